This is an optimization exercise on Yosys and OpenROAD, whose aim is small area, a short achievable clock period and few clock cycles per item, not a production implementation. RTL that was checked went through simulation tests only; none was proved equivalent to the original. Runs are listed by start time; runs that overlapped did not see each other's results, and the first one shown may already differ from the original design. Some runs may be left out. An edit can pass the tests and still lose a function that they never use. Only the layout flow was run in runs 3 to 6, 18 and 19; the RTL was not checked for function there. The clock port is modelled as an ideal driver, which makes a skipped or thinned clock tree look cheaper than it is; a real chip needs a root buffer or a tree. No activity file was given, so power comes from the tool's default toggle rates.

==> flow/design.v <==
`timescale 1ns / 1ns
module ram_dual_port
(
	clk,
	reset,
	clken,
	address_a,
	write_en_a,
	write_data_a,
	byte_en_a,
	read_data_a,
	address_b,
	write_en_b,
	write_data_b,
	byte_en_b,
	read_data_b
);
parameter  width_a = 1'd1;
parameter  widthad_a = 1'd1;
parameter  numwords_a = 1'd1;
parameter  width_be_a = 1'd1;
parameter  width_b = 1'd1;
parameter  widthad_b = 1'd1;
parameter  numwords_b = 1'd1;
parameter  width_be_b = 1'd1;
parameter  init_file = "";
parameter  latency = 1;
input  clk;
input  reset;
input  clken;
input [(widthad_a-1):0] address_a;
input  write_en_a;
input [(width_a-1):0] write_data_a;
input [width_be_a-1:0] byte_en_a;
output reg [(width_a-1):0] read_data_a;
input [(widthad_b-1):0] address_b;
input  write_en_b;
input [(width_b-1):0] write_data_b;
input [width_be_b-1:0] byte_en_b;
output reg [(width_b-1):0] read_data_b;
reg [width_a-1:0] ram [numwords_a-1:0];
always @(posedge clk) begin
	if (clken) begin
		if (write_en_a) ram[address_a] <= write_data_a;
		else read_data_a <= ram[address_a];
		if (write_en_b) ram[address_b] <= write_data_b;
		else read_data_b <= ram[address_b];
	end
end
endmodule
`timescale 1 ns / 1 ns
module gaussian_filter_pipelined_top
(
	clk,
	reset,
	start,
	ready,
	finish,
	on_switch,
	input_fifo,
	input_fifo_ready,
	input_fifo_valid,
	output_fifo,
	output_fifo_ready,
	output_fifo_valid
);
input  clk;
input  reset;
input  start;
output reg  ready;
output reg  finish;
input  on_switch;
input [7:0] input_fifo;
output reg  input_fifo_ready;
input  input_fifo_valid;
output reg [7:0] output_fifo;
input  output_fifo_ready;
output reg  output_fifo_valid;
reg  gaussian_filter_pipelined_inst_clk;
reg  gaussian_filter_pipelined_inst_reset;
reg  gaussian_filter_pipelined_inst_start;
wire  gaussian_filter_pipelined_inst_ready;
wire  gaussian_filter_pipelined_inst_finish;
reg  gaussian_filter_pipelined_inst_on_switch;
reg [7:0] gaussian_filter_pipelined_inst_input_fifo;
wire  gaussian_filter_pipelined_inst_input_fifo_ready;
reg  gaussian_filter_pipelined_inst_input_fifo_valid;
wire [7:0] gaussian_filter_pipelined_inst_output_fifo;
reg  gaussian_filter_pipelined_inst_output_fifo_ready;
wire  gaussian_filter_pipelined_inst_output_fifo_valid;
reg  gaussian_filter_pipelined_inst_finish_reg;
gaussian_filter_pipelined gaussian_filter_pipelined_inst (
	.clk (gaussian_filter_pipelined_inst_clk),
	.reset (gaussian_filter_pipelined_inst_reset),
	.start (gaussian_filter_pipelined_inst_start),
	.ready (gaussian_filter_pipelined_inst_ready),
	.finish (gaussian_filter_pipelined_inst_finish),
	.on_switch (gaussian_filter_pipelined_inst_on_switch),
	.input_fifo (gaussian_filter_pipelined_inst_input_fifo),
	.input_fifo_ready (gaussian_filter_pipelined_inst_input_fifo_ready),
	.input_fifo_valid (gaussian_filter_pipelined_inst_input_fifo_valid),
	.output_fifo (gaussian_filter_pipelined_inst_output_fifo),
	.output_fifo_ready (gaussian_filter_pipelined_inst_output_fifo_ready),
	.output_fifo_valid (gaussian_filter_pipelined_inst_output_fifo_valid)
);
always @(*) begin
	gaussian_filter_pipelined_inst_clk = clk;
end
always @(*) begin
	gaussian_filter_pipelined_inst_reset = reset;
end
always @(*) begin
	gaussian_filter_pipelined_inst_start = start;
end
always @(*) begin
	gaussian_filter_pipelined_inst_on_switch = on_switch;
end
always @(*) begin
	gaussian_filter_pipelined_inst_input_fifo = input_fifo;
end
always @(*) begin
	gaussian_filter_pipelined_inst_input_fifo_valid = input_fifo_valid;
end
always @(*) begin
	gaussian_filter_pipelined_inst_output_fifo_ready = output_fifo_ready;
end
always @(posedge clk) begin
	if ((reset | gaussian_filter_pipelined_inst_start)) begin
		gaussian_filter_pipelined_inst_finish_reg <= 1'd0;
	end
	if (gaussian_filter_pipelined_inst_finish) begin
		gaussian_filter_pipelined_inst_finish_reg <= 1'd1;
	end
end
always @(*) begin
	ready = gaussian_filter_pipelined_inst_ready;
end
always @(*) begin
	finish = gaussian_filter_pipelined_inst_finish;
end
always @(*) begin
	input_fifo_ready = gaussian_filter_pipelined_inst_input_fifo_ready;
end
always @(*) begin
	output_fifo = gaussian_filter_pipelined_inst_output_fifo;
end
always @(*) begin
	output_fifo_valid = gaussian_filter_pipelined_inst_output_fifo_valid;
end
endmodule
`timescale 1 ns / 1 ns
module gaussian_filter_pipelined
(
	clk,
	reset,
	start,
	ready,
	finish,
	on_switch,
	input_fifo,
	input_fifo_ready,
	input_fifo_valid,
	output_fifo,
	output_fifo_ready,
	output_fifo_valid
);
input  clk;
input  reset;
input  start;
output reg  ready;
output reg  finish;
input  on_switch;
input [7:0] input_fifo;
output reg  input_fifo_ready;
input  input_fifo_valid;
output reg [7:0] output_fifo;
input  output_fifo_ready;
output reg  output_fifo_valid;
reg  on_switch_reg;
reg [7:0] gaussian_filter_pipelined_entry_1;
reg [7:0] gaussian_filter_pipelined_entry_3;
reg [7:0] gaussian_filter_pipelined_entry_4;
reg [7:0] gaussian_filter_pipelined_entry_5;
reg [7:0] gaussian_filter_pipelined_entry_6;
reg [7:0] gaussian_filter_pipelined_entry_8;
reg [7:0] gaussian_filter_pipelined_entry_9;
reg [7:0] gaussian_filter_pipelined_entry_10;
reg [7:0] gaussian_filter_pipelined_entry_11;
reg [7:0] gaussian_filter_pipelined_entry_13;
reg [7:0] gaussian_filter_pipelined_entry_14;
reg [7:0] gaussian_filter_pipelined_entry_15;
reg [7:0] gaussian_filter_pipelined_entry_16;
reg [7:0] gaussian_filter_pipelined_entry_18;
reg [7:0] gaussian_filter_pipelined_entry_19;
reg [7:0] gaussian_filter_pipelined_entry_20;
reg [7:0] gaussian_filter_pipelined_entry_21;
reg [7:0] gaussian_filter_pipelined_entry_23;
reg [7:0] gaussian_filter_pipelined_entry_24;
reg [7:0] gaussian_filter_pipelined_entry_25;
reg [31:0] gaussian_filter_pipelined_entry_26;
reg [31:0] gaussian_filter_pipelined_entry_27;
reg [31:0] gaussian_filter_pipelined_entry_28;
reg [31:0] gaussian_filter_pipelined_entry_29;
wire  gaussian_filter_pipelined_entry_30;
reg  gaussian_filter_pipelined_entry_NotCondition;
reg [7:0] gaussian_filter_pipelined_entry_31;
reg [32-1:0] gaussian_filter_pipelined_entry_32;
reg [7:0] gaussian_filter_pipelined_entry_33;
reg [32-1:0] gaussian_filter_pipelined_entry_34;
reg [7:0] gaussian_filter_pipelined_entry_35;
reg [32-1:0] gaussian_filter_pipelined_entry_36;
reg [7:0] gaussian_filter_pipelined_entry_37;
reg [32-1:0] gaussian_filter_pipelined_entry_38;
reg [7:0] gaussian_filter_pipelined_entry_39;
reg  gaussian_filter_pipelined_entry_cmp46_i;
reg [31:0] gaussian_filter_pipelined_entry_add50_i;
reg [31:0] gaussian_filter_pipelined_entry_add50_i_var0;
reg  gaussian_filter_pipelined_entry_cmp_i;
reg  gaussian_filter_pipelined_entry_exitMask_T1;
reg [31:0] gaussian_filter_pipelined_entry_off;
reg  gaussian_filter_pipelined_entry_40;
reg [31:0] gaussian_filter_pipelined_entry_bit_concat43;
reg  gaussian_filter_pipelined_entry_cmp4_i;
reg [31:0] gaussian_filter_pipelined_entry_bit_concat42;
reg [31:0] gaussian_filter_pipelined_entry_or6_i;
reg  gaussian_filter_pipelined_entry_cmp9_i;
reg [31:0] gaussian_filter_pipelined_entry_bit_concat41;
reg [31:0] gaussian_filter_pipelined_entry_or11_i;
reg  gaussian_filter_pipelined_entry_tobool_i;
reg  gaussian_filter_pipelined_entry_cmp_i2;
reg  gaussian_filter_pipelined_entry_exitMask_T4;
reg [31:0] gaussian_filter_pipelined_entry_inc_i;
reg  gaussian_filter_pipelined_entry_cmp1_i;
reg  gaussian_filter_pipelined_entry_cmp2_i3;
reg  gaussian_filter_pipelined_entry_or_cond_i;
reg [31:0] gaussian_filter_pipelined_entry_inc5_i;
reg [31:0] gaussian_filter_pipelined_entry_inc5_i_var1;
reg [31:0] gaussian_filter_pipelined_entry_select11;
reg [31:0] gaussian_filter_pipelined_entry_select;
reg  gaussian_filter_pipelined_entry_41;
reg  gaussian_filter_pipelined_entry_brmerge;
reg  gaussian_filter_pipelined_entry_exitMask_T7;
reg  gaussian_filter_pipelined_entry_tobool_i_not;
reg  gaussian_filter_pipelined_entry_NotCondition8;
reg  gaussian_filter_pipelined_entry_exitMask_F9;
reg [31:0] gaussian_filter_pipelined_entry_bit_concat40;
reg [31:0] gaussian_filter_pipelined_entry_bit_concat39;
reg [31:0] gaussian_filter_pipelined_entry_bit_concat38;
reg [31:0] gaussian_filter_pipelined_entry_sr_add3;
reg [31:0] gaussian_filter_pipelined_entry_bit_concat37;
reg [31:0] gaussian_filter_pipelined_entry_newEarly_add_2;
reg [31:0] gaussian_filter_pipelined_entry_newCurOp_add_2;
reg [31:0] gaussian_filter_pipelined_entry_bit_concat36;
reg [31:0] gaussian_filter_pipelined_entry_bit_concat35;
reg [31:0] gaussian_filter_pipelined_entry_sr_add5;
reg [31:0] gaussian_filter_pipelined_entry_bit_concat34;
reg [31:0] gaussian_filter_pipelined_entry_bit_concat33;
reg [31:0] gaussian_filter_pipelined_entry_bit_concat32;
reg [31:0] gaussian_filter_pipelined_entry_sr_add8;
reg [31:0] gaussian_filter_pipelined_entry_bit_concat31;
reg [31:0] gaussian_filter_pipelined_entry_newEarly_newEarly_;
reg [31:0] gaussian_filter_pipelined_entry_bit_concat30;
reg [31:0] gaussian_filter_pipelined_entry_bit_concat29;
reg [31:0] gaussian_filter_pipelined_entry_sr_add11;
reg [31:0] gaussian_filter_pipelined_entry_newEarly_newEarly__var2;
reg [31:0] gaussian_filter_pipelined_entry_bit_concat28;
reg [31:0] gaussian_filter_pipelined_entry_bit_concat27;
reg [31:0] gaussian_filter_pipelined_entry_bit_concat26;
reg [31:0] gaussian_filter_pipelined_entry_sr_add13;
reg [31:0] gaussian_filter_pipelined_entry_bit_concat25;
reg [31:0] gaussian_filter_pipelined_entry_bit_concat24;
reg [31:0] gaussian_filter_pipelined_entry_bit_concat23;
reg [31:0] gaussian_filter_pipelined_entry_sr_add16;
reg [31:0] gaussian_filter_pipelined_entry_bit_concat22;
reg [31:0] gaussian_filter_pipelined_entry_bit_concat21;
reg [31:0] gaussian_filter_pipelined_entry_sr_add19;
reg [31:0] gaussian_filter_pipelined_entry_bit_concat20;
reg [31:0] gaussian_filter_pipelined_entry_bit_concat19;
reg [31:0] gaussian_filter_pipelined_entry_sr_add22;
reg [31:0] gaussian_filter_pipelined_entry_newEarly_add_1_1;
reg [31:0] gaussian_filter_pipelined_entry_bit_concat18;
reg [31:0] gaussian_filter_pipelined_entry_mul_291;
reg [31:0] gaussian_filter_pipelined_entry_bit_concat17;
reg [31:0] gaussian_filter_pipelined_entry_bit_concat16;
reg [31:0] gaussian_filter_pipelined_entry_sr_add24;
reg [31:0] gaussian_filter_pipelined_entry_newEarly_newEarly__var3;
reg [31:0] gaussian_filter_pipelined_entry_bit_concat15;
reg [31:0] gaussian_filter_pipelined_entry_bit_concat14;
reg [31:0] gaussian_filter_pipelined_entry_bit_concat13;
reg [31:0] gaussian_filter_pipelined_entry_sr_add28;
reg [31:0] gaussian_filter_pipelined_entry_newEarly_newEarly__var4;
reg [31:0] gaussian_filter_pipelined_entry_bit_concat12;
reg [31:0] gaussian_filter_pipelined_entry_newEarly_newEarly__var5;
reg [31:0] gaussian_filter_pipelined_entry_bit_concat11;
reg [31:0] gaussian_filter_pipelined_entry_bit_concat10;
reg [31:0] gaussian_filter_pipelined_entry_sr_add30;
reg [31:0] gaussian_filter_pipelined_entry_newEarly_newEarly__var6;
reg [31:0] gaussian_filter_pipelined_entry_bit_concat9;
reg [31:0] gaussian_filter_pipelined_entry_newEarly_newEarly__var7;
reg [31:0] gaussian_filter_pipelined_entry_newCurOp_newEarly_;
reg [31:0] gaussian_filter_pipelined_entry_bit_concat8;
reg [31:0] gaussian_filter_pipelined_entry_bit_concat7;
reg [31:0] gaussian_filter_pipelined_entry_sr_add32;
reg [31:0] gaussian_filter_pipelined_entry_newEarly_newEarly__var8;
reg [31:0] gaussian_filter_pipelined_entry_newCurOp_newEarly__var9;
reg [31:0] gaussian_filter_pipelined_entry_bit_concat6;
reg [31:0] gaussian_filter_pipelined_entry_newEarly_add_2302;
reg [29:0] gaussian_filter_pipelined_entry_bit_select4;
reg [31:0] gaussian_filter_pipelined_entry_bit_concat5;
reg [31:0] gaussian_filter_pipelined_entry_newCurOp_newEarly__var10;
reg [31:0] gaussian_filter_pipelined_entry_bit_concat3;
reg [31:0] gaussian_filter_pipelined_entry_bit_concat2;
reg [31:0] gaussian_filter_pipelined_entry_sr_add34;
reg [31:0] gaussian_filter_pipelined_entry_newEarly_newEarly__var11;
reg [31:0] gaussian_filter_pipelined_entry_newCurOp_newEarly__var12;
reg [31:0] gaussian_filter_pipelined_entry_newCurOp_newEarly__var13;
reg [31:0] gaussian_filter_pipelined_entry_bit_concat1;
reg [31:0] gaussian_filter_pipelined_entry_newEarly_newEarly__var14;
reg [31:0] gaussian_filter_pipelined_entry_newCurOp_newEarly__var15;
reg [31:0] gaussian_filter_pipelined_entry_newCurOp_newEarly__var16;
reg [31:0] gaussian_filter_pipelined_entry_newCurOp_newEarly__var17;
reg [31:0] gaussian_filter_pipelined_entry_newCurOp_add_4_4;
reg [7:0] gaussian_filter_pipelined_entry_bit_select;
reg  gaussian_filter_pipelined_entry_ORexitM180;
reg [7:0] gaussian_filter_pipelined_entry_select181;
reg [7:0] gaussian_filter_pipelined_entry_select185;
reg [7:0] gaussian_filter_pipelined_entry_select169;
reg [7:0] gaussian_filter_pipelined_entry_select173;
reg [7:0] gaussian_filter_pipelined_entry_select163;
reg [7:0] gaussian_filter_pipelined_entry_select167;
reg [7:0] gaussian_filter_pipelined_entry_select157;
reg [7:0] gaussian_filter_pipelined_entry_select161;
reg [7:0] gaussian_filter_pipelined_entry_select151;
reg [7:0] gaussian_filter_pipelined_entry_select155;
reg [7:0] gaussian_filter_pipelined_entry_select139;
reg [7:0] gaussian_filter_pipelined_entry_select143;
reg [7:0] gaussian_filter_pipelined_entry_select133;
reg [7:0] gaussian_filter_pipelined_entry_select137;
reg [7:0] gaussian_filter_pipelined_entry_select127;
reg [7:0] gaussian_filter_pipelined_entry_select131;
reg [7:0] gaussian_filter_pipelined_entry_select121;
reg [7:0] gaussian_filter_pipelined_entry_select125;
reg [7:0] gaussian_filter_pipelined_entry_select109;
reg [7:0] gaussian_filter_pipelined_entry_select113;
reg [7:0] gaussian_filter_pipelined_entry_select103;
reg [7:0] gaussian_filter_pipelined_entry_select107;
reg [7:0] gaussian_filter_pipelined_entry_select97;
reg [7:0] gaussian_filter_pipelined_entry_select101;
reg [7:0] gaussian_filter_pipelined_entry_select91;
reg [7:0] gaussian_filter_pipelined_entry_select95;
reg [7:0] gaussian_filter_pipelined_entry_select79;
reg [7:0] gaussian_filter_pipelined_entry_select83;
reg [7:0] gaussian_filter_pipelined_entry_select73;
reg [7:0] gaussian_filter_pipelined_entry_select77;
reg [7:0] gaussian_filter_pipelined_entry_select67;
reg [7:0] gaussian_filter_pipelined_entry_select71;
reg [7:0] gaussian_filter_pipelined_entry_select61;
reg [7:0] gaussian_filter_pipelined_entry_select65;
reg [7:0] gaussian_filter_pipelined_entry_select49;
reg [7:0] gaussian_filter_pipelined_entry_select53;
reg [7:0] gaussian_filter_pipelined_entry_select43;
reg [7:0] gaussian_filter_pipelined_entry_select47;
reg [7:0] gaussian_filter_pipelined_entry_select37;
reg [7:0] gaussian_filter_pipelined_entry_select41;
reg [31:0] gaussian_filter_pipelined_entry_select31;
reg [31:0] gaussian_filter_pipelined_entry_select35;
reg [31:0] gaussian_filter_pipelined_entry_bit_concat;
reg [31:0] gaussian_filter_pipelined_entry_inc;
reg [31:0] gaussian_filter_pipelined_entry_select27;
reg [31:0] gaussian_filter_pipelined_entry_select29;
reg [31:0] gaussian_filter_pipelined_entry_select19;
reg [31:0] gaussian_filter_pipelined_entry_select21;
reg [31:0] gaussian_filter_pipelined_entry_select23;
reg [31:0] gaussian_filter_pipelined_entry_select13;
reg [31:0] gaussian_filter_pipelined_entry_select15;
reg [31:0] gaussian_filter_pipelined_entry_select17;
reg [7:0] gaussian_filter_pipelined_line_buffer_window_a0_a1_inferred_reg;
reg [7:0] gaussian_filter_pipelined_line_buffer_window_a0_a2_inferred_reg;
reg [7:0] gaussian_filter_pipelined_line_buffer_window_a0_a3_inferred_reg;
reg [7:0] gaussian_filter_pipelined_line_buffer_window_a0_a4_inferred_reg;
reg [7:0] gaussian_filter_pipelined_line_buffer_window_a1_a1_inferred_reg;
reg [7:0] gaussian_filter_pipelined_line_buffer_window_a1_a2_inferred_reg;
reg [7:0] gaussian_filter_pipelined_line_buffer_window_a1_a3_inferred_reg;
reg [7:0] gaussian_filter_pipelined_line_buffer_window_a1_a4_inferred_reg;
reg [7:0] gaussian_filter_pipelined_line_buffer_window_a2_a1_inferred_reg;
reg [7:0] gaussian_filter_pipelined_line_buffer_window_a2_a2_inferred_reg;
reg [7:0] gaussian_filter_pipelined_line_buffer_window_a2_a3_inferred_reg;
reg [7:0] gaussian_filter_pipelined_line_buffer_window_a2_a4_inferred_reg;
reg [7:0] gaussian_filter_pipelined_line_buffer_window_a3_a1_inferred_reg;
reg [7:0] gaussian_filter_pipelined_line_buffer_window_a3_a2_inferred_reg;
reg [7:0] gaussian_filter_pipelined_line_buffer_window_a3_a3_inferred_reg;
reg [7:0] gaussian_filter_pipelined_line_buffer_window_a3_a4_inferred_reg;
reg [7:0] gaussian_filter_pipelined_line_buffer_window_a4_a1_inferred_reg;
reg [7:0] gaussian_filter_pipelined_line_buffer_window_a4_a2_inferred_reg;
reg [7:0] gaussian_filter_pipelined_line_buffer_window_a4_a3_inferred_reg;
reg [7:0] gaussian_filter_pipelined_line_buffer_window_a4_a4_inferred_reg;
reg [31:0] gaussian_filter_pipelined_line_buffer_prev_row_ind_inferred_reg;
reg  gaussian_filter_pipelined_line_buffer_prev_row_a0__clken;
reg [10:0] gaussian_filter_pipelined_line_buffer_prev_row_a0__address_a;
wire  gaussian_filter_pipelined_line_buffer_prev_row_a0__write_en_a;
wire [7:0] gaussian_filter_pipelined_line_buffer_prev_row_a0__write_data_a;
wire [7:0] gaussian_filter_pipelined_line_buffer_prev_row_a0__read_data_a;
reg  gaussian_filter_pipelined_line_buffer_prev_row_a0__read_en_a;
reg [10:0] gaussian_filter_pipelined_line_buffer_prev_row_a0__address_b;
reg  gaussian_filter_pipelined_line_buffer_prev_row_a0__write_en_b;
reg [7:0] gaussian_filter_pipelined_line_buffer_prev_row_a0__write_data_b;
wire [7:0] gaussian_filter_pipelined_line_buffer_prev_row_a0__read_data_b;
wire  gaussian_filter_pipelined_line_buffer_prev_row_a0__read_en_b;
reg  gaussian_filter_pipelined_line_buffer_prev_row_a1__clken;
reg [10:0] gaussian_filter_pipelined_line_buffer_prev_row_a1__address_a;
wire  gaussian_filter_pipelined_line_buffer_prev_row_a1__write_en_a;
wire [7:0] gaussian_filter_pipelined_line_buffer_prev_row_a1__write_data_a;
wire [7:0] gaussian_filter_pipelined_line_buffer_prev_row_a1__read_data_a;
reg  gaussian_filter_pipelined_line_buffer_prev_row_a1__read_en_a;
reg [10:0] gaussian_filter_pipelined_line_buffer_prev_row_a1__address_b;
reg  gaussian_filter_pipelined_line_buffer_prev_row_a1__write_en_b;
reg [7:0] gaussian_filter_pipelined_line_buffer_prev_row_a1__write_data_b;
wire [7:0] gaussian_filter_pipelined_line_buffer_prev_row_a1__read_data_b;
wire  gaussian_filter_pipelined_line_buffer_prev_row_a1__read_en_b;
reg  gaussian_filter_pipelined_line_buffer_prev_row_a2__clken;
reg [10:0] gaussian_filter_pipelined_line_buffer_prev_row_a2__address_a;
wire  gaussian_filter_pipelined_line_buffer_prev_row_a2__write_en_a;
wire [7:0] gaussian_filter_pipelined_line_buffer_prev_row_a2__write_data_a;
wire [7:0] gaussian_filter_pipelined_line_buffer_prev_row_a2__read_data_a;
reg  gaussian_filter_pipelined_line_buffer_prev_row_a2__read_en_a;
reg [10:0] gaussian_filter_pipelined_line_buffer_prev_row_a2__address_b;
reg  gaussian_filter_pipelined_line_buffer_prev_row_a2__write_en_b;
reg [7:0] gaussian_filter_pipelined_line_buffer_prev_row_a2__write_data_b;
wire [7:0] gaussian_filter_pipelined_line_buffer_prev_row_a2__read_data_b;
wire  gaussian_filter_pipelined_line_buffer_prev_row_a2__read_en_b;
reg  gaussian_filter_pipelined_line_buffer_prev_row_a3__clken;
reg [10:0] gaussian_filter_pipelined_line_buffer_prev_row_a3__address_a;
wire  gaussian_filter_pipelined_line_buffer_prev_row_a3__write_en_a;
wire [7:0] gaussian_filter_pipelined_line_buffer_prev_row_a3__write_data_a;
wire [7:0] gaussian_filter_pipelined_line_buffer_prev_row_a3__read_data_a;
reg  gaussian_filter_pipelined_line_buffer_prev_row_a3__read_en_a;
reg [10:0] gaussian_filter_pipelined_line_buffer_prev_row_a3__address_b;
reg  gaussian_filter_pipelined_line_buffer_prev_row_a3__write_en_b;
reg [7:0] gaussian_filter_pipelined_line_buffer_prev_row_a3__write_data_b;
wire [7:0] gaussian_filter_pipelined_line_buffer_prev_row_a3__read_data_b;
wire  gaussian_filter_pipelined_line_buffer_prev_row_a3__read_en_b;
reg [31:0] gaussian_filter_pipelined_count_inferred_reg;
reg [31:0] gaussian_filter_pipelined_i_inferred_reg;
reg [31:0] gaussian_filter_pipelined_j_inferred_reg;
reg  gaussian_filter_pipelined_valid_bit_0;
reg  gaussian_filter_pipelined_state_stall_0;
reg  gaussian_filter_pipelined_state_enable_0;
reg  gaussian_filter_pipelined_valid_bit_1;
reg  gaussian_filter_pipelined_state_stall_1;
reg  gaussian_filter_pipelined_state_enable_1;
reg  gaussian_filter_pipelined_valid_bit_2;
reg  gaussian_filter_pipelined_state_stall_2;
reg  gaussian_filter_pipelined_state_enable_2;
reg  gaussian_filter_pipelined_valid_bit_3;
reg  gaussian_filter_pipelined_state_stall_3;
reg  gaussian_filter_pipelined_state_enable_3;
reg  gaussian_filter_pipelined_valid_bit_4;
reg  gaussian_filter_pipelined_state_stall_4;
reg  gaussian_filter_pipelined_state_enable_4;
reg  gaussian_filter_pipelined_valid_bit_5;
wire  gaussian_filter_pipelined_state_stall_5;
reg  gaussian_filter_pipelined_state_enable_5;
reg  gaussian_filter_pipelined_II_counter;
reg [7:0] gaussian_filter_pipelined_entry_14_reg_stage3;
reg [7:0] gaussian_filter_pipelined_entry_14_reg_stage4;
reg  gaussian_filter_pipelined_entry_30_reg_stage1;
reg  gaussian_filter_pipelined_entry_30_reg_stage2;
reg  gaussian_filter_pipelined_entry_30_reg_stage3;
reg  gaussian_filter_pipelined_entry_30_reg_stage4;
reg  gaussian_filter_pipelined_entry_NotCondition_reg_stage1;
reg  gaussian_filter_pipelined_entry_NotCondition_reg_stage2;
reg  gaussian_filter_pipelined_entry_NotCondition_reg_stage3;
reg [32-1:0] gaussian_filter_pipelined_entry_32_reg_stage1;
reg [32-1:0] gaussian_filter_pipelined_entry_32_reg_stage2;
reg [32-1:0] gaussian_filter_pipelined_entry_32_reg_stage3;
reg [32-1:0] gaussian_filter_pipelined_entry_34_reg_stage1;
reg [32-1:0] gaussian_filter_pipelined_entry_34_reg_stage2;
reg [32-1:0] gaussian_filter_pipelined_entry_36_reg_stage1;
reg  gaussian_filter_pipelined_entry_exitMask_T7_reg_stage1;
reg  gaussian_filter_pipelined_entry_exitMask_T7_reg_stage2;
reg  gaussian_filter_pipelined_entry_exitMask_T7_reg_stage3;
reg  gaussian_filter_pipelined_entry_exitMask_T7_reg_stage4;
reg  gaussian_filter_pipelined_entry_exitMask_F9_reg_stage1;
reg  gaussian_filter_pipelined_entry_exitMask_F9_reg_stage2;
reg  gaussian_filter_pipelined_entry_exitMask_F9_reg_stage3;
reg  gaussian_filter_pipelined_entry_exitMask_F9_reg_stage4;
reg [31:0] gaussian_filter_pipelined_entry_bit_concat31_reg_stage4;
reg [31:0] gaussian_filter_pipelined_entry_sr_add22_reg_stage3;
reg [31:0] gaussian_filter_pipelined_entry_sr_add24_reg_stage2;
reg [31:0] gaussian_filter_pipelined_entry_sr_add28_reg_stage2;
reg [31:0] gaussian_filter_pipelined_entry_sr_add28_reg_stage3;
reg [31:0] gaussian_filter_pipelined_entry_sr_add28_reg_stage4;
reg [31:0] gaussian_filter_pipelined_entry_bit_concat12_reg_stage2;
reg [31:0] gaussian_filter_pipelined_entry_bit_concat12_reg_stage3;
reg [31:0] gaussian_filter_pipelined_entry_bit_concat12_reg_stage4;
reg [31:0] gaussian_filter_pipelined_entry_sr_add30_reg_stage2;
reg [31:0] gaussian_filter_pipelined_entry_sr_add30_reg_stage3;
reg [31:0] gaussian_filter_pipelined_entry_bit_concat9_reg_stage1;
reg [31:0] gaussian_filter_pipelined_entry_bit_concat9_reg_stage2;
reg [31:0] gaussian_filter_pipelined_entry_bit_concat9_reg_stage3;
reg [31:0] gaussian_filter_pipelined_entry_newEarly_newEarly__var7_reg_stage4;
reg [31:0] gaussian_filter_pipelined_entry_sr_add32_reg_stage1;
reg [31:0] gaussian_filter_pipelined_entry_sr_add32_reg_stage2;
reg [31:0] gaussian_filter_pipelined_entry_sr_add32_reg_stage3;
reg [31:0] gaussian_filter_pipelined_entry_newEarly_newEarly__var8_reg_stage4;
reg [31:0] gaussian_filter_pipelined_entry_bit_concat6_reg_stage1;
reg [31:0] gaussian_filter_pipelined_entry_bit_concat6_reg_stage2;
reg [31:0] gaussian_filter_pipelined_entry_bit_concat5_reg_stage3;
reg [31:0] gaussian_filter_pipelined_entry_bit_concat5_reg_stage4;
reg [31:0] gaussian_filter_pipelined_entry_sr_add34_reg_stage1;
reg [31:0] gaussian_filter_pipelined_entry_sr_add34_reg_stage2;
reg [31:0] gaussian_filter_pipelined_entry_newEarly_newEarly__var11_reg_stage3;
reg [31:0] gaussian_filter_pipelined_entry_newCurOp_newEarly__var12_reg_stage4;
reg [31:0] gaussian_filter_pipelined_entry_bit_concat1_reg_stage1;
reg [31:0] gaussian_filter_pipelined_entry_newEarly_newEarly__var14_reg_stage2;
reg [31:0] gaussian_filter_pipelined_entry_newCurOp_newEarly__var15_reg_stage3;
reg [31:0] gaussian_filter_pipelined_entry_newCurOp_newEarly__var15_reg_stage4;
reg  gaussian_filter_pipelined_entry_ORexitM180_reg_stage1;
reg  gaussian_filter_pipelined_entry_ORexitM180_reg_stage2;
reg  gaussian_filter_pipelined_entry_ORexitM180_reg_stage3;
reg  gaussian_filter_pipelined_entry_ORexitM180_reg_stage4;
reg  input_fifo_consumed_valid;
reg [7:0] input_fifo_consumed_data;
reg  input_fifo_consumed_taken;
reg [7:0] gaussian_filter_pipelined_line_buffer_prev_row_a3__read_data_wire_a;
reg  gaussian_filter_pipelined_line_buffer_prev_row_a3__clken_pipeline_cond;
reg [7:0] gaussian_filter_pipelined_line_buffer_prev_row_a2__read_data_wire_a;
reg  gaussian_filter_pipelined_line_buffer_prev_row_a2__clken_pipeline_cond;
reg [7:0] gaussian_filter_pipelined_line_buffer_prev_row_a1__read_data_wire_a;
reg  gaussian_filter_pipelined_line_buffer_prev_row_a1__clken_pipeline_cond;
reg [7:0] gaussian_filter_pipelined_line_buffer_prev_row_a0__read_data_wire_a;
reg  gaussian_filter_pipelined_line_buffer_prev_row_a0__clken_pipeline_cond;
wire [30:0] gaussian_filter_pipelined_entry_bit_concat43_bit_select_operand_0;
wire [30:0] gaussian_filter_pipelined_entry_bit_concat42_bit_select_operand_0;
wire [30:0] gaussian_filter_pipelined_entry_bit_concat41_bit_select_operand_0;
wire [12:0] gaussian_filter_pipelined_entry_cmp_i2_op1_temp;
reg  output_fifo_gaussian_filter_pipelined_state_4_not_accessed_due_to_stall_a;
reg  output_fifo_gaussian_filter_pipelined_state_4_stalln_reg;
reg  output_fifo_gaussian_filter_pipelined_state_4_enable_cond_a;
wire [23:0] gaussian_filter_pipelined_entry_bit_concat40_bit_select_operand_0;
wire [23:0] gaussian_filter_pipelined_entry_bit_concat39_bit_select_operand_0;
wire [22:0] gaussian_filter_pipelined_entry_bit_concat38_bit_select_operand_0;
wire  gaussian_filter_pipelined_entry_bit_concat38_bit_select_operand_4;
wire [21:0] gaussian_filter_pipelined_entry_bit_concat37_bit_select_operand_0;
wire [1:0] gaussian_filter_pipelined_entry_bit_concat37_bit_select_operand_4;
wire [23:0] gaussian_filter_pipelined_entry_bit_concat36_bit_select_operand_0;
wire [22:0] gaussian_filter_pipelined_entry_bit_concat35_bit_select_operand_0;
wire  gaussian_filter_pipelined_entry_bit_concat35_bit_select_operand_4;
wire [23:0] gaussian_filter_pipelined_entry_bit_concat34_bit_select_operand_0;
wire [23:0] gaussian_filter_pipelined_entry_bit_concat33_bit_select_operand_0;
wire [22:0] gaussian_filter_pipelined_entry_bit_concat32_bit_select_operand_0;
wire  gaussian_filter_pipelined_entry_bit_concat32_bit_select_operand_4;
wire [20:0] gaussian_filter_pipelined_entry_bit_concat31_bit_select_operand_0;
wire [2:0] gaussian_filter_pipelined_entry_bit_concat31_bit_select_operand_4;
wire [22:0] gaussian_filter_pipelined_entry_bit_concat30_bit_select_operand_0;
wire  gaussian_filter_pipelined_entry_bit_concat30_bit_select_operand_4;
wire [20:0] gaussian_filter_pipelined_entry_bit_concat29_bit_select_operand_0;
wire [2:0] gaussian_filter_pipelined_entry_bit_concat29_bit_select_operand_4;
wire [20:0] gaussian_filter_pipelined_entry_bit_concat28_bit_select_operand_0;
wire [2:0] gaussian_filter_pipelined_entry_bit_concat28_bit_select_operand_4;
wire [23:0] gaussian_filter_pipelined_entry_bit_concat27_bit_select_operand_0;
wire [22:0] gaussian_filter_pipelined_entry_bit_concat26_bit_select_operand_0;
wire  gaussian_filter_pipelined_entry_bit_concat26_bit_select_operand_4;
wire [23:0] gaussian_filter_pipelined_entry_bit_concat25_bit_select_operand_0;
wire [22:0] gaussian_filter_pipelined_entry_bit_concat24_bit_select_operand_0;
wire  gaussian_filter_pipelined_entry_bit_concat24_bit_select_operand_4;
wire [20:0] gaussian_filter_pipelined_entry_bit_concat23_bit_select_operand_0;
wire [2:0] gaussian_filter_pipelined_entry_bit_concat23_bit_select_operand_4;
wire [21:0] gaussian_filter_pipelined_entry_bit_concat22_bit_select_operand_0;
wire [1:0] gaussian_filter_pipelined_entry_bit_concat22_bit_select_operand_4;
wire [20:0] gaussian_filter_pipelined_entry_bit_concat21_bit_select_operand_0;
wire [2:0] gaussian_filter_pipelined_entry_bit_concat21_bit_select_operand_4;
wire [22:0] gaussian_filter_pipelined_entry_bit_concat20_bit_select_operand_0;
wire  gaussian_filter_pipelined_entry_bit_concat20_bit_select_operand_4;
wire [20:0] gaussian_filter_pipelined_entry_bit_concat19_bit_select_operand_0;
wire [2:0] gaussian_filter_pipelined_entry_bit_concat19_bit_select_operand_4;
wire [23:0] gaussian_filter_pipelined_entry_bit_concat18_bit_select_operand_0;
wire [23:0] gaussian_filter_pipelined_entry_bit_concat17_bit_select_operand_0;
wire [22:0] gaussian_filter_pipelined_entry_bit_concat16_bit_select_operand_0;
wire  gaussian_filter_pipelined_entry_bit_concat16_bit_select_operand_4;
wire [20:0] gaussian_filter_pipelined_entry_bit_concat15_bit_select_operand_0;
wire [2:0] gaussian_filter_pipelined_entry_bit_concat15_bit_select_operand_4;
wire [22:0] gaussian_filter_pipelined_entry_bit_concat14_bit_select_operand_0;
wire  gaussian_filter_pipelined_entry_bit_concat14_bit_select_operand_4;
wire [20:0] gaussian_filter_pipelined_entry_bit_concat13_bit_select_operand_0;
wire [2:0] gaussian_filter_pipelined_entry_bit_concat13_bit_select_operand_4;
wire [20:0] gaussian_filter_pipelined_entry_bit_concat12_bit_select_operand_0;
wire [2:0] gaussian_filter_pipelined_entry_bit_concat12_bit_select_operand_4;
wire [23:0] gaussian_filter_pipelined_entry_bit_concat11_bit_select_operand_0;
wire [22:0] gaussian_filter_pipelined_entry_bit_concat10_bit_select_operand_0;
wire  gaussian_filter_pipelined_entry_bit_concat10_bit_select_operand_4;
wire [23:0] gaussian_filter_pipelined_entry_bit_concat9_bit_select_operand_0;
wire [23:0] gaussian_filter_pipelined_entry_bit_concat8_bit_select_operand_0;
wire [22:0] gaussian_filter_pipelined_entry_bit_concat7_bit_select_operand_0;
wire  gaussian_filter_pipelined_entry_bit_concat7_bit_select_operand_4;
wire [23:0] gaussian_filter_pipelined_entry_bit_concat6_bit_select_operand_0;
wire [1:0] gaussian_filter_pipelined_entry_bit_concat5_bit_select_operand_2;
wire [23:0] gaussian_filter_pipelined_entry_bit_concat3_bit_select_operand_0;
wire [22:0] gaussian_filter_pipelined_entry_bit_concat2_bit_select_operand_0;
wire  gaussian_filter_pipelined_entry_bit_concat2_bit_select_operand_4;
wire [23:0] gaussian_filter_pipelined_entry_bit_concat1_bit_select_operand_0;
wire [30:0] gaussian_filter_pipelined_entry_bit_concat_bit_select_operand_0;
ram_dual_port gaussian_filter_pipelined_line_buffer_prev_row_a0_ (
	.clk( clk ),
	.reset( reset ),
	.clken( gaussian_filter_pipelined_line_buffer_prev_row_a0__clken ),
	.address_a( gaussian_filter_pipelined_line_buffer_prev_row_a0__address_a ),
	.write_en_a( gaussian_filter_pipelined_line_buffer_prev_row_a0__write_en_a ),
	.write_data_a( gaussian_filter_pipelined_line_buffer_prev_row_a0__write_data_a ),
	.byte_en_a( {1{1'b1}} ),
	.read_data_a( gaussian_filter_pipelined_line_buffer_prev_row_a0__read_data_a ),
	.address_b( gaussian_filter_pipelined_line_buffer_prev_row_a0__address_b ),
	.write_en_b( gaussian_filter_pipelined_line_buffer_prev_row_a0__write_en_b ),
	.write_data_b( gaussian_filter_pipelined_line_buffer_prev_row_a0__write_data_b ),
	.byte_en_b( {1{1'b1}} ),
	.read_data_b( gaussian_filter_pipelined_line_buffer_prev_row_a0__read_data_b )
);
defparam gaussian_filter_pipelined_line_buffer_prev_row_a0_.width_a = 8;
defparam gaussian_filter_pipelined_line_buffer_prev_row_a0_.widthad_a = 11;
defparam gaussian_filter_pipelined_line_buffer_prev_row_a0_.width_be_a = 1;
defparam gaussian_filter_pipelined_line_buffer_prev_row_a0_.numwords_a = 64;
defparam gaussian_filter_pipelined_line_buffer_prev_row_a0_.width_b = 8;
defparam gaussian_filter_pipelined_line_buffer_prev_row_a0_.widthad_b = 11;
defparam gaussian_filter_pipelined_line_buffer_prev_row_a0_.width_be_b = 1;
defparam gaussian_filter_pipelined_line_buffer_prev_row_a0_.numwords_b = 64;
defparam gaussian_filter_pipelined_line_buffer_prev_row_a0_.latency = 1;
defparam gaussian_filter_pipelined_line_buffer_prev_row_a0_.init_file = {"../mem_init/", "gaussian_filter_pipelined_line_buffer_prev_row_a0_.mem"};
ram_dual_port gaussian_filter_pipelined_line_buffer_prev_row_a1_ (
	.clk( clk ),
	.reset( reset ),
	.clken( gaussian_filter_pipelined_line_buffer_prev_row_a1__clken ),
	.address_a( gaussian_filter_pipelined_line_buffer_prev_row_a1__address_a ),
	.write_en_a( gaussian_filter_pipelined_line_buffer_prev_row_a1__write_en_a ),
	.write_data_a( gaussian_filter_pipelined_line_buffer_prev_row_a1__write_data_a ),
	.byte_en_a( {1{1'b1}} ),
	.read_data_a( gaussian_filter_pipelined_line_buffer_prev_row_a1__read_data_a ),
	.address_b( gaussian_filter_pipelined_line_buffer_prev_row_a1__address_b ),
	.write_en_b( gaussian_filter_pipelined_line_buffer_prev_row_a1__write_en_b ),
	.write_data_b( gaussian_filter_pipelined_line_buffer_prev_row_a1__write_data_b ),
	.byte_en_b( {1{1'b1}} ),
	.read_data_b( gaussian_filter_pipelined_line_buffer_prev_row_a1__read_data_b )
);
defparam gaussian_filter_pipelined_line_buffer_prev_row_a1_.width_a = 8;
defparam gaussian_filter_pipelined_line_buffer_prev_row_a1_.widthad_a = 11;
defparam gaussian_filter_pipelined_line_buffer_prev_row_a1_.width_be_a = 1;
defparam gaussian_filter_pipelined_line_buffer_prev_row_a1_.numwords_a = 64;
defparam gaussian_filter_pipelined_line_buffer_prev_row_a1_.width_b = 8;
defparam gaussian_filter_pipelined_line_buffer_prev_row_a1_.widthad_b = 11;
defparam gaussian_filter_pipelined_line_buffer_prev_row_a1_.width_be_b = 1;
defparam gaussian_filter_pipelined_line_buffer_prev_row_a1_.numwords_b = 64;
defparam gaussian_filter_pipelined_line_buffer_prev_row_a1_.latency = 1;
defparam gaussian_filter_pipelined_line_buffer_prev_row_a1_.init_file = {"../mem_init/", "gaussian_filter_pipelined_line_buffer_prev_row_a1_.mem"};
ram_dual_port gaussian_filter_pipelined_line_buffer_prev_row_a2_ (
	.clk( clk ),
	.reset( reset ),
	.clken( gaussian_filter_pipelined_line_buffer_prev_row_a2__clken ),
	.address_a( gaussian_filter_pipelined_line_buffer_prev_row_a2__address_a ),
	.write_en_a( gaussian_filter_pipelined_line_buffer_prev_row_a2__write_en_a ),
	.write_data_a( gaussian_filter_pipelined_line_buffer_prev_row_a2__write_data_a ),
	.byte_en_a( {1{1'b1}} ),
	.read_data_a( gaussian_filter_pipelined_line_buffer_prev_row_a2__read_data_a ),
	.address_b( gaussian_filter_pipelined_line_buffer_prev_row_a2__address_b ),
	.write_en_b( gaussian_filter_pipelined_line_buffer_prev_row_a2__write_en_b ),
	.write_data_b( gaussian_filter_pipelined_line_buffer_prev_row_a2__write_data_b ),
	.byte_en_b( {1{1'b1}} ),
	.read_data_b( gaussian_filter_pipelined_line_buffer_prev_row_a2__read_data_b )
);
defparam gaussian_filter_pipelined_line_buffer_prev_row_a2_.width_a = 8;
defparam gaussian_filter_pipelined_line_buffer_prev_row_a2_.widthad_a = 11;
defparam gaussian_filter_pipelined_line_buffer_prev_row_a2_.width_be_a = 1;
defparam gaussian_filter_pipelined_line_buffer_prev_row_a2_.numwords_a = 64;
defparam gaussian_filter_pipelined_line_buffer_prev_row_a2_.width_b = 8;
defparam gaussian_filter_pipelined_line_buffer_prev_row_a2_.widthad_b = 11;
defparam gaussian_filter_pipelined_line_buffer_prev_row_a2_.width_be_b = 1;
defparam gaussian_filter_pipelined_line_buffer_prev_row_a2_.numwords_b = 64;
defparam gaussian_filter_pipelined_line_buffer_prev_row_a2_.latency = 1;
defparam gaussian_filter_pipelined_line_buffer_prev_row_a2_.init_file = {"../mem_init/", "gaussian_filter_pipelined_line_buffer_prev_row_a2_.mem"};
ram_dual_port gaussian_filter_pipelined_line_buffer_prev_row_a3_ (
	.clk( clk ),
	.reset( reset ),
	.clken( gaussian_filter_pipelined_line_buffer_prev_row_a3__clken ),
	.address_a( gaussian_filter_pipelined_line_buffer_prev_row_a3__address_a ),
	.write_en_a( gaussian_filter_pipelined_line_buffer_prev_row_a3__write_en_a ),
	.write_data_a( gaussian_filter_pipelined_line_buffer_prev_row_a3__write_data_a ),
	.byte_en_a( {1{1'b1}} ),
	.read_data_a( gaussian_filter_pipelined_line_buffer_prev_row_a3__read_data_a ),
	.address_b( gaussian_filter_pipelined_line_buffer_prev_row_a3__address_b ),
	.write_en_b( gaussian_filter_pipelined_line_buffer_prev_row_a3__write_en_b ),
	.write_data_b( gaussian_filter_pipelined_line_buffer_prev_row_a3__write_data_b ),
	.byte_en_b( {1{1'b1}} ),
	.read_data_b( gaussian_filter_pipelined_line_buffer_prev_row_a3__read_data_b )
);
defparam gaussian_filter_pipelined_line_buffer_prev_row_a3_.width_a = 8;
defparam gaussian_filter_pipelined_line_buffer_prev_row_a3_.widthad_a = 11;
defparam gaussian_filter_pipelined_line_buffer_prev_row_a3_.width_be_a = 1;
defparam gaussian_filter_pipelined_line_buffer_prev_row_a3_.numwords_a = 64;
defparam gaussian_filter_pipelined_line_buffer_prev_row_a3_.width_b = 8;
defparam gaussian_filter_pipelined_line_buffer_prev_row_a3_.widthad_b = 11;
defparam gaussian_filter_pipelined_line_buffer_prev_row_a3_.width_be_b = 1;
defparam gaussian_filter_pipelined_line_buffer_prev_row_a3_.numwords_b = 64;
defparam gaussian_filter_pipelined_line_buffer_prev_row_a3_.latency = 1;
defparam gaussian_filter_pipelined_line_buffer_prev_row_a3_.init_file = {"../mem_init/", "gaussian_filter_pipelined_line_buffer_prev_row_a3_.mem"};
always @(posedge clk) begin
	if ((start & ready)) begin
		on_switch_reg <= on_switch;
	end
end
always @(*) begin
		gaussian_filter_pipelined_entry_1 = gaussian_filter_pipelined_line_buffer_window_a0_a1_inferred_reg;
end
always @(*) begin
		gaussian_filter_pipelined_entry_3 = gaussian_filter_pipelined_line_buffer_window_a0_a2_inferred_reg;
end
always @(*) begin
		gaussian_filter_pipelined_entry_4 = gaussian_filter_pipelined_line_buffer_window_a0_a3_inferred_reg;
end
always @(*) begin
		gaussian_filter_pipelined_entry_5 = gaussian_filter_pipelined_line_buffer_window_a0_a4_inferred_reg;
end
always @(*) begin
		gaussian_filter_pipelined_entry_6 = gaussian_filter_pipelined_line_buffer_window_a1_a1_inferred_reg;
end
always @(*) begin
		gaussian_filter_pipelined_entry_8 = gaussian_filter_pipelined_line_buffer_window_a1_a2_inferred_reg;
end
always @(*) begin
		gaussian_filter_pipelined_entry_9 = gaussian_filter_pipelined_line_buffer_window_a1_a3_inferred_reg;
end
always @(*) begin
		gaussian_filter_pipelined_entry_10 = gaussian_filter_pipelined_line_buffer_window_a1_a4_inferred_reg;
end
always @(*) begin
		gaussian_filter_pipelined_entry_11 = gaussian_filter_pipelined_line_buffer_window_a2_a1_inferred_reg;
end
always @(*) begin
		gaussian_filter_pipelined_entry_13 = gaussian_filter_pipelined_line_buffer_window_a2_a2_inferred_reg;
end
always @(*) begin
		gaussian_filter_pipelined_entry_14 = gaussian_filter_pipelined_line_buffer_window_a2_a3_inferred_reg;
end
always @(*) begin
		gaussian_filter_pipelined_entry_15 = gaussian_filter_pipelined_line_buffer_window_a2_a4_inferred_reg;
end
always @(*) begin
		gaussian_filter_pipelined_entry_16 = gaussian_filter_pipelined_line_buffer_window_a3_a1_inferred_reg;
end
always @(*) begin
		gaussian_filter_pipelined_entry_18 = gaussian_filter_pipelined_line_buffer_window_a3_a2_inferred_reg;
end
always @(*) begin
		gaussian_filter_pipelined_entry_19 = gaussian_filter_pipelined_line_buffer_window_a3_a3_inferred_reg;
end
always @(*) begin
		gaussian_filter_pipelined_entry_20 = gaussian_filter_pipelined_line_buffer_window_a3_a4_inferred_reg;
end
always @(*) begin
		gaussian_filter_pipelined_entry_21 = gaussian_filter_pipelined_line_buffer_window_a4_a1_inferred_reg;
end
always @(*) begin
		gaussian_filter_pipelined_entry_23 = gaussian_filter_pipelined_line_buffer_window_a4_a2_inferred_reg;
end
always @(*) begin
		gaussian_filter_pipelined_entry_24 = gaussian_filter_pipelined_line_buffer_window_a4_a3_inferred_reg;
end
always @(*) begin
		gaussian_filter_pipelined_entry_25 = gaussian_filter_pipelined_line_buffer_window_a4_a4_inferred_reg;
end
always @(*) begin
		gaussian_filter_pipelined_entry_26 = gaussian_filter_pipelined_line_buffer_prev_row_ind_inferred_reg;
end
always @(*) begin
		gaussian_filter_pipelined_entry_27 = gaussian_filter_pipelined_count_inferred_reg;
end
always @(*) begin
		gaussian_filter_pipelined_entry_28 = gaussian_filter_pipelined_i_inferred_reg;
end
always @(*) begin
		gaussian_filter_pipelined_entry_29 = gaussian_filter_pipelined_j_inferred_reg;
end
assign gaussian_filter_pipelined_entry_30 = ~(input_fifo_consumed_valid);
always @(*) begin
		gaussian_filter_pipelined_entry_NotCondition = (gaussian_filter_pipelined_entry_30 ^ 1'd1);
end
always @(*) begin
	gaussian_filter_pipelined_entry_31 = input_fifo_consumed_data;
end
always @(*) begin
		gaussian_filter_pipelined_entry_32 = (1'd0 + (1 * gaussian_filter_pipelined_entry_26));
end
always @(*) begin
		gaussian_filter_pipelined_entry_33 = gaussian_filter_pipelined_line_buffer_prev_row_a3__read_data_wire_a;
end
always @(*) begin
		gaussian_filter_pipelined_entry_34 = (1'd0 + (1 * gaussian_filter_pipelined_entry_26));
end
always @(*) begin
		gaussian_filter_pipelined_entry_35 = gaussian_filter_pipelined_line_buffer_prev_row_a2__read_data_wire_a;
end
always @(*) begin
		gaussian_filter_pipelined_entry_36 = (1'd0 + (1 * gaussian_filter_pipelined_entry_26));
end
always @(*) begin
		gaussian_filter_pipelined_entry_37 = gaussian_filter_pipelined_line_buffer_prev_row_a1__read_data_wire_a;
end
always @(*) begin
		gaussian_filter_pipelined_entry_38 = (1'd0 + (1 * gaussian_filter_pipelined_entry_26));
end
always @(*) begin
		gaussian_filter_pipelined_entry_39 = gaussian_filter_pipelined_line_buffer_prev_row_a0__read_data_wire_a;
end
always @(*) begin
		gaussian_filter_pipelined_entry_cmp46_i = (gaussian_filter_pipelined_entry_26 == 32'd63);
end
always @(*) begin
		gaussian_filter_pipelined_entry_add50_i = (gaussian_filter_pipelined_entry_26 + 32'd1);
end
always @(*) begin
		gaussian_filter_pipelined_entry_add50_i_var0 = (gaussian_filter_pipelined_entry_cmp46_i ? 32'd0 : gaussian_filter_pipelined_entry_add50_i);
end
always @(*) begin
		gaussian_filter_pipelined_entry_cmp_i = (gaussian_filter_pipelined_entry_27 > 32'd129);
end
always @(*) begin
		gaussian_filter_pipelined_entry_exitMask_T1 = (gaussian_filter_pipelined_entry_cmp_i & gaussian_filter_pipelined_entry_NotCondition);
end
always @(*) begin
		gaussian_filter_pipelined_entry_off = (gaussian_filter_pipelined_entry_28 + $signed(-32'd2));
end
always @(*) begin
		gaussian_filter_pipelined_entry_40 = (gaussian_filter_pipelined_entry_off > 32'd27);
end
always @(*) begin
		gaussian_filter_pipelined_entry_bit_concat43 = {gaussian_filter_pipelined_entry_bit_concat43_bit_select_operand_0[30:0], gaussian_filter_pipelined_entry_40};
end
always @(*) begin
		gaussian_filter_pipelined_entry_cmp4_i = (gaussian_filter_pipelined_entry_29 < 32'd2);
end
always @(*) begin
		gaussian_filter_pipelined_entry_bit_concat42 = {gaussian_filter_pipelined_entry_bit_concat42_bit_select_operand_0[30:0], gaussian_filter_pipelined_entry_cmp4_i};
end
always @(*) begin
		gaussian_filter_pipelined_entry_or6_i = (gaussian_filter_pipelined_entry_bit_concat43 | gaussian_filter_pipelined_entry_bit_concat42);
end
always @(*) begin
		gaussian_filter_pipelined_entry_cmp9_i = (gaussian_filter_pipelined_entry_29 > 32'd61);
end
always @(*) begin
		gaussian_filter_pipelined_entry_bit_concat41 = {gaussian_filter_pipelined_entry_bit_concat41_bit_select_operand_0[30:0], gaussian_filter_pipelined_entry_cmp9_i};
end
always @(*) begin
		gaussian_filter_pipelined_entry_or11_i = (gaussian_filter_pipelined_entry_or6_i | gaussian_filter_pipelined_entry_bit_concat41);
end
always @(*) begin
		gaussian_filter_pipelined_entry_tobool_i = (gaussian_filter_pipelined_entry_or11_i != 32'd0);
end
always @(*) begin
		gaussian_filter_pipelined_entry_cmp_i2 = ($signed(gaussian_filter_pipelined_entry_29) < $signed({19'd0,gaussian_filter_pipelined_entry_cmp_i2_op1_temp}));
end
always @(*) begin
		gaussian_filter_pipelined_entry_exitMask_T4 = (gaussian_filter_pipelined_entry_exitMask_T1 & gaussian_filter_pipelined_entry_cmp_i2);
end
always @(*) begin
		gaussian_filter_pipelined_entry_inc_i = (gaussian_filter_pipelined_entry_29 + 32'd1);
end
always @(*) begin
		gaussian_filter_pipelined_entry_cmp1_i = (gaussian_filter_pipelined_entry_28 == 32'd31);
end
always @(*) begin
		gaussian_filter_pipelined_entry_cmp2_i3 = (gaussian_filter_pipelined_entry_29 == 32'd63);
end
always @(*) begin
		gaussian_filter_pipelined_entry_or_cond_i = (gaussian_filter_pipelined_entry_cmp1_i & gaussian_filter_pipelined_entry_cmp2_i3);
end
always @(*) begin
		gaussian_filter_pipelined_entry_inc5_i = (gaussian_filter_pipelined_entry_28 + 32'd1);
end
always @(*) begin
		gaussian_filter_pipelined_entry_inc5_i_var1 = (gaussian_filter_pipelined_entry_or_cond_i ? 32'd0 : gaussian_filter_pipelined_entry_inc5_i);
end
always @(*) begin
		gaussian_filter_pipelined_entry_select11 = (gaussian_filter_pipelined_entry_exitMask_T4 ? gaussian_filter_pipelined_entry_28 : gaussian_filter_pipelined_entry_inc5_i_var1);
end
always @(*) begin
		gaussian_filter_pipelined_entry_select = (gaussian_filter_pipelined_entry_exitMask_T4 ? gaussian_filter_pipelined_entry_inc_i : 32'd0);
end
always @(*) begin
		gaussian_filter_pipelined_entry_41 = (on_switch_reg ^ 1'd1);
end
always @(*) begin
		gaussian_filter_pipelined_entry_brmerge = (gaussian_filter_pipelined_entry_tobool_i | gaussian_filter_pipelined_entry_41);
end
always @(*) begin
		gaussian_filter_pipelined_entry_exitMask_T7 = (gaussian_filter_pipelined_entry_exitMask_T1 & gaussian_filter_pipelined_entry_brmerge);
end
always @(*) begin
		gaussian_filter_pipelined_entry_tobool_i_not = (gaussian_filter_pipelined_entry_tobool_i ^ 1'd1);
end
always @(*) begin
		gaussian_filter_pipelined_entry_NotCondition8 = (on_switch_reg & gaussian_filter_pipelined_entry_tobool_i_not);
end
always @(*) begin
		gaussian_filter_pipelined_entry_exitMask_F9 = (gaussian_filter_pipelined_entry_exitMask_T1 & gaussian_filter_pipelined_entry_NotCondition8);
end
always @(*) begin
		gaussian_filter_pipelined_entry_bit_concat40 = {gaussian_filter_pipelined_entry_bit_concat40_bit_select_operand_0[23:0], gaussian_filter_pipelined_entry_1[7:0]};
end
always @(*) begin
		gaussian_filter_pipelined_entry_bit_concat39 = {gaussian_filter_pipelined_entry_bit_concat39_bit_select_operand_0[23:0], gaussian_filter_pipelined_entry_3[7:0]};
end
always @(*) begin
		gaussian_filter_pipelined_entry_bit_concat38 = {{gaussian_filter_pipelined_entry_bit_concat38_bit_select_operand_0[22:0], gaussian_filter_pipelined_entry_3[7:0]}, gaussian_filter_pipelined_entry_bit_concat38_bit_select_operand_4};
end
always @(*) begin
		gaussian_filter_pipelined_entry_sr_add3 = (gaussian_filter_pipelined_entry_bit_concat39 + gaussian_filter_pipelined_entry_bit_concat38);
end
always @(*) begin
		gaussian_filter_pipelined_entry_bit_concat37 = {{gaussian_filter_pipelined_entry_bit_concat37_bit_select_operand_0[21:0], gaussian_filter_pipelined_entry_4[7:0]}, gaussian_filter_pipelined_entry_bit_concat37_bit_select_operand_4[1:0]};
end
always @(*) begin
		gaussian_filter_pipelined_entry_newEarly_add_2 = (gaussian_filter_pipelined_entry_bit_concat40 + gaussian_filter_pipelined_entry_bit_concat37);
end
always @(*) begin
		gaussian_filter_pipelined_entry_newCurOp_add_2 = (gaussian_filter_pipelined_entry_newEarly_add_2 + gaussian_filter_pipelined_entry_sr_add3);
end
always @(*) begin
		gaussian_filter_pipelined_entry_bit_concat36 = {gaussian_filter_pipelined_entry_bit_concat36_bit_select_operand_0[23:0], gaussian_filter_pipelined_entry_5[7:0]};
end
always @(*) begin
		gaussian_filter_pipelined_entry_bit_concat35 = {{gaussian_filter_pipelined_entry_bit_concat35_bit_select_operand_0[22:0], gaussian_filter_pipelined_entry_5[7:0]}, gaussian_filter_pipelined_entry_bit_concat35_bit_select_operand_4};
end
always @(*) begin
		gaussian_filter_pipelined_entry_sr_add5 = (gaussian_filter_pipelined_entry_bit_concat36 + gaussian_filter_pipelined_entry_bit_concat35);
end
always @(*) begin
		gaussian_filter_pipelined_entry_bit_concat34 = {gaussian_filter_pipelined_entry_bit_concat34_bit_select_operand_0[23:0], gaussian_filter_pipelined_entry_33[7:0]};
end
always @(*) begin
		gaussian_filter_pipelined_entry_bit_concat33 = {gaussian_filter_pipelined_entry_bit_concat33_bit_select_operand_0[23:0], gaussian_filter_pipelined_entry_6[7:0]};
end
always @(*) begin
		gaussian_filter_pipelined_entry_bit_concat32 = {{gaussian_filter_pipelined_entry_bit_concat32_bit_select_operand_0[22:0], gaussian_filter_pipelined_entry_6[7:0]}, gaussian_filter_pipelined_entry_bit_concat32_bit_select_operand_4};
end
always @(*) begin
		gaussian_filter_pipelined_entry_sr_add8 = (gaussian_filter_pipelined_entry_bit_concat33 + gaussian_filter_pipelined_entry_bit_concat32);
end
always @(*) begin
		gaussian_filter_pipelined_entry_bit_concat31 = {{gaussian_filter_pipelined_entry_bit_concat31_bit_select_operand_0[20:0], gaussian_filter_pipelined_entry_8[7:0]}, gaussian_filter_pipelined_entry_bit_concat31_bit_select_operand_4[2:0]};
end
always @(*) begin
		gaussian_filter_pipelined_entry_newEarly_newEarly_ = (gaussian_filter_pipelined_entry_bit_concat34 + gaussian_filter_pipelined_entry_bit_concat31_reg_stage4);
end
always @(*) begin
		gaussian_filter_pipelined_entry_bit_concat30 = {{gaussian_filter_pipelined_entry_bit_concat30_bit_select_operand_0[22:0], gaussian_filter_pipelined_entry_9[7:0]}, gaussian_filter_pipelined_entry_bit_concat30_bit_select_operand_4};
end
always @(*) begin
		gaussian_filter_pipelined_entry_bit_concat29 = {{gaussian_filter_pipelined_entry_bit_concat29_bit_select_operand_0[20:0], gaussian_filter_pipelined_entry_9[7:0]}, gaussian_filter_pipelined_entry_bit_concat29_bit_select_operand_4[2:0]};
end
always @(*) begin
		gaussian_filter_pipelined_entry_sr_add11 = (gaussian_filter_pipelined_entry_bit_concat30 + gaussian_filter_pipelined_entry_bit_concat29);
end
always @(*) begin
		gaussian_filter_pipelined_entry_newEarly_newEarly__var2 = (gaussian_filter_pipelined_entry_sr_add8 + gaussian_filter_pipelined_entry_sr_add11);
end
always @(*) begin
		gaussian_filter_pipelined_entry_bit_concat28 = {{gaussian_filter_pipelined_entry_bit_concat28_bit_select_operand_0[20:0], gaussian_filter_pipelined_entry_10[7:0]}, gaussian_filter_pipelined_entry_bit_concat28_bit_select_operand_4[2:0]};
end
always @(*) begin
		gaussian_filter_pipelined_entry_bit_concat27 = {gaussian_filter_pipelined_entry_bit_concat27_bit_select_operand_0[23:0], gaussian_filter_pipelined_entry_35[7:0]};
end
always @(*) begin
		gaussian_filter_pipelined_entry_bit_concat26 = {{gaussian_filter_pipelined_entry_bit_concat26_bit_select_operand_0[22:0], gaussian_filter_pipelined_entry_35[7:0]}, gaussian_filter_pipelined_entry_bit_concat26_bit_select_operand_4};
end
always @(*) begin
		gaussian_filter_pipelined_entry_sr_add13 = (gaussian_filter_pipelined_entry_bit_concat27 + gaussian_filter_pipelined_entry_bit_concat26);
end
always @(*) begin
		gaussian_filter_pipelined_entry_bit_concat25 = {gaussian_filter_pipelined_entry_bit_concat25_bit_select_operand_0[23:0], gaussian_filter_pipelined_entry_11[7:0]};
end
always @(*) begin
		gaussian_filter_pipelined_entry_bit_concat24 = {{gaussian_filter_pipelined_entry_bit_concat24_bit_select_operand_0[22:0], gaussian_filter_pipelined_entry_13[7:0]}, gaussian_filter_pipelined_entry_bit_concat24_bit_select_operand_4};
end
always @(*) begin
		gaussian_filter_pipelined_entry_bit_concat23 = {{gaussian_filter_pipelined_entry_bit_concat23_bit_select_operand_0[20:0], gaussian_filter_pipelined_entry_13[7:0]}, gaussian_filter_pipelined_entry_bit_concat23_bit_select_operand_4[2:0]};
end
always @(*) begin
		gaussian_filter_pipelined_entry_sr_add16 = (gaussian_filter_pipelined_entry_bit_concat24 + gaussian_filter_pipelined_entry_bit_concat23);
end
always @(*) begin
		gaussian_filter_pipelined_entry_bit_concat22 = {{gaussian_filter_pipelined_entry_bit_concat22_bit_select_operand_0[21:0], gaussian_filter_pipelined_entry_14[7:0]}, gaussian_filter_pipelined_entry_bit_concat22_bit_select_operand_4[1:0]};
end
always @(*) begin
		gaussian_filter_pipelined_entry_bit_concat21 = {{gaussian_filter_pipelined_entry_bit_concat21_bit_select_operand_0[20:0], gaussian_filter_pipelined_entry_14[7:0]}, gaussian_filter_pipelined_entry_bit_concat21_bit_select_operand_4[2:0]};
end
always @(*) begin
		gaussian_filter_pipelined_entry_sr_add19 = (gaussian_filter_pipelined_entry_bit_concat22 + gaussian_filter_pipelined_entry_bit_concat21);
end
always @(*) begin
		gaussian_filter_pipelined_entry_bit_concat20 = {{gaussian_filter_pipelined_entry_bit_concat20_bit_select_operand_0[22:0], gaussian_filter_pipelined_entry_15[7:0]}, gaussian_filter_pipelined_entry_bit_concat20_bit_select_operand_4};
end
always @(*) begin
		gaussian_filter_pipelined_entry_bit_concat19 = {{gaussian_filter_pipelined_entry_bit_concat19_bit_select_operand_0[20:0], gaussian_filter_pipelined_entry_15[7:0]}, gaussian_filter_pipelined_entry_bit_concat19_bit_select_operand_4[2:0]};
end
always @(*) begin
		gaussian_filter_pipelined_entry_sr_add22 = (gaussian_filter_pipelined_entry_bit_concat20 + gaussian_filter_pipelined_entry_bit_concat19);
end
always @(*) begin
		gaussian_filter_pipelined_entry_newEarly_add_1_1 = (gaussian_filter_pipelined_entry_sr_add13 + gaussian_filter_pipelined_entry_sr_add22_reg_stage3);
end
always @(*) begin
		gaussian_filter_pipelined_entry_bit_concat18 = {gaussian_filter_pipelined_entry_bit_concat18_bit_select_operand_0[23:0], gaussian_filter_pipelined_entry_37[7:0]};
end
always @(*) begin
		gaussian_filter_pipelined_entry_mul_291 = (gaussian_filter_pipelined_entry_bit_concat25 + gaussian_filter_pipelined_entry_bit_concat18);
end
always @(*) begin
		gaussian_filter_pipelined_entry_bit_concat17 = {gaussian_filter_pipelined_entry_bit_concat17_bit_select_operand_0[23:0], gaussian_filter_pipelined_entry_16[7:0]};
end
always @(*) begin
		gaussian_filter_pipelined_entry_bit_concat16 = {{gaussian_filter_pipelined_entry_bit_concat16_bit_select_operand_0[22:0], gaussian_filter_pipelined_entry_16[7:0]}, gaussian_filter_pipelined_entry_bit_concat16_bit_select_operand_4};
end
always @(*) begin
		gaussian_filter_pipelined_entry_sr_add24 = (gaussian_filter_pipelined_entry_bit_concat17 + gaussian_filter_pipelined_entry_bit_concat16);
end
always @(*) begin
		gaussian_filter_pipelined_entry_newEarly_newEarly__var3 = (gaussian_filter_pipelined_entry_sr_add16 + gaussian_filter_pipelined_entry_sr_add24_reg_stage2);
end
always @(*) begin
		gaussian_filter_pipelined_entry_bit_concat15 = {{gaussian_filter_pipelined_entry_bit_concat15_bit_select_operand_0[20:0], gaussian_filter_pipelined_entry_18[7:0]}, gaussian_filter_pipelined_entry_bit_concat15_bit_select_operand_4[2:0]};
end
always @(*) begin
		gaussian_filter_pipelined_entry_bit_concat14 = {{gaussian_filter_pipelined_entry_bit_concat14_bit_select_operand_0[22:0], gaussian_filter_pipelined_entry_19[7:0]}, gaussian_filter_pipelined_entry_bit_concat14_bit_select_operand_4};
end
always @(*) begin
		gaussian_filter_pipelined_entry_bit_concat13 = {{gaussian_filter_pipelined_entry_bit_concat13_bit_select_operand_0[20:0], gaussian_filter_pipelined_entry_19[7:0]}, gaussian_filter_pipelined_entry_bit_concat13_bit_select_operand_4[2:0]};
end
always @(*) begin
		gaussian_filter_pipelined_entry_sr_add28 = (gaussian_filter_pipelined_entry_bit_concat14 + gaussian_filter_pipelined_entry_bit_concat13);
end
always @(*) begin
		gaussian_filter_pipelined_entry_newEarly_newEarly__var4 = (gaussian_filter_pipelined_entry_newCurOp_add_2 + gaussian_filter_pipelined_entry_sr_add28_reg_stage4);
end
always @(*) begin
		gaussian_filter_pipelined_entry_bit_concat12 = {{gaussian_filter_pipelined_entry_bit_concat12_bit_select_operand_0[20:0], gaussian_filter_pipelined_entry_20[7:0]}, gaussian_filter_pipelined_entry_bit_concat12_bit_select_operand_4[2:0]};
end
always @(*) begin
		gaussian_filter_pipelined_entry_newEarly_newEarly__var5 = (gaussian_filter_pipelined_entry_newEarly_newEarly_ + gaussian_filter_pipelined_entry_bit_concat12_reg_stage4);
end
always @(*) begin
		gaussian_filter_pipelined_entry_bit_concat11 = {gaussian_filter_pipelined_entry_bit_concat11_bit_select_operand_0[23:0], gaussian_filter_pipelined_entry_39[7:0]};
end
always @(*) begin
		gaussian_filter_pipelined_entry_bit_concat10 = {{gaussian_filter_pipelined_entry_bit_concat10_bit_select_operand_0[22:0], gaussian_filter_pipelined_entry_39[7:0]}, gaussian_filter_pipelined_entry_bit_concat10_bit_select_operand_4};
end
always @(*) begin
		gaussian_filter_pipelined_entry_sr_add30 = (gaussian_filter_pipelined_entry_bit_concat11 + gaussian_filter_pipelined_entry_bit_concat10);
end
always @(*) begin
		gaussian_filter_pipelined_entry_newEarly_newEarly__var6 = (gaussian_filter_pipelined_entry_newEarly_newEarly__var2 + gaussian_filter_pipelined_entry_sr_add30_reg_stage3);
end
always @(*) begin
		gaussian_filter_pipelined_entry_bit_concat9 = {gaussian_filter_pipelined_entry_bit_concat9_bit_select_operand_0[23:0], gaussian_filter_pipelined_entry_21[7:0]};
end
always @(*) begin
		gaussian_filter_pipelined_entry_newEarly_newEarly__var7 = (gaussian_filter_pipelined_entry_bit_concat28 + gaussian_filter_pipelined_entry_bit_concat9_reg_stage3);
end
always @(*) begin
		gaussian_filter_pipelined_entry_newCurOp_newEarly_ = (gaussian_filter_pipelined_entry_sr_add5 + gaussian_filter_pipelined_entry_newEarly_newEarly__var7_reg_stage4);
end
always @(*) begin
		gaussian_filter_pipelined_entry_bit_concat8 = {gaussian_filter_pipelined_entry_bit_concat8_bit_select_operand_0[23:0], gaussian_filter_pipelined_entry_23[7:0]};
end
always @(*) begin
		gaussian_filter_pipelined_entry_bit_concat7 = {{gaussian_filter_pipelined_entry_bit_concat7_bit_select_operand_0[22:0], gaussian_filter_pipelined_entry_23[7:0]}, gaussian_filter_pipelined_entry_bit_concat7_bit_select_operand_4};
end
always @(*) begin
		gaussian_filter_pipelined_entry_sr_add32 = (gaussian_filter_pipelined_entry_bit_concat8 + gaussian_filter_pipelined_entry_bit_concat7);
end
always @(*) begin
		gaussian_filter_pipelined_entry_newEarly_newEarly__var8 = (gaussian_filter_pipelined_entry_newEarly_add_1_1 + gaussian_filter_pipelined_entry_sr_add32_reg_stage3);
end
always @(*) begin
		gaussian_filter_pipelined_entry_newCurOp_newEarly__var9 = (gaussian_filter_pipelined_entry_newEarly_newEarly__var4 + gaussian_filter_pipelined_entry_newEarly_newEarly__var8_reg_stage4);
end
always @(*) begin
		gaussian_filter_pipelined_entry_bit_concat6 = {gaussian_filter_pipelined_entry_bit_concat6_bit_select_operand_0[23:0], gaussian_filter_pipelined_entry_24[7:0]};
end
always @(*) begin
		gaussian_filter_pipelined_entry_newEarly_add_2302 = (gaussian_filter_pipelined_entry_mul_291 + gaussian_filter_pipelined_entry_bit_concat6_reg_stage2);
end
always @(*) begin
		gaussian_filter_pipelined_entry_bit_select4 = gaussian_filter_pipelined_entry_newEarly_add_2302[29:0];
end
always @(*) begin
		gaussian_filter_pipelined_entry_bit_concat5 = {gaussian_filter_pipelined_entry_bit_select4[29:0], gaussian_filter_pipelined_entry_bit_concat5_bit_select_operand_2[1:0]};
end
always @(*) begin
		gaussian_filter_pipelined_entry_newCurOp_newEarly__var10 = (gaussian_filter_pipelined_entry_newEarly_newEarly__var5 + gaussian_filter_pipelined_entry_bit_concat5_reg_stage4);
end
always @(*) begin
		gaussian_filter_pipelined_entry_bit_concat3 = {gaussian_filter_pipelined_entry_bit_concat3_bit_select_operand_0[23:0], gaussian_filter_pipelined_entry_25[7:0]};
end
always @(*) begin
		gaussian_filter_pipelined_entry_bit_concat2 = {{gaussian_filter_pipelined_entry_bit_concat2_bit_select_operand_0[22:0], gaussian_filter_pipelined_entry_25[7:0]}, gaussian_filter_pipelined_entry_bit_concat2_bit_select_operand_4};
end
always @(*) begin
		gaussian_filter_pipelined_entry_sr_add34 = (gaussian_filter_pipelined_entry_bit_concat3 + gaussian_filter_pipelined_entry_bit_concat2);
end
always @(*) begin
		gaussian_filter_pipelined_entry_newEarly_newEarly__var11 = (gaussian_filter_pipelined_entry_newEarly_newEarly__var3 + gaussian_filter_pipelined_entry_sr_add34_reg_stage2);
end
always @(*) begin
		gaussian_filter_pipelined_entry_newCurOp_newEarly__var12 = (gaussian_filter_pipelined_entry_newEarly_newEarly__var6 + gaussian_filter_pipelined_entry_newEarly_newEarly__var11_reg_stage3);
end
always @(*) begin
		gaussian_filter_pipelined_entry_newCurOp_newEarly__var13 = (gaussian_filter_pipelined_entry_newCurOp_newEarly__var9 + gaussian_filter_pipelined_entry_newCurOp_newEarly__var12_reg_stage4);
end
always @(*) begin
		gaussian_filter_pipelined_entry_bit_concat1 = {gaussian_filter_pipelined_entry_bit_concat1_bit_select_operand_0[23:0], gaussian_filter_pipelined_entry_31[7:0]};
end
always @(*) begin
		gaussian_filter_pipelined_entry_newEarly_newEarly__var14 = (gaussian_filter_pipelined_entry_bit_concat15 + gaussian_filter_pipelined_entry_bit_concat1_reg_stage1);
end
always @(*) begin
		gaussian_filter_pipelined_entry_newCurOp_newEarly__var15 = (gaussian_filter_pipelined_entry_sr_add19 + gaussian_filter_pipelined_entry_newEarly_newEarly__var14_reg_stage2);
end
always @(*) begin
		gaussian_filter_pipelined_entry_newCurOp_newEarly__var16 = (gaussian_filter_pipelined_entry_newCurOp_newEarly_ + gaussian_filter_pipelined_entry_newCurOp_newEarly__var15_reg_stage4);
end
always @(*) begin
		gaussian_filter_pipelined_entry_newCurOp_newEarly__var17 = (gaussian_filter_pipelined_entry_newCurOp_newEarly__var16 + gaussian_filter_pipelined_entry_newCurOp_newEarly__var10);
end
always @(*) begin
		gaussian_filter_pipelined_entry_newCurOp_add_4_4 = (gaussian_filter_pipelined_entry_newCurOp_newEarly__var13 + gaussian_filter_pipelined_entry_newCurOp_newEarly__var17);
end
always @(*) begin
		gaussian_filter_pipelined_entry_bit_select = gaussian_filter_pipelined_entry_newCurOp_add_4_4[14:7];
end
always @(*) begin
		gaussian_filter_pipelined_entry_ORexitM180 = (gaussian_filter_pipelined_entry_30 | gaussian_filter_pipelined_entry_exitMask_T7);
end
always @(*) begin
		gaussian_filter_pipelined_entry_select181 = (gaussian_filter_pipelined_entry_30_reg_stage4 ? gaussian_filter_pipelined_entry_1 : gaussian_filter_pipelined_entry_3);
end
always @(*) begin
		gaussian_filter_pipelined_entry_select185 = (gaussian_filter_pipelined_entry_ORexitM180_reg_stage4 ? gaussian_filter_pipelined_entry_select181 : gaussian_filter_pipelined_entry_3);
end
always @(*) begin
		gaussian_filter_pipelined_entry_select169 = (gaussian_filter_pipelined_entry_30_reg_stage4 ? gaussian_filter_pipelined_entry_3 : gaussian_filter_pipelined_entry_4);
end
always @(*) begin
		gaussian_filter_pipelined_entry_select173 = (gaussian_filter_pipelined_entry_ORexitM180_reg_stage4 ? gaussian_filter_pipelined_entry_select169 : gaussian_filter_pipelined_entry_4);
end
always @(*) begin
		gaussian_filter_pipelined_entry_select163 = (gaussian_filter_pipelined_entry_30_reg_stage4 ? gaussian_filter_pipelined_entry_4 : gaussian_filter_pipelined_entry_5);
end
always @(*) begin
		gaussian_filter_pipelined_entry_select167 = (gaussian_filter_pipelined_entry_ORexitM180_reg_stage4 ? gaussian_filter_pipelined_entry_select163 : gaussian_filter_pipelined_entry_5);
end
always @(*) begin
		gaussian_filter_pipelined_entry_select157 = (gaussian_filter_pipelined_entry_30_reg_stage4 ? gaussian_filter_pipelined_entry_5 : gaussian_filter_pipelined_entry_33);
end
always @(*) begin
		gaussian_filter_pipelined_entry_select161 = (gaussian_filter_pipelined_entry_ORexitM180_reg_stage4 ? gaussian_filter_pipelined_entry_select157 : gaussian_filter_pipelined_entry_33);
end
always @(*) begin
		gaussian_filter_pipelined_entry_select151 = (gaussian_filter_pipelined_entry_30_reg_stage3 ? gaussian_filter_pipelined_entry_6 : gaussian_filter_pipelined_entry_8);
end
always @(*) begin
		gaussian_filter_pipelined_entry_select155 = (gaussian_filter_pipelined_entry_ORexitM180_reg_stage3 ? gaussian_filter_pipelined_entry_select151 : gaussian_filter_pipelined_entry_8);
end
always @(*) begin
		gaussian_filter_pipelined_entry_select139 = (gaussian_filter_pipelined_entry_30_reg_stage3 ? gaussian_filter_pipelined_entry_8 : gaussian_filter_pipelined_entry_9);
end
always @(*) begin
		gaussian_filter_pipelined_entry_select143 = (gaussian_filter_pipelined_entry_ORexitM180_reg_stage3 ? gaussian_filter_pipelined_entry_select139 : gaussian_filter_pipelined_entry_9);
end
always @(*) begin
		gaussian_filter_pipelined_entry_select133 = (gaussian_filter_pipelined_entry_30_reg_stage3 ? gaussian_filter_pipelined_entry_9 : gaussian_filter_pipelined_entry_10);
end
always @(*) begin
		gaussian_filter_pipelined_entry_select137 = (gaussian_filter_pipelined_entry_ORexitM180_reg_stage3 ? gaussian_filter_pipelined_entry_select133 : gaussian_filter_pipelined_entry_10);
end
always @(*) begin
		gaussian_filter_pipelined_entry_select127 = (gaussian_filter_pipelined_entry_30_reg_stage3 ? gaussian_filter_pipelined_entry_10 : gaussian_filter_pipelined_entry_35);
end
always @(*) begin
		gaussian_filter_pipelined_entry_select131 = (gaussian_filter_pipelined_entry_ORexitM180_reg_stage3 ? gaussian_filter_pipelined_entry_select127 : gaussian_filter_pipelined_entry_35);
end
always @(*) begin
		gaussian_filter_pipelined_entry_select121 = (gaussian_filter_pipelined_entry_30_reg_stage2 ? gaussian_filter_pipelined_entry_11 : gaussian_filter_pipelined_entry_13);
end
always @(*) begin
		gaussian_filter_pipelined_entry_select125 = (gaussian_filter_pipelined_entry_ORexitM180_reg_stage2 ? gaussian_filter_pipelined_entry_select121 : gaussian_filter_pipelined_entry_13);
end
always @(*) begin
		gaussian_filter_pipelined_entry_select109 = (gaussian_filter_pipelined_entry_30_reg_stage2 ? gaussian_filter_pipelined_entry_13 : gaussian_filter_pipelined_entry_14);
end
always @(*) begin
		gaussian_filter_pipelined_entry_select113 = (gaussian_filter_pipelined_entry_ORexitM180_reg_stage2 ? gaussian_filter_pipelined_entry_select109 : gaussian_filter_pipelined_entry_14);
end
always @(*) begin
		gaussian_filter_pipelined_entry_select103 = (gaussian_filter_pipelined_entry_30_reg_stage2 ? gaussian_filter_pipelined_entry_14 : gaussian_filter_pipelined_entry_15);
end
always @(*) begin
		gaussian_filter_pipelined_entry_select107 = (gaussian_filter_pipelined_entry_ORexitM180_reg_stage2 ? gaussian_filter_pipelined_entry_select103 : gaussian_filter_pipelined_entry_15);
end
always @(*) begin
		gaussian_filter_pipelined_entry_select97 = (gaussian_filter_pipelined_entry_30_reg_stage2 ? gaussian_filter_pipelined_entry_15 : gaussian_filter_pipelined_entry_37);
end
always @(*) begin
		gaussian_filter_pipelined_entry_select101 = (gaussian_filter_pipelined_entry_ORexitM180_reg_stage2 ? gaussian_filter_pipelined_entry_select97 : gaussian_filter_pipelined_entry_37);
end
always @(*) begin
		gaussian_filter_pipelined_entry_select91 = (gaussian_filter_pipelined_entry_30_reg_stage1 ? gaussian_filter_pipelined_entry_16 : gaussian_filter_pipelined_entry_18);
end
always @(*) begin
		gaussian_filter_pipelined_entry_select95 = (gaussian_filter_pipelined_entry_ORexitM180_reg_stage1 ? gaussian_filter_pipelined_entry_select91 : gaussian_filter_pipelined_entry_18);
end
always @(*) begin
		gaussian_filter_pipelined_entry_select79 = (gaussian_filter_pipelined_entry_30_reg_stage1 ? gaussian_filter_pipelined_entry_18 : gaussian_filter_pipelined_entry_19);
end
always @(*) begin
		gaussian_filter_pipelined_entry_select83 = (gaussian_filter_pipelined_entry_ORexitM180_reg_stage1 ? gaussian_filter_pipelined_entry_select79 : gaussian_filter_pipelined_entry_19);
end
always @(*) begin
		gaussian_filter_pipelined_entry_select73 = (gaussian_filter_pipelined_entry_30_reg_stage1 ? gaussian_filter_pipelined_entry_19 : gaussian_filter_pipelined_entry_20);
end
always @(*) begin
		gaussian_filter_pipelined_entry_select77 = (gaussian_filter_pipelined_entry_ORexitM180_reg_stage1 ? gaussian_filter_pipelined_entry_select73 : gaussian_filter_pipelined_entry_20);
end
always @(*) begin
		gaussian_filter_pipelined_entry_select67 = (gaussian_filter_pipelined_entry_30_reg_stage1 ? gaussian_filter_pipelined_entry_20 : gaussian_filter_pipelined_entry_39);
end
always @(*) begin
		gaussian_filter_pipelined_entry_select71 = (gaussian_filter_pipelined_entry_ORexitM180_reg_stage1 ? gaussian_filter_pipelined_entry_select67 : gaussian_filter_pipelined_entry_39);
end
always @(*) begin
		gaussian_filter_pipelined_entry_select61 = (gaussian_filter_pipelined_entry_30 ? gaussian_filter_pipelined_entry_21 : gaussian_filter_pipelined_entry_23);
end
always @(*) begin
		gaussian_filter_pipelined_entry_select65 = (gaussian_filter_pipelined_entry_ORexitM180 ? gaussian_filter_pipelined_entry_select61 : gaussian_filter_pipelined_entry_23);
end
always @(*) begin
		gaussian_filter_pipelined_entry_select49 = (gaussian_filter_pipelined_entry_30 ? gaussian_filter_pipelined_entry_23 : gaussian_filter_pipelined_entry_24);
end
always @(*) begin
		gaussian_filter_pipelined_entry_select53 = (gaussian_filter_pipelined_entry_ORexitM180 ? gaussian_filter_pipelined_entry_select49 : gaussian_filter_pipelined_entry_24);
end
always @(*) begin
		gaussian_filter_pipelined_entry_select43 = (gaussian_filter_pipelined_entry_30 ? gaussian_filter_pipelined_entry_24 : gaussian_filter_pipelined_entry_25);
end
always @(*) begin
		gaussian_filter_pipelined_entry_select47 = (gaussian_filter_pipelined_entry_ORexitM180 ? gaussian_filter_pipelined_entry_select43 : gaussian_filter_pipelined_entry_25);
end
always @(*) begin
		gaussian_filter_pipelined_entry_select37 = (gaussian_filter_pipelined_entry_30 ? gaussian_filter_pipelined_entry_25 : gaussian_filter_pipelined_entry_31);
end
always @(*) begin
		gaussian_filter_pipelined_entry_select41 = (gaussian_filter_pipelined_entry_ORexitM180 ? gaussian_filter_pipelined_entry_select37 : gaussian_filter_pipelined_entry_31);
end
always @(*) begin
		gaussian_filter_pipelined_entry_select31 = (gaussian_filter_pipelined_entry_30 ? gaussian_filter_pipelined_entry_26 : gaussian_filter_pipelined_entry_add50_i_var0);
end
always @(*) begin
		gaussian_filter_pipelined_entry_select35 = (gaussian_filter_pipelined_entry_ORexitM180 ? gaussian_filter_pipelined_entry_select31 : gaussian_filter_pipelined_entry_add50_i_var0);
end
always @(*) begin
		gaussian_filter_pipelined_entry_bit_concat = {gaussian_filter_pipelined_entry_bit_concat_bit_select_operand_0[30:0], gaussian_filter_pipelined_entry_exitMask_F9};
end
always @(*) begin
		gaussian_filter_pipelined_entry_inc = (gaussian_filter_pipelined_entry_bit_concat ^ 32'd1);
end
always @(*) begin
		gaussian_filter_pipelined_entry_select27 = (gaussian_filter_pipelined_entry_ORexitM180 ? 32'd0 : gaussian_filter_pipelined_entry_inc);
end
always @(*) begin
		gaussian_filter_pipelined_entry_select29 = (gaussian_filter_pipelined_entry_27 + gaussian_filter_pipelined_entry_select27);
end
always @(*) begin
		gaussian_filter_pipelined_entry_select19 = (gaussian_filter_pipelined_entry_30 ? gaussian_filter_pipelined_entry_28 : gaussian_filter_pipelined_entry_select11);
end
always @(*) begin
		gaussian_filter_pipelined_entry_select21 = (gaussian_filter_pipelined_entry_exitMask_F9 ? gaussian_filter_pipelined_entry_select11 : gaussian_filter_pipelined_entry_28);
end
always @(*) begin
		gaussian_filter_pipelined_entry_select23 = (gaussian_filter_pipelined_entry_ORexitM180 ? gaussian_filter_pipelined_entry_select19 : gaussian_filter_pipelined_entry_select21);
end
always @(*) begin
		gaussian_filter_pipelined_entry_select13 = (gaussian_filter_pipelined_entry_30 ? gaussian_filter_pipelined_entry_29 : gaussian_filter_pipelined_entry_select);
end
always @(*) begin
		gaussian_filter_pipelined_entry_select15 = (gaussian_filter_pipelined_entry_exitMask_F9 ? gaussian_filter_pipelined_entry_select : gaussian_filter_pipelined_entry_29);
end
always @(*) begin
		gaussian_filter_pipelined_entry_select17 = (gaussian_filter_pipelined_entry_ORexitM180 ? gaussian_filter_pipelined_entry_select13 : gaussian_filter_pipelined_entry_select15);
end
always @(posedge clk) begin
	if (reset) begin
		gaussian_filter_pipelined_line_buffer_window_a0_a1_inferred_reg <= 8'd0;
	end
	if ((gaussian_filter_pipelined_state_enable_4 & 1'd1)) begin
		gaussian_filter_pipelined_line_buffer_window_a0_a1_inferred_reg <= gaussian_filter_pipelined_entry_select185;
	end
end
always @(posedge clk) begin
	if (reset) begin
		gaussian_filter_pipelined_line_buffer_window_a0_a2_inferred_reg <= 8'd0;
	end
	if ((gaussian_filter_pipelined_state_enable_4 & 1'd1)) begin
		gaussian_filter_pipelined_line_buffer_window_a0_a2_inferred_reg <= gaussian_filter_pipelined_entry_select173;
	end
end
always @(posedge clk) begin
	if (reset) begin
		gaussian_filter_pipelined_line_buffer_window_a0_a3_inferred_reg <= 8'd0;
	end
	if ((gaussian_filter_pipelined_state_enable_4 & 1'd1)) begin
		gaussian_filter_pipelined_line_buffer_window_a0_a3_inferred_reg <= gaussian_filter_pipelined_entry_select167;
	end
end
always @(posedge clk) begin
	if (reset) begin
		gaussian_filter_pipelined_line_buffer_window_a0_a4_inferred_reg <= 8'd0;
	end
	if ((gaussian_filter_pipelined_state_enable_4 & 1'd1)) begin
		gaussian_filter_pipelined_line_buffer_window_a0_a4_inferred_reg <= gaussian_filter_pipelined_entry_select161;
	end
end
always @(posedge clk) begin
	if (reset) begin
		gaussian_filter_pipelined_line_buffer_window_a1_a1_inferred_reg <= 8'd0;
	end
	if ((gaussian_filter_pipelined_state_enable_3 & 1'd1)) begin
		gaussian_filter_pipelined_line_buffer_window_a1_a1_inferred_reg <= gaussian_filter_pipelined_entry_select155;
	end
end
always @(posedge clk) begin
	if (reset) begin
		gaussian_filter_pipelined_line_buffer_window_a1_a2_inferred_reg <= 8'd0;
	end
	if ((gaussian_filter_pipelined_state_enable_3 & 1'd1)) begin
		gaussian_filter_pipelined_line_buffer_window_a1_a2_inferred_reg <= gaussian_filter_pipelined_entry_select143;
	end
end
always @(posedge clk) begin
	if (reset) begin
		gaussian_filter_pipelined_line_buffer_window_a1_a3_inferred_reg <= 8'd0;
	end
	if ((gaussian_filter_pipelined_state_enable_3 & 1'd1)) begin
		gaussian_filter_pipelined_line_buffer_window_a1_a3_inferred_reg <= gaussian_filter_pipelined_entry_select137;
	end
end
always @(posedge clk) begin
	if (reset) begin
		gaussian_filter_pipelined_line_buffer_window_a1_a4_inferred_reg <= 8'd0;
	end
	if ((gaussian_filter_pipelined_state_enable_3 & 1'd1)) begin
		gaussian_filter_pipelined_line_buffer_window_a1_a4_inferred_reg <= gaussian_filter_pipelined_entry_select131;
	end
end
always @(posedge clk) begin
	if (reset) begin
		gaussian_filter_pipelined_line_buffer_window_a2_a1_inferred_reg <= 8'd0;
	end
	if ((gaussian_filter_pipelined_state_enable_2 & 1'd1)) begin
		gaussian_filter_pipelined_line_buffer_window_a2_a1_inferred_reg <= gaussian_filter_pipelined_entry_select125;
	end
end
always @(posedge clk) begin
	if (reset) begin
		gaussian_filter_pipelined_line_buffer_window_a2_a2_inferred_reg <= 8'd0;
	end
	if ((gaussian_filter_pipelined_state_enable_2 & 1'd1)) begin
		gaussian_filter_pipelined_line_buffer_window_a2_a2_inferred_reg <= gaussian_filter_pipelined_entry_select113;
	end
end
always @(posedge clk) begin
	if (reset) begin
		gaussian_filter_pipelined_line_buffer_window_a2_a3_inferred_reg <= 8'd0;
	end
	if ((gaussian_filter_pipelined_state_enable_2 & 1'd1)) begin
		gaussian_filter_pipelined_line_buffer_window_a2_a3_inferred_reg <= gaussian_filter_pipelined_entry_select107;
	end
end
always @(posedge clk) begin
	if (reset) begin
		gaussian_filter_pipelined_line_buffer_window_a2_a4_inferred_reg <= 8'd0;
	end
	if ((gaussian_filter_pipelined_state_enable_2 & 1'd1)) begin
		gaussian_filter_pipelined_line_buffer_window_a2_a4_inferred_reg <= gaussian_filter_pipelined_entry_select101;
	end
end
always @(posedge clk) begin
	if (reset) begin
		gaussian_filter_pipelined_line_buffer_window_a3_a1_inferred_reg <= 8'd0;
	end
	if ((gaussian_filter_pipelined_state_enable_1 & 1'd1)) begin
		gaussian_filter_pipelined_line_buffer_window_a3_a1_inferred_reg <= gaussian_filter_pipelined_entry_select95;
	end
end
always @(posedge clk) begin
	if (reset) begin
		gaussian_filter_pipelined_line_buffer_window_a3_a2_inferred_reg <= 8'd0;
	end
	if ((gaussian_filter_pipelined_state_enable_1 & 1'd1)) begin
		gaussian_filter_pipelined_line_buffer_window_a3_a2_inferred_reg <= gaussian_filter_pipelined_entry_select83;
	end
end
always @(posedge clk) begin
	if (reset) begin
		gaussian_filter_pipelined_line_buffer_window_a3_a3_inferred_reg <= 8'd0;
	end
	if ((gaussian_filter_pipelined_state_enable_1 & 1'd1)) begin
		gaussian_filter_pipelined_line_buffer_window_a3_a3_inferred_reg <= gaussian_filter_pipelined_entry_select77;
	end
end
always @(posedge clk) begin
	if (reset) begin
		gaussian_filter_pipelined_line_buffer_window_a3_a4_inferred_reg <= 8'd0;
	end
	if ((gaussian_filter_pipelined_state_enable_1 & 1'd1)) begin
		gaussian_filter_pipelined_line_buffer_window_a3_a4_inferred_reg <= gaussian_filter_pipelined_entry_select71;
	end
end
always @(posedge clk) begin
	if (reset) begin
		gaussian_filter_pipelined_line_buffer_window_a4_a1_inferred_reg <= 8'd0;
	end
	if ((gaussian_filter_pipelined_state_enable_0 & 1'd1)) begin
		gaussian_filter_pipelined_line_buffer_window_a4_a1_inferred_reg <= gaussian_filter_pipelined_entry_select65;
	end
end
always @(posedge clk) begin
	if (reset) begin
		gaussian_filter_pipelined_line_buffer_window_a4_a2_inferred_reg <= 8'd0;
	end
	if ((gaussian_filter_pipelined_state_enable_0 & 1'd1)) begin
		gaussian_filter_pipelined_line_buffer_window_a4_a2_inferred_reg <= gaussian_filter_pipelined_entry_select53;
	end
end
always @(posedge clk) begin
	if (reset) begin
		gaussian_filter_pipelined_line_buffer_window_a4_a3_inferred_reg <= 8'd0;
	end
	if ((gaussian_filter_pipelined_state_enable_0 & 1'd1)) begin
		gaussian_filter_pipelined_line_buffer_window_a4_a3_inferred_reg <= gaussian_filter_pipelined_entry_select47;
	end
end
always @(posedge clk) begin
	if (reset) begin
		gaussian_filter_pipelined_line_buffer_window_a4_a4_inferred_reg <= 8'd0;
	end
	if ((gaussian_filter_pipelined_state_enable_0 & 1'd1)) begin
		gaussian_filter_pipelined_line_buffer_window_a4_a4_inferred_reg <= gaussian_filter_pipelined_entry_select41;
	end
end
always @(posedge clk) begin
	if (reset) begin
		gaussian_filter_pipelined_line_buffer_prev_row_ind_inferred_reg <= 32'd0;
	end
	if ((gaussian_filter_pipelined_state_enable_0 & 1'd1)) begin
		gaussian_filter_pipelined_line_buffer_prev_row_ind_inferred_reg <= gaussian_filter_pipelined_entry_select35;
	end
end
always @(*) begin
	gaussian_filter_pipelined_line_buffer_prev_row_a0__clken = gaussian_filter_pipelined_line_buffer_prev_row_a0__clken_pipeline_cond;
end
always @(*) begin
	gaussian_filter_pipelined_line_buffer_prev_row_a0__address_a = 'dx;
	if ((gaussian_filter_pipelined_state_enable_0 & gaussian_filter_pipelined_entry_NotCondition)) begin
		gaussian_filter_pipelined_line_buffer_prev_row_a0__address_a = (gaussian_filter_pipelined_entry_38 >>> 1'd0);
	end
end
assign gaussian_filter_pipelined_line_buffer_prev_row_a0__write_en_a = 'd0;
assign gaussian_filter_pipelined_line_buffer_prev_row_a0__write_data_a = 'dx;
always @(*) begin
	gaussian_filter_pipelined_line_buffer_prev_row_a0__read_en_a = 'd0;
	if (gaussian_filter_pipelined_state_enable_0) begin
		gaussian_filter_pipelined_line_buffer_prev_row_a0__read_en_a = 1'd1;
	end
end
always @(*) begin
	gaussian_filter_pipelined_line_buffer_prev_row_a0__address_b = 'dx;
	if ((gaussian_filter_pipelined_valid_bit_0 & gaussian_filter_pipelined_entry_NotCondition)) begin
		gaussian_filter_pipelined_line_buffer_prev_row_a0__address_b = (gaussian_filter_pipelined_entry_38 >>> 1'd0);
	end
end
always @(*) begin
	gaussian_filter_pipelined_line_buffer_prev_row_a0__write_en_b = 'd0;
	if ((gaussian_filter_pipelined_state_enable_0 & gaussian_filter_pipelined_entry_NotCondition)) begin
		gaussian_filter_pipelined_line_buffer_prev_row_a0__write_en_b = 1'd1;
	end
end
always @(*) begin
	gaussian_filter_pipelined_line_buffer_prev_row_a0__write_data_b = 'dx;
	if ((gaussian_filter_pipelined_valid_bit_0 & gaussian_filter_pipelined_entry_NotCondition)) begin
		gaussian_filter_pipelined_line_buffer_prev_row_a0__write_data_b = gaussian_filter_pipelined_entry_31;
	end
end
assign gaussian_filter_pipelined_line_buffer_prev_row_a0__read_en_b = 'd0;
always @(*) begin
	gaussian_filter_pipelined_line_buffer_prev_row_a1__clken = gaussian_filter_pipelined_line_buffer_prev_row_a1__clken_pipeline_cond;
end
always @(*) begin
	gaussian_filter_pipelined_line_buffer_prev_row_a1__address_a = 'dx;
	if ((gaussian_filter_pipelined_state_enable_1 & gaussian_filter_pipelined_entry_NotCondition_reg_stage1)) begin
		gaussian_filter_pipelined_line_buffer_prev_row_a1__address_a = (gaussian_filter_pipelined_entry_36_reg_stage1 >>> 1'd0);
	end
end
assign gaussian_filter_pipelined_line_buffer_prev_row_a1__write_en_a = 'd0;
assign gaussian_filter_pipelined_line_buffer_prev_row_a1__write_data_a = 'dx;
always @(*) begin
	gaussian_filter_pipelined_line_buffer_prev_row_a1__read_en_a = 'd0;
	if (gaussian_filter_pipelined_state_enable_1) begin
		gaussian_filter_pipelined_line_buffer_prev_row_a1__read_en_a = 1'd1;
	end
end
always @(*) begin
	gaussian_filter_pipelined_line_buffer_prev_row_a1__address_b = 'dx;
	if ((gaussian_filter_pipelined_valid_bit_1 & gaussian_filter_pipelined_entry_NotCondition_reg_stage1)) begin
		gaussian_filter_pipelined_line_buffer_prev_row_a1__address_b = (gaussian_filter_pipelined_entry_36_reg_stage1 >>> 1'd0);
	end
end
always @(*) begin
	gaussian_filter_pipelined_line_buffer_prev_row_a1__write_en_b = 'd0;
	if ((gaussian_filter_pipelined_state_enable_1 & gaussian_filter_pipelined_entry_NotCondition_reg_stage1)) begin
		gaussian_filter_pipelined_line_buffer_prev_row_a1__write_en_b = 1'd1;
	end
end
always @(*) begin
	gaussian_filter_pipelined_line_buffer_prev_row_a1__write_data_b = 'dx;
	if ((gaussian_filter_pipelined_valid_bit_1 & gaussian_filter_pipelined_entry_NotCondition_reg_stage1)) begin
		gaussian_filter_pipelined_line_buffer_prev_row_a1__write_data_b = gaussian_filter_pipelined_entry_39;
	end
end
assign gaussian_filter_pipelined_line_buffer_prev_row_a1__read_en_b = 'd0;
always @(*) begin
	gaussian_filter_pipelined_line_buffer_prev_row_a2__clken = gaussian_filter_pipelined_line_buffer_prev_row_a2__clken_pipeline_cond;
end
always @(*) begin
	gaussian_filter_pipelined_line_buffer_prev_row_a2__address_a = 'dx;
	if ((gaussian_filter_pipelined_state_enable_2 & gaussian_filter_pipelined_entry_NotCondition_reg_stage2)) begin
		gaussian_filter_pipelined_line_buffer_prev_row_a2__address_a = (gaussian_filter_pipelined_entry_34_reg_stage2 >>> 1'd0);
	end
end
assign gaussian_filter_pipelined_line_buffer_prev_row_a2__write_en_a = 'd0;
assign gaussian_filter_pipelined_line_buffer_prev_row_a2__write_data_a = 'dx;
always @(*) begin
	gaussian_filter_pipelined_line_buffer_prev_row_a2__read_en_a = 'd0;
	if (gaussian_filter_pipelined_state_enable_2) begin
		gaussian_filter_pipelined_line_buffer_prev_row_a2__read_en_a = 1'd1;
	end
end
always @(*) begin
	gaussian_filter_pipelined_line_buffer_prev_row_a2__address_b = 'dx;
	if ((gaussian_filter_pipelined_valid_bit_2 & gaussian_filter_pipelined_entry_NotCondition_reg_stage2)) begin
		gaussian_filter_pipelined_line_buffer_prev_row_a2__address_b = (gaussian_filter_pipelined_entry_34_reg_stage2 >>> 1'd0);
	end
end
always @(*) begin
	gaussian_filter_pipelined_line_buffer_prev_row_a2__write_en_b = 'd0;
	if ((gaussian_filter_pipelined_state_enable_2 & gaussian_filter_pipelined_entry_NotCondition_reg_stage2)) begin
		gaussian_filter_pipelined_line_buffer_prev_row_a2__write_en_b = 1'd1;
	end
end
always @(*) begin
	gaussian_filter_pipelined_line_buffer_prev_row_a2__write_data_b = 'dx;
	if ((gaussian_filter_pipelined_valid_bit_2 & gaussian_filter_pipelined_entry_NotCondition_reg_stage2)) begin
		gaussian_filter_pipelined_line_buffer_prev_row_a2__write_data_b = gaussian_filter_pipelined_entry_37;
	end
end
assign gaussian_filter_pipelined_line_buffer_prev_row_a2__read_en_b = 'd0;
always @(*) begin
	gaussian_filter_pipelined_line_buffer_prev_row_a3__clken = gaussian_filter_pipelined_line_buffer_prev_row_a3__clken_pipeline_cond;
end
always @(*) begin
	gaussian_filter_pipelined_line_buffer_prev_row_a3__address_a = 'dx;
	if ((gaussian_filter_pipelined_state_enable_3 & gaussian_filter_pipelined_entry_NotCondition_reg_stage3)) begin
		gaussian_filter_pipelined_line_buffer_prev_row_a3__address_a = (gaussian_filter_pipelined_entry_32_reg_stage3 >>> 1'd0);
	end
end
assign gaussian_filter_pipelined_line_buffer_prev_row_a3__write_en_a = 'd0;
assign gaussian_filter_pipelined_line_buffer_prev_row_a3__write_data_a = 'dx;
always @(*) begin
	gaussian_filter_pipelined_line_buffer_prev_row_a3__read_en_a = 'd0;
	if (gaussian_filter_pipelined_state_enable_3) begin
		gaussian_filter_pipelined_line_buffer_prev_row_a3__read_en_a = 1'd1;
	end
end
always @(*) begin
	gaussian_filter_pipelined_line_buffer_prev_row_a3__address_b = 'dx;
	if ((gaussian_filter_pipelined_valid_bit_3 & gaussian_filter_pipelined_entry_NotCondition_reg_stage3)) begin
		gaussian_filter_pipelined_line_buffer_prev_row_a3__address_b = (gaussian_filter_pipelined_entry_32_reg_stage3 >>> 1'd0);
	end
end
always @(*) begin
	gaussian_filter_pipelined_line_buffer_prev_row_a3__write_en_b = 'd0;
	if ((gaussian_filter_pipelined_state_enable_3 & gaussian_filter_pipelined_entry_NotCondition_reg_stage3)) begin
		gaussian_filter_pipelined_line_buffer_prev_row_a3__write_en_b = 1'd1;
	end
end
always @(*) begin
	gaussian_filter_pipelined_line_buffer_prev_row_a3__write_data_b = 'dx;
	if ((gaussian_filter_pipelined_valid_bit_3 & gaussian_filter_pipelined_entry_NotCondition_reg_stage3)) begin
		gaussian_filter_pipelined_line_buffer_prev_row_a3__write_data_b = gaussian_filter_pipelined_entry_35;
	end
end
assign gaussian_filter_pipelined_line_buffer_prev_row_a3__read_en_b = 'd0;
always @(posedge clk) begin
	if (reset) begin
		gaussian_filter_pipelined_count_inferred_reg <= 32'd0;
	end
	if ((gaussian_filter_pipelined_state_enable_0 & 1'd1)) begin
		gaussian_filter_pipelined_count_inferred_reg <= gaussian_filter_pipelined_entry_select29;
	end
end
always @(posedge clk) begin
	if (reset) begin
		gaussian_filter_pipelined_i_inferred_reg <= 32'd0;
	end
	if ((gaussian_filter_pipelined_state_enable_0 & 1'd1)) begin
		gaussian_filter_pipelined_i_inferred_reg <= gaussian_filter_pipelined_entry_select23;
	end
end
always @(posedge clk) begin
	if (reset) begin
		gaussian_filter_pipelined_j_inferred_reg <= 32'd0;
	end
	if ((gaussian_filter_pipelined_state_enable_0 & 1'd1)) begin
		gaussian_filter_pipelined_j_inferred_reg <= gaussian_filter_pipelined_entry_select17;
	end
end
always @(posedge clk) begin
	if (~(gaussian_filter_pipelined_state_stall_0)) begin
		gaussian_filter_pipelined_valid_bit_0 <= (gaussian_filter_pipelined_II_counter & start);
	end
	if (reset) begin
		gaussian_filter_pipelined_valid_bit_0 <= 1'd0;
	end
end
always @(*) begin
	gaussian_filter_pipelined_state_stall_0 = 1'd0;
	if (gaussian_filter_pipelined_state_stall_1) begin
		gaussian_filter_pipelined_state_stall_0 = 1'd1;
	end
	if (((gaussian_filter_pipelined_valid_bit_0 & gaussian_filter_pipelined_entry_NotCondition) & ~(input_fifo_consumed_valid))) begin
		gaussian_filter_pipelined_state_stall_0 = 1'd1;
	end
end
always @(*) begin
	gaussian_filter_pipelined_state_enable_0 = (gaussian_filter_pipelined_valid_bit_0 & ~(gaussian_filter_pipelined_state_stall_0));
end
always @(posedge clk) begin
	if (~(gaussian_filter_pipelined_state_stall_1)) begin
		gaussian_filter_pipelined_valid_bit_1 <= gaussian_filter_pipelined_state_enable_0;
	end
	if (reset) begin
		gaussian_filter_pipelined_valid_bit_1 <= 1'd0;
	end
end
always @(*) begin
	gaussian_filter_pipelined_state_stall_1 = 1'd0;
	if (gaussian_filter_pipelined_state_stall_2) begin
		gaussian_filter_pipelined_state_stall_1 = 1'd1;
	end
end
always @(*) begin
	gaussian_filter_pipelined_state_enable_1 = (gaussian_filter_pipelined_valid_bit_1 & ~(gaussian_filter_pipelined_state_stall_1));
end
always @(posedge clk) begin
	if (~(gaussian_filter_pipelined_state_stall_2)) begin
		gaussian_filter_pipelined_valid_bit_2 <= gaussian_filter_pipelined_state_enable_1;
	end
	if (reset) begin
		gaussian_filter_pipelined_valid_bit_2 <= 1'd0;
	end
end
always @(*) begin
	gaussian_filter_pipelined_state_stall_2 = 1'd0;
	if (gaussian_filter_pipelined_state_stall_3) begin
		gaussian_filter_pipelined_state_stall_2 = 1'd1;
	end
end
always @(*) begin
	gaussian_filter_pipelined_state_enable_2 = (gaussian_filter_pipelined_valid_bit_2 & ~(gaussian_filter_pipelined_state_stall_2));
end
always @(posedge clk) begin
	if (~(gaussian_filter_pipelined_state_stall_3)) begin
		gaussian_filter_pipelined_valid_bit_3 <= gaussian_filter_pipelined_state_enable_2;
	end
	if (reset) begin
		gaussian_filter_pipelined_valid_bit_3 <= 1'd0;
	end
end
always @(*) begin
	gaussian_filter_pipelined_state_stall_3 = 1'd0;
	if (gaussian_filter_pipelined_state_stall_4) begin
		gaussian_filter_pipelined_state_stall_3 = 1'd1;
	end
end
always @(*) begin
	gaussian_filter_pipelined_state_enable_3 = (gaussian_filter_pipelined_valid_bit_3 & ~(gaussian_filter_pipelined_state_stall_3));
end
always @(posedge clk) begin
	if (~(gaussian_filter_pipelined_state_stall_4)) begin
		gaussian_filter_pipelined_valid_bit_4 <= gaussian_filter_pipelined_state_enable_3;
	end
	if (reset) begin
		gaussian_filter_pipelined_valid_bit_4 <= 1'd0;
	end
end
always @(*) begin
	gaussian_filter_pipelined_state_stall_4 = 1'd0;
	if (gaussian_filter_pipelined_state_stall_5) begin
		gaussian_filter_pipelined_state_stall_4 = 1'd1;
	end
	if ((((gaussian_filter_pipelined_valid_bit_4 & output_fifo_valid) & ~(output_fifo_ready)) & (output_fifo_gaussian_filter_pipelined_state_4_not_accessed_due_to_stall_a | output_fifo_gaussian_filter_pipelined_state_4_stalln_reg))) begin
		gaussian_filter_pipelined_state_stall_4 = 1'd1;
	end
	if ((((gaussian_filter_pipelined_valid_bit_4 & output_fifo_valid) & ~(output_fifo_ready)) & (output_fifo_gaussian_filter_pipelined_state_4_not_accessed_due_to_stall_a | output_fifo_gaussian_filter_pipelined_state_4_stalln_reg))) begin
		gaussian_filter_pipelined_state_stall_4 = 1'd1;
	end
end
always @(*) begin
	gaussian_filter_pipelined_state_enable_4 = (gaussian_filter_pipelined_valid_bit_4 & ~(gaussian_filter_pipelined_state_stall_4));
end
always @(posedge clk) begin
	if (~(gaussian_filter_pipelined_state_stall_5)) begin
		gaussian_filter_pipelined_valid_bit_5 <= gaussian_filter_pipelined_state_enable_4;
	end
	if (reset) begin
		gaussian_filter_pipelined_valid_bit_5 <= 1'd0;
	end
end
assign gaussian_filter_pipelined_state_stall_5 = 1'd0;
always @(*) begin
	gaussian_filter_pipelined_state_enable_5 = (gaussian_filter_pipelined_valid_bit_5 & ~(gaussian_filter_pipelined_state_stall_5));
end
always @(posedge clk) begin
	gaussian_filter_pipelined_II_counter <= 1'd1;
end
always @(posedge clk) begin
	if (gaussian_filter_pipelined_state_enable_2) begin
		gaussian_filter_pipelined_entry_14_reg_stage3 <= gaussian_filter_pipelined_entry_14;
	end
end
always @(posedge clk) begin
	if (gaussian_filter_pipelined_state_enable_3) begin
		gaussian_filter_pipelined_entry_14_reg_stage4 <= gaussian_filter_pipelined_entry_14_reg_stage3;
	end
end
always @(posedge clk) begin
	if (gaussian_filter_pipelined_state_enable_0) begin
		gaussian_filter_pipelined_entry_30_reg_stage1 <= gaussian_filter_pipelined_entry_30;
	end
end
always @(posedge clk) begin
	if (gaussian_filter_pipelined_state_enable_1) begin
		gaussian_filter_pipelined_entry_30_reg_stage2 <= gaussian_filter_pipelined_entry_30_reg_stage1;
	end
end
always @(posedge clk) begin
	if (gaussian_filter_pipelined_state_enable_2) begin
		gaussian_filter_pipelined_entry_30_reg_stage3 <= gaussian_filter_pipelined_entry_30_reg_stage2;
	end
end
always @(posedge clk) begin
	if (gaussian_filter_pipelined_state_enable_3) begin
		gaussian_filter_pipelined_entry_30_reg_stage4 <= gaussian_filter_pipelined_entry_30_reg_stage3;
	end
end
always @(posedge clk) begin
	if (gaussian_filter_pipelined_state_enable_0) begin
		gaussian_filter_pipelined_entry_NotCondition_reg_stage1 <= gaussian_filter_pipelined_entry_NotCondition;
	end
end
always @(posedge clk) begin
	if (gaussian_filter_pipelined_state_enable_1) begin
		gaussian_filter_pipelined_entry_NotCondition_reg_stage2 <= gaussian_filter_pipelined_entry_NotCondition_reg_stage1;
	end
end
always @(posedge clk) begin
	if (gaussian_filter_pipelined_state_enable_2) begin
		gaussian_filter_pipelined_entry_NotCondition_reg_stage3 <= gaussian_filter_pipelined_entry_NotCondition_reg_stage2;
	end
end
always @(posedge clk) begin
	if (gaussian_filter_pipelined_state_enable_0) begin
		gaussian_filter_pipelined_entry_32_reg_stage1 <= gaussian_filter_pipelined_entry_32;
	end
end
always @(posedge clk) begin
	if (gaussian_filter_pipelined_state_enable_1) begin
		gaussian_filter_pipelined_entry_32_reg_stage2 <= gaussian_filter_pipelined_entry_32_reg_stage1;
	end
end
always @(posedge clk) begin
	if (gaussian_filter_pipelined_state_enable_2) begin
		gaussian_filter_pipelined_entry_32_reg_stage3 <= gaussian_filter_pipelined_entry_32_reg_stage2;
	end
end
always @(posedge clk) begin
	if (gaussian_filter_pipelined_state_enable_0) begin
		gaussian_filter_pipelined_entry_34_reg_stage1 <= gaussian_filter_pipelined_entry_34;
	end
end
always @(posedge clk) begin
	if (gaussian_filter_pipelined_state_enable_1) begin
		gaussian_filter_pipelined_entry_34_reg_stage2 <= gaussian_filter_pipelined_entry_34_reg_stage1;
	end
end
always @(posedge clk) begin
	if (gaussian_filter_pipelined_state_enable_0) begin
		gaussian_filter_pipelined_entry_36_reg_stage1 <= gaussian_filter_pipelined_entry_36;
	end
end
always @(posedge clk) begin
	if (gaussian_filter_pipelined_state_enable_0) begin
		gaussian_filter_pipelined_entry_exitMask_T7_reg_stage1 <= gaussian_filter_pipelined_entry_exitMask_T7;
	end
end
always @(posedge clk) begin
	if (gaussian_filter_pipelined_state_enable_1) begin
		gaussian_filter_pipelined_entry_exitMask_T7_reg_stage2 <= gaussian_filter_pipelined_entry_exitMask_T7_reg_stage1;
	end
end
always @(posedge clk) begin
	if (gaussian_filter_pipelined_state_enable_2) begin
		gaussian_filter_pipelined_entry_exitMask_T7_reg_stage3 <= gaussian_filter_pipelined_entry_exitMask_T7_reg_stage2;
	end
end
always @(posedge clk) begin
	if (gaussian_filter_pipelined_state_enable_3) begin
		gaussian_filter_pipelined_entry_exitMask_T7_reg_stage4 <= gaussian_filter_pipelined_entry_exitMask_T7_reg_stage3;
	end
end
always @(posedge clk) begin
	if (gaussian_filter_pipelined_state_enable_0) begin
		gaussian_filter_pipelined_entry_exitMask_F9_reg_stage1 <= gaussian_filter_pipelined_entry_exitMask_F9;
	end
end
always @(posedge clk) begin
	if (gaussian_filter_pipelined_state_enable_1) begin
		gaussian_filter_pipelined_entry_exitMask_F9_reg_stage2 <= gaussian_filter_pipelined_entry_exitMask_F9_reg_stage1;
	end
end
always @(posedge clk) begin
	if (gaussian_filter_pipelined_state_enable_2) begin
		gaussian_filter_pipelined_entry_exitMask_F9_reg_stage3 <= gaussian_filter_pipelined_entry_exitMask_F9_reg_stage2;
	end
end
always @(posedge clk) begin
	if (gaussian_filter_pipelined_state_enable_3) begin
		gaussian_filter_pipelined_entry_exitMask_F9_reg_stage4 <= gaussian_filter_pipelined_entry_exitMask_F9_reg_stage3;
	end
end
always @(posedge clk) begin
	if (gaussian_filter_pipelined_state_enable_3) begin
		gaussian_filter_pipelined_entry_bit_concat31_reg_stage4 <= gaussian_filter_pipelined_entry_bit_concat31;
	end
end
always @(posedge clk) begin
	if (gaussian_filter_pipelined_state_enable_2) begin
		gaussian_filter_pipelined_entry_sr_add22_reg_stage3 <= gaussian_filter_pipelined_entry_sr_add22;
	end
end
always @(posedge clk) begin
	if (gaussian_filter_pipelined_state_enable_1) begin
		gaussian_filter_pipelined_entry_sr_add24_reg_stage2 <= gaussian_filter_pipelined_entry_sr_add24;
	end
end
always @(posedge clk) begin
	if (gaussian_filter_pipelined_state_enable_1) begin
		gaussian_filter_pipelined_entry_sr_add28_reg_stage2 <= gaussian_filter_pipelined_entry_sr_add28;
	end
end
always @(posedge clk) begin
	if (gaussian_filter_pipelined_state_enable_2) begin
		gaussian_filter_pipelined_entry_sr_add28_reg_stage3 <= gaussian_filter_pipelined_entry_sr_add28_reg_stage2;
	end
end
always @(posedge clk) begin
	if (gaussian_filter_pipelined_state_enable_3) begin
		gaussian_filter_pipelined_entry_sr_add28_reg_stage4 <= gaussian_filter_pipelined_entry_sr_add28_reg_stage3;
	end
end
always @(posedge clk) begin
	if (gaussian_filter_pipelined_state_enable_1) begin
		gaussian_filter_pipelined_entry_bit_concat12_reg_stage2 <= gaussian_filter_pipelined_entry_bit_concat12;
	end
end
always @(posedge clk) begin
	if (gaussian_filter_pipelined_state_enable_2) begin
		gaussian_filter_pipelined_entry_bit_concat12_reg_stage3 <= gaussian_filter_pipelined_entry_bit_concat12_reg_stage2;
	end
end
always @(posedge clk) begin
	if (gaussian_filter_pipelined_state_enable_3) begin
		gaussian_filter_pipelined_entry_bit_concat12_reg_stage4 <= gaussian_filter_pipelined_entry_bit_concat12_reg_stage3;
	end
end
always @(posedge clk) begin
	if (gaussian_filter_pipelined_state_enable_1) begin
		gaussian_filter_pipelined_entry_sr_add30_reg_stage2 <= gaussian_filter_pipelined_entry_sr_add30;
	end
end
always @(posedge clk) begin
	if (gaussian_filter_pipelined_state_enable_2) begin
		gaussian_filter_pipelined_entry_sr_add30_reg_stage3 <= gaussian_filter_pipelined_entry_sr_add30_reg_stage2;
	end
end
always @(posedge clk) begin
	if (gaussian_filter_pipelined_state_enable_0) begin
		gaussian_filter_pipelined_entry_bit_concat9_reg_stage1 <= gaussian_filter_pipelined_entry_bit_concat9;
	end
end
always @(posedge clk) begin
	if (gaussian_filter_pipelined_state_enable_1) begin
		gaussian_filter_pipelined_entry_bit_concat9_reg_stage2 <= gaussian_filter_pipelined_entry_bit_concat9_reg_stage1;
	end
end
always @(posedge clk) begin
	if (gaussian_filter_pipelined_state_enable_2) begin
		gaussian_filter_pipelined_entry_bit_concat9_reg_stage3 <= gaussian_filter_pipelined_entry_bit_concat9_reg_stage2;
	end
end
always @(posedge clk) begin
	if (gaussian_filter_pipelined_state_enable_3) begin
		gaussian_filter_pipelined_entry_newEarly_newEarly__var7_reg_stage4 <= gaussian_filter_pipelined_entry_newEarly_newEarly__var7;
	end
end
always @(posedge clk) begin
	if (gaussian_filter_pipelined_state_enable_0) begin
		gaussian_filter_pipelined_entry_sr_add32_reg_stage1 <= gaussian_filter_pipelined_entry_sr_add32;
	end
end
always @(posedge clk) begin
	if (gaussian_filter_pipelined_state_enable_1) begin
		gaussian_filter_pipelined_entry_sr_add32_reg_stage2 <= gaussian_filter_pipelined_entry_sr_add32_reg_stage1;
	end
end
always @(posedge clk) begin
	if (gaussian_filter_pipelined_state_enable_2) begin
		gaussian_filter_pipelined_entry_sr_add32_reg_stage3 <= gaussian_filter_pipelined_entry_sr_add32_reg_stage2;
	end
end
always @(posedge clk) begin
	if (gaussian_filter_pipelined_state_enable_3) begin
		gaussian_filter_pipelined_entry_newEarly_newEarly__var8_reg_stage4 <= gaussian_filter_pipelined_entry_newEarly_newEarly__var8;
	end
end
always @(posedge clk) begin
	if (gaussian_filter_pipelined_state_enable_0) begin
		gaussian_filter_pipelined_entry_bit_concat6_reg_stage1 <= gaussian_filter_pipelined_entry_bit_concat6;
	end
end
always @(posedge clk) begin
	if (gaussian_filter_pipelined_state_enable_1) begin
		gaussian_filter_pipelined_entry_bit_concat6_reg_stage2 <= gaussian_filter_pipelined_entry_bit_concat6_reg_stage1;
	end
end
always @(posedge clk) begin
	if (gaussian_filter_pipelined_state_enable_2) begin
		gaussian_filter_pipelined_entry_bit_concat5_reg_stage3 <= gaussian_filter_pipelined_entry_bit_concat5;
	end
end
always @(posedge clk) begin
	if (gaussian_filter_pipelined_state_enable_3) begin
		gaussian_filter_pipelined_entry_bit_concat5_reg_stage4 <= gaussian_filter_pipelined_entry_bit_concat5_reg_stage3;
	end
end
always @(posedge clk) begin
	if (gaussian_filter_pipelined_state_enable_0) begin
		gaussian_filter_pipelined_entry_sr_add34_reg_stage1 <= gaussian_filter_pipelined_entry_sr_add34;
	end
end
always @(posedge clk) begin
	if (gaussian_filter_pipelined_state_enable_1) begin
		gaussian_filter_pipelined_entry_sr_add34_reg_stage2 <= gaussian_filter_pipelined_entry_sr_add34_reg_stage1;
	end
end
always @(posedge clk) begin
	if (gaussian_filter_pipelined_state_enable_2) begin
		gaussian_filter_pipelined_entry_newEarly_newEarly__var11_reg_stage3 <= gaussian_filter_pipelined_entry_newEarly_newEarly__var11;
	end
end
always @(posedge clk) begin
	if (gaussian_filter_pipelined_state_enable_3) begin
		gaussian_filter_pipelined_entry_newCurOp_newEarly__var12_reg_stage4 <= gaussian_filter_pipelined_entry_newCurOp_newEarly__var12;
	end
end
always @(posedge clk) begin
	if (gaussian_filter_pipelined_state_enable_0) begin
		gaussian_filter_pipelined_entry_bit_concat1_reg_stage1 <= gaussian_filter_pipelined_entry_bit_concat1;
	end
end
always @(posedge clk) begin
	if (gaussian_filter_pipelined_state_enable_1) begin
		gaussian_filter_pipelined_entry_newEarly_newEarly__var14_reg_stage2 <= gaussian_filter_pipelined_entry_newEarly_newEarly__var14;
	end
end
always @(posedge clk) begin
	if (gaussian_filter_pipelined_state_enable_2) begin
		gaussian_filter_pipelined_entry_newCurOp_newEarly__var15_reg_stage3 <= gaussian_filter_pipelined_entry_newCurOp_newEarly__var15;
	end
end
always @(posedge clk) begin
	if (gaussian_filter_pipelined_state_enable_3) begin
		gaussian_filter_pipelined_entry_newCurOp_newEarly__var15_reg_stage4 <= gaussian_filter_pipelined_entry_newCurOp_newEarly__var15_reg_stage3;
	end
end
always @(posedge clk) begin
	if (gaussian_filter_pipelined_state_enable_0) begin
		gaussian_filter_pipelined_entry_ORexitM180_reg_stage1 <= gaussian_filter_pipelined_entry_ORexitM180;
	end
end
always @(posedge clk) begin
	if (gaussian_filter_pipelined_state_enable_1) begin
		gaussian_filter_pipelined_entry_ORexitM180_reg_stage2 <= gaussian_filter_pipelined_entry_ORexitM180_reg_stage1;
	end
end
always @(posedge clk) begin
	if (gaussian_filter_pipelined_state_enable_2) begin
		gaussian_filter_pipelined_entry_ORexitM180_reg_stage3 <= gaussian_filter_pipelined_entry_ORexitM180_reg_stage2;
	end
end
always @(posedge clk) begin
	if (gaussian_filter_pipelined_state_enable_3) begin
		gaussian_filter_pipelined_entry_ORexitM180_reg_stage4 <= gaussian_filter_pipelined_entry_ORexitM180_reg_stage3;
	end
end
always @(posedge clk) begin
	if (input_fifo_consumed_taken) begin
		input_fifo_consumed_valid <= 1'd0;
	end
	if ((input_fifo_ready & input_fifo_valid)) begin
		input_fifo_consumed_valid <= 1'd1;
	end
	if (reset) begin
		input_fifo_consumed_valid <= 1'd0;
	end
end
always @(posedge clk) begin
	if ((input_fifo_ready & input_fifo_valid)) begin
		input_fifo_consumed_data <= input_fifo;
	end
	if (reset) begin
		input_fifo_consumed_data <= 1'd0;
	end
end
always @(*) begin
	input_fifo_consumed_taken = 1'd0;
	if ((gaussian_filter_pipelined_valid_bit_0 & gaussian_filter_pipelined_entry_NotCondition)) begin
		input_fifo_consumed_taken = ~(gaussian_filter_pipelined_state_stall_0);
	end
end
always @(*) begin
	gaussian_filter_pipelined_line_buffer_prev_row_a3__read_data_wire_a = gaussian_filter_pipelined_line_buffer_prev_row_a3__read_data_a;
end
always @(*) begin
	gaussian_filter_pipelined_line_buffer_prev_row_a3__clken_pipeline_cond = ~(gaussian_filter_pipelined_state_stall_4);
end
always @(*) begin
	gaussian_filter_pipelined_line_buffer_prev_row_a2__read_data_wire_a = gaussian_filter_pipelined_line_buffer_prev_row_a2__read_data_a;
end
always @(*) begin
	gaussian_filter_pipelined_line_buffer_prev_row_a2__clken_pipeline_cond = ~(gaussian_filter_pipelined_state_stall_3);
end
always @(*) begin
	gaussian_filter_pipelined_line_buffer_prev_row_a1__read_data_wire_a = gaussian_filter_pipelined_line_buffer_prev_row_a1__read_data_a;
end
always @(*) begin
	gaussian_filter_pipelined_line_buffer_prev_row_a1__clken_pipeline_cond = ~(gaussian_filter_pipelined_state_stall_2);
end
always @(*) begin
	gaussian_filter_pipelined_line_buffer_prev_row_a0__read_data_wire_a = gaussian_filter_pipelined_line_buffer_prev_row_a0__read_data_a;
end
always @(*) begin
	gaussian_filter_pipelined_line_buffer_prev_row_a0__clken_pipeline_cond = ~(gaussian_filter_pipelined_state_stall_1);
end
assign gaussian_filter_pipelined_entry_bit_concat43_bit_select_operand_0 = 31'd0;
assign gaussian_filter_pipelined_entry_bit_concat42_bit_select_operand_0 = 31'd0;
assign gaussian_filter_pipelined_entry_bit_concat41_bit_select_operand_0 = 31'd0;
assign gaussian_filter_pipelined_entry_cmp_i2_op1_temp = 32'd63;
always @(posedge clk) begin
	output_fifo_gaussian_filter_pipelined_state_4_not_accessed_due_to_stall_a <= ((gaussian_filter_pipelined_state_stall_4 & output_fifo_valid) & ~(output_fifo_ready));
end
always @(posedge clk) begin
	output_fifo_gaussian_filter_pipelined_state_4_stalln_reg <= ~(gaussian_filter_pipelined_state_stall_4);
end
always @(*) begin
	output_fifo_gaussian_filter_pipelined_state_4_enable_cond_a = (gaussian_filter_pipelined_valid_bit_4 & (output_fifo_gaussian_filter_pipelined_state_4_not_accessed_due_to_stall_a | output_fifo_gaussian_filter_pipelined_state_4_stalln_reg));
end
assign gaussian_filter_pipelined_entry_bit_concat40_bit_select_operand_0 = 24'd0;
assign gaussian_filter_pipelined_entry_bit_concat39_bit_select_operand_0 = 24'd0;
assign gaussian_filter_pipelined_entry_bit_concat38_bit_select_operand_0 = 23'd0;
assign gaussian_filter_pipelined_entry_bit_concat38_bit_select_operand_4 = 1'd0;
assign gaussian_filter_pipelined_entry_bit_concat37_bit_select_operand_0 = 22'd0;
assign gaussian_filter_pipelined_entry_bit_concat37_bit_select_operand_4 = 2'd0;
assign gaussian_filter_pipelined_entry_bit_concat36_bit_select_operand_0 = 24'd0;
assign gaussian_filter_pipelined_entry_bit_concat35_bit_select_operand_0 = 23'd0;
assign gaussian_filter_pipelined_entry_bit_concat35_bit_select_operand_4 = 1'd0;
assign gaussian_filter_pipelined_entry_bit_concat34_bit_select_operand_0 = 24'd0;
assign gaussian_filter_pipelined_entry_bit_concat33_bit_select_operand_0 = 24'd0;
assign gaussian_filter_pipelined_entry_bit_concat32_bit_select_operand_0 = 23'd0;
assign gaussian_filter_pipelined_entry_bit_concat32_bit_select_operand_4 = 1'd0;
assign gaussian_filter_pipelined_entry_bit_concat31_bit_select_operand_0 = 21'd0;
assign gaussian_filter_pipelined_entry_bit_concat31_bit_select_operand_4 = 3'd0;
assign gaussian_filter_pipelined_entry_bit_concat30_bit_select_operand_0 = 23'd0;
assign gaussian_filter_pipelined_entry_bit_concat30_bit_select_operand_4 = 1'd0;
assign gaussian_filter_pipelined_entry_bit_concat29_bit_select_operand_0 = 21'd0;
assign gaussian_filter_pipelined_entry_bit_concat29_bit_select_operand_4 = 3'd0;
assign gaussian_filter_pipelined_entry_bit_concat28_bit_select_operand_0 = 21'd0;
assign gaussian_filter_pipelined_entry_bit_concat28_bit_select_operand_4 = 3'd0;
assign gaussian_filter_pipelined_entry_bit_concat27_bit_select_operand_0 = 24'd0;
assign gaussian_filter_pipelined_entry_bit_concat26_bit_select_operand_0 = 23'd0;
assign gaussian_filter_pipelined_entry_bit_concat26_bit_select_operand_4 = 1'd0;
assign gaussian_filter_pipelined_entry_bit_concat25_bit_select_operand_0 = 24'd0;
assign gaussian_filter_pipelined_entry_bit_concat24_bit_select_operand_0 = 23'd0;
assign gaussian_filter_pipelined_entry_bit_concat24_bit_select_operand_4 = 1'd0;
assign gaussian_filter_pipelined_entry_bit_concat23_bit_select_operand_0 = 21'd0;
assign gaussian_filter_pipelined_entry_bit_concat23_bit_select_operand_4 = 3'd0;
assign gaussian_filter_pipelined_entry_bit_concat22_bit_select_operand_0 = 22'd0;
assign gaussian_filter_pipelined_entry_bit_concat22_bit_select_operand_4 = 2'd0;
assign gaussian_filter_pipelined_entry_bit_concat21_bit_select_operand_0 = 21'd0;
assign gaussian_filter_pipelined_entry_bit_concat21_bit_select_operand_4 = 3'd0;
assign gaussian_filter_pipelined_entry_bit_concat20_bit_select_operand_0 = 23'd0;
assign gaussian_filter_pipelined_entry_bit_concat20_bit_select_operand_4 = 1'd0;
assign gaussian_filter_pipelined_entry_bit_concat19_bit_select_operand_0 = 21'd0;
assign gaussian_filter_pipelined_entry_bit_concat19_bit_select_operand_4 = 3'd0;
assign gaussian_filter_pipelined_entry_bit_concat18_bit_select_operand_0 = 24'd0;
assign gaussian_filter_pipelined_entry_bit_concat17_bit_select_operand_0 = 24'd0;
assign gaussian_filter_pipelined_entry_bit_concat16_bit_select_operand_0 = 23'd0;
assign gaussian_filter_pipelined_entry_bit_concat16_bit_select_operand_4 = 1'd0;
assign gaussian_filter_pipelined_entry_bit_concat15_bit_select_operand_0 = 21'd0;
assign gaussian_filter_pipelined_entry_bit_concat15_bit_select_operand_4 = 3'd0;
assign gaussian_filter_pipelined_entry_bit_concat14_bit_select_operand_0 = 23'd0;
assign gaussian_filter_pipelined_entry_bit_concat14_bit_select_operand_4 = 1'd0;
assign gaussian_filter_pipelined_entry_bit_concat13_bit_select_operand_0 = 21'd0;
assign gaussian_filter_pipelined_entry_bit_concat13_bit_select_operand_4 = 3'd0;
assign gaussian_filter_pipelined_entry_bit_concat12_bit_select_operand_0 = 21'd0;
assign gaussian_filter_pipelined_entry_bit_concat12_bit_select_operand_4 = 3'd0;
assign gaussian_filter_pipelined_entry_bit_concat11_bit_select_operand_0 = 24'd0;
assign gaussian_filter_pipelined_entry_bit_concat10_bit_select_operand_0 = 23'd0;
assign gaussian_filter_pipelined_entry_bit_concat10_bit_select_operand_4 = 1'd0;
assign gaussian_filter_pipelined_entry_bit_concat9_bit_select_operand_0 = 24'd0;
assign gaussian_filter_pipelined_entry_bit_concat8_bit_select_operand_0 = 24'd0;
assign gaussian_filter_pipelined_entry_bit_concat7_bit_select_operand_0 = 23'd0;
assign gaussian_filter_pipelined_entry_bit_concat7_bit_select_operand_4 = 1'd0;
assign gaussian_filter_pipelined_entry_bit_concat6_bit_select_operand_0 = 24'd0;
assign gaussian_filter_pipelined_entry_bit_concat5_bit_select_operand_2 = 2'd0;
assign gaussian_filter_pipelined_entry_bit_concat3_bit_select_operand_0 = 24'd0;
assign gaussian_filter_pipelined_entry_bit_concat2_bit_select_operand_0 = 23'd0;
assign gaussian_filter_pipelined_entry_bit_concat2_bit_select_operand_4 = 1'd0;
assign gaussian_filter_pipelined_entry_bit_concat1_bit_select_operand_0 = 24'd0;
assign gaussian_filter_pipelined_entry_bit_concat_bit_select_operand_0 = 31'd0;
always @(*) begin
	ready = ~(gaussian_filter_pipelined_state_stall_0);
end
always @(posedge clk) begin
	finish <= gaussian_filter_pipelined_state_enable_5;
end
always @(*) begin
	input_fifo_ready = (~(input_fifo_consumed_valid) | input_fifo_consumed_taken);
	if (reset) begin
		input_fifo_ready = 1'd0;
	end
end
always @(*) begin
	if ((gaussian_filter_pipelined_valid_bit_4 & gaussian_filter_pipelined_entry_exitMask_T7_reg_stage4)) begin
		output_fifo = gaussian_filter_pipelined_entry_14_reg_stage4;
	end
	else   begin
		output_fifo = gaussian_filter_pipelined_entry_bit_select;
	end
end
always @(*) begin
	output_fifo_valid = 1'd0;
	if ((output_fifo_gaussian_filter_pipelined_state_4_enable_cond_a & gaussian_filter_pipelined_entry_exitMask_T7_reg_stage4)) begin
		output_fifo_valid = 1'd1;
	end
	if ((output_fifo_gaussian_filter_pipelined_state_4_enable_cond_a & gaussian_filter_pipelined_entry_exitMask_F9_reg_stage4)) begin
		output_fifo_valid = 1'd1;
	end
end
endmodule
`timescale 1 ns / 1 ns
module gaussian_stream
(
	input        clk,
	input        reset,
	input        on_switch,
	input  [7:0] input_fifo,
	input        input_fifo_valid,
	output       input_fifo_ready,
	output [7:0] output_fifo,
	output       output_fifo_valid,
	input        output_fifo_ready
);
wire unused_ready;
wire unused_finish;
gaussian_filter_pipelined_top core (
	.clk (clk),
	.reset (reset),
	.start (1'b1),
	.ready (unused_ready),
	.finish (unused_finish),
	.on_switch (on_switch),
	.input_fifo (input_fifo),
	.input_fifo_ready (input_fifo_ready),
	.input_fifo_valid (input_fifo_valid),
	.output_fifo (output_fifo),
	.output_fifo_ready (output_fifo_ready),
	.output_fifo_valid (output_fifo_valid)
);
endmodule
==> flow/run.sh <==
#!/bin/bash
# synth_recipe.tcl (not shown) runs the flow's synth.tcl, then flattens the netlist and writes it again
# the make line also repeats each setting of config.mk as NAME=value (left out here)
make -C /OpenROAD-flow-scripts/flow DESIGN_CONFIG=/design/flow/config.mk WORK_HOME=/design/flow/orfs CLKGATE_MAP_FILE= SYNTH_SCRIPT=/design/flow/synth_recipe.tcl finish
==> flow/config.mk <==
export PLATFORM = sky130hd
export DESIGN_NAME = gaussian_stream
export DESIGN_NICKNAME = gaussian_stream
export VERILOG_FILES = /design/flow/design.v
export SDC_FILE = /design/flow/constraint.sdc
export NUM_CORES = 4
export LEC_CHECK = 0
export CAP_MARGIN = 20
export CORE_MARGIN = 2
export CORE_UTILIZATION = 40
export PLACE_DENSITY = 0.6
export SLEW_MARGIN = 20
==> flow/constraint.sdc <==
create_clock -name core_clock -period 10.0 [get_ports {clk}]
set_input_delay 2.0000 -clock core_clock [delete_from_list [all_inputs] [get_ports {clk}]]
set_output_delay 2.0000 -clock core_clock [all_outputs]
set_load 0.01 [all_outputs]
==> results.py, run 1 <==
metrics = {
    "cells_and_area": {
        "area_growth_syn_to_layout_pct": 13.2,
        "utilization_pct": 45.6,
        "final_nets": 7227,
        "instances_no_fill": 10700,
        "multi_input_comb_area_sq_um": 26200,
        "drive_above_1_share_pct": 9.14,
        "seqCellArea_sq_um": 82500,
        "fillers": 23400,
    },
    "hold_path": {
        "min_path_type": "register to register",
    },
    "timing": {
        "hold_viol": 0,
        "fin_hold_ws_ns": 0.397,
        "rsz0062_at_grt": "true",
        "max_freq_mhz": 103,
        "setup_slack_ns": 0.307,
        "fin_crit_sh_pct": 96.9,
        "slew-limit-headroom_pct": 27.0,
        "finalClockSkew_ns": 0.0514,
        "layout_min_cycle_time_ns": 9.69,
        "final-max-slew-violation-count": 0,
        "setup_viol": 0,
        "worstMarginPinSlew_ns": 1.09,
    },
    "synthesis": {
        "ys_seq_area_share_pct": 74.6,
        "synth_top_area_cell": "edfxtp_1",
        "syn-num-nets": 7119,
        "ys_seq_elements": 2752,
        "netlist_instances": 6731,
        "synth_area_per_cell_sq_um": 16.4,
        "synth_edf_count": 2736,
        "async_flop_share_pct": 0,
        "ys_types": 73,
        "synthFlopType": "edfxtp_1",
        "synth.top_cell.area_share_pct": 74.4,
        "syn_area_sq_um": 110000,
        "ys_warn_count": 6,
        "synthTopCellsByArea": "edfxtp_1, a22oi_1, fa_1",
    },
    "cts": {
        "clk_path_buf_depth": 4,
        "clkSlewWorstSetupHoldPaths_ns": 0.06,
        "clock_latency_ns": 0.93,
        "cts_root_buf": "clkbuf_16",
        "clock-sinks": 2752,
        "cts_max_level": 5,
        "cts_hold_buf": 0,
        "cts_tree": "done",
        "numCtsBuffers": 305,
    },
    "drt": {
        "wl_per_cell_um": 25.6,
        "wirelength_mm": 275,
        "first_pass_iters": 6,
        "drt_iter0_markers": 6917,
        "drc": 0,
        "vias_per_cell": 5.72,
        "vias": 61400,
        "ant_nets": 0,
    },
    "floorplan": {
        "start_util_pct": 40.3,
        "coreArea_sq_um": 274000,
        "ios": 23,
        "fp-row-count": 192,
        "fp.dieH_um": 530,
        "die_area_sq_um": 280000,
        "die_w_um": 530,
    },
    "global_routing": {
        "first_global_vias": 60600,
        "grt_max_degree": 89,
        "antenna_found_initial": 6,
        "grt_pass1_wl_mm": 409,
        "grt-ovfl-total": 0,
        "grt_use_total_pct": 19.4,
    },
    "critical_path": {
        "setup.worst_path.class": "register to output port",
        "critPathArrivalTime_ns": 7.69,
        "cp_common_cell": "fa_1",
        "crit_required_ns": 8.00,
        "path_max_fanout": 4,
        "slowest_delay_ns": 0.54,
        "critPathCaptureType": "output port",
        "setup.worst_path.start_class": "register",
        "crit_slowest_cell": "fa_1",
    },
    "placed_design": {
        "gp_congestion": 0.817,
        "pre_cts_ws_ns": 0.0453,
        "place_inst": 10200,
        "portBuffers": 22,
        "dp_hpwl_mm": 163,
    },
    "outcome": {
        "status": "complete, no violations",
    },
    "job": {
        "maxCapViolations": 0,
    },
    "power": {
        "vdd_drop_max_v": 0.000375,
        "power_per_cell_area_nw_per_um2": 240,
        "power.leakage_uw": 0.0411,
        "p_total_uw": 30000,
    },
}
-- where the power goes --
part           internal [uW]  leakage, uW  total, uW  switching (uW)
Clock                   6570      0.00470      11000            4410
Sequential             13300       0.0254      13500             200
Combinational           2240       0.0110       5480            3240
Total                  22100       0.0411      30000            7850
-- path summary, 6_finish.rpt --
| check | from | end | slack, ns | cells after the start |
|---|---|---|---|---|
| worst max-delay path | register | output_fifo[7] | 0.31 | 28 |
| worst min-delay path | register | register | 0.40 | 0 |
| worst max register to register | register | register | 5.12 | 16 |
| worst min register to register | register | register | 0.40 | 0 |
-- kinds of logic after synthesis --
kind of cell	share of synthesized area [%]
adder cells (fa/ha/maj)	5.44
AO/OA/AOI/OAI	10.4
flip-flops	74.6
multiplexers	0.132
buffers and inverters	2.03
AND/OR/NAND/NOR	5.58
XOR/XNOR	1.79
-- critical path, delay by kind of cell (launching register included) --
family / cells / cell delay [ns]
compound gates: 7 / 1.40
fa+ha+maj: 8 / 3.56
buf+inv: 8 / 0.71
flops: 1 / 0.34
simple gates: 5 / 0.74
-- Yosys cell counts, types with 25 or more instances --
library cell and instances:
a21oi_1 151, fa_1 176, a22oi_1 650, a21o_1 45, inv_1 246, nor2_1 475
nand3_1 100, a221oi_1 189, buf_1 43, xor2_1 97, a22o_1 191, a31oi_1 179
nand2_1 117, xnor2_1 129, o21ai_0 55, edfxtp_1 2736, ha_1 199, nand4_1 113
or3_1 25, nor3_1 29, and3_1 185, o21bai_1 34, clkbuf_1 292, nor4_1 67
-- what timing repair did --
| action | CTS | global route |
|---|---|---|
| resized for setup | 26 | 28 |
| pin swaps | 12 | 33 |
| setup buffers | 3 | 3 |
| endpoints found under the setup margin | 6 | 7 |
-- cell type report --
type / count / area share (%)
flip-flops and latches: 2752 / 66.0
clock inverters: 155 / 1.32
inverters: 247 / 0.746
repair buffers: 146 / 0.964
multi-input cells: 3387 / 20.9
clock buffers: 370 / 6.39
diodes: 2 / 0.00400
well taps: 3686 / 3.69
-- through the flow --
step                      instance area (sq um)  setup TNS [ns]
after floorplan                          110000               0
after global placement                   115000         -0.0171
after detailed placement                 115000               0
after CTS                                125000         -0.0516
after global routing                     125000         -0.0750
final                                    125000               0
-- layer usage --
metal / GRT usage (%) / share of wire, % / vias up
met5: 0 / 0.0047 / -
li1: - / - / 27000
met2: 31.0 / 47 / 2318
met1: 27.6 / 43 / 31600
met3: 2.72 / 6.6 / 471
met4: 5.69 / 2.7 / 2
-- cell usage in the layout (no fill, tap or decap), types with 10 or more instances in the layout --
master and instances:
clkbuf_16 309, and3_1 181, nand2_1 114, clkinv_2 37, o21ai_0 50, xor2_1 95
clkbuf_1 58, a31oi_1 175, a22oi_1 650, a21oi_1 147, edfxtp_1 2736, nor3b_2 13
nor4_1 67, nor2b_1 13, ha_1 195, nand4_1 113, bufinv_16 35, buf_4 122
a221oi_1 189, and2_1 14, nor2_1 469, a21o_1 45, nor3_1 24, clkinv_1 64
nand2b_1 13, or3_1 24, xnor2_1 129, inv_1 238, o211ai_1 10, o21bai_1 34
fa_1 175, a22o_1 191, nand3b_1 11, inv_6 10, nand3_1 100, clkdlybuf4s50_1 16
Testbench counts, summed over its fixed seeds: cycles 49,192, items 49,152.
==> run 2, diff against run 1 <==
==> flow/design.v (replaced) <==
`timescale 1 ns / 1 ns
module gaussian_stream
(
	input        clk,
	input        reset,
	input        on_switch,
	input  [7:0] input_fifo,
	input        input_fifo_valid,
	output       input_fifo_ready,
	output [7:0] output_fifo,
	output       output_fifo_valid,
	input        output_fifo_ready
);
localparam integer DEPTH = 260;    
localparam integer SLOTS = 5;      
reg        rdy;
reg  [7:0] in_reg;
reg        sh;
wire       take = input_fifo_valid & rdy & ~reset;
always @(posedge clk) begin
	if (take) in_reg <= input_fifo;
	sh <= take;
end
reg [8*DEPTH-1:0] chain;
always @(posedge clk)
	if (sh) chain <= {chain[8*DEPTH-9:0], in_reg};
function [7:0] tap;
	input integer d;
	begin
		if (d == 0) tap = in_reg;
		else tap = chain[8*(d-1) +: 8];
	end
endfunction
reg [10:0] pos;
reg        primed;
wire [5:0] px = pos[5:0];
wire [4:0] py = pos[10:6];
wire border = ~on_switch | (px < 6'd2) | (px > 6'd61) | (py < 5'd2) | (py > 5'd29);
always @(posedge clk) begin
	if (reset) begin
		pos <= 11'd1918;       
		primed <= 1'b0;
	end else if (sh) begin
		pos <= pos + 11'd1;
		if (pos == 11'd2047) primed <= 1'b1;
	end
end
reg        v1, b1;
reg  [7:0] ctr1;
reg  [9:0] c1, c3a, c3b, c4, c8, c10;
always @(posedge clk) begin
	v1 <= ~reset & sh & primed;
	b1 <= border;
	ctr1 <= tap(260 - 64*(2) - (2));
	c1  <= tap(260 - 64*(0) - (0)) + tap(260 - 64*(0) - (4)) + tap(260 - 64*(4) - (0)) + tap(260 - 64*(4) - (4));
	c3a <= tap(260 - 64*(0) - (1)) + tap(260 - 64*(0) - (3)) + tap(260 - 64*(1) - (0)) + tap(260 - 64*(3) - (0));
	c3b <= tap(260 - 64*(4) - (1)) + tap(260 - 64*(4) - (3)) + tap(260 - 64*(1) - (4)) + tap(260 - 64*(3) - (4));
	c4  <= tap(260 - 64*(0) - (2)) + tap(260 - 64*(2) - (0)) + tap(260 - 64*(4) - (2)) + tap(260 - 64*(2) - (4));
	c8  <= tap(260 - 64*(1) - (1)) + tap(260 - 64*(1) - (3)) + tap(260 - 64*(3) - (1)) + tap(260 - 64*(3) - (3));
	c10 <= tap(260 - 64*(1) - (2)) + tap(260 - 64*(2) - (1)) + tap(260 - 64*(3) - (2)) + tap(260 - 64*(2) - (3));
end
reg        v2, b2;
reg  [7:0] ctr2;
reg [13:0] sx, sy;      
always @(posedge clk) begin
	v2 <= ~reset & v1;
	b2 <= b1;
	ctr2 <= ctr1;
	sx <= c1 + c3a + c3b + {c3a, 1'b0} + {c3b, 1'b0} + {c4, 2'b00};
	sy <= {c8, 2'b00} + c10 + {c10, 2'b00} + {ctr1, 1'b0} + {ctr1, 2'b00};
end
wire [14:0] s = sx + {sy, 1'b0};
wire  [7:0] res = b2 ? ctr2 : s[14:7];
reg        ovalid;
reg  [7:0] odata;
reg  [7:0] mem [0:SLOTS-2];
reg  [1:0] wp, rp;
reg  [2:0] fcnt;
reg  [2:0] occ;
wire head_free = ~ovalid | output_fifo_ready;
wire otake = ovalid & output_fifo_ready;
wire pop = head_free & (fcnt != 3'd0);
wire push = v2 & ~(head_free & (fcnt == 3'd0));
wire drop = sh & ~primed;
wire [2:0] occ_n = occ + {2'b00, take} - {2'b00, drop} - {2'b00, otake};
always @(posedge clk) begin
	if (push) mem[wp] <= res;
	if (reset) begin
		ovalid <= 1'b0;
		wp <= 2'd0;
		rp <= 2'd0;
		fcnt <= 3'd0;
		occ <= 3'd0;
		rdy <= 1'b1;
	end else begin
		if (head_free) begin
			if (pop) begin
				odata <= mem[rp];
				ovalid <= 1'b1;
			end else if (v2) begin
				odata <= res;
				ovalid <= 1'b1;
			end else begin
				ovalid <= 1'b0;
			end
		end
		if (push) wp <= wp + 2'd1;
		if (pop) rp <= rp + 2'd1;
		fcnt <= fcnt + {2'b00, push} - {2'b00, pop};
		occ <= occ_n;
		rdy <= occ_n < SLOTS;
	end
end
assign input_fifo_ready = rdy;
assign output_fifo = odata;
assign output_fifo_valid = ovalid;
endmodule
==> run 2 against run 1 <==
Against the previous run: power decreased by 29%; register-to-register slack gained 0.65 ns; wire length decreased by 64%; clock power fell by 31%; still clean; synthesized cell count down 53%; non-clock buffer count shrank 106; highest routed layer is now met4.
==> results.py, run 2 <==
metrics = {
    "outcome": {
        "status": "complete, no violations",
    },
    "hold_path": {
        "min_path_type": "register to register",
    },
    "timing": {
        "layout_min_cycle_time_ns": 4.67,
        "fin_hold_ws_ns": 0.336,
        "max_freq_mhz": 214,
        "fin_crit_sh_pct": 46.7,
        "finalClockSkew_ns": 0.0284,
        "worstMarginPinSlew_ns": 1.16,
        "setup_tns_ns": 0,
        "setup_viol": 0,
        "hold_viol": 0,
        "final-max-slew-violation-count": 0,
        "slew-limit-headroom_pct": 22.4,
        "rsz0062_at_grt": "false",
        "setup_slack_ns": 5.33,
    },
    "placed_design": {
        "dp_hpwl_mm": 52.9,
        "pre_cts_ws_ns": 4.45,
        "gp_congestion": 0.759,
        "portBuffers": 22,
    },
    "synthesis": {
        "ys_types": 48,
        "ys_seq_area_share_pct": 89.3,
        "synthTopCellsByCount": "edfxtp_1, inv_1, fa_1",
        "synthTopCellsByArea": "edfxtp_1, fa_1, dfxtp_1",
        "synthFlopType": "edfxtp_1",
        "synth_edf_count": 2128,
        "yosysMostFrequentCell": "edfxtp_1",
        "synth.top_cell.area_share_pct": 85.7,
        "ys_seq_elements": 2262,
        "netlist_instances": 3145,
        "syn_area_sq_um": 74500,
        "ys_warn_count": 1,
        "async_flop_share_pct": 0,
        "synth_area_per_cell_sq_um": 23.7,
        "synth_top_area_cell": "edfxtp_1",
        "syn-num-nets": 3431,
    },
    "drt": {
        "vias_per_cell": 4.43,
        "drc": 0,
        "first_pass_iters": 5,
        "wl_per_cell_um": 16.3,
        "drt_iter0_markers": 2385,
        "drt-met1-wl_mm": 51.1,
        "ant_nets": 0,
        "wirelength_mm": 98.3,
        "wl_met3_mm": 3.79,
        "top_layer_used": "met4",
        "vias": 26800,
        "wl_met2_mm": 41.0,
    },
    "critical_path": {
        "crit_family": "buffers and inverters",
        "slowest_delay_ns": 0.91,
        "crit_slowest_cell": "and3_1",
        "path_buf_inv": 2,
        "critPathArrivalTime_ns": 5.34,
        "path_cells": "clkdlybuf4s50_1 -> inv_1 -> and3_1 -> fa_1 -> ha_2 -> ha_4 -> xnor2_1 -> nor2_1 -> o21ai_1",
        "setup.worst_path.class": "primary input to register",
        "path_max_fanout": 18,
        "setup.worst_path.start_class": "primary input",
        "critPathCaptureType": "register",
        "crit_required_ns": 10.67,
    },
    "cts": {
        "numCtsBuffers": 207,
        "clk_path_buf_depth": 3,
        "clock_latency_ns": 0.80,
        "cts_hold_buf": 0,
        "clkSlewWorstSetupHoldPaths_ns": 0.06,
        "cts_max_level": 4,
        "cts_tree": "done",
        "clock-sinks": 2262,
        "post_cts_resized": 0,
        "cts_root_buf": "clkbuf_16",
        "postCtsSetupRepairBufs": 0,
    },
    "floorplan": {
        "fp-row-count": 158,
        "die_w_um": 436,
        "die_area_sq_um": 190000,
        "fp.dieH_um": 436,
        "start_util_pct": 40.2,
        "coreArea_sq_um": 185000,
        "ios": 23,
    },
    "global_routing": {
        "grt_pass1_wl_mm": 154,
        "grt-ovfl-total": 0,
        "first_global_vias": 26500,
        "antenna_found_initial": 5,
        "grt_max_degree": 220,
        "grt_use_total_pct": 10.3,
    },
    "cells_and_area": {
        "top_regs": "chain: 2080 flops, mem: 32 flops, sy: 14 flops",
        "largest_register_ffs": 2080,
        "final_nets": 3670,
        "largest_register": "chain",
        "drive_above_1_share_pct": 9.17,
        "final_common_cell": "edfxtp_1",
        "layout_common_cells": "edfxtp_1, clkbuf_16, inv_1",
        "area_growth_syn_to_layout_pct": 13.7,
        "fillers": 15200,
        "utilization_pct": 45.7,
    },
    "power": {
        "power_frac_comb_pct": 11.6,
        "switching_share_pct": 23.8,
        "power_per_cell_area_nw_per_um2": 251,
        "p_int_uw": 16200,
        "p_switching_uw": 5050,
        "power.share.sequential_pct": 52.4,
        "clockPowerShare_pct": 36.0,
        "power.leakage_uw": 0.0225,
        "vdd_drop_max_v": 0.000232,
        "p_total_uw": 21200,
    },
    "job": {
        "maxCapViolations": 0,
    },
}
run 2: layout make-up:
class	count	area [sq um]	share of cell area [%]
antenna	1	2.50	0.00295
clock buffer	262	5470	6.45
clock inverter	119	1120	1.32
inverter	198	743	0.877
multi-input combinational	675	7200	8.49
sequential	2262	66600	78.6
tap	2480	3100	3.66
timing repair buffer	40	519	0.613
run 2: cell families after synthesis:
kind of cell,after synthesis,share of synthesized area [%]
flops,2262,89.3
fa+ha+maj,273,6.19
buf+inv,208,1.05
simple gates,191,1.20
compound gates,128,1.10
xor+xnor,68,0.799
mux,15,0.347
run 2: metrics by stage:
| stage | instance area [sq um] | cells |
|---|---|---|
| final | 84700 | 6037 |
| after global routing | 84700 | 6037 |
| after CTS | 84600 | 6033 |
| after detailed placement | 78100 | 5652 |
| after global placement | 78100 | 5652 |
| after floorplan | 74600 | 3145 |
run 2: layer usage:
layer	track usage, %	up-vias
met2	13.6	384
li1	-	12500
met4	3.54	0
met3	2.44	194
met1	16.5	13700
met5	0	-
run 2: worst paths after layout:
path / cells past startpoint / startpoint / slack (ns) / to
worst max-delay path: 9 / reset / 5.33 / rdy$_SDFF_PP1_
worst min-delay path: 0 / b1$_DFF_P_ / 0.34 / b2$_DFF_P_
worst max register to register: 15 / ctr1[1]$_DFF_P_ / 5.77 / sy[13]$_DFF_P_
worst min register to register: 0 / b1$_DFF_P_ / 0.34 / b2$_DFF_P_
run 2: power groups by stage:
stage	combinational, uW	clock, uW	sequential, uW
final	2470	7640	11100
after global routing	2800	8270	11200
after CTS	2490	7900	11100
after detailed placement	2480	0	11300
after global placement	2430	0	11300
after floorplan	1440	0	12400
Testbench counts for the RTL of run 2, summed over its fixed seeds: cycles 49,184, items 49,152.
==> run 3, diff against run 2 <==
--- a/flow/design.v
+++ b/flow/design.v
@@ -18,7 +18,7 @@
 reg        sh;
 wire       take = input_fifo_valid & rdy & ~reset;
 always @(posedge clk) begin
-	if (take) in_reg <= input_fifo;
+	in_reg <= input_fifo;
 	sh <= take;
 end
 reg [8*DEPTH-1:0] chain;
--- a/flow/config.mk
+++ b/flow/config.mk
@@ -7,6 +7,9 @@
 export LEC_CHECK = 0
 export CAP_MARGIN = 20
 export CORE_MARGIN = 2
-export CORE_UTILIZATION = 40
-export PLACE_DENSITY = 0.6
+export CORE_UTILIZATION = 60
+export CTS_CLUSTER_DIAMETER = 80
+export CTS_CLUSTER_SIZE = 30
+export PLACE_DENSITY = 0.7
+export SETUP_SLACK_MARGIN = 5
 export SLEW_MARGIN = 20
==> run 3 against run 2 <==
Against the previous run: area after synthesis decreased by 0.11%; synthesized cell count is the same; highest routed layer unchanged; sequential share of layout area rose by 4.9 points; wire length fell by 5.1%; non-clock buffer count up 3; first-iteration DRC count rose by 9.4%; still clean; utilization rose by 19 points; critical path depth is 6 higher; critical path type is now register to register; power fell by 16%.
==> results.py, run 3 <==
metrics = {
    "outcome": {
        "status": "complete, no violations",
    },
    "critical_path": {
        "critPathArrivalTime_ns": 4.90,
        "setup.worst_path.class": "register to register",
        "crit_slowest_cell": "fa_1",
        "rrSetupSlack_ns": 5.69,
        "setup.worst_path.start_class": "register",
        "crit_required_ns": 10.59,
        "path_cells": "inv_1 -> fa_1 -> inv_1 -> fa_1 -> inv_1 -> fa_1 -> inv_1 -> ha_1 -> fa_1 -> a21oi_1 -> nor2b_1 -> o31a_1 -> or4_1 -> a2111o_1 -> o311ai_1",
        "timing.rr.start": "ctr1[1]$_DFF_P_",
        "reg2reg_depth": 15,
        "slowest_delay_ns": 0.53,
        "path_max_fanout": 3,
        "r2r-end": "sy[13]$_DFF_P_",
        "critPathCaptureType": "register",
    },
    "power": {
        "power.leakage_uw": 0.0206,
        "p_total_uw": 17800,
        "power_per_cell_area_nw_per_um2": 223,
        "vdd_drop_max_v": 0.000241,
    },
    "floorplan": {
        "fp-row-count": 129,
        "fp.dieH_um": 356,
        "coreArea_sq_um": 123000,
        "start_util_pct": 60.3,
        "ios": 23,
        "die_w_um": 356,
        "die_area_sq_um": 127000,
    },
    "placed_design": {
        "dp_hpwl_mm": 52.7,
        "gp_congestion": 0.842,
        "pre_cts_ws_ns": 5.05,
        "portBuffers": 22,
    },
    "drt": {
        "drt_iter0_markers": 2609,
        "vias": 26100,
        "wirelength_mm": 93.2,
        "vias_per_cell": 5.26,
        "first_pass_iters": 5,
        "ant_nets": 0,
        "wl_per_cell_um": 18.8,
        "drc": 0,
    },
    "timing": {
        "setup_viol": 0,
        "fin_crit_sh_pct": 43.1,
        "layout_min_cycle_time_ns": 4.31,
        "hold_viol": 0,
        "setup_tns_ns": 0,
        "final-max-slew-violation-count": 0,
        "fin_hold_ws_ns": 0.342,
        "slew-limit-headroom_pct": 25.1,
        "finalClockSkew_ns": 0.0344,
        "max_freq_mhz": 232,
        "worstMarginPinSlew_ns": 1.12,
        "rsz0062_at_grt": "false",
        "setup_slack_ns": 5.69,
    },
    "synthesis": {
        "synthTopCellsByArea": "edfxtp_1, fa_1, dfxtp_1",
        "synth.top_cell.area_share_pct": 85.5,
        "syn_area_sq_um": 74500,
        "yosysMostFrequentCell": "edfxtp_1",
        "ys_warn_count": 1,
        "syn-num-nets": 3431,
        "synthFlopType": "edfxtp_1",
        "synth_area_per_cell_sq_um": 23.7,
        "ys_seq_area_share_pct": 89.3,
        "ys_seq_elements": 2262,
        "netlist_instances": 3145,
        "synth_top_area_cell": "edfxtp_1",
        "ys_types": 48,
        "synth_edf_count": 2120,
        "synthTopCellsByCount": "edfxtp_1, inv_1, fa_1",
        "async_flop_share_pct": 0,
    },
    "cts": {
        "cts_max_level": 3,
        "clock-sinks": 2262,
        "post_cts_resized": 0,
        "clkSlewWorstSetupHoldPaths_ns": 0.11,
        "postCtsSetupRepairBufs": 0,
        "cts_root_buf": "clkbuf_16",
        "cts_hold_buf": 0,
        "clock_latency_ns": 0.70,
        "cts_tree": "done",
        "numCtsBuffers": 90,
        "clk_path_buf_depth": 3,
    },
    "hold_path": {
        "hp-start": "b1$_DFF_P_",
        "min_path_type": "register to register",
        "min_to": "b2$_DFF_P_",
        "hold_path_depth": 0,
    },
    "cells_and_area": {
        "final_common_cell": "edfxtp_1",
        "layout_common_cells": "edfxtp_1, inv_1, fa_1",
        "final_nets": 3556,
        "area_growth_syn_to_layout_pct": 7.00,
        "drive_above_1_share_pct": 4.73,
        "utilization_pct": 64.5,
        "top_regs": "chain: 2080 flops, mem: 32 flops, sy: 14 flops",
        "largest_register_ffs": 2080,
        "largest_register": "chain",
        "fillers": 7901,
    },
    "global_routing": {
        "first_global_vias": 26100,
        "antenna_found_initial": 3,
        "grt-ovfl-total": 0,
        "grt_max_degree": 231,
        "grt_pass1_wl_mm": 148,
        "grt_use_total_pct": 14.9,
    },
    "job": {
        "maxCapViolations": 0,
    },
}
-- run 3: cell count changes after synthesis, sizes merged --
| cell | previous run | this run |
|---|---|---|
| edfxtp | 2128 | 2120 |
| dfxtp | 134 | 142 |
-- run 3: routing by layer --
metal | share of wire, % | track usage (%) | vias to the layer above
met4 | 2.4 | 4.36 | 0
met3 | 3.2 | 2.08 | 145
met1 | 50 | 24.0 | 13500
li1 | - | - | 12100
met2 | 45 | 21.6 | 334
met5 | 0 | 0 | -
-- run 3: worst max-delay path by stage --
stage,startpoint,endpoint,cells after the start
finish,ctr1[1]$_DFF_P_,sy[13]$_DFF_P_,15
global route,ctr1[1]$_DFF_P_,sy[13]$_DFF_P_,15
CTS,ctr1[1]$_DFF_P_,sy[13]$_DFF_P_,15
detailed placement,reset,rdy$_SDFF_PP1_,11
global placement,reset,rdy$_SDFF_PP1_,11
floorplan,sh$_DFF_P_,rdy$_SDFF_PP1_,8
-- run 3: power breakdown --
part	total (uW)	internal, uW	switching, uW
Sequential	11100	10900	155
Clock	4380	1780	2600
Combinational	2310	827	1480
Total	17800	13500	4240
-- run 3: critical path, delay by kind of cell, from the launching register on --
kind                       cells  cell delay [ns]
AOI/OAI and AO/OA              4             0.89
and+or+nand+nor                2             0.53
adders and majority gates      5             2.16
buffers and inverters          4             0.24
DFF                            1             0.39
-- run 3: through the flow --
step	area [sq um]	instances
3_5_place_dp	76900	4813
4_1_cts	79600	4957
5_1_grt	79700	4959
6_report	79700	4960
2_1_floorplan	74500	3145
3_3_place_gp	76900	4813
-- run 3: area by class of cell --
| class | instances | area, sq um | share of cell area [%] |
|---|---|---|---|
| antenna | 1 | 2.50 | 0.00314 |
| timing repair buffer | 43 | 500 | 0.628 |
| tap | 1637 | 2050 | 2.57 |
| sequential | 2262 | 66500 | 83.5 |
| multi-input combinational | 675 | 7200 | 9.04 |
| clock buffer | 124 | 2450 | 3.08 |
| clock inverter | 20 | 219 | 0.275 |
| inverter | 198 | 743 | 0.933 |
-- run 3: cell families after synthesis --
kind of cell | share of synthesized area [%]
flops | 89.3
fa+ha+maj | 6.20
buf+inv | 1.05
simple gates | 1.20
compound gates | 1.10
xor+xnor | 0.800
mux | 0.348
==> run 4, diff against run 3 <==
==> flow/flow/run.sh (new file) <==
#!/bin/bash
set -euo pipefail
bash standard.sh SETUP_SLACK_MARGIN=7 finish > standard_flow.log 2>&1
==> flow/standard.sh (new file) <==
#!/bin/bash
# synth_recipe.tcl (not shown) runs the flow's synth.tcl, then flattens the netlist and writes it again
# the make line also repeats each setting of config.mk as NAME=value (left out here)
make -C /OpenROAD-flow-scripts/flow DESIGN_CONFIG=/design/flow/config.mk WORK_HOME=/design/flow/orfs CLKGATE_MAP_FILE= SYNTH_SCRIPT=/design/flow/synth_recipe.tcl "${@:-finish}"
--- a/flow/config.mk
+++ b/flow/config.mk
@@ -11,5 +11,4 @@
 export CTS_CLUSTER_DIAMETER = 80
 export CTS_CLUSTER_SIZE = 30
 export PLACE_DENSITY = 0.7
-export SETUP_SLACK_MARGIN = 5
 export SLEW_MARGIN = 20
removed: flow/run.sh
==> run 4 against run 3 <==
Against the previous run: synthesized cell count unchanged; clock skew up 0.00089 ns; die area unchanged; hold slack better by 0.0019 ns; still clean on timing, DRC and antenna; sequential share of layout area down 1.0 points; power up 4.3%; highest routed layer unchanged; cell area up 1.2%.
==> results.py, run 4 <==
metrics = {
    "critical_path": {
        "setup.worst_path.class": "register to register",
        "crit_slowest_cell": "fa_1",
        "critPathArrivalTime_ns": 4.73,
        "path_max_fanout": 2,
        "crit_required_ns": 10.60,
        "slowest_delay_ns": 0.54,
        "setup.worst_path.start_class": "register",
        "path_cells": "inv_2 -> fa_1 -> inv_2 -> fa_1 -> inv_2 -> fa_1 -> inv_1 -> ha_2 -> fa_2 -> a21oi_2 -> nor2b_1 -> o31a_1 -> or4_4 -> a2111o_1 -> o311ai_1",
        "reg2reg_depth": 15,
        "critPathCaptureType": "register",
    },
    "synthesis": {
        "synth.top_cell.area_share_pct": 85.5,
        "ys_types": 48,
        "synth_area_per_cell_sq_um": 23.7,
        "netlist_instances": 3145,
        "synthMuxAreaShare_pct": 0.348,
        "synth_top_area_cell": "edfxtp_1",
        "yosys.area_share.xor_xnor_pct": 0.800,
        "syn_area_sq_um": 74500,
        "async_flop_share_pct": 0,
        "ys_warn_count": 1,
        "synth-simple-area-share_pct": 1.20,
        "synthTopCellsByCount": "edfxtp_1, inv_1, fa_1",
        "yosysMostFrequentCell": "edfxtp_1",
        "synthFlopType": "edfxtp_1",
        "synth_compound_area_share_pct": 1.10,
        "synthTopCellsByArea": "edfxtp_1, fa_1, dfxtp_1",
        "ys_seq_area_share_pct": 89.3,
        "synthAdderAreaFrac_pct": 6.20,
        "syn-num-nets": 3431,
        "synth_top_family_by_area": "adder cells",
        "ys_seq_elements": 2262,
        "synth_edf_count": 2120,
    },
    "timing": {
        "layout_min_cycle_time_ns": 4.13,
        "worstMarginPinSlew_ns": 1.09,
        "rsz0062_at_grt": "true",
        "fin_crit_sh_pct": 41.3,
        "setup_tns_ns": 0,
        "slew-limit-headroom_pct": 27.3,
        "hold_viol": 0,
        "max_freq_mhz": 242,
        "final-max-slew-violation-count": 0,
        "finalClockSkew_ns": 0.0353,
        "setup_viol": 0,
    },
    "floorplan": {
        "ios": 23,
        "die_area_sq_um": 127000,
        "coreArea_sq_um": 123000,
        "fp.dieH_um": 356,
        "fp-row-count": 129,
        "start_util_pct": 60.3,
        "die_w_um": 356,
    },
    "cells_and_area": {
        "drive_above_1_share_pct": 10.2,
        "final_common_cell": "edfxtp_1",
        "layout_common_cells": "edfxtp_1, inv_1, fa_1",
        "largest_register": "chain",
        "fillers": 7801,
        "num_antenna_cells": 0,
        "largest_register_ffs": 2080,
        "final_nets": 3610,
        "top_regs": "chain: 2080 flops, mem: 32 flops, sy: 14 flops",
        "final_cell_area_sq_um": 80700,
        "area_growth_syn_to_layout_pct": 8.32,
    },
    "drt": {
        "wl_per_cell_um": 19.0,
        "ant_nets": 0,
        "wirelength_mm": 95.2,
        "vias_per_cell": 5.27,
        "first_pass_iters": 5,
        "drt_iter0_markers": 2454,
        "drc": 0,
        "vias": 26400,
    },
    "global_routing": {
        "grt-ovfl-total": 0,
        "grt_use_total_pct": 15.1,
        "grt_max_degree": 231,
        "grt_pass1_wl_mm": 150,
        "first_global_vias": 26500,
        "antenna_found_initial": 3,
    },
    "cts": {
        "cts_tree": "done",
        "cts_root_buf": "clkbuf_16",
        "cts_hold_buf": 0,
        "cts_max_level": 3,
        "clock-sinks": 2262,
        "clk_path_buf_depth": 3,
        "numCtsBuffers": 90,
        "clkSlewWorstSetupHoldPaths_ns": 0.11,
        "clock_latency_ns": 0.70,
    },
    "placed_design": {
        "dpl_cell_area_sq_um": 76900,
        "gp_congestion": 0.842,
        "portBuffers": 22,
        "dp_hpwl_mm": 52.7,
    },
    "outcome": {
        "status": "complete, no violations",
    },
    "job": {
        "maxCapViolations": 0,
    },
    "hold_path": {
        "min_path_type": "register to register",
        "hold_path_depth": 0,
    },
    "power": {
        "power_per_cell_area_nw_per_um2": 230,
        "power.leakage_uw": 0.0210,
        "vdd_drop_max_v": 0.000343,
    },
}
run 4: cell counts after synthesis:
No cell type changed its count.
run 4: kinds of logic after synthesis:
group	count (synthesis)
xor+xnor	68
buf+inv	208
compound gates	128
mux	15
flops	2262
fa+ha+maj	273
simple gates	191
run 4: final timing paths:
path	startpoint	endpoint	slack, ns
min	b1$_DFF_P_	b2$_DFF_P_	0.34
min reg2reg	b1$_DFF_P_	b2$_DFF_P_	0.34
max reg2reg	ctr1[1]$_DFF_P_	sy[13]$_DFF_P_	5.87
max	ctr1[1]$_DFF_P_	sy[13]$_DFF_P_	5.87
run 4: stage by stage:
step                worst slack [ns]  power (uW)  hold WS [ns]  instances  util, %
floorplan                      -5.86       13800         0.310       3145        -
finish                          5.87       18600         0.344       5013     65.3
CTS                             5.87       18400         0.340       4987     65.0
detailed placement              5.05       13700         0.315       4813     62.3
global placement                5.13       13600         0.325       4813     62.3
global route                    5.71       19400         0.348       5013     65.3
run 4: routing by layer:
| layer | global-route usage (%) | vias up | part of all wire (%) |
|---|---|---|---|
| met5 | 0 | - | 0 |
| met4 | 4.34 | 0 | 2.4 |
| met3 | 2.10 | 155 | 3.2 |
| met2 | 22.2 | 350 | 45 |
| met1 | 24.3 | 13700 | 49 |
| li1 | - | 12200 | - |
run 4: cell type report:
| class | count | area [sq um] | share of cell area, % |
|---|---|---|---|
| multi-input cells | 675 | 7630 | 9.46 |
| clock inverters | 20 | 219 | 0.271 |
| well taps | 1637 | 2050 | 2.54 |
| repair buffers | 97 | 1040 | 1.29 |
| flip-flops and latches | 2262 | 66500 | 82.5 |
| inverters | 198 | 747 | 0.926 |
| clock buffers | 124 | 2450 | 3.04 |
run 4: critical path: cells and delay by family, from the launching register on:
kind                       cells  cell delay (ns)
adders and majority gates      5             2.12
and+or+nand+nor                2             0.51
buffers and inverters          4             0.16
DFF                            1             0.35
AOI/OAI and AO/OA              4             0.87
run 4: timing repair:
item / in CTS / in global routing
pin swaps: 40 / 55
setup endpoints to repair: 842 / 983
buffers inserted: 28 / 25
resized for setup: 162 / 78
cloned: 2 / 0
run 4: report_power, final:
| part | switching, uW | total (uW) | internal (uW) |
|---|---|---|---|
| clock network | 2610 | 4390 | 1780 |
| registers | 150 | 11100 | 10900 |
| logic | 1780 | 3080 | 1310 |
| total | 4540 | 18600 | 14000 |
==> run 5, diff against run 4 <==
==> flow/design.v (replaced) <==
`timescale 1 ns / 1 ns
module gaussian_stream
(
	input        clk,
	input        reset,
	input        on_switch,
	input  [7:0] input_fifo,
	input        input_fifo_valid,
	output       input_fifo_ready,
	output [7:0] output_fifo,
	output       output_fifo_valid,
	input        output_fifo_ready
);
localparam integer SLOTS = 6;      
reg        rdy;
reg  [7:0] in_reg;
reg        sh;            
wire       take = input_fifo_valid & rdy & ~reset;
always @(posedge clk) begin
	in_reg <= input_fifo;
	sh <= take;
end
reg [511:0] ring0, ring1, ring2, ring3;
reg  [31:0] ev;           
wire [7:0] out0 = ring0[511:504];
wire [7:0] out1 = ring1[511:504];
wire [7:0] out2 = ring2[511:504];
wire [7:0] out3 = ring3[511:504];
always @(posedge clk) begin
	ring0 <= {ring0[503:0], sh ? in_reg : out0};
	ring1 <= {ring1[503:0], sh ? out0 : out1};
	ring2 <= {ring2[503:0], sh ? out1 : out2};
	ring3 <= {ring3[503:0], sh ? out2 : out3};
	if (sh) ev <= {ev[23:0], out3};
end
function [7:0] win;
	input integer m, n;
	reg [511:0] r;
	begin
		if (n == 4) begin
			case (m)
			4: win = in_reg;
			3: win = out0;
			2: win = out1;
			1: win = out2;
			default: win = out3;
			endcase
		end else begin
			case (m)
			4: r = ring0;
			3: r = ring1;
			2: r = ring2;
			default: r = ring3;
			endcase
			if (m == 0) win = ev[8*(3-n) +: 8];
			else win = r[8*(3-n) +: 8];
		end
	end
endfunction
reg  [5:0] ph, nx;
reg [10:0] pos;
reg        primed;
wire [5:0] px = pos[5:0];
wire [4:0] py = pos[10:6];
wire border = ~on_switch | (px < 6'd2) | (px > 6'd61) | (py < 5'd2) | (py > 5'd29);
always @(posedge clk) begin
	if (reset) begin
		ph <= 6'd63;
		nx <= 6'd0;
		pos <= 11'd1918;       
		primed <= 1'b0;
	end else begin
		ph <= ph + 6'd1;
		if (take) nx <= nx + 6'd1;
		if (sh) begin
			pos <= pos + 11'd1;
			if (pos == 11'd2047) primed <= 1'b1;
		end
	end
end
reg        v1, b1;
reg  [7:0] ctr1;
reg  [9:0] c1, c3a, c3b, c4, c8, c10;
always @(posedge clk) begin
	v1 <= ~reset & sh & primed;
	b1 <= border;
	ctr1 <= win(2, 2);
	c1  <= win(0, 0) + win(0, 4) + win(4, 0) + win(4, 4);
	c3a <= win(0, 1) + win(0, 3) + win(1, 0) + win(3, 0);
	c3b <= win(4, 1) + win(4, 3) + win(1, 4) + win(3, 4);
	c4  <= win(0, 2) + win(2, 0) + win(4, 2) + win(2, 4);
	c8  <= win(1, 1) + win(1, 3) + win(3, 1) + win(3, 3);
	c10 <= win(1, 2) + win(2, 1) + win(3, 2) + win(2, 3);
end
reg        v2, b2;
reg  [7:0] ctr2;
reg [11:0] sa;            
reg [11:0] sb, sd;        
reg [10:0] se;            
wire [11:0] a_sum = c1 + c3a + c3b;
always @(posedge clk) begin
	v2 <= ~reset & v1;
	b2 <= b1;
	ctr2 <= ctr1;
	sa <= a_sum;
	sb <= c3a + c3b + {c4, 1'b0};
	sd <= c8 + c10 + ctr1;
	se <= c10 + {ctr1, 1'b0};
end
reg        v3, b3;
reg  [7:0] ctr3;
reg [10:0] sf;            
reg [11:0] sd3;
wire [12:0] f_sum = sa[11:1] + sb + se;
always @(posedge clk) begin
	v3 <= ~reset & v2;
	b3 <= b2;
	ctr3 <= ctr2;
	sf <= f_sum[12:2];
	sd3 <= sd;
end
wire [11:0] t = sf + sd3;     
wire  [7:0] res = b3 ? ctr3 : t[11:4];
reg        ovalid;
reg  [7:0] odata;
reg  [7:0] mem [0:SLOTS-2];
reg  [2:0] wp, rp;
reg  [2:0] fcnt;
reg  [2:0] occ;
wire head_free = ~ovalid | output_fifo_ready;
wire otake = ovalid & output_fifo_ready;
wire pop = head_free & (fcnt != 3'd0);
wire push = v3 & ~(head_free & (fcnt == 3'd0));
wire drop = sh & ~primed;
wire [2:0] occ_n = occ + {2'b00, take} - {2'b00, drop} - {2'b00, otake};
wire [5:0] nx_n = nx + {5'd0, take};
always @(posedge clk) begin
	if (push) mem[wp] <= res;
	if (reset) begin
		ovalid <= 1'b0;
		wp <= 3'd0;
		rp <= 3'd0;
		fcnt <= 3'd0;
		occ <= 3'd0;
		rdy <= 1'b1;
	end else begin
		if (head_free) begin
			if (pop) begin
				odata <= mem[rp];
				ovalid <= 1'b1;
			end else if (v3) begin
				odata <= res;
				ovalid <= 1'b1;
			end else begin
				ovalid <= 1'b0;
			end
		end
		if (push) wp <= (wp == SLOTS - 2) ? 3'd0 : wp + 3'd1;
		if (pop) rp <= (rp == SLOTS - 2) ? 3'd0 : rp + 3'd1;
		fcnt <= fcnt + {2'b00, push} - {2'b00, pop};
		occ <= occ_n;
		rdy <= (occ_n < SLOTS) & (ph + 6'd2 == nx_n);
	end
end
assign input_fifo_ready = rdy;
assign output_fifo = odata;
assign output_fifo_valid = ovalid;
endmodule
==> flow/run.sh (new file) <==
#!/bin/bash
# synth_recipe.tcl (not shown) runs the flow's synth.tcl, then flattens the netlist and writes it again
# the make line also repeats each setting of config.mk as NAME=value (left out here)
make -C /OpenROAD-flow-scripts/flow DESIGN_CONFIG=/design/flow/config.mk WORK_HOME=/design/flow/orfs CLKGATE_MAP_FILE= SYNTH_SCRIPT=/design/flow/synth_recipe.tcl finish
--- a/flow/config.mk
+++ b/flow/config.mk
@@ -11,4 +11,5 @@
 export CTS_CLUSTER_DIAMETER = 80
 export CTS_CLUSTER_SIZE = 30
 export PLACE_DENSITY = 0.7
+export SETUP_SLACK_MARGIN = 5
 export SLEW_MARGIN = 20
removed: flow/flow/run.sh
removed: flow/standard.sh
==> run 5 against run 4 <==
Against the previous run: still clean; wire length fell by 29%; power fell by 10%; clock skew fell by 0.0058 ns; clock-buffer cell count fell by 17; combinational power fell by about 20%; maximum frequency fell by 6.2%; first-iteration DRC count fell by 55%; register-to-register slack improved by 0.87 ns; sequential cell count rose by 51; utilization fell by 0.22 points; hold slack got worse by 0.045 ns; critical path type is now primary input to register; critical endpoint is now rdy$_SDFF_PP1_.
==> results.py, run 5 <==
metrics = {
    "drt": {
        "vias_per_cell": 4.41,
        "ant_nets": 0,
        "vias": 21400,
        "first_pass_iters": 5,
        "wl_per_cell_um": 13.9,
        "wirelength_mm": 67.6,
        "drt_iter0_markers": 1116,
        "drc": 0,
    },
    "timing": {
        "hold_viol": 0,
        "setup_slack_ns": 5.59,
        "setup_tns_ns": 0,
        "layout_min_cycle_time_ns": 4.41,
        "final-max-slew-violation-count": 0,
        "slew-limit-headroom_pct": 44.2,
        "setup_viol": 0,
        "rsz0062_at_grt": "false",
        "max_freq_mhz": 227,
        "fin_crit_sh_pct": 44.1,
        "worstMarginPinSlew_ns": 0.837,
        "fin_hold_ws_ns": 0.299,
        "finalClockSkew_ns": 0.0295,
    },
    "critical_path": {
        "critPathCaptureType": "register",
        "rrSetupSlack_ns": 6.74,
        "critPathArrivalTime_ns": 5.04,
        "reg2reg_depth": 10,
        "setup.worst_path.class": "primary input to register",
        "timing.rr.start": "ring2[18]$_DFF_P_",
        "path_max_fanout": 28,
        "r2r-end": "c10[8]$_DFF_P_",
        "setup.worst_path.start_class": "primary input",
        "crit_required_ns": 10.64,
    },
    "cts": {
        "cts_tree": "done",
        "cts_root_buf": "clkbuf_16",
        "numCtsBuffers": 89,
        "clkSlewWorstSetupHoldPaths_ns": 0.11,
        "cts_hold_buf": 0,
        "cts_max_level": 3,
        "postCtsSetupRepairBufs": 0,
        "clock_latency_ns": 0.68,
        "post_cts_resized": 0,
        "clock-sinks": 2313,
        "clk_path_buf_depth": 3,
    },
    "outcome": {
        "status": "complete, no violations",
    },
    "floorplan": {
        "die_w_um": 311,
        "coreArea_sq_um": 93300,
        "fp-row-count": 112,
        "ios": 23,
        "start_util_pct": 60.5,
        "fp.dieH_um": 311,
        "die_area_sq_um": 96700,
    },
    "synthesis": {
        "synth.top_cell.area_share_pct": 79.1,
        "ys_seq_elements": 2313,
        "syn_area_sq_um": 56500,
        "async_flop_share_pct": 0,
        "ys_warn_count": 1,
        "yosysMostFrequentCell": "dfxtp_1",
        "netlist_instances": 3473,
        "synth_area_per_cell_sq_um": 16.3,
        "synthFlopType": "dfxtp_1",
        "synth_edf_count": 80,
        "synthTopCellsByArea": "dfxtp_1, fa_1, edfxtp_1",
        "ys_seq_area_share_pct": 83.4,
        "synthTopCellsByCount": "dfxtp_1, inv_1, fa_1",
        "syn-num-nets": 3757,
        "ys_types": 62,
        "synth_top_area_cell": "dfxtp_1",
    },
    "power": {
        "power_frac_comb_pct": 14.7,
        "p_int_uw": 12600,
        "power.share.sequential_pct": 59.9,
        "power_per_cell_area_nw_per_um2": 275,
        "switching_share_pct": 24.3,
        "p_switching_uw": 4050,
        "power.leakage_uw": 0.0252,
        "vdd_drop_max_v": 0.000218,
        "clockPowerShare_pct": 25.4,
    },
    "cells_and_area": {
        "layout_common_cells": "dfxtp_1, inv_1, fa_1",
        "final_common_cell": "dfxtp_1",
        "final_nets": 3856,
        "final_cell_area_sq_um": 60800,
        "num_antenna_cells": 0,
        "area_growth_syn_to_layout_pct": 7.54,
        "drive_above_1_share_pct": 4.14,
    },
    "global_routing": {
        "antenna_found_initial": 3,
        "use_met1_pct": 21.9,
        "busiest_layer": "met1",
        "grt_use_total_pct": 14.4,
        "grt_max_degree": 53,
        "grt_pass1_wl_mm": 112,
        "first_global_vias": 21600,
        "grt_use_met2_pct": 21.2,
        "grt.met3_usage_pct": 2.89,
        "grt-ovfl-total": 0,
    },
    "job": {
        "maxCapViolations": 0,
    },
    "placed_design": {
        "dpl_cell_area_sq_um": 58300,
        "pre_cts_ws_ns": 4.89,
        "gp_congestion": 0.792,
        "portBuffers": 22,
        "dp_hpwl_mm": 42.3,
    },
    "hold_path": {
        "min_path_type": "register to register",
        "hold_path_depth": 0,
        "hp-start": "ring0[265]$_DFF_P_",
        "min_to": "ring0[273]$_DFF_P_",
    },
}
-- run 5: per-stage QoR --
stage / util (%) / total power, uW / instances
floorplan: - / 12100 / 3473
global placement: 62.4 / 12600 / 4735
detailed placement: 62.4 / 12700 / 4735
CTS: 65.1 / 16900 / 4854
global route: 65.1 / 17600 / 4854
finish: 65.1 / 16700 / 4854
-- run 5: how the worst max path moves through the flow --
stage | start | end | cells after the start | slack (ns)
finish | reset | rdy$_SDFF_PP1_ | 12 | 5.59
global route | reset | rdy$_SDFF_PP1_ | 12 | 5.46
CTS | reset | rdy$_SDFF_PP1_ | 12 | 5.64
detailed placement | reset | rdy$_SDFF_PP1_ | 12 | 4.89
global placement | reset | rdy$_SDFF_PP1_ | 12 | 4.93
floorplan | reset | rdy$_SDFF_PP1_ | 11 | 5.62
-- run 5: cell type report --
| cell class | count | area (sq um) |
|---|---|---|
| sequential | 2313 | 47100 |
| fill | 6557 | 32600 |
| multi-input combinational | 874 | 8320 |
| clock buffer | 107 | 2330 |
| tap | 1254 | 1570 |
| inverter | 264 | 991 |
| timing repair buffer | 30 | 280 |
| clock inverter | 12 | 171 |
-- run 5: cells by family after synthesis --
group | after synthesis | share of synthesized area, %
multiplexers | 32 | 0.775
buffers and inverters | 286 | 1.91
AND/OR/NAND/NOR | 239 | 1.97
AO/OA/AOI/OAI | 221 | 2.42
XOR/XNOR | 111 | 1.72
adder cells (fa/ha/maj) | 271 | 7.85
flip-flops | 2313 | 83.4
-- run 5: power by group through the flow --
stage          sequential (uW)  combinational [uW]  clock (uW)
5_1_grt                  10000                2800        4700
3_3_place_gp             10200                2440           0
2_1_floorplan            10100                1980           0
3_5_place_dp             10200                2470           0
4_1_cts                  10000                2490        4390
6_report                  9990                2460        4240
-- run 5: worst max-delay path, cell delays in order --
cell and delay (ns):
clkdlybuf4s50_1 0.39, buf_4 0.22, nor2_1 0.41, inv_1 0.13, fa_1 0.45, ha_1 0.28
inv_1 0.04, ha_1 0.20, xnor2_1 0.13, xnor2_1 0.14, a2111oi_0 0.42, a31o_2 0.21
-- run 5: metal layers --
| layer | wire length [um] | part of all wire (%) |
|---|---|---|
| met5 | 37 | 0.055 |
| met4 | 1640 | 2.4 |
| met3 | 2070 | 3.1 |
| met2 | 28000 | 41 |
| met1 | 35900 | 53 |
==> run 6, diff against run 5 <==
==> flow/flow/run.sh (new file) <==
#!/bin/bash
set -euo pipefail
bash standard.sh SETUP_SLACK_MARGIN=7 finish > standard_flow.log 2>&1
==> flow/standard.sh (new file) <==
#!/bin/bash
# synth_recipe.tcl (not shown) runs the flow's synth.tcl, then flattens the netlist and writes it again
# the make line also repeats each setting of config.mk as NAME=value (left out here)
make -C /OpenROAD-flow-scripts/flow DESIGN_CONFIG=/design/flow/config.mk WORK_HOME=/design/flow/orfs CLKGATE_MAP_FILE= SYNTH_SCRIPT=/design/flow/synth_recipe.tcl "${@:-finish}"
--- a/flow/config.mk
+++ b/flow/config.mk
@@ -11,5 +11,4 @@
 export CTS_CLUSTER_DIAMETER = 80
 export CTS_CLUSTER_SIZE = 30
 export PLACE_DENSITY = 0.7
-export SETUP_SLACK_MARGIN = 5
 export SLEW_MARGIN = 20
removed: flow/run.sh
==> run 6 against run 5 <==
Against the previous run: still clean on timing, DRC and antenna; sequential power is essentially flat; power grew 1.3%; cell area grew 1.0%; non-clock buffer count grew 8; sequential share of layout area shrank 0.73 points; via count grew 1.9%; maximum frequency grew 28%; synthesized cell count is the same; utilization grew 0.65 points; critical path type unchanged; largest cell class unchanged; highest routed layer is now met4.
==> results.py, run 6 <==
metrics = {
    "timing": {
        "setup_viol": 0,
        "slew-limit-headroom_pct": 28.3,
        "worstMarginPinSlew_ns": 1.08,
        "max_freq_mhz": 290,
        "final-max-slew-violation-count": 0,
        "layout_min_cycle_time_ns": 3.44,
        "fin_crit_sh_pct": 34.4,
        "hold_viol": 0,
        "rsz0062_at_grt": "true",
        "setup_tns_ns": 0,
        "finalClockSkew_ns": 0.0284,
    },
    "cts": {
        "cts_tree": "done",
        "cts_max_level": 3,
        "numCtsBuffers": 89,
        "clock-sinks": 2313,
        "cts_root_buf": "clkbuf_16",
        "clkSlewWorstSetupHoldPaths_ns": 0.11,
        "clock_latency_ns": 0.69,
        "clk_path_buf_depth": 3,
    },
    "global_routing": {
        "antenna_found_initial": 2,
        "grt_use_total_pct": 15.1,
        "first_global_vias": 22900,
        "grt_pass1_wl_mm": 119,
        "grt-ovfl-total": 0,
        "grt_max_degree": 85,
    },
    "cells_and_area": {
        "fillers": 6460,
        "final_cell_area_sq_um": 61400,
        "final_nets": 3865,
        "seqCellArea_sq_um": 47100,
        "multi_input_comb_area_sq_um": 8790,
        "utilization_pct": 65.8,
        "drive_above_1_share_pct": 7.15,
        "instances_no_fill": 4864,
        "layout_common_cells": "dfxtp_1, inv_1, fa_1",
        "final_common_cell": "dfxtp_1",
        "area_growth_syn_to_layout_pct": 8.62,
    },
    "power": {
        "power.share.sequential_pct": 59.2,
        "switching_share_pct": 24.7,
        "power_frac_comb_pct": 15.4,
        "p_int_uw": 12700,
        "vdd_drop_max_v": 0.000196,
        "power.leakage_uw": 0.0253,
        "p_switching_uw": 4170,
        "power_per_cell_area_nw_per_um2": 275,
        "clockPowerShare_pct": 25.4,
    },
    "floorplan": {
        "fp.dieH_um": 311,
        "start_util_pct": 60.5,
        "die_w_um": 311,
        "fp-row-count": 112,
        "ios": 23,
        "coreArea_sq_um": 93300,
        "die_area_sq_um": 96700,
    },
    "drt": {
        "wirelength_mm": 71.6,
        "drc": 0,
        "vias_per_cell": 4.48,
        "vias": 21800,
        "drt_iter0_markers": 960,
        "ant_nets": 0,
        "first_pass_iters": 5,
        "wl_per_cell_um": 14.7,
    },
    "critical_path": {
        "path_max_fanout": 2,
        "critPathArrivalTime_ns": 4.05,
        "crit_required_ns": 10.61,
        "setup.worst_path.start_class": "primary input",
        "timing.rr.start": "ring1[1]$_DFF_P_",
        "setup.worst_path.class": "primary input to register",
        "cp-startpoint": "reset",
        "critPathCaptureType": "register",
    },
    "synthesis": {
        "syn_area_sq_um": 56500,
        "synth_top_family_by_area": "adder cells",
        "ys_types": 62,
        "synthTopCellsByArea": "dfxtp_1, fa_1, edfxtp_1",
        "synth_edf_count": 80,
        "synthFlopType": "dfxtp_1",
        "synthMuxAreaShare_pct": 0.775,
        "ys_seq_area_share_pct": 83.4,
        "synth_area_per_cell_sq_um": 16.3,
        "netlist_instances": 3473,
        "yosys.area_share.xor_xnor_pct": 1.72,
        "ys_warn_count": 1,
        "synth_compound_area_share_pct": 2.42,
        "yosysMostFrequentCell": "dfxtp_1",
        "ys_seq_elements": 2313,
        "syn-num-nets": 3757,
        "synth.top_cell.area_share_pct": 79.1,
        "synthAdderAreaFrac_pct": 7.85,
        "synth_top_area_cell": "dfxtp_1",
        "async_flop_share_pct": 0,
        "synthTopCellsByCount": "dfxtp_1, inv_1, fa_1",
        "synth-simple-area-share_pct": 1.97,
    },
    "placed_design": {
        "portBuffers": 22,
        "place_inst": 4729,
        "dpl_cell_area_sq_um": 58400,
        "dp_hpwl_mm": 44.8,
        "gp_congestion": 0.826,
    },
    "outcome": {
        "status": "complete, no violations",
    },
    "hold_path": {
        "min_path_type": "register to register",
        "hp-start": "ring2[132]$_DFF_P_",
    },
    "job": {
        "maxCapViolations": 0,
    },
}
==> run 6: changes by cell type in the layout (fill, tap and decap cells not counted), moves of 8 or more <==
cell             previous run  this run
dfxtp_1                  2232      2219
clkdlybuf4s50_1            22         9
a21oi_1                    68        50
ha_1                      132       122
fa_2                        0         8
fa_1                      139       131
a21oi_2                     2        16
o21ai_0                    62        53
buf_2                       0        10
dfxtp_2                     0        10
==> run 6: path summary, 6_finish.rpt <==
kind                         to  slack, ns  depth (start not counted)
min          ring2[140]$_DFF_P_       0.31                          0
max reg2reg       c8[7]$_DFF_P_       7.04                         11
min reg2reg  ring2[140]$_DFF_P_       0.31                          0
max              rdy$_SDFF_PP1_       6.56                         12
==> run 6: worst max-delay path, stage by stage <==
cell       delay [ns]
buf_8            0.10
buf_12           0.11
nor2_4           0.09
inv_2            0.04
fa_2             0.52
inv_2            0.05
ha_4             0.15
ha_4             0.17
xnor2_4          0.13
xnor2_2          0.17
a2111oi_4        0.31
a31o_2           0.20
==> run 6: cell families after synthesis <==
kind of cell,count (synthesis)
buffers and inverters,286
AO/OA/AOI/OAI,221
AND/OR/NAND/NOR,239
flip-flops,2313
XOR/XNOR,111
multiplexers,32
adder cells (fa/ha/maj),271
==> run 6: cell type report <==
type                            count  share of cell area [%]
Tap cell                         1254                    2.56
Antenna cell                        1                 0.00408
Multi-Input combinational cell    875                    14.3
Timing Repair Buffer               38                   0.546
Sequential cell                  2313                    76.8
Inverter                          264                    1.61
Clock inverter                     13                   0.338
Clock buffer                      106                    3.84
==> run 6: power groups by stage <==
stage / sequential (uW) / clock (uW) / combinational (uW)
2_1_floorplan: 10100 / 0 / 2010
3_3_place_gp: 10200 / 0 / 2480
3_5_place_dp: 10200 / 0 / 2530
4_1_cts: 10000 / 4430 / 2580
5_1_grt: 10100 / 4740 / 2930
6_report: 10000 / 4290 / 2610
==> run 6: layer usage <==
layer	track usage, %	part of all wire (%)	wire (um)	up-vias
li1	-	-	-	11100
met1	22.5	52	36900	10400
met2	22.8	43	30700	219
met3	2.47	3.3	2330	110
met4	4.95	2.4	1720	0
met5	0	0	0	-
==> run 6: repair_timing <==
item / CTS / global route
buffers inserted: 5 / 8
gates cloned: 1 / 1
hold buffers: 0 / 0
pin swaps: 14 / 37
resized for setup: 105 / 43
setup endpoints to repair: 93 / 36
==> run 6: metrics by stage <==
stage / total power (uW) / hold WS [ns] / worst slack [ns]
6_report: 16900 / 0.315 / 6.56
5_1_grt: 17700 / 0.321 / 6.51
4_1_cts: 17000 / 0.313 / 6.50
3_5_place_dp: 12700 / 0.312 / 5.12
3_3_place_gp: 12700 / 0.310 / 5.18
2_1_floorplan: 12100 / 0.310 / 6.01
==> run 7, diff against run 6 <==
--- a/flow/design.v
+++ b/flow/design.v
@@ -66,12 +66,10 @@
 always @(posedge clk) begin
 	if (reset) begin
 		ph <= 6'd63;
-		nx <= 6'd0;
 		pos <= 11'd1918;       
 		primed <= 1'b0;
 	end else begin
 		ph <= ph + 6'd1;
-		if (take) nx <= nx + 6'd1;
 		if (sh) begin
 			pos <= pos + 11'd1;
 			if (pos == 11'd2047) primed <= 1'b1;
@@ -123,43 +121,44 @@
 wire  [7:0] res = b3 ? ctr3 : t[11:4];
 reg        ovalid;
 reg  [7:0] odata;
-reg  [7:0] mem [0:SLOTS-2];
+reg  [7:0] mem [0:SLOTS-1];
 reg  [2:0] wp, rp;
-reg  [2:0] fcnt;
+reg  [2:0] cnt;
 reg  [2:0] occ;
-wire head_free = ~ovalid | output_fifo_ready;
-wire otake = ovalid & output_fifo_ready;
-wire pop = head_free & (fcnt != 3'd0);
-wire push = v3 & ~(head_free & (fcnt == 3'd0));
-wire drop = sh & ~primed;
-wire [2:0] occ_n = occ + {2'b00, take} - {2'b00, drop} - {2'b00, otake};
-wire [5:0] nx_n = nx + {5'd0, take};
+wire       push = v3;
+wire       pop = ovalid & output_fifo_ready;
+wire [2:0] wp1 = (wp == SLOTS - 1) ? 3'd0 : wp + 3'd1;
+wire [2:0] rp1 = (rp == SLOTS - 1) ? 3'd0 : rp + 3'd1;
+wire [7:0] head0 = mem[rp];
+wire [7:0] head1 = mem[rp1];
+wire       empty0 = cnt == 3'd0;
+wire       empty1 = cnt == 3'd1;
+wire       left_empty = empty0 | (empty1 & pop);    
+wire       drop = sh & ~primed;                     
+wire [2:0] occ_b = occ - {2'b00, drop};
+wire       room_p = occ_b < SLOTS - 1;
+wire       room_0 = occ_b < SLOTS;
+wire       eq0 = (ph + 6'd2) == nx;
+wire       eq1 = (ph + 6'd1) == nx;
 always @(posedge clk) begin
 	if (push) mem[wp] <= res;
+	odata <= left_empty ? res : pop ? head1 : head0;
 	if (reset) begin
 		ovalid <= 1'b0;
 		wp <= 3'd0;
 		rp <= 3'd0;
-		fcnt <= 3'd0;
+		cnt <= 3'd0;
 		occ <= 3'd0;
+		nx <= 6'd0;
 		rdy <= 1'b1;
 	end else begin
-		if (head_free) begin
-			if (pop) begin
-				odata <= mem[rp];
-				ovalid <= 1'b1;
-			end else if (v3) begin
-				odata <= res;
-				ovalid <= 1'b1;
-			end else begin
-				ovalid <= 1'b0;
-			end
-		end
-		if (push) wp <= (wp == SLOTS - 2) ? 3'd0 : wp + 3'd1;
-		if (pop) rp <= (rp == SLOTS - 2) ? 3'd0 : rp + 3'd1;
-		fcnt <= fcnt + {2'b00, push} - {2'b00, pop};
-		occ <= occ_n;
-		rdy <= (occ_n < SLOTS) & (ph + 6'd2 == nx_n);
+		ovalid <= push | ~left_empty;
+		if (push) wp <= wp1;
+		if (pop) rp <= rp1;
+		cnt <= pop ? (push ? cnt : cnt - 3'd1) : (push ? cnt + 3'd1 : cnt);
+		occ <= take ? (pop ? occ_b : occ_b + 3'd1) : (pop ? occ_b - 3'd1 : occ_b);
+		if (take) nx <= nx + 6'd1;
+		rdy <= take ? (eq1 & (pop ? room_0 : room_p)) : (eq0 & (pop | room_0));
 	end
 end
 assign input_fifo_ready = rdy;
==> flow/run.sh (new file) <==
#!/bin/bash
# synth_recipe.tcl (not shown) runs the flow's synth.tcl, then flattens the netlist and writes it again
# the make line also repeats each setting of config.mk as NAME=value (left out here)
make -C /OpenROAD-flow-scripts/flow DESIGN_CONFIG=/design/flow/config.mk WORK_HOME=/design/flow/orfs CLKGATE_MAP_FILE= SYNTH_SCRIPT=/design/flow/synth_recipe.tcl finish
--- a/flow/config.mk
+++ b/flow/config.mk
@@ -11,4 +11,5 @@
 export CTS_CLUSTER_DIAMETER = 80
 export CTS_CLUSTER_SIZE = 30
 export PLACE_DENSITY = 0.7
+export SETUP_SLACK_MARGIN = 5
 export SLEW_MARGIN = 20
removed: flow/flow/run.sh
removed: flow/standard.sh
==> run 7 against run 6 <==
Against the previous run: maximum frequency fell by 7.5%; still clean; via count rose by 2.7%; sequential share of layout area barely moved; critical path type is now register to output port; clock skew fell by 0.0082 ns; clock-buffer cell count fell by 2.
==> results.py, run 7 <==
metrics = {
    "outcome": {
        "status": "complete, no violations",
    },
    "critical_path": {
        "timing.rr.start": "ring2[17]$_DFF_P_",
        "r2r-end": "c10[9]$_DFF_P_",
        "crit_family": "buffers and inverters",
        "critPathArrivalTime_ns": 1.72,
        "slowest_delay_ns": 0.59,
        "path_cells": "clkdlybuf4s50_1",
        "crit_required_ns": 8.00,
        "critPathCaptureType": "output port",
        "crit_slowest_cell": "clkdlybuf4s50_1",
        "path_buf_inv": 1,
        "setup.worst_path.start_class": "register",
        "path_max_fanout": 1,
        "reg2reg_depth": 11,
        "setup.worst_path.class": "register to output port",
        "rrSetupSlack_ns": 6.81,
    },
    "cts": {
        "cts_root_buf": "clkbuf_16",
        "cts_hold_buf": 0,
        "numCtsBuffers": 90,
        "clock_latency_ns": 0.70,
        "clkSlewWorstSetupHoldPaths_ns": 0.11,
        "clock-sinks": 2321,
        "cts_tree": "done",
        "postCtsSetupRepairBufs": 0,
        "cts_max_level": 3,
        "clk_path_buf_depth": 3,
        "post_cts_resized": 0,
    },
    "floorplan": {
        "die_w_um": 313,
        "ios": 23,
        "fp-row-count": 113,
        "die_area_sq_um": 97900,
        "coreArea_sq_um": 94700,
        "start_util_pct": 60.5,
        "fp.dieH_um": 313,
    },
    "timing": {
        "worstMarginPinSlew_ns": 1.09,
        "setup_tns_ns": 0,
        "fin_crit_sh_pct": 37.2,
        "max_freq_mhz": 269,
        "hold_viol": 0,
        "setup_viol": 0,
        "layout_min_cycle_time_ns": 3.72,
        "slew-limit-headroom_pct": 27.4,
        "fin_hold_ws_ns": 0.318,
        "final-max-slew-violation-count": 0,
        "rsz0062_at_grt": "false",
        "finalClockSkew_ns": 0.0202,
        "setup_slack_ns": 6.28,
    },
    "placed_design": {
        "gp_congestion": 0.795,
        "portBuffers": 22,
        "place_inst": 4830,
        "pre_cts_ws_ns": 5.64,
        "dp_hpwl_mm": 44.9,
    },
    "cells_and_area": {
        "num_antenna_cells": 0,
        "layout_common_cells": "dfxtp_1, inv_1, fa_1",
        "instances_no_fill": 4951,
        "utilization_pct": 65.0,
        "final_common_cell": "dfxtp_1",
        "area_growth_syn_to_layout_pct": 7.49,
        "final_nets": 3936,
        "drive_above_1_share_pct": 4.34,
    },
    "power": {
        "power_per_cell_area_nw_per_um2": 272,
        "vdd_drop_max_v": 0.000184,
        "power.leakage_uw": 0.0253,
    },
    "synthesis": {
        "netlist_instances": 3570,
        "yosysMostFrequentCell": "dfxtp_1",
        "synthTopCellsByArea": "dfxtp_1, fa_1, edfxtp_1",
        "ys_seq_area_share_pct": 82.5,
        "synthAdderAreaFrac_pct": 7.61,
        "yosys.area_share.xor_xnor_pct": 1.71,
        "synth_area_per_cell_sq_um": 16.0,
        "ys_warn_count": 1,
        "ys_types": 63,
        "synth.top_cell.area_share_pct": 78.3,
        "async_flop_share_pct": 0,
        "synth_edf_count": 80,
        "syn_area_sq_um": 57300,
        "synth_compound_area_share_pct": 2.63,
        "synth_top_family_by_area": "adder cells",
        "ys_seq_elements": 2321,
        "synth-simple-area-share_pct": 2.50,
        "synthTopCellsByCount": "dfxtp_1, inv_1, fa_1",
        "syn-num-nets": 3849,
        "synthMuxAreaShare_pct": 1.12,
        "synth_top_area_cell": "dfxtp_1",
        "synthFlopType": "dfxtp_1",
    },
    "job": {
        "maxCapViolations": 0,
    },
    "hold_path": {
        "hp-start": "ring0[63]$_DFF_P_",
        "min_to": "ring0[71]$_DFF_P_",
        "hold_path_depth": 0,
        "min_path_type": "register to register",
    },
    "drt": {
        "vias": 22400,
        "first_pass_iters": 5,
        "drc": 0,
        "wirelength_mm": 72.0,
        "ant_nets": 0,
        "vias_per_cell": 4.52,
        "wl_per_cell_um": 14.6,
        "drt_iter0_markers": 1311,
    },
    "global_routing": {
        "antenna_found_initial": 0,
        "grt_max_degree": 87,
        "first_global_vias": 22500,
        "grt_use_total_pct": 15.1,
        "grt-ovfl-total": 0,
        "grt_pass1_wl_mm": 118,
    },
}
==> run 7: cell types whose count changed in the layout (fill, tap and decap cells not counted), sizes merged, moves of 12 or more <==
| cell | previous run | this run |
|---|---|---|
| buf | 28 | 7 |
| nor3 | 11 | 29 |
| nor2 | 64 | 80 |
| nand2 | 89 | 104 |
| clkdlybuf4s50 | 9 | 22 |
| nand3 | 11 | 23 |
==> run 7: per-layer routing <==
| metal | routed length, um | global-route usage, % |
|---|---|---|
| met1 | 37500 | 22.5 |
| met2 | 30600 | 22.9 |
| met3 | 2170 | 2.64 |
| met4 | 1820 | 4.50 |
| met5 | 0 | 0 |
==> run 7: power by group <==
| group | switching, uW | leakage, uW | internal (uW) |
|---|---|---|---|
| combinational | 1290 | 0.00500 | 1130 |
| clock | 2590 | 0.00126 | 1740 |
| sequential | 209 | 0.0190 | 9790 |
==> run 7: cell type report <==
cell class	instances	area, sq um
sequential	2321	47300
multi-input combinational	965	8930
clock inverter	17	188
clock buffer	104	2380
tap	1265	1580
fill	6702	33200
timing repair buffer	29	273
inverter	250	941
==> run 7: cell families (layout without fill, tap and decap cells) <==
family          after synthesis  in the layout
xor+xnor                    112            112
compound gates              240            240
mux                          42             42
fa+ha+maj                   266            266
simple gates                305            305
flops                      2321           2321
buf+inv                     284            400
==> run 7: worst max-delay path by stage <==
stage / from / endpoint / slack (ns) / cells after the start
global route: odata[4]$_DFF_P_ / output_fifo[4] / 6.22 / 1
global placement: reset / rdy$_SDFF_PP1_ / 5.67 / 8
CTS: odata[4]$_DFF_P_ / output_fifo[4] / 6.22 / 1
floorplan: reset / rdy$_SDFF_PP1_ / 6.48 / 8
finish: odata[4]$_DFF_P_ / output_fifo[4] / 6.28 / 1
detailed placement: output_fifo_ready / rdy$_SDFF_PP1_ / 5.64 / 7
==> run 7: stage by stage <==
step | power, uW | cell area, sq um
after floorplan | 12100 | 57300
after global placement | 12600 | 59000
after detailed placement | 12600 | 59000
after CTS | 16900 | 61600
after global routing | 17600 | 61600
final | 16800 | 61600
Testbench counts for the RTL of run 7, summed over its fixed seeds: cycles 49,192, items 49,152.
==> run 8, diff against run 7 <==
==> flow/flow/run.sh (new file) <==
#!/bin/bash
set -euo pipefail
bash standard.sh SETUP_SLACK_MARGIN=7 finish > standard_flow.log 2>&1
==> flow/standard.sh (new file) <==
#!/bin/bash
# synth_recipe.tcl (not shown) runs the flow's synth.tcl, then flattens the netlist and writes it again
# the make line also repeats each setting of config.mk as NAME=value (left out here)
make -C /OpenROAD-flow-scripts/flow DESIGN_CONFIG=/design/flow/config.mk WORK_HOME=/design/flow/orfs CLKGATE_MAP_FILE= SYNTH_SCRIPT=/design/flow/synth_recipe.tcl "${@:-finish}"
--- a/flow/config.mk
+++ b/flow/config.mk
@@ -7,9 +7,8 @@
 export LEC_CHECK = 0
 export CAP_MARGIN = 20
 export CORE_MARGIN = 2
-export CORE_UTILIZATION = 60
+export CORE_UTILIZATION = 70
 export CTS_CLUSTER_DIAMETER = 80
 export CTS_CLUSTER_SIZE = 30
-export PLACE_DENSITY = 0.7
-export SETUP_SLACK_MARGIN = 5
+export PLACE_DENSITY = 0.8
 export SLEW_MARGIN = 20
removed: flow/run.sh
==> run 8 against run 7 <==
Against the previous run: critical endpoint unchanged; cell area grew 0.48%; register-to-register slack improved by 0.08 ns; highest routed layer unchanged; setup slack better by 0.57 ns; power increased by 1.5%; utilization is 12 points higher; wire length up 27%; still clean; largest cell class unchanged; critical path depth did not move; largest power group unchanged; final cell count down 3.7%; sequential share of layout area shrank 0.31 points; critical path type unchanged.
==> results.py, run 8 <==
metrics = {
    "outcome": {
        "status": "complete, no violations",
    },
    "timing": {
        "fin_crit_sh_pct": 31.5,
        "hold_viol": 0,
        "layout_min_cycle_time_ns": 3.15,
        "slew-limit-headroom_pct": 26.6,
        "max_freq_mhz": 317,
        "finalClockSkew_ns": 0.0389,
        "setup_tns_ns": 0,
        "final-max-slew-violation-count": 0,
        "worstMarginPinSlew_ns": 1.09,
        "setup_viol": 0,
        "rsz0062_at_grt": "true",
    },
    "synthesis": {
        "ys_types": 63,
        "netlist_instances": 3570,
        "yosysMostFrequentCell": "dfxtp_1",
        "async_flop_share_pct": 0,
        "synth_top_area_cell": "dfxtp_1",
        "ys_warn_count": 1,
        "synthTopCellsByCount": "dfxtp_1, inv_1, fa_1",
        "synthTopCellsByArea": "dfxtp_1, fa_1, edfxtp_1",
        "ys_seq_area_share_pct": 82.5,
        "synth_edf_count": 80,
        "syn-num-nets": 3849,
        "synth_area_per_cell_sq_um": 16.0,
        "ys_seq_elements": 2321,
        "syn_area_sq_um": 57300,
        "synth.top_cell.area_share_pct": 78.3,
        "synthFlopType": "dfxtp_1",
    },
    "global_routing": {
        "grt_pass1_wl_mm": 145,
        "grt_use_total_pct": 22.1,
        "grt-ovfl-total": 0,
        "grt_max_degree": 91,
        "antenna_found_initial": 1,
        "first_global_vias": 25900,
    },
    "floorplan": {
        "coreArea_sq_um": 80800,
        "fp.dieH_um": 290,
        "die_w_um": 290,
        "start_util_pct": 70.9,
        "die_area_sq_um": 84100,
        "ios": 23,
        "fp-row-count": 104,
    },
    "cells_and_area": {
        "final_nets": 3961,
        "layout_common_cells": "dfxtp_1, inv_1, fa_1",
        "instances_no_fill": 4767,
        "drive_above_1_share_pct": 7.53,
        "utilization_pct": 76.5,
        "area_growth_syn_to_layout_pct": 8.01,
        "final_common_cell": "dfxtp_1",
        "num_antenna_cells": 0,
    },
    "critical_path": {
        "path_max_fanout": 1,
        "slowest_delay_ns": 0.38,
        "crit_slowest_cell": "dfxtp_4",
        "setup.worst_path.class": "register to output port",
        "r2r-end": "c3a[8]$_DFF_P_",
        "crit_required_ns": 8.00,
        "path_cells": "buf_6",
        "cp-startpoint": "odata[4]$_DFF_P_",
        "path_depth": 1,
        "critPathArrivalTime_ns": 1.15,
        "crit_family": "flip-flops",
        "critPathCaptureType": "output port",
        "rrSetupSlack_ns": 6.89,
        "crit_end": "output_fifo[4]",
        "setup.worst_path.start_class": "register",
        "reg2reg_depth": 10,
        "path_buf_inv": 1,
        "timing.rr.start": "ev[2]$_DFFE_PP_",
    },
    "hold_path": {
        "min_path_type": "register to register",
    },
    "power": {
        "power.leakage_uw": 0.0255,
        "power_per_cell_area_nw_per_um2": 275,
        "vdd_drop_max_v": 0.000199,
    },
    "drt": {
        "drt_iter0_markers": 1255,
        "vias": 23500,
        "first_pass_iters": 5,
        "drc": 0,
        "wirelength_mm": 91.2,
        "ant_nets": 0,
        "wl_per_cell_um": 19.1,
        "vias_per_cell": 4.93,
    },
    "placed_design": {
        "dp_hpwl_mm": 51.6,
        "gp_congestion": 0.850,
        "portBuffers": 22,
        "place_inst": 4624,
    },
    "cts": {
        "clk_path_buf_depth": 3,
        "clock_latency_ns": 0.69,
        "numCtsBuffers": 89,
        "clkSlewWorstSetupHoldPaths_ns": 0.11,
        "cts_root_buf": "clkbuf_16",
        "cts_max_level": 3,
        "clock-sinks": 2321,
        "cts_tree": "done",
    },
    "job": {
        "maxCapViolations": 0,
    },
}
## run 8: cell types whose count changed in the layout (fill, tap and decap cells not counted), moves of 10 or more
cell             delta
dfxtp_1            -26
dfxtp_2            +25
buf_4              +23
a21oi_1            -18
a21oi_2            +16
clkdlybuf4s50_1    -12
fa_1               -10
fa_2               +10
o21ai_0            -10
## run 8: metal layers
metal,track usage [%],wire length [um],vias to the layer above
met5,0,0,-
met4,6.08,2040,0
met3,2.77,2770,133
met2,39.0,46500,352
met1,29.1,39900,11500
li1,-,-,11500
## run 8: logic make-up (layout without fill, tap and decap cells)
group	Yosys count	count (layout)	share of synthesized area (%)
buffers and inverters	284	421	1.90
multiplexers	42	42	1.12
flip-flops	2321	2321	82.5
AND/OR/NAND/NOR	305	305	2.50
adder cells (fa/ha/maj)	266	266	7.61
XOR/XNOR	112	112	1.71
AO/OA/AOI/OAI	240	240	2.63
## run 8: worst min-delay path by stage
stage	startpoint	endpoint	slack (ns)	depth (start not counted)
after floorplan	b1$_DFF_P_	b2$_DFF_P_	0.31	0
after global placement	ring2[204]$_DFF_P_	ring2[212]$_DFF_P_	0.31	0
after detailed placement	ring0[286]$_DFF_P_	ring0[294]$_DFF_P_	0.31	0
after CTS	ring2[126]$_DFF_P_	ring2[134]$_DFF_P_	0.31	0
after global routing	ring2[45]$_DFF_P_	ring2[53]$_DFF_P_	0.31	0
final	ring2[45]$_DFF_P_	ring2[53]$_DFF_P_	0.30	0
## run 8: cell type report
class / instances / area (sq um)
Sequential cell: 2321 / 47300
Fill cell: 4296 / 19000
Multi-Input combinational cell: 965 / 9200
Clock buffer: 105 / 2350
Tap cell: 1060 / 1330
Inverter: 250 / 946
Timing Repair Buffer: 55 / 519
Clock inverter: 11 / 201
## run 8: what timing repair did
item / 4_1_cts / 5_1_grt
setup endpoints to repair: 44 / 34
setup buffers: 10 / 15
resized for setup: 104 / 50
gates cloned: 1 / 0
pin swaps: 15 / 45
hold buffers: 0 / 0
## run 8: per-stage QoR
step                      hold slack [ns]  setup slack [ns]  total power, uW  area, sq um
after floorplan                     0.310              6.60            12100        57400
after global placement              0.310              5.77            12600        58800
after detailed placement            0.312              5.77            12700        58800
after CTS                           0.306              6.81            17000        61600
after global routing                0.313              6.81            17700        61900
final                               0.304              6.85            17000        61900
## run 8: report_power, final
part | internal [uW] | total, uW | switching, uW
Sequential | 9800 | 10000 | 229
Clock | 1720 | 4390 | 2660
Combinational | 1180 | 2590 | 1410
==> run 9, diff against run 8 <==
--- a/flow/config.mk
+++ b/flow/config.mk
@@ -7,8 +7,8 @@
 export LEC_CHECK = 0
 export CAP_MARGIN = 20
 export CORE_MARGIN = 2
-export CORE_UTILIZATION = 70
+export CORE_UTILIZATION = 60
 export CTS_CLUSTER_DIAMETER = 80
 export CTS_CLUSTER_SIZE = 30
-export PLACE_DENSITY = 0.8
+export PLACE_DENSITY = 0.7
 export SLEW_MARGIN = 20
==> run 9 against run 8 <==
Against the previous run: still clean; final cell count is 4.0% higher; first-iteration DRC count is 2.5% higher; synthesized cell count stayed put; die area is 16% higher; critical path depth stayed put; utilization is 11 points lower; largest cell class unchanged.
==> results.py, run 9 <==
metrics = {
    "job": {
        "maxCapViolations": 0,
    },
    "cells_and_area": {
        "final_nets": 3945,
        "layout_common_cells": "dfxtp_1, inv_1, fa_1",
        "final_cell_area_sq_um": 61900,
        "multi_input_comb_area_sq_um": 9180,
        "final_common_cell": "dfxtp_1",
        "num_antenna_cells": 0,
        "fillers": 6642,
        "seqCellArea_sq_um": 47300,
        "area_growth_syn_to_layout_pct": 8.06,
        "drive_above_1_share_pct": 6.56,
    },
    "cts": {
        "clock_latency_ns": 0.70,
        "cts_hold_buf": 0,
        "cts_max_level": 3,
        "numCtsBuffers": 89,
        "clkSlewWorstSetupHoldPaths_ns": 0.11,
        "clk_path_buf_depth": 3,
        "cts_tree": "done",
        "clock-sinks": 2321,
        "cts_root_buf": "clkbuf_16",
    },
    "hold_path": {
        "min_path_type": "register to register",
        "hold_path_depth": 0,
    },
    "global_routing": {
        "grt_pass1_wl_mm": 119,
        "first_global_vias": 22800,
        "grt_max_degree": 50,
        "grt-ovfl-total": 0,
        "antenna_found_initial": 0,
        "grt_use_total_pct": 15.3,
    },
    "critical_path": {
        "path_cells": "buf_6",
        "critPathArrivalTime_ns": 1.19,
        "rrSetupSlack_ns": 7.11,
        "slowest_delay_ns": 0.38,
        "crit_family": "flip-flops",
        "path_depth": 1,
        "setup.worst_path.class": "register to output port",
        "crit_required_ns": 8.00,
        "critPathCaptureType": "output port",
        "setup.worst_path.start_class": "register",
        "crit_slowest_cell": "dfxtp_4",
        "path_buf_inv": 1,
        "reg2reg_depth": 11,
        "path_max_fanout": 1,
    },
    "drt": {
        "drc": 0,
        "ant_nets": 0,
        "wirelength_mm": 72.5,
        "vias_per_cell": 4.53,
        "vias": 22500,
        "wl_per_cell_um": 14.6,
        "first_pass_iters": 5,
        "drt_iter0_markers": 1286,
    },
    "timing": {
        "hold_viol": 0,
        "max_freq_mhz": 314,
        "worstMarginPinSlew_ns": 0.971,
        "fin_crit_sh_pct": 31.9,
        "layout_min_cycle_time_ns": 3.19,
        "slew-limit-headroom_pct": 34.6,
        "setup_tns_ns": 0,
        "setup_slack_ns": 6.81,
        "final-max-slew-violation-count": 0,
        "rsz0062_at_grt": "true",
        "setup_viol": 0,
        "finalClockSkew_ns": 0.0210,
    },
    "power": {
        "power_per_cell_area_nw_per_um2": 271,
        "power.leakage_uw": 0.0254,
        "p_total_uw": 16700,
        "vdd_drop_max_v": 0.000176,
    },
    "synthesis": {
        "synth_edf_count": 80,
        "ys_seq_area_share_pct": 82.5,
        "synthTopCellsByArea": "dfxtp_1, fa_1, edfxtp_1",
        "ys_seq_elements": 2321,
        "netlist_instances": 3570,
        "syn-num-nets": 3849,
        "synth_area_per_cell_sq_um": 16.0,
        "synthFlopType": "dfxtp_1",
        "synth_top_area_cell": "dfxtp_1",
        "synthTopCellsByCount": "dfxtp_1, inv_1, fa_1",
        "syn_area_sq_um": 57300,
        "synth.top_cell.area_share_pct": 78.3,
        "ys_warn_count": 1,
        "ys_types": 63,
        "async_flop_share_pct": 0,
        "yosysMostFrequentCell": "dfxtp_1",
    },
    "placed_design": {
        "gp_congestion": 0.796,
        "portBuffers": 22,
        "pre_cts_ws_ns": 5.79,
        "dpl_cell_area_sq_um": 59000,
        "dp_hpwl_mm": 45.2,
    },
    "floorplan": {
        "coreArea_sq_um": 94700,
        "fp.dieH_um": 313,
        "ios": 23,
        "die_area_sq_um": 97900,
        "die_w_um": 313,
        "fp-row-count": 113,
        "start_util_pct": 60.5,
    },
    "outcome": {
        "status": "complete, no violations",
    },
}
[run 9: cell counts after synthesis]
Identical to the previous run, type by type.
[run 9: path summary, 6_finish.rpt]
kind                                           end                from
worst max register to register       c1[9]$_DFF_P_   in_reg[1]$_DFF_P_
worst min register to register  ring0[282]$_DFF_P_  ring0[274]$_DFF_P_
worst max-delay path                output_fifo[6]    odata[6]$_DFF_P_
worst min-delay path            ring0[282]$_DFF_P_  ring0[274]$_DFF_P_
[run 9: power by group]
group	internal [uW]	leakage (uW)	switching [uW]	total, uW
clock network	1690	0.00121	2570	4260
logic	1160	0.00514	1320	2480
registers	9800	0.0190	207	10000
total	12600	0.0254	4090	16700
[run 9: logic make-up after synthesis]
group	count (synthesis)	share of synthesized area, %
AO/OA/AOI/OAI	240	2.63
XOR/XNOR	112	1.71
adder cells (fa/ha/maj)	266	7.61
buffers and inverters	284	1.90
flip-flops	2321	82.5
multiplexers	42	1.12
AND/OR/NAND/NOR	305	2.50
[run 9: layout make-up]
| class | count | area share [%] |
|---|---|---|
| well taps | 1265 | 2.56 |
| clock inverters | 15 | 0.340 |
| flip-flops and latches | 2321 | 76.4 |
| clock buffers | 101 | 3.67 |
| repair buffers | 39 | 0.633 |
| multi-input cells | 965 | 14.8 |
| inverters | 250 | 1.53 |
[run 9: timing repair]
item | in CTS | in global routing
gates resized for setup | 94 | 38
setup buffers | 6 | 4
gates cloned | 1 | 0
endpoints found under the setup margin | 37 | 32
pin swaps | 14 | 26
[run 9: metal layers]
metal  global-route usage (%)  up-vias  wire length, um
met3                     2.79      126             2180
met4                     4.99        0             2110
li1                         -    11500                -
met5                        0        -                0
met2                     23.0      226            30700
met1                     22.5    10700            37500
[run 9: per-stage QoR]
| step | cells | hold WS [ns] | utilization (%) |
|---|---|---|---|
| final | 4956 | 0.319 | 65.3 |
| after detailed placement | 4829 | 0.312 | 62.3 |
| after global routing | 4956 | 0.327 | 65.3 |
| after CTS | 4952 | 0.324 | 65.1 |
| after global placement | 4829 | 0.310 | 62.3 |
| after floorplan | 3570 | 0.310 | - |
==> run 10, diff against run 9 <==
--- a/flow/design.v
+++ b/flow/design.v
@@ -57,19 +57,21 @@
 		end
 	end
 endfunction
-reg  [5:0] ph, nx;
+wire [7:0] ctr_1 = ring2[8*2 +: 8];
+wire [7:0] ctr_2 = ring2[8*3 +: 8];
 reg [10:0] pos;
 reg        primed;
+reg  [5:0] lead;
 wire [5:0] px = pos[5:0];
 wire [4:0] py = pos[10:6];
 wire border = ~on_switch | (px < 6'd2) | (px > 6'd61) | (py < 5'd2) | (py > 5'd29);
 always @(posedge clk) begin
 	if (reset) begin
-		ph <= 6'd63;
 		pos <= 11'd1918;       
 		primed <= 1'b0;
+		lead <= 6'd1;
 	end else begin
-		ph <= ph + 6'd1;
+		lead <= sh ? lead : lead + 6'd1;
 		if (sh) begin
 			pos <= pos + 11'd1;
 			if (pos == 11'd2047) primed <= 1'b1;
@@ -77,12 +79,10 @@
 	end
 end
 reg        v1, b1;
-reg  [7:0] ctr1;
 reg  [9:0] c1, c3a, c3b, c4, c8, c10;
 always @(posedge clk) begin
 	v1 <= ~reset & sh & primed;
 	b1 <= border;
-	ctr1 <= win(2, 2);
 	c1  <= win(0, 0) + win(0, 4) + win(4, 0) + win(4, 4);
 	c3a <= win(0, 1) + win(0, 3) + win(1, 0) + win(3, 0);
 	c3b <= win(4, 1) + win(4, 3) + win(1, 4) + win(3, 4);
@@ -91,34 +91,25 @@
 	c10 <= win(1, 2) + win(2, 1) + win(3, 2) + win(2, 3);
 end
 reg        v2, b2;
-reg  [7:0] ctr2;
-reg [11:0] sa;            
+reg [10:0] sa;            
 reg [11:0] sb, sd;        
 reg [10:0] se;            
 wire [11:0] a_sum = c1 + c3a + c3b;
 always @(posedge clk) begin
 	v2 <= ~reset & v1;
 	b2 <= b1;
-	ctr2 <= ctr1;
-	sa <= a_sum;
+	sa <= a_sum[11:1];
 	sb <= c3a + c3b + {c4, 1'b0};
-	sd <= c8 + c10 + ctr1;
-	se <= c10 + {ctr1, 1'b0};
+	sd <= c8 + c10 + ctr_1;
+	se <= c10 + {ctr_1, 1'b0};
 end
-reg        v3, b3;
-reg  [7:0] ctr3;
-reg [10:0] sf;            
-reg [11:0] sd3;
-wire [12:0] f_sum = sa[11:1] + sb + se;
+reg        v3;
+reg  [7:0] res;
+wire [13:0] h = sa + sb + se + {sd, 2'b00};     
 always @(posedge clk) begin
 	v3 <= ~reset & v2;
-	b3 <= b2;
-	ctr3 <= ctr2;
-	sf <= f_sum[12:2];
-	sd3 <= sd;
+	res <= b2 ? ctr_2 : h[13:6];
 end
-wire [11:0] t = sf + sd3;     
-wire  [7:0] res = b3 ? ctr3 : t[11:4];
 reg        ovalid;
 reg  [7:0] odata;
 reg  [7:0] mem [0:SLOTS-1];
@@ -138,8 +129,8 @@
 wire [2:0] occ_b = occ - {2'b00, drop};
 wire       room_p = occ_b < SLOTS - 1;
 wire       room_0 = occ_b < SLOTS;
-wire       eq0 = (ph + 6'd2) == nx;
-wire       eq1 = (ph + 6'd1) == nx;
+wire       eq0 = lead == {5'd0, sh};
+wire       eq1 = lead == {5'd0, sh} + 6'd1;
 always @(posedge clk) begin
 	if (push) mem[wp] <= res;
 	odata <= left_empty ? res : pop ? head1 : head0;
@@ -149,7 +140,6 @@
 		rp <= 3'd0;
 		cnt <= 3'd0;
 		occ <= 3'd0;
-		nx <= 6'd0;
 		rdy <= 1'b1;
 	end else begin
 		ovalid <= push | ~left_empty;
@@ -157,7 +147,6 @@
 		if (pop) rp <= rp1;
 		cnt <= pop ? (push ? cnt : cnt - 3'd1) : (push ? cnt + 3'd1 : cnt);
 		occ <= take ? (pop ? occ_b : occ_b + 3'd1) : (pop ? occ_b - 3'd1 : occ_b);
-		if (take) nx <= nx + 6'd1;
 		rdy <= take ? (eq1 & (pop ? room_0 : room_p)) : (eq0 & (pop | room_0));
 	end
 end
==> run 10 against run 9 <==
Against the previous run: wire length down 3.7%; sequential cell count fell by 22; via count down 3.3%; die area decreased by 1.5%; sequential power hardly changed; final cell count decreased by 1.3%; critical endpoint is now input_fifo_ready; non-clock buffer count up 10; area after synthesis down 1.5%; cell area fell by 1.2%; critical path depth unchanged; synthesized cell count fell by 1.8%; register-to-register slack lost 0.22 ns.
==> results.py, run 10 <==
metrics = {
    "outcome": {
        "status": "complete, no violations",
    },
    "critical_path": {
        "crit_required_ns": 8.00,
        "crit_family": "flip-flops",
        "path_max_fanout": 2,
        "path_buf_inv": 1,
        "slowest_delay_ns": 0.34,
        "path_cells": "buf_6",
        "crit_slowest_cell": "dfxtp_2",
        "critPathArrivalTime_ns": 1.15,
        "setup.worst_path.class": "register to output port",
        "critPathCaptureType": "output port",
        "setup.worst_path.start_class": "register",
        "rrSetupSlack_ns": 6.89,
    },
    "placed_design": {
        "gp_congestion": 0.793,
        "pre_cts_ws_ns": 5.89,
        "portBuffers": 22,
        "dp_hpwl_mm": 43.7,
    },
    "cts": {
        "cts_tree": "done",
        "cts_hold_buf": 0,
        "numCtsBuffers": 88,
        "cts_root_buf": "clkbuf_16",
        "clock-sinks": 2299,
        "clk_path_buf_depth": 3,
        "clock_latency_ns": 0.70,
        "cts_max_level": 3,
        "clkSlewWorstSetupHoldPaths_ns": 0.11,
    },
    "timing": {
        "rsz0062_at_grt": "true",
        "fin_crit_sh_pct": 31.5,
        "slew-limit-headroom_pct": 28.4,
        "final-max-slew-violation-count": 0,
        "max_freq_mhz": 318,
        "layout_min_cycle_time_ns": 3.15,
        "setup_slack_ns": 6.85,
        "setup_viol": 0,
        "finalClockSkew_ns": 0.0165,
        "fin_hold_ws_ns": 0.321,
        "hold_viol": 0,
        "setup_tns_ns": 0,
        "worstMarginPinSlew_ns": 1.06,
    },
    "power": {
        "power.leakage_uw": 0.0253,
        "power_per_cell_area_nw_per_um2": 283,
        "vdd_drop_max_v": 0.000287,
    },
    "cells_and_area": {
        "area_growth_syn_to_layout_pct": 8.37,
        "drive_above_1_share_pct": 7.58,
        "final_nets": 3891,
        "final_common_cell": "dfxtp_1",
        "num_antenna_cells": 0,
        "layout_common_cells": "dfxtp_1, inv_1, fa_1",
    },
    "hold_path": {
        "min_path_type": "register to register",
    },
    "synthesis": {
        "ys_warn_count": 1,
        "ys_seq_area_share_pct": 83.0,
        "synthMuxAreaShare_pct": 1.02,
        "yosysMostFrequentCell": "dfxtp_1",
        "syn-num-nets": 3783,
        "synthAdderAreaFrac_pct": 7.81,
        "syn_area_sq_um": 56400,
        "synth_compound_area_share_pct": 2.42,
        "synth_edf_count": 80,
        "synthTopCellsByArea": "dfxtp_1, fa_1, edfxtp_1",
        "ys_types": 58,
        "synth-simple-area-share_pct": 2.46,
        "synth_area_per_cell_sq_um": 16.1,
        "synth.top_cell.area_share_pct": 78.8,
        "synthTopCellsByCount": "dfxtp_1, inv_1, fa_1",
        "synthFlopType": "dfxtp_1",
        "ys_seq_elements": 2299,
        "synth_top_family_by_area": "adder cells",
        "synth_top_area_cell": "dfxtp_1",
        "yosys.area_share.xor_xnor_pct": 1.32,
        "async_flop_share_pct": 0,
        "netlist_instances": 3505,
    },
    "floorplan": {
        "fp.dieH_um": 311,
        "start_util_pct": 60.5,
        "die_w_um": 311,
        "coreArea_sq_um": 93200,
        "ios": 23,
        "fp-row-count": 112,
        "die_area_sq_um": 96500,
    },
    "job": {
        "maxCapViolations": 0,
    },
    "drt": {
        "vias_per_cell": 4.44,
        "first_pass_iters": 5,
        "drt-met1-wl_mm": 36.7,
        "drc": 0,
        "top_layer_used": "met4",
        "ant_nets": 0,
        "wl_met3_mm": 1.88,
        "wl_per_cell_um": 14.3,
        "wirelength_mm": 69.8,
        "vias": 21700,
        "drt_iter0_markers": 1177,
        "wl_met2_mm": 29.5,
    },
    "global_routing": {
        "grt_use_total_pct": 14.7,
        "grt-ovfl-total": 0,
        "first_global_vias": 21700,
        "grt_max_degree": 58,
        "grt_pass1_wl_mm": 114,
        "antenna_found_initial": 2,
    },
}
-- run 10: changes by cell type after synthesis, sizes merged, moves of 12 or more --
cell,change
mux2,+14
xnor2,-13
nand2b,+13
o21ai,+19
a21oi,-19
nand2,-13
nor2,+12
xor2,-14
dfxtp,-22
-- run 10: report_power, final --
part | total [uW] | internal [uW] | switching [uW]
clock | 4270 | 1710 | 2560
sequential | 9920 | 9710 | 203
combinational | 3090 | 1400 | 1690
total | 17300 | 12800 | 4450
-- run 10: worst paths after layout --
path                            cells past startpoint               start                 end
worst min-delay path                                0  ring1[418]$_DFF_P_  ring1[426]$_DFF_P_
worst max-delay path                                1      rdy$_SDFF_PP1_    input_fifo_ready
worst min register to register                      0  ring1[418]$_DFF_P_  ring1[426]$_DFF_P_
worst max register to register                     11       sa[4]$_DFF_P_      res[6]$_DFF_P_
-- run 10: timing repair --
item	in CTS	in global routing
endpoints found under the setup margin	49	53
pin swaps	11	47
gates resized for setup	88	85
gates cloned	0	0
buffers inserted	6	14
endpoints found under the hold margin	0	0
-- run 10: layer usage --
metal | vias to the layer above | track usage, %
li1 | 11200 | -
met1 | 10200 | 22.4
met2 | 195 | 21.8
met3 | 107 | 2.57
met4 | 0 | 4.31
met5 | - | 0
-- run 10: kinds of logic after synthesis --
group,count (synthesis)
flops,2299
simple gates,301
buf+inv,292
fa+ha+maj,265
compound gates,219
xor+xnor,85
mux,44
-- run 10: stage by stage --
step	cell area [sq um]	instances	total power, uW	util [%]
2_1_floorplan	56400	3505	12000	-
3_3_place_gp	58100	4757	12700	62.4
3_5_place_dp	58200	4757	12800	62.4
4_1_cts	60800	4879	17200	65.3
5_1_grt	61100	4893	18200	65.6
6_report	61100	4893	17300	65.6
-- run 10: area by class of cell --
type	count	area (sq um)
sequential	2299	46900
tap	1254	1570
fill	6459	32100
timing repair buffer	49	430
clock buffer	101	2250
clock inverter	15	269
inverter	261	980
multi-input combinational	914	8750
Testbench counts for the RTL of run 10, summed over its fixed seeds: cycles 49,192, items 49,152.
==> run 11, diff against run 10 <==
==> flow/flow/run.sh (replaced) <==
#!/bin/bash
set -euo pipefail
bash standard.sh SETUP_SLACK_MARGIN=7 "CTS_ARGS=-sink_clustering_enable -repair_clock_nets -sink_clustering_size 30 -sink_clustering_max_diameter 80 -apply_ndr full -dont_use_dummy_load" finish > standard_flow.log 2>&1
==> run 11 against run 10 <==
Against the previous run: die area unchanged; sequential power about the same; maximum frequency increased by 0.42%; combinational power increased by 2%; critical path depth increased by 10; area after synthesis unchanged; clock power decreased by 5.6%; first-iteration DRC count decreased by 2.5%; hold slack got worse by 0.030 ns; setup slack improved by 0.013 ns; largest cell class unchanged.
==> results.py, run 11 <==
metrics = {
    "timing": {
        "rsz0062_at_grt": "true",
        "fin_crit_sh_pct": 31.3,
        "layout_min_cycle_time_ns": 3.13,
        "hold_viol": 0,
        "setup_viol": 0,
        "final-max-slew-violation-count": 0,
        "setup_tns_ns": 0,
        "worstMarginPinSlew_ns": 1.06,
        "slew-limit-headroom_pct": 28.9,
        "finalClockSkew_ns": 0.0549,
        "max_freq_mhz": 319,
    },
    "hold_path": {
        "hp-start": "ring3[461]$_DFF_P_",
        "hold_path_depth": 0,
        "min_to": "ring3[469]$_DFF_P_",
        "min_path_type": "register to register",
    },
    "floorplan": {
        "start_util_pct": 60.5,
        "fp-row-count": 112,
        "ios": 23,
        "coreArea_sq_um": 93200,
        "die_w_um": 311,
        "die_area_sq_um": 96500,
        "fp.dieH_um": 311,
    },
    "critical_path": {
        "critPathArrivalTime_ns": 3.70,
        "setup.worst_path.class": "register to register",
        "crit_required_ns": 10.57,
        "timing.rr.start": "sa[4]$_DFF_P_",
        "path_max_fanout": 3,
        "critPathCaptureType": "register",
        "setup.worst_path.start_class": "register",
        "reg2reg_depth": 11,
        "rrSetupSlack_ns": 6.87,
        "r2r-end": "res[6]$_DFF_P_",
    },
    "cells_and_area": {
        "layout_common_cells": "dfxtp_1, inv_1, fa_1",
        "final_common_cell": "dfxtp_1",
        "num_antenna_cells": 0,
        "area_growth_syn_to_layout_pct": 7.88,
        "final_nets": 3895,
        "drive_above_1_share_pct": 7.33,
    },
    "synthesis": {
        "async_flop_share_pct": 0,
        "synthTopCellsByCount": "dfxtp_1, inv_1, fa_1",
        "ys_seq_area_share_pct": 83.0,
        "ys_warn_count": 1,
        "syn-num-nets": 3783,
        "synthFlopType": "dfxtp_1",
        "ys_seq_elements": 2299,
        "synth_edf_count": 80,
        "synth.top_cell.area_share_pct": 78.8,
        "yosysMostFrequentCell": "dfxtp_1",
        "ys_types": 58,
        "syn_area_sq_um": 56400,
        "synthTopCellsByArea": "dfxtp_1, fa_1, edfxtp_1",
        "netlist_instances": 3505,
        "synth_top_area_cell": "dfxtp_1",
        "synth_area_per_cell_sq_um": 16.1,
    },
    "power": {
        "power.leakage_uw": 0.0251,
        "power_per_cell_area_nw_per_um2": 281,
        "p_total_uw": 17100,
        "vdd_drop_max_v": 0.000264,
    },
    "job": {
        "maxCapViolations": 0,
    },
    "cts": {
        "clock-sinks": 2299,
        "cts_hold_buf": 0,
        "clock_latency_ns": 0.70,
        "cts_max_level": 3,
        "clkSlewWorstSetupHoldPaths_ns": 0.10,
        "clk_path_buf_depth": 3,
        "cts_tree": "done",
        "numCtsBuffers": 88,
        "cts_root_buf": "clkbuf_16",
    },
    "global_routing": {
        "grt_pass1_wl_mm": 114,
        "grt_use_total_pct": 14.7,
        "grt_max_degree": 58,
        "first_global_vias": 21600,
        "antenna_found_initial": 2,
        "grt-ovfl-total": 0,
    },
    "drt": {
        "ant_nets": 0,
        "drc": 0,
        "drt_iter0_markers": 1147,
        "wl_per_cell_um": 14.3,
        "vias": 21700,
        "vias_per_cell": 4.45,
        "wirelength_mm": 69.7,
        "first_pass_iters": 5,
    },
    "placed_design": {
        "gp_congestion": 0.793,
        "dp_hpwl_mm": 43.7,
        "portBuffers": 22,
    },
    "outcome": {
        "status": "complete, no violations",
    },
}
[run 11: cell counts after synthesis]
No cell type changed its count.
[run 11: cell type report]
| type | instances | area [sq um] |
|---|---|---|
| Clock buffer | 88 | 2200 |
| Fill cell | 6502 | 32300 |
| Tap cell | 1254 | 1570 |
| Inverter | 261 | 980 |
| Timing Repair Buffer | 53 | 460 |
| Multi-Input combinational cell | 914 | 8770 |
| Sequential cell | 2299 | 46900 |
[run 11: where the power goes]
group	total (uW)	switching (uW)	internal [uW]
clock network	4030	2440	1590
logic	3150	1710	1440
registers	9920	203	9710
[run 11: worst max path at each step]
| stage | start | endpoint | cells past startpoint |
|---|---|---|---|
| 3_3_place_gp | output_fifo_ready | odata[5]$_DFF_P_ | 5 |
| 5_1_grt | sa[4]$_DFF_P_ | res[6]$_DFF_P_ | 11 |
| 3_5_place_dp | output_fifo_ready | odata[6]$_DFF_P_ | 5 |
| 6_report | sa[4]$_DFF_P_ | res[6]$_DFF_P_ | 11 |
| 4_1_cts | rdy$_SDFF_PP1_ | input_fifo_ready | 1 |
| 2_1_floorplan | sa[9]$_DFF_P_ | res[6]$_DFF_P_ | 10 |
[run 11: what timing repair did]
item,4_1_cts,5_1_grt
endpoints found under the setup margin,47,58
gates resized for setup,85,90
pin swaps,11,52
gates cloned,0,0
buffers inserted,5,19
hold endpoints to repair,0,0
[run 11: kinds of logic (layout without fill, tap and decap cells)]
logic type	count (synthesis)	count (layout)	synth area share, %
muxes	44	44	1.02
adders and majority gates	265	265	7.81
and+or+nand+nor	301	301	2.46
buffers and inverters	292	402	1.96
DFF	2299	2299	83.0
xor gates and xnor gates	85	85	1.32
AOI/OAI and AO/OA	219	219	2.42
[run 11: per-layer routing]
metal	share of wire [%]	wire length, um	vias up	track usage, %
met2	42	29400	187	21.7
met1	53	36700	10200	22.4
met3	2.6	1830	112	2.51
met5	0	0	-	0
met4	2.6	1790	0	4.21
li1	-	-	11200	-
[run 11: critical path: stages (launching register included)]
cell and delay (ns):
dfxtp_2 0.33, inv_2 0.03, fa_1 0.54, inv_2 0.04
fa_1 0.56, ha_4 0.22, a21oi_2 0.14, o21ai_2 0.09
a41o_2 0.27, o311a_1 0.31, or3_1 0.31, a31o_1 0.19
[run 11: per-stage QoR]
stage	util (%)	setup WS [ns]	cells	area, sq um	hold slack [ns]
floorplan	-	7.00	3505	56400	0.310
global placement	62.4	5.94	4757	58100	0.310
detailed placement	62.4	5.89	4757	58200	0.312
CTS	64.9	6.83	4850	60500	0.302
global route	65.3	6.77	4869	60800	0.295
finish	65.3	6.87	4869	60800	0.290
==> run 12, diff against run 11 <==
==> flow/flow/run.sh (replaced) <==
#!/bin/bash
set -euo pipefail
bash standard.sh SETUP_SLACK_MARGIN=7 "CTS_ARGS=-sink_clustering_enable -repair_clock_nets -sink_clustering_size 20 -sink_clustering_max_diameter 60 -sink_clustering_buffer sky130_fd_sc_hd__clkbuf_8 -dont_use_dummy_load" finish > standard_flow.log 2>&1
==> run 12 against run 11 <==
Against the previous run: utilization fell by 0.13 points; clock power fell by 4%; still clean on timing, DRC and antenna; power fell by 1.3%; register-to-register slack improved by 0.03 ns; largest power group unchanged; setup slack got worse by 0.016 ns; die area did not move.
==> results.py, run 12 <==
metrics = {
    "critical_path": {
        "crit_family": "flip-flops",
        "rrSetupSlack_ns": 6.90,
        "crit_slowest_cell": "dfxtp_2",
        "path_max_fanout": 1,
        "setup.worst_path.start_class": "register",
        "setup.worst_path.class": "register to output port",
        "path_cells": "buf_6",
        "crit_required_ns": 8.00,
        "critPathArrivalTime_ns": 1.15,
        "slowest_delay_ns": 0.34,
        "path_buf_inv": 1,
        "critPathCaptureType": "output port",
    },
    "placed_design": {
        "portBuffers": 22,
        "gp_congestion": 0.793,
        "dp_hpwl_mm": 43.7,
    },
    "cts": {
        "clkSlewWorstSetupHoldPaths_ns": 0.11,
        "clock_latency_ns": 0.71,
        "cts_root_buf": "clkbuf_16",
        "clk_path_buf_depth": 3,
        "cts_max_level": 4,
        "numCtsBuffers": 140,
        "cts_hold_buf": 0,
        "clock-sinks": 2299,
        "cts_tree": "done",
    },
    "global_routing": {
        "antenna_found_initial": 2,
        "first_global_vias": 22200,
        "grt_pass1_wl_mm": 115,
        "grt-ovfl-total": 0,
        "grt_max_degree": 58,
        "grt_use_total_pct": 15.0,
    },
    "timing": {
        "slew-limit-headroom_pct": 29.5,
        "hold_viol": 0,
        "setup_tns_ns": 0,
        "layout_min_cycle_time_ns": 3.15,
        "final-max-slew-violation-count": 0,
        "rsz0062_at_grt": "true",
        "finalClockSkew_ns": 0.0630,
        "fin_hold_ws_ns": 0.250,
        "worstMarginPinSlew_ns": 1.05,
        "fin_crit_sh_pct": 31.5,
        "setup_viol": 0,
        "max_freq_mhz": 318,
    },
    "power": {
        "power.leakage_uw": 0.0251,
        "p_int_uw": 12500,
        "power_per_cell_area_nw_per_um2": 278,
        "vdd_drop_max_v": 0.000259,
        "power.share.sequential_pct": 58.8,
        "switching_share_pct": 25.8,
        "clockPowerShare_pct": 23.0,
        "power_frac_comb_pct": 18.2,
        "p_switching_uw": 4350,
    },
    "drt": {
        "vias_per_cell": 4.47,
        "wirelength_mm": 70.0,
        "first_pass_iters": 6,
        "drt_iter0_markers": 1050,
        "wl_per_cell_um": 14.2,
        "vias": 22000,
        "drc": 0,
        "ant_nets": 0,
    },
    "synthesis": {
        "synth_edf_count": 80,
        "synthTopCellsByArea": "dfxtp_1, fa_1, edfxtp_1",
        "ys_seq_elements": 2299,
        "synth_area_per_cell_sq_um": 16.1,
        "ys_types": 58,
        "ys_warn_count": 1,
        "yosysMostFrequentCell": "dfxtp_1",
        "synthFlopType": "dfxtp_1",
        "synth_top_area_cell": "dfxtp_1",
        "ys_seq_area_share_pct": 83.0,
        "synth.top_cell.area_share_pct": 78.8,
        "netlist_instances": 3505,
        "syn-num-nets": 3783,
        "synthTopCellsByCount": "dfxtp_1, inv_1, fa_1",
        "syn_area_sq_um": 56400,
        "async_flop_share_pct": 0,
    },
    "floorplan": {
        "coreArea_sq_um": 93200,
        "fp.dieH_um": 311,
        "ios": 23,
        "start_util_pct": 60.5,
        "die_w_um": 311,
        "die_area_sq_um": 96500,
        "fp-row-count": 112,
    },
    "cells_and_area": {
        "area_growth_syn_to_layout_pct": 7.68,
        "final_common_cell": "dfxtp_1",
        "layout_common_cells": "dfxtp_1, inv_1, fa_1",
        "num_antenna_cells": 0,
        "final_nets": 3945,
        "drive_above_1_share_pct": 8.57,
    },
    "job": {
        "maxCapViolations": 0,
    },
    "outcome": {
        "status": "complete, no violations",
    },
    "hold_path": {
        "min_path_type": "register to register",
    },
}
[run 12: cell counts after synthesis]
No cell type changed its count.
[run 12: cell type report]
class / count / area [sq um]
Fill cell: 6485 / 32500
Timing Repair Buffer: 51 / 445
Inverter: 261 / 982
Multi-Input combinational cell: 914 / 8750
Sequential cell: 2299 / 46900
Tap cell: 1254 / 1570
Clock buffer: 140 / 2120
[run 12: through the flow]
stage | power (uW) | utilization (%) | area (sq um) | setup WS (ns) | cells
after global routing | 17800 | 65.2 | 60700 | 6.78 | 4919
after global placement | 12700 | 62.4 | 58100 | 5.94 | 4757
after detailed placement | 12800 | 62.4 | 58200 | 5.89 | 4757
after floorplan | 12000 | - | 56400 | 7.00 | 3505
final | 16900 | 65.2 | 60700 | 6.85 | 4919
after CTS | 16900 | 64.8 | 60400 | 6.79 | 4903
[run 12: repair_timing]
action / CTS / global route
hold endpoints to repair: 0 / 0
pin swaps: 12 / 54
setup endpoints to repair: 48 / 54
setup buffers: 6 / 16
gates resized for setup: 88 / 86
[run 12: cell families after synthesis]
| logic type | count (synthesis) | share of synthesized area [%] |
|---|---|---|
| simple gates | 301 | 2.46 |
| compound gates | 219 | 2.42 |
| flops | 2299 | 83.0 |
| fa+ha+maj | 265 | 7.81 |
| xor+xnor | 85 | 1.32 |
| buf+inv | 292 | 1.96 |
| mux | 44 | 1.02 |
[run 12: final timing paths]
kind | depth (start not counted) | to | from
max reg2reg | 11 | res[6]$_DFF_P_ | sa[4]$_DFF_P_
max | 1 | output_fifo[4] | odata[4]$_DFF_P_
min | 0 | ring1[252]$_DFF_P_ | ring1[244]$_DFF_P_
min reg2reg | 0 | ring1[252]$_DFF_P_ | ring1[244]$_DFF_P_
[run 12: power by group through the flow]
stage	Sequential [uW]	Clock [uW]	Combinational (uW)
2_1_floorplan	10100	0	1960
5_1_grt	9980	4380	3450
3_5_place_dp	10100	0	2660
3_3_place_gp	10100	0	2610
6_report	9920	3880	3070
4_1_cts	9920	4060	2870
[run 12: layer usage]
metal  routed length [um]  track usage, %
met1                35900            22.1
met2                29400            21.8
met3                 2520            2.97
met4                 2190            6.41
met5                    0               0
==> run 13, diff against run 12 <==
==> flow/design.v (replaced) <==
`timescale 1 ns / 1 ns
module gaussian_stream
(
	input        clk,
	input        reset,
	input        on_switch,
	input  [7:0] input_fifo,
	input        input_fifo_valid,
	output       input_fifo_ready,
	output [7:0] output_fifo,
	output       output_fifo_valid,
	input        output_fifo_ready
);
localparam integer SLOTS = 6;      
reg        rdy;
reg  [7:0] in_reg;
reg        sh;            
wire       take = input_fifo_valid & rdy & ~reset;
always @(posedge clk) begin
	in_reg <= input_fifo;
	sh <= take;
end
localparam integer DEPTH = 260;    
reg [8*DEPTH-1:0] chain;
always @(posedge clk)
	if (sh) chain <= {chain[8*DEPTH-9:0], in_reg};
function [7:0] tap;
	input integer d;
	begin
		if (d == 0) tap = in_reg;
		else tap = chain[8*(d-1) +: 8];
	end
endfunction
reg [10:0] pos;
reg        primed;
wire [5:0] px = pos[5:0];
wire [4:0] py = pos[10:6];
wire border = ~on_switch | (px < 6'd2) | (px > 6'd61) | (py < 5'd2) | (py > 5'd29);
always @(posedge clk) begin
	if (reset) begin
		pos <= 11'd1918;       
		primed <= 1'b0;
	end else begin
		if (sh) begin
			pos <= pos + 11'd1;
			if (pos == 11'd2047) primed <= 1'b1;
		end
	end
end
reg        v1, b1;
reg  [7:0] ctr_1, ctr_2;
reg  [9:0] c1, c3a, c3b, c4, c8, c10;
always @(posedge clk) begin
	v1 <= ~reset & sh & primed;
	b1 <= border;
	ctr_1 <= tap(260 - 64*(2) - (2));
	c1  <= tap(260 - 64*(0) - (0)) + tap(260 - 64*(0) - (4)) + tap(260 - 64*(4) - (0)) + tap(260 - 64*(4) - (4));
	c3a <= tap(260 - 64*(0) - (1)) + tap(260 - 64*(0) - (3)) + tap(260 - 64*(1) - (0)) + tap(260 - 64*(3) - (0));
	c3b <= tap(260 - 64*(4) - (1)) + tap(260 - 64*(4) - (3)) + tap(260 - 64*(1) - (4)) + tap(260 - 64*(3) - (4));
	c4  <= tap(260 - 64*(0) - (2)) + tap(260 - 64*(2) - (0)) + tap(260 - 64*(4) - (2)) + tap(260 - 64*(2) - (4));
	c8  <= tap(260 - 64*(1) - (1)) + tap(260 - 64*(1) - (3)) + tap(260 - 64*(3) - (1)) + tap(260 - 64*(3) - (3));
	c10 <= tap(260 - 64*(1) - (2)) + tap(260 - 64*(2) - (1)) + tap(260 - 64*(3) - (2)) + tap(260 - 64*(2) - (3));
end
reg        v2, b2;
reg [10:0] sa;            
reg [11:0] sb, sd;        
reg [10:0] se;            
wire [11:0] a_sum = c1 + c3a + c3b;
always @(posedge clk) begin
	v2 <= ~reset & v1;
	b2 <= b1;
	ctr_2 <= ctr_1;
	sa <= a_sum[11:1];
	sb <= c3a + c3b + {c4, 1'b0};
	sd <= c8 + c10 + ctr_1;
	se <= c10 + {ctr_1, 1'b0};
end
reg        v3;
reg  [7:0] res;
wire [13:0] h = sa + sb + se + {sd, 2'b00};     
always @(posedge clk) begin
	v3 <= ~reset & v2;
	res <= b2 ? ctr_2 : h[13:6];
end
reg        ovalid;
reg  [7:0] odata;
reg  [7:0] mem [0:SLOTS-1];
reg  [2:0] wp, rp;
reg  [2:0] cnt;
reg  [2:0] occ;
wire       push = v3;
wire       pop = ovalid & output_fifo_ready;
wire [2:0] wp1 = (wp == SLOTS - 1) ? 3'd0 : wp + 3'd1;
wire [2:0] rp1 = (rp == SLOTS - 1) ? 3'd0 : rp + 3'd1;
wire [7:0] head0 = mem[rp];
wire [7:0] head1 = mem[rp1];
wire       empty0 = cnt == 3'd0;
wire       empty1 = cnt == 3'd1;
wire       left_empty = empty0 | (empty1 & pop);    
wire       drop = sh & ~primed;                     
wire [2:0] occ_b = occ - {2'b00, drop};
wire       room_p = occ_b < SLOTS - 1;
wire       room_0 = occ_b < SLOTS;
always @(posedge clk) begin
	if (push) mem[wp] <= res;
	odata <= left_empty ? res : pop ? head1 : head0;
	if (reset) begin
		ovalid <= 1'b0;
		wp <= 3'd0;
		rp <= 3'd0;
		cnt <= 3'd0;
		occ <= 3'd0;
		rdy <= 1'b1;
	end else begin
		ovalid <= push | ~left_empty;
		if (push) wp <= wp1;
		if (pop) rp <= rp1;
		cnt <= pop ? (push ? cnt : cnt - 3'd1) : (push ? cnt + 3'd1 : cnt);
		occ <= take ? (pop ? occ_b : occ_b + 3'd1) : (pop ? occ_b - 3'd1 : occ_b);
		rdy <= take ? (pop ? room_0 : room_p) : (pop | room_0);
	end
end
assign input_fifo_ready = rdy;
assign output_fifo = odata;
assign output_fifo_valid = ovalid;
endmodule
==> flow/flow/run.sh (replaced) <==
#!/bin/bash
set -euo pipefail
bash standard.sh SETUP_SLACK_MARGIN=7 finish > standard_flow.log 2>&1
==> run 13 against run 12 <==
Against the previous run: still clean; sequential power is 11% higher; clock power rose by 19%; setup slack got worse by 0.057 ns; sequential share of layout area rose by 4.3 points; cell area rose by 36%; critical endpoint is now output_fifo[6]; highest routed layer unchanged.
==> results.py, run 13 <==
metrics = {
    "synthesis": {
        "synth_area_per_cell_sq_um": 22.7,
        "ys_seq_area_share_pct": 88.2,
        "synth_top_area_cell": "edfxtp_1",
        "synth_edf_count": 2128,
        "synth.top_cell.area_share_pct": 83.5,
        "ys_types": 57,
        "ys_warn_count": 1,
        "yosysMostFrequentCell": "edfxtp_1",
        "synthTopCellsByCount": "edfxtp_1, inv_1, dfxtp_1",
        "netlist_instances": 3369,
        "async_flop_share_pct": 0,
        "synthFlopType": "edfxtp_1",
        "syn-num-nets": 3646,
        "synthTopCellsByArea": "edfxtp_1, dfxtp_1, fa_1",
        "ys_seq_elements": 2309,
        "syn_area_sq_um": 76500,
    },
    "cts": {
        "cts_hold_buf": 0,
        "cts_tree": "done",
        "clk_path_buf_depth": 3,
        "clock-sinks": 2309,
        "clock_latency_ns": 0.74,
        "clkSlewWorstSetupHoldPaths_ns": 0.11,
        "cts_max_level": 3,
        "cts_root_buf": "clkbuf_16",
        "numCtsBuffers": 92,
    },
    "critical_path": {
        "crit_required_ns": 8.00,
        "cp-startpoint": "odata[6]$_DFF_P_",
        "timing.rr.start": "chain[1537]$_DFFE_PP_",
        "rrSetupSlack_ns": 7.07,
        "path_max_fanout": 1,
        "path_buf_inv": 1,
        "r2r-end": "c8[7]$_DFF_P_",
        "setup.worst_path.start_class": "register",
        "setup.worst_path.class": "register to output port",
        "crit_slowest_cell": "dfxtp_4",
        "crit_family": "flip-flops",
        "critPathArrivalTime_ns": 1.20,
        "slowest_delay_ns": 0.37,
        "reg2reg_depth": 13,
        "path_cells": "buf_6",
        "critPathCaptureType": "output port",
    },
    "hold_path": {
        "hold_path_depth": 0,
        "min_path_type": "register to register",
        "min_to": "b2$_DFF_P_",
        "hp-start": "b1$_DFF_P_",
    },
    "timing": {
        "layout_min_cycle_time_ns": 3.20,
        "worstMarginPinSlew_ns": 1.10,
        "hold_viol": 0,
        "fin_hold_ws_ns": 0.366,
        "setup_viol": 0,
        "rsz0062_at_grt": "true",
        "fin_crit_sh_pct": 32.0,
        "setup_slack_ns": 6.80,
        "slew-limit-headroom_pct": 26.4,
        "final-max-slew-violation-count": 0,
        "max_freq_mhz": 312,
        "setup_tns_ns": 0,
        "finalClockSkew_ns": 0.0373,
    },
    "floorplan": {
        "fp-row-count": 131,
        "die_area_sq_um": 130000,
        "fp.dieH_um": 361,
        "die_w_um": 361,
        "coreArea_sq_um": 127000,
        "start_util_pct": 60.3,
        "ios": 23,
    },
    "global_routing": {
        "grt_use_total_pct": 15.4,
        "grt_max_degree": 213,
        "grt_pass1_wl_mm": 157,
        "grt-ovfl-total": 0,
        "first_global_vias": 27700,
        "antenna_found_initial": 2,
    },
    "cells_and_area": {
        "top_regs": "chain: 2080 flops, mem: 48 flops",
        "fillers": 8043,
        "drive_above_1_share_pct": 9.71,
        "final_cell_area_sq_um": 82900,
        "layout_common_cells": "edfxtp_1, inv_1, dfxtp_1",
        "area_growth_syn_to_layout_pct": 8.27,
        "largest_register": "chain",
        "largest_register_ffs": 2080,
        "final_common_cell": "edfxtp_1",
        "num_antenna_cells": 0,
        "final_nets": 3807,
    },
    "power": {
        "power_per_cell_area_nw_per_um2": 214,
        "vdd_drop_max_v": 0.000184,
        "power.leakage_uw": 0.0225,
        "p_total_uw": 17800,
    },
    "drt": {
        "vias": 27700,
        "drc": 0,
        "wl_per_cell_um": 19.0,
        "first_pass_iters": 5,
        "wirelength_mm": 99.9,
        "vias_per_cell": 5.27,
        "ant_nets": 0,
        "drt_iter0_markers": 2350,
    },
    "placed_design": {
        "gp_congestion": 0.823,
        "dp_hpwl_mm": 55.1,
        "dpl_cell_area_sq_um": 79000,
        "pre_cts_ws_ns": 5.34,
        "portBuffers": 22,
    },
    "outcome": {
        "status": "complete, no violations",
    },
    "job": {
        "maxCapViolations": 0,
    },
}
## run 13: cell types whose count changed in the layout (fill, tap and decap cells not counted), sizes merged, moves of 25 or more
cell    previous run  this run
inv              261       286
o21ai             87        42
dfxtp           2219       181
buf               39        73
edfxtp            80      2128
nor2              92        66
nand2             91        57
## run 13: worst max path at each step
stage	endpoint	slack, ns	cells after the start
2_1_floorplan	occ[2]$_SDFF_PP0_	-5.79	8
3_3_place_gp	odata[4]$_DFF_P_	5.41	6
3_5_place_dp	odata[4]$_DFF_P_	5.34	6
4_1_cts	output_fifo[6]	6.73	1
5_1_grt	output_fifo[6]	6.73	1
6_report	output_fifo[6]	6.80	1
## run 13: layer usage
layer | global-route usage, % | wire [um] | vias up
li1 | - | - | 12900
met5 | 0 | 0 | -
met4 | 4.26 | 2490 | 0
met2 | 23.2 | 46400 | 329
met3 | 2.44 | 2840 | 165
met1 | 23.9 | 48100 | 14300
## run 13: through the flow
step / util (%) / cells
6_report: 65.2 / 5265
3_5_place_dp: 62.2 / 5055
2_1_floorplan: - / 3369
3_3_place_gp: 62.2 / 5053
4_1_cts: 64.8 / 5235
5_1_grt: 65.2 / 5265
## run 13: area by class of cell
cell class	instances	area, sq um	share of cell area, %
Clock inverter	28	330	0.399
Sequential cell	2309	67500	81.5
Inverter	277	1040	1.25
Multi-Input combinational cell	763	8390	10.1
Timing Repair Buffer	87	925	1.12
Clock buffer	139	2550	3.08
Tap cell	1662	2080	2.51
## run 13: timing repair
action / 4_1_cts / 5_1_grt
endpoints found under the hold margin: 0 / 0
cloned: 0 / 2
endpoints found under the setup margin: 949 / 1208
gates resized for setup: 127 / 82
pin swaps: 21 / 81
buffers inserted: 13 / 28
## run 13: kinds of logic after synthesis
| kind of cell | count (synthesis) | synth area share (%) |
|---|---|---|
| multiplexers | 41 | 0.860 |
| XOR/XNOR | 89 | 1.02 |
| AND/OR/NAND/NOR | 187 | 1.11 |
| adder cells (fa/ha/maj) | 264 | 5.74 |
| AO/OA/AOI/OAI | 182 | 1.54 |
| flip-flops | 2309 | 88.2 |
| buffers and inverters | 297 | 1.51 |
## run 13: power breakdown
group          internal, uW  switching [uW]
Clock                  1890            2700
Combinational           945            1240
Sequential            10800             121
Testbench counts for the RTL of run 13, summed over its fixed seeds: cycles 49,192, items 49,152.
==> run 14, diff against run 13 <==
==> flow/design.v (replaced) <==
`timescale 1 ns / 1 ns
module gaussian_stream
(
	input        clk,
	input        reset,
	input        on_switch,
	input  [7:0] input_fifo,
	input        input_fifo_valid,
	output       input_fifo_ready,
	output [7:0] output_fifo,
	output       output_fifo_valid,
	input        output_fifo_ready
);
localparam integer SLOTS = 7;      
reg        rdy;
reg  [7:0] in_reg;
reg        sh;            
wire       take = input_fifo_valid & rdy & ~reset;
always @(posedge clk) begin
	in_reg <= input_fifo;
	sh <= take;
end
reg [511:0] ring0, ring1, ring2, ring3;
reg  [31:0] ev;           
wire [7:0] out0 = ring0[511:504];
wire [7:0] out1 = ring1[511:504];
wire [7:0] out2 = ring2[511:504];
wire [7:0] out3 = ring3[511:504];
always @(posedge clk) begin
	ring0 <= {ring0[503:0], sh ? in_reg : out0};
	ring1 <= {ring1[503:0], sh ? out0 : out1};
	ring2 <= {ring2[503:0], sh ? out1 : out2};
	ring3 <= {ring3[503:0], sh ? out2 : out3};
	if (sh) ev <= {ev[23:0], out3};
end
function [7:0] win;
	input integer m, n;
	reg [511:0] r;
	begin
		if (n == 4) begin
			case (m)
			4: win = in_reg;
			3: win = out0;
			2: win = out1;
			1: win = out2;
			default: win = out3;
			endcase
		end else begin
			case (m)
			4: r = ring0;
			3: r = ring1;
			2: r = ring2;
			default: r = ring3;
			endcase
			if (m == 0) win = ev[8*(3-n) +: 8];
			else win = r[8*(3-n) +: 8];
		end
	end
endfunction
wire [7:0] ctr_1 = ring2[8*2 +: 8];
wire [7:0] ctr_3 = ring2[8*4 +: 8];
reg [10:0] pos;
reg        primed;
reg  [5:0] lead;
wire [5:0] px = pos[5:0];
wire [4:0] py = pos[10:6];
wire border = ~on_switch | (px < 6'd2) | (px > 6'd61) | (py < 5'd2) | (py > 5'd29);
always @(posedge clk) begin
	if (reset) begin
		pos <= 11'd1918;       
		primed <= 1'b0;
		lead <= 6'd1;
	end else begin
		lead <= sh ? lead : lead + 6'd1;
		if (sh) begin
			pos <= pos + 11'd1;
			if (pos == 11'd2047) primed <= 1'b1;
		end
	end
end
reg        v1, b1;
reg  [9:0] c1, c3a, c3b, c4, c8, c10;
always @(posedge clk) begin
	v1 <= ~reset & sh & primed;
	b1 <= border;
	c1  <= win(0, 0) + win(0, 4) + win(4, 0) + win(4, 4);
	c3a <= win(0, 1) + win(0, 3) + win(1, 0) + win(3, 0);
	c3b <= win(4, 1) + win(4, 3) + win(1, 4) + win(3, 4);
	c4  <= win(0, 2) + win(2, 0) + win(4, 2) + win(2, 4);
	c8  <= win(1, 1) + win(1, 3) + win(3, 1) + win(3, 3);
	c10 <= win(1, 2) + win(2, 1) + win(3, 2) + win(2, 3);
end
reg        v2, b2;
reg [10:0] sa;            
reg [11:0] sb, sd;        
reg [10:0] se;            
wire [11:0] a_sum = c1 + c3a + c3b;
always @(posedge clk) begin
	v2 <= ~reset & v1;
	b2 <= b1;
	sa <= a_sum[11:1];
	sb <= c3a + c3b + {c4, 1'b0};
	sd <= c8 + c10 + ctr_1;
	se <= c10 + {ctr_1, 1'b0};
end
wire [13:0] ta = {3'b000, sa};
wire [13:0] tb = {2'b00, sb};
wire [13:0] tc = {3'b000, se};
wire [13:0] td = {sd, 2'b00};
wire [13:0] x1 = ta ^ tb ^ tc;
wire [13:0] y1 = {(ta[12:0] & tb[12:0]) | (ta[12:0] & tc[12:0]) | (tb[12:0] & tc[12:0]), 1'b0};
wire [13:0] x2 = x1 ^ y1 ^ td;
wire [13:0] y2 = {(x1[12:0] & y1[12:0]) | (x1[12:0] & td[12:0]) | (y1[12:0] & td[12:0]), 1'b0};
wire  [6:0] low = x2[5:0] + y2[5:0];
reg        v3, b3;
reg  [7:0] hx, hy;
reg        hc;
always @(posedge clk) begin
	v3 <= ~reset & v2;
	b3 <= b2;
	hx <= x2[13:6];
	hy <= y2[13:6];
	hc <= low[6];
end
reg        v4;
reg  [7:0] res;
wire [7:0] h = hx + hy + {7'd0, hc};
always @(posedge clk) begin
	v4 <= ~reset & v3;
	res <= b3 ? ctr_3 : h;
end
reg        ovalid;
reg  [7:0] odata;
reg  [7:0] mem [0:SLOTS-1];
reg  [2:0] wp, rp;
reg  [2:0] cnt;
reg  [2:0] occ;
wire       push = v4;
wire       pop = ovalid & output_fifo_ready;
wire [2:0] wp1 = (wp == SLOTS - 1) ? 3'd0 : wp + 3'd1;
wire [2:0] rp1 = (rp == SLOTS - 1) ? 3'd0 : rp + 3'd1;
wire [7:0] head0 = mem[rp];
wire [7:0] head1 = mem[rp1];
wire       empty0 = cnt == 3'd0;
wire       empty1 = cnt == 3'd1;
wire       left_empty = empty0 | (empty1 & pop);    
wire       drop = sh & ~primed;                     
wire [2:0] occ_b = occ - {2'b00, drop};
wire       room_p = occ_b < SLOTS - 1;
wire       room_0 = occ_b < SLOTS;
wire       eq0 = lead == {5'd0, sh};
wire       eq1 = lead == {5'd0, sh} + 6'd1;
always @(posedge clk) begin
	if (push) mem[wp] <= res;
	odata <= left_empty ? res : pop ? head1 : head0;
	if (reset) begin
		ovalid <= 1'b0;
		wp <= 3'd0;
		rp <= 3'd0;
		cnt <= 3'd0;
		occ <= 3'd0;
		rdy <= 1'b1;
	end else begin
		ovalid <= push | ~left_empty;
		if (push) wp <= wp1;
		if (pop) rp <= rp1;
		cnt <= pop ? (push ? cnt : cnt - 3'd1) : (push ? cnt + 3'd1 : cnt);
		occ <= take ? (pop ? occ_b : occ_b + 3'd1) : (pop ? occ_b - 3'd1 : occ_b);
		rdy <= take ? (eq1 & (pop ? room_0 : room_p)) : (eq0 & (pop | room_0));
	end
end
assign input_fifo_ready = rdy;
assign output_fifo = odata;
assign output_fifo_valid = ovalid;
endmodule
==> flow/flow/run.sh (replaced) <==
#!/bin/bash
set -euo pipefail
here=$(pwd)
bash standard.sh SETUP_SLACK_MARGIN=7 \
  "CTS_ARGS=-sink_clustering_enable -repair_clock_nets -sink_clustering_size 30 -sink_clustering_max_diameter 80 -dont_use_dummy_load" \
  POST_CTS_TCL="$here/flow/clktop.tcl" finish > standard_flow.log 2>&1
==> flow/flow/clktop.tcl (new file) <==
# POST_CTS hook: rebuild the top of the clock tree as two buffer levels.
# The clock port drives 4 new root buffers (clkbuf_16), one per quadrant of
# the leaf buffers, and each root drives the leaf buffers of its quadrant;
# the leaf level that CTS built is kept. Every register still gets its clock
# through two buffers, so the tree stays balanced, with a shorter insertion
# delay than the three-level tree.
set nroot [expr {[info exists ::env(NROOT)] ? $::env(NROOT) : 4}]
set block [ord::get_db_block]
set db [ord::get_db]
set master [$db findMaster sky130_fd_sc_hd__clkbuf_16]
set clkport [$block findBTerm clk]
set clknet [$clkport getNet]
# the old upper tree: every buffer between the port and the leaf buffers
# (CTS names the leaf buffers clkbuf_leaf_*)
proc upstream {inst} {
  foreach it [$inst getITerms] { if {[$it isInputSignal]} { return [$it getNet] } }
  return NULL
}
set leaves {}
set oldinsts {}
set oldnets {}
set todo [list $clknet]
while {[llength $todo]} {
  set net [lindex $todo 0]
  set todo [lrange $todo 1 end]
  foreach it [$net getITerms] {
    if {![$it isInputSignal]} continue
    set inst [$it getInst]
    set n [$inst getName]
    if {[string match "clkbuf_leaf_*" $n]} { lappend leaves $inst; continue }
    if {[string match "clkload*" $n]} { lappend oldinsts $n; continue }
    if {![string match "*clkbuf*" [[$inst getMaster] getName]]} {
      error "clktop: $n, a [[$inst getMaster] getName], sits above the leaf buffers"
    }
    lappend oldinsts $n
    foreach ot [$inst getITerms] {
      if {[$ot isOutputSignal] && [$ot getNet] ne "NULL"} {
        lappend oldnets [[$ot getNet] getName]
        lappend todo [$ot getNet]
      }
    }
  }
}
puts "clktop: [llength $leaves] leaf buffers; old upper tree: $oldinsts"
# leaf locations, k-means into nroot groups
set pts {}
foreach l $leaves { set loc [$l getLocation]; lappend pts [list [lindex $loc 0] [lindex $loc 1]] }
set xs [lmap p $pts {lindex $p 0}]; set ys [lmap p $pts {lindex $p 1}]
set xmin [tcl::mathfunc::min {*}$xs]; set xmax [tcl::mathfunc::max {*}$xs]
set ymin [tcl::mathfunc::min {*}$ys]; set ymax [tcl::mathfunc::max {*}$ys]
set cents {}
if {$nroot == 4} {
  foreach fx {0.25 0.75} { foreach fy {0.25 0.75} { lappend cents [list [expr {$xmin + $fx*($xmax-$xmin)}] [expr {$ymin + $fy*($ymax-$ymin)}]] } }
} else {
  foreach fx {0.5} { foreach fy {0.25 0.75} { lappend cents [list [expr {$xmin + $fx*($xmax-$xmin)}] [expr {$ymin + $fy*($ymax-$ymin)}]] } }
}
for {set it 0} {$it < 20} {incr it} {
  set asg {}
  foreach p $pts {
    set best 0; set bd 1e18; set k 0
    foreach c $cents { set d [expr {abs([lindex $p 0]-[lindex $c 0]) + abs([lindex $p 1]-[lindex $c 1])}]; if {$d < $bd} {set bd $d; set best $k}; incr k }
    lappend asg $best
  }
  set nc {}
  for {set k 0} {$k < [llength $cents]} {incr k} {
    set sx 0; set sy 0; set cnt 0
    foreach p $pts a $asg { if {$a == $k} { set sx [expr {$sx+[lindex $p 0]}]; set sy [expr {$sy+[lindex $p 1]}]; incr cnt } }
    if {$cnt > 0} { lappend nc [list [expr {$sx/$cnt}] [expr {$sy/$cnt}]] } else { lappend nc [lindex $cents $k] }
  }
  set cents $nc
}
# disconnect port net from the old root, delete old tree
foreach nn $oldinsts { odb::dbInst_destroy [$block findInst $nn] }
foreach nn $oldnets { set net [$block findNet $nn]; if {$net ne "NULL"} { odb::dbNet_destroy $net } }
# also dummy loads left without a net are harmless; remove instances whose input is unconnected
foreach inst [$block getInsts] {
  if {[string match "clkload*" [$inst getName]] && [upstream $inst] eq "NULL"} {
    odb::dbInst_destroy $inst
  }
}
# new roots
set k 0
foreach c $cents {
  set inst [odb::dbInst_create $block $master "clkroot_$k"]
  set net [odb::dbNet_create $block "clkroot_net_$k"]
  $net setSigType CLOCK
  [$inst findITerm A] connect $clknet
  [$inst findITerm X] connect $net
  $inst setLocation [expr {int([lindex $c 0])}] [expr {int([lindex $c 1])}]
  $inst setPlacementStatus PLACED
  incr k
}
foreach l $leaves a $asg {
  set it [$l findITerm A]
  $it disconnect
  $it connect [$block findNet "clkroot_net_$a"]
}
set cnts {}
for {set k 0} {$k < [llength $cents]} {incr k} { lappend cnts [llength [lsearch -all $asg $k]] }
puts "clktop: roots at $cents with leaves $cnts"
detailed_placement
check_placement -verbose
estimate_parasitics -placement
report_clock_latency
repair_timing_helper
detailed_placement
check_placement -verbose
estimate_parasitics -placement
report_clock_latency
report_worst_slack -max
report_worst_slack -min
==> run 14 against run 13 <==
Against the previous run: critical path depth stayed put; hold slack worse by 0.088 ns; via count is 20% lower; largest power group unchanged.
==> results.py, run 14 <==
metrics = {
    "cells_and_area": {
        "layout_common_cells": "dfxtp_1, inv_1, fa_1",
        "area_growth_syn_to_layout_pct": 7.12,
        "instances_no_fill": 4905,
        "num_antenna_cells": 0,
        "drive_above_1_share_pct": 5.91,
        "final_nets": 3918,
        "final_common_cell": "dfxtp_1",
    },
    "critical_path": {
        "path_max_fanout": 2,
        "critPathCaptureType": "output port",
        "path_cells": "buf_6",
        "path_buf_inv": 1,
        "critPathArrivalTime_ns": 1.00,
        "setup.worst_path.class": "register to output port",
        "crit_family": "flip-flops",
        "crit_slowest_cell": "dfxtp_2",
        "setup.worst_path.start_class": "register",
        "slowest_delay_ns": 0.34,
        "crit_required_ns": 8.00,
    },
    "global_routing": {
        "grt_pass1_wl_mm": 116,
        "grt_use_total_pct": 14.7,
        "grt-ovfl-total": 0,
        "grt_max_degree": 87,
        "antenna_found_initial": 0,
        "first_global_vias": 22300,
    },
    "cts": {
        "clock_latency_ns": 0.55,
        "clkSlewWorstSetupHoldPaths_ns": 0.11,
        "clock-sinks": 2325,
    },
    "timing": {
        "slew-limit-headroom_pct": 33.0,
        "worstMarginPinSlew_ns": 1.00,
        "layout_min_cycle_time_ns": 3.00,
        "setup_tns_ns": 0,
        "fin_crit_sh_pct": 30.0,
        "setup_slack_ns": 7.00,
        "max_freq_mhz": 333,
        "finalClockSkew_ns": 0.0684,
        "hold_viol": 0,
        "rsz0062_at_grt": "true",
        "setup_viol": 0,
        "final-max-slew-violation-count": 0,
    },
    "synthesis": {
        "synthFlopType": "dfxtp_1",
        "async_flop_share_pct": 0,
        "ys_seq_elements": 2325,
        "ys_warn_count": 1,
        "syn_area_sq_um": 57200,
        "yosysMostFrequentCell": "dfxtp_1",
        "synth_area_per_cell_sq_um": 16.1,
        "ys_types": 63,
        "synth_edf_count": 88,
        "synth.top_cell.area_share_pct": 78.2,
        "ys_seq_area_share_pct": 82.8,
        "synth_top_area_cell": "dfxtp_1",
        "netlist_instances": 3548,
        "synthTopCellsByCount": "dfxtp_1, inv_1, fa_1",
        "synthTopCellsByArea": "dfxtp_1, fa_1, edfxtp_1",
        "syn-num-nets": 3824,
    },
    "placed_design": {
        "pre_cts_ws_ns": 6.11,
        "gp_congestion": 0.794,
        "place_inst": 4808,
        "portBuffers": 22,
        "dp_hpwl_mm": 44.6,
    },
    "floorplan": {
        "ios": 23,
        "fp.dieH_um": 313,
        "die_area_sq_um": 97900,
        "fp-row-count": 113,
        "coreArea_sq_um": 94700,
        "die_w_um": 313,
        "start_util_pct": 60.4,
    },
    "drt": {
        "ant_nets": 0,
        "drc": 0,
        "drt_iter0_markers": 1181,
        "wl_per_cell_um": 14.4,
        "vias": 22100,
        "first_pass_iters": 4,
        "vias_per_cell": 4.51,
        "wirelength_mm": 70.8,
    },
    "power": {
        "power.leakage_uw": 0.0252,
        "power_per_cell_area_nw_per_um2": 277,
        "vdd_drop_max_v": 0.000219,
    },
    "job": {
        "maxCapViolations": 0,
    },
    "hold_path": {
        "min_path_type": "register to register",
    },
    "outcome": {
        "status": "complete, no violations",
    },
}
-- run 14: path summary, 6_finish.rpt --
check                                        start                  to  slack [ns]  cells after the start
worst max register to register     ev[1]$_DFFE_PP_      c3a[9]$_DFF_P_        7.01                      9
worst min register to register  ring2[289]$_DFF_P_  ring2[297]$_DFF_P_        0.28                      0
worst max-delay path                rdy$_SDFF_PP1_    input_fifo_ready        7.00                      1
worst min-delay path            ring2[289]$_DFF_P_  ring2[297]$_DFF_P_        0.28                      0
-- run 14: per-stage QoR --
stage	hold WS [ns]	utilization (%)	instance area, sq um	total power, uW
after global placement	0.310	62.2	58900	13200
final	0.278	64.7	61300	17000
after floorplan	0.310	-	57200	12500
after detailed placement	0.312	62.2	58900	13300
after global routing	0.290	64.7	61300	17900
-- run 14: final cells by class, clock buffers not listed --
type / instances / area (sq um)
Fill cell: 6704 / 33400
Inverter: 283 / 1060
Buffer: 4 / 100
Timing Repair Buffer: 38 / 334
Tap cell: 1265 / 1580
Multi-Input combinational cell: 911 / 8810
Sequential cell: 2325 / 47500
-- run 14: logic make-up (layout without fill, tap and decap cells) --
kind of cell	Yosys count	after routing	synth area share (%)
AOI/OAI and AO/OA	251	251	2.90
xor gates and xnor gates	85	85	1.30
adders and majority gates	264	264	7.71
buffers and inverters	314	404	2.12
DFF	2325	2325	82.8
muxes	46	46	1.02
and+or+nand+nor	263	265	2.11
-- run 14: metal layers --
layer	wire length [um]	global-route usage (%)
met1	37700	22.7
met2	29700	22.1
met3	1800	2.09
met5	0	0
met4	1720	3.74
-- run 14: power breakdown --
group          internal [uW]  switching [uW]
Sequential             10000             286
Clock                   1480            2400
Combinational           1270            1510
Total                  12800            4200
Testbench counts for the RTL of run 14, summed over its fixed seeds: cycles 49,200, items 49,152.
==> run 15, diff against run 14 <==
==> flow/flow/run.sh (replaced) <==
#!/bin/bash
set -euo pipefail
here=$(pwd)
bash standard.sh SETUP_SLACK_MARGIN=7 \
  "CTS_ARGS=-sink_clustering_enable -repair_clock_nets -sink_clustering_size 20 -sink_clustering_max_diameter 60 -sink_clustering_buffer sky130_fd_sc_hd__clkbuf_8 -dont_use_dummy_load" \
  POST_CTS_TCL="$here/flow/clktop.tcl" finish > standard_flow.log 2>&1
==> run 15 against run 14 <==
Against the previous run: still clean on timing, DRC and antenna; sequential cell count did not move; utilization fell by 0.28 points; cell area decreased by 0.43%; via count rose by 1.4%; highest routed layer unchanged; final cell count is 0.94% higher; clock power fell by 8.0%; critical endpoint is now odata[0]$_DFF_P_; first-iteration DRC count shrank 8.6%; setup slack got worse by 0.0079 ns; register-to-register slack better by 0.02 ns; combinational power about the same.
==> results.py, run 15 <==
metrics = {
    "power": {
        "vdd_drop_max_v": 0.000181,
        "power.leakage_uw": 0.0251,
        "p_total_uw": 16700,
        "power_per_cell_area_nw_per_um2": 273,
    },
    "timing": {
        "final-max-slew-violation-count": 0,
        "max_freq_mhz": 332,
        "worstMarginPinSlew_ns": 1.00,
        "layout_min_cycle_time_ns": 3.01,
        "finalClockSkew_ns": 0.0884,
        "slew-limit-headroom_pct": 33.3,
        "rsz0062_at_grt": "true",
        "setup_tns_ns": 0,
        "fin_hold_ws_ns": 0.272,
        "setup_viol": 0,
        "fin_crit_sh_pct": 30.1,
        "setup_slack_ns": 6.99,
        "hold_viol": 0,
    },
    "floorplan": {
        "fp.dieH_um": 313,
        "coreArea_sq_um": 94700,
        "ios": 23,
        "start_util_pct": 60.4,
        "die_w_um": 313,
        "fp-row-count": 113,
        "die_area_sq_um": 97900,
    },
    "placed_design": {
        "portBuffers": 22,
        "pre_cts_ws_ns": 6.11,
        "gp_congestion": 0.794,
        "dp_hpwl_mm": 44.6,
        "place_inst": 4808,
    },
    "cts": {
        "clock-sinks": 2325,
        "clkSlewWorstSetupHoldPaths_ns": 0.11,
        "clock_latency_ns": 0.55,
    },
    "synthesis": {
        "synth_edf_count": 88,
        "synthTopCellsByCount": "dfxtp_1, inv_1, fa_1",
        "synth_top_family_by_area": "adder cells",
        "synthAdderAreaFrac_pct": 7.71,
        "synthMuxAreaShare_pct": 1.02,
        "syn_area_sq_um": 57200,
        "synth-simple-area-share_pct": 2.11,
        "synth_top_area_cell": "dfxtp_1",
        "netlist_instances": 3548,
        "synthTopCellsByArea": "dfxtp_1, fa_1, edfxtp_1",
        "synth_area_per_cell_sq_um": 16.1,
        "yosys.area_share.xor_xnor_pct": 1.30,
        "syn-num-nets": 3824,
        "ys_warn_count": 1,
        "ys_types": 63,
        "ys_seq_elements": 2325,
        "async_flop_share_pct": 0,
        "synth.top_cell.area_share_pct": 78.2,
        "yosysMostFrequentCell": "dfxtp_1",
        "ys_seq_area_share_pct": 82.8,
        "synthFlopType": "dfxtp_1",
        "synth_compound_area_share_pct": 2.90,
    },
    "critical_path": {
        "path_cells": "clkdlybuf4s50_1 -> a31oi_4 -> or2_4 -> o211ai_1 -> o22ai_1 -> a21oi_1",
        "slowest_delay_ns": 0.62,
        "setup.worst_path.start_class": "primary input",
        "setup.worst_path.class": "primary input to register",
        "path_buf_inv": 1,
        "critPathCaptureType": "register",
        "crit_slowest_cell": "clkdlybuf4s50_1",
        "crit_required_ns": 10.40,
        "path_max_fanout": 8,
        "crit_family": "buffers and inverters",
        "critPathArrivalTime_ns": 3.42,
    },
    "cells_and_area": {
        "layout_common_cells": "dfxtp_1, inv_1, fa_1",
        "fillers": 6752,
        "final_common_cell": "dfxtp_1",
        "instances_no_fill": 4951,
        "drive_above_1_share_pct": 6.98,
        "final_nets": 3962,
        "area_growth_syn_to_layout_pct": 6.66,
    },
    "global_routing": {
        "antenna_found_initial": 0,
        "first_global_vias": 22600,
        "grt_pass1_wl_mm": 117,
        "grt_use_total_pct": 14.8,
        "grt_max_degree": 87,
        "grt-ovfl-total": 0,
    },
    "drt": {
        "vias_per_cell": 4.53,
        "drt_iter0_markers": 1079,
        "drc": 0,
        "wirelength_mm": 71.2,
        "ant_nets": 0,
        "first_pass_iters": 5,
        "wl_per_cell_um": 14.4,
        "vias": 22400,
    },
    "outcome": {
        "status": "complete, no violations",
    },
    "hold_path": {
        "min_path_type": "register to register",
    },
    "job": {
        "maxCapViolations": 0,
    },
}
## run 15: kinds of logic (layout without fill, tap and decap cells)
family	after synthesis	in the layout
compound gates	251	251
xor+xnor	85	85
fa+ha+maj	264	264
buf+inv	314	447
flops	2325	2325
mux	46	46
other cells	0	2
simple gates	263	266
## run 15: path summary, 6_finish.rpt
| check | startpoint | end | slack, ns | depth (start not counted) |
|---|---|---|---|---|
| worst max-delay path | output_fifo_ready | odata[0]$_DFF_P_ | 6.99 | 6 |
| worst min-delay path | ring0[117]$_DFF_P_ | ring0[125]$_DFF_P_ | 0.27 | 0 |
| worst max register to register | ring0[9]$_DFF_P_ | c4[9]$_DFF_P_ | 7.03 | 11 |
| worst min register to register | ring0[117]$_DFF_P_ | ring0[125]$_DFF_P_ | 0.27 | 0 |
## run 15: worst reg2reg max path: stages, from the launching register on
cell and delay (ns):
dfxtp_2 0.35, inv_1 0.05, fa_1 0.53, inv_1 0.05, fa_1 0.48, ha_4 0.19, fa_2 0.35, a21o_1 0.20
a21oi_4 0.19, o211ai_1 0.15, a21o_1 0.19, a21o_1 0.16
## run 15: final cells by class, clock buffers not listed
type / instances / area [sq um] / area share (%)
inverters: 283 / 1060 / 1.74
well taps: 1265 / 1580 / 2.59
plain buffers: 4 / 100 / 0.164
repair buffers: 37 / 327 / 0.535
multi-input cells: 912 / 8840 / 14.5
flip-flops and latches: 2325 / 47500 / 77.7
diodes: 2 / 5.00 / 0.00820
## run 15: stage by stage
stage	util (%)	instance area (sq um)
5_1_grt	64.4	61100
3_5_place_dp	62.2	58900
3_3_place_gp	62.2	58900
6_report	64.5	61100
2_1_floorplan	-	57200
## run 15: per-layer routing
layer  track usage [%]  wire [um]  vias to the layer above
met3              2.53       2280                      137
li1                  -          -                    11400
met4              4.40       1900                        0
met5                 0          0                        -
met2              21.9      29600                      282
met1              22.5      37400                    10600
## run 15: power by group
group	leakage [uW]	total, uW	internal (uW)	switching, uW
registers	0.0191	10300	10000	286
clock network	0.000934	3570	1170	2400
logic	0.00501	2790	1270	1520
==> run 16, diff against run 15 <==
==> flow/flow/run.sh (replaced) <==
#!/bin/bash
set -euo pipefail
here=$(pwd)
bash standard.sh SETUP_SLACK_MARGIN=7.2 \
  "CTS_ARGS=-sink_clustering_enable -repair_clock_nets -sink_clustering_size 30 -sink_clustering_max_diameter 80 -dont_use_dummy_load" \
  POST_CTS_TCL="$here/flow/clktop.tcl" finish > standard_flow.log 2>&1
==> run 16 against run 15 <==
Against the previous run: combinational power increased by 3%; critical endpoint is now output_fifo[7]; via count decreased by 0.82%; register-to-register slack improved by 0.09 ns; largest cell class unchanged; sequential cell count unchanged; utilization increased by 0.70 points; first-iteration DRC count increased by 20%; critical path type is now register to output port; hold slack got worse by 0.017 ns; global-route usage increased by 0.20 points; area after synthesis unchanged; synthesized cell count unchanged.
==> results.py, run 16 <==
metrics = {
    "outcome": {
        "status": "complete, no violations",
    },
    "timing": {
        "layout_min_cycle_time_ns": 2.98,
        "rsz0062_at_grt": "true",
        "setup_tns_ns": 0,
        "setup_viol": 0,
        "slew-limit-headroom_pct": 36.3,
        "fin_hold_ws_ns": 0.256,
        "hold_viol": 0,
        "finalClockSkew_ns": 0.0729,
        "final-max-slew-violation-count": 0,
        "fin_crit_sh_pct": 29.8,
        "worstMarginPinSlew_ns": 0.954,
        "max_freq_mhz": 336,
    },
    "power": {
        "vdd_drop_max_v": 0.000230,
        "p_total_uw": 17100,
        "power_per_cell_area_nw_per_um2": 277,
        "power.leakage_uw": 0.0253,
    },
    "synthesis": {
        "syn-num-nets": 3824,
        "yosysMostFrequentCell": "dfxtp_1",
        "ys_seq_elements": 2325,
        "synthTopCellsByCount": "dfxtp_1, inv_1, fa_1",
        "synthTopCellsByArea": "dfxtp_1, fa_1, edfxtp_1",
        "synth_top_area_cell": "dfxtp_1",
        "ys_seq_area_share_pct": 82.8,
        "syn_area_sq_um": 57200,
        "synthFlopType": "dfxtp_1",
        "synth_edf_count": 88,
        "synth_area_per_cell_sq_um": 16.1,
        "async_flop_share_pct": 0,
        "netlist_instances": 3548,
        "synth.top_cell.area_share_pct": 78.2,
        "ys_warn_count": 1,
        "ys_types": 63,
    },
    "hold_path": {
        "hp-start": "ring0[142]$_DFF_P_",
        "min_to": "ring0[150]$_DFF_P_",
        "hold_path_depth": 0,
        "min_path_type": "register to register",
    },
    "critical_path": {
        "path_max_fanout": 1,
        "critPathArrivalTime_ns": 0.98,
        "setup.worst_path.class": "register to output port",
        "crit_required_ns": 8.00,
        "r2r-end": "c3b[9]$_DFF_P_",
        "setup.worst_path.start_class": "register",
        "path_buf_inv": 1,
        "rrSetupSlack_ns": 7.12,
        "crit_family": "flip-flops",
        "reg2reg_depth": 11,
        "critPathCaptureType": "output port",
        "timing.rr.start": "ring0[1]$_DFF_P_",
        "slowest_delay_ns": 0.37,
        "path_cells": "buf_6",
        "crit_slowest_cell": "dfxtp_2",
    },
    "global_routing": {
        "first_global_vias": 22200,
        "antenna_found_initial": 3,
        "grt_pass1_wl_mm": 118,
        "grt-ovfl-total": 0,
        "grt_use_total_pct": 15.0,
        "grt_max_degree": 82,
    },
    "drt": {
        "wl_per_cell_um": 14.7,
        "first_pass_iters": 5,
        "wirelength_mm": 72.5,
        "drt_iter0_markers": 1299,
        "vias": 22300,
        "vias_per_cell": 4.52,
        "ant_nets": 0,
        "drc": 0,
    },
    "floorplan": {
        "fp-row-count": 113,
        "die_w_um": 313,
        "fp.dieH_um": 313,
        "ios": 23,
        "start_util_pct": 60.4,
        "die_area_sq_um": 97900,
        "coreArea_sq_um": 94700,
    },
    "cells_and_area": {
        "instances_no_fill": 4922,
        "seqCellArea_sq_um": 47500,
        "final_nets": 3933,
        "area_growth_syn_to_layout_pct": 7.82,
        "fillers": 6696,
        "drive_above_1_share_pct": 8.04,
        "multi_input_comb_area_sq_um": 9000,
        "final_common_cell": "dfxtp_1",
        "layout_common_cells": "dfxtp_1, inv_1, fa_1",
    },
    "cts": {
        "clock_latency_ns": 0.55,
        "clock-sinks": 2325,
        "clkSlewWorstSetupHoldPaths_ns": 0.11,
    },
    "placed_design": {
        "gp_congestion": 0.804,
        "dp_hpwl_mm": 45.2,
        "portBuffers": 22,
        "place_inst": 4807,
    },
    "job": {
        "maxCapViolations": 0,
    },
}
-- run 16: cell counts after synthesis --
No cell type changed its count.
-- run 16: report_power, final --
part / switching (uW) / internal (uW) / total [uW]
sequential: 300 / 10000 / 10300
combinational: 1540 / 1320 / 2860
clock: 2440 / 1500 / 3930
-- run 16: cells by family after synthesis --
family | count (synthesis) | share of synthesized area, %
adders and majority gates | 264 | 7.71
DFF | 2325 | 82.8
buffers and inverters | 314 | 2.12
and+or+nand+nor | 263 | 2.11
AOI/OAI and AO/OA | 251 | 2.90
xor gates and xnor gates | 85 | 1.30
muxes | 46 | 1.02
-- run 16: per-stage QoR --
stage | setup slack [ns] | util [%] | instance area, sq um
global placement | 5.98 | 62.3 | 59000
floorplan | 7.13 | - | 57300
detailed placement | 5.97 | 62.3 | 59000
finish | 7.02 | 65.2 | 61700
global route | 6.97 | 65.2 | 61700
-- run 16: metal layers --
layer / wire length (um) / global-route usage (%) / share of wire, % / up-vias
li1: - / - / - / 11400
met2: 31200 / 23.2 / 43 / 234
met5: 10 / 0 / 0.014 / -
met3: 2210 / 1.97 / 3.0 / 124
met4: 1740 / 4.23 / 2.4 / 2
met1: 37300 / 22.4 / 51 / 10500
-- run 16: worst max path at each step --
stage	slack, ns	endpoint	cells after the start	from
final	7.02	output_fifo[7]	1	odata[7]$_DFF_P_
after detailed placement	5.97	rdy$_SDFF_PP1_	6	output_fifo_ready
after global routing	6.97	output_fifo_valid	1	ovalid$_SDFF_PP0_
after global placement	5.98	rdy$_SDFF_PP1_	6	output_fifo_ready
after floorplan	7.13	odata[6]$_DFF_P_	6	output_fifo_ready
-- run 16: area by class of cell, clock buffers not listed --
| class | count | share of cell area, % |
|---|---|---|
| flip-flops and latches | 2325 | 77.0 |
| diodes | 2 | 0.00811 |
| plain buffers | 4 | 0.162 |
| inverters | 283 | 1.73 |
| multi-input cells | 910 | 14.6 |
| well taps | 1265 | 2.56 |
| repair buffers | 53 | 0.756 |
==> run 17, diff against run 16 <==
==> flow/flow/run.sh (replaced) <==
#!/bin/bash
set -euo pipefail
here=$(pwd)
bash standard.sh SETUP_SLACK_MARGIN=7 \
  "CTS_ARGS=-sink_clustering_enable -repair_clock_nets -sink_clustering_size 30 -sink_clustering_max_diameter 80 -dont_use_dummy_load" \
  POST_CTS_TCL="$here/flow/clktop.tcl" finish > standard_flow.log 2>&1
--- a/flow/config.mk
+++ b/flow/config.mk
@@ -7,8 +7,8 @@
 export LEC_CHECK = 0
 export CAP_MARGIN = 20
 export CORE_MARGIN = 2
-export CORE_UTILIZATION = 60
+export CORE_UTILIZATION = 70
 export CTS_CLUSTER_DIAMETER = 80
 export CTS_CLUSTER_SIZE = 30
-export PLACE_DENSITY = 0.7
+export PLACE_DENSITY = 0.8
 export SLEW_MARGIN = 20
==> run 17 against run 16 <==
Against the previous run: setup slack got worse by 0.056 ns; utilization up 10 points; wire length grew 18%; largest cell class unchanged; register-to-register slack got worse by 0.15 ns; largest power group unchanged; critical endpoint is now c1[9]$_DFF_P_; maximum frequency is 1.8% lower; final cell count decreased by 4.4%; cell area down 1.1%; sequential share of layout area is 0.76 points higher; synthesized cell count is the same; area after synthesis unchanged; critical path type is now register to register; sequential cell count is the same.
==> results.py, run 17 <==
metrics = {
    "floorplan": {
        "fp.dieH_um": 290,
        "ios": 23,
        "fp-row-count": 104,
        "coreArea_sq_um": 80800,
        "die_area_sq_um": 84100,
        "start_util_pct": 70.8,
        "die_w_um": 290,
    },
    "critical_path": {
        "setup.worst_path.start_class": "register",
        "crit_required_ns": 10.42,
        "critPathArrivalTime_ns": 3.46,
        "setup.worst_path.class": "register to register",
        "rrSetupSlack_ns": 6.97,
        "reg2reg_depth": 11,
        "critPathCaptureType": "register",
        "path_max_fanout": 2,
    },
    "outcome": {
        "status": "complete, no violations",
    },
    "synthesis": {
        "netlist_instances": 3548,
        "synth_edf_count": 88,
        "synth_area_per_cell_sq_um": 16.1,
        "ys_seq_area_share_pct": 82.8,
        "synth.top_cell.area_share_pct": 78.2,
        "ys_types": 63,
        "synth_top_area_cell": "dfxtp_1",
        "synthTopCellsByArea": "dfxtp_1, fa_1, edfxtp_1",
        "syn-num-nets": 3824,
        "async_flop_share_pct": 0,
        "syn_area_sq_um": 57200,
        "ys_warn_count": 1,
        "yosysMostFrequentCell": "dfxtp_1",
        "ys_seq_elements": 2325,
        "synthFlopType": "dfxtp_1",
        "synthTopCellsByCount": "dfxtp_1, inv_1, fa_1",
    },
    "timing": {
        "worstMarginPinSlew_ns": 1.10,
        "slew-limit-headroom_pct": 26.7,
        "rsz0062_at_grt": "true",
        "hold_viol": 0,
        "layout_min_cycle_time_ns": 3.03,
        "setup_tns_ns": 0,
        "final-max-slew-violation-count": 0,
        "finalClockSkew_ns": 0.0531,
        "setup_viol": 0,
        "fin_crit_sh_pct": 30.3,
        "max_freq_mhz": 330,
        "fin_hold_ws_ns": 0.297,
    },
    "global_routing": {
        "grt_use_total_pct": 20.7,
        "antenna_found_initial": 1,
        "grt_max_degree": 90,
        "first_global_vias": 24700,
        "grt_pass1_wl_mm": 137,
        "grt-ovfl-total": 0,
    },
    "drt": {
        "wirelength_mm": 85.7,
        "first_pass_iters": 5,
        "wl_per_cell_um": 18.2,
        "ant_nets": 0,
        "drt_iter0_markers": 1365,
        "vias_per_cell": 4.92,
        "drc": 0,
        "vias": 23100,
    },
    "power": {
        "p_int_uw": 12800,
        "power_frac_comb_pct": 16.8,
        "power.leakage_uw": 0.0252,
        "clockPowerShare_pct": 23.0,
        "switching_share_pct": 25.4,
        "vdd_drop_max_v": 0.000246,
        "p_switching_uw": 4370,
        "power.share.sequential_pct": 60.2,
        "p_total_uw": 17200,
        "power_per_cell_area_nw_per_um2": 281,
    },
    "cells_and_area": {
        "final_common_cell": "dfxtp_1",
        "drive_above_1_share_pct": 6.01,
        "layout_common_cells": "dfxtp_1, inv_1, fa_1",
        "final_nets": 3923,
        "fillers": 4520,
        "area_growth_syn_to_layout_pct": 6.67,
    },
    "hold_path": {
        "min_path_type": "register to register",
        "hold_path_depth": 0,
    },
    "placed_design": {
        "dp_hpwl_mm": 51.2,
        "portBuffers": 22,
        "gp_congestion": 0.857,
    },
    "cts": {
        "clkSlewWorstSetupHoldPaths_ns": 0.11,
        "clock-sinks": 2325,
        "clock_latency_ns": 0.53,
    },
    "job": {
        "maxCapViolations": 0,
    },
}
run 17: cell count changes in the layout (fill, tap and decap cells not counted), sizes merged:
| cell | change |
|---|---|
| diode | -1 |
| dlygate4sd2 | -1 |
| clkinvlp | -1 |
| buf | -9 |
| inv | +1 |
run 17: kinds of logic after synthesis:
logic type                 Yosys count  share of synthesized area, %
and+or+nand+nor                    263                          2.11
muxes                               46                          1.02
xor gates and xnor gates            85                          1.30
buffers and inverters              314                          2.12
adders and majority gates          264                          7.71
AOI/OAI and AO/OA                  251                          2.90
DFF                               2325                          82.8
run 17: layout make-up, clock buffers not listed:
class / instances / area [sq um] / area share (%)
sequential: 2325 / 47500 / 77.7
timing repair buffer: 44 / 374 / 0.613
antenna: 1 / 2.50 / 0.00410
multi-input combinational: 910 / 8760 / 14.4
tap: 1060 / 1330 / 2.17
inverter: 283 / 1060 / 1.74
buffer: 4 / 100 / 0.164
run 17: through the flow:
step | cells | utilization (%) | instance area (sq um) | setup slack [ns]
2_1_floorplan | 3548 | - | 57200 | 7.03
3_3_place_gp | 4603 | 72.6 | 58700 | 6.08
3_5_place_dp | 4603 | 72.6 | 58700 | 6.05
5_1_grt | 4705 | 75.6 | 61100 | 6.91
6_report | 4706 | 75.6 | 61100 | 6.97
run 17: critical path, cell delays in order, from the launching register on:
cell,delay [ns]
dfxtp_2,0.34
inv_1,0.05
fa_1,0.53
inv_1,0.06
fa_1,0.45
ha_2,0.23
fa_2,0.43
a21o_1,0.18
a21oi_2,0.19
o21ai_2,0.09
nor4_2,0.31
nor3_1,0.07
run 17: path summary, 6_finish.rpt:
path,startpoint,to
hold / removal,ring0[153]$_DFF_P_,ring0[161]$_DFF_P_
hold reg to reg,ring0[153]$_DFF_P_,ring0[161]$_DFF_P_
setup / recovery,in_reg[1]$_DFF_P_,c1[9]$_DFF_P_
setup reg to reg,in_reg[1]$_DFF_P_,c1[9]$_DFF_P_
run 17: power groups by stage:
stage          logic, uW  registers (uW)  clock network (uW)
5_1_grt             3250           10400                4320
2_1_floorplan       2110           10400                   0
6_report            2880           10300                3950
3_5_place_dp        2770           10500                   0
3_3_place_gp        2670           10500                   0
run 17: per-layer routing:
| metal | up-vias | share of wire (%) | global-route usage, % |
|---|---|---|---|
| met3 | 120 | 3.0 | 2.17 |
| met2 | 383 | 50 | 35.9 |
| met1 | 11300 | 45 | 28.6 |
| met4 | 0 | 2.2 | 4.92 |
| met5 | - | 0 | 0 |
| li1 | 11300 | - | - |
==> run 18, diff against run 17 <==
--- a/flow/design.v
+++ b/flow/design.v
@@ -11,7 +11,7 @@
 	output       output_fifo_valid,
 	input        output_fifo_ready
 );
-localparam integer SLOTS = 7;      
+localparam integer SLOTS = 6;      
 reg        rdy;
 reg  [7:0] in_reg;
 reg        sh;            
@@ -58,7 +58,7 @@
 	end
 endfunction
 wire [7:0] ctr_1 = ring2[8*2 +: 8];
-wire [7:0] ctr_3 = ring2[8*4 +: 8];
+wire [7:0] ctr_2 = ring2[8*3 +: 8];
 reg [10:0] pos;
 reg        primed;
 reg  [5:0] lead;
@@ -91,43 +91,21 @@
 	c10 <= win(1, 2) + win(2, 1) + win(3, 2) + win(2, 3);
 end
 reg        v2, b2;
-reg [10:0] sa;            
-reg [11:0] sb, sd;        
-reg [10:0] se;            
-wire [11:0] a_sum = c1 + c3a + c3b;
+reg [12:0] w1, w2;
+reg [11:0] w3;
 always @(posedge clk) begin
 	v2 <= ~reset & v1;
 	b2 <= b1;
-	sa <= a_sum[11:1];
-	sb <= c3a + c3b + {c4, 1'b0};
-	sd <= c8 + c10 + ctr_1;
-	se <= c10 + {ctr_1, 1'b0};
+	w1 <= c1 + c3a + c3b + {c4, 2'b00};
+	w2 <= c3a + c3b + {c8, 2'b00} + c10;
+	w3 <= {c10, 1'b0} + {ctr_1, 1'b0} + ctr_1;
 end
-wire [13:0] ta = {3'b000, sa};
-wire [13:0] tb = {2'b00, sb};
-wire [13:0] tc = {3'b000, se};
-wire [13:0] td = {sd, 2'b00};
-wire [13:0] x1 = ta ^ tb ^ tc;
-wire [13:0] y1 = {(ta[12:0] & tb[12:0]) | (ta[12:0] & tc[12:0]) | (tb[12:0] & tc[12:0]), 1'b0};
-wire [13:0] x2 = x1 ^ y1 ^ td;
-wire [13:0] y2 = {(x1[12:0] & y1[12:0]) | (x1[12:0] & td[12:0]) | (y1[12:0] & td[12:0]), 1'b0};
-wire  [6:0] low = x2[5:0] + y2[5:0];
-reg        v3, b3;
-reg  [7:0] hx, hy;
-reg        hc;
+reg        v3;
+reg  [7:0] res;
+wire [14:0] s = w1 + {w2, 1'b0} + {w3, 2'b00};
 always @(posedge clk) begin
 	v3 <= ~reset & v2;
-	b3 <= b2;
-	hx <= x2[13:6];
-	hy <= y2[13:6];
-	hc <= low[6];
-end
-reg        v4;
-reg  [7:0] res;
-wire [7:0] h = hx + hy + {7'd0, hc};
-always @(posedge clk) begin
-	v4 <= ~reset & v3;
-	res <= b3 ? ctr_3 : h;
+	res <= b2 ? ctr_2 : s[14:7];
 end
 reg        ovalid;
 reg  [7:0] odata;
@@ -135,7 +113,7 @@
 reg  [2:0] wp, rp;
 reg  [2:0] cnt;
 reg  [2:0] occ;
-wire       push = v4;
+wire       push = v3;
 wire       pop = ovalid & output_fifo_ready;
 wire [2:0] wp1 = (wp == SLOTS - 1) ? 3'd0 : wp + 3'd1;
 wire [2:0] rp1 = (rp == SLOTS - 1) ? 3'd0 : rp + 3'd1;
==> flow/flow/run.sh (replaced) <==
#!/bin/bash
set -euo pipefail
here=$(pwd)
bash standard.sh SETUP_SLACK_MARGIN=7.2 \
  "CTS_ARGS=-sink_clustering_enable -repair_clock_nets -sink_clustering_size 30 -sink_clustering_max_diameter 80 -dont_use_dummy_load" \
  POST_CTS_TCL="$here/flow/clktop.tcl" finish > standard_flow.log 2>&1
--- a/flow/config.mk
+++ b/flow/config.mk
@@ -7,8 +7,8 @@
 export LEC_CHECK = 0
 export CAP_MARGIN = 20
 export CORE_MARGIN = 2
-export CORE_UTILIZATION = 70
+export CORE_UTILIZATION = 60
 export CTS_CLUSTER_DIAMETER = 80
 export CTS_CLUSTER_SIZE = 30
-export PLACE_DENSITY = 0.8
+export PLACE_DENSITY = 0.7
 export SLEW_MARGIN = 20
==> run 18 against run 17 <==
Against the previous run: synthesized cell count is 2.5% lower; via count is 5.9% lower; sequential share of layout area is 1.5 points lower; global-route usage is 4.7 points lower; sequential power hardly changed; combinational power is 51% higher; critical path depth stayed put; wire length is 12% lower; utilization is 9.7 points lower; die area is 14% higher; first-iteration DRC count is 17% lower; critical path type unchanged; critical endpoint is now w2[11]$_DFF_P_; highest routed layer unchanged.
==> results.py, run 18 <==
metrics = {
    "drt": {
        "first_pass_iters": 4,
        "wirelength_mm": 75.8,
        "drt_iter0_markers": 1129,
        "vias": 21800,
        "vias_per_cell": 4.49,
        "ant_nets": 0,
        "drc": 0,
        "wl_per_cell_um": 15.6,
    },
    "floorplan": {
        "start_util_pct": 60.3,
        "fp-row-count": 112,
        "die_area_sq_um": 96000,
        "coreArea_sq_um": 93000,
        "ios": 23,
        "fp.dieH_um": 310,
        "die_w_um": 310,
    },
    "critical_path": {
        "path_max_fanout": 2,
        "critPathArrivalTime_ns": 3.68,
        "crit_required_ns": 10.47,
        "setup.worst_path.class": "register to register",
        "critPathCaptureType": "register",
        "setup.worst_path.start_class": "register",
        "rrSetupSlack_ns": 6.79,
    },
    "synthesis": {
        "yosysMostFrequentCell": "dfxtp_1",
        "ys_seq_area_share_pct": 83.1,
        "async_flop_share_pct": 0,
        "synthAdderAreaFrac_pct": 7.92,
        "synth-simple-area-share_pct": 2.03,
        "synthTopCellsByArea": "dfxtp_1, fa_1, edfxtp_1",
        "synth.top_cell.area_share_pct": 78.8,
        "synth_area_per_cell_sq_um": 16.2,
        "synthFlopType": "dfxtp_1",
        "ys_warn_count": 1,
        "ys_seq_elements": 2289,
        "netlist_instances": 3458,
        "synthTopCellsByCount": "dfxtp_1, inv_1, fa_1",
        "synthMuxAreaShare_pct": 1.33,
        "synth_edf_count": 80,
        "syn-num-nets": 3735,
        "syn_area_sq_um": 56100,
        "yosys.area_share.xor_xnor_pct": 1.31,
        "synth_top_area_cell": "dfxtp_1",
        "ys_types": 58,
        "synth_compound_area_share_pct": 2.03,
        "synth_top_family_by_area": "adder cells",
    },
    "cts": {
        "clock_latency_ns": 0.55,
        "clock-sinks": 2289,
        "clkSlewWorstSetupHoldPaths_ns": 0.11,
    },
    "global_routing": {
        "grt_max_degree": 76,
        "grt_pass1_wl_mm": 123,
        "antenna_found_initial": 1,
        "grt-ovfl-total": 0,
        "first_global_vias": 23000,
        "grt_use_total_pct": 16.0,
    },
    "cells_and_area": {
        "layout_common_cells": "dfxtp_1, inv_1, fa_1",
        "num_antenna_cells": 0,
        "final_nets": 3881,
        "drive_above_1_share_pct": 10.6,
        "utilization_pct": 65.9,
        "area_growth_syn_to_layout_pct": 9.16,
        "final_common_cell": "dfxtp_1",
    },
    "power": {
        "power_per_cell_area_nw_per_um2": 298,
        "power.leakage_uw": 0.0254,
        "vdd_drop_max_v": 0.000379,
    },
    "timing": {
        "worstMarginPinSlew_ns": 0.972,
        "setup_viol": 0,
        "final-max-slew-violation-count": 0,
        "fin_crit_sh_pct": 32.1,
        "layout_min_cycle_time_ns": 3.21,
        "setup_tns_ns": 0,
        "rsz0062_at_grt": "true",
        "finalClockSkew_ns": 0.0680,
        "max_freq_mhz": 312,
        "slew-limit-headroom_pct": 35.2,
        "hold_viol": 0,
    },
    "placed_design": {
        "dp_hpwl_mm": 46.4,
        "gp_congestion": 0.839,
        "portBuffers": 22,
    },
    "outcome": {
        "status": "complete, no violations",
    },
    "hold_path": {
        "min_path_type": "register to register",
    },
    "job": {
        "maxCapViolations": 0,
    },
}
-- run 18: kinds of logic (layout without fill, tap and decap cells) --
logic type | count (synthesis) | count (layout)
buf+inv | 342 | 486
simple gates | 254 | 254
flops | 2289 | 2289
compound gates | 176 | 176
mux | 49 | 49
fa+ha+maj | 264 | 264
xor+xnor | 84 | 84
-- run 18: report_power, final --
group / internal (uW) / switching (uW)
sequential: 9810 / 242
clock: 1480 / 2390
combinational: 2090 / 2270
total: 13400 / 4900
-- run 18: cell type report, clock buffers not listed --
type,instances,area (sq um)
inverters,316,1190
multi-input cells,827,9010
repair buffers,87,744
fillers,6425,31800
well taps,1254,1570
plain buffers,4,100
flip-flops and latches,2289,46700
-- run 18: final timing paths --
check | start | end | cells past startpoint
worst min-delay path | ring1[245]$_DFF_P_ | ring1[253]$_DFF_P_ | 0
worst max-delay path | c8[1]$_DFF_P_ | w2[11]$_DFF_P_ | 11
worst min register to register | ring1[245]$_DFF_P_ | ring1[253]$_DFF_P_ | 0
worst max register to register | c8[1]$_DFF_P_ | w2[11]$_DFF_P_ | 11
-- run 18: critical path: stages, from the launching register on --
cell,delay (ns)
dfxtp_2,0.34
inv_2,0.04
fa_1,0.51
fa_1,0.60
inv_2,0.05
ha_4,0.20
a21oi_2,0.13
nor2b_2,0.06
o31a_1,0.31
or4_4,0.43
a2111o_1,0.42
o311ai_1,0.08
-- run 18: metrics by stage --
| step | area (sq um) | setup slack [ns] | hold slack (ns) | power, uW | instances |
|---|---|---|---|---|---|
| after detailed placement | 58100 | 5.87 | 0.312 | 13600 | 4714 |
| after global routing | 61300 | 6.66 | 0.284 | 19200 | 4856 |
| after global placement | 58100 | 5.89 | 0.310 | 13500 | 4714 |
| final | 61300 | 6.79 | 0.285 | 18300 | 4856 |
| after floorplan | 56400 | 6.71 | 0.310 | 12800 | 3458 |
-- run 18: metal layers --
| layer | vias to the layer above | wire, um | share of wire [%] | GRT usage, % |
|---|---|---|---|---|
| met5 | - | 0 | 0 | 0 |
| met4 | 0 | 1770 | 2.3 | 4.06 |
| met3 | 109 | 2000 | 2.6 | 2.35 |
| met2 | 199 | 34700 | 46 | 25.8 |
| met1 | 10500 | 37300 | 49 | 23.1 |
| li1 | 11000 | - | - | - |
==> run 19, diff against run 18 <==
--- a/flow/design.v
+++ b/flow/design.v
@@ -11,7 +11,7 @@
 	output       output_fifo_valid,
 	input        output_fifo_ready
 );
-localparam integer SLOTS = 6;      
+localparam integer SLOTS = 5;      
 reg        rdy;
 reg  [7:0] in_reg;
 reg        sh;            
@@ -100,20 +100,15 @@
 	w2 <= c3a + c3b + {c8, 2'b00} + c10;
 	w3 <= {c10, 1'b0} + {ctr_1, 1'b0} + ctr_1;
 end
-reg        v3;
-reg  [7:0] res;
 wire [14:0] s = w1 + {w2, 1'b0} + {w3, 2'b00};
-always @(posedge clk) begin
-	v3 <= ~reset & v2;
-	res <= b2 ? ctr_2 : s[14:7];
-end
+wire  [7:0] res = b2 ? ctr_2 : s[14:7];
 reg        ovalid;
 reg  [7:0] odata;
 reg  [7:0] mem [0:SLOTS-1];
 reg  [2:0] wp, rp;
 reg  [2:0] cnt;
 reg  [2:0] occ;
-wire       push = v3;
+wire       push = v2;
 wire       pop = ovalid & output_fifo_ready;
 wire [2:0] wp1 = (wp == SLOTS - 1) ? 3'd0 : wp + 3'd1;
 wire [2:0] rp1 = (rp == SLOTS - 1) ? 3'd0 : rp + 3'd1;
==> run 19 against run 18 <==
Against the previous run: critical path depth is the same; sequential share of layout area grew 0.054 points; final cell count shrank 0.31%; first-iteration DRC count grew 3.5%; die area shrank 0.91%; clock power is essentially flat; highest routed layer unchanged.
==> results.py, run 19 <==
metrics = {
    "outcome": {
        "status": "complete, no violations",
    },
    "timing": {
        "finalClockSkew_ns": 0.107,
        "fin_hold_ws_ns": 0.302,
        "fin_crit_sh_pct": 32.4,
        "rsz0062_at_grt": "true",
        "layout_min_cycle_time_ns": 3.24,
        "max_freq_mhz": 309,
        "hold_viol": 0,
        "final-max-slew-violation-count": 0,
        "setup_tns_ns": 0,
        "setup_viol": 0,
        "worstMarginPinSlew_ns": 0.974,
        "slew-limit-headroom_pct": 34.8,
    },
    "floorplan": {
        "ios": 23,
        "die_w_um": 308,
        "die_area_sq_um": 95200,
        "fp-row-count": 111,
        "fp.dieH_um": 308,
        "start_util_pct": 60.6,
        "coreArea_sq_um": 91800,
    },
    "synthesis": {
        "synth_edf_count": 72,
        "yosysMostFrequentCell": "dfxtp_1",
        "synth_area_per_cell_sq_um": 16.1,
        "ys_seq_area_share_pct": 83.1,
        "synth.top_cell.area_share_pct": 79.2,
        "ys_warn_count": 1,
        "async_flop_share_pct": 0,
        "syn_area_sq_um": 55600,
        "ys_seq_elements": 2272,
        "netlist_instances": 3456,
        "synth_top_area_cell": "dfxtp_1",
        "syn-num-nets": 3737,
        "synthTopCellsByCount": "dfxtp_1, inv_1, fa_1",
        "synthTopCellsByArea": "dfxtp_1, fa_1, edfxtp_1",
        "ys_types": 63,
        "synthFlopType": "dfxtp_1",
    },
    "hold_path": {
        "hold_path_depth": 0,
        "min_path_type": "register to register",
        "hp-start": "ring1[315]$_DFF_P_",
        "min_to": "ring1[323]$_DFF_P_",
    },
    "critical_path": {
        "critPathArrivalTime_ns": 3.64,
        "setup.worst_path.start_class": "register",
        "r2r-end": "w2[11]$_DFF_P_",
        "path_max_fanout": 3,
        "rrSetupSlack_ns": 6.76,
        "timing.rr.start": "c8[1]$_DFF_P_",
        "path_buf_inv": 2,
        "slowest_delay_ns": 0.54,
        "reg2reg_depth": 11,
        "crit_slowest_cell": "fa_1",
        "crit_required_ns": 10.40,
        "setup.worst_path.class": "register to register",
        "crit_family": "adder cells",
        "critPathCaptureType": "register",
        "path_cells": "inv_1 -> fa_1 -> fa_1 -> inv_1 -> ha_1 -> a21oi_2 -> nor2b_1 -> o31a_1 -> or4_4 -> nand4_1 -> or3b_1",
        "path_depth": 11,
    },
    "power": {
        "power_per_cell_area_nw_per_um2": 297,
        "p_total_uw": 18000,
        "power.leakage_uw": 0.0253,
        "vdd_drop_max_v": 0.000354,
    },
    "drt": {
        "first_pass_iters": 4,
        "wirelength_mm": 72.4,
        "vias": 21700,
        "ant_nets": 0,
        "vias_per_cell": 4.48,
        "drt_iter0_markers": 1169,
        "drc": 0,
        "wl_per_cell_um": 15.0,
    },
    "cells_and_area": {
        "drive_above_1_share_pct": 10.7,
        "instances_no_fill": 4841,
        "final_common_cell": "dfxtp_1",
        "layout_common_cells": "dfxtp_1, inv_1, fa_1",
        "num_antenna_cells": 0,
        "fillers": 6326,
        "seqCellArea_sq_um": 46300,
        "area_growth_syn_to_layout_pct": 9.11,
        "final_nets": 3881,
        "multi_input_comb_area_sq_um": 8840,
    },
    "global_routing": {
        "grt-ovfl-total": 0,
        "grt_max_degree": 59,
        "grt_pass1_wl_mm": 118,
        "grt_use_total_pct": 15.5,
        "antenna_found_initial": 3,
        "first_global_vias": 22500,
    },
    "cts": {
        "clock_latency_ns": 0.56,
        "clock-sinks": 2272,
        "clkSlewWorstSetupHoldPaths_ns": 0.11,
    },
    "placed_design": {
        "portBuffers": 22,
        "dp_hpwl_mm": 45.4,
        "place_inst": 4706,
        "gp_congestion": 0.841,
    },
    "job": {
        "maxCapViolations": 0,
    },
}
[run 19: cell count changes in the layout (fill, tap and decap cells not counted), moves of 7 or more]
cell / delta
mux2i_1: -10
a2111oi_4: -7
o22ai_1: +7
inv_1: +12
nand2_1: +16
buf_6: -8
nor2_1: -25
mux4_1: -7
nor2b_1: +7
edfxtp_1: -8
dfxtp_1: -9
[run 19: kinds of logic (layout without fill, tap and decap cells)]
kind of cell,count (synthesis),count (layout),synth area share (%)
flops,2272,2272,83.1
buf+inv,353,495,2.39
fa+ha+maj,268,268,8.08
simple gates,244,244,1.96
compound gates,201,201,2.33
xor+xnor,81,81,1.28
mux,37,37,0.891
[run 19: worst max path at each step]
stage / startpoint / to / slack, ns
finish: c8[1]$_DFF_P_ / w2[11]$_DFF_P_ / 6.76
global route: c3a[3]$_DFF_P_ / w2[11]$_DFF_P_ / 6.63
detailed placement: reset / v1$_DFF_P_ / 6.16
global placement: output_fifo_ready / odata[0]$_DFF_P_ / 6.23
floorplan: c8[1]$_DFF_P_ / w2[11]$_DFF_P_ / 6.97
[run 19: metal layers]
metal  wire length [um]  GRT usage [%]  up-vias
li1                   -              -    11000
met1              36400           22.5    10400
met2              31900           24.4      237
met5                  0              0        -
met3               2210           2.32      108
met4               1850           4.25        0
[run 19: area by class of cell, clock buffers not listed]
class	instances	area share [%]
tap	1243	2.56
multi-input combinational	831	14.6
inverter	333	2.06
sequential	2272	76.3
timing repair buffer	78	1.08
buffer	4	0.165
[run 19: per-stage QoR]
step / utilization (%) / area, sq um / setup WS, ns
after floorplan: - / 55700 / 6.97
after global placement: 62.6 / 57500 / 6.23
after detailed placement: 62.6 / 57500 / 6.16
after global routing: 66.1 / 60700 / 6.63
final: 66.1 / 60700 / 6.76
[run 19: power breakdown]
part / leakage (uW) / total (uW) / internal (uW) / switching, uW
Sequential: 0.0187 / 9970 / 9740 / 229
Clock: 0.00104 / 3860 / 1490 / 2370
Combinational: 0.00558 / 4180 / 1990 / 2190
Total: 0.0253 / 18000 / 13200 / 4790
[run 19: worst reg2reg max path, stage by stage, from the launching register on]
cell and delay [ns]:
dfxtp_1 0.32, inv_1 0.05, fa_1 0.49, fa_1 0.54
inv_1 0.05, ha_1 0.29, a21oi_2 0.13, nor2b_1 0.07
o31a_1 0.27, or4_4 0.45, nand4_1 0.09, or3b_1 0.35
==> run 20, diff against run 19 <==
--- a/flow/design.v
+++ b/flow/design.v
@@ -11,7 +11,7 @@
 	output       output_fifo_valid,
 	input        output_fifo_ready
 );
-localparam integer SLOTS = 5;      
+localparam integer SLOTS = 6;      
 reg        rdy;
 reg  [7:0] in_reg;
 reg        sh;            
@@ -58,7 +58,7 @@
 	end
 endfunction
 wire [7:0] ctr_1 = ring2[8*2 +: 8];
-wire [7:0] ctr_2 = ring2[8*3 +: 8];
+wire [7:0] ctr_3 = ring2[8*4 +: 8];
 reg [10:0] pos;
 reg        primed;
 reg  [5:0] lead;
@@ -91,24 +91,46 @@
 	c10 <= win(1, 2) + win(2, 1) + win(3, 2) + win(2, 3);
 end
 reg        v2, b2;
-reg [12:0] w1, w2;
-reg [11:0] w3;
+reg [10:0] sa;            
+reg [11:0] sb, sd;        
+reg [10:0] se;            
+wire [11:0] a_sum = c1 + c3a + c3b;
 always @(posedge clk) begin
 	v2 <= ~reset & v1;
 	b2 <= b1;
-	w1 <= c1 + c3a + c3b + {c4, 2'b00};
-	w2 <= c3a + c3b + {c8, 2'b00} + c10;
-	w3 <= {c10, 1'b0} + {ctr_1, 1'b0} + ctr_1;
+	sa <= a_sum[11:1];
+	sb <= c3a + c3b + {c4, 1'b0};
+	sd <= c8 + c10 + ctr_1;
+	se <= c10 + {ctr_1, 1'b0};
 end
-wire [14:0] s = w1 + {w2, 1'b0} + {w3, 2'b00};
-wire  [7:0] res = b2 ? ctr_2 : s[14:7];
+wire [13:0] ta = {3'b000, sa};
+wire [13:0] tb = {2'b00, sb};
+wire [13:0] tc = {3'b000, se};
+wire [13:0] td = {sd, 2'b00};
+wire [13:0] x1 = ta ^ tb ^ tc;
+wire [13:0] y1 = {(ta[12:0] & tb[12:0]) | (ta[12:0] & tc[12:0]) | (tb[12:0] & tc[12:0]), 1'b0};
+wire [13:0] x2 = x1 ^ y1 ^ td;
+wire [13:0] y2 = {(x1[12:0] & y1[12:0]) | (x1[12:0] & td[12:0]) | (y1[12:0] & td[12:0]), 1'b0};
+wire  [6:0] low = x2[5:0] + y2[5:0];
+reg        v3, b3;
+reg  [7:0] hx, hy;
+reg        hc;
+always @(posedge clk) begin
+	v3 <= ~reset & v2;
+	b3 <= b2;
+	hx <= x2[13:6];
+	hy <= y2[13:6];
+	hc <= low[6];
+end
+wire [7:0] h = hx + hy + {7'd0, hc};
+wire [7:0] res = b3 ? ctr_3 : h;
 reg        ovalid;
 reg  [7:0] odata;
 reg  [7:0] mem [0:SLOTS-1];
 reg  [2:0] wp, rp;
 reg  [2:0] cnt;
 reg  [2:0] occ;
-wire       push = v2;
+wire       push = v3;
 wire       pop = ovalid & output_fifo_ready;
 wire [2:0] wp1 = (wp == SLOTS - 1) ? 3'd0 : wp + 3'd1;
 wire [2:0] rp1 = (rp == SLOTS - 1) ? 3'd0 : rp + 3'd1;
==> run 20 against run 19 <==
Against the previous run: still clean; setup slack improved by 0.29 ns; die area increased by 1.9%; clock skew decreased by 0.025 ns; utilization decreased by 0.73 points; register-to-register slack improved by 0.29 ns; hold slack got worse by 0.014 ns.
==> results.py, run 20 <==
metrics = {
    "synthesis": {
        "yosysMostFrequentCell": "dfxtp_1",
        "ys_warn_count": 1,
        "ys_seq_elements": 2308,
        "syn-num-nets": 3780,
        "netlist_instances": 3504,
        "synthTopCellsByArea": "dfxtp_1, fa_1, edfxtp_1",
        "ys_types": 63,
        "synth.top_cell.area_share_pct": 78.7,
        "synth_top_area_cell": "dfxtp_1",
        "async_flop_share_pct": 0,
        "synth_area_per_cell_sq_um": 16.2,
        "synth_edf_count": 80,
        "synthFlopType": "dfxtp_1",
        "synthTopCellsByCount": "dfxtp_1, inv_1, fa_1",
        "ys_seq_area_share_pct": 82.9,
        "syn_area_sq_um": 56700,
    },
    "timing": {
        "hold_viol": 0,
        "fin_crit_sh_pct": 29.4,
        "layout_min_cycle_time_ns": 2.94,
        "finalClockSkew_ns": 0.0825,
        "worstMarginPinSlew_ns": 0.914,
        "setup_tns_ns": 0,
        "final-max-slew-violation-count": 0,
        "slew-limit-headroom_pct": 38.7,
        "max_freq_mhz": 340,
        "setup_viol": 0,
        "fin_hold_ws_ns": 0.288,
        "rsz0062_at_grt": "true",
        "setup_slack_ns": 7.06,
    },
    "drt": {
        "drc": 0,
        "drt-met1-wl_mm": 37.4,
        "ant_nets": 0,
        "drt_iter0_markers": 1062,
        "wl_per_cell_um": 14.8,
        "vias_per_cell": 4.49,
        "first_pass_iters": 5,
        "wl_met3_mm": 2.24,
        "wl_met2_mm": 30.7,
        "vias": 21900,
        "wirelength_mm": 72.1,
        "top_layer_used": "met4",
    },
    "power": {
        "power_frac_comb_pct": 17.1,
        "power.share.sequential_pct": 60.3,
        "power_per_cell_area_nw_per_um2": 280,
        "switching_share_pct": 24.9,
        "vdd_drop_max_v": 0.000218,
        "clockPowerShare_pct": 22.6,
        "p_switching_uw": 4260,
        "p_int_uw": 12900,
        "power.leakage_uw": 0.0253,
    },
    "cells_and_area": {
        "area_growth_syn_to_layout_pct": 7.81,
        "final_common_cell": "dfxtp_1",
        "final_nets": 3899,
        "instances_no_fill": 4877,
        "fillers": 6508,
        "drive_above_1_share_pct": 7.65,
        "final_cell_area_sq_um": 61100,
        "layout_common_cells": "dfxtp_1, inv_1, fa_1",
    },
    "critical_path": {
        "setup.worst_path.class": "register to output port",
        "crit_slowest_cell": "dfxtp_2",
        "setup.worst_path.start_class": "register",
        "slowest_delay_ns": 0.36,
        "path_max_fanout": 2,
        "crit_required_ns": 8.00,
        "path_buf_inv": 1,
        "timing.rr.start": "ring0[25]$_DFF_P_",
        "critPathArrivalTime_ns": 0.94,
        "crit_family": "flip-flops",
        "path_cells": "buf_6",
        "critPathCaptureType": "output port",
        "cp-startpoint": "ovalid$_SDFF_PP0_",
    },
    "cts": {
        "clock-sinks": 2308,
        "clock_latency_ns": 0.54,
        "clkSlewWorstSetupHoldPaths_ns": 0.10,
    },
    "global_routing": {
        "grt_max_degree": 69,
        "grt_use_total_pct": 15.0,
        "first_global_vias": 22200,
        "grt_pass1_wl_mm": 116,
        "antenna_found_initial": 3,
        "grt-ovfl-total": 0,
    },
    "placed_design": {
        "portBuffers": 22,
        "dp_hpwl_mm": 45.2,
        "pre_cts_ws_ns": 5.89,
        "gp_congestion": 0.806,
        "dpl_cell_area_sq_um": 58500,
        "place_inst": 4757,
    },
    "floorplan": {
        "fp-row-count": 112,
        "die_w_um": 311,
        "fp.dieH_um": 311,
        "die_area_sq_um": 96900,
        "start_util_pct": 60.6,
        "coreArea_sq_um": 93500,
        "ios": 23,
    },
    "hold_path": {
        "hp-start": "ring1[500]$_DFF_P_",
        "min_path_type": "register to register",
    },
    "job": {
        "maxCapViolations": 0,
    },
    "outcome": {
        "status": "complete, no violations",
    },
}
==> run 20: cell count changes after synthesis, moves of 8 or more <==
cell / previous run / this run
inv_1: 333 / 282
mux2i_1: 9 / 18
nor2b_1: 14 / 24
nor2_1: 68 / 84
dfxtp_1: 2200 / 2228
o21ai_0: 58 / 72
mux2_2: 20 / 8
a211oi_1: 4 / 15
edfxtp_1: 72 / 80
nand2_1: 101 / 79
==> run 20: layer usage <==
layer / global-route usage, % / up-vias
met5: 0 / -
met4: 3.85 / 0
met3: 2.27 / 116
met2: 22.9 / 224
met1: 22.6 / 10400
li1: - / 11200
==> run 20: worst paths after layout <==
kind                                           end  slack, ns  depth (start not counted)
worst max register to register       c1[7]$_DFF_P_       7.06                         11
worst min-delay path            ring1[508]$_DFF_P_       0.29                          0
worst min register to register  ring1[508]$_DFF_P_       0.29                          0
worst max-delay path             output_fifo_valid       7.06                          1
==> run 20: area by class of cell, clock buffers not listed <==
class,count,area [sq um],area share [%]
well taps,1254,1570,2.57
flip-flops and latches,2308,47100,77.0
plain buffers,4,100,0.164
inverters,282,1060,1.73
repair buffers,63,532,0.870
diodes,2,5.00,0.00819
multi-input cells,885,8810,14.4
==> run 20: per-stage QoR <==
step                      total power (uW)  utilization, %
final                                17100            65.4
after floorplan                      12500               -
after global placement               13200            62.5
after global routing                 18100            65.4
after detailed placement             13300            62.5
==> run 20: cell families after synthesis <==
family                   count (synthesis)  share of synthesized area, %
AO/OA/AOI/OAI                          229                          2.58
XOR/XNOR                                82                          1.27
AND/OR/NAND/NOR                        269                          2.23
multiplexers                            42                          1.11
buffers and inverters                  311                          2.11
adder cells (fa/ha/maj)                263                          7.77
flip-flops                            2308                          82.9
==> run 20: power groups by stage <==
stage | clock (uW) | combinational (uW) | sequential (uW)
after detailed placement | 0 | 2760 | 10500
after floorplan | 0 | 2120 | 10400
after global routing | 4310 | 3340 | 10400
final | 3880 | 2920 | 10300
after global placement | 0 | 2710 | 10500
Testbench counts for the RTL of run 20, summed over its fixed seeds: cycles 49,192, items 49,152.
==> run 21, diff against run 20 <==
==> flow/flow/run.sh (replaced) <==
#!/bin/bash
set -euo pipefail
here=$(pwd)
bash standard.sh SETUP_SLACK_MARGIN=7.35 \
  "CTS_ARGS=-sink_clustering_enable -repair_clock_nets -sink_clustering_size 30 -sink_clustering_max_diameter 80 -dont_use_dummy_load" \
  POST_CTS_TCL="$here/flow/clktop.tcl" finish > standard_flow.log 2>&1
==> run 21 against run 20 <==
Against the previous run: sequential cell count did not move; maximum frequency fell by 1.1%; clock power barely moved; clock skew rose by 0.0099 ns; register-to-register slack barely moved; largest cell class unchanged.
==> results.py, run 21 <==
metrics = {
    "synthesis": {
        "netlist_instances": 3504,
        "ys_warn_count": 1,
        "synth_area_per_cell_sq_um": 16.2,
        "ys_seq_area_share_pct": 82.9,
        "synthFlopType": "dfxtp_1",
        "syn_area_sq_um": 56700,
        "syn-num-nets": 3780,
        "ys_types": 63,
        "yosysMostFrequentCell": "dfxtp_1",
        "async_flop_share_pct": 0,
        "synth_top_area_cell": "dfxtp_1",
        "ys_seq_elements": 2308,
        "synth.top_cell.area_share_pct": 78.7,
        "synthTopCellsByArea": "dfxtp_1, fa_1, edfxtp_1",
        "synth_edf_count": 80,
        "synthTopCellsByCount": "dfxtp_1, inv_1, fa_1",
    },
    "critical_path": {
        "critPathCaptureType": "output port",
        "path_cells": "buf_6",
        "path_max_fanout": 3,
        "critPathArrivalTime_ns": 0.98,
        "setup.worst_path.start_class": "register",
        "crit_required_ns": 8.00,
        "slowest_delay_ns": 0.37,
        "setup.worst_path.class": "register to output port",
        "crit_slowest_cell": "dfxtp_2",
        "path_buf_inv": 1,
        "crit_family": "flip-flops",
    },
    "floorplan": {
        "die_area_sq_um": 96900,
        "die_w_um": 311,
        "coreArea_sq_um": 93500,
        "fp-row-count": 112,
        "fp.dieH_um": 311,
        "ios": 23,
        "start_util_pct": 60.6,
    },
    "cells_and_area": {
        "layout_common_cells": "dfxtp_1, inv_1, fa_1",
        "fillers": 6530,
        "drive_above_1_share_pct": 9.26,
        "final_cell_area_sq_um": 61500,
        "multi_input_comb_area_sq_um": 9050,
        "final_nets": 3908,
        "seqCellArea_sq_um": 47100,
        "area_growth_syn_to_layout_pct": 8.53,
        "final_common_cell": "dfxtp_1",
    },
    "power": {
        "power.leakage_uw": 0.0254,
        "p_total_uw": 17300,
        "vdd_drop_max_v": 0.000187,
        "power_per_cell_area_nw_per_um2": 281,
    },
    "global_routing": {
        "grt-ovfl-total": 0,
        "grt_use_total_pct": 15.0,
        "first_global_vias": 21900,
        "grt_max_degree": 90,
        "antenna_found_initial": 6,
        "grt_pass1_wl_mm": 117,
    },
    "placed_design": {
        "dpl_cell_area_sq_um": 58500,
        "dp_hpwl_mm": 44.4,
        "gp_congestion": 0.806,
        "portBuffers": 22,
    },
    "timing": {
        "slew-limit-headroom_pct": 31.9,
        "final-max-slew-violation-count": 0,
        "layout_min_cycle_time_ns": 2.98,
        "fin_crit_sh_pct": 29.8,
        "rsz0062_at_grt": "true",
        "max_freq_mhz": 336,
        "hold_viol": 0,
        "setup_tns_ns": 0,
        "setup_viol": 0,
        "finalClockSkew_ns": 0.0924,
        "worstMarginPinSlew_ns": 1.02,
    },
    "drt": {
        "first_pass_iters": 6,
        "vias": 21900,
        "wirelength_mm": 72.0,
        "ant_nets": 0,
        "wl_per_cell_um": 14.7,
        "vias_per_cell": 4.48,
        "drc": 0,
        "drt_iter0_markers": 900,
    },
    "job": {
        "maxCapViolations": 0,
    },
    "cts": {
        "clkSlewWorstSetupHoldPaths_ns": 0.11,
        "clock_latency_ns": 0.56,
        "clock-sinks": 2308,
    },
    "outcome": {
        "status": "complete, no violations",
    },
    "hold_path": {
        "min_path_type": "register to register",
    },
}
run 21: power by group:
| group | internal [uW] | switching (uW) | leakage [uW] |
|---|---|---|---|
| Sequential | 10000 | 306 | 0.0190 |
| Clock | 1480 | 2410 | 0.00102 |
| Combinational | 1450 | 1620 | 0.00534 |
run 21: layer usage:
layer  wire length [um]  global-route usage, %  vias up
li1                   -                      -    11200
met1              37500                   22.9    10400
met2              30500                   22.6      184
met3               2390                   2.29      112
met4               1570                   3.61        0
met5                  0                      0        -
run 21: layout make-up, clock buffers not listed:
class / instances / share of cell area, %
Buffer: 4 / 0.163
Inverter: 282 / 1.72
Sequential cell: 2308 / 76.6
Multi-Input combinational cell: 885 / 14.7
Antenna cell: 1 / 0.00407
Timing Repair Buffer: 72 / 1.08
Tap cell: 1254 / 2.55
run 21: cell families after synthesis:
| kind of cell | Yosys count | synth area share, % |
|---|---|---|
| and+or+nand+nor | 269 | 2.23 |
| xor gates and xnor gates | 82 | 1.27 |
| AOI/OAI and AO/OA | 229 | 2.58 |
| adders and majority gates | 263 | 7.77 |
| DFF | 2308 | 82.9 |
| buffers and inverters | 311 | 2.11 |
| muxes | 42 | 1.11 |
run 21: path summary, 6_finish.rpt:
| path | start | end | slack (ns) | cells past startpoint |
|---|---|---|---|---|
| worst max-delay path | rdy$_SDFF_PP1_ | input_fifo_ready | 7.02 | 1 |
| worst min-delay path | ring0[486]$_DFF_P_ | ring0[494]$_DFF_P_ | 0.27 | 0 |
| worst max register to register | ring3[1]$_DFF_P_ | c8[7]$_DFF_P_ | 7.06 | 11 |
| worst min register to register | ring0[486]$_DFF_P_ | ring0[494]$_DFF_P_ | 0.27 | 0 |
run 21: metrics by stage:
step           setup WS (ns)  instances  utilization [%]  hold slack [ns]
2_1_floorplan           6.94       3504                -            0.310
3_3_place_gp            5.88       4758             62.6            0.310
3_5_place_dp            5.87       4758             62.6            0.312
5_1_grt                 6.91       4884             65.8            0.278
6_report                7.02       4885             65.8            0.274
==> run 22, diff against run 21 <==
==> flow/flow/run.sh (replaced) <==
#!/bin/bash
set -euo pipefail
here=$(pwd)
bash standard.sh SETUP_SLACK_MARGIN=7.1 \
  "CTS_ARGS=-sink_clustering_enable -repair_clock_nets -sink_clustering_size 30 -sink_clustering_max_diameter 80 -dont_use_dummy_load" \
  POST_CTS_TCL="$here/flow/clktop.tcl" finish > standard_flow.log 2>&1
==> run 22 against run 21 <==
Against the previous run: critical path type unchanged; first-iteration DRC count up 22%; largest power group unchanged; clock power about the same; hold slack worse by 0.0052 ns.
==> results.py, run 22 <==
metrics = {
    "outcome": {
        "status": "complete, no violations",
    },
    "cells_and_area": {
        "final_nets": 3898,
        "instances_no_fill": 4875,
        "seqCellArea_sq_um": 47100,
        "fillers": 6548,
        "final_common_cell": "dfxtp_1",
        "layout_common_cells": "dfxtp_1, inv_1, fa_1",
        "drive_above_1_share_pct": 7.07,
        "area_growth_syn_to_layout_pct": 7.74,
        "multi_input_comb_area_sq_um": 8750,
        "final_cell_area_sq_um": 61100,
    },
    "power": {
        "power.leakage_uw": 0.0253,
        "power_per_cell_area_nw_per_um2": 280,
        "vdd_drop_max_v": 0.000202,
        "p_total_uw": 17100,
    },
    "global_routing": {
        "first_global_vias": 22200,
        "antenna_found_initial": 2,
        "grt-ovfl-total": 0,
        "grt_pass1_wl_mm": 116,
        "grt_max_degree": 90,
        "grt_use_total_pct": 14.9,
    },
    "critical_path": {
        "path_max_fanout": 2,
        "path_cells": "buf_6",
        "crit_required_ns": 8.00,
        "slowest_delay_ns": 0.36,
        "crit_family": "flip-flops",
        "critPathArrivalTime_ns": 0.95,
        "setup.worst_path.start_class": "register",
        "setup.worst_path.class": "register to output port",
        "path_buf_inv": 1,
        "critPathCaptureType": "output port",
        "crit_slowest_cell": "dfxtp_2",
    },
    "job": {
        "maxCapViolations": 0,
    },
    "synthesis": {
        "syn-num-nets": 3780,
        "netlist_instances": 3504,
        "syn_area_sq_um": 56700,
        "ys_types": 63,
        "synth_area_per_cell_sq_um": 16.2,
        "synth.top_cell.area_share_pct": 78.7,
        "synthTopCellsByCount": "dfxtp_1, inv_1, fa_1",
        "yosysMostFrequentCell": "dfxtp_1",
        "ys_warn_count": 1,
        "async_flop_share_pct": 0,
        "synth_edf_count": 80,
        "synthFlopType": "dfxtp_1",
        "ys_seq_area_share_pct": 82.9,
        "synthTopCellsByArea": "dfxtp_1, fa_1, edfxtp_1",
        "ys_seq_elements": 2308,
        "synth_top_area_cell": "dfxtp_1",
    },
    "placed_design": {
        "pre_cts_ws_ns": 5.91,
        "portBuffers": 22,
        "dpl_cell_area_sq_um": 58400,
        "dp_hpwl_mm": 44.5,
        "place_inst": 4758,
        "gp_congestion": 0.802,
    },
    "cts": {
        "clock-sinks": 2308,
        "clock_latency_ns": 0.58,
        "clkSlewWorstSetupHoldPaths_ns": 0.10,
    },
    "timing": {
        "finalClockSkew_ns": 0.106,
        "hold_viol": 0,
        "max_freq_mhz": 339,
        "setup_slack_ns": 7.05,
        "setup_viol": 0,
        "slew-limit-headroom_pct": 31.0,
        "layout_min_cycle_time_ns": 2.95,
        "worstMarginPinSlew_ns": 1.03,
        "setup_tns_ns": 0,
        "final-max-slew-violation-count": 0,
        "fin_crit_sh_pct": 29.5,
        "rsz0062_at_grt": "true",
    },
    "drt": {
        "drc": 0,
        "ant_nets": 0,
        "wl_met3_mm": 2.24,
        "wl_met2_mm": 29.8,
        "top_layer_used": "met4",
        "vias_per_cell": 4.50,
        "wl_per_cell_um": 14.7,
        "vias": 21900,
        "drt_iter0_markers": 1102,
        "first_pass_iters": 5,
        "wirelength_mm": 71.4,
        "drt-met1-wl_mm": 37.6,
    },
    "floorplan": {
        "start_util_pct": 60.6,
        "die_area_sq_um": 96900,
        "die_w_um": 311,
        "fp.dieH_um": 311,
        "ios": 23,
        "fp-row-count": 112,
        "coreArea_sq_um": 93500,
    },
    "hold_path": {
        "min_path_type": "register to register",
    },
}
## run 22: cell counts after synthesis
Identical to the previous run, type by type.
## run 22: worst paths after layout
check	start	end	slack [ns]	cells after the start
max	rdy$_SDFF_PP1_	input_fifo_ready	7.05	1
min	ring2[95]$_DFF_P_	ring2[103]$_DFF_P_	0.27	0
max reg2reg	ring3[1]$_DFF_P_	c8[7]$_DFF_P_	7.06	11
min reg2reg	ring2[95]$_DFF_P_	ring2[103]$_DFF_P_	0.27	0
## run 22: kinds of logic after synthesis
kind of cell               share of synthesized area, %
buffers and inverters                              2.11
DFF                                                82.9
muxes                                              1.11
adders and majority gates                          7.77
and+or+nand+nor                                    2.23
xor gates and xnor gates                           1.27
AOI/OAI and AO/OA                                  2.58
## run 22: per-layer routing
metal  vias to the layer above  track usage (%)
met3                       125             2.25
met2                       248             22.3
li1                      11200                -
met5                         -                0
met1                     10400             22.8
met4                         0             4.10
## run 22: metrics by stage
stage	hold slack [ns]	util [%]
global route	0.258	65.3
finish	0.269	65.3
global placement	0.310	62.5
floorplan	0.310	-
detailed placement	0.312	62.5
## run 22: power by group
part | leakage (uW) | internal, uW | switching, uW
combinational | 0.00523 | 1350 | 1510
sequential | 0.0190 | 10000 | 306
clock | 0.00102 | 1480 | 2410
## run 22: cell type report, clock buffers not listed
cell class | count | share of cell area (%)
diodes | 1 | 0.00410
repair buffers | 62 | 0.895
well taps | 1254 | 2.57
multi-input cells | 885 | 14.3
plain buffers | 4 | 0.164
inverters | 282 | 1.73
flip-flops and latches | 2308 | 77.1
==> run 23, diff against run 22 <==
==> flow/flow/run.sh (replaced) <==
#!/bin/bash
set -euo pipefail
here=$(pwd)
bash standard.sh SETUP_SLACK_MARGIN=7.2 \
  "CTS_ARGS=-sink_clustering_enable -repair_clock_nets -sink_clustering_size 24 -sink_clustering_max_diameter 60 -dont_use_dummy_load" \
  POST_CTS_TCL="$here/flow/clktop.tcl" finish > standard_flow.log 2>&1
==> run 23 against run 22 <==
Against the previous run: synthesized cell count unchanged; still clean on timing, DRC and antenna; highest routed layer unchanged; clock power increased by 16%; area after synthesis unchanged.
==> results.py, run 23 <==
metrics = {
    "outcome": {
        "status": "complete, no violations",
    },
    "synthesis": {
        "synthAdderAreaFrac_pct": 7.77,
        "synthMuxAreaShare_pct": 1.11,
        "synth_compound_area_share_pct": 2.58,
        "ys_seq_area_share_pct": 82.9,
        "synth_top_family_by_area": "adder cells",
        "synth.top_cell.area_share_pct": 78.7,
        "synthFlopType": "dfxtp_1",
        "synth_top_area_cell": "dfxtp_1",
        "synth_area_per_cell_sq_um": 16.2,
        "yosysMostFrequentCell": "dfxtp_1",
        "ys_warn_count": 1,
        "synth_edf_count": 80,
        "syn-num-nets": 3780,
        "ys_seq_elements": 2308,
        "yosys.area_share.xor_xnor_pct": 1.27,
        "syn_area_sq_um": 56700,
        "synthTopCellsByArea": "dfxtp_1, fa_1, edfxtp_1",
        "ys_types": 63,
        "synthTopCellsByCount": "dfxtp_1, inv_1, fa_1",
        "synth-simple-area-share_pct": 2.23,
        "async_flop_share_pct": 0,
        "netlist_instances": 3504,
    },
    "power": {
        "power.leakage_uw": 0.0257,
        "power_per_cell_area_nw_per_um2": 287,
        "p_total_uw": 17800,
        "vdd_drop_max_v": 0.000221,
    },
    "placed_design": {
        "dp_hpwl_mm": 45.2,
        "gp_congestion": 0.806,
        "portBuffers": 22,
    },
    "job": {
        "maxCapViolations": 0,
    },
    "floorplan": {
        "die_w_um": 311,
        "coreArea_sq_um": 93500,
        "ios": 23,
        "die_area_sq_um": 96900,
        "fp-row-count": 112,
        "fp.dieH_um": 311,
        "start_util_pct": 60.6,
    },
    "cells_and_area": {
        "num_antenna_cells": 0,
        "fillers": 6404,
        "layout_common_cells": "dfxtp_1, inv_1, fa_1",
        "drive_above_1_share_pct": 8.51,
        "area_growth_syn_to_layout_pct": 9.28,
        "final_common_cell": "dfxtp_1",
        "final_nets": 3932,
    },
    "global_routing": {
        "grt_max_degree": 69,
        "first_global_vias": 22600,
        "grt_pass1_wl_mm": 118,
        "antenna_found_initial": 2,
        "grt-ovfl-total": 0,
        "grt_use_total_pct": 15.2,
    },
    "critical_path": {
        "setup.worst_path.class": "register to output port",
        "path_max_fanout": 1,
        "slowest_delay_ns": 0.36,
        "critPathArrivalTime_ns": 1.01,
        "critPathCaptureType": "output port",
        "rrSetupSlack_ns": 7.02,
        "crit_required_ns": 8.00,
        "crit_slowest_cell": "dfxtp_2",
        "setup.worst_path.start_class": "register",
        "path_buf_inv": 1,
        "path_depth": 1,
        "reg2reg_depth": 11,
        "path_cells": "buf_6",
        "crit_family": "flip-flops",
    },
    "timing": {
        "final-max-slew-violation-count": 0,
        "setup_tns_ns": 0,
        "finalClockSkew_ns": 0.105,
        "max_freq_mhz": 332,
        "setup_viol": 0,
        "layout_min_cycle_time_ns": 3.01,
        "hold_viol": 0,
        "worstMarginPinSlew_ns": 0.900,
        "rsz0062_at_grt": "true",
        "fin_crit_sh_pct": 30.1,
        "slew-limit-headroom_pct": 39.7,
    },
    "cts": {
        "clock_latency_ns": 0.62,
        "clock-sinks": 2308,
        "clkSlewWorstSetupHoldPaths_ns": 0.09,
    },
    "drt": {
        "vias": 22100,
        "ant_nets": 0,
        "wl_per_cell_um": 14.9,
        "drt_iter0_markers": 1099,
        "first_pass_iters": 4,
        "drc": 0,
        "wirelength_mm": 72.9,
        "vias_per_cell": 4.50,
    },
    "hold_path": {
        "min_path_type": "register to register",
        "hold_path_depth": 0,
    },
}
run 23: report_power, final:
part	total, uW	internal [uW]	switching, uW
sequential	10300	10000	304
clock	4500	1990	2510
combinational	2940	1380	1560
total	17800	13400	4380
run 23: final cells by class, clock buffers not listed:
type                       count  area [sq um]  area share, %
sequential                  2308         47100           76.0
multi-input combinational    885          8830           14.3
tap                         1254          1570           2.53
inverter                     282          1060           1.71
timing repair buffer          65           576          0.929
buffer                         4           100          0.162
run 23: final timing paths:
path | from | to
max | odata[5]$_DFF_P_ | output_fifo[5]
min | ring1[246]$_DFF_P_ | ring1[254]$_DFF_P_
max reg2reg | ring2[1]$_DFF_P_ | c10[7]$_DFF_P_
min reg2reg | ring1[246]$_DFF_P_ | ring1[254]$_DFF_P_
run 23: through the flow:
step                      cell area, sq um  setup WS, ns  utilization (%)  cells  hold slack (ns)
after global placement               58500          5.86             62.5   4757            0.310
after global routing                 61900          6.91             66.3   4908            0.283
final                                61900          6.99             66.3   4908            0.277
after detailed placement             58500          5.89             62.5   4757            0.312
after floorplan                      56800          6.94                -   3504            0.310
run 23: routing by layer:
| layer | vias up | wire [um] | track usage [%] |
|---|---|---|---|
| met1 | 10400 | 37600 | 22.7 |
| met5 | - | 0 | 0 |
| met4 | 0 | 1820 | 4.16 |
| met3 | 141 | 2280 | 2.41 |
| li1 | 11300 | - | - |
| met2 | 237 | 31200 | 23.2 |
run 23: cells by family (layout without fill, tap and decap cells):
logic type | count (synthesis) | count (layout)
AO/OA/AOI/OAI | 229 | 229
XOR/XNOR | 82 | 82
adder cells (fa/ha/maj) | 263 | 263
buffers and inverters | 311 | 461
flip-flops | 2308 | 2308
multiplexers | 42 | 42
AND/OR/NAND/NOR | 269 | 269
==> run 24, diff against run 23 <==
--- a/flow/design.v
+++ b/flow/design.v
@@ -20,48 +20,19 @@
 	in_reg <= input_fifo;
 	sh <= take;
 end
-reg [511:0] ring0, ring1, ring2, ring3;
-reg  [31:0] ev;           
-wire [7:0] out0 = ring0[511:504];
-wire [7:0] out1 = ring1[511:504];
-wire [7:0] out2 = ring2[511:504];
-wire [7:0] out3 = ring3[511:504];
-always @(posedge clk) begin
-	ring0 <= {ring0[503:0], sh ? in_reg : out0};
-	ring1 <= {ring1[503:0], sh ? out0 : out1};
-	ring2 <= {ring2[503:0], sh ? out1 : out2};
-	ring3 <= {ring3[503:0], sh ? out2 : out3};
-	if (sh) ev <= {ev[23:0], out3};
-end
-function [7:0] win;
-	input integer m, n;
-	reg [511:0] r;
+localparam integer DEPTH = 260;    
+reg [8*DEPTH-1:0] chain;
+always @(posedge clk)
+	if (sh) chain <= {chain[8*DEPTH-9:0], in_reg};
+function [7:0] tap;
+	input integer d;
 	begin
-		if (n == 4) begin
-			case (m)
-			4: win = in_reg;
-			3: win = out0;
-			2: win = out1;
-			1: win = out2;
-			default: win = out3;
-			endcase
-		end else begin
-			case (m)
-			4: r = ring0;
-			3: r = ring1;
-			2: r = ring2;
-			default: r = ring3;
-			endcase
-			if (m == 0) win = ev[8*(3-n) +: 8];
-			else win = r[8*(3-n) +: 8];
-		end
+		if (d == 0) tap = in_reg;
+		else tap = chain[8*(d-1) +: 8];
 	end
 endfunction
-wire [7:0] ctr_1 = ring2[8*2 +: 8];
-wire [7:0] ctr_3 = ring2[8*4 +: 8];
 reg [10:0] pos;
 reg        primed;
-reg  [5:0] lead;
 wire [5:0] px = pos[5:0];
 wire [4:0] py = pos[10:6];
 wire border = ~on_switch | (px < 6'd2) | (px > 6'd61) | (py < 5'd2) | (py > 5'd29);
@@ -69,9 +40,7 @@
 	if (reset) begin
 		pos <= 11'd1918;       
 		primed <= 1'b0;
-		lead <= 6'd1;
 	end else begin
-		lead <= sh ? lead : lead + 6'd1;
 		if (sh) begin
 			pos <= pos + 11'd1;
 			if (pos == 11'd2047) primed <= 1'b1;
@@ -79,16 +48,18 @@
 	end
 end
 reg        v1, b1;
+reg  [7:0] ctr_1, ctr_2, ctr_3;
 reg  [9:0] c1, c3a, c3b, c4, c8, c10;
 always @(posedge clk) begin
 	v1 <= ~reset & sh & primed;
 	b1 <= border;
-	c1  <= win(0, 0) + win(0, 4) + win(4, 0) + win(4, 4);
-	c3a <= win(0, 1) + win(0, 3) + win(1, 0) + win(3, 0);
-	c3b <= win(4, 1) + win(4, 3) + win(1, 4) + win(3, 4);
-	c4  <= win(0, 2) + win(2, 0) + win(4, 2) + win(2, 4);
-	c8  <= win(1, 1) + win(1, 3) + win(3, 1) + win(3, 3);
-	c10 <= win(1, 2) + win(2, 1) + win(3, 2) + win(2, 3);
+	ctr_1 <= tap(260 - 64*(2) - (2));
+	c1  <= tap(260 - 64*(0) - (0)) + tap(260 - 64*(0) - (4)) + tap(260 - 64*(4) - (0)) + tap(260 - 64*(4) - (4));
+	c3a <= tap(260 - 64*(0) - (1)) + tap(260 - 64*(0) - (3)) + tap(260 - 64*(1) - (0)) + tap(260 - 64*(3) - (0));
+	c3b <= tap(260 - 64*(4) - (1)) + tap(260 - 64*(4) - (3)) + tap(260 - 64*(1) - (4)) + tap(260 - 64*(3) - (4));
+	c4  <= tap(260 - 64*(0) - (2)) + tap(260 - 64*(2) - (0)) + tap(260 - 64*(4) - (2)) + tap(260 - 64*(2) - (4));
+	c8  <= tap(260 - 64*(1) - (1)) + tap(260 - 64*(1) - (3)) + tap(260 - 64*(3) - (1)) + tap(260 - 64*(3) - (3));
+	c10 <= tap(260 - 64*(1) - (2)) + tap(260 - 64*(2) - (1)) + tap(260 - 64*(3) - (2)) + tap(260 - 64*(2) - (3));
 end
 reg        v2, b2;
 reg [10:0] sa;            
@@ -98,6 +69,7 @@
 always @(posedge clk) begin
 	v2 <= ~reset & v1;
 	b2 <= b1;
+	ctr_2 <= ctr_1;
 	sa <= a_sum[11:1];
 	sb <= c3a + c3b + {c4, 1'b0};
 	sd <= c8 + c10 + ctr_1;
@@ -118,6 +90,7 @@
 always @(posedge clk) begin
 	v3 <= ~reset & v2;
 	b3 <= b2;
+	ctr_3 <= ctr_2;
 	hx <= x2[13:6];
 	hy <= y2[13:6];
 	hc <= low[6];
@@ -143,8 +116,6 @@
 wire [2:0] occ_b = occ - {2'b00, drop};
 wire       room_p = occ_b < SLOTS - 1;
 wire       room_0 = occ_b < SLOTS;
-wire       eq0 = lead == {5'd0, sh};
-wire       eq1 = lead == {5'd0, sh} + 6'd1;
 always @(posedge clk) begin
 	if (push) mem[wp] <= res;
 	odata <= left_empty ? res : pop ? head1 : head0;
@@ -161,7 +132,7 @@
 		if (pop) rp <= rp1;
 		cnt <= pop ? (push ? cnt : cnt - 3'd1) : (push ? cnt + 3'd1 : cnt);
 		occ <= take ? (pop ? occ_b : occ_b + 3'd1) : (pop ? occ_b - 3'd1 : occ_b);
-		rdy <= take ? (eq1 & (pop ? room_0 : room_p)) : (eq0 & (pop | room_0));
+		rdy <= take ? (pop ? room_0 : room_p) : (pop | room_0);
 	end
 end
 assign input_fifo_ready = rdy;
==> flow/flow/run.sh (replaced) <==
#!/bin/bash
set -euo pipefail
here=$(pwd)
bash standard.sh SETUP_SLACK_MARGIN=7.2 \
  "CTS_ARGS=-sink_clustering_enable -repair_clock_nets -sink_clustering_size 30 -sink_clustering_max_diameter 80 -dont_use_dummy_load" \
  POST_CTS_TCL="$here/flow/clktop.tcl" finish > standard_flow.log 2>&1
==> run 24 against run 23 <==
Against the previous run: die area rose by 35%; critical path depth unchanged; final cell count increased by 7.1%; critical endpoint unchanged; sequential power rose by 8%; utilization decreased by 1.4 points; combinational power shrank 49%; cell area increased by 33%; via count grew 26%; wire length increased by 37%; clock power down about 10%; still clean on timing, DRC and antenna; largest cell class unchanged; power decreased by 6.6%; hold slack improved by 0.042 ns.
==> results.py, run 24 <==
metrics = {
    "timing": {
        "final-max-slew-violation-count": 0,
        "setup_viol": 0,
        "finalClockSkew_ns": 0.0691,
        "slew-limit-headroom_pct": 24.7,
        "max_freq_mhz": 326,
        "setup_slack_ns": 6.93,
        "fin_crit_sh_pct": 30.7,
        "worstMarginPinSlew_ns": 1.12,
        "hold_viol": 0,
        "rsz0062_at_grt": "true",
        "setup_tns_ns": 0,
        "layout_min_cycle_time_ns": 3.07,
    },
    "placed_design": {
        "portBuffers": 22,
        "gp_congestion": 0.809,
        "pre_cts_ws_ns": 6.05,
        "dp_hpwl_mm": 57.5,
    },
    "drt": {
        "drt_iter0_markers": 2656,
        "wl_per_cell_um": 19.1,
        "wirelength_mm": 100,
        "vias": 27800,
        "first_pass_iters": 5,
        "ant_nets": 0,
        "vias_per_cell": 5.29,
        "drc": 0,
    },
    "synthesis": {
        "syn-num-nets": 3710,
        "synth_top_family_by_area": "adder cells",
        "syn_area_sq_um": 77000,
        "synth_area_per_cell_sq_um": 22.4,
        "synth-simple-area-share_pct": 1.38,
        "synthTopCellsByArea": "edfxtp_1, dfxtp_1, fa_1",
        "synthFlopType": "edfxtp_1",
        "ys_seq_elements": 2326,
        "synth_edf_count": 2128,
        "synthAdderAreaFrac_pct": 5.70,
        "netlist_instances": 3435,
        "synthMuxAreaShare_pct": 0.788,
        "yosys.area_share.xor_xnor_pct": 0.841,
        "yosysMostFrequentCell": "edfxtp_1",
        "synth.top_cell.area_share_pct": 82.9,
        "synth_top_area_cell": "edfxtp_1",
        "synth_compound_area_share_pct": 1.67,
        "synthTopCellsByCount": "edfxtp_1, inv_1, dfxtp_1",
        "ys_types": 62,
        "ys_seq_area_share_pct": 88.1,
        "ys_warn_count": 1,
        "async_flop_share_pct": 0,
    },
    "floorplan": {
        "start_util_pct": 60.4,
        "coreArea_sq_um": 128000,
        "fp.dieH_um": 362,
        "die_area_sq_um": 131000,
        "die_w_um": 362,
        "fp-row-count": 131,
        "ios": 23,
    },
    "cells_and_area": {
        "drive_above_1_share_pct": 8.76,
        "num_antenna_cells": 0,
        "area_growth_syn_to_layout_pct": 7.28,
        "layout_common_cells": "edfxtp_1, inv_1, dfxtp_1",
        "utilization_pct": 64.8,
        "top_regs": "chain: 2080 flops, mem: 48 flops",
        "final_nets": 3872,
        "final_common_cell": "edfxtp_1",
        "fillers": 8225,
        "largest_register": "chain",
        "largest_register_ffs": 2080,
    },
    "hold_path": {
        "hold_path_depth": 0,
        "hp-start": "sd[11]$_DFF_P_",
        "min_path_type": "register to register",
        "min_to": "hx[7]$_DFF_P_",
    },
    "critical_path": {
        "timing.rr.start": "chain[537]$_DFFE_PP_",
        "path_max_fanout": 1,
        "rrSetupSlack_ns": 6.96,
        "slowest_delay_ns": 0.40,
        "setup.worst_path.class": "register to output port",
        "r2r-end": "c3a[7]$_DFF_P_",
        "crit_required_ns": 8.00,
        "critPathCaptureType": "output port",
        "path_depth": 1,
        "path_buf_inv": 1,
        "critPathArrivalTime_ns": 1.07,
        "crit_family": "flip-flops",
        "setup.worst_path.start_class": "register",
        "reg2reg_depth": 11,
        "path_cells": "buf_6",
        "crit_slowest_cell": "dfxtp_4",
    },
    "power": {
        "power.leakage_uw": 0.0227,
        "vdd_drop_max_v": 0.000175,
        "power_per_cell_area_nw_per_um2": 201,
    },
    "cts": {
        "clock_latency_ns": 0.56,
        "clock-sinks": 2326,
        "clkSlewWorstSetupHoldPaths_ns": 0.10,
    },
    "global_routing": {
        "grt_pass1_wl_mm": 155,
        "antenna_found_initial": 1,
        "grt_use_total_pct": 15.2,
        "first_global_vias": 27000,
        "grt_max_degree": 212,
        "grt-ovfl-total": 0,
    },
    "job": {
        "maxCapViolations": 0,
    },
    "outcome": {
        "status": "complete, no violations",
    },
}
==> run 24: logic make-up after synthesis <==
group           Yosys count
compound gates          199
xor+xnor                 74
fa+ha+maj               262
buf+inv                 312
flops                  2326
mux                      40
simple gates            222
==> run 24: how the worst max path moves through the flow <==
stage / endpoint / slack (ns) / from
global route: c3a[7]$_DFF_P_ / 6.81 / chain[537]$_DFFE_PP_
finish: output_fifo[5] / 6.93 / odata[5]$_DFF_P_
detailed placement: occ[2]$_SDFF_PP0_ / 6.05 / reset
floorplan: occ[2]$_SDFF_PP0_ / -5.77 / sh$_DFF_P_
global placement: occ[1]$_SDFF_PP0_ / 6.02 / reset
==> run 24: cell type report, clock buffers not listed <==
| type | instances | area, sq um | share of cell area (%) |
|---|---|---|---|
| Sequential cell | 2326 | 67900 | 82.1 |
| Multi-Input combinational cell | 797 | 8420 | 10.2 |
| Tap cell | 1662 | 2080 | 2.52 |
| Inverter | 294 | 1100 | 1.34 |
| Timing Repair Buffer | 91 | 981 | 1.19 |
| Buffer | 4 | 100 | 0.121 |
==> run 24: through the flow <==
| stage | cells | instance area [sq um] | hold slack [ns] | total power, uW |
|---|---|---|---|---|
| after global routing | 5257 | 82700 | 0.321 | 17300 |
| after detailed placement | 5120 | 79600 | 0.315 | 12700 |
| after floorplan | 3435 | 77100 | 0.310 | 12700 |
| final | 5257 | 82700 | 0.320 | 16600 |
| after global placement | 5120 | 79600 | 0.314 | 12700 |
==> run 24: where the power goes <==
part	switching, uW	leakage [uW]	internal, uW
combinational	947	0.00559	558
clock	2490	0.00107	1540
sequential	127	0.0161	10900
total	3560	0.0227	13000
==> run 24: routing by layer <==
metal	track usage [%]	routed length [um]
met5	0	0
met4	3.99	2390
met3	1.79	3210
met2	22.4	44800
met1	24.8	49800
Testbench counts for the RTL of run 24, summed over its fixed seeds: cycles 49,192, items 49,152.
==> run 25, diff against run 24 <==
==> flow/design.v: back to that of run 20 <==
--- a/flow/config.mk
+++ b/flow/config.mk
@@ -7,8 +7,8 @@
 export LEC_CHECK = 0
 export CAP_MARGIN = 20
 export CORE_MARGIN = 2
-export CORE_UTILIZATION = 60
+export CORE_UTILIZATION = 55
 export CTS_CLUSTER_DIAMETER = 80
 export CTS_CLUSTER_SIZE = 30
-export PLACE_DENSITY = 0.7
+export PLACE_DENSITY = 0.65
 export SLEW_MARGIN = 20
==> run 25 against run 24 <==
Against the previous run: first-iteration DRC count decreased by 63%; synthesized cell count increased by 2.0%; clock skew increased by 0.021 ns; global-route usage decreased by 1.6 points; utilization decreased by 4.5 points; sequential power decreased by 7%; setup slack improved by 0.086 ns; final cell count decreased by 5.0%; combinational power increased by 95%; still clean; hold slack got worse by 0.058 ns; maximum frequency increased by 2.9%; die area decreased by 20%.
==> results.py, run 25 <==
metrics = {
    "synthesis": {
        "synth.top_cell.area_share_pct": 78.7,
        "ys_seq_area_share_pct": 82.9,
        "synthTopCellsByCount": "dfxtp_1, inv_1, fa_1",
        "ys_warn_count": 1,
        "ys_seq_elements": 2308,
        "synth_area_per_cell_sq_um": 16.2,
        "synth_edf_count": 80,
        "yosysMostFrequentCell": "dfxtp_1",
        "syn_area_sq_um": 56700,
        "netlist_instances": 3504,
        "synth_top_area_cell": "dfxtp_1",
        "ys_types": 63,
        "synthFlopType": "dfxtp_1",
        "async_flop_share_pct": 0,
        "syn-num-nets": 3780,
        "synthTopCellsByArea": "dfxtp_1, fa_1, edfxtp_1",
    },
    "hold_path": {
        "hold_path_depth": 0,
        "min_path_type": "register to register",
        "hp-start": "ring0[227]$_DFF_P_",
        "min_to": "ring0[235]$_DFF_P_",
    },
    "outcome": {
        "status": "complete, no violations",
    },
    "drt": {
        "wirelength_mm": 71.2,
        "vias": 22000,
        "ant_nets": 0,
        "drt_iter0_markers": 970,
        "first_pass_iters": 6,
        "wl_per_cell_um": 14.2,
        "drc": 0,
        "vias_per_cell": 4.41,
    },
    "cells_and_area": {
        "final_nets": 3905,
        "area_growth_syn_to_layout_pct": 8.53,
        "final_common_cell": "dfxtp_1",
        "layout_common_cells": "dfxtp_1, inv_1, fa_1",
        "drive_above_1_share_pct": 8.63,
        "utilization_pct": 60.3,
    },
    "critical_path": {
        "rrSetupSlack_ns": 7.05,
        "path_max_fanout": 3,
        "critPathCaptureType": "output port",
        "path_buf_inv": 1,
        "reg2reg_depth": 11,
        "path_cells": "buf_6",
        "timing.rr.start": "ring1[1]$_DFF_P_",
        "critPathArrivalTime_ns": 0.98,
        "crit_slowest_cell": "dfxtp_4",
        "crit_family": "flip-flops",
        "path_depth": 1,
        "setup.worst_path.start_class": "register",
        "slowest_delay_ns": 0.38,
        "crit_required_ns": 8.00,
        "r2r-end": "c8[7]$_DFF_P_",
        "setup.worst_path.class": "register to output port",
    },
    "power": {
        "vdd_drop_max_v": 0.000177,
        "power.leakage_uw": 0.0254,
        "power_per_cell_area_nw_per_um2": 279,
    },
    "global_routing": {
        "first_global_vias": 22000,
        "grt_max_degree": 69,
        "grt_use_total_pct": 13.7,
        "grt_pass1_wl_mm": 116,
        "grt-ovfl-total": 0,
        "antenna_found_initial": 5,
    },
    "timing": {
        "finalClockSkew_ns": 0.0902,
        "slew-limit-headroom_pct": 28.8,
        "setup_tns_ns": 0,
        "hold_viol": 0,
        "setup_viol": 0,
        "final-max-slew-violation-count": 0,
        "fin_crit_sh_pct": 29.8,
        "rsz0062_at_grt": "true",
        "max_freq_mhz": 335,
        "worstMarginPinSlew_ns": 1.06,
        "layout_min_cycle_time_ns": 2.98,
    },
    "floorplan": {
        "ios": 23,
        "coreArea_sq_um": 102000,
        "fp-row-count": 117,
        "die_w_um": 325,
        "start_util_pct": 55.5,
        "die_area_sq_um": 106000,
        "fp.dieH_um": 325,
    },
    "job": {
        "maxCapViolations": 0,
    },
    "cts": {
        "clock_latency_ns": 0.56,
        "clock-sinks": 2308,
        "clkSlewWorstSetupHoldPaths_ns": 0.10,
    },
    "placed_design": {
        "gp_congestion": 0.824,
        "portBuffers": 22,
        "dp_hpwl_mm": 45.0,
    },
}
-- run 25: changes by cell type in the layout (fill, tap and decap cells not counted), sizes merged, moves of 6 or more --
cell,delta
a2111oi,+6
mux2i,+8
nand2,+33
buf,-22
nor2b,+6
dfxtp,+2030
o21ai,+22
inv,-12
edfxtp,-2048
-- run 25: worst max-delay path by stage --
stage                           start           endpoint  slack [ns]
floorplan           output_fifo_ready   odata[2]$_DFF_P_        6.94
global placement                reset  occ[1]$_SDFF_PP0_        5.87
detailed placement              reset  occ[2]$_SDFF_PP0_        5.89
global route           rdy$_SDFF_PP1_   input_fifo_ready        6.97
finish                 rdy$_SDFF_PP1_   input_fifo_ready        7.02
-- run 25: metrics by stage --
stage                     hold slack [ns]  setup slack [ns]  area [sq um]  power, uW  cells
after floorplan                     0.310              6.94         56800      12500   3504
after global placement              0.310              5.87         58600      13300   4871
after detailed placement            0.312              5.89         58600      13300   4871
after global routing                0.263              6.97         61500      18200   4995
final                               0.261              7.02         61500      17200   4996
-- run 25: cells by family after synthesis --
logic type	count (synthesis)	share of synthesized area (%)
XOR/XNOR	82	1.27
adder cells (fa/ha/maj)	263	7.77
AO/OA/AOI/OAI	229	2.58
flip-flops	2308	82.9
AND/OR/NAND/NOR	269	2.23
multiplexers	42	1.11
buffers and inverters	311	2.11
-- run 25: area by class of cell, clock buffers not listed --
cell class	count	area, sq um
buffer	4	100
inverter	282	1060
sequential	2308	47100
timing repair buffer	68	633
fill	7706	40500
multi-input combinational	885	8930
tap	1368	1710
antenna	1	2.50
-- run 25: layer usage --
layer,vias up,global-route usage (%),share of wire [%]
li1,11200,-,-
met1,10500,20.8,53
met2,206,20.2,41
met3,122,2.37,3.3
met4,0,3.94,2.7
met5,-,0,0
-- run 25: report_power, final --
part | switching (uW) | internal [uW]
registers | 303 | 10000
logic | 1570 | 1380
clock network | 2400 | 1490
total | 4280 | 12900
Testbench counts for the RTL of run 25, summed over its fixed seeds: cycles 49,192, items 49,152.

==> what the ideal ports hide <==
The results above use ideal ports. As a check the final layouts listed here were re-extracted and re-timed, cells and wires unchanged.
Step 1 sets driving cells, clkbuf_16 on the clock port and buf_2 on the other inputs (assumed; they add their load-dependent delay and slew).
Step 2 moves the port delays by t, midway between the first and last clock arrival at a register: inputs arrive t later, outputs are due t later. That takes back most of the time a late clock gives input paths.
Slacks: no drivers / after step 1 / after step 2; pairs: no drivers / after step 1.
run | t (ns) | setup WS [ns] | worst setup path after step 2
run 1 | 1.000 | 0.307 / 0.215 / 1.215 | register to output
run 2 | 0.861 | 5.334 / 5.383 / 4.522 | input to register
run 3 | 0.749 | 5.695 / 5.695 / 5.029 | input to register
run 4 | 0.752 | 5.865 / 5.865 / 5.865 | register to register
run 5 | 0.735 | 5.591 / 5.632 / 4.897 | input to register
run 6 | 0.742 | 6.556 / 6.581 / 5.839 | input to register
run 7 | 0.746 | 6.278 / 6.215 / 5.605 | input to register
run 8 | 0.742 | 6.849 / 6.782 / 6.327 | input to register
run 9 | 0.753 | 6.813 / 6.749 / 6.334 | input to register
run 10 | 0.754 | 6.855 / 6.793 / 6.496 | input to register
run 11 | 0.730 | 6.868 / 6.825 / 6.455 | input to register
run 12 | 0.754 | 6.852 / 6.790 / 6.460 | input to register
run 13 | 0.787 | 6.795 / 6.723 / 6.387 | input to register
run 14 | 0.654 | 6.995 / 6.859 / 6.507 | input to register
run 15 | 0.646 | 6.987 / 6.884 / 6.453 | input to register
run 16 | 0.654 | 7.023 / 6.881 / 6.656 | input to register
run 17 | 0.649 | 6.967 / 6.889 / 6.527 | input to register
run 18 | 0.663 | 6.793 / 6.793 / 6.616 | input to register
run 19 | 0.645 | 6.763 / 6.763 / 6.682 | input to register
run 20 | 0.637 | 7.056 / 6.918 / 6.777 | input to register
run 21 | 0.655 | 7.022 / 6.887 / 6.775 | input to register
run 22 | 0.663 | 7.052 / 6.913 / 6.593 | input to register
run 23 | 0.708 | 6.986 / 6.847 / 6.601 | input to register
run 24 | 0.685 | 6.931 / 6.777 / 6.730 | input to register
run 25 | 0.657 | 7.017 / 6.872 / 6.771 | input to register
After both steps every run listed still meets setup and hold. For run 2, which loses most, drivers alone change the setup slack by +0.049 ns; drivers and shift together by -0.812 ns.
